Background: an optimization exercise with open tools, aiming at small area, a short achievable clock period and few clock cycles. Do not read the settings as production practice. At most, simulation tests tie the RTL to the original design; equivalence was not proved. Order is by start time. A run may have started before the one above it ended, and the first run may already hold edits. The series may have gaps, and a smaller design here may also do less where the tests do not look. No functional check of the RTL was part of runs 3 to 9, 14 to 20, 28 and 38.

File: config.mk
export PLATFORM = sky130hd
export DESIGN_NAME = Milestone_1
export DESIGN_NICKNAME = Milestone_1
export VERILOG_FILES = /design/flow/design.v
export SDC_FILE = /design/flow/constraint.sdc
export NUM_CORES = 4
export LEC_CHECK = 0
export CAP_MARGIN = 20
export CORE_MARGIN = 2
export CORE_UTILIZATION = 40
export PLACE_DENSITY = 0.6
export SLEW_MARGIN = 20
File: constraint.sdc
create_clock -name core_clock -period 12.0 [get_ports {Clock_50}]
set_input_delay 2.4000 -clock core_clock [delete_from_list [all_inputs] [get_ports {Clock_50}]]
set_output_delay 2.4000 -clock core_clock [all_outputs]
set_load 0.01 [all_outputs]
File: design.v
`timescale 1ns/100ps
`default_nettype none
module Milestone_1 (
		input logic Clock_50,
		input logic Resetn,
		input logic M1_Start,
		input logic [15:0] SRAM_read_data,
		output logic M1_Finish,
		output logic [15:0] M1_write_data,
		output logic [17:0] M1_address,
		output logic M1_we_n
);
typedef enum logic [4:0] {
	S_IDLE_M1,
	S_WAIT_NEW_PIXEL_ROW,
	S_LEAD_IN_DELAY_1,
	S_LEAD_IN_DELAY_2,
	S_LEAD_IN_DELAY_3,
	S_LEAD_IN_DELAY_4,
	S_LEAD_IN_DELAY_5,
	S_LEAD_IN_DELAY_6,
	S_LEAD_IN_DELAY_7,
	S_LEAD_IN_DELAY_8,
	S_CM_0,
	S_CM_1,
	S_CM_TEST_STATE,
	S_CM_2,
	S_CM_3,
	S_CM_4,
	S_CM_5,
	S_CM_6,
	S_CM_7,
	S_LEAD_OUT_0,
	S_M1_DONE
} M1_SRAM_state_type;
M1_SRAM_state_type M1_SRAM_state;
logic [15:0] u_segment_start;
logic [15:0] v_segment_start;
logic [17:0] rgb_segment_start;
logic [15:0] y_offset_counter;
logic [17:0] rgb_offset_counter;
logic [15:0] new_row_offset_counter;
logic left_lead_in;
logic [15:0] Y_reg;
logic [7:0] U_reg;
logic [7:0] V_reg;
logic [7:0] Y_reg_buf;
logic [31:0] Mult1_op_1, Mult1_op_2, Mult1_result;
logic [63:0] Mult1_result_long;
logic [31:0] Mult2_op_1, Mult2_op_2, Mult2_result;
logic [63:0] Mult2_result_long;
logic [31:0] Mult3_op_1, Mult3_op_2, Mult3_result;
logic [63:0] Mult3_result_long;
logic [17:0] CC_a;
logic [17:0] CC_b;
logic [17:0] CC_c;
logic [17:0] CC_d;
logic [17:0] CC_e;
logic [31:0] CC_even_Y_a;
logic [31:0] CC_even_U_b;
logic [31:0] CC_even_V_c;
logic [31:0] CC_even_U_d;
logic [31:0] CC_even_V_e;
logic [31:0] CC_odd_Y_a;
logic [31:0] CC_odd_U_b;
logic [31:0] CC_odd_V_c;
logic [31:0] CC_odd_U_d;
logic [31:0] CC_odd_V_e;
logic [15:0] int_addr_u1;
logic [15:0] int_addr_u2;
logic [15:0] int_addr_u3;
logic [15:0] int_addr_v1;
logic [15:0] int_addr_v2;
logic [15:0] int_addr_v3;
logic [31:0] int_mult_u1_odd;
logic [31:0] int_mult_u2_odd;
logic [31:0] int_mult_u3_odd;
logic [31:0] int_mult_v1_odd;
logic [31:0] int_mult_v2_odd;
logic [31:0] int_mult_v3_odd;
logic [31:0] int_acc_u_odd;
logic [31:0] int_acc_v_odd;
logic [31:0] CC_acc_R_even;
logic [31:0] CC_acc_G_even;
logic [31:0] CC_acc_B_even;
logic [31:0] CC_acc_R_odd;
logic [31:0] CC_acc_G_odd;
logic [31:0] CC_acc_B_odd;
logic [31:0] reg_16a;
logic [31:0] reg_128c;
logic [31:0] reg_128b;
logic [31:0] reg_128e;
logic [31:0] reg_128d;
logic [7:0] int_shift_reg_u [5:0];
logic [7:0] int_shift_reg_v [5:0];
always_ff @ (posedge Clock_50 or negedge Resetn) begin
	if (Resetn == 1'b0) begin
		M1_SRAM_state <= S_IDLE_M1;			
		M1_we_n <= 1'b1;
		M1_Finish <= 1'b0;
		M1_write_data <= 16'd0;
		M1_address <= 18'd0;
		u_segment_start <= 16'd38400;
		v_segment_start <= 16'd57600;
		rgb_segment_start <= 18'd146944;
		y_offset_counter <= 16'd0;
		rgb_offset_counter <= 18'd0;
		new_row_offset_counter <= 16'd0;
		Y_reg <= 16'd0;
		Y_reg_buf <= 8'd0;
		U_reg <= 8'd0;
		V_reg <= 8'd0;
		left_lead_in <= 1'b1;
		CC_a <= 18'd76284;
		CC_b <= -18'd25624;
		CC_c <= 18'd104595;
		CC_d <= 18'd132251;
		CC_e <= -18'd53281;
		Mult1_op_1 <= 32'd0;
		Mult1_op_2 <= 32'd0;
		Mult2_op_1 <= 32'd0;
		Mult2_op_2 <= 32'd0;
		Mult3_op_1 <= 32'd0;
		Mult3_op_2 <= 32'd0;
		CC_even_Y_a <= 32'd0;
		CC_even_U_b <= 32'd0;
		CC_even_V_c <= 32'd0;
		CC_even_U_d <= 32'd0;
		CC_even_V_e <= 32'd0;
		CC_odd_Y_a <= 32'd0;
		CC_odd_U_b <= 32'd0;
		CC_odd_V_c <= 32'd0;
		CC_odd_U_d <= 32'd0;
		CC_odd_V_e <= 32'd0;
		int_addr_u1 <= 16'd0;
		int_addr_u2 <= 16'd0;
		int_addr_u3 <= 16'd0;
		int_addr_v1 <= 16'd0;
		int_addr_v2 <= 16'd0;
		int_addr_v3 <= 16'd0;
		int_mult_u1_odd <= 32'd0;
		int_mult_u2_odd <= 32'd0;
		int_mult_u3_odd <= 32'd0;
		int_mult_v1_odd <= 32'd0;
		int_mult_v2_odd <= 32'd0;
		int_mult_v3_odd <= 32'd0;
		int_acc_u_odd <= 32'd0;
		int_acc_v_odd <= 32'd0;
		CC_acc_R_even <= 32'd0;
		CC_acc_G_even <= 32'd0;
		CC_acc_B_even <= 32'd0;
		CC_acc_R_odd <= 32'd0;
		CC_acc_G_odd <= 32'd0;
		CC_acc_B_odd <= 32'd0;
		reg_128c <= 32'd13388160;
		reg_16a <= 32'd1220544;
		reg_128b <= 32'd3279872;
		reg_128e <= 32'd6819968;
		reg_128d <= 32'd16928128;
		int_shift_reg_u[5] <= 8'd0;
		int_shift_reg_u[4] <= 8'd0;
		int_shift_reg_u[3] <= 8'd0;
		int_shift_reg_u[2] <= 8'd0;
		int_shift_reg_u[1] <= 8'd0;
		int_shift_reg_u[0] <= 8'd0;
		int_shift_reg_v[5] <= 8'd0;
		int_shift_reg_v[4] <= 8'd0;
		int_shift_reg_v[3] <= 8'd0;
		int_shift_reg_v[2] <= 8'd0;
		int_shift_reg_v[1] <= 8'd0;
		int_shift_reg_v[0] <= 8'd0;
	end else begin
		case (M1_SRAM_state)
			S_IDLE_M1: begin
				if (M1_Start == 1'b0) begin
					M1_SRAM_state <= S_IDLE_M1;
				end else begin
					M1_SRAM_state <= S_WAIT_NEW_PIXEL_ROW;
				end
			end
			S_WAIT_NEW_PIXEL_ROW: begin
				if (y_offset_counter == 16'd38400) begin
					M1_we_n <= 1'b1;
					M1_Finish <= 1'b0;
					M1_write_data <= 16'd0;
					M1_address <= 18'd0;
					u_segment_start <= 16'd38400;
					v_segment_start <= 16'd57600;
					rgb_segment_start <= 18'd146944;
					y_offset_counter <= 16'd0;
					rgb_offset_counter <= 18'd0;
					new_row_offset_counter <= 16'd0;
					Y_reg <= 16'd0;
					Y_reg_buf <= 8'd0;
					U_reg <= 8'd0;
					V_reg <= 8'd0;
					left_lead_in <= 1'b1;
					CC_a <= 18'd76284;
					CC_b <= 18'd25624;
					CC_c <= 18'd104595;
					CC_d <= 18'd132251;
					CC_e <= 18'd53281;
					Mult1_op_1 <= 32'd0;
					Mult1_op_2 <= 32'd0;
					Mult2_op_1 <= 32'd0;
					Mult2_op_2 <= 32'd0;
					Mult3_op_1 <= 32'd0;
					Mult3_op_2 <= 32'd0;
					CC_even_Y_a <= 32'd0;
					CC_even_U_b <= 32'd0;
					CC_even_V_c <= 32'd0;
					CC_even_U_d <= 32'd0;
					CC_even_V_e <= 32'd0;
					CC_odd_Y_a <= 32'd0;
					CC_odd_U_b <= 32'd0;
					CC_odd_V_c <= 32'd0;
					CC_odd_U_d <= 32'd0;
					CC_odd_V_e <= 32'd0;
					int_addr_u1 <= 16'd0;
					int_addr_u2 <= 16'd0;
					int_addr_u3 <= 16'd0;
					int_addr_v1 <= 16'd0;
					int_addr_v2 <= 16'd0;
					int_addr_v3 <= 16'd0;
					int_mult_u1_odd <= 32'd0;
					int_mult_u2_odd <= 32'd0;
					int_mult_u3_odd <= 32'd0;
					int_mult_v1_odd <= 32'd0;
					int_mult_v2_odd <= 32'd0;
					int_mult_v3_odd <= 32'd0;
					int_acc_u_odd <= 32'd0;
					int_acc_v_odd <= 32'd0;
					CC_acc_R_even <= 32'd0;
					CC_acc_G_even <= 32'd0;
					CC_acc_B_even <= 32'd0;
					CC_acc_R_odd <= 32'd0;
					CC_acc_G_odd <= 32'd0;
					CC_acc_B_odd <= 32'd0;
					reg_128c <= 32'd13388160;
					reg_16a <= 32'd1220544;
					reg_128b <= 32'd3279872;
					reg_128e <= 32'd6819968;
					reg_128d <= 32'd16928128;
					int_shift_reg_u[5] <= 8'd0;
					int_shift_reg_u[4] <= 8'd0;
					int_shift_reg_u[3] <= 8'd0;
					int_shift_reg_u[2] <= 8'd0;
					int_shift_reg_u[1] <= 8'd0;
					int_shift_reg_u[0] <= 8'd0;
					int_shift_reg_v[5] <= 8'd0;
					int_shift_reg_v[4] <= 8'd0;
					int_shift_reg_v[3] <= 8'd0;
					int_shift_reg_v[2] <= 8'd0;
					int_shift_reg_v[1] <= 8'd0;
					int_shift_reg_v[0] <= 8'd0;
					M1_SRAM_state <= S_M1_DONE;
				end else begin
					new_row_offset_counter <= 16'd0;
					int_acc_u_odd <= 32'd0;
					int_acc_v_odd <= 32'd0;
					CC_acc_R_even <= 32'd0;
					CC_acc_G_even <= 32'd0;
					CC_acc_B_even <= 32'd0;
					CC_acc_R_odd <= 32'd0;
					CC_acc_G_odd <= 32'd0;
					CC_acc_B_odd <= 32'd0;
					Mult1_op_1 <= 32'd0;
					Mult1_op_2 <= 32'd0;
					Mult2_op_1 <= 32'd0;
					Mult2_op_2 <= 32'd0;
					Mult3_op_1 <= 32'd0;
					Mult3_op_2 <= 32'd0;
					CC_even_Y_a <= 32'd0;
					CC_even_U_b <= 32'd0;
					CC_even_V_c <= 32'd0;
					CC_even_U_d <= 32'd0;
					CC_even_V_e <= 32'd0;
					CC_odd_Y_a <= 32'd0;
					CC_odd_U_b <= 32'd0;
					CC_odd_V_c <= 32'd0;
					CC_odd_U_d <= 32'd0;
					CC_odd_V_e <= 32'd0;
					Y_reg <= 16'd0;
					Y_reg_buf <= 8'd0;
					U_reg <= 8'd0;
					V_reg <= 8'd0;
					M1_write_data <= 16'd0;
					M1_address <= 18'd0;
					M1_SRAM_state <= S_LEAD_IN_DELAY_1;
				end
				M1_we_n <= 1'b1;
			end
			S_LEAD_IN_DELAY_1: begin  
				M1_address <= y_offset_counter;
				M1_SRAM_state <= S_LEAD_IN_DELAY_2;
			end
			S_LEAD_IN_DELAY_2: begin  
				M1_address <= u_segment_start + (y_offset_counter >> 1);
				M1_SRAM_state <= S_LEAD_IN_DELAY_3;
			end
			S_LEAD_IN_DELAY_3: begin  
				M1_address <= v_segment_start + (y_offset_counter >> 1);
				y_offset_counter <= y_offset_counter + 16'd1;
				new_row_offset_counter <= new_row_offset_counter + 16'd1;
				M1_SRAM_state <= S_LEAD_IN_DELAY_4;
			end
			S_LEAD_IN_DELAY_4: begin  
				M1_address <= u_segment_start + (y_offset_counter >> 1) + 18'd1;
				Y_reg <= SRAM_read_data;
				M1_SRAM_state <= S_LEAD_IN_DELAY_5;
			end
			S_LEAD_IN_DELAY_5: begin  
				M1_address <= v_segment_start + (y_offset_counter >> 1) + 18'd1;
				U_reg <= SRAM_read_data[15:8];
				int_shift_reg_u[5] <= SRAM_read_data[15:8];  
				int_shift_reg_u[4] <= SRAM_read_data[15:8];
				int_shift_reg_u[3] <= SRAM_read_data[15:8];
				int_shift_reg_u[2] <= SRAM_read_data[7:0];
				int_shift_reg_u[1] <= SRAM_read_data[15:8];
				int_shift_reg_u[0] <= SRAM_read_data[15:8];  
				M1_SRAM_state <= S_LEAD_IN_DELAY_6;
			end
			S_LEAD_IN_DELAY_6: begin  
				V_reg <= SRAM_read_data[15:8];
				int_shift_reg_v[5] <= SRAM_read_data[15:8];  
				int_shift_reg_v[4] <= SRAM_read_data[15:8];
				int_shift_reg_v[3] <= SRAM_read_data[15:8];
				int_shift_reg_v[2] <= SRAM_read_data[7:0];
				int_shift_reg_v[1] <= SRAM_read_data[15:8];
				int_shift_reg_v[0] <= SRAM_read_data[15:8];  
				M1_SRAM_state <= S_LEAD_IN_DELAY_7;
			end
			S_LEAD_IN_DELAY_7: begin  
				int_shift_reg_u[1] <= SRAM_read_data[15:8];
				int_shift_reg_u[0] <= SRAM_read_data[7:0];  
				M1_SRAM_state <= S_LEAD_IN_DELAY_8;
			end
			S_LEAD_IN_DELAY_8: begin  
				int_shift_reg_v[1] <= SRAM_read_data[15:8];
				int_shift_reg_v[0] <= SRAM_read_data[7:0];  
				left_lead_in <= 1'b1;
				M1_SRAM_state <= S_CM_0;
			end
			S_CM_0: begin  
				M1_address <= y_offset_counter;
				M1_we_n <= 1'b1;
				M1_SRAM_state <= S_CM_1;
			end
			S_CM_1: begin  
				if (new_row_offset_counter >= 16'd157 && new_row_offset_counter <= 16'd160) begin
					if (new_row_offset_counter == 16'd157) begin
						if (y_offset_counter[0] == 1'b1) begin  
							M1_address <= u_segment_start + ((y_offset_counter >> 1) + 18'd1);  
						end else begin  
							M1_address <= u_segment_start + ((y_offset_counter >> 1) + 18'd1);  
						end
					end else begin
						if (y_offset_counter[0] == 1'b1) begin  
							M1_address <= u_segment_start + ((y_offset_counter >> 1));  
						end else begin  
							M1_address <= u_segment_start + ((y_offset_counter >> 1));  
						end
					end
				end else begin
					if (y_offset_counter[0] == 1'b1) begin  
						M1_address <= u_segment_start + ((y_offset_counter >> 1) + 18'd2);  
					end else begin  
						M1_address <= u_segment_start + ((y_offset_counter >> 1) + 18'd1);  
					end
				end
				Mult1_op_1 <= Y_reg[15:8];
				Mult1_op_2 <= CC_a;
				Mult2_op_1 <= V_reg;
				Mult2_op_2 <= CC_c;
				Mult3_op_1 <= U_reg;
				Mult3_op_2 <= $signed(CC_b);
				int_addr_u1 <= int_shift_reg_u[5] + int_shift_reg_u[0];
				int_addr_u2 <= int_shift_reg_u[4] + int_shift_reg_u[1];
				int_addr_u3 <= int_shift_reg_u[3] + int_shift_reg_u[2];
				M1_SRAM_state <= S_CM_2;
			end
			S_CM_2: begin  
				CC_even_Y_a <= Mult1_result;  
				CC_even_V_c <= Mult2_result;
				CC_even_U_b <= Mult3_result;
				if (new_row_offset_counter >= 16'd157 && new_row_offset_counter <= 16'd160) begin
					if (new_row_offset_counter == 16'd157) begin
						if (y_offset_counter[0] == 1'b1) begin  
							M1_address <= v_segment_start + ((y_offset_counter >> 1) + 18'd1);  
						end else begin  
							M1_address <= v_segment_start + ((y_offset_counter >> 1) + 18'd1);  
						end
					end else begin
						if (y_offset_counter[0] == 1'b1) begin  
							M1_address <= v_segment_start + ((y_offset_counter >> 1));  
						end else begin  
							M1_address <= v_segment_start + ((y_offset_counter >> 1));  
						end
					end
				end else begin
					if (y_offset_counter[0] == 1'b1) begin  
						M1_address <= v_segment_start + ((y_offset_counter >> 1) + 18'd2);  
					end else begin  
						M1_address <= v_segment_start + ((y_offset_counter >> 1) + 18'd1);  
					end
				end
				int_addr_v1 <= int_shift_reg_v[5] + int_shift_reg_v[0];
				int_addr_v2 <= int_shift_reg_v[4] + int_shift_reg_v[1];
				int_addr_v3 <= int_shift_reg_v[3] + int_shift_reg_v[2];
				Mult1_op_1 <= 32'd21;
				Mult1_op_2 <= int_addr_u1;
				Mult2_op_1 <= 32'd52;
				Mult2_op_2 <= int_addr_u2;
				Mult3_op_1 <= 32'd159;
				Mult3_op_2 <= int_addr_u3;
				int_acc_u_odd <= 32'd128;
				M1_SRAM_state <= S_CM_3;
			end
			S_CM_3: begin  
				if (y_offset_counter[0] == 1'b1) begin  
					M1_address <= u_segment_start + ((y_offset_counter >> 1));  
				end else begin  
					M1_address <= u_segment_start + ((y_offset_counter >> 1));  
				end
				Y_reg_buf <= Y_reg[7:0];
				Y_reg <= SRAM_read_data;
				Mult1_op_1 <= 32'd21;
				Mult1_op_2 <= int_addr_v1;
				Mult2_op_1 <= 32'd52;
				Mult2_op_2 <= int_addr_v2;
				Mult3_op_1 <= 32'd159;
				Mult3_op_2 <= int_addr_v3;
				int_acc_u_odd <= ((int_acc_u_odd + Mult1_result - Mult2_result + Mult3_result) >> 8);
				int_acc_v_odd <= 32'd128;
				M1_SRAM_state <= S_CM_4;
			end
			S_CM_4: begin  
				if (y_offset_counter[0] == 1'b1) begin  
					M1_address <= v_segment_start + ((y_offset_counter >> 1));  
				end else begin  
					M1_address <= v_segment_start + ((y_offset_counter >> 1));  
				end
				if (new_row_offset_counter >= 16'd157 && new_row_offset_counter <= 16'd160) begin
					if (y_offset_counter[0] == 1'b1) begin
						int_shift_reg_u[5] <= int_shift_reg_u[4];
						int_shift_reg_u[4] <= int_shift_reg_u[3];
						int_shift_reg_u[3] <= int_shift_reg_u[2];
						int_shift_reg_u[2] <= int_shift_reg_u[1];
						int_shift_reg_u[1] <= int_shift_reg_u[0];
						int_shift_reg_u[0] <= SRAM_read_data[7:0];  
					end else begin
						int_shift_reg_u[5] <= int_shift_reg_u[4];
						int_shift_reg_u[4] <= int_shift_reg_u[3];
						int_shift_reg_u[3] <= int_shift_reg_u[2];
						int_shift_reg_u[2] <= int_shift_reg_u[1];
						int_shift_reg_u[1] <= int_shift_reg_u[0];
						int_shift_reg_u[0] <= SRAM_read_data[7:0];  
					end
				end else begin
					if (y_offset_counter[0] == 1'b1) begin
						int_shift_reg_u[5] <= int_shift_reg_u[4];
						int_shift_reg_u[4] <= int_shift_reg_u[3];
						int_shift_reg_u[3] <= int_shift_reg_u[2];
						int_shift_reg_u[2] <= int_shift_reg_u[1];
						int_shift_reg_u[1] <= int_shift_reg_u[0];
						int_shift_reg_u[0] <= SRAM_read_data[15:8];  
					end else begin
						int_shift_reg_u[5] <= int_shift_reg_u[4];
						int_shift_reg_u[4] <= int_shift_reg_u[3];
						int_shift_reg_u[3] <= int_shift_reg_u[2];
						int_shift_reg_u[2] <= int_shift_reg_u[1];
						int_shift_reg_u[1] <= int_shift_reg_u[0];
						int_shift_reg_u[0] <= SRAM_read_data[7:0];  
					end
				end
				Mult1_op_1 <= V_reg;
				Mult1_op_2 <= $signed(CC_e);
				Mult2_op_1 <= U_reg;
				Mult2_op_2 <= CC_d;
				Mult3_op_1 <= int_acc_u_odd;
				Mult3_op_2 <= CC_d;
				int_acc_v_odd <= ((int_acc_v_odd + Mult1_result - Mult2_result + Mult3_result) >> 8);
				CC_acc_R_even <= ($signed(CC_even_Y_a - reg_16a + CC_even_V_c - reg_128c) >>> 16);
				M1_SRAM_state <= S_CM_5;
			end
			S_CM_5: begin  
				CC_even_U_d <= Mult2_result;
				CC_odd_U_d <= Mult3_result;
				if (left_lead_in == 1'b0) begin
					M1_address <= rgb_segment_start + rgb_offset_counter;
					M1_we_n <= 1'b0;
					if (CC_acc_B_odd[31] == 1'b1 || CC_acc_G_odd[31] == 1'b1) begin  
						if (CC_acc_B_odd[31] == 1'b1 && CC_acc_G_odd[31] == 1'b1) begin
							M1_write_data <= {8'd0, 8'd0};
						end
						if (CC_acc_B_odd[31] == 1'b1 && CC_acc_G_odd[31] == 1'b0 && CC_acc_G_odd <= 32'd255) begin
							M1_write_data <= {CC_acc_G_odd[7:0], 8'd0};
						end
						if (CC_acc_B_odd[31] == 1'b1 && CC_acc_G_odd[31] == 1'b0 && CC_acc_G_odd > 32'd255) begin
							M1_write_data <= {8'd255, 8'd0};
						end
						if (CC_acc_B_odd[31] == 1'b0 && CC_acc_G_odd[31] == 1'b1 && CC_acc_B_odd <= 32'd255) begin
							M1_write_data <= {8'd0, CC_acc_B_odd[7:0]};
						end
						if (CC_acc_B_odd[31] == 1'b0 && CC_acc_G_odd[31] == 1'b1 && CC_acc_B_odd > 32'd255) begin
							M1_write_data <= {8'd0, 8'd255};
						end
					end else begin
						if (CC_acc_B_odd > 32'd255 || CC_acc_G_odd > 32'd255) begin  
							if (CC_acc_B_odd > 32'd255 && CC_acc_G_odd > 32'd255) begin
								M1_write_data <= {8'd255, 8'd255};
							end
							if (CC_acc_B_odd > 32'd255 && CC_acc_G_odd <= 32'd255) begin
								M1_write_data <= {CC_acc_G_odd[7:0], 8'd255};
							end
							if (CC_acc_B_odd <= 32'd255 && CC_acc_G_odd > 32'd255) begin
								M1_write_data <= {8'd255, CC_acc_B_odd[7:0]};
							end
						end else begin
							M1_write_data <= {CC_acc_G_odd[7:0], CC_acc_B_odd[7:0]};  
						end
					end
					rgb_offset_counter <= rgb_offset_counter + 18'd1;
				end
				if (new_row_offset_counter >= 16'd157 && new_row_offset_counter <= 16'd160) begin
					if (y_offset_counter[0] == 1'b1) begin
						int_shift_reg_v[5] <= int_shift_reg_v[4];
						int_shift_reg_v[4] <= int_shift_reg_v[3];
						int_shift_reg_v[3] <= int_shift_reg_v[2];
						int_shift_reg_v[2] <= int_shift_reg_v[1];
						int_shift_reg_v[1] <= int_shift_reg_v[0];
						int_shift_reg_v[0] <= SRAM_read_data[7:0];  
					end else begin
						int_shift_reg_v[5] <= int_shift_reg_v[4];
						int_shift_reg_v[4] <= int_shift_reg_v[3];
						int_shift_reg_v[3] <= int_shift_reg_v[2];
						int_shift_reg_v[2] <= int_shift_reg_v[1];
						int_shift_reg_v[1] <= int_shift_reg_v[0];
						int_shift_reg_v[0] <= SRAM_read_data[7:0];  
					end
				end else begin
					if (y_offset_counter[0] == 1'b1) begin
						int_shift_reg_v[5] <= int_shift_reg_v[4];
						int_shift_reg_v[4] <= int_shift_reg_v[3];
						int_shift_reg_v[3] <= int_shift_reg_v[2];
						int_shift_reg_v[2] <= int_shift_reg_v[1];
						int_shift_reg_v[1] <= int_shift_reg_v[0];
						int_shift_reg_v[0] <= SRAM_read_data[15:8];  
					end else begin
						int_shift_reg_v[5] <= int_shift_reg_v[4];
						int_shift_reg_v[4] <= int_shift_reg_v[3];
						int_shift_reg_v[3] <= int_shift_reg_v[2];
						int_shift_reg_v[2] <= int_shift_reg_v[1];
						int_shift_reg_v[1] <= int_shift_reg_v[0];
						int_shift_reg_v[0] <= SRAM_read_data[7:0];  
					end
				end
				Mult1_op_1 <= Y_reg_buf;
				Mult1_op_2 <= CC_a;
				Mult2_op_1 <= int_acc_v_odd;
				Mult2_op_2 <= CC_c;
				Mult3_op_1 <= int_acc_u_odd;
				Mult3_op_2 <= $signed(CC_b);
				CC_acc_G_even <= ($signed(CC_even_Y_a - reg_16a + CC_even_U_b + reg_128b + Mult1_result + reg_128e) >>> 16);
				M1_SRAM_state <= S_CM_6;
			end
			S_CM_6: begin  
				CC_odd_Y_a <= Mult1_result;
				CC_odd_U_b <= Mult3_result;
				M1_address <= rgb_segment_start + rgb_offset_counter;
				M1_we_n <= 1'b0;
				if (CC_acc_G_even[31] == 1'b1 || CC_acc_R_even[31] == 1'b1) begin  
					if (CC_acc_G_even[31] == 1'b1 && CC_acc_R_even[31] == 1'b1) begin
						M1_write_data <= {8'd0, 8'd0};
					end
					if (CC_acc_G_even[31] == 1'b1 && CC_acc_R_even[31] == 1'b0 && CC_acc_R_even <= 32'd255) begin
						M1_write_data <= {CC_acc_R_even[7:0], 8'd0};
					end
					if (CC_acc_G_even[31] == 1'b1 && CC_acc_R_even[31] == 1'b0 && CC_acc_R_even > 32'd255) begin
						M1_write_data <= {8'd255, 8'd0};
					end
					if (CC_acc_G_even[31] == 1'b0 && CC_acc_R_even[31] == 1'b1 && CC_acc_G_even <= 32'd255) begin
						M1_write_data <= {8'd0, CC_acc_G_even[7:0]};
					end
					if (CC_acc_G_even[31] == 1'b0 && CC_acc_R_even[31] == 1'b1 && CC_acc_G_even > 32'd255) begin
						M1_write_data <= {8'd0, 8'd255};
					end
				end else begin
					if (CC_acc_G_even > 32'd255 || CC_acc_R_even > 32'd255) begin  
						if (CC_acc_G_even > 32'd255 && CC_acc_R_even > 32'd255) begin
							M1_write_data <= {8'd255, 8'd255};
						end
						if (CC_acc_G_even > 32'd255 && CC_acc_R_even <= 32'd255) begin
							M1_write_data <= {CC_acc_R_even[7:0], 8'd255};
						end
						if (CC_acc_G_even <= 32'd255 && CC_acc_R_even > 32'd255) begin
							M1_write_data <= {8'd255, CC_acc_G_even[7:0]};
						end
					end else begin
						M1_write_data <= {CC_acc_R_even[7:0], CC_acc_G_even[7:0]};  
					end
				end
				rgb_offset_counter <= rgb_offset_counter + 18'd1;
				if (y_offset_counter[0] == 1'b1) begin  
					U_reg <= SRAM_read_data[7:0];  
				end else begin  
					U_reg <= SRAM_read_data[15:8];  
				end
				Mult1_op_1 <= int_acc_v_odd;
				Mult1_op_2 <= $signed(CC_e);
				CC_acc_R_odd <= ($signed(Mult1_result - reg_16a + Mult2_result - reg_128c) >>> 16);
				CC_acc_B_even <= ($signed(CC_even_Y_a - reg_16a + CC_even_U_d - reg_128d) >>> 16);
				CC_acc_B_odd <= ($signed(Mult1_result - reg_16a + CC_odd_U_d - reg_128d) >>> 16);
				left_lead_in <= 1'b0;  
				M1_SRAM_state <= S_CM_7;
			end
			S_CM_7: begin  
				M1_address <= rgb_segment_start + rgb_offset_counter;
				if (CC_acc_R_odd[31] == 1'b1 || CC_acc_B_even[31] == 1'b1) begin  
					if (CC_acc_R_odd[31] == 1'b1 && CC_acc_B_even[31] == 1'b1) begin
						M1_write_data <= {8'd0, 8'd0};
					end
					if (CC_acc_R_odd[31] == 1'b1 && CC_acc_B_even[31] == 1'b0 && CC_acc_B_even <= 32'd255) begin
						M1_write_data <= {CC_acc_B_even[7:0], 8'd0};
					end
					if (CC_acc_R_odd[31] == 1'b1 && CC_acc_B_even[31] == 1'b0 && CC_acc_B_even > 32'd255) begin
						M1_write_data <= {8'd255, 8'd0};
					end
					if (CC_acc_R_odd[31] == 1'b0 && CC_acc_B_even[31] == 1'b1 && CC_acc_R_odd <= 32'd255) begin
						M1_write_data <= {8'd0, CC_acc_R_odd[7:0]};
					end
					if (CC_acc_R_odd[31] == 1'b0 && CC_acc_B_even[31] == 1'b1 && CC_acc_R_odd > 32'd255) begin
						M1_write_data <= {8'd0, 8'd255};
					end
				end else begin
					if (CC_acc_R_odd > 32'd255 || CC_acc_B_even > 32'd255) begin  
						if (CC_acc_R_odd > 32'd255 && CC_acc_B_even > 32'd255) begin
							M1_write_data <= {8'd255, 8'd255};
						end
						if (CC_acc_R_odd > 32'd255 && CC_acc_B_even <= 32'd255) begin
							M1_write_data <= {CC_acc_B_even[7:0], 8'd255};
						end
						if (CC_acc_R_odd <= 32'd255 && CC_acc_B_even > 32'd255) begin
							M1_write_data <= {8'd255, CC_acc_R_odd[7:0]};
						end
					end else begin
						M1_write_data <= {CC_acc_B_even[7:0], CC_acc_R_odd[7:0]};  
					end
				end
				rgb_offset_counter <= rgb_offset_counter + 18'd1;
				if (y_offset_counter[0] == 1'b1) begin  
					V_reg <= SRAM_read_data[7:0];  
				end else begin  
					V_reg <= SRAM_read_data[15:8];  
				end
				CC_acc_G_odd <= ($signed(CC_odd_Y_a - reg_16a + CC_odd_U_b + reg_128b + Mult1_result + reg_128e) >>> 16);
				y_offset_counter <= y_offset_counter + 16'd1;
				new_row_offset_counter <= new_row_offset_counter + 16'd1;
				if (new_row_offset_counter == 16'd160) begin 
					M1_SRAM_state <= S_LEAD_OUT_0;  
				end else begin
					M1_SRAM_state <= S_CM_0;  
				end
			end
			S_LEAD_OUT_0: begin
				M1_address <= rgb_segment_start + rgb_offset_counter;
				if (CC_acc_B_odd[31] == 1'b1 || CC_acc_G_odd[31] == 1'b1) begin  
					if (CC_acc_B_odd[31] == 1'b1 && CC_acc_G_odd[31] == 1'b1) begin
						M1_write_data <= {8'd0, 8'd0};
					end
					if (CC_acc_B_odd[31] == 1'b1 && CC_acc_G_odd[31] == 1'b0 && CC_acc_G_odd <= 32'd255) begin
						M1_write_data <= {CC_acc_G_odd[7:0], 8'd0};
					end
					if (CC_acc_B_odd[31] == 1'b1 && CC_acc_G_odd[31] == 1'b0 && CC_acc_G_odd > 32'd255) begin
						M1_write_data <= {8'd255, 8'd0};
					end
					if (CC_acc_B_odd[31] == 1'b0 && CC_acc_G_odd[31] == 1'b1 && CC_acc_B_odd <= 32'd255) begin
						M1_write_data <= {8'd0, CC_acc_B_odd[7:0]};
					end
					if (CC_acc_B_odd[31] == 1'b0 && CC_acc_G_odd[31] == 1'b1 && CC_acc_B_odd > 32'd255) begin
						M1_write_data <= {8'd0, 8'd255};
					end
				end else begin
					if (CC_acc_B_odd > 32'd255 || CC_acc_G_odd > 32'd255) begin  
						if (CC_acc_B_odd > 32'd255 && CC_acc_G_odd > 32'd255) begin
							M1_write_data <= {8'd255, 8'd255};
						end
						if (CC_acc_B_odd > 32'd255 && CC_acc_G_odd <= 32'd255) begin
							M1_write_data <= {CC_acc_G_odd[7:0], 8'd255};
						end
						if (CC_acc_B_odd <= 32'd255 && CC_acc_G_odd > 32'd255) begin
							M1_write_data <= {8'd255, CC_acc_B_odd[7:0]};
						end
					end else begin
						M1_write_data <= {CC_acc_G_odd[7:0], CC_acc_B_odd[7:0]};  
					end
				end
				rgb_offset_counter <= rgb_offset_counter + 18'd1;
				y_offset_counter <= y_offset_counter - 16'd1;
				M1_SRAM_state <= S_WAIT_NEW_PIXEL_ROW;
			end
			S_M1_DONE: begin
				M1_we_n <= 1'b1;
				M1_Finish <= 1'b1;
				M1_SRAM_state <= S_IDLE_M1;
			end
		default: M1_SRAM_state <= S_IDLE_M1;
		endcase
	end
end
assign Mult1_result_long = Mult1_op_1 * Mult1_op_2;
assign Mult1_result = Mult1_result_long[31:0];
assign Mult2_result_long = Mult2_op_1 * Mult2_op_2;
assign Mult2_result = Mult2_result_long[31:0];
assign Mult3_result_long = Mult3_op_1 * Mult3_op_2;
assign Mult3_result = Mult3_result_long[31:0];
endmodule
File: run.sh
#!/bin/bash
# synth_recipe.tcl (not shown) runs the flow's synth.tcl, then flattens the netlist and writes it again
# the make line also repeats each setting of config.mk as NAME=value (left out here)
make -C /OpenROAD-flow-scripts/flow DESIGN_CONFIG=/design/flow/config.mk WORK_HOME=/design/flow/orfs CLKGATE_MAP_FILE= SYNTH_SCRIPT=/design/flow/synth_recipe.tcl finish
==> impl_metrics.ini, run 1 <==
[synthesis]
syn_area_per_cell_sq_um = 9.44
ys_ff_latch = 760
syn_inst = 9220
synth_warnings = 3
yosysTopAreaCell = fa_1
async_flop_share = 1.00
synth_flop_cell = dfrtp_1
netlist_area_sq_um = 87100
syn-num-nets = 11300
ys_seq_area_frac = 0.218
synth_top_area_frac = 0.250
synth_edf_count = 0
synthTopCellsByArea = fa_1, dfrtp_1, ha_1
synth_cell_types = 92

[die]
coreArea_sq_um = 217000
die_area_sq_um = 221000
fp.dieH_microns = 471
ioPinCount = 55
rows = 171
initial_core_util = 0.402
die-width_microns = 471

[clock_tree]
clk-insertion-delay-late_ns = 0.71
holdBufCountCts = 0
clock_sink_count = 760
ctsHtreeMaxLevel = 3
cts_setup_buffers = 0
ctsResizeCount = 0
cts_root_buffer = clkbuf_16
numCtsBuffers = 92
clk_pin_slew_ns = 0.06
clock_path_buffers = 3
cts_tree = done

[worst_setup_path]
path_common_cell = fa_1
required_ns = 12.59
crit_fanout = 19
critPathArrivalTime_ns = 11.88
startpoint_type = register
cp_top_family = adder cells
crit_slowest_cell = a2111oi_1
slowest_delay_ns = 0.84
critPathBufInv = 6
criticalPathCategory = register to register
crit_path_end_kind = register

[sta]
setup_viol = 0
skew_ns = 0.0215
slew-limit-headroom = 0.187
grt_setup_unrepaired = no
maxSlewViolCount = 0
setup_ws_ns = 0.711
min_period_ns = 11.29
hold_viol = 0
tightest_slew_ns = 1.22
setup-tns-final_ns = 0
fmax_ghz = 0.0886
fin_crit_sh = 0.941

[global_route]
grt_antenna_before_repair = 11
grtUsageTotal = 0.253
overflow = 0
grt_max_degree = 154
grt_pass1_wl_mm = 431
grt_pass1_vias = 69300

[cells_and_area]
final_util = 0.435
final_nets = 11200
syn2layout_area_growth_pct = 8.35
top_regs = int_shift_reg_u x48, int_shift_reg_v x48
stdcell_count = 12100
drive_above_1_share = 0.0424
layout_commonest_cell = inv_1
layout_common_cells = inv_1, fa_1, ha_1, nand2_1, dfrtp_1
nFillCells = 20900

[place]
numPortBuffers = 54
pre_cts_slack_ns = 0.900
dp.cells = 11900
dp_hpwl_mm = 223
gp_congestion = 0.967

[status]
run_status = finished clean

[route]
avgRoutedWirePerCell_microns = 23.2
vias = 66600
drt_iter0_drc = 5925
ant_nets = 0
drtPass1Iterations = 10
drt_wl_total_mm = 280
remaining_drc_errors = 0
vias_per_cell = 5.52

[run]
maxCapViolCount = 0

[hold_path]
hp-class = register to register
[final cells by class]
cell class	count	area, sq um	share of cell area
inverters	1606	6030	0.0639
clock buffers	126	2630	0.0279
repair buffers	201	1690	0.0180
diodes	2	5.00	0.0000530
well taps	2854	3570	0.0379
flip-flops and latches	760	19000	0.202
clock inverters	45	559	0.00593
multi-input cells	6474	60800	0.645
[synthesized netlist by cell type (165+ instances only)]
master / number
a21oi_1: 277
a22o_1: 175
and2_1: 488
clkbuf_1: 345
dfrtp_1: 757
fa_1: 1089
ha_1: 972
inv_1: 1604
nand2_1: 956
nand3_1: 165
nor2_1: 224
o21ai_0: 533
xnor2_1: 316
xor2_1: 194
[layer usage]
metal  vias to the layer above  part of all wire  GRT usage
li1                      29900                 -          -
met1                     33800              0.43      0.344
met2                      2419              0.46      0.410
met3                       491             0.068     0.0368
met4                         6             0.040     0.0932
met5                         -           0.00015          0
[worst register-to-register path, delay by kind of cell, from the launching register on]
family                   cells  cell delay (ns)
adder cells (fa/ha/maj)     12             5.18
XOR/XNOR                     2             0.51
AO/OA/AOI/OAI                9             3.55
AND/OR/NAND/NOR              3             0.54
buffers and inverters        6             0.95
flip-flops                   1             0.41
[cells by family (layout without fill, tap and decap cells)]
| kind of cell | after synthesis | in the layout | synth area share |
|---|---|---|---|
| simple gates | 2158 | 2158 | 0.119 |
| fa+ha+maj | 2066 | 2066 | 0.391 |
| buf+inv | 1986 | 1978 | 0.0857 |
| compound gates | 1711 | 1711 | 0.131 |
| flops | 760 | 760 | 0.218 |
| xor+xnor | 513 | 513 | 0.0521 |
| mux | 26 | 26 | 0.00312 |
| other cells | 0 | 2 | 0 |
[final timing paths]
| check | startpoint | to | slack [ns] | cells past startpoint |
|---|---|---|---|---|
| worst max-delay path | Mult3_op_2[30]$_DFFE_PN0P_ | int_acc_u_odd[19]$_DFFE_PN0P_ | 0.71 | 32 |
| worst min register to register | CC_acc_R_even[4]$_DFFE_PN0P_ | CC_acc_R_even[4]$_DFFE_PN0P_ | 0.47 | 2 |
| worst max register to register | Mult3_op_2[30]$_DFFE_PN0P_ | int_acc_u_odd[19]$_DFFE_PN0P_ | 0.71 | 32 |
| worst min-delay path | CC_acc_R_even[4]$_DFFE_PN0P_ | CC_acc_R_even[4]$_DFFE_PN0P_ | 0.47 | 2 |
| min in group asynchronous | Resetn | new_row_offset_counter[4]$_DFFE_PN0P_ | 1.69 | 1 |
| max in group asynchronous | Resetn | Mult1_op_2[5]$_DFFE_PN0P_ | 8.00 | 3 |
[per-stage QoR]
stage               instance area (sq um)  hold slack [ns]
floorplan                           87100            0.443
global placement                    91100            0.459
detailed placement                  91100            0.466
CTS                                 94300            0.480
global route                        94300            0.508
finish                              94300            0.475
Testbench counts, summed over its fixed seeds: cycles 1,238,412.
Power of run 1 is not shown: the default activity estimate is doubtful for this run.
==> inputs of run 2 (changes only) <==
==> design.v (replaced) <==
`timescale 1ns/100ps
`default_nettype none
module Milestone_1 (
		input logic Clock_50,
		input logic Resetn,
		input logic M1_Start,
		input logic [15:0] SRAM_read_data,
		output logic M1_Finish,
		output logic [15:0] M1_write_data,
		output logic [17:0] M1_address,
		output logic M1_we_n
);
localparam logic [17:0] U_BASE   = 18'd38400;
localparam logic [17:0] V_BASE   = 18'd57600;
localparam logic [17:0] RGB_BASE = 18'd146944;
logic        running;
logic [1:0]  fin_cnt;      
logic        fin_wait;
logic [2:0]  ph;           
logic [7:0]  kk;           
logic [15:0] ypt;          
logic [14:0] uvp;          
logic [17:0] wpt;          
logic ph0, ph1, ph2, ph3, ph4;
assign ph0 = (ph == 3'd0);
assign ph1 = (ph == 3'd1);
assign ph2 = (ph == 3'd2);
assign ph3 = (ph == 3'd3);
assign ph4 = (ph == 3'd4);
logic lead0, lead1, pair;    
assign lead0 = (kk == 8'd0);
assign lead1 = (kk == 8'd1);
assign pair  = ~lead0 & ~lead1;
logic last_slot;             
assign last_slot = (kk == 8'd161);
logic uv_rd_slot;
assign uv_rd_slot = (kk <= 8'd155);
logic y_rd_slot;
assign y_rd_slot = (kk <= 8'd159);
logic clamp;
assign clamp = (kk >= 8'd158);
logic is_write;
assign is_write = running & pair & (ph0 | ph1 | ph2);
logic rd_u, rd_v;    
always_comb begin
	rd_u = 1'b0;
	rd_v = 1'b0;
	if (lead0) begin
		rd_u = ph0 | ph2;
		rd_v = ph1 | ph3;
	end else if (lead1) begin
		rd_v = ph0;
		rd_u = ph3;
	end else if (ph3 & uv_rd_slot) begin
		rd_v = ~kk[0];
		rd_u = kk[0];
	end
end
logic uv_inc;
assign uv_inc = running & (lead0 ? rd_v : rd_u);
logic [17:0] uv_addr;
assign uv_addr = (rd_v ? V_BASE : U_BASE) + {3'd0, uvp};
logic row_end, frame_end;
assign row_end   = last_slot & ph2;
assign frame_end = row_end & (ypt == 16'd38400);
always_ff @(posedge Clock_50 or negedge Resetn) begin
	if (!Resetn) begin
		running   <= 1'b0;
		fin_wait  <= 1'b0;
		fin_cnt   <= 2'd0;
		M1_Finish <= 1'b0;
		M1_we_n   <= 1'b1;
		ph        <= 3'd0;
		kk        <= 8'd0;
		ypt       <= 16'd0;
		uvp       <= 15'd0;
		wpt       <= RGB_BASE;
	end else begin
		M1_we_n <= ~is_write;
		if (running) begin
			if (frame_end) begin
				running  <= 1'b0;
				fin_wait <= 1'b1;
			end
			if (row_end) begin
				ph <= 3'd0;
				kk <= 8'd0;
			end else if (ph4) begin
				ph <= 3'd0;
				kk <= kk + 8'd1;
			end else begin
				ph <= ph + 3'd1;
			end
			if (ph4 & y_rd_slot) ypt <= ypt + 16'd1;
			if (uv_inc) uvp <= uvp + 15'd1;
			if (is_write) wpt <= wpt + 18'd1;
		end else if (fin_wait) begin
			fin_cnt <= fin_cnt + 2'd1;
			if (fin_cnt == 2'd1) begin
				M1_Finish <= 1'b1;
				fin_wait  <= 1'b0;
			end
		end else if (M1_Start & ~M1_Finish) begin
			running <= 1'b1;
		end
	end
end
always_ff @(posedge Clock_50) begin
	if (is_write)
		M1_address <= wpt;
	else if (rd_u | rd_v)
		M1_address <= uv_addr;
	else
		M1_address <= {2'd0, ypt};
end
logic [7:0]  wu0, wu1, wu2, wu3, wu4, wu5;    
logic [7:0]  wv0, wv1, wv2, wv3, wv4, wv5;    
logic [15:0] pend;                             
logic [15:0] y_reg;
logic [8:0]  su, sv;                           
logic        nu, nv;                           
logic [7:0]  b0_reg;
wire [7:0] dh = SRAM_read_data[15:8];
wire [7:0] dl = SRAM_read_data[7:0];
logic [7:0] u_in, v_in;
always_comb begin
	if (clamp) begin
		u_in = wu5;
		v_in = wv5;
	end else if (~kk[0]) begin    
		u_in = dh;
		v_in = pend[15:8];
	end else begin
		u_in = pend[15:8];
		v_in = pend[7:0];
	end
end
always_ff @(posedge Clock_50) begin
	if (ph2) y_reg <= SRAM_read_data;
	if (lead0 & ph3) begin
		wu0 <= dh; wu1 <= dh; wu2 <= dh; wu3 <= dl;
	end else if (lead1 & ph0) begin
		wu4 <= dh; wu5 <= dl;
	end else if (pair & ph1) begin
		wu0 <= wu1; wu1 <= wu2; wu2 <= wu3; wu3 <= wu4; wu4 <= wu5; wu5 <= u_in;
	end
	if (lead0 & ph4) begin
		wv0 <= dh; wv1 <= dh; wv2 <= dh; wv3 <= dl;
	end else if (lead1 & ph1) begin
		wv4 <= dh; wv5 <= dl;
	end else if (pair & ph1) begin
		wv0 <= wv1; wv1 <= wv2; wv2 <= wv3; wv3 <= wv4; wv4 <= wv5; wv5 <= v_in;
	end
	if (lead1 & ph3)
		pend <= SRAM_read_data;
	else if (pair & ph1)
		pend <= kk[0] ? SRAM_read_data : {dl, pend[7:0]};
end
logic [7:0] f0, f1, f2, f3, f4, f5;
assign f0 = ph4 ? wv0 : wu0;
assign f1 = ph4 ? wv1 : wu1;
assign f2 = ph4 ? wv2 : wu2;
assign f3 = ph4 ? wv3 : wu3;
assign f4 = ph4 ? wv4 : wu4;
assign f5 = ph4 ? wv5 : wu5;
logic signed [18:0] ftot;
assign ftot = 19'sd128
            + 19'sd21  * $signed({11'd0, f0} + {11'd0, f5})
            - 19'sd52  * $signed({11'd0, f1} + {11'd0, f4})
            + 19'sd159 * $signed({11'd0, f2} + {11'd0, f3});
always_ff @(posedge Clock_50) begin
	if (ph3) begin
		su <= ftot[16:8];
		nu <= ftot[18];
	end
	if (ph4) begin
		sv <= ftot[16:8];
		nv <= ftot[18];
	end
end
logic        odd;
logic [7:0]  py;
logic [8:0]  pu, pv;
logic        pnu, pnv;
assign odd = ~ph0;
assign py  = odd ? y_reg[7:0] : y_reg[15:8];
assign pu  = odd ? su : {1'b0, wu2};
assign pv  = odd ? sv : {1'b0, wv2};
assign pnu = odd & nu;
assign pnv = odd & nv;
logic signed [27:0] r_sum, g_sum, b_sum;
assign r_sum = $signed({20'd0, py}) * 28'sd76284 + $signed({19'd0, pv}) * 28'sd104595 - 28'sd14608704;
assign g_sum = $signed({20'd0, py}) * 28'sd76284 - $signed({19'd0, pu}) * 28'sd25624
             - $signed({19'd0, pv}) * 28'sd53281 + 28'sd8879296;
assign b_sum = $signed({20'd0, py}) * 28'sd76284 + $signed({19'd0, pu}) * 28'sd132251 - 28'sd18148672;
function automatic [7:0] clip(input logic signed [27:0] s, input logic neg);
	if (neg | s[27])
		clip = 8'd0;
	else if (|s[26:24])
		clip = 8'd255;
	else
		clip = s[23:16];
endfunction
logic [7:0] r_px, g_px, b_px;
assign r_px = clip(r_sum, pnv);
assign g_px = clip(g_sum, pnu | pnv);
assign b_px = clip(b_sum, pnu);
always_ff @(posedge Clock_50) begin
	b0_reg <= b_px;
	if (ph0)
		M1_write_data <= {r_px, g_px};
	else if (ph1)
		M1_write_data <= {b0_reg, r_px};
	else
		M1_write_data <= {g_px, b_px};
end
endmodule
==> impl_metrics.ini, run 2 <==
[global_route]
grt_pass1_vias = 20100
grt_pass1_wl_mm = 108
grtUsageTotal = 0.186
grt_antenna_before_repair = 0
overflow = 0
grt_max_degree = 67

[sta]
setup_viol = 0
slew-limit-headroom = 0.293
hold_viol = 0
tightest_slew_ns = 1.06
skew_ns = 0.0504
setup-tns-final_ns = 0
fin_crit_sh = 0.852
grt_setup_unrepaired = no
min_period_ns = 10.22
fmax_ghz = 0.0978
maxSlewViolCount = 0

[synthesis]
synth_top_area_frac = 0.246
netlist_area_sq_um = 28300
synth_edf_count = 148
async_flop_share = 0.258
synth_compound_area_frac = 0.101
syn_inst = 3035
synth_top_family_by_area = adder cells
yosys-top-cells-count = ha_1, inv_1, nand2_1, fa_1, edfxtp_1
synth_most_common_cell = ha_1
synthTopCellsByArea = ha_1, edfxtp_1, fa_1
synth_warnings = 1
syn_area_per_cell_sq_um = 9.33
yosysTopAreaCell = ha_1
synthXorXnorAreaFrac = 0.0628
synth.area.mux_share = 0.0256
synth_adder_area_share = 0.371
ys_seq_area_frac = 0.245
ys_ff_latch = 256
synth-simple-area-share = 0.118
synth_flop_cell = edfxtp_1
syn-num-nets = 3788
synth_cell_types = 80

[clock_tree]
cts_root_buffer = clkbuf_16
clock_path_buffers = 3
numCtsBuffers = 30
ctsResizeCount = 0
holdBufCountCts = 0
cts_setup_buffers = 0
ctsHtreeMaxLevel = 1
clk_pin_slew_ns = 0.07
clock_sink_count = 256
cts_tree = done
clk-insertion-delay-late_ns = 0.60

[route]
vias = 20100
drt_wl_total_mm = 67.3
ant_nets = 0
drt_iter0_drc = 982
remaining_drc_errors = 0
vias_per_cell = 4.96
drtPass1Iterations = 5
avgRoutedWirePerCell_microns = 16.6

[place]
gp_congestion = 0.858
dp_hpwl_mm = 55.6
dp.cells = 3999
numPortBuffers = 54

[worst_setup_path]
required_ns = 12.42
slowest_delay_ns = 0.64
criticalPathCategory = register to register
critPathArrivalTime_ns = 10.64
startpoint_type = register
cp_top_family = adder cells
crit_slowest_cell = nor2b_4
crit_path_end_kind = register
crit_fanout = 18
path_common_cell = ha_1
critPathBufInv = 6

[die]
rows = 97
die-width_microns = 270
initial_core_util = 0.405
ioPinCount = 55
die_area_sq_um = 73000
coreArea_sq_um = 70000
fp.dieH_microns = 270

[cells_and_area]
final_nets = 3844
top_regs = M1_address x18, wpt x18
layout_commonest_cell = ha_1
syn2layout_area_growth_pct = 9.26
drive_above_1_share = 0.0417
layout_common_cells = ha_1, inv_1, nand2_1, fa_1, edfxtp_1
stdcell_count = 4054
nFillCells = 6883
n_antenna_cell = 0

[hold_path]
hp-class = register to register

[run]
maxCapViolCount = 0

[status]
run_status = finished clean
## run 2: final cells by class
| type | count | area [sq um] | area share |
|---|---|---|---|
| sequential | 256 | 6950 | 0.224 |
| timing repair buffer | 74 | 686 | 0.0222 |
| clock inverter | 5 | 58.8 | 0.00190 |
| multi-input combinational | 2203 | 19200 | 0.621 |
| clock buffer | 50 | 898 | 0.0290 |
| tap | 940 | 1180 | 0.0380 |
| inverter | 526 | 1970 | 0.0638 |
## run 2: cells by family (layout without fill, tap and decap cells)
logic type | Yosys count | in the layout
buffers and inverters | 576 | 655
AND/OR/NAND/NOR | 757 | 757
XOR/XNOR | 203 | 203
adder cells (fa/ha/maj) | 734 | 734
multiplexers | 69 | 69
flip-flops | 256 | 256
AO/OA/AOI/OAI | 440 | 440
## run 2: through the flow
stage	hold slack, ns	setup slack [ns]	util	instance area [sq um]
floorplan	0.448	2.80	-	28300
global placement	0.466	1.92	0.428	30000
detailed placement	0.471	1.84	0.428	30000
CTS	0.483	1.75	0.442	31000
global route	0.504	0.904	0.442	31000
finish	0.477	1.78	0.442	31000
## run 2: path summary, 6_finish.rpt
check	startpoint	to	slack [ns]	cells after the start
min in group asynchronous	Resetn	wpt[15]$_DFFE_PN0P_	1.99	2
max in group asynchronous	Resetn	ph[2]$_DFFE_PN0P_	9.39	2
min reg2reg	fin_cnt[0]$_DFFE_PN0P_	fin_cnt[0]$_DFFE_PN0P_	0.48	1
min	fin_cnt[0]$_DFFE_PN0P_	fin_cnt[0]$_DFFE_PN0P_	0.48	1
max	ph[0]$_DFFE_PN0P_	M1_write_data[3]$_DFF_P_	1.78	36
max reg2reg	ph[0]$_DFFE_PN0P_	M1_write_data[3]$_DFF_P_	1.78	36
## run 2: layer usage
layer | track usage | part of all wire | vias up | wire [microns]
met1 | 0.249 | 0.46 | 9508 | 31100
li1 | - | - | 10200 | -
met4 | 0.0482 | 0.029 | 0 | 1930
met2 | 0.316 | 0.47 | 301 | 31600
met5 | 0 | 0 | - | 0
met3 | 0.0240 | 0.038 | 82 | 2570
Testbench counts for the RTL of run 2, summed over its fixed seeds: cycles 775,692.
Power of run 2 is left out: the tool's default activity adds up to more than one toggle a clock period on the data nets, which glitch-free logic cannot reach.
==> inputs of run 3 (changes only) <==
--- a/design.v
+++ b/design.v
@@ -105,6 +105,22 @@
 		end
 	end
 end
+logic [2:0] ph_n;
+always_comb begin
+	if (~running | row_end | ph4)
+		ph_n = 3'd0;
+	else
+		ph_n = ph + 3'd1;
+end
+logic sel_fv, sel_e, sel_f, sel_w0, sel_w1, en_su;
+always_ff @(posedge Clock_50) begin
+	sel_fv     <= (ph_n == 3'd3);
+	en_su      <= (ph_n == 3'd3);
+	sel_e      <= (ph_n == 3'd3);
+	sel_f      <= (ph_n == 3'd4);
+	sel_w0     <= (ph_n == 3'd0);
+	sel_w1     <= (ph_n == 3'd1);
+end
 always_ff @(posedge Clock_50) begin
 	if (is_write)
 		M1_address <= wpt;
@@ -117,8 +133,8 @@
 logic [7:0]  wv0, wv1, wv2, wv3, wv4, wv5;    
 logic [15:0] pend;                             
 logic [15:0] y_reg;
-logic [8:0]  su, sv;                           
-logic        nu, nv;                           
+logic [8:0]  su;                               
+logic        nu;                               
 logic [7:0]  b0_reg;
 wire [7:0] dh = SRAM_read_data[15:8];
 wire [7:0] dl = SRAM_read_data[7:0];
@@ -157,49 +173,1092 @@
 		pend <= kk[0] ? SRAM_read_data : {dl, pend[7:0]};
 end
 logic [7:0] f0, f1, f2, f3, f4, f5;
-assign f0 = ph4 ? wv0 : wu0;
-assign f1 = ph4 ? wv1 : wu1;
-assign f2 = ph4 ? wv2 : wu2;
-assign f3 = ph4 ? wv3 : wu3;
-assign f4 = ph4 ? wv4 : wu4;
-assign f5 = ph4 ? wv5 : wu5;
-logic signed [18:0] ftot;
-assign ftot = 19'sd128
-            + 19'sd21  * $signed({11'd0, f0} + {11'd0, f5})
-            - 19'sd52  * $signed({11'd0, f1} + {11'd0, f4})
-            + 19'sd159 * $signed({11'd0, f2} + {11'd0, f3});
+assign f0 = sel_fv ? wv0 : wu0;
+assign f1 = sel_fv ? wv1 : wu1;
+assign f2 = sel_fv ? wv2 : wu2;
+assign f3 = sel_fv ? wv3 : wu3;
+assign f4 = sel_fv ? wv4 : wu4;
+assign f5 = sel_fv ? wv5 : wu5;
+logic [8:0] p05, p14, p23;
+always_ff @(posedge Clock_50) begin
+	p05 <= {1'b0, f0} + {1'b0, f5};
+	p14 <= {1'b0, f1} + {1'b0, f4};
+	p23 <= {1'b0, f2} + {1'b0, f3};
+end
+wire [18:0] ftot;
+wire ft_w1;
+wire ft_w2;
+wire ft_w3;
+wire ft_w4;
+wire ft_w5;
+wire ft_w6;
+wire ft_w7;
+wire ft_w8;
+wire ft_w9;
+wire ft_w10;
+wire ft_w11;
+wire ft_w12;
+wire ft_w13;
+wire ft_w14;
+wire ft_w15;
+wire ft_w16;
+wire ft_w17;
+wire ft_w18;
+wire ft_w19;
+wire ft_w20;
+wire ft_w21;
+wire ft_w22;
+wire ft_w23;
+wire ft_w24;
+wire ft_w25;
+wire ft_w26;
+wire ft_w27;
+wire ft_w28;
+wire ft_w29;
+wire ft_w30;
+wire ft_w31;
+wire ft_w32;
+wire ft_w33;
+wire ft_w34;
+wire ft_w35;
+wire ft_w36;
+wire ft_w37;
+wire ft_w38;
+wire ft_w39;
+wire ft_w40;
+wire ft_w41;
+wire ft_w42;
+wire ft_w43;
+wire ft_w44;
+wire ft_w45;
+wire ft_w46;
+wire ft_w47;
+wire ft_w48;
+wire ft_w49;
+wire ft_w50;
+wire ft_w51;
+wire ft_w52;
+wire ft_w53;
+wire ft_w54;
+wire ft_w55;
+wire ft_w56;
+wire ft_w57;
+wire ft_w58;
+wire ft_w59;
+wire ft_w60;
+wire ft_w61;
+wire ft_w62;
+wire ft_w63;
+wire ft_w64;
+wire ft_w65;
+wire ft_w66;
+wire ft_w67;
+wire ft_w68;
+wire ft_w69;
+wire ft_w70;
+wire ft_w71;
+wire ft_w72;
+wire ft_w73;
+wire ft_w74;
+wire ft_w75;
+wire ft_w76;
+wire ft_w77;
+wire ft_w78;
+wire ft_w79;
+wire ft_w80;
+wire ft_w81;
+wire ft_w82;
+wire ft_w83;
+wire ft_w84;
+wire ft_w85;
+wire ft_w86;
+wire ft_w87;
+wire ft_w88;
+wire ft_w89;
+wire ft_w90;
+wire ft_w91;
+wire ft_w92;
+wire ft_w93;
+wire ft_w94;
+wire ft_w95;
+wire ft_w96;
+wire ft_w97;
+wire ft_w98;
+wire ft_w99;
+wire ft_w100;
+wire ft_w101;
+wire ft_w102;
+wire ft_w103;
+wire ft_w104;
+wire ft_w105;
+wire ft_w106;
+wire ft_w107;
+wire ft_w108;
+wire ft_w109;
+wire ft_w110;
+wire ft_w111;
+wire ft_w112;
+wire ft_w113;
+wire ft_w114;
+wire ft_w115;
+wire ft_w116;
+wire ft_w117;
+wire ft_w118;
+wire ft_w119;
+wire ft_w120;
+wire ft_w121;
+wire ft_w122;
+wire ft_w123;
+wire ft_w124;
+wire ft_w125;
+wire ft_w126;
+wire ft_w127;
+wire ft_w128;
+wire ft_w129;
+wire ft_w130;
+wire ft_w131;
+wire ft_w132;
+wire ft_w133;
+wire ft_w134;
+wire ft_w135;
+wire ft_w136;
+wire ft_w137;
+wire ft_w138;
+wire ft_w139;
+wire ft_w140;
+wire ft_w141;
+wire ft_w142;
+wire ft_w143;
+wire ft_w144;
+assign {ft_w2, ft_w1} = p05[5] + p05[3];
+assign {ft_w4, ft_w3} = p05[8] + p05[6] + p05[4];
+assign {ft_w6, ft_w5} = p05[5] + p05[3];
+assign {ft_w8, ft_w7} = p05[4] + p05[2] + p14[2];
+assign {ft_w10, ft_w9} = p23[1] + {~p14[4]};
+assign {ft_w12, ft_w11} = p14[3] + p23[2] + p23[0];
+assign {ft_w14, ft_w13} = p05[6] + ft_w1 + {~p14[5]};
+assign {ft_w16, ft_w15} = {~p14[1]} + {~p23[7]};
+assign {ft_w18, ft_w17} = p14[4] + p23[3] + p23[1];
+assign {ft_w20, ft_w19} = p05[7] + ft_w2 + ft_w3;
+assign {ft_w22, ft_w21} = p14[6] + p14[2] + p23[8];
+assign {ft_w24, ft_w23} = p05[5] + p14[5] + p23[4];
+assign {ft_w26, ft_w25} = p23[2] + ft_w4 + {~p14[7]};
+assign {ft_w28, ft_w27} = {~p14[3]} + {~p05[7]};
+assign {ft_w30, ft_w29} = p05[6] + p14[6] + p23[5];
+assign {ft_w32, ft_w31} = p23[3] + p05[7] + {~p14[8]};
+assign {ft_w34, ft_w33} = {~p14[4]} + {~p05[8]};
+assign {ft_w36, ft_w35} = p05[7] + p14[7] + p23[6];
+assign {ft_w38, ft_w37} = p23[4] + p05[8];
+assign {ft_w40, ft_w39} = p14[8] + p23[7];
+assign {ft_w42, ft_w41} = p05[3] + p05[1];
+assign {ft_w44, ft_w43} = p05[4] + p05[2] + p05[0];
+assign {ft_w46, ft_w45} = p14[0] + {~p14[2]};
+assign {ft_w48, ft_w47} = p05[1] + p14[1] + p23[0];
+assign {ft_w50, ft_w49} = ft_w5 + {~p14[3]} + {~p23[5]};
+assign {ft_w52, ft_w51} = ft_w6 + ft_w7 + ft_w9;
+assign {ft_w54, ft_w53} = p14[0] + p23[6] + p05[6];
+assign {ft_w56, ft_w55} = ft_w8 + ft_w10 + ft_w11;
+assign {ft_w58, ft_w57} = ft_w13 + ft_w15 + {~p05[7]};
+assign {ft_w60, ft_w59} = ft_w12 + ft_w14 + ft_w16;
+assign {ft_w62, ft_w61} = ft_w17 + ft_w19 + {~ft_w21};
+assign {ft_w64, ft_w63} = ft_w18 + ft_w20 + ft_w23;
+assign {ft_w66, ft_w65} = ft_w25 + ft_w27 + {~ft_w22};
+assign {ft_w68, ft_w67} = ft_w24 + ft_w26 + ft_w28;
+assign {ft_w70, ft_w69} = ft_w29 + ft_w31 + ft_w33;
+assign {ft_w72, ft_w71} = ft_w30 + ft_w32 + ft_w34;
+assign {ft_w74, ft_w73} = ft_w35 + ft_w37 + {~p14[5]};
+assign {ft_w76, ft_w75} = p23[5] + ft_w36 + ft_w38;
+assign {ft_w78, ft_w77} = ft_w39 + {~p14[6]} + {~p05[8]};
+assign {ft_w80, ft_w79} = p23[8] + p23[6] + p05[8];
+assign {ft_w82, ft_w81} = p14[7] + ft_w40;
+assign {ft_w84, ft_w83} = p23[7] + p14[8];
+assign {ft_w86, ft_w85} = p05[0] + {~p14[0]};
+assign {ft_w88, ft_w87} = p05[2] + ft_w41 + {~p14[1]};
+assign {ft_w90, ft_w89} = ft_w42 + ft_w43 + ft_w45;
+assign {ft_w92, ft_w91} = ft_w44 + ft_w46 + ft_w47;
+assign {ft_w94, ft_w93} = ft_w48 + ft_w50 + ft_w51;
+assign {ft_w96, ft_w95} = ft_w52 + ft_w55 + ft_w57;
+assign {ft_w98, ft_w97} = ft_w56 + ft_w58 + ft_w59;
+assign {ft_w100, ft_w99} = ft_w60 + ft_w62 + ft_w63;
+assign {ft_w102, ft_w101} = ft_w64 + ft_w66 + ft_w67;
+assign {ft_w104, ft_w103} = ft_w68 + ft_w70 + ft_w71;
+assign {ft_w106, ft_w105} = ft_w72 + ft_w74 + ft_w75;
+assign {ft_w108, ft_w107} = ft_w76 + ft_w78 + ft_w79;
+assign {ft_w110, ft_w109} = ft_w80 + ft_w82 + ft_w83;
+assign {ft_w112, ft_w111} = p23[8] + ft_w84;
+assign {ft_w114, ft_w113} = p05[1] + p05[0];
+assign {ft_w116, ft_w115} = ft_w85 + {~p23[2]} + {~p05[2]};
+assign {ft_w118, ft_w117} = ft_w86 + ft_w87 + {~p23[3]};
+assign {ft_w120, ft_w119} = ft_w88 + ft_w89 + {~p23[4]};
+assign {ft_w122, ft_w121} = ft_w49 + ft_w90 + ft_w91;
+assign {ft_w124, ft_w123} = ft_w92 + ft_w93 + {~ft_w53};
+assign {ft_w126, ft_w125} = ft_w94 + ft_w95 + {~ft_w54};
+assign {ft_w128, ft_w127} = ft_w61 + ft_w96 + ft_w97;
+assign {ft_w130, ft_w129} = ft_w65 + ft_w98 + ft_w99;
+assign {ft_w132, ft_w131} = ft_w69 + ft_w100 + ft_w101;
+assign {ft_w134, ft_w133} = ft_w73 + ft_w102 + ft_w103;
+assign {ft_w136, ft_w135} = ft_w77 + ft_w104 + ft_w105;
+assign {ft_w138, ft_w137} = ft_w81 + ft_w106 + ft_w107;
+assign {ft_w140, ft_w139} = ft_w108 + ft_w109 + {~p14[7]};
+assign {ft_w142, ft_w141} = ft_w110 + ft_w111 + {~p14[8]};
+assign {ft_w144, ft_w143} = 1'b1 + ft_w112;
+wire [18:0] ft_ra = {1'b1, 1'b1, ft_w142, ft_w140, ft_w138, ft_w136, ft_w134, ft_w132, ft_w130, ft_w128, ft_w126, ft_w124, ft_w122, ft_w120, ft_w118, ft_w116, ft_w114, {~p23[1]}, {~p23[0]}};
+wire [18:0] ft_rb = {1'b0, ft_w144, ft_w143, ft_w141, ft_w139, ft_w137, ft_w135, ft_w133, ft_w131, ft_w129, ft_w127, ft_w125, ft_w123, ft_w121, ft_w119, ft_w117, ft_w115, ft_w113, {~p05[0]}};
+assign ftot = ft_ra + ft_rb;
 always_ff @(posedge Clock_50) begin
-	if (ph3) begin
+	if (en_su) begin
 		su <= ftot[16:8];
 		nu <= ftot[18];
 	end
-	if (ph4) begin
-		sv <= ftot[16:8];
-		nv <= ftot[18];
-	end
-end
-logic        odd;
-logic [7:0]  py;
-logic [8:0]  pu, pv;
-logic        pnu, pnv;
-assign odd = ~ph0;
-assign py  = odd ? y_reg[7:0] : y_reg[15:8];
-assign pu  = odd ? su : {1'b0, wu2};
-assign pv  = odd ? sv : {1'b0, wv2};
-assign pnu = odd & nu;
-assign pnv = odd & nv;
-logic signed [27:0] r_sum, g_sum, b_sum;
-assign r_sum = $signed({20'd0, py}) * 28'sd76284 + $signed({19'd0, pv}) * 28'sd104595 - 28'sd14608704;
-assign g_sum = $signed({20'd0, py}) * 28'sd76284 - $signed({19'd0, pu}) * 28'sd25624
-             - $signed({19'd0, pv}) * 28'sd53281 + 28'sd8879296;
-assign b_sum = $signed({20'd0, py}) * 28'sd76284 + $signed({19'd0, pu}) * 28'sd132251 - 28'sd18148672;
-function automatic [7:0] clip(input logic signed [27:0] s, input logic neg);
-	if (neg | s[27])
+end
+logic [7:0] ly, hy;
+logic [8:0] lu, lv, hu, hv;
+logic       lnu, lnv, hnu, hnv;
+always_ff @(posedge Clock_50) begin
+	if (sel_e) begin
+		ly  <= y_reg[15:8];
+		lu  <= {1'b0, wu2};
+		lv  <= {1'b0, wv2};
+		lnu <= 1'b0;
+		lnv <= 1'b0;
+	end else begin
+		ly  <= y_reg[7:0];
+		lu  <= su;
+		lnu <= nu;
+		if (sel_f) begin
+			lv  <= ftot[16:8];
+			lnv <= ftot[18];
+		end
+	end
+	hy  <= ly;
+	hu  <= lu;
+	hv  <= lv;
+	hnu <= lnu;
+	hnv <= lnv;
+end
+logic pnu, pnv;
+assign pnu = hnu;
+assign pnv = hnv;
+wire [20:0] r_lsum;
+wire rlo_w1;
+wire rlo_w2;
+wire rlo_w3;
+wire rlo_w4;
+wire rlo_w5;
+wire rlo_w6;
+wire rlo_w7;
+wire rlo_w8;
+wire rlo_w9;
+wire rlo_w10;
+wire rlo_w11;
+wire rlo_w12;
+wire rlo_w13;
+wire rlo_w14;
+wire rlo_w15;
+wire rlo_w16;
+wire rlo_w17;
+wire rlo_w18;
+wire rlo_w19;
+wire rlo_w20;
+wire rlo_w21;
+wire rlo_w22;
+wire rlo_w23;
+wire rlo_w24;
+wire rlo_w25;
+wire rlo_w26;
+wire rlo_w27;
+wire rlo_w28;
+wire rlo_w29;
+wire rlo_w30;
+wire rlo_w31;
+wire rlo_w32;
+wire rlo_w33;
+wire rlo_w34;
+wire rlo_w35;
+wire rlo_w36;
+wire rlo_w37;
+wire rlo_w38;
+wire rlo_w39;
+wire rlo_w40;
+wire rlo_w41;
+wire rlo_w42;
+wire rlo_w43;
+wire rlo_w44;
+wire rlo_w45;
+wire rlo_w46;
+wire rlo_w47;
+wire rlo_w48;
+wire rlo_w49;
+wire rlo_w50;
+wire rlo_w51;
+wire rlo_w52;
+wire rlo_w53;
+wire rlo_w54;
+wire rlo_w55;
+wire rlo_w56;
+wire rlo_w57;
+wire rlo_w58;
+wire rlo_w59;
+wire rlo_w60;
+wire rlo_w61;
+wire rlo_w62;
+wire rlo_w63;
+wire rlo_w64;
+wire rlo_w65;
+wire rlo_w66;
+wire rlo_w67;
+wire rlo_w68;
+wire rlo_w69;
+wire rlo_w70;
+wire rlo_w71;
+wire rlo_w72;
+wire rlo_w73;
+wire rlo_w74;
+wire rlo_w75;
+wire rlo_w76;
+wire rlo_w77;
+wire rlo_w78;
+wire rlo_w79;
+wire rlo_w80;
+wire rlo_w81;
+wire rlo_w82;
+wire rlo_w83;
+wire rlo_w84;
+wire rlo_w85;
+wire rlo_w86;
+wire rlo_w87;
+wire rlo_w88;
+wire rlo_w89;
+wire rlo_w90;
+wire rlo_w91;
+wire rlo_w92;
+wire rlo_w93;
+wire rlo_w94;
+wire rlo_w95;
+wire rlo_w96;
+wire rlo_w97;
+wire rlo_w98;
+wire rlo_w99;
+wire rlo_w100;
+wire rlo_w101;
+wire rlo_w102;
+wire rlo_w103;
+wire rlo_w104;
+wire rlo_w105;
+wire rlo_w106;
+wire rlo_w107;
+wire rlo_w108;
+wire rlo_w109;
+wire rlo_w110;
+wire rlo_w111;
+wire rlo_w112;
+wire rlo_w113;
+wire rlo_w114;
+wire rlo_w115;
+wire rlo_w116;
+wire rlo_w117;
+wire rlo_w118;
+assign {rlo_w2, rlo_w1} = ly[4] + ly[2];
+assign {rlo_w4, rlo_w3} = ly[5] + ly[3];
+assign {rlo_w6, rlo_w5} = ly[4] + ly[2] + lv[8];
+assign {rlo_w8, rlo_w7} = ly[5] + ly[3] + ly[0];
+assign {rlo_w10, rlo_w9} = lv[3] + ly[6];
+assign {rlo_w12, rlo_w11} = ly[6] + ly[4] + ly[1];
+assign {rlo_w14, rlo_w13} = lv[4] + lv[0] + ly[7];
+assign {rlo_w16, rlo_w15} = lv[5] + lv[3] + lv[0];
+assign {rlo_w18, rlo_w17} = lv[6] + lv[4] + lv[1];
+assign {rlo_w20, rlo_w19} = {~ly[6]} + {~lv[8]};
+assign {rlo_w22, rlo_w21} = ly[0] + lv[7] + lv[5];
+assign {rlo_w24, rlo_w23} = lv[2] + {~ly[7]};
+assign {rlo_w26, rlo_w25} = ly[1] + lv[8] + lv[6];
+assign {rlo_w28, rlo_w27} = ly[0] + lv[7] + lv[4];
+assign {rlo_w30, rlo_w29} = ly[1] + lv[8] + lv[5];
+assign {rlo_w32, rlo_w31} = ly[2] + {~lv[1]};
+assign {rlo_w34, rlo_w33} = ly[0] + lv[6] + lv[0];
+assign {rlo_w36, rlo_w35} = ly[3] + rlo_w1 + {~lv[2]};
+assign {rlo_w38, rlo_w37} = ly[1] + lv[7] + lv[1];
+assign {rlo_w40, rlo_w39} = rlo_w2 + rlo_w3 + {~lv[3]};
+assign {rlo_w42, rlo_w41} = lv[2] + rlo_w4 + rlo_w5;
+assign {rlo_w44, rlo_w43} = lv[4] + lv[0] + ly[6];
+assign {rlo_w46, rlo_w45} = rlo_w6 + rlo_w7 + rlo_w9;
+assign {rlo_w48, rlo_w47} = lv[5] + lv[1] + ly[7];
+assign {rlo_w50, rlo_w49} = rlo_w8 + rlo_w10 + rlo_w11;
+assign {rlo_w52, rlo_w51} = rlo_w13 + {~lv[6]} + {~lv[2]};
+assign {rlo_w54, rlo_w53} = lv[1] + {~ly[1]};
+assign {rlo_w56, rlo_w55} = lv[2] + lv[0] + {~ly[2]};
+assign {rlo_w58, rlo_w57} = lv[3] + lv[1] + {~ly[3]};
+assign {rlo_w60, rlo_w59} = lv[4] + lv[2] + ly[4];
+assign {rlo_w62, rlo_w61} = ly[5] + rlo_w15 + {~lv[7]};
+assign {rlo_w64, rlo_w63} = rlo_w16 + rlo_w17 + rlo_w19;
+assign {rlo_w66, rlo_w65} = rlo_w18 + rlo_w20 + rlo_w21;
+assign {rlo_w68, rlo_w67} = lv[3] + rlo_w22 + rlo_w24;
+assign {rlo_w70, rlo_w69} = rlo_w26 + rlo_w27 + {~lv[0]};
+assign {rlo_w72, rlo_w71} = rlo_w28 + rlo_w29 + rlo_w31;
+assign {rlo_w74, rlo_w73} = rlo_w30 + rlo_w32 + rlo_w33;
+assign {rlo_w76, rlo_w75} = rlo_w34 + rlo_w36 + rlo_w37;
+assign {rlo_w78, rlo_w77} = rlo_w38 + rlo_w40 + rlo_w41;
+assign {rlo_w80, rlo_w79} = rlo_w42 + rlo_w45 + {~rlo_w44};
+assign {rlo_w82, rlo_w81} = rlo_w46 + rlo_w49 + rlo_w51;
+assign {rlo_w84, rlo_w83} = rlo_w12 + rlo_w14 + rlo_w50;
+assign {rlo_w86, rlo_w85} = lv[0] + ly[0];
+assign {rlo_w88, rlo_w87} = rlo_w53 + {~lv[3]} + {~ly[0]};
+assign {rlo_w90, rlo_w89} = rlo_w54 + rlo_w55 + {~lv[4]};
+assign {rlo_w92, rlo_w91} = rlo_w56 + rlo_w57 + {~lv[5]};
+assign {rlo_w94, rlo_w93} = rlo_w58 + rlo_w59 + {~lv[6]};
+assign {rlo_w96, rlo_w95} = rlo_w60 + rlo_w61 + {~ly[4]};
+assign {rlo_w98, rlo_w97} = rlo_w62 + rlo_w63 + {~ly[5]};
+assign {rlo_w100, rlo_w99} = rlo_w23 + rlo_w64 + rlo_w65;
+assign {rlo_w102, rlo_w101} = rlo_w25 + rlo_w66 + rlo_w67;
+assign {rlo_w104, rlo_w103} = rlo_w68 + rlo_w69 + {~ly[2]};
+assign {rlo_w106, rlo_w105} = rlo_w70 + rlo_w71 + {~ly[3]};
+assign {rlo_w108, rlo_w107} = rlo_w35 + rlo_w72 + rlo_w73;
+assign {rlo_w110, rlo_w109} = rlo_w39 + rlo_w74 + rlo_w75;
+assign {rlo_w112, rlo_w111} = rlo_w76 + rlo_w77 + {~rlo_w43};
+assign {rlo_w114, rlo_w113} = rlo_w78 + rlo_w79 + {~rlo_w47};
+assign {rlo_w116, rlo_w115} = rlo_w80 + rlo_w81 + {~rlo_w48};
+assign {rlo_w118, rlo_w117} = rlo_w52 + rlo_w82 + rlo_w83;
+wire [20:0] rlo_ra = {1'b0, rlo_w84, rlo_w116, rlo_w114, rlo_w112, rlo_w110, rlo_w108, rlo_w106, rlo_w104, rlo_w102, rlo_w100, rlo_w98, rlo_w96, rlo_w94, rlo_w92, rlo_w90, rlo_w88, rlo_w86, {~lv[2]}, {~lv[1]}, lv[0]};
+wire [20:0] rlo_rb = {1'b0, rlo_w118, rlo_w117, rlo_w115, rlo_w113, rlo_w111, rlo_w109, rlo_w107, rlo_w105, rlo_w103, rlo_w101, rlo_w99, rlo_w97, rlo_w95, rlo_w93, rlo_w91, rlo_w89, rlo_w87, rlo_w85, {~lv[0]}, 1'b0};
+assign r_lsum = rlo_ra + rlo_rb;
+logic [2:0] r_cy;
+always_ff @(posedge Clock_50) r_cy <= r_lsum[20:18];
+wire [8:0] r_sum;
+wire rhi_w1;
+wire rhi_w2;
+wire rhi_w3;
+wire rhi_w4;
+wire rhi_w5;
+wire rhi_w6;
+wire rhi_w7;
+wire rhi_w8;
+wire rhi_w9;
+wire rhi_w10;
+wire rhi_w11;
+wire rhi_w12;
+wire rhi_w13;
+wire rhi_w14;
+wire rhi_w15;
+wire rhi_w16;
+wire rhi_w17;
+wire rhi_w18;
+wire rhi_w19;
+wire rhi_w20;
+wire rhi_w21;
+wire rhi_w22;
+wire rhi_w23;
+wire rhi_w24;
+wire rhi_w25;
+wire rhi_w26;
+wire rhi_w27;
+wire rhi_w28;
+wire rhi_w29;
+wire rhi_w30;
+wire rhi_w31;
+wire rhi_w32;
+wire rhi_w33;
+wire rhi_w34;
+wire rhi_w35;
+wire rhi_w36;
+wire rhi_w37;
+wire rhi_w38;
+wire rhi_w39;
+wire rhi_w40;
+wire rhi_w41;
+wire rhi_w42;
+wire rhi_w43;
+wire rhi_w44;
+wire rhi_w45;
+wire rhi_w46;
+wire rhi_w47;
+wire rhi_w48;
+assign {rhi_w2, rhi_w1} = hy[7] + hy[5] + hy[2];
+assign {rhi_w4, rhi_w3} = hy[6] + hy[3] + hv[6];
+assign {rhi_w6, rhi_w5} = hy[4] + hv[7];
+assign {rhi_w8, rhi_w7} = hv[5] + hv[1] + r_cy[0];
+assign {rhi_w10, rhi_w9} = hv[2] + r_cy[1] + rhi_w2;
+assign {rhi_w12, rhi_w11} = rhi_w3 + {~hv[8]};
+assign {rhi_w14, rhi_w13} = hv[3] + r_cy[2] + rhi_w4;
+assign {rhi_w16, rhi_w15} = rhi_w5 + {~hv[5]} + {~hy[7]};
+assign {rhi_w18, rhi_w17} = hy[5] + hv[8] + hv[4];
+assign {rhi_w20, rhi_w19} = hy[7] + rhi_w6 + {~hv[6]};
+assign {rhi_w22, rhi_w21} = hy[6] + hv[5];
+assign {rhi_w24, rhi_w23} = rhi_w1 + rhi_w7;
+assign {rhi_w26, rhi_w25} = rhi_w8 + rhi_w9 + rhi_w11;
+assign {rhi_w28, rhi_w27} = rhi_w10 + rhi_w12 + rhi_w13;
+assign {rhi_w30, rhi_w29} = rhi_w14 + rhi_w16 + rhi_w17;
+assign {rhi_w32, rhi_w31} = rhi_w18 + rhi_w20 + rhi_w21;
+assign {rhi_w34, rhi_w33} = hy[7] + hv[6] + rhi_w22;
+assign {rhi_w36, rhi_w35} = rhi_w23 + {~hv[7]};
+assign {rhi_w38, rhi_w37} = rhi_w24 + rhi_w25 + {~hv[4]};
+assign {rhi_w40, rhi_w39} = rhi_w15 + rhi_w26 + rhi_w27;
+assign {rhi_w42, rhi_w41} = rhi_w19 + rhi_w28 + rhi_w29;
+assign {rhi_w44, rhi_w43} = rhi_w30 + rhi_w31 + {~hv[7]};
+assign {rhi_w46, rhi_w45} = rhi_w32 + rhi_w33 + {~hv[8]};
+assign {rhi_w48, rhi_w47} = hv[7] + rhi_w34;
+wire [8:0] rhi_ra = {{~hv[8]}, {~hv[8]}, rhi_w46, rhi_w44, rhi_w42, rhi_w40, rhi_w38, rhi_w36, {~hv[3]}};
+wire [8:0] rhi_rb = {1'b0, rhi_w48, rhi_w47, rhi_w45, rhi_w43, rhi_w41, rhi_w39, rhi_w37, rhi_w35};
+assign r_sum = rhi_ra + rhi_rb;
+wire [21:0] g_lsum;
+wire glo_w1;
+wire glo_w2;
+wire glo_w3;
+wire glo_w4;
+wire glo_w5;
+wire glo_w6;
+wire glo_w7;
+wire glo_w8;
+wire glo_w9;
+wire glo_w10;
+wire glo_w11;
+wire glo_w12;
+wire glo_w13;
+wire glo_w14;
+wire glo_w15;
+wire glo_w16;
+wire glo_w17;
+wire glo_w18;
+wire glo_w19;
+wire glo_w20;
+wire glo_w21;
+wire glo_w22;
+wire glo_w23;
+wire glo_w24;
+wire glo_w25;
+wire glo_w26;
+wire glo_w27;
+wire glo_w28;
+wire glo_w29;
+wire glo_w30;
+wire glo_w31;
+wire glo_w32;
+wire glo_w33;
+wire glo_w34;
+wire glo_w35;
+wire glo_w36;
+wire glo_w37;
+wire glo_w38;
+wire glo_w39;
+wire glo_w40;
+wire glo_w41;
+wire glo_w42;
+wire glo_w43;
+wire glo_w44;
+wire glo_w45;
+wire glo_w46;
+wire glo_w47;
+wire glo_w48;
+wire glo_w49;
+wire glo_w50;
+wire glo_w51;
+wire glo_w52;
+wire glo_w53;
+wire glo_w54;
+wire glo_w55;
+wire glo_w56;
+wire glo_w57;
+wire glo_w58;
+wire glo_w59;
+wire glo_w60;
+wire glo_w61;
+wire glo_w62;
+wire glo_w63;
+wire glo_w64;
+wire glo_w65;
+wire glo_w66;
+wire glo_w67;
+wire glo_w68;
+wire glo_w69;
+wire glo_w70;
+wire glo_w71;
+wire glo_w72;
+wire glo_w73;
+wire glo_w74;
+wire glo_w75;
+wire glo_w76;
+wire glo_w77;
+wire glo_w78;
+wire glo_w79;
+wire glo_w80;
+wire glo_w81;
+wire glo_w82;
+wire glo_w83;
+wire glo_w84;
+wire glo_w85;
+wire glo_w86;
+wire glo_w87;
+wire glo_w88;
+wire glo_w89;
+wire glo_w90;
+wire glo_w91;
+wire glo_w92;
+wire glo_w93;
+wire glo_w94;
+wire glo_w95;
+wire glo_w96;
+wire glo_w97;
+wire glo_w98;
+wire glo_w99;
+wire glo_w100;
+wire glo_w101;
+wire glo_w102;
+wire glo_w103;
+wire glo_w104;
+wire glo_w105;
+wire glo_w106;
+wire glo_w107;
+wire glo_w108;
+wire glo_w109;
+wire glo_w110;
+wire glo_w111;
+wire glo_w112;
+wire glo_w113;
+wire glo_w114;
+wire glo_w115;
+wire glo_w116;
+wire glo_w117;
+wire glo_w118;
+wire glo_w119;
+wire glo_w120;
+wire glo_w121;
+wire glo_w122;
+wire glo_w123;
+wire glo_w124;
+wire glo_w125;
+wire glo_w126;
+wire glo_w127;
+wire glo_w128;
+wire glo_w129;
+wire glo_w130;
+wire glo_w131;
+wire glo_w132;
+wire glo_w133;
+wire glo_w134;
+wire glo_w135;
+wire glo_w136;
+wire glo_w137;
+wire glo_w138;
+wire glo_w139;
+wire glo_w140;
+wire glo_w141;
+wire glo_w142;
+assign {glo_w2, glo_w1} = ly[7] + ly[5] + ly[3];
+assign {glo_w4, glo_w3} = ly[6] + ly[4];
+assign {glo_w6, glo_w5} = ly[3] + ly[1];
+assign {glo_w8, glo_w7} = ly[4] + ly[2] + ly[0];
+assign {glo_w10, glo_w9} = lu[0] + {~lu[8]};
+assign {glo_w12, glo_w11} = ly[5] + ly[3] + ly[1];
+assign {glo_w14, glo_w13} = lu[1] + lv[0];
+assign {glo_w16, glo_w15} = ly[4] + ly[2] + lu[2];
+assign {glo_w18, glo_w17} = lv[1] + {~lu[5]} + {~lu[0]};
+assign {glo_w20, glo_w19} = ly[0] + lu[3] + lv[2];
+assign {glo_w22, glo_w21} = ly[6] + glo_w1 + {~lu[6]};
+assign {glo_w24, glo_w23} = {~lu[1]} + {~lv[4]};
+assign {glo_w26, glo_w25} = ly[1] + lu[4] + lv[3];
+assign {glo_w28, glo_w27} = glo_w2 + glo_w3 + {~lu[7]};
+assign {glo_w30, glo_w29} = lu[2] + lv[5] + lv[1];
+assign {glo_w32, glo_w31} = lu[2] + {~ly[3]};
+assign {glo_w34, glo_w33} = lu[3] + {~ly[4]} + {~lu[1]};
+assign {glo_w36, glo_w35} = lu[4] + {~ly[5]} + {~lu[2]};
+assign {glo_w38, glo_w37} = lu[5] + ly[6] + {~lu[3]};
+assign {glo_w40, glo_w39} = ly[0] + lu[6] + ly[7];
+assign {glo_w42, glo_w41} = {~lu[4]} + {~lv[4]};
+assign {glo_w44, glo_w43} = ly[1] + lu[7] + {~lu[5]};
+assign {glo_w46, glo_w45} = lu[0] + lv[5] + ly[7];
+assign {glo_w48, glo_w47} = ly[0] + lu[8] + {~lu[6]};
+assign {glo_w50, glo_w49} = lu[1] + lv[6] + ly[2];
+assign {glo_w52, glo_w51} = ly[2] + glo_w5 + {~lu[7]};
+assign {glo_w54, glo_w53} = lu[2] + lv[7] + lv[0];
+assign {glo_w56, glo_w55} = glo_w6 + glo_w7 + glo_w9;
+assign {glo_w58, glo_w57} = lu[3] + lv[8] + lv[1];
+assign {glo_w60, glo_w59} = glo_w8 + glo_w10 + glo_w11;
+assign {glo_w62, glo_w61} = glo_w13 + {~lu[4]} + {~lv[2]};
+assign {glo_w64, glo_w63} = glo_w12 + glo_w14 + glo_w15;
+assign {glo_w66, glo_w65} = glo_w17 + {~lv[3]} + {~ly[6]};
+assign {glo_w68, glo_w67} = glo_w16 + glo_w18 + glo_w19;
+assign {glo_w70, glo_w69} = glo_w21 + glo_w23 + {~lv[0]};
+assign {glo_w72, glo_w71} = glo_w20 + glo_w22 + glo_w24;
+assign {glo_w74, glo_w73} = glo_w25 + glo_w27 + {~glo_w29};
+assign {glo_w76, glo_w75} = glo_w4 + glo_w26 + glo_w28;
+assign {glo_w78, glo_w77} = lu[0] + {~ly[1]};
+assign {glo_w80, glo_w79} = lu[1] + {~ly[2]};
+assign {glo_w82, glo_w81} = glo_w31 + {~lu[0]} + {~lv[5]};
+assign {glo_w84, glo_w83} = glo_w32 + glo_w33 + {~lv[6]};
+assign {glo_w86, glo_w85} = glo_w34 + glo_w35 + {~lv[7]};
+assign {glo_w88, glo_w87} = glo_w36 + glo_w37 + {~lv[8]};
+assign {glo_w90, glo_w89} = glo_w38 + glo_w39 + glo_w41;
+assign {glo_w92, glo_w91} = glo_w40 + glo_w42 + glo_w43;
+assign {glo_w94, glo_w93} = glo_w44 + glo_w47 + {~glo_w46};
+assign {glo_w96, glo_w95} = glo_w48 + glo_w51 + {~glo_w50};
+assign {glo_w98, glo_w97} = glo_w52 + glo_w55 + {~glo_w54};
+assign {glo_w100, glo_w99} = glo_w56 + glo_w59 + glo_w61;
+assign {glo_w102, glo_w101} = glo_w60 + glo_w62 + glo_w63;
+assign {glo_w104, glo_w103} = glo_w64 + glo_w66 + glo_w67;
+assign {glo_w106, glo_w105} = glo_w68 + glo_w70 + glo_w71;
+assign {glo_w108, glo_w107} = glo_w72 + glo_w74 + glo_w75;
+assign {glo_w110, glo_w109} = glo_w77 + {~lv[3]};
+assign {glo_w112, glo_w111} = glo_w78 + glo_w79 + {~lv[4]};
+assign {glo_w114, glo_w113} = glo_w80 + glo_w81 + {~lv[0]};
+assign {glo_w116, glo_w115} = glo_w82 + glo_w83 + {~lv[1]};
+assign {glo_w118, glo_w117} = glo_w84 + glo_w85 + {~lv[2]};
+assign {glo_w120, glo_w119} = glo_w86 + glo_w87 + {~lv[3]};
+assign {glo_w122, glo_w121} = glo_w88 + glo_w89 + {~ly[6]};
+assign {glo_w124, glo_w123} = glo_w90 + glo_w91 + {~glo_w45};
+assign {glo_w126, glo_w125} = glo_w92 + glo_w93 + {~glo_w49};
+assign {glo_w128, glo_w127} = glo_w94 + glo_w95 + {~glo_w53};
+assign {glo_w130, glo_w129} = glo_w96 + glo_w97 + {~glo_w57};
+assign {glo_w132, glo_w131} = glo_w98 + glo_w99 + {~glo_w58};
+assign {glo_w134, glo_w133} = glo_w65 + glo_w100 + glo_w101;
+assign {glo_w136, glo_w135} = glo_w69 + glo_w102 + glo_w103;
+assign {glo_w138, glo_w137} = glo_w73 + glo_w104 + glo_w105;
+assign {glo_w140, glo_w139} = glo_w106 + glo_w107 + {~glo_w30};
+assign {glo_w142, glo_w141} = glo_w76 + glo_w108;
+wire [21:0] glo_ra = {1'b0, glo_w142, glo_w140, glo_w138, glo_w136, glo_w134, glo_w132, glo_w130, glo_w128, glo_w126, glo_w124, glo_w122, glo_w120, glo_w118, glo_w116, glo_w114, glo_w112, glo_w110, {~ly[0]}, ly[0], {~lv[1]}, lv[0]};
+wire [21:0] glo_rb = {1'b0, 1'b0, glo_w141, glo_w139, glo_w137, glo_w135, glo_w133, glo_w131, glo_w129, glo_w127, glo_w125, glo_w123, glo_w121, glo_w119, glo_w117, glo_w115, glo_w113, glo_w111, glo_w109, {~lv[2]}, {~lv[0]}, 1'b0};
+assign g_lsum = glo_ra + glo_rb;
+logic [3:0] g_cy;
+always_ff @(posedge Clock_50) g_cy <= g_lsum[21:18];
+wire [8:0] g_sum;
+wire ghi_w1;
+wire ghi_w2;
+wire ghi_w3;
+wire ghi_w4;
+wire ghi_w5;
+wire ghi_w6;
+wire ghi_w7;
+wire ghi_w8;
+wire ghi_w9;
+wire ghi_w10;
+wire ghi_w11;
+wire ghi_w12;
+wire ghi_w13;
+wire ghi_w14;
+wire ghi_w15;
+wire ghi_w16;
+wire ghi_w17;
+wire ghi_w18;
+wire ghi_w19;
+wire ghi_w20;
+wire ghi_w21;
+wire ghi_w22;
+wire ghi_w23;
+wire ghi_w24;
+wire ghi_w25;
+wire ghi_w26;
+wire ghi_w27;
+wire ghi_w28;
+wire ghi_w29;
+wire ghi_w30;
+wire ghi_w31;
+wire ghi_w32;
+wire ghi_w33;
+wire ghi_w34;
+wire ghi_w35;
+wire ghi_w36;
+wire ghi_w37;
+wire ghi_w38;
+wire ghi_w39;
+wire ghi_w40;
+wire ghi_w41;
+wire ghi_w42;
+wire ghi_w43;
+wire ghi_w44;
+wire ghi_w45;
+wire ghi_w46;
+wire ghi_w47;
+wire ghi_w48;
+wire ghi_w49;
+wire ghi_w50;
+wire ghi_w51;
+wire ghi_w52;
+wire ghi_w53;
+wire ghi_w54;
+wire ghi_w55;
+wire ghi_w56;
+wire ghi_w57;
+wire ghi_w58;
+wire ghi_w59;
+wire ghi_w60;
+wire ghi_w61;
+wire ghi_w62;
+wire ghi_w63;
+wire ghi_w64;
+wire ghi_w65;
+wire ghi_w66;
+wire ghi_w67;
+wire ghi_w68;
+wire ghi_w69;
+wire ghi_w70;
+wire ghi_w71;
+wire ghi_w72;
+wire ghi_w73;
+wire ghi_w74;
+wire ghi_w75;
+wire ghi_w76;
+assign {ghi_w2, ghi_w1} = hy[7] + hy[5];
+assign {ghi_w4, ghi_w3} = hy[2] + hu[5] + hv[4];
+assign {ghi_w6, ghi_w5} = g_cy[0] + ghi_w1;
+assign {ghi_w8, ghi_w7} = hy[6] + hy[3] + hu[6];
+assign {ghi_w10, ghi_w9} = hv[5] + g_cy[1] + ghi_w2;
+assign {ghi_w12, ghi_w11} = {~hu[4]} + {~hv[7]};
+assign {ghi_w14, ghi_w13} = hy[7] + hy[4] + hu[7];
+assign {ghi_w16, ghi_w15} = hv[6] + g_cy[2] + {~hu[5]};
+assign {ghi_w18, ghi_w17} = {~hv[8]} + {~hv[4]};
+assign {ghi_w20, ghi_w19} = hu[8] + hv[7] + g_cy[3];
+assign {ghi_w22, ghi_w21} = {~hu[6]} + {~hv[5]};
+assign {ghi_w24, ghi_w23} = hv[8] + hy[5];
+assign {ghi_w26, ghi_w25} = ghi_w3 + ghi_w5 + {~hu[8]};
+assign {ghi_w28, ghi_w27} = ghi_w4 + ghi_w6 + ghi_w7;
+assign {ghi_w30, ghi_w29} = ghi_w9 + ghi_w11;
+assign {ghi_w32, ghi_w31} = ghi_w8 + ghi_w10 + ghi_w12;
+assign {ghi_w34, ghi_w33} = ghi_w13 + ghi_w15 + ghi_w17;
+assign {ghi_w36, ghi_w35} = ghi_w14 + ghi_w16 + ghi_w18;
+assign {ghi_w38, ghi_w37} = ghi_w19 + ghi_w21 + {~hy[5]};
+assign {ghi_w40, ghi_w39} = ghi_w20 + ghi_w22 + ghi_w23;
+assign {ghi_w42, ghi_w41} = hu[7] + hv[6] + hy[6];
+assign {ghi_w44, ghi_w43} = hy[7] + hy[6] + ghi_w24;
+assign {ghi_w46, ghi_w45} = {~hu[8]} + {~hv[7]};
+assign {ghi_w48, ghi_w47} = ghi_w25 + {~hu[3]};
+assign {ghi_w50, ghi_w49} = ghi_w26 + ghi_w27 + ghi_w29;
+assign {ghi_w52, ghi_w51} = ghi_w28 + ghi_w30 + ghi_w31;
+assign {ghi_w54, ghi_w53} = ghi_w32 + ghi_w34 + ghi_w35;
+assign {ghi_w56, ghi_w55} = ghi_w36 + ghi_w38 + ghi_w39;
+assign {ghi_w58, ghi_w57} = ghi_w40 + ghi_w43 + ghi_w45;
+assign {ghi_w60, ghi_w59} = hv[8] + ghi_w44;
+assign {ghi_w62, ghi_w61} = ghi_w47 + {~hv[6]};
+assign {ghi_w64, ghi_w63} = ghi_w48 + ghi_w49 + {~hv[3]};
+assign {ghi_w66, ghi_w65} = ghi_w33 + ghi_w50 + ghi_w51;
+assign {ghi_w68, ghi_w67} = ghi_w37 + ghi_w52 + ghi_w53;
+assign {ghi_w70, ghi_w69} = ghi_w54 + ghi_w55 + {~ghi_w41};
+assign {ghi_w72, ghi_w71} = ghi_w56 + ghi_w57 + {~ghi_w42};
+assign {ghi_w74, ghi_w73} = ghi_w46 + ghi_w58 + ghi_w59;
+assign {ghi_w76, ghi_w75} = ghi_w60 + {~hv[8]};
+wire [8:0] ghi_ra = {1'b1, ghi_w74, ghi_w72, ghi_w70, ghi_w68, ghi_w66, ghi_w64, ghi_w62, {~hv[2]}};
+wire [8:0] ghi_rb = {ghi_w76, ghi_w75, ghi_w73, ghi_w71, ghi_w69, ghi_w67, ghi_w65, ghi_w63, ghi_w61};
+assign g_sum = ghi_ra + ghi_rb;
+wire [20:0] b_lsum;
+wire blo_w1;
+wire blo_w2;
+wire blo_w3;
+wire blo_w4;
+wire blo_w5;
+wire blo_w6;
+wire blo_w7;
+wire blo_w8;
+wire blo_w9;
+wire blo_w10;
+wire blo_w11;
+wire blo_w12;
+wire blo_w13;
+wire blo_w14;
+wire blo_w15;
+wire blo_w16;
+wire blo_w17;
+wire blo_w18;
+wire blo_w19;
+wire blo_w20;
+wire blo_w21;
+wire blo_w22;
+wire blo_w23;
+wire blo_w24;
+wire blo_w25;
+wire blo_w26;
+wire blo_w27;
+wire blo_w28;
+wire blo_w29;
+wire blo_w30;
+wire blo_w31;
+wire blo_w32;
+wire blo_w33;
+wire blo_w34;
+wire blo_w35;
+wire blo_w36;
+wire blo_w37;
+wire blo_w38;
+wire blo_w39;
+wire blo_w40;
+wire blo_w41;
+wire blo_w42;
+wire blo_w43;
+wire blo_w44;
+wire blo_w45;
+wire blo_w46;
+wire blo_w47;
+wire blo_w48;
+wire blo_w49;
+wire blo_w50;
+wire blo_w51;
+wire blo_w52;
+wire blo_w53;
+wire blo_w54;
+wire blo_w55;
+wire blo_w56;
+wire blo_w57;
+wire blo_w58;
+wire blo_w59;
+wire blo_w60;
+wire blo_w61;
+wire blo_w62;
+wire blo_w63;
+wire blo_w64;
+wire blo_w65;
+wire blo_w66;
+wire blo_w67;
+wire blo_w68;
+wire blo_w69;
+wire blo_w70;
+wire blo_w71;
+wire blo_w72;
+wire blo_w73;
+wire blo_w74;
+wire blo_w75;
+wire blo_w76;
+wire blo_w77;
+wire blo_w78;
+wire blo_w79;
+wire blo_w80;
+wire blo_w81;
+wire blo_w82;
+wire blo_w83;
+wire blo_w84;
+wire blo_w85;
+wire blo_w86;
+wire blo_w87;
+wire blo_w88;
+wire blo_w89;
+wire blo_w90;
+wire blo_w91;
+wire blo_w92;
+wire blo_w93;
+wire blo_w94;
+wire blo_w95;
+wire blo_w96;
+wire blo_w97;
+wire blo_w98;
+wire blo_w99;
+wire blo_w100;
+wire blo_w101;
+wire blo_w102;
+wire blo_w103;
+wire blo_w104;
+wire blo_w105;
+wire blo_w106;
+assign {blo_w2, blo_w1} = lu[2] + lu[0] + ly[5];
+assign {blo_w4, blo_w3} = lu[3] + lu[1] + {~ly[6]};
+assign {blo_w6, blo_w5} = {~lu[8]} + {~lu[6]};
+assign {blo_w8, blo_w7} = ly[0] + lu[4] + lu[2];
+assign {blo_w10, blo_w9} = {~ly[7]} + {~lu[7]};
+assign {blo_w12, blo_w11} = lu[5] + lu[3] + lu[0];
+assign {blo_w14, blo_w13} = {~lu[8]} + {~ly[1]};
+assign {blo_w16, blo_w15} = ly[2] + ly[0] + lu[6];
+assign {blo_w18, blo_w17} = lu[4] + lu[1] + ly[1];
+assign {blo_w20, blo_w19} = ly[3] + ly[1] + lu[7];
+assign {blo_w22, blo_w21} = lu[5] + lu[2];
+assign {blo_w24, blo_w23} = ly[4] + ly[2] + ly[0];
+assign {blo_w26, blo_w25} = lu[8] + lu[6] + lu[3];
+assign {blo_w28, blo_w27} = ly[5] + ly[3] + ly[1];
+assign {blo_w30, blo_w29} = lu[7] + lu[4];
+assign {blo_w32, blo_w31} = ly[6] + ly[4] + ly[2];
+assign {blo_w34, blo_w33} = lu[8] + lu[5];
+assign {blo_w36, blo_w35} = ly[5] + ly[3] + ly[0];
+assign {blo_w38, blo_w37} = lu[6] + {~ly[7]};
+assign {blo_w40, blo_w39} = ly[4] + ly[1] + lu[7];
+assign {blo_w42, blo_w41} = lu[0] + ly[7] + {~ly[6]};
+assign {blo_w44, blo_w43} = {~ly[2]} + {~lu[4]};
+assign {blo_w46, blo_w45} = lu[0] + {~ly[3]} + {~lu[5]};
+assign {blo_w48, blo_w47} = lu[1] + ly[4] + {~lu[6]};
+assign {blo_w50, blo_w49} = blo_w1 + {~lu[7]} + {~lu[5]};
+assign {blo_w52, blo_w51} = blo_w2 + blo_w3 + blo_w5;
+assign {blo_w54, blo_w53} = blo_w4 + blo_w6 + blo_w7;
+assign {blo_w56, blo_w55} = blo_w8 + blo_w10 + blo_w11;
+assign {blo_w58, blo_w57} = blo_w12 + blo_w14 + blo_w15;
+assign {blo_w60, blo_w59} = blo_w16 + blo_w18 + blo_w19;
+assign {blo_w62, blo_w61} = blo_w20 + blo_w22 + blo_w23;
+assign {blo_w64, blo_w63} = blo_w24 + blo_w26 + blo_w27;
+assign {blo_w66, blo_w65} = blo_w28 + blo_w30 + blo_w31;
+assign {blo_w68, blo_w67} = blo_w32 + blo_w34 + blo_w35;
+assign {blo_w70, blo_w69} = blo_w36 + blo_w38 + blo_w39;
+assign {blo_w72, blo_w71} = ly[6] + blo_w40;
+assign {blo_w74, blo_w73} = {~ly[0]} + {~lu[2]};
+assign {blo_w76, blo_w75} = ly[1] + {~lu[3]} + {~lu[1]};
+assign {blo_w78, blo_w77} = blo_w43 + {~lu[2]} + {~ly[1]};
+assign {blo_w80, blo_w79} = blo_w44 + blo_w45 + {~lu[3]};
+assign {blo_w82, blo_w81} = blo_w46 + blo_w47 + {~lu[4]};
+assign {blo_w84, blo_w83} = blo_w48 + blo_w49 + {~ly[4]};
+assign {blo_w86, blo_w85} = blo_w50 + blo_w51 + {~ly[5]};
+assign {blo_w88, blo_w87} = blo_w9 + blo_w52 + blo_w53;
+assign {blo_w90, blo_w89} = blo_w13 + blo_w54 + blo_w55;
+assign {blo_w92, blo_w91} = blo_w17 + blo_w56 + blo_w57;
+assign {blo_w94, blo_w93} = blo_w21 + blo_w58 + blo_w59;
+assign {blo_w96, blo_w95} = blo_w25 + blo_w60 + blo_w61;
+assign {blo_w98, blo_w97} = blo_w29 + blo_w62 + blo_w63;
+assign {blo_w100, blo_w99} = blo_w33 + blo_w64 + blo_w65;
+assign {blo_w102, blo_w101} = blo_w37 + blo_w66 + blo_w67;
+assign {blo_w104, blo_w103} = blo_w41 + blo_w68 + blo_w69;
+assign {blo_w106, blo_w105} = blo_w42 + blo_w70 + blo_w71;
+wire [20:0] blo_ra = {1'b0, blo_w72, blo_w104, blo_w102, blo_w100, blo_w98, blo_w96, blo_w94, blo_w92, blo_w90, blo_w88, blo_w86, blo_w84, blo_w82, blo_w80, blo_w78, blo_w76, blo_w74, {~lu[0]}, {~lu[1]}, lu[0]};
+wire [20:0] blo_rb = {1'b0, blo_w106, blo_w105, blo_w103, blo_w101, blo_w99, blo_w97, blo_w95, blo_w93, blo_w91, blo_w89, blo_w87, blo_w85, blo_w83, blo_w81, blo_w79, blo_w77, blo_w75, blo_w73, {~lu[0]}, 1'b0};
+assign b_lsum = blo_ra + blo_rb;
+logic [2:0] b_cy;
+always_ff @(posedge Clock_50) b_cy <= b_lsum[20:18];
+wire [8:0] b_sum;
+wire bhi_w1;
+wire bhi_w2;
+wire bhi_w3;
+wire bhi_w4;
+wire bhi_w5;
+wire bhi_w6;
+wire bhi_w7;
+wire bhi_w8;
+wire bhi_w9;
+wire bhi_w10;
+wire bhi_w11;
+wire bhi_w12;
+wire bhi_w13;
+wire bhi_w14;
+wire bhi_w15;
+wire bhi_w16;
+wire bhi_w17;
+wire bhi_w18;
+wire bhi_w19;
+wire bhi_w20;
+wire bhi_w21;
+wire bhi_w22;
+wire bhi_w23;
+wire bhi_w24;
+wire bhi_w25;
+wire bhi_w26;
+wire bhi_w27;
+wire bhi_w28;
+wire bhi_w29;
+wire bhi_w30;
+wire bhi_w31;
+wire bhi_w32;
+assign {bhi_w2, bhi_w1} = hy[7] + hy[5] + hy[2];
+assign {bhi_w4, bhi_w3} = hy[3] + hu[2];
+assign {bhi_w6, bhi_w5} = hy[7] + hy[4] + hu[3];
+assign {bhi_w8, bhi_w7} = hu[8] + hu[1];
+assign {bhi_w10, bhi_w9} = b_cy[1] + bhi_w2 + bhi_w3;
+assign {bhi_w12, bhi_w11} = b_cy[2] + hy[6] + bhi_w4;
+assign {bhi_w14, bhi_w13} = hu[4] + bhi_w6;
+assign {bhi_w16, bhi_w15} = hu[5] + hy[5];
+assign {bhi_w18, bhi_w17} = hu[6] + hy[6];
+assign {bhi_w20, bhi_w19} = b_cy[0] + bhi_w1;
+assign {bhi_w22, bhi_w21} = bhi_w8 + bhi_w9 + {~hy[6]};
+assign {bhi_w24, bhi_w23} = bhi_w5 + bhi_w10 + bhi_w11;
+assign {bhi_w26, bhi_w25} = bhi_w12 + bhi_w13 + {~hy[5]};
+assign {bhi_w28, bhi_w27} = bhi_w14 + bhi_w15 + {~hy[6]};
+assign {bhi_w30, bhi_w29} = bhi_w16 + bhi_w17 + {~hy[7]};
+assign {bhi_w32, bhi_w31} = hu[7] + hy[7] + bhi_w18;
+wire [8:0] bhi_ra = {{~hu[8]}, {~hu[8]}, bhi_w30, bhi_w28, bhi_w26, bhi_w24, bhi_w22, bhi_w20, bhi_w7};
+wire [8:0] bhi_rb = {1'b0, bhi_w32, bhi_w31, bhi_w29, bhi_w27, bhi_w25, bhi_w23, bhi_w21, bhi_w19};
+assign b_sum = bhi_ra + bhi_rb;
+function automatic [7:0] clip(input logic [8:0] s, input logic neg);
+	if (neg | s[8])
 		clip = 8'd0;
-	else if (|s[26:24])
+	else if (|s[7:6])
 		clip = 8'd255;
 	else
-		clip = s[23:16];
+		clip = s[5:-2];
 endfunction
 logic [7:0] r_px, g_px, b_px;
 assign r_px = clip(r_sum, pnv);
@@ -207,9 +1266,9 @@
 assign b_px = clip(b_sum, pnu);
 always_ff @(posedge Clock_50) begin
 	b0_reg <= b_px;
-	if (ph0)
+	if (sel_w0)
 		M1_write_data <= {r_px, g_px};
-	else if (ph1)
+	else if (sel_w1)
 		M1_write_data <= {b0_reg, r_px};
 	else
 		M1_write_data <= {g_px, b_px};
==> impl_metrics.ini, run 3 <==
[cells_and_area]
regArea_sq_um = 8530
syn2layout_area_growth_pct = 11.1
drive_above_1_share = 0.0822
layout_common_cells = inv_1, fa_1, nand2_1, ha_1, edfxtp_1
nFillCells = 5748
layout_commonest_cell = inv_1
final_nets = 2883
multi_input_area_sq_um = 14400
n_antenna_cell = 0
top_regs = M1_address x18, wpt x18

[synthesis]
synth_cell_types = 87
synth_most_common_cell = inv_1
syn_area_per_cell_sq_um = 10.7
netlist_area_sq_um = 24800
yosys-top-cells-count = inv_1, fa_1, nand2_1, ha_1, edfxtp_1
async_flop_share = 0.196
synth_flop_cell = edfxtp_1
synthTopCellsByArea = fa_1, edfxtp_1, ha_1
synth_top_area_frac = 0.214
ys_seq_area_frac = 0.343
yosysTopAreaCell = fa_1
synth_edf_count = 146
syn-num-nets = 2818
synth_warnings = 4
ys_ff_latch = 336
syn_inst = 2325

[worst_setup_path]
reg2regPathDepth = 17
required_ns = 12.47
crit_fanout = 13
crit_path_end_kind = register
critPathArrivalTime_ns = 5.64
r2r_start = hy[6]$_DFF_P_
cp-startpoint = hy[6]$_DFF_P_
criticalPathCategory = register to register
r2r-end = M1_write_data[14]$_DFF_P_
startpoint_type = register
endpoint = M1_write_data[14]$_DFF_P_
ff2ff_setup_slack_ns = 6.83

[sta]
maxSlewViolCount = 0
setup_ws_ns = 6.83
setup_viol = 0
setup-tns-final_ns = 0
tightest_slew_ns = 1.08
min_period_ns = 5.17
slew-limit-headroom = 0.281
fin_crit_sh = 0.431
hold_viol = 0
fmax_ghz = 0.193
skew_ns = 0.0275
grt_setup_unrepaired = no

[die]
die_area_sq_um = 64100
rows = 91
fp.dieH_microns = 253
ioPinCount = 55
coreArea_sq_um = 61500
die-width_microns = 253
initial_core_util = 0.404

[global_route]
grtUsageTotal = 0.189
grt_max_degree = 67
grt_antenna_before_repair = 0
grt_pass1_wl_mm = 93.6
overflow = 0
grt_pass1_vias = 17100

[clock_tree]
clk-insertion-delay-late_ns = 0.57
cts_root_buffer = clkbuf_16
holdBufCountCts = 0
numCtsBuffers = 40
clock_path_buffers = 3
ctsHtreeMaxLevel = 2
ctsResizeCount = 0
clock_sink_count = 336
cts_tree = done
cts_setup_buffers = 0
clk_pin_slew_ns = 0.06

[place]
dp_hpwl_mm = 45.7
pre_cts_slack_ns = 6.85
gp_congestion = 0.912
numPortBuffers = 54

[status]
run_status = finished clean

[route]
vias_per_cell = 5.03
wl_met2_mm = 27.9
drt-met1-wl_mm = 26.6
drtPass1Iterations = 6
avgRoutedWirePerCell_microns = 18.2
drt_iter0_drc = 1021
remaining_drc_errors = 0
top_layer = met4
route.met3.wl_mm = 2.58
ant_nets = 0
vias = 16200
drt_wl_total_mm = 58.3

[run]
maxCapViolCount = 0

[hold_path]
hp-class = register to register
hold_start = lnv$_SDFFE_PP0P_
run 3: worst min-delay path by stage:
stage                             end  cells after the start
after floorplan           hnu$_DFF_P_                      0
after global placement    hnv$_DFF_P_                      0
after detailed placement  hnv$_DFF_P_                      0
after CTS                 hnv$_DFF_P_                      0
after global routing      hnv$_DFF_P_                      0
final                     hnv$_DFF_P_                      0
run 3: area by class of cell:
| cell class | instances | area share |
|---|---|---|
| clock buffers | 48 | 0.0395 |
| clock inverters | 25 | 0.00907 |
| inverters | 451 | 0.0614 |
| multi-input cells | 1490 | 0.521 |
| flip-flops and latches | 336 | 0.309 |
| well taps | 790 | 0.0358 |
| repair buffers | 71 | 0.0240 |
run 3: metal layers:
| layer | vias to the layer above | GRT usage |
|---|---|---|
| met1 | 8009 | 0.261 |
| met2 | 360 | 0.312 |
| met4 | 0 | 0.0475 |
| met5 | - | 0 |
| met3 | 69 | 0.0263 |
| li1 | 7723 | - |
run 3: worst max-delay path, stage by stage, from the launching register on:
cell,delay (ns)
dfxtp_1,0.47
inv_1,0.25
fa_1,0.56
inv_1,0.05
fa_1,0.49
inv_1,0.05
fa_1,0.47
inv_1,0.05
fa_1,0.50
inv_1,0.06
fa_1,0.42
nor2b_1,0.21
o2111ai_1,0.26
nand4b_1,0.16
a21boi_0,0.18
and3_1,0.48
nor3_1,0.13
a221oi_1,0.29
run 3: metrics by stage:
| stage | hold slack (ns) | cells | cell area, sq um | util |
|---|---|---|---|---|
| detailed placement | 0.337 | 3138 | 26200 | 0.427 |
| finish | 0.346 | 3211 | 27600 | 0.449 |
| CTS | 0.349 | 3211 | 27600 | 0.449 |
| global placement | 0.335 | 3138 | 26200 | 0.427 |
| global route | 0.364 | 3211 | 27600 | 0.449 |
| floorplan | 0.310 | 2325 | 24800 | - |
run 3: cells by family after synthesis:
kind of cell | Yosys count | share of synthesized area
and+or+nand+nor | 517 | 0.0971
DFF | 336 | 0.343
buffers and inverters | 499 | 0.0778
AOI/OAI and AO/OA | 285 | 0.0772
xor gates and xnor gates | 99 | 0.0349
adders and majority gates | 474 | 0.319
muxes | 115 | 0.0505
Power of run 3 is left out for the same reason.
==> inputs of run 4 (changes only) <==
--- a/config.mk
+++ b/config.mk
@@ -7,6 +7,6 @@
 export LEC_CHECK = 0
 export CAP_MARGIN = 20
 export CORE_MARGIN = 2
-export CORE_UTILIZATION = 40
-export PLACE_DENSITY = 0.6
+export CORE_UTILIZATION = 65
+export PLACE_DENSITY = 0.75
 export SLEW_MARGIN = 20
==> impl_metrics.ini, run 4 <==
[worst_setup_path]
crit_path_end_kind = register
slowest_delay_ns = 0.56
critPathArrivalTime_ns = 5.62
reg2regPathDepth = 17
cp_cell_sequence = inv_1 > fa_1 > inv_1 > fa_1 > inv_1 > fa_1 > inv_1 > fa_1 > inv_1 > fa_1 > nor2b_1 > o2111ai_1 > nand4b_1 > a21boi_0 > and3_1 > nor3_1 > a221oi_1
crit_slowest_cell = fa_1
r2r-end = M1_write_data[14]$_DFF_P_
required_ns = 12.42
crit_fanout = 13
r2r_start = hy[6]$_DFF_P_
startpoint_type = register
criticalPathCategory = register to register
ff2ff_setup_slack_ns = 6.80

[cells_and_area]
top_regs = M1_address x18, wpt x18
syn2layout_area_growth_pct = 9.26
nFillCells = 2806
layout_commonest_cell = inv_1
final_nets = 2878
drive_above_1_share = 0.0783
regArea_sq_um = 8530
layout_common_cells = inv_1, fa_1, nand2_1, ha_1, edfxtp_1
n_antenna_cell = 0
multi_input_area_sq_um = 14400

[synthesis]
netlist_area_sq_um = 24800
synth_flop_cell = edfxtp_1
synth_top_area_frac = 0.214
synth_cell_types = 87
yosysTopAreaCell = fa_1
ys_ff_latch = 336
syn-num-nets = 2818
yosys-top-cells-count = inv_1, fa_1, nand2_1, ha_1, edfxtp_1
synth_warnings = 4
synthTopCellsByArea = fa_1, edfxtp_1, ha_1
async_flop_share = 0.196
syn_inst = 2325
syn_area_per_cell_sq_um = 10.7
ys_seq_area_frac = 0.343
synth_edf_count = 146
synth_most_common_cell = inv_1

[route]
ant_nets = 0
avgRoutedWirePerCell_microns = 19.3
vias_per_cell = 5.67
vias = 16600
drtPass1Iterations = 5
drt_wl_total_mm = 56.3
drt_iter0_drc = 1108
remaining_drc_errors = 0

[clock_tree]
numCtsBuffers = 37
clk-insertion-delay-late_ns = 0.54
cts_root_buffer = clkbuf_16
clk_pin_slew_ns = 0.06
cts_tree = done
cts_setup_buffers = 0
clock_path_buffers = 3
clock_sink_count = 336
holdBufCountCts = 0
ctsResizeCount = 0
ctsHtreeMaxLevel = 2

[sta]
slew-limit-headroom = 0.246
setup-tns-final_ns = 0
hold_viol = 0
skew_ns = 0.0219
fmax_ghz = 0.192
fin_crit_sh = 0.434
maxSlewViolCount = 0
tightest_slew_ns = 1.13
grt_setup_unrepaired = no
min_period_ns = 5.20
setup_viol = 0

[hold_path]
hp-class = register to register
hold_path_depth = 0
worstHoldEndpoint = hnu$_DFF_P_
hold_start = lnu$_SDFF_PP0_

[global_route]
grt_pass1_wl_mm = 91.2
use_met2 = 0.493
grt_pass1_vias = 17200
grt_max_degree = 67
top_usage_layer = met2
grt_antenna_before_repair = 2
gr-usage-met3 = 0.0523
grt_use_met1 = 0.415
grtUsageTotal = 0.300
overflow = 0

[die]
fp.dieH_microns = 199
die_area_sq_um = 39800
ioPinCount = 55
initial_core_util = 0.659
coreArea_sq_um = 37700
rows = 71
die-width_microns = 199

[place]
gp_congestion = 0.922
dp_hpwl_mm = 43.6
numPortBuffers = 54

[status]
run_status = finished clean

[run]
maxCapViolCount = 0
[run 4: cell count changes in the layout (fill, tap and decap cells not counted), sizes merged]
cell	previous run	this run
inv	456	455
clkinvlp	2	0
clkbuf	48	58
bufinv	4	1
buf	18	16
clkinv	14	4
[run 4: cell families after synthesis]
logic type / after synthesis / share of synthesized area
buffers and inverters: 499 / 0.0778
flip-flops: 336 / 0.343
XOR/XNOR: 99 / 0.0349
adder cells (fa/ha/maj): 474 / 0.319
AND/OR/NAND/NOR: 517 / 0.0971
AO/OA/AOI/OAI: 285 / 0.0772
multiplexers: 115 / 0.0505
[run 4: how the worst max path moves through the flow]
stage | cells after the start | slack, ns | end | startpoint
after global routing | 17 | 6.35 | M1_write_data[14]$_DFF_P_ | hy[6]$_DFF_P_
final | 17 | 6.80 | M1_write_data[14]$_DFF_P_ | hy[6]$_DFF_P_
after detailed placement | 17 | 6.84 | M1_write_data[14]$_DFF_P_ | hy[6]$_DFF_P_
after CTS | 17 | 6.82 | M1_write_data[14]$_DFF_P_ | hy[6]$_DFF_P_
after global placement | 17 | 7.01 | M1_write_data[13]$_DFF_P_ | hy[6]$_DFF_P_
after floorplan | 18 | 7.41 | M1_write_data[7]$_DFF_P_ | hy[6]$_DFF_P_
[run 4: final cells by class]
cell class / instances / area share
Inverter: 451 / 0.0624
Multi-Input combinational cell: 1490 / 0.530
Sequential cell: 336 / 0.314
Tap cell: 511 / 0.0236
Clock inverter: 9 / 0.00323
Timing Repair Buffer: 69 / 0.0239
Clock buffer: 58 / 0.0428
[run 4: metrics by stage]
step,hold WS [ns],std cells,worst slack [ns],area (sq um),utilization
6_report,0.336,2924,6.80,27100,0.720
5_1_grt,0.340,2924,6.35,27100,0.720
4_1_cts,0.341,2924,6.82,27100,0.720
3_5_place_dp,0.328,2857,6.84,25900,0.687
3_3_place_gp,0.313,2857,7.01,25900,0.687
2_1_floorplan,0.310,2325,7.41,24800,-
[run 4: worst max-delay path: cells and delay by family, from the launching register on]
family | cells | cell delay (ns)
AOI/OAI and AO/OA | 3 | 0.75
adders and majority gates | 5 | 2.47
buffers and inverters | 5 | 0.44
DFF | 1 | 0.45
and+or+nand+nor | 4 | 0.98
[run 4: metal layers]
layer / part of all wire / up-vias
met5: 0.00023 / -
met4: 0.027 / 2
met3: 0.065 / 106
met2: 0.48 / 455
met1: 0.43 / 8294
li1: - / 7724
Power of run 4 is left out for the same reason.
==> inputs of run 5 (changes only) <==
==> flow/run.sh (new file) <==
#!/bin/bash
# Standard layout, but with timing repair aiming for extra setup slack
# (the clock period and constraints stay the design's).
set -euo pipefail
MARGIN=${MARGIN:-8}
bash standard.sh SETUP_SLACK_MARGIN=$MARGIN finish > standard_flow.log 2>&1
==> standard.sh (new file) <==
#!/bin/bash
# synth_recipe.tcl (not shown) runs the flow's synth.tcl, then flattens the netlist and writes it again
# the make line also repeats each setting of config.mk as NAME=value (left out here)
make -C /OpenROAD-flow-scripts/flow DESIGN_CONFIG=/design/flow/config.mk WORK_HOME=/design/flow/orfs CLKGATE_MAP_FILE= SYNTH_SCRIPT=/design/flow/synth_recipe.tcl "${@:-finish}"
--- a/config.mk
+++ b/config.mk
@@ -7,6 +7,6 @@
 export LEC_CHECK = 0
 export CAP_MARGIN = 20
 export CORE_MARGIN = 2
-export CORE_UTILIZATION = 65
-export PLACE_DENSITY = 0.75
+export CORE_UTILIZATION = 40
+export PLACE_DENSITY = 0.6
 export SLEW_MARGIN = 20
removed: run.sh
==> impl_metrics.ini, run 5 <==
[die]
die_area_sq_um = 64100
coreArea_sq_um = 61500
die-width_microns = 253
initial_core_util = 0.404
rows = 91
fp.dieH_microns = 253
ioPinCount = 55

[synthesis]
synth_most_common_cell = inv_1
yosys-top-cells-count = inv_1, fa_1, nand2_1, ha_1, edfxtp_1
synth_edf_count = 146
async_flop_share = 0.196
syn_area_per_cell_sq_um = 10.7
synth_top_area_frac = 0.214
synth_flop_cell = edfxtp_1
ys_ff_latch = 336
ys_seq_area_frac = 0.343
synthTopCellsByArea = fa_1, edfxtp_1, ha_1
syn-num-nets = 2818
syn_inst = 2325
synth_warnings = 4
netlist_area_sq_um = 24800
synth_cell_types = 87
yosysTopAreaCell = fa_1

[cells_and_area]
top_regs = M1_address x18, wpt x18
layout_common_cells = inv_1, fa_1, nand2_1, ha_1, edfxtp_1
layout_commonest_cell = inv_1
drive_above_1_share = 0.147
syn2layout_area_growth_pct = 15.5
final_util = 0.467
n_antenna_cell = 0
regArea_sq_um = 8600
nFillCells = 5622
multi_input_area_sq_um = 15000
final_nets = 2933

[clock_tree]
ctsHtreeMaxLevel = 2
clock_sink_count = 336
clk_pin_slew_ns = 0.06
cts_root_buffer = clkbuf_16
holdBufCountCts = 0
clock_path_buffers = 3
cts_tree = done
numCtsBuffers = 41
clk-insertion-delay-late_ns = 0.56

[route]
drt_iter0_drc = 895
ant_nets = 0
drtPass1Iterations = 5
avgRoutedWirePerCell_microns = 18.2
vias = 16500
remaining_drc_errors = 0
drt_wl_total_mm = 59.2
vias_per_cell = 5.06

[worst_setup_path]
crit_path_end_kind = register
startpoint_type = register
crit_fanout = 4
required_ns = 12.31
critPathArrivalTime_ns = 4.78
criticalPathCategory = register to register

[sta]
setup_ws_ns = 7.53
fmax_ghz = 0.223
setup-tns-final_ns = 0
slew-limit-headroom = 0.331
setup_viol = 0
grt_setup_unrepaired = yes
tightest_slew_ns = 1.00
min_period_ns = 4.47
fin_crit_sh = 0.373
holdWs_ns = 0.379
hold_viol = 0
maxSlewViolCount = 0
skew_ns = 0.0140

[global_route]
grt_pass1_vias = 17500
grt_antenna_before_repair = 2
overflow = 0
grtUsageTotal = 0.190
grt_pass1_wl_mm = 95.0
grt_max_degree = 71

[place]
pre_cts_slack_ns = 7.32
dp_hpwl_mm = 44.9
numPortBuffers = 54
gp_congestion = 0.866

[status]
run_status = finished clean

[run]
maxCapViolCount = 0

[hold_path]
hp-class = register to register
-- run 5: cell counts after synthesis --
No cell type changed its count.
-- run 5: worst max-delay path: stages, from the launching register on --
cell and delay [ns]:
dfxtp_4 0.35, fa_1 0.57, fa_2 0.45, fa_2 0.34, inv_2 0.06, fa_1 0.42
fa_1 0.50, inv_2 0.05, ha_4 0.25, and3_4 0.16, a211oi_4 0.33, a21boi_2 0.12
buf_4 0.17, xor2_4 0.16, mux2_4 0.27
-- run 5: kinds of logic (layout without fill, tap and decap cells) --
logic type,after synthesis,count (layout),synth area share
buf+inv,499,645,0.0778
compound gates,285,285,0.0772
xor+xnor,99,99,0.0349
mux,115,115,0.0505
fa+ha+maj,474,474,0.319
simple gates,517,518,0.0971
flops,336,336,0.343
-- run 5: cell type report --
type                       count  area share
clock buffer                  62      0.0435
clock inverter                13     0.00384
inverter                     451      0.0593
multi-input combinational   1491       0.522
sequential                   336       0.300
tap                          790      0.0345
timing repair buffer         119      0.0373
-- run 5: metrics by stage --
stage	std cells	cell area [sq um]
after CTS	3254	28400
after detailed placement	3134	26300
final	3262	28700
after global routing	3262	28700
after global placement	3134	26300
after floorplan	2325	25000
-- run 5: final timing paths --
| kind | startpoint | endpoint | slack (ns) | cells past startpoint |
|---|---|---|---|---|
| min reg2reg | lnu$_SDFF_PP0_ | hnu$_DFF_P_ | 0.38 | 0 |
| min in group asynchronous | Resetn | fin_cnt[0]$_DFFE_PN0P_ | 2.00 | 2 |
| max reg2reg | p05[4]$_DFF_P_ | lv[4]$_DFFE_PP_ | 7.53 | 14 |
| min | lnu$_SDFF_PP0_ | hnu$_DFF_P_ | 0.38 | 0 |
| max in group asynchronous | Resetn | wpt[2]$_DFFE_PN0P_ | 9.39 | 2 |
| max | p05[4]$_DFF_P_ | lv[4]$_DFFE_PP_ | 7.53 | 14 |
-- run 5: routing by layer --
layer | GRT usage | share of wire
met2 | 0.332 | 0.50
met4 | 0.0592 | 0.030
met1 | 0.244 | 0.43
met5 | 0 | 0
met3 | 0.0259 | 0.039
-- run 5: timing repair --
| action | CTS | global route |
|---|---|---|
| resized for setup | 91 | 43 |
| buffers inserted | 44 | 8 |
| gates cloned | 1 | 0 |
| pin swaps | 33 | 32 |
| setup endpoints to repair | 51 | 57 |
Power of run 5 is left out for the same reason.
--- run 6: outline of the changes from run 5 ---
design.v: 1276 -> 1284 lines; modules unchanged: 0
  Milestone_1: edited, 1274 -> 1282 lines, shown in part
==> module Milestone_1, changes in run 6, first 33 of 957 lines <==
@@ -15,9 +15,10 @@
 logic [1:0]  fin_cnt;      
 logic        fin_wait;
 logic [2:0]  ph;           
-logic [7:0]  kk;           
+logic [7:0]  kk;
+logic        lin;          
+logic [3:0]  li;           
 logic [15:0] ypt;          
-logic [14:0] uvp;          
 logic [17:0] wpt;          
 logic ph0, ph1, ph2, ph3, ph4;
 assign ph0 = (ph == 3'd0);
@@ -25,41 +26,36 @@
 assign ph2 = (ph == 3'd2);
 assign ph3 = (ph == 3'd3);
 assign ph4 = (ph == 3'd4);
-logic lead0, lead1, pair;    
-assign lead0 = (kk == 8'd0);
-assign lead1 = (kk == 8'd1);
-assign pair  = ~lead0 & ~lead1;
-logic last_slot;             
-assign last_slot = (kk == 8'd161);
-logic uv_rd_slot;
-assign uv_rd_slot = (kk <= 8'd155);
-logic y_rd_slot;
-assign y_rd_slot = (kk <= 8'd159);
+logic pair, wait_lead;
+assign pair      = (kk >= 8'd2);
+assign wait_lead = (kk == 8'd0);
+logic l0, l1, l3, l4, l5, l6, l7, l8, l9, l10;
+assign l0  = lin & (li == 4'd0);
+assign l1  = lin & (li == 4'd1);
==> impl_metrics.ini, run 6 <==
[status]
run_status = finished clean

[clock_tree]
cts_tree = done
numCtsBuffers = 38
ctsHtreeMaxLevel = 2
clock_path_buffers = 3
cts_root_buffer = clkbuf_16
clk_pin_slew_ns = 0.06
clk-insertion-delay-late_ns = 0.57
clock_sink_count = 333

[global_route]
grt_antenna_before_repair = 2
grtUsageTotal = 0.191
overflow = 0
grt_pass1_vias = 16500
grt_pass1_wl_mm = 90.6
grt_max_degree = 57

[worst_setup_path]
cp_top_family = adder cells
reg2regPathDepth = 18
r2r-end = M1_write_data[9]$_DFF_P_
cp-startpoint = hy[4]$_DFF_P_
slowest_delay_ns = 0.58
required_ns = 12.49
criticalPathCategory = register to register
cp_cell_sequence = fa_1 > fa_1 > ha_1 > inv_2 > fa_1 > inv_1 > fa_1 > buf_4 > fa_2 > a211oi_2 > o21ai_0 > a21oi_2 > nor3_2 > a311oi_4 > buf_4 > o21ai_2 > o21a_1 > a21oi_1
crit_slowest_cell = fa_1
crit_fanout = 3
critPathBufInv = 4
r2r_start = hy[4]$_DFF_P_
path_common_cell = fa_1
critPathArrivalTime_ns = 5.23
crit_path_end_kind = register
ff2ff_setup_slack_ns = 7.26
startpoint_type = register

[synthesis]
ys_ff_latch = 333
syn_inst = 2135
yosys-top-cells-count = inv_1, fa_1, ha_1, edfxtp_1, dfxtp_1
synth_flop_cell = edfxtp_1
synth_top_area_frac = 0.224
synth_most_common_cell = inv_1
synth_cell_types = 78
ys_seq_area_frac = 0.354
async_flop_share = 0.168
syn_area_per_cell_sq_um = 11.1
synth_edf_count = 146
netlist_area_sq_um = 23800
synth_warnings = 1
synthTopCellsByArea = fa_1, edfxtp_1, dfxtp_1
syn-num-nets = 2622
yosysTopAreaCell = fa_1

[sta]
tightest_slew_ns = 1.03
setup_viol = 0
skew_ns = 0.0261
hold_viol = 0
setup-tns-final_ns = 0
fin_crit_sh = 0.395
maxSlewViolCount = 0
slew-limit-headroom = 0.311
grt_setup_unrepaired = yes
holdWs_ns = 0.330
fmax_ghz = 0.211
min_period_ns = 4.74
setup_ws_ns = 7.26

[hold_path]
hold_start = lnu$_SDFF_PP0_
hp-class = register to register
worstHoldEndpoint = hnu$_DFF_P_
hold_path_depth = 0

[route]
drt_wl_total_mm = 56.7
vias = 15500
ant_nets = 0
remaining_drc_errors = 0
vias_per_cell = 5.03
drtPass1Iterations = 5
avgRoutedWirePerCell_microns = 18.4
drt_iter0_drc = 663

[die]
initial_core_util = 0.404
rows = 89
ioPinCount = 55
die-width_microns = 248
coreArea_sq_um = 58900
fp.dieH_microns = 248
die_area_sq_um = 61400

[place]
dp_hpwl_mm = 43.6
pre_cts_slack_ns = 6.92
gp_congestion = 0.879
numPortBuffers = 54

[cells_and_area]
nFillCells = 5331
layout_commonest_cell = inv_1
final_nets = 2764
syn2layout_area_growth_pct = 16.6
layout_common_cells = inv_1, fa_1, ha_1, edfxtp_1, nand2_1
final_util = 0.470
n_antenna_cell = 0
drive_above_1_share = 0.160
top_regs = M1_address x18, wpt x18

[run]
maxCapViolCount = 0
run 6: what timing repair did:
| item | 4_1_cts | 5_1_grt |
|---|---|---|
| endpoints found under the setup margin | 55 | 58 |
| pin swaps | 42 | 30 |
| gates resized for setup | 71 | 69 |
| buffers inserted | 50 | 26 |
| cloned | 1 | 0 |
| hold buffers | 0 | 0 |
run 6: how the worst max path moves through the flow:
stage | cells past startpoint | to | slack [ns]
3_3_place_gp | 15 | M1_write_data[4]$_DFF_P_ | 6.96
3_5_place_dp | 15 | M1_write_data[1]$_DFF_P_ | 6.92
6_report | 18 | M1_write_data[9]$_DFF_P_ | 7.26
5_1_grt | 18 | M1_write_data[11]$_DFF_P_ | 7.02
2_1_floorplan | 16 | M1_write_data[10]$_DFF_P_ | 7.40
4_1_cts | 17 | M1_write_data[11]$_DFF_P_ | 7.15
run 6: final cells by class:
| class | instances | area [sq um] | area share |
|---|---|---|---|
| timing repair buffer | 136 | 1220 | 0.0441 |
| clock inverter | 25 | 224 | 0.00808 |
| tap | 773 | 967 | 0.0349 |
| inverter | 442 | 1670 | 0.0601 |
| clock buffer | 45 | 1020 | 0.0368 |
| sequential | 333 | 8490 | 0.307 |
| multi-input combinational | 1326 | 14100 | 0.509 |
run 6: cells by family (layout without fill, tap and decap cells):
logic type / Yosys count / count (layout) / synth area share
flops: 333 / 333 / 0.354
buf+inv: 477 / 648 / 0.0758
compound gates: 324 / 325 / 0.0898
xor+xnor: 93 / 93 / 0.0343
simple gates: 342 / 342 / 0.0703
mux: 98 / 98 / 0.0455
fa+ha+maj: 468 / 468 / 0.330
run 6: through the flow:
stage | cells | instance area [sq um]
final | 3080 | 27700
after global routing | 3080 | 27700
after CTS | 3054 | 27200
after detailed placement | 2933 | 25400
after global placement | 2933 | 25300
after floorplan | 2135 | 23900
run 6: routing by layer:
metal  up-vias  GRT usage  routed length (microns)
li1       7343          -                        -
met1      7828      0.250                    25400
met2       248      0.332                    28300
met3        74     0.0268                     1840
met4         0     0.0451                     1230
met5         -          0                        0
Power of run 6 is left out for the same reason.
==> run 7: too many edits to list; what changed since run 6 <==
design.v: 1284 -> 1308 lines; modules unchanged: 0
  Milestone_1: edited, 1282 -> 1306 lines, not shown
==> impl_metrics.ini, run 7 <==
[worst_setup_path]
required_ns = 12.30
reg2regPathDepth = 15
criticalPathCategory = register to register
crit_fanout = 5
critPathArrivalTime_ns = 4.78
crit_path_end_kind = register
startpoint_type = register

[place]
gp_congestion = 0.897
placed_area_sq_um = 26300
dp_hpwl_mm = 45.7
numPortBuffers = 54
dp.cells = 3077

[route]
remaining_drc_errors = 0
vias_per_cell = 5.08
vias = 16500
ant_nets = 0
drtPass1Iterations = 5
drt_iter0_drc = 996
avgRoutedWirePerCell_microns = 18.7
drt_wl_total_mm = 60.8

[clock_tree]
ctsHtreeMaxLevel = 2
clk_pin_slew_ns = 0.06
numCtsBuffers = 40
cts_root_buffer = clkbuf_16
clock_path_buffers = 3
clock_sink_count = 335
cts_tree = done
clk-insertion-delay-late_ns = 0.57

[synthesis]
ys_seq_area_frac = 0.341
yosysTopAreaCell = fa_1
synth_top_area_frac = 0.214
synth_most_common_cell = inv_1
synth_edf_count = 146
netlist_area_sq_um = 24800
yosys-top-cells-count = inv_1, fa_1, ha_1, edfxtp_1, dfxtp_1
syn_inst = 2272
ys_ff_latch = 335
syn-num-nets = 2769
synth_cell_types = 86
synthTopCellsByArea = fa_1, edfxtp_1, ha_1
synth_flop_cell = edfxtp_1
syn_area_per_cell_sq_um = 10.9
synth_warnings = 1
async_flop_share = 0.167

[status]
run_status = finished clean

[die]
initial_core_util = 0.403
rows = 91
fp.dieH_microns = 253
ioPinCount = 55
coreArea_sq_um = 61500
die-width_microns = 253
die_area_sq_um = 63900

[sta]
grt_setup_unrepaired = yes
tightest_slew_ns = 1.04
maxSlewViolCount = 0
fin_crit_sh = 0.373
hold_viol = 0
min_period_ns = 4.48
setup_viol = 0
slew-limit-headroom = 0.305
fmax_ghz = 0.223
skew_ns = 0.0342
setup-tns-final_ns = 0

[cells_and_area]
syn2layout_area_growth_pct = 19.0
layout_common_cells = inv_1, fa_1, ha_1, edfxtp_1, nor2_1
layout_commonest_cell = inv_1
final_nets = 2917
n_antenna_cell = 0
drive_above_1_share = 0.197
top_regs = M1_address x18, wpt x18
fin_area_sq_um = 29500
stdcell_count = 3242

[run]
maxCapViolCount = 0

[global_route]
grt_max_degree = 57
grtUsageTotal = 0.195
grt_pass1_wl_mm = 97.1
grt_pass1_vias = 17600
grt_antenna_before_repair = 0
overflow = 0

[hold_path]
hold_path_depth = 0
hp-class = register to register
run 7: cell count changes after synthesis, sizes merged, moves of 12 or more:
cell	change
o21ai	-21
a21oi	+16
nor2	+46
inv	+12
nand2	-13
nand3	+12
run 7: cells by family (layout without fill, tap and decap cells):
family / count (synthesis) / after routing / share of synthesized area
multiplexers: 100 / 100 / 0.0446
XOR/XNOR: 97 / 97 / 0.0343
buffers and inverters: 497 / 676 / 0.0771
flip-flops: 335 / 335 / 0.341
adder cells (fa/ha/maj): 478 / 478 / 0.322
AND/OR/NAND/NOR: 427 / 427 / 0.0904
AO/OA/AOI/OAI: 338 / 339 / 0.0904
run 7: area by class of cell:
type,count,area (sq um)
tap,790,988
timing repair buffer,148,1350
clock buffer,54,1170
sequential,335,8550
multi-input combinational,1441,15400
inverter,454,1720
fill,5458,32000
clock inverter,20,280
run 7: metal layers:
metal | GRT usage | vias up | wire [microns]
met5 | 0 | - | 0
met2 | 0.318 | 332 | 28600
met4 | 0.0590 | 0 | 1840
met1 | 0.268 | 8140 | 27600
met3 | 0.0296 | 102 | 2650
li1 | - | 7885 | -
run 7: through the flow:
stage	utilization	hold WS (ns)	setup WS (ns)
after global routing	0.479	0.342	7.38
after floorplan	-	0.310	7.55
final	0.479	0.326	7.52
after CTS	0.470	0.329	7.50
after global placement	0.428	0.313	7.28
after detailed placement	0.428	0.318	7.21
run 7: final timing paths:
kind | slack, ns | startpoint | end
max | 7.52 | p05[8]$_DFF_P_ | lv[6]$_DFFE_PP_
min | 0.33 | lnu$_SDFF_PP0_ | hnu$_DFF_P_
max reg2reg | 7.52 | p05[8]$_DFF_P_ | lv[6]$_DFFE_PP_
min reg2reg | 0.33 | lnu$_SDFF_PP0_ | hnu$_DFF_P_
max in group asynchronous | 9.53 | Resetn | li[1]$_DFFE_PN0P_
min in group asynchronous | 1.96 | Resetn | wpt[14]$_DFFE_PN0P_
run 7: worst max-delay path, stage by stage (launching register included):
cell      delay (ns)
dfxtp_4         0.35
fa_1            0.49
fa_2            0.37
inv_2           0.06
fa_1            0.42
fa_1            0.49
fa_1            0.53
inv_2           0.05
ha_4            0.17
a211o_1         0.26
a211oi_2        0.21
o211ai_1        0.15
a21oi_2         0.16
buf_6           0.15
xnor2_4         0.08
mux2_2          0.25
run 7: timing repair:
item                                    CTS  global route
resized for setup                       143            77
buffers inserted                         59            29
pin swaps                                64            45
cloned                                    2             0
hold buffers                              0             0
endpoints found under the setup margin   53            59
endpoints found under the hold margin     0             0
Power of run 7 is left out for the same reason.
==> inputs of run 8 (changes only) <==
==> flow/run.sh (replaced) <==
#!/bin/bash
# Standard layout, but with timing repair aiming for extra setup slack
# (the clock period and constraints stay the design's).
set -euo pipefail
MARGIN=${MARGIN:-10}
bash standard.sh SETUP_SLACK_MARGIN=$MARGIN finish > standard_flow.log 2>&1
==> impl_metrics.ini, run 8 <==
[synthesis]
yosys-top-cells-count = inv_1, fa_1, ha_1, edfxtp_1, dfxtp_1
syn_inst = 2272
synth_compound_area_frac = 0.0904
synth_adder_area_share = 0.322
synth.area.mux_share = 0.0446
yosysTopAreaCell = fa_1
async_flop_share = 0.167
synth-simple-area-share = 0.0904
synth_edf_count = 146
synth_most_common_cell = inv_1
synth_top_family_by_area = adder cells
syn-num-nets = 2769
synthTopCellsByArea = fa_1, edfxtp_1, ha_1
netlist_area_sq_um = 24800
syn_area_per_cell_sq_um = 10.9
synth_flop_cell = edfxtp_1
synthXorXnorAreaFrac = 0.0343
synth_warnings = 1
synth_cell_types = 86
ys_seq_area_frac = 0.341
ys_ff_latch = 335
synth_top_area_frac = 0.214

[sta]
min_period_ns = 4.54
skew_ns = 0.0385
fmax_ghz = 0.220
fin_crit_sh = 0.378
tightest_slew_ns = 1.35
maxSlewViolCount = 0
setup_ws_ns = 7.46
hold_viol = 0
setup_viol = 0
setup-tns-final_ns = 0
slew-limit-headroom = 0.0979
grt_setup_unrepaired = yes

[clock_tree]
clock_path_buffers = 3
clock_sink_count = 335
ctsHtreeMaxLevel = 2
cts_tree = done
cts_root_buffer = clkbuf_16
numCtsBuffers = 39
holdBufCountCts = 0
clk_pin_slew_ns = 0.06
clk-insertion-delay-late_ns = 0.59

[hold_path]
hold_start = lnu$_SDFF_PP0_
hp-class = register to register

[global_route]
grt_max_degree = 28
overflow = 0
grt_pass1_wl_mm = 106
grt_pass1_vias = 18800
grt_antenna_before_repair = 2
grtUsageTotal = 0.215

[worst_setup_path]
crit_fanout = 5
required_ns = 12.32
ff2ff_setup_slack_ns = 7.46
critPathArrivalTime_ns = 4.86
slowest_delay_ns = 0.57
startpoint_type = register
cp_top_family = adder cells
r2r_start = p05[4]$_DFF_P_
critPathBufInv = 2
path_common_cell = fa_1
cp_cell_sequence = fa_1 > fa_2 > fa_2 > inv_2 > fa_1 > fa_1 > inv_2 > ha_4 > o21a_1 > a211oi_2 > o211ai_1 > a21oi_4 > xnor2_2 > mux2_2
crit_slowest_cell = fa_1
cp-startpoint = p05[4]$_DFF_P_
criticalPathCategory = register to register
crit_path_end_kind = register

[route]
vias_per_cell = 5.26
drt_wl_total_mm = 69.8
drt_iter0_drc = 1098
drt-met1-wl_mm = 30.8
ant_nets = 0
top_layer = met4
drtPass1Iterations = 5
vias = 18000
route.met3.wl_mm = 3.05
avgRoutedWirePerCell_microns = 20.4
wl_met2_mm = 34.1
remaining_drc_errors = 0

[place]
pre_cts_slack_ns = 7.27
gp_congestion = 0.845
dp_hpwl_mm = 47.8
numPortBuffers = 54

[status]
run_status = finished clean

[cells_and_area]
drive_above_1_share = 0.384
final_nets = 3095
layout_common_cells = inv_1, fa_1, ha_1, buf_4, edfxtp_1
syn2layout_area_growth_pct = 36.4
layout_commonest_cell = inv_1
top_regs = M1_address x18, wpt x18

[die]
coreArea_sq_um = 61500
ioPinCount = 55
die_area_sq_um = 63900
rows = 91
initial_core_util = 0.403
fp.dieH_microns = 253
die-width_microns = 253

[run]
maxCapViolCount = 0
-- run 8: cell count changes in the layout (fill, tap and decap cells not counted), moves of 38 or more --
cell	delta
buf_4	+83
ha_4	+38
buf_6	+81
dfxtp_1	-42
clkdlybuf4s50_1	-52
-- run 8: layout make-up --
| class | count | area (sq um) |
|---|---|---|
| fillers | 5049 | 27700 |
| multi-input cells | 1457 | 17700 |
| flip-flops and latches | 335 | 8640 |
| clock buffers | 46 | 1030 |
| inverters | 454 | 1750 |
| well taps | 790 | 988 |
| repair inverters | 2 | 27.5 |
| diodes | 1 | 2.50 |
| repair buffers | 309 | 3350 |
| clock inverters | 26 | 337 |
-- run 8: timing repair --
action,CTS,global route
pin swaps,138,142
hold endpoints to repair,0,0
setup buffers,177,66
setup endpoints to repair,428,349
resized for setup,610,208
cloned,18,10
-- run 8: metrics by stage --
stage / utilization / cell area [sq um] / hold WS [ns] / std cells
after global routing: 0.550 / 33800 / 0.344 / 3419
after floorplan: - / 26200 / 0.310 / 2272
after detailed placement: 0.445 / 27400 / 0.317 / 3076
after global placement: 0.445 / 27400 / 0.313 / 3076
after CTS: 0.522 / 32100 / 0.329 / 3343
final: 0.550 / 33800 / 0.326 / 3420
-- run 8: logic make-up (layout without fill, tap and decap cells) --
family                     Yosys count  in the layout
AOI/OAI and AO/OA                  338            339
xor gates and xnor gates            97             97
adders and majority gates          478            478
buffers and inverters              497            837
DFF                                335            335
muxes                              100            100
other                                0              1
and+or+nand+nor                    427            443
-- run 8: worst paths after layout --
| kind | endpoint | depth (start not counted) |
|---|---|---|
| max in group asynchronous | wpt[12]$_DFFE_PN1P_ | 2 |
| min in group asynchronous | kk[1]$_DFFE_PN0P_ | 2 |
| max | lv[6]$_DFFE_PP_ | 14 |
| max reg2reg | lv[6]$_DFFE_PP_ | 14 |
| min reg2reg | hnu$_DFF_P_ | 0 |
| min | hnu$_DFF_P_ | 0 |
-- run 8: metal layers --
metal  up-vias  GRT usage
met5         -          0
met4         0     0.0558
met3       112     0.0263
met2       436      0.362
met1      9166      0.294
li1       8277          -
Power of run 8 is left out for the same reason.
==> inputs of run 9 (changes only) <==
==> flow/run.sh (replaced) <==
#!/bin/bash
# Standard layout, but with timing repair aiming for extra setup slack
# (the clock period and constraints stay the design's).
set -euo pipefail
MARGIN=${MARGIN:-6}
bash standard.sh SETUP_SLACK_MARGIN=$MARGIN finish > standard_flow.log 2>&1
==> impl_metrics.ini, run 9 <==
[clock_tree]
clk_pin_slew_ns = 0.06
ctsResizeCount = 0
cts_root_buffer = clkbuf_16
numCtsBuffers = 39
clock_path_buffers = 3
ctsHtreeMaxLevel = 2
cts_setup_buffers = 0
clk-insertion-delay-late_ns = 0.58
cts_tree = done
holdBufCountCts = 0
clock_sink_count = 335

[die]
die_area_sq_um = 63900
ioPinCount = 55
rows = 91
fp.dieH_microns = 253
coreArea_sq_um = 61500
initial_core_util = 0.403
die-width_microns = 253

[sta]
grt_setup_unrepaired = no
tightest_slew_ns = 1.10
holdWs_ns = 0.325
fmax_ghz = 0.189
hold_viol = 0
setup_viol = 0
maxSlewViolCount = 0
skew_ns = 0.0428
fin_crit_sh = 0.441
min_period_ns = 5.29
slew-limit-headroom = 0.265
setup-tns-final_ns = 0

[worst_setup_path]
slowest_delay_ns = 0.61
startpoint_type = register
reg2regPathDepth = 16
crit_fanout = 9
criticalPathCategory = register to register
cp_cell_sequence = inv_1 > fa_1 > inv_1 > fa_1 > inv_1 > fa_1 > inv_1 > fa_1 > inv_1 > fa_1 > nand2b_1 > a21oi_1 > o22ai_1 > mux2i_1 > nand2_1 > o221ai_1
required_ns = 12.49
critPathArrivalTime_ns = 5.78
crit_path_end_kind = register
crit_slowest_cell = mux2i_1
ff2ff_setup_slack_ns = 6.71

[global_route]
overflow = 0
grt_pass1_wl_mm = 92.5
grt_pass1_vias = 16900
grtUsageTotal = 0.185
grt_antenna_before_repair = 1
grt_max_degree = 70

[synthesis]
synth_warnings = 1
synth_top_area_frac = 0.214
synthTopCellsByArea = fa_1, edfxtp_1, ha_1
syn-num-nets = 2769
netlist_area_sq_um = 24800
synth_most_common_cell = inv_1
synth_flop_cell = edfxtp_1
synth_edf_count = 146
yosysTopAreaCell = fa_1
ys_ff_latch = 335
async_flop_share = 0.167
ys_seq_area_frac = 0.341
yosys-top-cells-count = inv_1, fa_1, ha_1, edfxtp_1, dfxtp_1
syn_area_per_cell_sq_um = 10.9
synth_cell_types = 86
syn_inst = 2272

[cells_and_area]
n_antenna_cell = 0
layout_commonest_cell = inv_1
final_nets = 2834
layout_common_cells = inv_1, fa_1, ha_1, edfxtp_1, dfxtp_1
top_regs = M1_address x18, wpt x18
syn2layout_area_growth_pct = 11.1
drive_above_1_share = 0.0836

[route]
avgRoutedWirePerCell_microns = 18.2
ant_nets = 0
remaining_drc_errors = 0
drtPass1Iterations = 5
drt_wl_total_mm = 57.4
vias = 16100
vias_per_cell = 5.10
drt_iter0_drc = 1030

[place]
numPortBuffers = 54
gp_congestion = 0.885
dp_hpwl_mm = 45.6

[hold_path]
hp-class = register to register
hold_path_depth = 0

[run]
maxCapViolCount = 0

[status]
run_status = finished clean
run 9: cell count changes in the layout (fill, tap and decap cells not counted), moves of 38 or more:
cell | before | now
a21oi_1 | 42 | 90
buf_6 | 97 | 0
dfxtp_2 | 48 | 0
buf_4 | 156 | 12
dfxtp_1 | 58 | 132
ha_4 | 50 | 0
clkdlybuf4s50_1 | 0 | 53
ha_1 | 159 | 213
inv_1 | 415 | 453
run 9: critical path: cells and delay by family, from the launching register on:
family	cells	cell delay [ns]
simple gates	2	0.51
compound gates	3	0.73
fa+ha+maj	5	2.45
flops	1	0.46
mux	1	0.61
buf+inv	5	0.45
run 9: metal layers:
| metal | share of wire | wire, microns | GRT usage |
|---|---|---|---|
| met5 | 0 | 0 | 0 |
| met1 | 0.46 | 26400 | 0.253 |
| met4 | 0.015 | 854 | 0.0347 |
| met2 | 0.48 | 27600 | 0.312 |
| met3 | 0.044 | 2520 | 0.0277 |
run 9: stage by stage:
| step | setup slack (ns) | cell area, sq um | util | std cells |
|---|---|---|---|---|
| floorplan | 7.36 | 24800 | - | 2272 |
| global placement | 6.84 | 26200 | 0.426 | 3085 |
| detailed placement | 6.75 | 26200 | 0.426 | 3085 |
| CTS | 6.73 | 27500 | 0.447 | 3157 |
| global route | 6.34 | 27500 | 0.448 | 3158 |
| finish | 6.71 | 27500 | 0.448 | 3158 |
run 9: layout make-up:
class	count	area [sq um]
fill	5732	34000
multi-input combinational	1440	14400
sequential	335	8460
inverter	454	1710
clock buffer	54	1090
tap	790	988
timing repair buffer	67	646
clock inverter	18	210
run 9: path summary, 6_finish.rpt:
path                                       endpoint            from
max                        M1_write_data[3]$_DFF_P_   hy[6]$_DFF_P_
min                                     hnu$_DFF_P_  lnu$_SDFF_PP0_
max reg2reg                M1_write_data[3]$_DFF_P_   hy[6]$_DFF_P_
min reg2reg                             hnu$_DFF_P_  lnu$_SDFF_PP0_
max in group asynchronous        ypt[6]$_DFFE_PN0P_          Resetn
min in group asynchronous       wpt[14]$_DFFE_PN0P_          Resetn
run 9: cell families after synthesis:
logic type      after synthesis  share of synthesized area
mux                         100                     0.0446
compound gates              338                     0.0904
xor+xnor                     97                     0.0343
simple gates                427                     0.0904
buf+inv                     497                     0.0771
flops                       335                      0.341
fa+ha+maj                   478                      0.322
Power of run 9 is left out for the same reason.
==> inputs of run 10 (changes only) <==
--- a/design.v
+++ b/design.v
@@ -202,11 +202,16 @@
 assign f3 = sel_fv ? wv3 : wu3;
 assign f4 = sel_fv ? wv4 : wu4;
 assign f5 = sel_fv ? wv5 : wu5;
-logic [8:0] p05, p14, p23;
+wire [8:0] fs1 = {1'b0, f0} + {1'b0, f5};
+wire [8:0] fs2 = {1'b0, f1} + {1'b0, f4};
+wire [8:0] fs3 = {1'b0, f2} + {1'b0, f3};
+logic [9:0] fD13, fD12, fD32;
+logic [8:0] fS3;
 always_ff @(posedge Clock_50) begin
-	p05 <= {1'b0, f0} + {1'b0, f5};
-	p14 <= {1'b0, f1} + {1'b0, f4};
-	p23 <= {1'b0, f2} + {1'b0, f3};
+	fS3  <= fs3;
+	fD13 <= {1'b0, fs1} - {1'b0, fs3};
+	fD12 <= {1'b0, fs1} - {1'b0, fs2};
+	fD32 <= {1'b0, fs3} - {1'b0, fs2};
 end
 wire [18:0] ftot;
 wire ft_w1;
@@ -275,158 +280,41 @@
 wire ft_w64;
 wire ft_w65;
 wire ft_w66;
-wire ft_w67;
-wire ft_w68;
-wire ft_w69;
-wire ft_w70;
-wire ft_w71;
-wire ft_w72;
-wire ft_w73;
-wire ft_w74;
-wire ft_w75;
-wire ft_w76;
-wire ft_w77;
-wire ft_w78;
-wire ft_w79;
-wire ft_w80;
-wire ft_w81;
-wire ft_w82;
-wire ft_w83;
-wire ft_w84;
-wire ft_w85;
-wire ft_w86;
-wire ft_w87;
-wire ft_w88;
-wire ft_w89;
-wire ft_w90;
-wire ft_w91;
-wire ft_w92;
-wire ft_w93;
-wire ft_w94;
-wire ft_w95;
-wire ft_w96;
-wire ft_w97;
-wire ft_w98;
-wire ft_w99;
-wire ft_w100;
-wire ft_w101;
-wire ft_w102;
-wire ft_w103;
-wire ft_w104;
-wire ft_w105;
-wire ft_w106;
-wire ft_w107;
-wire ft_w108;
-wire ft_w109;
-wire ft_w110;
-wire ft_w111;
-wire ft_w112;
-wire ft_w113;
-wire ft_w114;
-wire ft_w115;
-wire ft_w116;
-wire ft_w117;
-wire ft_w118;
-wire ft_w119;
-wire ft_w120;
-wire ft_w121;
-wire ft_w122;
-wire ft_w123;
-wire ft_w124;
-wire ft_w125;
-wire ft_w126;
-wire ft_w127;
-wire ft_w128;
-wire ft_w129;
-wire ft_w130;
-wire ft_w131;
-wire ft_w132;
-wire ft_w133;
-wire ft_w134;
-wire ft_w135;
-wire ft_w136;
-wire ft_w137;
-wire ft_w138;
-wire ft_w139;
-wire ft_w140;
-wire ft_w141;
-wire ft_w142;
-wire ft_w143;
-wire ft_w144;
-assign {ft_w2, ft_w1} = p05[5] + p05[3];
-assign {ft_w4, ft_w3} = p05[8] + p05[6] + p05[4];
-assign {ft_w6, ft_w5} = p05[5] + p05[3];
-assign {ft_w8, ft_w7} = p05[4] + p05[2] + p14[2];
-assign {ft_w10, ft_w9} = p23[1] + {~p14[4]};
-assign {ft_w12, ft_w11} = p14[3] + p23[2] + p23[0];
-assign {ft_w14, ft_w13} = p05[6] + ft_w1 + {~p14[5]};
-assign {ft_w16, ft_w15} = {~p14[1]} + {~p23[7]};
-assign {ft_w18, ft_w17} = p14[4] + p23[3] + p23[1];
-assign {ft_w20, ft_w19} = p05[7] + ft_w2 + ft_w3;
-assign {ft_w22, ft_w21} = p14[6] + p14[2] + p23[8];
-assign {ft_w24, ft_w23} = p05[5] + p14[5] + p23[4];
-assign {ft_w26, ft_w25} = p23[2] + ft_w4 + {~p14[7]};
-assign {ft_w28, ft_w27} = {~p14[3]} + {~p05[7]};
-assign {ft_w30, ft_w29} = p05[6] + p14[6] + p23[5];
-assign {ft_w32, ft_w31} = p23[3] + p05[7] + {~p14[8]};
-assign {ft_w34, ft_w33} = {~p14[4]} + {~p05[8]};
-assign {ft_w36, ft_w35} = p05[7] + p14[7] + p23[6];
-assign {ft_w38, ft_w37} = p23[4] + p05[8];
-assign {ft_w40, ft_w39} = p14[8] + p23[7];
-assign {ft_w42, ft_w41} = p05[3] + p05[1];
-assign {ft_w44, ft_w43} = p05[4] + p05[2] + p05[0];
-assign {ft_w46, ft_w45} = p14[0] + {~p14[2]};
-assign {ft_w48, ft_w47} = p05[1] + p14[1] + p23[0];
-assign {ft_w50, ft_w49} = ft_w5 + {~p14[3]} + {~p23[5]};
-assign {ft_w52, ft_w51} = ft_w6 + ft_w7 + ft_w9;
-assign {ft_w54, ft_w53} = p14[0] + p23[6] + p05[6];
-assign {ft_w56, ft_w55} = ft_w8 + ft_w10 + ft_w11;
-assign {ft_w58, ft_w57} = ft_w13 + ft_w15 + {~p05[7]};
-assign {ft_w60, ft_w59} = ft_w12 + ft_w14 + ft_w16;
-assign {ft_w62, ft_w61} = ft_w17 + ft_w19 + {~ft_w21};
-assign {ft_w64, ft_w63} = ft_w18 + ft_w20 + ft_w23;
-assign {ft_w66, ft_w65} = ft_w25 + ft_w27 + {~ft_w22};
-assign {ft_w68, ft_w67} = ft_w24 + ft_w26 + ft_w28;
-assign {ft_w70, ft_w69} = ft_w29 + ft_w31 + ft_w33;
-assign {ft_w72, ft_w71} = ft_w30 + ft_w32 + ft_w34;
-assign {ft_w74, ft_w73} = ft_w35 + ft_w37 + {~p14[5]};
-assign {ft_w76, ft_w75} = p23[5] + ft_w36 + ft_w38;
-assign {ft_w78, ft_w77} = ft_w39 + {~p14[6]} + {~p05[8]};
-assign {ft_w80, ft_w79} = p23[8] + p23[6] + p05[8];
-assign {ft_w82, ft_w81} = p14[7] + ft_w40;
-assign {ft_w84, ft_w83} = p23[7] + p14[8];
-assign {ft_w86, ft_w85} = p05[0] + {~p14[0]};
-assign {ft_w88, ft_w87} = p05[2] + ft_w41 + {~p14[1]};
-assign {ft_w90, ft_w89} = ft_w42 + ft_w43 + ft_w45;
-assign {ft_w92, ft_w91} = ft_w44 + ft_w46 + ft_w47;
-assign {ft_w94, ft_w93} = ft_w48 + ft_w50 + ft_w51;
-assign {ft_w96, ft_w95} = ft_w52 + ft_w55 + ft_w57;
-assign {ft_w98, ft_w97} = ft_w56 + ft_w58 + ft_w59;
-assign {ft_w100, ft_w99} = ft_w60 + ft_w62 + ft_w63;
-assign {ft_w102, ft_w101} = ft_w64 + ft_w66 + ft_w67;
-assign {ft_w104, ft_w103} = ft_w68 + ft_w70 + ft_w71;
-assign {ft_w106, ft_w105} = ft_w72 + ft_w74 + ft_w75;
-assign {ft_w108, ft_w107} = ft_w76 + ft_w78 + ft_w79;
-assign {ft_w110, ft_w109} = ft_w80 + ft_w82 + ft_w83;
-assign {ft_w112, ft_w111} = p23[8] + ft_w84;
-assign {ft_w114, ft_w113} = p05[1] + p05[0];
-assign {ft_w116, ft_w115} = ft_w85 + {~p23[2]} + {~p05[2]};
-assign {ft_w118, ft_w117} = ft_w86 + ft_w87 + {~p23[3]};
-assign {ft_w120, ft_w119} = ft_w88 + ft_w89 + {~p23[4]};
-assign {ft_w122, ft_w121} = ft_w49 + ft_w90 + ft_w91;
-assign {ft_w124, ft_w123} = ft_w92 + ft_w93 + {~ft_w53};
-assign {ft_w126, ft_w125} = ft_w94 + ft_w95 + {~ft_w54};
-assign {ft_w128, ft_w127} = ft_w61 + ft_w96 + ft_w97;
-assign {ft_w130, ft_w129} = ft_w65 + ft_w98 + ft_w99;
-assign {ft_w132, ft_w131} = ft_w69 + ft_w100 + ft_w101;
-assign {ft_w134, ft_w133} = ft_w73 + ft_w102 + ft_w103;
-assign {ft_w136, ft_w135} = ft_w77 + ft_w104 + ft_w105;
-assign {ft_w138, ft_w137} = ft_w81 + ft_w106 + ft_w107;
-assign {ft_w140, ft_w139} = ft_w108 + ft_w109 + {~p14[7]};
-assign {ft_w142, ft_w141} = ft_w110 + ft_w111 + {~p14[8]};
-assign {ft_w144, ft_w143} = 1'b1 + ft_w112;
-wire [18:0] ft_ra = {1'b1, 1'b1, ft_w142, ft_w140, ft_w138, ft_w136, ft_w134, ft_w132, ft_w130, ft_w128, ft_w126, ft_w124, ft_w122, ft_w120, ft_w118, ft_w116, ft_w114, {~p23[1]}, {~p23[0]}};
-wire [18:0] ft_rb = {1'b0, ft_w144, ft_w143, ft_w141, ft_w139, ft_w137, ft_w135, ft_w133, ft_w131, ft_w129, ft_w127, ft_w125, ft_w123, ft_w121, ft_w119, ft_w117, ft_w115, ft_w113, {~p05[0]}};
+assign {ft_w2, ft_w1} = fD12[5] + fD12[3];
+assign {ft_w4, ft_w3} = fD13[8] + fD12[6] + fD12[4];
+assign {ft_w6, ft_w5} = fD32[3] + fS3[1];
+assign {ft_w8, ft_w7} = fD12[7] + fD12[5] + fD32[4];
+assign {ft_w10, ft_w9} = fS3[2] + fD13[9];
+assign {ft_w12, ft_w11} = fD12[6] + fD32[5] + fS3[3];
+assign {ft_w14, ft_w13} = {~fD13[9]} + {~fD12[8]};
+assign {ft_w16, ft_w15} = fD12[7] + fD32[6] + fS3[4];
+assign {ft_w18, ft_w17} = fD12[8] + {~fD12[9]};
+assign {ft_w20, ft_w19} = fD32[7] + fS3[5];
+assign {ft_w22, ft_w21} = fD32[8] + fS3[6];
+assign {ft_w24, ft_w23} = fD13[5] + fD12[3];
+assign {ft_w26, ft_w25} = fD13[6] + fD12[4] + fD12[2];
+assign {ft_w28, ft_w27} = fD32[2] + fS3[0] + ft_w1;
+assign {ft_w30, ft_w29} = fD13[7] + ft_w2 + ft_w3;
+assign {ft_w32, ft_w31} = ft_w4 + ft_w6 + ft_w7;
+assign {ft_w34, ft_w33} = ft_w8 + ft_w10 + ft_w11;
+assign {ft_w36, ft_w35} = ft_w12 + ft_w14 + ft_w15;
+assign {ft_w38, ft_w37} = ft_w16 + ft_w18 + ft_w19;
+assign {ft_w40, ft_w39} = fD12[8] + ft_w20 + ft_w21;
+assign {ft_w42, ft_w41} = fS3[7] + ft_w22;
+assign {ft_w44, ft_w43} = fD13[4] + fD12[2];
+assign {ft_w46, ft_w45} = fD12[1] + fD32[0] + ft_w23;
+assign {ft_w48, ft_w47} = fD32[1] + ft_w24 + ft_w25;
+assign {ft_w50, ft_w49} = ft_w26 + ft_w27 + {~fD13[7]};
+assign {ft_w52, ft_w51} = ft_w5 + ft_w28 + ft_w29;
+assign {ft_w54, ft_w53} = ft_w9 + ft_w30 + ft_w31;
+assign {ft_w56, ft_w55} = ft_w13 + ft_w32 + ft_w33;
+assign {ft_w58, ft_w57} = ft_w17 + ft_w34 + ft_w35;
+assign {ft_w60, ft_w59} = ft_w36 + ft_w37 + {~fD12[8]};
+assign {ft_w62, ft_w61} = ft_w38 + ft_w39 + {~fD12[9]};
+assign {ft_w64, ft_w63} = ft_w40 + ft_w41 + {~fD32[9]};
+assign {ft_w66, ft_w65} = ft_w42 + {~fS3[8]};
+wire [18:0] ft_ra = {{~fS3[8]}, {~fS3[8]}, {~fS3[8]}, ft_w64, ft_w62, ft_w60, ft_w58, ft_w56, ft_w54, ft_w52, ft_w50, ft_w48, ft_w46, ft_w44, fD12[0], fD13[3], fD13[2], fD13[1], fD13[0]};
+wire [18:0] ft_rb = {1'b0, 1'b0, ft_w66, ft_w65, ft_w63, ft_w61, ft_w59, ft_w57, ft_w55, ft_w53, ft_w51, ft_w49, ft_w47, ft_w45, ft_w43, fD12[1], fD12[0], 1'b0, 1'b0};
 assign ftot = ft_ra + ft_rb;
 always_ff @(posedge Clock_50) begin
 	if (en_su) begin
==> flow/run.sh (replaced) <==
#!/bin/bash
# Standard layout, but with timing repair aiming for extra setup slack
# (the clock period and constraints stay the design's).
set -euo pipefail
MARGIN=${MARGIN:-8}
bash standard.sh SETUP_SLACK_MARGIN=$MARGIN finish > standard_flow.log 2>&1
==> impl_metrics.ini, run 10 <==
[synthesis]
yosysTopAreaCell = fa_1
synthTopCellsByArea = fa_1, edfxtp_1, ha_1
netlist_area_sq_um = 24200
syn_area_per_cell_sq_um = 11.1
synth_edf_count = 146
synth_cell_types = 88
async_flop_share = 0.162
synth_flop_cell = edfxtp_1
ys_seq_area_frac = 0.357
syn-num-nets = 2675
ys_ff_latch = 345
yosys-top-cells-count = inv_1, ha_1, fa_1, edfxtp_1, dfxtp_1
synth_top_area_frac = 0.193
synth_warnings = 1
synth_most_common_cell = inv_1
syn_inst = 2188

[route]
remaining_drc_errors = 0
avgRoutedWirePerCell_microns = 18.1
ant_nets = 0
drt_wl_total_mm = 57.2
vias_per_cell = 5.03
vias = 15900
drtPass1Iterations = 5
drt_iter0_drc = 922

[sta]
tightest_slew_ns = 0.924
maxSlewViolCount = 0
skew_ns = 0.0284
min_period_ns = 4.61
grt_setup_unrepaired = yes
fin_crit_sh = 0.384
fmax_ghz = 0.217
slew-limit-headroom = 0.380
hold_viol = 0
setup-tns-final_ns = 0
setup_viol = 0

[worst_setup_path]
critPathArrivalTime_ns = 5.05
crit_fanout = 6
criticalPathCategory = register to register
crit_path_end_kind = register
required_ns = 12.44
startpoint_type = register

[cells_and_area]
layout_common_cells = inv_1, fa_1, ha_1, edfxtp_1, dfxtp_1
layout_commonest_cell = inv_1
n_antenna_cell = 0
syn2layout_area_growth_pct = 17.7
nFillCells = 5467
top_regs = M1_address x18, wpt x18
final_nets = 2844
drive_above_1_share = 0.181

[clock_tree]
clock_path_buffers = 3
ctsHtreeMaxLevel = 2
numCtsBuffers = 38
clock_sink_count = 345
cts_tree = done
holdBufCountCts = 0
cts_root_buffer = clkbuf_16
clk-insertion-delay-late_ns = 0.58
clk_pin_slew_ns = 0.06

[global_route]
overflow = 0
grt_antenna_before_repair = 1
grt_pass1_wl_mm = 92.1
grt_pass1_vias = 17100
grt_max_degree = 62
grtUsageTotal = 0.187

[die]
rows = 90
coreArea_sq_um = 60100
initial_core_util = 0.403
ioPinCount = 55
die_area_sq_um = 62600
fp.dieH_microns = 250
die-width_microns = 250

[place]
gp_congestion = 0.869
dp_hpwl_mm = 42.9
numPortBuffers = 54

[status]
run_status = finished clean

[hold_path]
hp-class = register to register

[run]
maxCapViolCount = 0
## run 10: cell count changes in the layout (fill, tap and decap cells not counted), sizes merged, moves of 16 or more
cell	before	now
inv	458	435
ha	213	235
o21bai	3	19
buf	14	106
fa	265	233
nor2	115	77
a21oi	92	114
## run 10: final cells by class
type,count,area (sq um),area share
Multi-Input combinational cell,1375,14400,0.504
Sequential cell,345,8730,0.306
Inverter,438,1680,0.0587
Timing Repair Buffer,159,1490,0.0523
Clock buffer,54,1100,0.0387
Tap cell,782,978,0.0343
Clock inverter,15,153,0.00535
## run 10: critical path: stages (launching register included)
cell	delay [ns]
dfxtp_4	0.37
inv_8	0.03
fa_1	0.51
inv_2	0.05
fa_1	0.50
inv_1	0.05
fa_1	0.50
inv_2	0.04
fa_2	0.55
inv_2	0.04
fa_2	0.36
nor2b_4	0.13
o31a_1	0.20
o31a_1	0.23
nor2_2	0.08
a211oi_4	0.27
buf_6	0.17
nand2_1	0.08
a221o_1	0.32
## run 10: logic make-up (layout without fill, tap and decap cells)
group	count (synthesis)	count (layout)	share of synthesized area
adders and majority gates	468	468	0.314
buffers and inverters	468	666	0.0732
and+or+nand+nor	357	357	0.0761
DFF	345	345	0.357
muxes	104	104	0.0478
AOI/OAI and AO/OA	334	334	0.0912
xor gates and xnor gates	112	112	0.0405
## run 10: what timing repair did
item | in CTS | in global routing
cloned | 0 | 0
setup endpoints to repair | 59 | 60
buffers inserted | 62 | 36
resized for setup | 75 | 90
pin swaps | 30 | 54
## run 10: path summary, 6_finish.rpt
kind / start / end / slack [ns] / cells after the start
worst max-delay path: hy[6]$_DFF_P_ / M1_write_data[3]$_DFF_P_ / 7.39 / 18
worst min-delay path: lnu$_SDFF_PP0_ / hnu$_DFF_P_ / 0.35 / 0
worst max register to register: hy[6]$_DFF_P_ / M1_write_data[3]$_DFF_P_ / 7.39 / 18
worst min register to register: lnu$_SDFF_PP0_ / hnu$_DFF_P_ / 0.35 / 0
max in group asynchronous: Resetn / kk[0]$_DFFE_PN0P_ / 9.49 / 2
min in group asynchronous: Resetn / wpt[7]$_DFFE_PN0P_ / 1.98 / 2
## run 10: per-stage QoR
step	worst slack [ns]	util	cells	instance area [sq um]	hold WS [ns]
after floorplan	7.55	-	2188	24400	0.310
after detailed placement	7.16	0.429	2999	25800	0.320
after CTS	7.43	0.463	3130	27800	0.351
after global placement	7.23	0.429	2999	25800	0.321
after global routing	7.23	0.474	3168	28500	0.357
final	7.39	0.474	3168	28500	0.347
## run 10: per-layer routing
metal	global-route usage	vias up	wire length (microns)	part of all wire
met1	0.247	7897	25800	0.45
li1	-	7627	-	-
met3	0.0326	98	2540	0.044
met5	0	-	0	0
met4	0.0554	0	1560	0.027
met2	0.316	310	27300	0.48
Testbench counts for the RTL of run 10, summed over its fixed seeds: cycles 773,792.
Power of run 10 is left out for the same reason.
==> inputs of run 11 (changes only) <==
==> flow/run.sh (replaced) <==
#!/bin/bash
# Standard layout, but with timing repair aiming for extra setup slack
# (the clock period and constraints stay the design's).
set -euo pipefail
MARGIN=${MARGIN:-7}
bash standard.sh SETUP_SLACK_MARGIN=$MARGIN finish > standard_flow.log 2>&1
==> impl_metrics.ini, run 11 <==
[status]
run_status = finished clean

[route]
remaining_drc_errors = 0
ant_nets = 0
drt_wl_total_mm = 54.4
vias = 15400
drt_iter0_drc = 929
vias_per_cell = 5.01
drtPass1Iterations = 5
avgRoutedWirePerCell_microns = 17.7

[synthesis]
synth_cell_types = 88
synth.area.mux_share = 0.0478
async_flop_share = 0.162
synth_compound_area_frac = 0.0912
synth_edf_count = 146
yosysTopAreaCell = fa_1
syn_inst = 2188
synthXorXnorAreaFrac = 0.0405
synthTopCellsByArea = fa_1, edfxtp_1, ha_1
ys_seq_area_frac = 0.357
synth_most_common_cell = inv_1
synth-simple-area-share = 0.0761
synth_warnings = 1
ys_ff_latch = 345
syn_area_per_cell_sq_um = 11.1
yosys-top-cells-count = inv_1, ha_1, fa_1, edfxtp_1, dfxtp_1
synth_flop_cell = edfxtp_1
syn-num-nets = 2675
synth_top_area_frac = 0.193
synth_top_family_by_area = adder cells
synth_adder_area_share = 0.314
netlist_area_sq_um = 24200

[sta]
maxSlewViolCount = 0
tightest_slew_ns = 1.05
setup-tns-final_ns = 0
slew-limit-headroom = 0.300
setup_viol = 0
fin_crit_sh = 0.402
holdWs_ns = 0.338
fmax_ghz = 0.208
min_period_ns = 4.82
skew_ns = 0.0499
grt_setup_unrepaired = yes
hold_viol = 0

[worst_setup_path]
slowest_delay_ns = 0.54
criticalPathCategory = register to register
ff2ff_setup_slack_ns = 7.18
required_ns = 12.45
crit_path_end_kind = register
cp_cell_sequence = inv_1 > fa_1 > fa_1 > inv_1 > fa_1 > fa_1 > ha_1 > o21a_1 > o31a_1 > o31a_1 > o22ai_2 > mux2i_2 > nor2_2 > a221o_1
startpoint_type = register
path_common_cell = fa_1
crit_fanout = 8
critPathArrivalTime_ns = 5.27
crit_slowest_cell = fa_1

[cells_and_area]
syn2layout_area_growth_pct = 12.3
drive_above_1_share = 0.0996
nFillCells = 5534
n_antenna_cell = 0
layout_commonest_cell = inv_1
top_regs = M1_address x18, wpt x18
stdcell_count = 3082
final_nets = 2754
layout_common_cells = inv_1, ha_1, fa_1, edfxtp_1, dfxtp_1

[die]
ioPinCount = 55
fp.dieH_microns = 250
coreArea_sq_um = 60100
rows = 90
die-width_microns = 250
die_area_sq_um = 62600
initial_core_util = 0.403

[clock_tree]
numCtsBuffers = 42
clk-insertion-delay-late_ns = 0.59
clk_pin_slew_ns = 0.06
clock_sink_count = 345
clock_path_buffers = 3
ctsHtreeMaxLevel = 2
cts_tree = done
cts_root_buffer = clkbuf_16
holdBufCountCts = 0

[global_route]
overflow = 0
grt_max_degree = 62
grt_antenna_before_repair = 3
grt_pass1_vias = 16500
grt_pass1_wl_mm = 88.7
grtUsageTotal = 0.180

[place]
gp_congestion = 0.884
dp.cells = 3002
numPortBuffers = 54
dp_hpwl_mm = 43.2

[run]
maxCapViolCount = 0

[hold_path]
hp-class = register to register
==> run 11: cell counts after synthesis <==
No cell type changed its count.
==> run 11: logic make-up after synthesis <==
group,after synthesis
AOI/OAI and AO/OA,334
xor gates and xnor gates,112
adders and majority gates,468
buffers and inverters,468
DFF,345
muxes,104
and+or+nand+nor,357
==> run 11: critical path: cells and delay by family (launching register included) <==
family,cells,cell delay [ns]
adder cells (fa/ha/maj),5,2.28
buffers and inverters,2,0.27
AND/OR/NAND/NOR,1,0.15
multiplexers,1,0.34
AO/OA/AOI/OAI,5,1.15
flip-flops,1,0.49
==> run 11: metrics by stage <==
step | util | worst slack (ns) | cell area [sq um]
final | 0.452 | 7.18 | 27200
after detailed placement | 0.427 | 6.80 | 25700
after CTS | 0.452 | 7.01 | 27200
after floorplan | - | 7.30 | 24200
after global routing | 0.452 | 6.97 | 27200
after global placement | 0.427 | 6.93 | 25700
==> run 11: layout make-up <==
type	count	area (sq um)	area share
multi-input combinational	1375	13800	0.508
sequential	345	8670	0.319
inverter	438	1650	0.0605
clock buffer	54	1190	0.0436
tap	782	978	0.0360
timing repair buffer	65	631	0.0232
clock inverter	23	278	0.0102
==> run 11: path summary, 6_finish.rpt <==
path / startpoint / to / cells after the start
worst max-delay path: hy[7]$_DFF_P_ / M1_write_data[0]$_DFF_P_ / 14
worst min-delay path: lnu$_SDFF_PP0_ / hnu$_DFF_P_ / 0
worst max register to register: hy[7]$_DFF_P_ / M1_write_data[0]$_DFF_P_ / 14
worst min register to register: lnu$_SDFF_PP0_ / hnu$_DFF_P_ / 0
max in group asynchronous: Resetn / ypt[3]$_DFFE_PN0P_ / 2
min in group asynchronous: Resetn / wpt[8]$_DFFE_PN0P_ / 2
==> run 11: per-layer routing <==
metal	track usage	vias to the layer above	part of all wire
met5	0	-	0
met4	0.0477	0	0.021
met3	0.0231	69	0.033
met2	0.316	233	0.50
met1	0.233	7680	0.45
li1	-	7445	-
==> run 11: what timing repair did <==
item                       4_1_cts  5_1_grt
pin swaps                        1        0
hold endpoints to repair         0        0
cloned                           0        0
setup buffers                    2        0
resized for setup                3       12
setup endpoints to repair       16       21
Power of run 11 is left out for the same reason.
==> inputs of run 12 (changes only) <==
==> flow/run.sh (replaced) <==
#!/bin/bash
# Standard layout, but with timing repair aiming for extra setup slack
# (the clock period and constraints stay the design's).
set -euo pipefail
MARGIN=${MARGIN:-8}
bash standard.sh SETUP_SLACK_MARGIN=$MARGIN finish > standard_flow.log 2>&1
--- a/config.mk
+++ b/config.mk
@@ -5,6 +5,7 @@
 export SDC_FILE = /design/flow/constraint.sdc
 export NUM_CORES = 4
 export LEC_CHECK = 0
+export ABC_CLOCK_PERIOD_IN_PS = 4000
 export CAP_MARGIN = 20
 export CORE_MARGIN = 2
 export CORE_UTILIZATION = 40
==> impl_metrics.ini, run 12 <==
[die]
initial_core_util = 0.403
ioPinCount = 55
coreArea_sq_um = 60100
die_area_sq_um = 62600
rows = 90
fp.dieH_microns = 250
die-width_microns = 250

[synthesis]
synth_edf_count = 146
syn_inst = 2188
synthXorXnorAreaFrac = 0.0405
netlist_area_sq_um = 24200
synth_most_common_cell = inv_1
synth_warnings = 1
yosysTopAreaCell = fa_1
synth_flop_cell = edfxtp_1
synth_top_family_by_area = adder cells
synth-simple-area-share = 0.0761
syn_area_per_cell_sq_um = 11.1
synth_cell_types = 88
synth_compound_area_frac = 0.0912
syn-num-nets = 2675
synth_top_area_frac = 0.193
synth_adder_area_share = 0.314
synthTopCellsByArea = fa_1, edfxtp_1, ha_1
ys_ff_latch = 345
async_flop_share = 0.162
yosys-top-cells-count = inv_1, ha_1, fa_1, edfxtp_1, dfxtp_1
synth.area.mux_share = 0.0478
ys_seq_area_frac = 0.357

[hold_path]
hold_start = lnu$_SDFF_PP0_
hp-class = register to register

[sta]
min_period_ns = 4.61
setup_ws_ns = 7.39
slew-limit-headroom = 0.380
setup-tns-final_ns = 0
fmax_ghz = 0.217
tightest_slew_ns = 0.924
fin_crit_sh = 0.384
maxSlewViolCount = 0
hold_viol = 0
setup_viol = 0
grt_setup_unrepaired = yes
skew_ns = 0.0284

[route]
vias_per_cell = 5.03
drt_iter0_drc = 922
remaining_drc_errors = 0
avgRoutedWirePerCell_microns = 18.1
drtPass1Iterations = 5
vias = 15900
ant_nets = 0
drt_wl_total_mm = 57.2

[cells_and_area]
final_nets = 2844
syn2layout_area_growth_pct = 17.7
top_regs = M1_address x18, wpt x18
n_antenna_cell = 0
layout_commonest_cell = inv_1
nFillCells = 5467
final_util = 0.474
layout_common_cells = inv_1, fa_1, ha_1, edfxtp_1, dfxtp_1
drive_above_1_share = 0.181

[worst_setup_path]
startpoint_type = register
crit_path_end_kind = register
cp-startpoint = hy[6]$_DFF_P_
crit_fanout = 6
cp_cell_sequence = inv_8 > fa_1 > inv_2 > fa_1 > inv_1 > fa_1 > inv_2 > fa_2 > inv_2 > fa_2 > nor2b_4 > o31a_1 > o31a_1 > nor2_2 > a211oi_4 > buf_6 > nand2_1 > a221o_1
critPathArrivalTime_ns = 5.05
required_ns = 12.44
criticalPathCategory = register to register
slowest_delay_ns = 0.55
crit_slowest_cell = fa_2
r2r_start = hy[6]$_DFF_P_

[global_route]
grt_max_degree = 62
overflow = 0
grt_pass1_wl_mm = 92.1
grt_pass1_vias = 17100
grtUsageTotal = 0.187
grt_antenna_before_repair = 1

[clock_tree]
clock_sink_count = 345
clock_path_buffers = 3
cts_root_buffer = clkbuf_16
holdBufCountCts = 0
clk_pin_slew_ns = 0.06
cts_tree = done
numCtsBuffers = 38
clk-insertion-delay-late_ns = 0.58
ctsHtreeMaxLevel = 2

[status]
run_status = finished clean

[run]
maxCapViolCount = 0

[place]
gp_congestion = 0.869
dp_hpwl_mm = 42.9
numPortBuffers = 54
pre_cts_slack_ns = 7.16
-- run 12: cell counts after synthesis --
No cell type changed its count.
-- run 12: cells by family after synthesis --
logic type      Yosys count
buf+inv                 468
fa+ha+maj               468
simple gates            357
flops                   345
compound gates          334
xor+xnor                112
mux                     104
-- run 12: through the flow --
stage / std cells / hold WS (ns) / area (sq um)
global placement: 2999 / 0.321 / 25800
detailed placement: 2999 / 0.320 / 25800
floorplan: 2188 / 0.310 / 24400
CTS: 3130 / 0.351 / 27800
finish: 3168 / 0.347 / 28500
global route: 3168 / 0.357 / 28500
-- run 12: worst max-delay path: cells and delay by family (launching register included) --
family                     cells  cell delay [ns]
adders and majority gates      5             2.42
AOI/OAI and AO/OA              4             1.02
buffers and inverters          6             0.38
DFF                            1             0.37
and+or+nand+nor                3             0.29
-- run 12: path summary, 6_finish.rpt --
check                      cells after the start  slack, ns                       end
hold / removal                                 0       0.35               hnu$_DFF_P_
setup reg to reg                              18       7.39  M1_write_data[3]$_DFF_P_
setup / recovery                              18       7.39  M1_write_data[3]$_DFF_P_
hold reg to reg                                0       0.35               hnu$_DFF_P_
min in group asynchronous                      2       1.98        wpt[7]$_DFFE_PN0P_
max in group asynchronous                      2       9.49         kk[0]$_DFFE_PN0P_
-- run 12: layer usage --
layer,global-route usage,share of wire
met5,0,0
met1,0.247,0.45
met4,0.0554,0.027
met3,0.0326,0.044
met2,0.316,0.48
-- run 12: timing repair --
item                                    4_1_cts  5_1_grt
buffers inserted                             62       36
resized for setup                            75       90
endpoints found under the hold margin         0        0
gates cloned                                  0        0
endpoints found under the setup margin       59       60
pin swaps                                    30       54
-- run 12: cell type report --
cell class | count | area [sq um] | share of cell area
Inverter | 438 | 1680 | 0.0587
Timing Repair Buffer | 159 | 1490 | 0.0523
Tap cell | 782 | 978 | 0.0343
Clock buffer | 54 | 1100 | 0.0387
Sequential cell | 345 | 8730 | 0.306
Multi-Input combinational cell | 1375 | 14400 | 0.504
Clock inverter | 15 | 153 | 0.00535
Power of run 12 is left out for the same reason.
==> inputs of run 13 (changes only) <==
==> config.mk (replaced) <==
export PLATFORM = sky130hd
export DESIGN_NAME = Milestone_1
export DESIGN_NICKNAME = Milestone_1
export VERILOG_FILES = /design/flow/design.v
export SDC_FILE = /design/flow/constraint.sdc
export NUM_CORES = 4
export LEC_CHECK = 0
export CAP_MARGIN = 20
export CORE_MARGIN = 2
export CORE_UTILIZATION = 60
export PLACE_DENSITY = 0.75
export SLEW_MARGIN = 20
==> impl_metrics.ini, run 13 <==
[worst_setup_path]
r2r_start = hy[3]$_DFF_P_
crit_fanout = 8
r2r-end = M1_write_data[3]$_DFF_P_
criticalPathCategory = register to register
reg2regPathDepth = 19
critPathArrivalTime_ns = 5.00
crit_path_end_kind = register
required_ns = 12.44
ff2ff_setup_slack_ns = 7.44
startpoint_type = register

[sta]
grt_setup_unrepaired = yes
setup-tns-final_ns = 0
holdWs_ns = 0.360
fmax_ghz = 0.219
skew_ns = 0.0276
setup_viol = 0
slew-limit-headroom = 0.306
min_period_ns = 4.56
tightest_slew_ns = 1.04
hold_viol = 0
maxSlewViolCount = 0
fin_crit_sh = 0.380

[hold_path]
hold_start = lnu$_SDFF_PP0_
worstHoldEndpoint = hnu$_DFF_P_
hold_path_depth = 0
hp-class = register to register

[synthesis]
ys_seq_area_frac = 0.357
synth_edf_count = 146
syn_area_per_cell_sq_um = 11.1
synth_warnings = 1
synthTopCellsByArea = fa_1, edfxtp_1, ha_1
synth_compound_area_frac = 0.0912
synth_top_family_by_area = adder cells
synthXorXnorAreaFrac = 0.0405
async_flop_share = 0.162
synth.area.mux_share = 0.0478
synth-simple-area-share = 0.0761
synth_adder_area_share = 0.314
synth_top_area_frac = 0.193
ys_ff_latch = 345
syn_inst = 2188
syn-num-nets = 2675
synth_cell_types = 88
synth_most_common_cell = inv_1
yosys-top-cells-count = inv_1, ha_1, fa_1, edfxtp_1, dfxtp_1
netlist_area_sq_um = 24200
synth_flop_cell = edfxtp_1
yosysTopAreaCell = fa_1

[die]
coreArea_sq_um = 39800
die_area_sq_um = 42000
initial_core_util = 0.608
fp.dieH_microns = 205
die-width_microns = 205
ioPinCount = 55
rows = 73

[cells_and_area]
final_nets = 2823
layout_common_cells = inv_1, fa_1, ha_1, edfxtp_1, dfxtp_1
drive_above_1_share = 0.174
layout_commonest_cell = inv_1
syn2layout_area_growth_pct = 16.2
top_regs = M1_address x18, wpt x18
fin_area_sq_um = 28200

[clock_tree]
cts_tree = done
ctsHtreeMaxLevel = 2
clk-insertion-delay-late_ns = 0.57
clock_path_buffers = 3
cts_root_buffer = clkbuf_16
holdBufCountCts = 0
numCtsBuffers = 37
clk_pin_slew_ns = 0.07
clock_sink_count = 345

[place]
numPortBuffers = 54
gp_congestion = 0.904
placed_area_sq_um = 25500
dp_hpwl_mm = 41.7

[route]
drtPass1Iterations = 5
vias = 16400
ant_nets = 0
drt_wl_total_mm = 58.0
remaining_drc_errors = 0
avgRoutedWirePerCell_microns = 20.1
vias_per_cell = 5.66
drt_iter0_drc = 1098

[global_route]
grt_pass1_vias = 17200
grt_antenna_before_repair = 1
grt_pass1_wl_mm = 92.2
overflow = 0
grt_max_degree = 60
grtUsageTotal = 0.286

[run]
maxCapViolCount = 0

[status]
run_status = finished clean
run 13: what timing repair did:
| item | in CTS | in global routing |
|---|---|---|
| cloned | 0 | 1 |
| buffers inserted | 52 | 28 |
| pin swaps | 49 | 72 |
| resized for setup | 72 | 98 |
| setup endpoints to repair | 54 | 62 |
run 13: how the worst max path moves through the flow:
stage,startpoint,to,slack [ns]
after floorplan,hy[6]$_DFF_P_,M1_write_data[14]$_DFF_P_,7.55
after global placement,hy[6]$_DFF_P_,M1_write_data[14]$_DFF_P_,7.27
after detailed placement,hy[6]$_DFF_P_,M1_write_data[14]$_DFF_P_,7.16
after CTS,hy[3]$_DFF_P_,M1_write_data[11]$_DFF_P_,7.45
after global routing,hy[3]$_DFF_P_,M1_write_data[1]$_DFF_P_,7.29
final,hy[3]$_DFF_P_,M1_write_data[3]$_DFF_P_,7.44
run 13: layout make-up:
| cell class | count | area (sq um) |
|---|---|---|
| antenna | 1 | 2.50 |
| clock buffer | 51 | 1050 |
| clock inverter | 17 | 223 |
| fill | 2850 | 11700 |
| inverter | 438 | 1670 |
| multi-input combinational | 1375 | 14500 |
| sequential | 345 | 8730 |
| tap | 525 | 657 |
| timing repair buffer | 139 | 1340 |
run 13: routing by layer:
layer / global-route usage / wire length [microns] / vias up
met5: 0 / 13 / -
met4: 0.0768 / 1460 / 2
met3: 0.0563 / 4190 / 120
met2: 0.457 / 27100 / 550
met1: 0.402 / 25300 / 8105
li1: - / - / 7598
run 13: critical path, cell delays in order (launching register included):
cell	delay [ns]
dfxtp_2	0.34
inv_2	0.04
fa_1	0.52
inv_1	0.05
fa_1	0.48
inv_1	0.05
fa_1	0.49
inv_2	0.04
fa_2	0.55
inv_2	0.05
fa_2	0.39
nor2b_4	0.13
o31a_1	0.15
o31a_1	0.22
buf_4	0.14
nor2_2	0.04
a211oi_4	0.16
buf_6	0.17
nand2_1	0.08
a221o_1	0.35
run 13: stage by stage:
stage,worst slack (ns),instances,util
after global placement,7.27,2741,0.640
after global routing,7.29,2890,0.707
after CTS,7.45,2861,0.689
final,7.44,2891,0.707
after floorplan,7.55,2188,-
after detailed placement,7.16,2741,0.640
run 13: kinds of logic (layout without fill, tap and decap cells):
kind of cell	count (synthesis)	in the layout
fa+ha+maj	468	468
mux	104	104
compound gates	334	334
other cells	0	1
xor+xnor	112	112
flops	345	345
buf+inv	468	645
simple gates	357	357
Power of run 13 is left out for the same reason.
--- run 14: outline of the changes from run 13 ---
design.v: 1196 -> 1160 lines; modules unchanged: 0
  Milestone_1: edited, 1194 -> 1158 lines, not shown
--- a/config.mk
+++ b/config.mk
@@ -7,6 +7,6 @@
 export LEC_CHECK = 0
 export CAP_MARGIN = 20
 export CORE_MARGIN = 2
-export CORE_UTILIZATION = 60
-export PLACE_DENSITY = 0.75
+export CORE_UTILIZATION = 40
+export PLACE_DENSITY = 0.6
 export SLEW_MARGIN = 20
==> impl_metrics.ini, run 14 <==
[cells_and_area]
top_regs = M1_address x18, wpt x18
final_util = 0.477
syn2layout_area_growth_pct = 18.0
drive_above_1_share = 0.171
fin_area_sq_um = 28800
final_nets = 2899
layout_common_cells = inv_1, ha_1, fa_1, edfxtp_1, dfxtp_1
n_antenna_cell = 0
layout_commonest_cell = inv_1
nFillCells = 5499

[place]
pre_cts_slack_ns = 7.09
placed_area_sq_um = 25800
numPortBuffers = 54
gp_congestion = 0.893
dp_hpwl_mm = 45.4

[synthesis]
netlist_area_sq_um = 24400
synth_adder_area_share = 0.309
synth.area.mux_share = 0.0429
synth_edf_count = 146
synth_top_family_by_area = adder cells
syn_inst = 2229
ys_seq_area_frac = 0.359
synth_most_common_cell = inv_1
synth_warnings = 1
synth_cell_types = 78
synth_compound_area_frac = 0.0890
syn-num-nets = 2714
synth_top_area_frac = 0.186
yosysTopAreaCell = fa_1
synth_flop_cell = dfxtp_1
synthXorXnorAreaFrac = 0.0492
synth-simple-area-share = 0.0836
ys_ff_latch = 350
async_flop_share = 0.160
syn_area_per_cell_sq_um = 11.0
synthTopCellsByArea = fa_1, edfxtp_1, ha_1
yosys-top-cells-count = inv_1, ha_1, fa_1, dfxtp_1, edfxtp_1

[clock_tree]
cts_tree = done
cts_root_buffer = clkbuf_16
clock_path_buffers = 3
clk-insertion-delay-late_ns = 0.57
clock_sink_count = 350
clk_pin_slew_ns = 0.06
holdBufCountCts = 0
numCtsBuffers = 41
ctsHtreeMaxLevel = 2

[global_route]
grt_antenna_before_repair = 0
top_usage_layer = met2
grt_max_degree = 57
grtUsageTotal = 0.195
grt_pass1_vias = 17200
grt_pass1_wl_mm = 95.7
gr-usage-met3 = 0.0236
grt_use_met1 = 0.258
use_met2 = 0.333
overflow = 0

[die]
rows = 90
die-width_microns = 251
ioPinCount = 55
die_area_sq_um = 63000
initial_core_util = 0.404
fp.dieH_microns = 251
coreArea_sq_um = 60400

[route]
vias = 16400
remaining_drc_errors = 0
drt_iter0_drc = 862
vias_per_cell = 5.08
ant_nets = 0
avgRoutedWirePerCell_microns = 18.8
drtPass1Iterations = 7
drt_wl_total_mm = 60.5

[status]
run_status = finished clean

[sta]
fin_crit_sh = 0.336
skew_ns = 0.0219
setup-tns-final_ns = 0
slew-limit-headroom = 0.301
fmax_ghz = 0.248
hold_viol = 0
min_period_ns = 4.03
grt_setup_unrepaired = yes
setup_viol = 0
maxSlewViolCount = 0
tightest_slew_ns = 1.04
setup_ws_ns = 7.97

[worst_setup_path]
critPathArrivalTime_ns = 4.49
ff2ff_setup_slack_ns = 7.97
startpoint_type = register
required_ns = 12.46
crit_fanout = 7
criticalPathCategory = register to register
crit_path_end_kind = register

[run]
maxCapViolCount = 0

[hold_path]
hp-class = register to register
==> run 14: changes by cell type after synthesis, sizes merged, moves of 8 or more <==
cell    change
nor2       +25
xor2       +19
o21ai      +15
a21o       +12
and2        -9
mux2        -8
nor3       +10
inv        -40
nand4       +8
nor2b       +8
a21oi      -19
a221o      -13
clkbuf     +15
==> run 14: cell families (layout without fill, tap and decap cells) <==
logic type / count (synthesis) / in the layout
muxes: 94 / 94
buffers and inverters: 436 / 652
DFF: 350 / 350
AOI/OAI and AO/OA: 340 / 340
and+or+nand+nor: 406 / 406
adders and majority gates: 466 / 466
xor gates and xnor gates: 137 / 137
==> run 14: worst max-delay path: stages, from the launching register on <==
cell,delay (ns)
dfxtp_4,0.40
buf_6,0.14
ha_1,0.27
inv_1,0.05
fa_1,0.49
inv_1,0.06
fa_1,0.49
inv_1,0.05
fa_1,0.47
inv_1,0.06
ha_4,0.26
a211oi_2,0.17
o21a_1,0.22
nor4b_4,0.32
o31ai_4,0.12
a21o_1,0.18
and2_1,0.15
==> run 14: layout make-up <==
class	instances	area [sq um]	area share
Tap cell	782	978	0.0340
Sequential cell	350	8820	0.306
Inverter	397	1540	0.0535
Clock buffer	49	1120	0.0388
Clock inverter	25	293	0.0102
Timing Repair Buffer	181	1630	0.0566
Multi-Input combinational cell	1443	14400	0.501
==> run 14: worst paths after layout <==
| kind | from | endpoint | depth (start not counted) |
|---|---|---|---|
| max | ly[3]$_DFF_P_ | g_cy[3]$_DFF_P_ | 16 |
| min in group asynchronous | Resetn | wpt[16]$_DFFE_PN0P_ | 2 |
| max in group asynchronous | Resetn | kk[2]$_DFFE_PN0P_ | 2 |
| min | lnu$_SDFF_PP0_ | hnu$_DFF_P_ | 0 |
| min reg2reg | lnu$_SDFF_PP0_ | hnu$_DFF_P_ | 0 |
| max reg2reg | ly[3]$_DFF_P_ | g_cy[3]$_DFF_P_ | 16 |
==> run 14: timing repair <==
action,in CTS,in global routing
pin swaps,34,29
cloned,0,1
resized for setup,65,77
endpoints found under the setup margin,44,32
setup buffers,83,40
==> run 14: metal layers <==
metal,share of wire,up-vias
li1,-,7838
met1,0.45,8104
met2,0.48,355
met3,0.040,109
met4,0.030,0
met5,0,-
==> run 14: stage by stage <==
step	instances	hold WS, ns
after detailed placement	3029	0.312
after floorplan	2229	0.310
final	3227	0.327
after global placement	3029	0.317
after global routing	3227	0.359
after CTS	3186	0.328
Power of run 14 is not shown: the default activity estimate is doubtful for this run.
==> run 15: too many edits to list; what changed since run 14 <==
design.v: 1160 -> 1078 lines; modules unchanged: 0
  Milestone_1: edited, 1158 -> 1076 lines, not shown
==> impl_metrics.ini, run 15 <==
[run]
maxCapViolCount = 0

[worst_setup_path]
crit_fanout = 3
criticalPathCategory = register to register
critPathArrivalTime_ns = 4.49
crit_slowest_cell = fa_1
slowest_delay_ns = 0.57
cp_cell_sequence = fa_1 > inv_2 > fa_1 > fa_1 > fa_1 > inv_2 > ha_4 > nand3_2 > o21bai_1 > a21o_1 > a2bb2oi_2 > a21boi_2 > a211o_1 > a21o_1
crit_path_end_kind = register
startpoint_type = register
cp.depth = 14
ff2ff_setup_slack_ns = 7.98
path_common_cell = fa_1
critPathBufInv = 2
cp_top_family = adder cells
reg2regPathDepth = 14
required_ns = 12.47

[route]
ant_nets = 0
remaining_drc_errors = 0
drt_iter0_drc = 966
vias = 16300
vias_per_cell = 5.09
avgRoutedWirePerCell_microns = 19.0
drtPass1Iterations = 5
drt_wl_total_mm = 60.7

[synthesis]
synth_most_common_cell = inv_1
yosysTopAreaCell = edfxtp_1
ys_ff_latch = 368
syn-num-nets = 2732
synth_top_area_frac = 0.178
netlist_area_sq_um = 24600
yosys-top-cells-count = inv_1, ha_1, fa_1, dfxtp_1, edfxtp_1
ys_seq_area_frac = 0.370
synthTopCellsByArea = edfxtp_1, fa_1, dfxtp_1
synth_cell_types = 86
synth_warnings = 1
syn_area_per_cell_sq_um = 10.9
async_flop_share = 0.152
synth_edf_count = 146
syn_inst = 2260
synth_flop_cell = dfxtp_1

[cells_and_area]
drive_above_1_share = 0.123
top_regs = M1_address x18, wpt x18
n_antenna_cell = 0
syn2layout_area_growth_pct = 14.1
layout_commonest_cell = inv_1
final_nets = 2858
layout_common_cells = inv_1, ha_1, fa_1, dfxtp_1, edfxtp_1

[clock_tree]
numCtsBuffers = 43
cts_tree = done
clock_sink_count = 368
clk-insertion-delay-late_ns = 0.58
clock_path_buffers = 3
clk_pin_slew_ns = 0.06
cts_root_buffer = clkbuf_16
ctsHtreeMaxLevel = 2

[global_route]
grt_pass1_wl_mm = 95.1
grt_pass1_vias = 17000
grt_max_degree = 57
grt_antenna_before_repair = 2
overflow = 0
grtUsageTotal = 0.194

[sta]
tightest_slew_ns = 1.10
slew-limit-headroom = 0.265
grt_setup_unrepaired = yes
setup_viol = 0
skew_ns = 0.0258
min_period_ns = 4.02
fin_crit_sh = 0.335
holdWs_ns = 0.328
setup-tns-final_ns = 0
maxSlewViolCount = 0
hold_viol = 0
fmax_ghz = 0.249

[die]
initial_core_util = 0.407
rows = 90
die_area_sq_um = 63600
coreArea_sq_um = 60600
ioPinCount = 55
die-width_microns = 252
fp.dieH_microns = 252

[status]
run_status = finished clean

[place]
gp_congestion = 0.920
dp_hpwl_mm = 47.7
numPortBuffers = 54

[hold_path]
hold_path_depth = 0
hp-class = register to register
-- run 15: layout make-up --
class / count / area, sq um
inverter: 410 / 1580
sequential: 368 / 9160
multi-input combinational: 1444 / 14000
clock buffer: 59 / 1230
timing repair buffer: 119 / 1060
tap: 782 / 978
fill: 5597 / 32500
clock inverter: 18 / 145
-- run 15: per-stage QoR --
step | std cells | setup WS (ns) | area [sq um] | util
finish | 3200 | 7.98 | 28100 | 0.464
global route | 3200 | 7.84 | 28100 | 0.464
CTS | 3184 | 7.98 | 27800 | 0.460
detailed placement | 3065 | 7.52 | 26100 | 0.430
global placement | 3065 | 7.58 | 26100 | 0.430
floorplan | 2260 | 7.97 | 24700 | -
-- run 15: cells by family after synthesis --
group | count (synthesis) | share of synthesized area
adder cells (fa/ha/maj) | 453 | 0.293
buffers and inverters | 448 | 0.0693
AO/OA/AOI/OAI | 399 | 0.102
flip-flops | 368 | 0.370
AND/OR/NAND/NOR | 352 | 0.0710
XOR/XNOR | 142 | 0.0505
multiplexers | 98 | 0.0439
-- run 15: timing repair --
action	in CTS	in global routing
endpoints found under the hold margin	0	0
cloned	0	0
pin swaps	5	12
hold buffers	0	0
resized for setup	30	35
setup endpoints to repair	30	29
buffers inserted	42	15
-- run 15: final timing paths --
kind / from / end
worst max-delay path: lv[0]$_DFFE_PP_ / g_cy[2]$_DFF_P_
worst min-delay path: lnu$_SDFF_PP0_ / hnu$_DFF_P_
worst max register to register: lv[0]$_DFFE_PP_ / g_cy[2]$_DFF_P_
worst min register to register: lnu$_SDFF_PP0_ / hnu$_DFF_P_
max in group asynchronous: Resetn / kk[0]$_DFFE_PN0P_
min in group asynchronous: Resetn / wpt[16]$_DFFE_PN0P_
-- run 15: routing by layer --
| layer | global-route usage | part of all wire |
|---|---|---|
| met1 | 0.252 | 0.44 |
| met2 | 0.332 | 0.48 |
| met3 | 0.0277 | 0.042 |
| met4 | 0.0698 | 0.034 |
| met5 | 0 | 0.00021 |
Power of run 15 is left out: the tool's default activity adds up to more than one toggle a clock period on the data nets, which glitch-free logic cannot reach.
==> inputs of run 16 (changes only) <==
==> design.v: back to that of run 14 <==
==> flow/run.sh (replaced) <==
#!/bin/bash
# Standard layout with two changes to how it is made (the clock period and
# constraints stay the design's): timing repair aims for extra setup slack,
# and the port buffers are plain buffers (buf_2) rather than the resizer's
# default pick.
set -euo pipefail
MARGIN=${MARGIN:-8}
bash standard.sh SETUP_SLACK_MARGIN=$MARGIN "BUFFER_PORTS_ARGS=-buffer_cell sky130_fd_sc_hd__buf_2" finish > standard_flow.log 2>&1
==> impl_metrics.ini, run 16 <==
[synthesis]
synth_cell_types = 78
ys_ff_latch = 350
syn_inst = 2229
yosys-top-cells-count = inv_1, ha_1, fa_1, dfxtp_1, edfxtp_1
synthTopCellsByArea = fa_1, edfxtp_1, ha_1
netlist_area_sq_um = 24400
ys_seq_area_frac = 0.359
synth_top_area_frac = 0.186
synth_most_common_cell = inv_1
syn-num-nets = 2714
synth_warnings = 1
async_flop_share = 0.160
synth_edf_count = 146
syn_area_per_cell_sq_um = 11.0
synth_flop_cell = dfxtp_1
yosysTopAreaCell = fa_1

[cells_and_area]
top_regs = M1_address x18, wpt x18
fin_area_sq_um = 28300
nFillCells = 5511
final_nets = 2882
syn2layout_area_growth_pct = 15.9
n_antenna_cell = 0
layout_common_cells = inv_1, ha_1, fa_1, edfxtp_1, dfxtp_1
drive_above_1_share = 0.184
layout_commonest_cell = inv_1

[status]
run_status = finished clean

[place]
dp_hpwl_mm = 45.3
placed_area_sq_um = 25600
numPortBuffers = 54
gp_congestion = 0.897

[route]
drtPass1Iterations = 5
avgRoutedWirePerCell_microns = 18.8
remaining_drc_errors = 0
vias_per_cell = 5.11
ant_nets = 0
drt_iter0_drc = 979
drt_wl_total_mm = 60.3
vias = 16400

[clock_tree]
clock_sink_count = 350
clk-insertion-delay-late_ns = 0.59
cts_root_buffer = clkbuf_16
holdBufCountCts = 0
numCtsBuffers = 40
clk_pin_slew_ns = 0.06
clock_path_buffers = 3
cts_tree = done
ctsHtreeMaxLevel = 2

[worst_setup_path]
crit_slowest_cell = fa_2
criticalPathCategory = register to register
crit_path_end_kind = register
critPathArrivalTime_ns = 4.55
required_ns = 12.45
critPathBufInv = 3
startpoint_type = register
cp_top_family = adder cells
crit_fanout = 3
cp_cell_sequence = buf_4 > fa_2 > inv_2 > fa_2 > fa_1 > fa_1 > inv_1 > ha_4 > o21ai_1 > o21a_1 > nor4b_4 > o31ai_4 > a21o_1 > xor2_1
slowest_delay_ns = 0.55

[die]
initial_core_util = 0.404
coreArea_sq_um = 60400
die_area_sq_um = 63000
die-width_microns = 251
fp.dieH_microns = 251
ioPinCount = 55
rows = 90

[sta]
setup_viol = 0
holdWs_ns = 0.332
hold_viol = 0
slew-limit-headroom = 0.295
fmax_ghz = 0.244
grt_setup_unrepaired = yes
maxSlewViolCount = 0
setup-tns-final_ns = 0
skew_ns = 0.0278
tightest_slew_ns = 1.05
min_period_ns = 4.10
fin_crit_sh = 0.341

[global_route]
grtUsageTotal = 0.195
grt_antenna_before_repair = 1
grt_pass1_wl_mm = 96.0
grt_pass1_vias = 17300
overflow = 0
grt_max_degree = 57

[run]
maxCapViolCount = 0

[hold_path]
hp-class = register to register
[run 16: changes by cell type after synthesis, moves of 16 or more]
| cell | before | now |
|---|---|---|
| a21oi_1 | 131 | 94 |
| xnor2_1 | 99 | 77 |
| fa_1 | 207 | 227 |
| dfxtp_1 | 166 | 148 |
| nor2_1 | 85 | 102 |
| xor2_1 | 43 | 60 |
| nor3_1 | 14 | 30 |
[run 16: cell families after synthesis]
family	synth area share
adder cells (fa/ha/maj)	0.309
buffers and inverters	0.0679
AND/OR/NAND/NOR	0.0836
flip-flops	0.359
AO/OA/AOI/OAI	0.0890
XOR/XNOR	0.0492
multiplexers	0.0429
[run 16: area by class of cell]
| cell class | count | area (sq um) | share of cell area |
|---|---|---|---|
| well taps | 782 | 978 | 0.0346 |
| flip-flops and latches | 350 | 8820 | 0.312 |
| multi-input cells | 1443 | 14400 | 0.510 |
| inverters | 397 | 1550 | 0.0549 |
| clock buffers | 60 | 1160 | 0.0409 |
| clock inverters | 12 | 139 | 0.00491 |
| repair buffers | 165 | 1230 | 0.0433 |
[run 16: metrics by stage]
stage | setup WS [ns] | instances | utilization
final | 7.90 | 3209 | 0.469
after global routing | 7.75 | 3209 | 0.469
after CTS | 7.87 | 3187 | 0.462
after detailed placement | 7.14 | 3030 | 0.424
after global placement | 7.14 | 3030 | 0.424
after floorplan | 7.95 | 2229 | -
[run 16: final timing paths]
| check | cells past startpoint | to | from | slack [ns] |
|---|---|---|---|---|
| max | 14 | g_cy[2]$_DFF_P_ | ly[3]$_DFF_P_ | 7.90 |
| min | 0 | hnu$_DFF_P_ | lnu$_SDFF_PP0_ | 0.33 |
| max reg2reg | 14 | g_cy[2]$_DFF_P_ | ly[3]$_DFF_P_ | 7.90 |
| min reg2reg | 0 | hnu$_DFF_P_ | lnu$_SDFF_PP0_ | 0.33 |
| max in group asynchronous | 2 | ypt[8]$_DFFE_PN0P_ | Resetn | 9.55 |
| min in group asynchronous | 2 | wpt[14]$_DFFE_PN0P_ | Resetn | 1.95 |
[run 16: worst register-to-register path, stage by stage, from the launching register on]
cell and delay (ns):
dfxtp_4 0.38, buf_4 0.18, fa_2 0.54, inv_2 0.06, fa_2 0.55, fa_1 0.44
fa_1 0.49, inv_1 0.06, ha_4 0.24, o21ai_1 0.08, o21a_1 0.18, nor4b_4 0.31
o31ai_4 0.11, a21o_1 0.20, xor2_1 0.16
[run 16: timing repair]
action                     4_1_cts  5_1_grt
setup endpoints to repair       42       34
setup buffers                   84       22
cloned                           1        0
pin swaps                       21       35
gates resized for setup         77       56
[run 16: routing by layer]
metal / part of all wire / global-route usage / vias up
li1: - / - / 7797
met1: 0.45 / 0.255 / 8209
met2: 0.49 / 0.339 / 314
met3: 0.039 / 0.0271 / 74
met4: 0.021 / 0.0505 / 0
met5: 0 / 0 / -
Power of run 16 is not shown: the default activity estimate is doubtful for this run.
==> inputs of run 17 (changes only) <==
==> design.v: back to that of run 15 <==
==> impl_metrics.ini, run 17 <==
[status]
run_status = finished clean

[clock_tree]
clock_sink_count = 368
holdBufCountCts = 0
ctsHtreeMaxLevel = 2
clk_pin_slew_ns = 0.06
numCtsBuffers = 44
clk-insertion-delay-late_ns = 0.59
cts_root_buffer = clkbuf_16
clock_path_buffers = 3
cts_tree = done

[synthesis]
synthTopCellsByArea = edfxtp_1, fa_1, dfxtp_1
ys_seq_area_frac = 0.370
async_flop_share = 0.152
syn_area_per_cell_sq_um = 10.9
synth_most_common_cell = inv_1
yosysTopAreaCell = edfxtp_1
syn_inst = 2260
netlist_area_sq_um = 24600
synth_cell_types = 86
synth_flop_cell = dfxtp_1
ys_ff_latch = 368
yosys-top-cells-count = inv_1, ha_1, fa_1, dfxtp_1, edfxtp_1
synth_edf_count = 146
synth_top_area_frac = 0.178
syn-num-nets = 2732
synth_warnings = 1

[hold_path]
hp-class = register to register
hold_start = lnu$_SDFF_PP0_

[die]
ioPinCount = 55
rows = 90
die-width_microns = 252
die_area_sq_um = 63600
coreArea_sq_um = 60600
fp.dieH_microns = 252
initial_core_util = 0.407

[worst_setup_path]
cp_cell_sequence = buf_12 > fa_1 > inv_1 > fa_1 > fa_1 > fa_1 > inv_2 > ha_4 > nand3_2 > o21bai_1 > a21o_1 > a2bb2oi_2 > buf_4 > buf_6 > buf_6 > buf_6 > nand2_1 > nor2_2 > nor2_1
critPathArrivalTime_ns = 4.53
criticalPathCategory = register to register
required_ns = 12.49
cp-startpoint = lv[0]$_DFFE_PP_
cp_top_family = adder cells
crit_fanout = 2
startpoint_type = register
critPathBufInv = 7
path_common_cell = fa_1
crit_slowest_cell = fa_1
r2r_start = lv[0]$_DFFE_PP_
slowest_delay_ns = 0.50
crit_path_end_kind = register

[global_route]
grt_max_degree = 72
grt_pass1_wl_mm = 95.3
overflow = 0
grt_antenna_before_repair = 0
grtUsageTotal = 0.195
grt_pass1_vias = 17100

[cells_and_area]
layout_common_cells = inv_1, ha_1, fa_1, dfxtp_1, edfxtp_1
final_nets = 2863
top_regs = M1_address x18, wpt x18
layout_commonest_cell = inv_1
nFillCells = 5592
regArea_sq_um = 9160
drive_above_1_share = 0.152
multi_input_area_sq_um = 14100
syn2layout_area_growth_pct = 14.2

[place]
dp_hpwl_mm = 47.6
numPortBuffers = 54
gp_congestion = 0.936

[sta]
skew_ns = 0.0338
tightest_slew_ns = 0.892
setup_viol = 0
maxSlewViolCount = 0
min_period_ns = 4.04
setup-tns-final_ns = 0
hold_viol = 0
fmax_ghz = 0.248
grt_setup_unrepaired = yes
slew-limit-headroom = 0.405
fin_crit_sh = 0.336

[route]
remaining_drc_errors = 0
ant_nets = 0
drtPass1Iterations = 5
drt_wl_total_mm = 61.1
vias = 16300
avgRoutedWirePerCell_microns = 19.1
drt_iter0_drc = 880
vias_per_cell = 5.10

[run]
maxCapViolCount = 0
==> run 17: cell count changes after synthesis, sizes merged, moves of 11 or more <==
cell,before,now
a21oi,95,132
xnor2,77,99
fa,227,207
dfxtp,148,166
nor2,102,85
xor2,60,43
o21ai,82,98
nor3,30,16
inv,397,410
clkbuf,32,20
buf,7,18
==> run 17: cell type report <==
cell class | instances | share of cell area
sequential | 368 | 0.326
antenna | 1 | 0.0000889
inverter | 410 | 0.0559
clock inverter | 21 | 0.0104
timing repair buffer | 123 | 0.0320
tap | 782 | 0.0348
clock buffer | 57 | 0.0412
multi-input combinational | 1444 | 0.500
==> run 17: cells by family after synthesis <==
logic type,after synthesis,share of synthesized area
AO/OA/AOI/OAI,399,0.102
XOR/XNOR,142,0.0505
adder cells (fa/ha/maj),453,0.293
buffers and inverters,448,0.0693
flip-flops,368,0.370
multiplexers,98,0.0439
AND/OR/NAND/NOR,352,0.0710
==> run 17: per-layer routing <==
| layer | up-vias | wire, microns | track usage |
|---|---|---|---|
| met5 | - | 0 | 0 |
| met4 | 0 | 2040 | 0.0663 |
| met3 | 106 | 2070 | 0.0233 |
| met2 | 334 | 30500 | 0.346 |
| met1 | 8070 | 26500 | 0.245 |
| li1 | 7837 | - | - |
==> run 17: final timing paths <==
| check | to | slack (ns) | cells past startpoint |
|---|---|---|---|
| setup / recovery | g_lb[0]$_DFF_P_ | 7.96 | 19 |
| hold / removal | hnu$_DFF_P_ | 0.32 | 0 |
| setup reg to reg | g_lb[0]$_DFF_P_ | 7.96 | 19 |
| hold reg to reg | hnu$_DFF_P_ | 0.32 | 0 |
| max in group asynchronous | kk[0]$_DFFE_PN0P_ | 9.53 | 2 |
| min in group asynchronous | wpt[14]$_DFFE_PN0P_ | 1.91 | 2 |
==> run 17: metrics by stage <==
step                cell area, sq um  worst slack [ns]  hold slack [ns]  cells  utilization
floorplan                      24700              7.97            0.310   2260            -
global placement               25800              7.63            0.311   3066        0.426
global route                   28100              7.79            0.335   3205        0.464
detailed placement             25800              7.56            0.314   3066        0.426
CTS                            27700              7.94            0.327   3178        0.457
finish                         28100              7.96            0.325   3206        0.464
==> run 17: what timing repair did <==
item / CTS / global route
setup endpoints to repair: 31 / 33
setup buffers: 34 / 26
gates resized for setup: 44 / 57
pin swaps: 12 / 26
Power of run 17 is not shown: default switching activity piles up to over one toggle a cycle in this logic, so the estimate is an artifact.
## Run 18: large edit since run 17, in outline
design.v: 1078 -> 1075 lines; modules unchanged: 0
  Milestone_1: edited, 1076 -> 1073 lines, not shown
==> impl_metrics.ini, run 18 <==
[status]
run_status = finished clean

[worst_setup_path]
r2r_start = ly[5]$_DFF_P_
cp-startpoint = ly[5]$_DFF_P_
startpoint_type = register
crit_path_end_kind = register
reg2regPathDepth = 13
required_ns = 12.46
r2r-end = g_cy[2]$_DFF_P_
crit_fanout = 4
criticalPathCategory = register to register
endpoint = g_cy[2]$_DFF_P_
ff2ff_setup_slack_ns = 8.07
critPathArrivalTime_ns = 4.39

[place]
gp_congestion = 0.944
dp_hpwl_mm = 48.2
numPortBuffers = 54

[synthesis]
syn-num-nets = 2795
syn_area_per_cell_sq_um = 10.8
async_flop_share = 0.152
synthTopCellsByArea = edfxtp_1, fa_1, dfxtp_1
ys_seq_area_frac = 0.362
yosysTopAreaCell = edfxtp_1
synth_warnings = 1
synth_cell_types = 95
synth_edf_count = 146
synth_most_common_cell = inv_1
netlist_area_sq_um = 25200
synth_top_area_frac = 0.174
syn_inst = 2322
yosys-top-cells-count = inv_1, ha_1, fa_1, dfxtp_1, edfxtp_1
synth_flop_cell = dfxtp_1
ys_ff_latch = 368

[cells_and_area]
regArea_sq_um = 9160
syn2layout_area_growth_pct = 13.4
drive_above_1_share = 0.145
final_nets = 2927
multi_input_area_sq_um = 14500
nFillCells = 5844
layout_commonest_cell = inv_1
top_regs = M1_address x18, wpt x18
layout_common_cells = inv_1, ha_1, fa_1, dfxtp_1, edfxtp_1

[route]
avgRoutedWirePerCell_microns = 18.4
top_layer = met4
drt_wl_total_mm = 61.3
remaining_drc_errors = 0
route.met3.wl_mm = 2.46
drtPass1Iterations = 6
ant_nets = 0
vias_per_cell = 5.07
drt-met1-wl_mm = 26.1
vias = 16800
drt_iter0_drc = 1104
wl_met2_mm = 30.3

[sta]
skew_ns = 0.0350
maxSlewViolCount = 0
min_period_ns = 3.93
fmax_ghz = 0.255
setup_viol = 0
slew-limit-headroom = 0.324
hold_viol = 0
fin_crit_sh = 0.327
setup-tns-final_ns = 0
tightest_slew_ns = 1.01
grt_setup_unrepaired = yes

[die]
die-width_microns = 255
initial_core_util = 0.406
rows = 91
coreArea_sq_um = 61900
ioPinCount = 55
die_area_sq_um = 64900
fp.dieH_microns = 255

[global_route]
grtUsageTotal = 0.193
grt_pass1_vias = 17900
grt_pass1_wl_mm = 96.9
grt_antenna_before_repair = 0
overflow = 0
grt_max_degree = 57

[clock_tree]
ctsHtreeMaxLevel = 2
clock_sink_count = 368
cts_tree = done
clock_path_buffers = 3
holdBufCountCts = 0
cts_root_buffer = clkbuf_16
clk_pin_slew_ns = 0.07
clk-insertion-delay-late_ns = 0.58
numCtsBuffers = 41

[run]
maxCapViolCount = 0

[hold_path]
hp-class = register to register
-- run 18: cell types whose count changed after synthesis, sizes merged, moves of 6 or more --
cell    delta
a21oi     -44
a21boi     +8
nand3      +9
nor2      +33
o21a       +7
buf        +6
a21o       -8
a22oi      -8
nor3      +16
o21bai    -15
a31oi      +9
nor2b      +6
nand4      +8
clkbuf     -9
-- run 18: stage by stage --
step / instance area [sq um] / util / instances / hold WS, ns / setup slack (ns)
2_1_floorplan: 25200 / - / 2322 / 0.310 / 7.98
3_3_place_gp: 26400 / 0.426 / 3184 / 0.311 / 7.60
3_5_place_dp: 26400 / 0.426 / 3184 / 0.327 / 7.41
4_1_cts: 28100 / 0.454 / 3299 / 0.341 / 8.00
5_1_grt: 28500 / 0.460 / 3324 / 0.353 / 7.97
6_report: 28500 / 0.460 / 3325 / 0.339 / 8.07
-- run 18: per-layer routing --
metal	GRT usage	vias up
li1	-	8090
met1	0.238	8282
met2	0.342	366
met3	0.0254	107
met4	0.0740	0
met5	0	-
-- run 18: worst max-delay path, stage by stage (launching register included) --
cell and delay, ns:
dfxtp_4 0.37, buf_12 0.14, fa_1 0.53, inv_1 0.05, fa_2 0.54, fa_2 0.44, fa_1 0.48, inv_1 0.06
ha_4 0.22, o21ai_2 0.13, a21oi_2 0.06, o31a_1 0.33, o31a_1 0.26, or2_1 0.20
-- run 18: timing repair --
action                     4_1_cts  5_1_grt
resized for setup               43       42
buffers inserted                39       24
pin swaps                        5       15
gates cloned                     0        1
setup endpoints to repair       42       34
-- run 18: cells by family after synthesis --
logic type / share of synthesized area
simple gates: 0.0880
mux: 0.0429
flops: 0.362
fa+ha+maj: 0.288
compound gates: 0.0989
xor+xnor: 0.0522
buf+inv: 0.0680
-- run 18: cell type report --
class | count | area share
diodes | 1 | 0.0000877
inverters | 411 | 0.0553
clock buffers | 53 | 0.0387
multi-input cells | 1508 | 0.509
flip-flops and latches | 368 | 0.321
clock inverters | 23 | 0.00702
repair buffers | 124 | 0.0319
well taps | 837 | 0.0367
-- run 18: how the worst min path moves through the flow --
stage	from	end	cells after the start
3_5_place_dp	lnu$_SDFF_PP0_	hnu$_DFF_P_	0
5_1_grt	lnu$_SDFF_PP0_	hnu$_DFF_P_	0
4_1_cts	lnu$_SDFF_PP0_	hnu$_DFF_P_	0
3_3_place_gp	lnu$_SDFF_PP0_	hnu$_DFF_P_	0
2_1_floorplan	lnu$_SDFF_PP0_	hnu$_DFF_P_	0
6_report	lnu$_SDFF_PP0_	hnu$_DFF_P_	0
Power of run 18 is not shown: the default activity estimate is doubtful for this run.
## Run 19: large edit since run 18, in outline
design.v: 1075 -> 1070 lines; modules unchanged: 0
  Milestone_1: edited, 1073 -> 1068 lines, not shown
==> impl_metrics.ini, run 19 <==
[global_route]
grtUsageTotal = 0.194
grt_antenna_before_repair = 2
overflow = 0
grt_pass1_wl_mm = 96.3
grt_max_degree = 57
grt_pass1_vias = 17700

[sta]
setup-tns-final_ns = 0
tightest_slew_ns = 1.02
setup_viol = 0
slew-limit-headroom = 0.314
grt_setup_unrepaired = yes
fin_crit_sh = 0.342
maxSlewViolCount = 0
min_period_ns = 4.10
skew_ns = 0.0404
fmax_ghz = 0.244
hold_viol = 0

[synthesis]
netlist_area_sq_um = 24900
synth_top_family_by_area = adder cells
syn_area_per_cell_sq_um = 10.8
synth_cell_types = 73
yosys-top-cells-count = inv_1, ha_1, fa_1, dfxtp_1, edfxtp_1
synth-simple-area-share = 0.0867
async_flop_share = 0.152
syn_inst = 2302
yosysTopAreaCell = edfxtp_1
synth_most_common_cell = inv_1
ys_seq_area_frac = 0.366
synth_compound_area_frac = 0.0946
synth_top_area_frac = 0.176
synth_adder_area_share = 0.290
synth.area.mux_share = 0.0442
synth_warnings = 1
syn-num-nets = 2774
synthXorXnorAreaFrac = 0.0514
synth_edf_count = 146
synth_flop_cell = dfxtp_1
ys_ff_latch = 368
synthTopCellsByArea = edfxtp_1, fa_1, dfxtp_1

[route]
avgRoutedWirePerCell_microns = 18.4
ant_nets = 0
remaining_drc_errors = 0
drt_wl_total_mm = 60.9
drt_iter0_drc = 802
drtPass1Iterations = 5
vias_per_cell = 5.03
vias = 16700

[cells_and_area]
syn2layout_area_growth_pct = 14.8
nFillCells = 5684
layout_common_cells = inv_1, ha_1, fa_1, dfxtp_1, edfxtp_1
regArea_sq_um = 9160
n_antenna_cell = 0
top_regs = M1_address x18, wpt x18
drive_above_1_share = 0.146
final_nets = 2912
layout_commonest_cell = inv_1
multi_input_area_sq_um = 14300

[clock_tree]
ctsHtreeMaxLevel = 2
cts_root_buffer = clkbuf_16
clock_sink_count = 368
clk-insertion-delay-late_ns = 0.59
clock_path_buffers = 3
clk_pin_slew_ns = 0.06
cts_tree = done
holdBufCountCts = 0
numCtsBuffers = 42

[place]
numPortBuffers = 54
gp_congestion = 0.910
dp_hpwl_mm = 46.2

[worst_setup_path]
ff2ff_setup_slack_ns = 7.90
crit_path_end_kind = register
startpoint_type = register
crit_fanout = 2
path_common_cell = fa_1
slowest_delay_ns = 0.54
r2r_start = lv[3]$_DFFE_PP_
cp_top_family = adder cells
critPathBufInv = 0
required_ns = 12.48
cp_cell_sequence = fa_1 > fa_1 > fa_1 > fa_2 > ha_1 > a21o_1 > a21oi_2 > o21ai_2 > or4_4 > a211o_1 > o211ai_1
criticalPathCategory = register to register
reg2regPathDepth = 11
critPathArrivalTime_ns = 4.58
r2r-end = g_hreg[9]$_DFF_P_
crit_slowest_cell = fa_1

[die]
die_area_sq_um = 64200
ioPinCount = 55
initial_core_util = 0.404
fp.dieH_microns = 253
die-width_microns = 253
coreArea_sq_um = 61600
rows = 91

[status]
run_status = finished clean

[hold_path]
hp-class = register to register
hold_start = lnu$_SDFF_PP0_
hold_path_depth = 0
worstHoldEndpoint = hnu$_DFF_P_

[run]
maxCapViolCount = 0
[run 19: cell count changes in the layout (fill, tap and decap cells not counted), sizes merged, moves of 5 or more]
cell and delta:
nand2 +8, a21oi -9, buf +7, clkinv -7, bufinv +7, nand4 -5, o311ai +5, and2 +5
nor4 +5, nor2 -8, inv -11, a31oi -6
[run 19: worst register-to-register path: cells and delay by family, from the launching register on]
kind	cells	cell delay [ns]
AO/OA/AOI/OAI	5	0.82
adder cells (fa/ha/maj)	5	2.30
flip-flops	1	0.47
AND/OR/NAND/NOR	1	0.42
[run 19: final cells by class]
class | instances | share of cell area
Inverter | 399 | 0.0535
Sequential cell | 368 | 0.321
Clock buffer | 54 | 0.0398
Clock inverter | 24 | 0.0147
Timing Repair Buffer | 131 | 0.0338
Multi-Input combinational cell | 1498 | 0.501
Tap cell | 837 | 0.0367
[run 19: how the worst max path moves through the flow]
stage,endpoint,cells after the start,start,slack (ns)
2_1_floorplan,g_hreg[9]$_DFF_P_,12,lv[4]$_DFFE_PP_,8.00
3_3_place_gp,fD13[8]$_DFF_P_,14,en_su$_DFF_P_,7.43
3_5_place_dp,fD13[8]$_DFF_P_,14,en_su$_DFF_P_,7.34
4_1_cts,g_hreg[9]$_DFF_P_,11,lv[3]$_DFFE_PP_,7.94
5_1_grt,g_hreg[9]$_DFF_P_,13,lv[4]$_DFFE_PP_,7.85
6_report,g_hreg[9]$_DFF_P_,11,lv[3]$_DFFE_PP_,7.90
[run 19: logic make-up after synthesis]
family,after synthesis
fa+ha+maj,453
simple gates,439
buf+inv,436
flops,368
compound gates,360
xor+xnor,146
mux,100
[run 19: metrics by stage]
step / cells / setup slack, ns / utilization / instance area, sq um / hold slack (ns)
after floorplan: 2302 / 8.00 / - / 24900 / 0.310
after global placement: 3161 / 7.43 / 0.424 / 26100 / 0.396
after detailed placement: 3161 / 7.34 / 0.424 / 26100 / 0.403
after CTS: 3284 / 7.94 / 0.457 / 28200 / 0.413
after global routing: 3311 / 7.85 / 0.464 / 28600 / 0.420
final: 3311 / 7.90 / 0.464 / 28600 / 0.404
[run 19: metal layers]
metal | track usage | up-vias | share of wire
met4 | 0.0705 | 0 | 0.034
met2 | 0.348 | 328 | 0.50
li1 | - | 8025 | -
met5 | 0 | - | 0
met1 | 0.236 | 8203 | 0.43
met3 | 0.0284 | 113 | 0.038
[run 19: what timing repair did]
action	in CTS	in global routing
endpoints found under the setup margin	35	26
pin swaps	4	12
endpoints found under the hold margin	0	0
resized for setup	33	42
gates cloned	1	0
buffers inserted	44	25
Power of run 19 is not shown: the default activity estimate is doubtful for this run.
--- run 20: outline of the changes from run 19 ---
design.v: 1070 -> 948 lines; modules unchanged: 0
  Milestone_1: edited, 1068 -> 946 lines, shown in part
==> module Milestone_1, changes in run 20, first 27 of 691 lines <==
@@ -29,9 +29,9 @@
 logic pair, wait_lead;
 assign pair      = (kk >= 8'd2);
 assign wait_lead = (kk == 8'd0);
-logic l0, l1, l3, l4, l5, l6, l7, l8, l9, l10;
+logic l0, l2, l3, l4, l5, l6, l7, l8, l9, l10, l11;
 assign l0  = lin & (li == 4'd0);
-assign l1  = lin & (li == 4'd1);
+assign l2  = lin & (li == 4'd2);
 assign l3  = lin & (li == 4'd3);
 assign l4  = lin & (li == 4'd4);
 assign l5  = lin & (li == 4'd5);
@@ -40,23 +40,24 @@
 assign l8  = lin & (li == 4'd8);
 assign l9  = lin & (li == 4'd9);
 assign l10 = lin & (li == 4'd10);
+assign l11 = lin & (li == 4'd11);
 logic clamp;
 assign clamp = (kk >= 8'd158);
 logic is_write;
-assign is_write = running & pair & (ph0 | ph1 | ph2);
+assign is_write = running & pair & (ph0 | ph1 | ph3);
 logic uv_rd_slot;
-assign uv_rd_slot = ph3 & (kk != 8'd0) & (kk <= 8'd155);
+assign uv_rd_slot = ph2 & (kk != 8'd0) & (kk <= 8'd155);
 logic rd_u, rd_v, rd_y;
 assign rd_u = l0 | l5 | (uv_rd_slot & kk[0]);
==> impl_metrics.ini, run 20 <==
[die]
initial_core_util = 0.406
rows = 90
coreArea_sq_um = 60600
fp.dieH_microns = 252
ioPinCount = 55
die_area_sq_um = 63500
die-width_microns = 252

[worst_setup_path]
r2r_start = lu3[0]$_DFF_P_
criticalPathCategory = register to register
cp-startpoint = lu3[0]$_DFF_P_
crit_path_end_kind = register
slowest_delay_ns = 0.53
path_common_cell = fa_1
crit_slowest_cell = fa_1
startpoint_type = register
required_ns = 12.46
crit_fanout = 3
cp_cell_sequence = fa_1 > inv_1 > fa_1 > inv_1 > fa_1 > fa_1 > inv_2 > ha_4 > o21a_1 > o211ai_1 > a31o_2 > o311ai_4 > o31a_1 > a21oi_2 > xnor2_1
critPathArrivalTime_ns = 4.49

[cells_and_area]
multi_input_area_sq_um = 13500
drive_above_1_share = 0.135
n_antenna_cell = 0
stdcell_count = 3204
layout_commonest_cell = inv_1
syn2layout_area_growth_pct = 13.3
nFillCells = 5587
top_regs = M1_address x18, wpt x18
regArea_sq_um = 9590
layout_common_cells = inv_1, ha_1, fa_1, dfxtp_1, edfxtp_1
final_nets = 2838

[route]
drt_iter0_drc = 720
avgRoutedWirePerCell_microns = 17.7
vias_per_cell = 4.97
ant_nets = 0
drtPass1Iterations = 5
drt_wl_total_mm = 56.6
vias = 15900
remaining_drc_errors = 0

[sta]
slew-limit-headroom = 0.406
grt_setup_unrepaired = yes
hold_viol = 0
fin_crit_sh = 0.335
setup_ws_ns = 7.98
fmax_ghz = 0.249
maxSlewViolCount = 0
setup_viol = 0
skew_ns = 0.0244
tightest_slew_ns = 0.884
min_period_ns = 4.02
setup-tns-final_ns = 0

[place]
dp_hpwl_mm = 44.2
pre_cts_slack_ns = 7.49
dp.cells = 3085
gp_congestion = 0.874
numPortBuffers = 54

[synthesis]
synth_cell_types = 71
synth_top_area_frac = 0.181
syn-num-nets = 2726
yosysTopAreaCell = edfxtp_1
yosys-top-cells-count = inv_1, ha_1, dfxtp_1, fa_1, edfxtp_1
synth_flop_cell = dfxtp_1
ys_ff_latch = 388
synthTopCellsByArea = edfxtp_1, dfxtp_1, fa_1
netlist_area_sq_um = 24600
syn_area_per_cell_sq_um = 10.8
syn_inst = 2274
synth_warnings = 1
ys_seq_area_frac = 0.388
async_flop_share = 0.144
synth_edf_count = 148
synth_most_common_cell = inv_1

[clock_tree]
clk_pin_slew_ns = 0.06
holdBufCountCts = 0
clk-insertion-delay-late_ns = 0.60
cts_tree = done
cts_root_buffer = clkbuf_16
numCtsBuffers = 45
clock_sink_count = 388
clock_path_buffers = 3
ctsHtreeMaxLevel = 2

[global_route]
grt_pass1_wl_mm = 90.1
grt_antenna_before_repair = 1
grtUsageTotal = 0.183
grt_pass1_vias = 16700
overflow = 0
grt_max_degree = 59

[hold_path]
hp-class = register to register
hold_start = lnv$_DFF_P_

[run]
maxCapViolCount = 0

[status]
run_status = finished clean
## run 20: changes by cell type after synthesis, sizes merged, moves of 18 or more
cell	previous run	this run
a21oi	79	102
dfxtp	166	184
fa	207	177
inv	399	418
nor3	33	13
o21bai	9	28
## run 20: layer usage
metal | up-vias | global-route usage | part of all wire
li1 | 7761 | - | -
met1 | 7860 | 0.247 | 0.46
met2 | 236 | 0.302 | 0.47
met3 | 81 | 0.0284 | 0.039
met4 | 0 | 0.0543 | 0.025
met5 | - | 0 | 0
## run 20: cell type report
cell class / instances / share of cell area
Tap cell: 782 / 0.0351
Multi-Input combinational cell: 1434 / 0.485
Timing Repair Buffer: 99 / 0.0240
Sequential cell: 388 / 0.344
Clock inverter: 17 / 0.00858
Clock buffer: 66 / 0.0468
Inverter: 418 / 0.0569
## run 20: through the flow
stage | hold slack [ns] | area, sq um | utilization
2_1_floorplan | 0.310 | 24600 | -
3_3_place_gp | 0.323 | 25800 | 0.426
3_5_place_dp | 0.325 | 25800 | 0.426
4_1_cts | 0.339 | 27600 | 0.455
5_1_grt | 0.344 | 27900 | 0.460
6_report | 0.336 | 27900 | 0.460
## run 20: kinds of logic (layout without fill, tap and decap cells)
logic type / count (synthesis) / count (layout) / synth area share
buf+inv: 452 / 600 / 0.0695
fa+ha+maj: 433 / 433 / 0.274
simple gates: 389 / 389 / 0.0766
flops: 388 / 388 / 0.388
compound gates: 365 / 365 / 0.0944
xor+xnor: 143 / 143 / 0.0509
mux: 104 / 104 / 0.0465
## run 20: worst paths after layout
kind | to | slack [ns] | cells past startpoint
worst max-delay path | g_cy[1]$_DFF_P_ | 7.98 | 15
max in group asynchronous | ypt[12]$_DFFE_PN0P_ | 9.54 | 2
worst min register to register | hnv$_DFF_P_ | 0.34 | 0
worst min-delay path | hnv$_DFF_P_ | 0.34 | 0
worst max register to register | g_cy[1]$_DFF_P_ | 7.98 | 15
min in group asynchronous | wpt[8]$_DFFE_PN0P_ | 1.95 | 2
## run 20: worst max-delay path: cells and delay by family (launching register included)
family                     cells  cell delay (ns)
adders and majority gates      5             2.19
AOI/OAI and AO/OA              6             1.11
DFF                            1             0.35
buffers and inverters          3             0.15
xor gates and xnor gates       1             0.09
## run 20: repair_timing
item / CTS / global route
pin swaps: 13 / 21
endpoints found under the setup margin: 36 / 30
resized for setup: 42 / 29
cloned: 0 / 1
setup buffers: 16 / 19
Power of run 20 is not shown: the default activity estimate is doubtful for this run.
==> inputs of run 21 (changes only) <==
--- a/design.v
+++ b/design.v
@@ -505,7 +505,7 @@
 always_ff @(posedge Clock_50) r_hreg <= r_hpre;
 wire [8:0] r_hsum = r_hreg + {6'd0, r_cy} + 9'd456;
 wire [10:0] r_sum = {r_hsum, r_lb};
-wire [20:0] g_lsum;
+wire [19:0] g_lsum;
 wire glo_w1;
 wire glo_w2;
 wire glo_w3;
@@ -608,80 +608,65 @@
 wire glo_w100;
 wire glo_w101;
 wire glo_w102;
-wire glo_w103;
-wire glo_w104;
-wire glo_w105;
-wire glo_w106;
-wire glo_w107;
-wire glo_w108;
-wire glo_w109;
-wire glo_w110;
-wire glo_w111;
-wire glo_w112;
 assign {glo_w2, glo_w1} = ly[3] + ly5[1];
 assign {glo_w4, glo_w3} = ly5[2] + {~lu[3]} + {~lu3[0]};
 assign {glo_w6, glo_w5} = ly5[3] + ly[4] + {~lu[4]};
 assign {glo_w8, glo_w7} = ly[6] + ly5[4] + ly[5];
 assign {glo_w10, glo_w9} = ly[7] + ly5[5] + {~lu[6]};
-assign {glo_w12, glo_w11} = ly5[6] + ly[0] + {~lu[7]};
-assign {glo_w14, glo_w13} = ly[4] + {~lu3[3]};
-assign {glo_w16, glo_w15} = ly[5] + {~lu3[4]} + {~lv[2]};
-assign {glo_w18, glo_w17} = ly[6] + lu3[5] + lv[3];
-assign {glo_w20, glo_w19} = {~ly[7]} + {~lu3[6]};
-assign {glo_w22, glo_w21} = ly[1] + ly[0] + {~lu[0]};
-assign {glo_w24, glo_w23} = ly5[0] + {~lu[1]} + {~lu3[8]};
-assign {glo_w26, glo_w25} = ly[2] + glo_w1 + {~lu[2]};
-assign {glo_w28, glo_w27} = {~lu3[9]} + {~lv[0]};
-assign {glo_w30, glo_w29} = glo_w2 + glo_w3 + {~lu3[10]};
-assign {glo_w32, glo_w31} = lv[1] + lv[8] + ly[4];
-assign {glo_w34, glo_w33} = glo_w4 + glo_w5 + {~lu3[1]};
-assign {glo_w36, glo_w35} = lv[2] + lv3[0] + ly[5];
-assign {glo_w38, glo_w37} = glo_w6 + glo_w7 + {~lu[5]};
-assign {glo_w40, glo_w39} = lu3[2] + lv[3] + lv3[1];
-assign {glo_w42, glo_w41} = glo_w8 + glo_w9 + {~lu3[3]};
-assign {glo_w44, glo_w43} = lv[4] + lv3[2] + ly[0];
-assign {glo_w46, glo_w45} = glo_w10 + glo_w11 + {~lu3[4]};
-assign {glo_w48, glo_w47} = lv[5] + lv3[3] + ly[1];
-assign {glo_w50, glo_w49} = ly[1] + {~lu3[0]};
-assign {glo_w52, glo_w51} = ly[2] + lu3[1] + lv[4];
-assign {glo_w54, glo_w53} = ly[3] + {~lu3[2]} + {~lv[0]};
-assign {glo_w56, glo_w55} = glo_w13 + {~lv[1]} + {~lv[6]};
-assign {glo_w58, glo_w57} = glo_w14 + glo_w15 + {~lv[7]};
-assign {glo_w60, glo_w59} = glo_w16 + {~lv[8]} + {~ly[5]};
-assign {glo_w62, glo_w61} = glo_w19 + {~lv[4]} + {~ly[0]};
-assign {glo_w64, glo_w63} = glo_w20 + glo_w21 + {~lu3[7]};
-assign {glo_w66, glo_w65} = glo_w22 + glo_w23 + {~lv[6]};
-assign {glo_w68, glo_w67} = glo_w24 + glo_w25 + glo_w27;
-assign {glo_w70, glo_w69} = glo_w26 + glo_w28 + glo_w29;
-assign {glo_w72, glo_w71} = glo_w30 + glo_w33 + {~glo_w32};
-assign {glo_w74, glo_w73} = glo_w34 + glo_w37 + {~glo_w36};
-assign {glo_w76, glo_w75} = glo_w38 + glo_w41 + {~glo_w40};
-assign {glo_w78, glo_w77} = glo_w42 + glo_w45 + {~glo_w44};
-assign {glo_w80, glo_w79} = ly[1] + glo_w12 + glo_w46;
-assign {glo_w82, glo_w81} = glo_w49 + {~lv[3]};
-assign {glo_w84, glo_w83} = glo_w50 + {~ly[1]} + {~glo_w51};
-assign {glo_w86, glo_w85} = glo_w53 + {~lv[5]} + {~glo_w52};
-assign {glo_w88, glo_w87} = glo_w54 + glo_w55 + {~ly[3]};
-assign {glo_w90, glo_w89} = glo_w56 + glo_w57 + {~ly[4]};
-assign {glo_w92, glo_w91} = glo_w58 + glo_w59 + {~glo_w17};
-assign {glo_w94, glo_w93} = glo_w60 + glo_w61 + {~glo_w18};
-assign {glo_w96, glo_w95} = glo_w62 + glo_w63 + {~lv[5]};
-assign {glo_w98, glo_w97} = glo_w64 + glo_w65 + {~ly[2]};
-assign {glo_w100, glo_w99} = glo_w66 + glo_w67 + {~lv[7]};
-assign {glo_w102, glo_w101} = glo_w68 + glo_w69 + {~glo_w31};
-assign {glo_w104, glo_w103} = glo_w70 + glo_w71 + {~glo_w35};
-assign {glo_w106, glo_w105} = glo_w72 + glo_w73 + {~glo_w39};
-assign {glo_w108, glo_w107} = glo_w74 + glo_w75 + {~glo_w43};
-assign {glo_w110, glo_w109} = glo_w76 + glo_w77 + {~glo_w47};
-assign {glo_w112, glo_w111} = glo_w78 + glo_w79 + {~glo_w48};
-wire [20:0] glo_ra = {1'b0, glo_w80, glo_w110, glo_w108, glo_w106, glo_w104, glo_w102, glo_w100, glo_w98, glo_w96, glo_w94, glo_w92, glo_w90, glo_w88, glo_w86, glo_w84, glo_w82, {~ly[0]}, ly[0], {~lv[1]}, lv[0]};
-wire [20:0] glo_rb = {1'b0, glo_w112, glo_w111, glo_w109, glo_w107, glo_w105, glo_w103, glo_w101, glo_w99, glo_w97, glo_w95, glo_w93, glo_w91, glo_w89, glo_w87, glo_w85, glo_w83, glo_w81, {~lv[2]}, {~lv[0]}, 1'b0};
+assign {glo_w12, glo_w11} = ly[4] + {~lu3[3]};
+assign {glo_w14, glo_w13} = ly[5] + {~lu3[4]} + {~lv[2]};
+assign {glo_w16, glo_w15} = ly[6] + lu3[5] + lv[3];
+assign {glo_w18, glo_w17} = {~ly[7]} + {~lu3[6]};
+assign {glo_w20, glo_w19} = ly[1] + ly[0] + {~lu[0]};
+assign {glo_w22, glo_w21} = ly5[0] + {~lu[1]} + {~lu3[8]};
+assign {glo_w24, glo_w23} = ly[2] + glo_w1 + {~lu[2]};
+assign {glo_w26, glo_w25} = {~lu3[9]} + {~lv[0]};
+assign {glo_w28, glo_w27} = glo_w2 + glo_w3 + {~lu3[10]};
+assign {glo_w30, glo_w29} = lv[1] + lv[8] + ly[4];
+assign {glo_w32, glo_w31} = glo_w4 + glo_w5 + {~lu3[1]};
+assign {glo_w34, glo_w33} = lv[2] + lv3[0] + ly[5];
+assign {glo_w36, glo_w35} = glo_w6 + glo_w7 + {~lu[5]};
+assign {glo_w38, glo_w37} = lu3[2] + lv[3] + lv3[1];
+assign {glo_w40, glo_w39} = glo_w8 + glo_w9 + {~lu3[3]};
+assign {glo_w42, glo_w41} = lv[4] + lv3[2] + ly[0];
+assign {glo_w44, glo_w43} = ly[1] + {~lu3[0]};
+assign {glo_w46, glo_w45} = ly[2] + lu3[1] + lv[4];
+assign {glo_w48, glo_w47} = ly[3] + {~lu3[2]} + {~lv[0]};
+assign {glo_w50, glo_w49} = glo_w11 + {~lv[1]} + {~lv[6]};
+assign {glo_w52, glo_w51} = glo_w12 + glo_w13 + {~lv[7]};
+assign {glo_w54, glo_w53} = glo_w14 + {~lv[8]} + {~ly[5]};
+assign {glo_w56, glo_w55} = glo_w17 + {~lv[4]} + {~ly[0]};
+assign {glo_w58, glo_w57} = glo_w18 + glo_w19 + {~lu3[7]};
+assign {glo_w60, glo_w59} = glo_w20 + glo_w21 + {~lv[6]};
+assign {glo_w62, glo_w61} = glo_w22 + glo_w23 + glo_w25;
+assign {glo_w64, glo_w63} = glo_w24 + glo_w26 + glo_w27;
+assign {glo_w66, glo_w65} = glo_w28 + glo_w31 + {~glo_w30};
+assign {glo_w68, glo_w67} = glo_w32 + glo_w35 + {~glo_w34};
+assign {glo_w70, glo_w69} = glo_w36 + glo_w39 + {~glo_w38};
+assign {glo_w72, glo_w71} = ly[0] + glo_w10 + glo_w40;
+assign {glo_w74, glo_w73} = glo_w43 + {~lv[3]};
+assign {glo_w76, glo_w75} = glo_w44 + {~ly[1]} + {~glo_w45};
+assign {glo_w78, glo_w77} = glo_w47 + {~lv[5]} + {~glo_w46};
+assign {glo_w80, glo_w79} = glo_w48 + glo_w49 + {~ly[3]};
+assign {glo_w82, glo_w81} = glo_w50 + glo_w51 + {~ly[4]};
+assign {glo_w84, glo_w83} = glo_w52 + glo_w53 + {~glo_w15};
+assign {glo_w86, glo_w85} = glo_w54 + glo_w55 + {~glo_w16};
+assign {glo_w88, glo_w87} = glo_w56 + glo_w57 + {~lv[5]};
+assign {glo_w90, glo_w89} = glo_w58 + glo_w59 + {~ly[2]};
+assign {glo_w92, glo_w91} = glo_w60 + glo_w61 + {~lv[7]};
+assign {glo_w94, glo_w93} = glo_w62 + glo_w63 + {~glo_w29};
+assign {glo_w96, glo_w95} = glo_w64 + glo_w65 + {~glo_w33};
+assign {glo_w98, glo_w97} = glo_w66 + glo_w67 + {~glo_w37};
+assign {glo_w100, glo_w99} = glo_w68 + glo_w69 + {~glo_w41};
+assign {glo_w102, glo_w101} = glo_w70 + glo_w71 + {~glo_w42};
+wire [19:0] glo_ra = {1'b0, glo_w72, glo_w100, glo_w98, glo_w96, glo_w94, glo_w92, glo_w90, glo_w88, glo_w86, glo_w84, glo_w82, glo_w80, glo_w78, glo_w76, glo_w74, {~ly[0]}, ly[0], {~lv[1]}, lv[0]};
+wire [19:0] glo_rb = {1'b0, glo_w102, glo_w101, glo_w99, glo_w97, glo_w95, glo_w93, glo_w91, glo_w89, glo_w87, glo_w85, glo_w83, glo_w81, glo_w79, glo_w77, glo_w75, glo_w73, {~lv[2]}, {~lv[0]}, 1'b0};
 assign g_lsum = glo_ra + glo_rb;
 logic [2:0] g_cy;
-always_ff @(posedge Clock_50) g_cy <= g_lsum[20:18];
-logic [1:0] g_lb;
-always_ff @(posedge Clock_50) g_lb <= g_lsum[17:16];
-wire [8:0] g_hpre;
+always_ff @(posedge Clock_50) g_cy <= g_lsum[19:17];
+logic [0:0] g_lb;
+always_ff @(posedge Clock_50) g_lb <= g_lsum[16:16];
+wire [9:0] g_hpre;
 wire ghi_w1;
 wire ghi_w2;
 wire ghi_w3;
@@ -716,29 +701,47 @@
 wire ghi_w32;
 wire ghi_w33;
 wire ghi_w34;
-assign {ghi_w2, ghi_w1} = ly[2] + ly5[7] + {~lu[8]};
-assign {ghi_w4, ghi_w3} = ly[3] + ly5[8] + {~lu3[6]};
-assign {ghi_w6, ghi_w5} = ly[4] + ly5[9] + {~lu3[7]};
-assign {ghi_w8, ghi_w7} = ly[5] + ly5[10];
-assign {ghi_w10, ghi_w9} = ghi_w1 + {~lu3[5]};
-assign {ghi_w12, ghi_w11} = ghi_w2 + ghi_w3 + {~lv[7]};
-assign {ghi_w14, ghi_w13} = ghi_w4 + ghi_w5 + {~lv[8]};
-assign {ghi_w16, ghi_w15} = ghi_w6 + ghi_w7 + {~lu3[8]};
-assign {ghi_w18, ghi_w17} = ly[6] + ghi_w8 + {~lu3[9]};
-assign {ghi_w20, ghi_w19} = ly[7] + {~lu3[10]};
-assign {ghi_w22, ghi_w21} = ghi_w9 + {~lv[6]};
-assign {ghi_w24, ghi_w23} = ghi_w10 + ghi_w11 + {~lv3[5]};
-assign {ghi_w26, ghi_w25} = ghi_w12 + ghi_w13 + {~lv3[6]};
-assign {ghi_w28, ghi_w27} = ghi_w14 + ghi_w15 + {~lv3[7]};
-assign {ghi_w30, ghi_w29} = ghi_w16 + ghi_w17 + {~lv3[8]};
-assign {ghi_w32, ghi_w31} = ghi_w18 + ghi_w19 + {~lv3[9]};
-assign {ghi_w34, ghi_w33} = ghi_w20 + {~lv3[10]};
-wire [8:0] ghi_ra = {1'b0, ghi_w34, ghi_w32, ghi_w30, ghi_w28, ghi_w26, ghi_w24, ghi_w22, {~lv3[4]}};
-wire [8:0] ghi_rb = {1'b0, 1'b0, ghi_w33, ghi_w31, ghi_w29, ghi_w27, ghi_w25, ghi_w23, ghi_w21};
+wire ghi_w35;
+wire ghi_w36;
+wire ghi_w37;
+wire ghi_w38;
+wire ghi_w39;
+wire ghi_w40;
+wire ghi_w41;
+wire ghi_w42;
+wire ghi_w43;
+wire ghi_w44;
+wire ghi_w45;
+wire ghi_w46;
+assign {ghi_w2, ghi_w1} = ly[1] + ly5[6] + {~lu[7]};
+assign {ghi_w4, ghi_w3} = ly[2] + ly5[7] + {~lu[8]};
+assign {ghi_w6, ghi_w5} = {~lu3[5]} + {~lv[6]};
+assign {ghi_w8, ghi_w7} = ly[3] + ly5[8] + {~lu3[6]};
+assign {ghi_w10, ghi_w9} = {~lv[7]} + {~lv3[5]};
+assign {ghi_w12, ghi_w11} = ly[4] + ly5[9] + {~lu3[7]};
+assign {ghi_w14, ghi_w13} = {~lv[8]} + {~lv3[6]};
+assign {ghi_w16, ghi_w15} = ly[5] + ly5[10] + {~lu3[8]};
+assign {ghi_w18, ghi_w17} = ghi_w1 + {~lu3[4]};
+assign {ghi_w20, ghi_w19} = ghi_w2 + ghi_w3 + ghi_w5;
+assign {ghi_w22, ghi_w21} = ghi_w4 + ghi_w6 + ghi_w7;
+assign {ghi_w24, ghi_w23} = ghi_w8 + ghi_w10 + ghi_w11;
+assign {ghi_w26, ghi_w25} = ghi_w12 + ghi_w14 + ghi_w15;
+assign {ghi_w28, ghi_w27} = ly[6] + ghi_w16 + {~lu3[9]};
+assign {ghi_w30, ghi_w29} = ly[7] + {~lu3[10]};
+assign {ghi_w32, ghi_w31} = ghi_w17 + {~lv[5]};
+assign {ghi_w34, ghi_w33} = ghi_w18 + ghi_w19 + {~lv3[4]};
+assign {ghi_w36, ghi_w35} = ghi_w9 + ghi_w20 + ghi_w21;
+assign {ghi_w38, ghi_w37} = ghi_w13 + ghi_w22 + ghi_w23;
+assign {ghi_w40, ghi_w39} = ghi_w24 + ghi_w25 + {~lv3[7]};
+assign {ghi_w42, ghi_w41} = ghi_w26 + ghi_w27 + {~lv3[8]};
+assign {ghi_w44, ghi_w43} = ghi_w28 + ghi_w29 + {~lv3[9]};
+assign {ghi_w46, ghi_w45} = ghi_w30 + {~lv3[10]};
+wire [9:0] ghi_ra = {1'b0, ghi_w46, ghi_w44, ghi_w42, ghi_w40, ghi_w38, ghi_w36, ghi_w34, ghi_w32, {~lv3[3]}};
+wire [9:0] ghi_rb = {1'b0, 1'b0, ghi_w45, ghi_w43, ghi_w41, ghi_w39, ghi_w37, ghi_w35, ghi_w33, ghi_w31};
 assign g_hpre = ghi_ra + ghi_rb;
-logic [8:0] g_hreg;
+logic [9:0] g_hreg;
 always_ff @(posedge Clock_50) g_hreg <= g_hpre;
-wire [8:0] g_hsum = g_hreg + {6'd0, g_cy} + 9'd343;
+wire [9:0] g_hsum = g_hreg + {7'd0, g_cy} + 10'd687;
 wire [10:0] g_sum = {g_hsum, g_lb};
 wire [20:0] b_lsum;
 wire blo_w1;
--- a/flow/run.sh
+++ b/flow/run.sh
@@ -4,5 +4,5 @@
 # and the port buffers are plain buffers (buf_2) rather than the resizer's
 # default pick.
 set -euo pipefail
-MARGIN=${MARGIN:-8}
+MARGIN=${MARGIN:-8.5}
 bash standard.sh SETUP_SLACK_MARGIN=$MARGIN "BUFFER_PORTS_ARGS=-buffer_cell sky130_fd_sc_hd__buf_2" finish > standard_flow.log 2>&1
==> impl_metrics.ini, run 21 <==
[synthesis]
yosysTopAreaCell = edfxtp_1
ys_seq_area_frac = 0.376
syn-num-nets = 2810
ys_ff_latch = 388
syn_inst = 2355
synth_most_common_cell = inv_1
yosys-top-cells-count = inv_1, ha_1, dfxtp_1, fa_1, edfxtp_1
syn_area_per_cell_sq_um = 10.8
synth_cell_types = 85
synth_warnings = 1
netlist_area_sq_um = 25300
async_flop_share = 0.144
synthTopCellsByArea = edfxtp_1, dfxtp_1, fa_1
synth_edf_count = 148
synth_top_area_frac = 0.175
synth_flop_cell = dfxtp_1

[die]
rows = 92
initial_core_util = 0.403
die-width_microns = 256
coreArea_sq_um = 62900
die_area_sq_um = 65400
fp.dieH_microns = 256
ioPinCount = 55

[hold_path]
hp-class = register to register
hold_path_depth = 0

[sta]
hold_viol = 0
skew_ns = 0.0333
maxSlewViolCount = 0
setup_viol = 0
fin_crit_sh = 0.319
grt_setup_unrepaired = yes
tightest_slew_ns = 1.01
min_period_ns = 3.82
setup-tns-final_ns = 0
slew-limit-headroom = 0.321
fmax_ghz = 0.262

[cells_and_area]
layout_commonest_cell = inv_1
syn2layout_area_growth_pct = 16.6
layout_common_cells = inv_1, ha_1, fa_1, edfxtp_1, dfxtp_1
n_antenna_cell = 0
drive_above_1_share = 0.188
top_regs = M1_address x18, wpt x18
final_nets = 2951

[clock_tree]
ctsHtreeMaxLevel = 2
clk_pin_slew_ns = 0.06
clock_sink_count = 388
clk-insertion-delay-late_ns = 0.61
clock_path_buffers = 3
holdBufCountCts = 0
numCtsBuffers = 46
cts_root_buffer = clkbuf_16
cts_tree = done

[route]
vias = 17000
vias_per_cell = 5.03
ant_nets = 0
avgRoutedWirePerCell_microns = 18.2
drtPass1Iterations = 5
remaining_drc_errors = 0
drt_wl_total_mm = 61.6
drt_iter0_drc = 928

[worst_setup_path]
required_ns = 12.53
startpoint_type = register
criticalPathCategory = register to register
critPathArrivalTime_ns = 4.36
reg2regPathDepth = 15
crit_fanout = 3
crit_path_end_kind = register

[place]
gp_congestion = 0.874
dp_hpwl_mm = 46.8
numPortBuffers = 54

[status]
run_status = finished clean

[global_route]
grt_pass1_wl_mm = 96.8
grt_antenna_before_repair = 0
grt_pass1_vias = 17900
grt_max_degree = 57
overflow = 0
grtUsageTotal = 0.187

[run]
maxCapViolCount = 0
-- run 21: cell types whose count changed in the layout (fill, tap and decap cells not counted), sizes merged, moves of 12 or more --
| cell | delta |
|---|---|
| o21ai | -13 |
| buf | +26 |
| nand4 | +12 |
| nor3 | +24 |
| nor2 | +15 |
| o21bai | -18 |
| nor2b | +18 |
| inv | -16 |
-- run 21: repair_timing --
action                                  4_1_cts  5_1_grt
pin swaps                                    38       50
gates resized for setup                     107       96
cloned                                        2        1
setup buffers                                40       19
endpoints found under the setup margin       60       63
-- run 21: path summary, 6_finish.rpt --
| path | to | startpoint | slack, ns |
|---|---|---|---|
| min in group asynchronous | wpt[2]$_DFFE_PN0P_ | Resetn | 1.95 |
| max in group asynchronous | kk[1]$_DFFE_PN0P_ | Resetn | 9.49 |
| hold reg to reg | hnu$_DFF_P_ | lnu$_DFF_P_ | 0.33 |
| setup reg to reg | g_cy[1]$_DFF_P_ | ly[4]$_DFF_P_ | 8.18 |
| hold / removal | hnu$_DFF_P_ | lnu$_DFF_P_ | 0.33 |
| setup / recovery | g_cy[1]$_DFF_P_ | ly[4]$_DFF_P_ | 8.18 |
-- run 21: per-stage QoR --
stage | worst slack, ns | cells | util | hold slack, ns | instance area [sq um]
2_1_floorplan | 8.03 | 2355 | - | 0.310 | 25400
3_3_place_gp | 7.67 | 3232 | 0.424 | 0.313 | 26600
3_5_place_dp | 7.61 | 3232 | 0.424 | 0.316 | 26600
4_1_cts | 8.20 | 3360 | 0.460 | 0.330 | 28900
5_1_grt | 8.02 | 3380 | 0.470 | 0.342 | 29600
6_report | 8.18 | 3380 | 0.470 | 0.329 | 29600
-- run 21: cells by family after synthesis --
logic type | Yosys count | share of synthesized area
and+or+nand+nor | 457 | 0.0915
adders and majority gates | 436 | 0.267
buffers and inverters | 435 | 0.0663
DFF | 388 | 0.376
AOI/OAI and AO/OA | 384 | 0.101
xor gates and xnor gates | 145 | 0.0501
muxes | 110 | 0.0474
-- run 21: routing by layer --
layer | global-route usage | wire, microns | up-vias
li1 | - | - | 8249
met1 | 0.245 | 27900 | 8353
met2 | 0.324 | 30100 | 303
met3 | 0.0237 | 2220 | 89
met4 | 0.0533 | 1430 | 0
met5 | 0 | 0 | -
-- run 21: layout make-up --
cell class | count | area (sq um)
Inverter | 401 | 1520
Multi-Input combinational cell | 1532 | 14900
Tap cell | 846 | 1060
Timing Repair Buffer | 127 | 943
Clock inverter | 26 | 299
Sequential cell | 388 | 9640
Fill cell | 5786 | 33300
Clock buffer | 60 | 1250
-- run 21: worst max-delay path: stages, from the launching register on --
cell	delay, ns
dfxtp_4	0.36
clkinvlp_4	0.09
fa_1	0.48
inv_1	0.05
fa_1	0.47
inv_1	0.05
fa_1	0.40
fa_1	0.54
inv_1	0.04
ha_1	0.31
nand2_1	0.09
nor2_1	0.06
a21oi_1	0.17
nand2_2	0.12
a2111oi_2	0.38
nand3b_1	0.15
Testbench counts for the RTL of run 21, summed over its fixed seeds: cycles 774,760.
Power of run 21 is not shown: the default activity estimate is doubtful for this run.
==> inputs of run 22 (changes only) <==
--- a/flow/run.sh
+++ b/flow/run.sh
@@ -4,5 +4,5 @@
 # and the port buffers are plain buffers (buf_2) rather than the resizer's
 # default pick.
 set -euo pipefail
-MARGIN=${MARGIN:-8.5}
+MARGIN=${MARGIN:-9}
 bash standard.sh SETUP_SLACK_MARGIN=$MARGIN "BUFFER_PORTS_ARGS=-buffer_cell sky130_fd_sc_hd__buf_2" finish > standard_flow.log 2>&1
==> impl_metrics.ini, run 22 <==
[status]
run_status = finished clean

[clock_tree]
clk_pin_slew_ns = 0.06
numCtsBuffers = 44
clock_sink_count = 388
cts_tree = done
clk-insertion-delay-late_ns = 0.60
clock_path_buffers = 3
cts_root_buffer = clkbuf_16
ctsHtreeMaxLevel = 2

[synthesis]
synth_flop_cell = dfxtp_1
yosys-top-cells-count = inv_1, ha_1, dfxtp_1, fa_1, edfxtp_1
syn_inst = 2355
yosysTopAreaCell = edfxtp_1
ys_ff_latch = 388
ys_seq_area_frac = 0.376
synth_adder_area_share = 0.267
synthXorXnorAreaFrac = 0.0501
synthTopCellsByArea = edfxtp_1, dfxtp_1, fa_1
synth_most_common_cell = inv_1
synth_warnings = 1
synth_edf_count = 148
netlist_area_sq_um = 25300
async_flop_share = 0.144
synth.area.mux_share = 0.0474
synth-simple-area-share = 0.0915
synth_top_family_by_area = adder cells
synth_top_area_frac = 0.175
syn-num-nets = 2810
syn_area_per_cell_sq_um = 10.8
synth_compound_area_frac = 0.101
synth_cell_types = 85

[cells_and_area]
layout_common_cells = inv_1, ha_1, fa_1, edfxtp_1, dfxtp_1
nFillCells = 5492
layout_commonest_cell = inv_1
drive_above_1_share = 0.278
final_nets = 3035
n_antenna_cell = 0
syn2layout_area_growth_pct = 25.2
final_util = 0.505
top_regs = M1_address x18, wpt x18

[worst_setup_path]
critPathArrivalTime_ns = 4.37
ff2ff_setup_slack_ns = 8.17
path_common_cell = fa_1
r2r-end = g_cy[1]$_DFF_P_
reg2regPathDepth = 14
crit_path_end_kind = register
crit_fanout = 3
slowest_delay_ns = 0.51
crit_slowest_cell = fa_1
startpoint_type = register
required_ns = 12.53
cp_cell_sequence = clkinvlp_4 > fa_1 > inv_1 > fa_1 > inv_1 > fa_1 > fa_1 > inv_2 > ha_4 > a21oi_4 > nand3_1 > a311o_1 > a2111oi_2 > nand3b_1
criticalPathCategory = register to register
r2r_start = ly[4]$_DFF_P_

[sta]
tightest_slew_ns = 1.05
setup-tns-final_ns = 0
min_period_ns = 3.83
fin_crit_sh = 0.320
holdWs_ns = 0.330
fmax_ghz = 0.261
slew-limit-headroom = 0.297
maxSlewViolCount = 0
skew_ns = 0.0360
grt_setup_unrepaired = yes
setup_viol = 0
hold_viol = 0

[global_route]
grt_max_degree = 57
grtUsageTotal = 0.194
overflow = 0
grt_pass1_wl_mm = 100
grt_pass1_vias = 18300
grt_antenna_before_repair = 0

[hold_path]
hp-class = register to register
hold_path_depth = 0
worstHoldEndpoint = hnu$_DFF_P_
hold_start = lnu$_DFF_P_

[die]
die-width_microns = 256
fp.dieH_microns = 256
initial_core_util = 0.403
coreArea_sq_um = 62900
die_area_sq_um = 65400
ioPinCount = 55
rows = 92

[route]
drt_wl_total_mm = 64.4
remaining_drc_errors = 0
vias = 17600
vias_per_cell = 5.08
drt_iter0_drc = 955
avgRoutedWirePerCell_microns = 18.6
drtPass1Iterations = 5
ant_nets = 0

[place]
gp_congestion = 0.916
dp_hpwl_mm = 47.3
numPortBuffers = 54

[run]
maxCapViolCount = 0
-- run 22: cell type report --
| type | instances | area [sq um] | share of cell area |
|---|---|---|---|
| multi-input cells | 1532 | 16200 | 0.511 |
| flip-flops and latches | 388 | 9650 | 0.304 |
| repair buffers | 213 | 1810 | 0.0569 |
| inverters | 401 | 1530 | 0.0482 |
| clock buffers | 62 | 1230 | 0.0387 |
| well taps | 846 | 1060 | 0.0334 |
| clock inverters | 20 | 243 | 0.00765 |
-- run 22: logic make-up after synthesis --
group	Yosys count
AND/OR/NAND/NOR	457
adder cells (fa/ha/maj)	436
buffers and inverters	435
flip-flops	388
AO/OA/AOI/OAI	384
XOR/XNOR	145
multiplexers	110
-- run 22: timing repair --
| action | 4_1_cts | 5_1_grt |
|---|---|---|
| pin swaps | 99 | 100 |
| resized for setup | 184 | 194 |
| setup buffers | 79 | 66 |
| endpoints found under the setup margin | 130 | 127 |
| gates cloned | 2 | 1 |
| hold buffers | 0 | 0 |
-- run 22: stage by stage --
stage / std cells / cell area (sq um) / worst slack [ns]
2_1_floorplan: 2355 / 26100 / 8.03
3_3_place_gp: 3232 / 27200 / 7.81
3_5_place_dp: 3232 / 27200 / 7.73
4_1_cts: 3395 / 30300 / 8.16
5_1_grt: 3462 / 31700 / 8.02
6_report: 3462 / 31700 / 8.17
-- run 22: worst max-delay path by stage --
stage / from / slack (ns) / to
finish: ly[4]$_DFF_P_ / 8.17 / g_cy[1]$_DFF_P_
global route: ly[4]$_DFF_P_ / 8.02 / g_cy[0]$_DFF_P_
CTS: ly[4]$_DFF_P_ / 8.16 / g_cy[1]$_DFF_P_
detailed placement: ly[4]$_DFF_P_ / 7.73 / g_cy[1]$_DFF_P_
global placement: ly[4]$_DFF_P_ / 7.81 / g_cy[1]$_DFF_P_
floorplan: ly[4]$_DFF_P_ / 8.03 / g_cy[1]$_DFF_P_
-- run 22: per-layer routing --
layer / track usage / wire length, microns / up-vias
li1: - / - / 8415
met1: 0.253 / 28700 / 8793
met2: 0.341 / 32200 / 279
met3: 0.0261 / 2130 / 97
met4: 0.0461 / 1480 / 0
met5: 0 / 0 / -
-- run 22: worst max-delay path: cells and delay by family (launching register included) --
kind	cells	cell delay, ns
compound gates	3	0.79
fa+ha+maj	5	2.16
buf+inv	4	0.24
flops	1	0.36
simple gates	2	0.24
Power of run 22 is not shown: the default activity estimate is doubtful for this run.
==> inputs of run 23 (changes only) <==
--- a/flow/run.sh
+++ b/flow/run.sh
@@ -4,5 +4,5 @@
 # and the port buffers are plain buffers (buf_2) rather than the resizer's
 # default pick.
 set -euo pipefail
-MARGIN=${MARGIN:-9}
+MARGIN=${MARGIN:-8}
 bash standard.sh SETUP_SLACK_MARGIN=$MARGIN "BUFFER_PORTS_ARGS=-buffer_cell sky130_fd_sc_hd__buf_2" finish > standard_flow.log 2>&1
--- a/config.mk
+++ b/config.mk
@@ -7,6 +7,6 @@
 export LEC_CHECK = 0
 export CAP_MARGIN = 20
 export CORE_MARGIN = 2
-export CORE_UTILIZATION = 40
-export PLACE_DENSITY = 0.6
+export CORE_UTILIZATION = 60
+export PLACE_DENSITY = 0.75
 export SLEW_MARGIN = 20
==> impl_metrics.ini, run 23 <==
[worst_setup_path]
critPathArrivalTime_ns = 4.52
criticalPathCategory = register to register
startpoint_type = register
ff2ff_setup_slack_ns = 7.99
crit_path_end_kind = register
required_ns = 12.51
crit_fanout = 3

[clock_tree]
ctsHtreeMaxLevel = 2
holdBufCountCts = 0
clock_path_buffers = 3
cts_root_buffer = clkbuf_16
cts_tree = done
numCtsBuffers = 43
clk-insertion-delay-late_ns = 0.57
clock_sink_count = 388
clk_pin_slew_ns = 0.06

[place]
numPortBuffers = 54
dp_hpwl_mm = 44.3
gp_congestion = 0.955
pre_cts_slack_ns = 7.60

[die]
fp.dieH_microns = 210
die_area_sq_um = 43900
coreArea_sq_um = 41900
initial_core_util = 0.606
rows = 75
die-width_microns = 210
ioPinCount = 55

[cells_and_area]
top_regs = M1_address x18, wpt x18
nFillCells = 3185
n_antenna_cell = 0
drive_above_1_share = 0.113
syn2layout_area_growth_pct = 9.65
layout_commonest_cell = inv_1
final_nets = 2890
layout_common_cells = inv_1, ha_1, fa_1, dfxtp_1, edfxtp_1

[route]
vias_per_cell = 5.67
drt_wl_total_mm = 57.1
ant_nets = 0
avgRoutedWirePerCell_microns = 19.0
remaining_drc_errors = 0
drtPass1Iterations = 5
drt_iter0_drc = 920
vias = 17100

[synthesis]
synth_flop_cell = dfxtp_1
syn-num-nets = 2810
netlist_area_sq_um = 25300
yosys-top-cells-count = inv_1, ha_1, dfxtp_1, fa_1, edfxtp_1
ys_seq_area_frac = 0.376
synth_cell_types = 85
syn_area_per_cell_sq_um = 10.8
synth_most_common_cell = inv_1
synth_edf_count = 148
async_flop_share = 0.144
synth_warnings = 1
ys_ff_latch = 388
syn_inst = 2355
synthTopCellsByArea = edfxtp_1, dfxtp_1, fa_1
synth_top_area_frac = 0.175
yosysTopAreaCell = edfxtp_1

[sta]
grt_setup_unrepaired = yes
fmax_ghz = 0.250
skew_ns = 0.0132
hold_viol = 0
tightest_slew_ns = 1.02
setup-tns-final_ns = 0
slew-limit-headroom = 0.320
fin_crit_sh = 0.334
setup_ws_ns = 7.99
maxSlewViolCount = 0
min_period_ns = 4.01
setup_viol = 0

[global_route]
grt_pass1_vias = 17500
grt_pass1_wl_mm = 91.0
grt_antenna_before_repair = 0
grt_max_degree = 59
overflow = 0
grtUsageTotal = 0.265

[status]
run_status = finished clean

[run]
maxCapViolCount = 0

[hold_path]
hp-class = register to register
## run 23: cell counts after synthesis
No cell type changed its count.
## run 23: worst paths after layout
path                                      end  depth (start not counted)     startpoint
max                           g_cy[1]$_DFF_P_                         14  ly[4]$_DFF_P_
min                               hnu$_DFF_P_                          0    lnu$_DFF_P_
max reg2reg                   g_cy[1]$_DFF_P_                         14  ly[4]$_DFF_P_
min reg2reg                       hnu$_DFF_P_                          0    lnu$_DFF_P_
max in group asynchronous  ypt[6]$_DFFE_PN0P_                          2         Resetn
min in group asynchronous   li[2]$_DFFE_PN0P_                          2         Resetn
## run 23: layer usage
metal | vias up | GRT usage | share of wire | routed length [microns]
li1 | 8132 | - | - | -
met3 | 122 | 0.0389 | 0.047 | 2700
met2 | 431 | 0.459 | 0.49 | 28300
met4 | 0 | 0.106 | 0.037 | 2120
met1 | 8370 | 0.338 | 0.42 | 24000
met5 | - | 0 | 0 | 0
## run 23: kinds of logic after synthesis
logic type	count (synthesis)	share of synthesized area
multiplexers	110	0.0474
buffers and inverters	435	0.0663
XOR/XNOR	145	0.0501
AND/OR/NAND/NOR	457	0.0915
adder cells (fa/ha/maj)	436	0.267
flip-flops	388	0.376
AO/OA/AOI/OAI	384	0.101
## run 23: metrics by stage
| step | instance area, sq um | instances | hold WS, ns | util |
|---|---|---|---|---|
| 5_1_grt | 27800 | 3008 | 0.333 | 0.664 |
| 3_3_place_gp | 26200 | 2924 | 0.312 | 0.626 |
| 6_report | 27800 | 3008 | 0.326 | 0.664 |
| 2_1_floorplan | 25400 | 2355 | 0.310 | - |
| 3_5_place_dp | 26200 | 2924 | 0.312 | 0.626 |
| 4_1_cts | 27700 | 3007 | 0.326 | 0.661 |
## run 23: layout make-up
cell class	count	area, sq um	area share
Multi-Input combinational cell	1532	14200	0.512
Sequential cell	388	9570	0.344
Inverter	401	1510	0.0544
Clock buffer	61	1220	0.0438
Tap cell	539	674	0.0243
Timing Repair Buffer	69	425	0.0153
Clock inverter	18	161	0.00581
## run 23: repair_timing
item	4_1_cts	5_1_grt
resized for setup	25	23
cloned	0	1
setup buffers	4	0
setup endpoints to repair	25	24
pin swaps	0	6
## run 23: worst max-delay path, cell delays in order (launching register included)
cell and delay (ns):
dfxtp_4 0.36, clkinvlp_4 0.10, fa_1 0.55, inv_1 0.05
fa_1 0.47, inv_1 0.06, fa_1 0.46, fa_1 0.49
inv_1 0.07, ha_4 0.26, a21oi_4 0.16, nand3_1 0.09
a311o_1 0.40, a2111oi_4 0.31, nand3b_1 0.14
Power of run 23 is not shown: the default activity estimate is doubtful for this run.
==> inputs of run 24 (changes only) <==
--- a/config.mk
+++ b/config.mk
@@ -7,6 +7,6 @@
 export LEC_CHECK = 0
 export CAP_MARGIN = 20
 export CORE_MARGIN = 2
-export CORE_UTILIZATION = 60
-export PLACE_DENSITY = 0.75
+export CORE_UTILIZATION = 70
+export PLACE_DENSITY = 0.85
 export SLEW_MARGIN = 20
==> impl_metrics.ini, run 24 <==
[clock_tree]
cts_tree = done
clock_sink_count = 388
ctsHtreeMaxLevel = 2
clock_path_buffers = 3
numCtsBuffers = 41
cts_root_buffer = clkbuf_16
clk-insertion-delay-late_ns = 0.59
clk_pin_slew_ns = 0.07

[place]
gp_congestion = 0.992
placed_area_sq_um = 26100
dp.cells = 2846
numPortBuffers = 54
dp_hpwl_mm = 44.9

[cells_and_area]
top_regs = M1_address x18, wpt x18
multi_input_area_sq_um = 14200
n_antenna_cell = 0
final_nets = 2912
syn2layout_area_growth_pct = 10.4
nFillCells = 2199
final_util = 0.785
fin_area_sq_um = 28000
layout_commonest_cell = inv_1
layout_common_cells = inv_1, ha_1, fa_1, dfxtp_1, edfxtp_1
regArea_sq_um = 9580
stdcell_count = 2951
drive_above_1_share = 0.127

[synthesis]
async_flop_share = 0.144
synth_warnings = 1
yosysTopAreaCell = edfxtp_1
syn_area_per_cell_sq_um = 10.8
synth_flop_cell = dfxtp_1
netlist_area_sq_um = 25300
synth_most_common_cell = inv_1
synthTopCellsByArea = edfxtp_1, dfxtp_1, fa_1
ys_seq_area_frac = 0.376
ys_ff_latch = 388
syn-num-nets = 2810
synth_cell_types = 85
synth_top_area_frac = 0.175
yosys-top-cells-count = inv_1, ha_1, dfxtp_1, fa_1, edfxtp_1
syn_inst = 2355
synth_edf_count = 148

[worst_setup_path]
required_ns = 12.53
crit_fanout = 3
startpoint_type = register
critPathArrivalTime_ns = 4.54
criticalPathCategory = register to register
crit_path_end_kind = register

[die]
initial_core_util = 0.711
coreArea_sq_um = 35700
ioPinCount = 55
fp.dieH_microns = 194
rows = 69
die-width_microns = 194
die_area_sq_um = 37700

[global_route]
grt_pass1_vias = 18300
grtUsageTotal = 0.327
grt_max_degree = 59
overflow = 0
grt_pass1_wl_mm = 96.1
grt_antenna_before_repair = 0

[sta]
tightest_slew_ns = 0.989
fmax_ghz = 0.249
setup_viol = 0
slew-limit-headroom = 0.337
skew_ns = 0.0317
maxSlewViolCount = 0
grt_setup_unrepaired = yes
hold_viol = 0
min_period_ns = 4.01
fin_crit_sh = 0.334
setup-tns-final_ns = 0

[route]
ant_nets = 0
drt_iter0_drc = 1257
vias = 17800
vias_per_cell = 6.03
drt_wl_total_mm = 60.3
avgRoutedWirePerCell_microns = 20.4
drtPass1Iterations = 24
remaining_drc_errors = 0

[status]
run_status = finished clean

[hold_path]
hp-class = register to register

[run]
maxCapViolCount = 0
[run 24: cell counts after synthesis]
No cell type changed its count.
[run 24: worst max-delay path: stages, from the launching register on]
cell and delay, ns:
dfxtp_4 0.37, clkinvlp_4 0.09, fa_1 0.53, inv_1 0.05, fa_1 0.50, inv_2 0.04
fa_1 0.45, fa_1 0.51, inv_2 0.05, ha_4 0.23, a21oi_4 0.19, nand3_2 0.09
a311o_1 0.38, a2111oi_2 0.31, nand3b_1 0.17
[run 24: final timing paths]
path                       cells after the start                  end     startpoint  slack [ns]
max in group asynchronous                      2  ypt[12]$_DFFE_PN0P_         Resetn        9.55
setup / recovery                              14      g_cy[1]$_DFF_P_  ly[4]$_DFF_P_        7.99
hold reg to reg                                0          hnu$_DFF_P_    lnu$_DFF_P_        0.33
min in group asynchronous                      2   wpt[8]$_DFFE_PN0P_         Resetn        1.96
setup reg to reg                              14      g_cy[1]$_DFF_P_  ly[4]$_DFF_P_        7.99
hold / removal                                 0          hnu$_DFF_P_    lnu$_DFF_P_        0.33
[run 24: routing by layer]
| metal | global-route usage | vias to the layer above | wire length (microns) |
|---|---|---|---|
| li1 | - | 8187 | - |
| met1 | 0.402 | 8701 | 23300 |
| met2 | 0.579 | 734 | 30500 |
| met3 | 0.0536 | 172 | 4170 |
| met4 | 0.129 | 0 | 2390 |
| met5 | 0 | - | 0 |
[run 24: cell type report]
| class | count | share of cell area |
|---|---|---|
| tap | 461 | 0.0206 |
| multi-input combinational | 1532 | 0.509 |
| timing repair buffer | 93 | 0.0215 |
| clock inverter | 23 | 0.0118 |
| clock buffer | 53 | 0.0405 |
| inverter | 401 | 0.0542 |
| sequential | 388 | 0.342 |
[run 24: what timing repair did]
action,4_1_cts,5_1_grt
hold buffers,0,0
endpoints found under the hold margin,0,0
resized for setup,26,33
buffers inserted,6,22
gates cloned,0,1
endpoints found under the setup margin,30,21
pin swaps,2,4
[run 24: cell families after synthesis]
kind of cell	Yosys count	share of synthesized area
buffers and inverters	435	0.0663
adders and majority gates	436	0.267
AOI/OAI and AO/OA	384	0.101
DFF	388	0.376
xor gates and xnor gates	145	0.0501
muxes	110	0.0474
and+or+nand+nor	457	0.0915
[run 24: metrics by stage]
stage	setup slack (ns)	hold WS [ns]
final	7.99	0.326
after global routing	7.88	0.335
after CTS	7.93	0.329
after detailed placement	7.43	0.315
after global placement	7.62	0.311
after floorplan	8.01	0.310
Power of run 24 is not shown: the default activity estimate is doubtful for this run.
==> inputs of run 25 (changes only) <==
--- a/config.mk
+++ b/config.mk
@@ -7,6 +7,7 @@
 export LEC_CHECK = 0
 export CAP_MARGIN = 20
 export CORE_MARGIN = 2
-export CORE_UTILIZATION = 70
-export PLACE_DENSITY = 0.85
+export CORE_UTILIZATION = 40
+export CTS_BUF_LIST = sky130_fd_sc_hd__clkbuf_4 sky130_fd_sc_hd__clkbuf_8
+export PLACE_DENSITY = 0.6
 export SLEW_MARGIN = 20
==> impl_metrics.ini, run 25 <==
[status]
run_status = finished clean

[route]
vias_per_cell = 4.99
drtPass1Iterations = 5
drt_wl_total_mm = 60.1
drt_iter0_drc = 846
ant_nets = 0
vias = 16900
avgRoutedWirePerCell_microns = 17.8
remaining_drc_errors = 0

[cells_and_area]
layout_common_cells = inv_1, ha_1, fa_1, dfxtp_1, edfxtp_1
nFillCells = 5957
final_nets = 2935
drive_above_1_share = 0.138
syn2layout_area_growth_pct = 11.9
top_regs = M1_address x18, wpt x18
layout_commonest_cell = inv_1

[synthesis]
syn_area_per_cell_sq_um = 10.8
synth_top_area_frac = 0.175
synth_most_common_cell = inv_1
synth_warnings = 1
synth_cell_types = 85
yosysTopAreaCell = edfxtp_1
ys_seq_area_frac = 0.376
ys_ff_latch = 388
syn-num-nets = 2810
synth_edf_count = 148
yosys-top-cells-count = inv_1, ha_1, dfxtp_1, fa_1, edfxtp_1
synthTopCellsByArea = edfxtp_1, dfxtp_1, fa_1
async_flop_share = 0.144
netlist_area_sq_um = 25300
syn_inst = 2355
synth_flop_cell = dfxtp_1

[die]
fp.dieH_microns = 256
initial_core_util = 0.403
die_area_sq_um = 65400
die-width_microns = 256
rows = 92
coreArea_sq_um = 62900
ioPinCount = 55

[worst_setup_path]
criticalPathCategory = register to register
startpoint_type = register
endpoint = g_cy[1]$_DFF_P_
cp-startpoint = lu3[0]$_DFF_P_
ff2ff_setup_slack_ns = 8.08
required_ns = 12.61
slowest_delay_ns = 0.51
r2r_start = lu3[0]$_DFF_P_
cp_cell_sequence = fa_1 > inv_1 > fa_1 > inv_1 > fa_2 > fa_1 > inv_1 > ha_1 > a21oi_4 > nand3_1 > a311o_1 > a2111oi_2 > nand3b_1
crit_fanout = 7
crit_path_end_kind = register
crit_slowest_cell = dfxtp_2
r2r-end = g_cy[1]$_DFF_P_
critPathArrivalTime_ns = 4.53
reg2regPathDepth = 13

[sta]
min_period_ns = 3.92
grt_setup_unrepaired = yes
hold_viol = 0
setup_viol = 0
fmax_ghz = 0.255
slew-limit-headroom = 0.306
maxSlewViolCount = 0
skew_ns = 0.0458
tightest_slew_ns = 1.04
fin_crit_sh = 0.327
setup-tns-final_ns = 0

[global_route]
grt_pass1_vias = 17700
overflow = 0
grtUsageTotal = 0.187
grt_max_degree = 59
grt_pass1_wl_mm = 96.0
grt_antenna_before_repair = 2

[clock_tree]
cts_tree = done
clk_pin_slew_ns = 0.06
ctsHtreeMaxLevel = 3
numCtsBuffers = 70
clock_sink_count = 388
clock_path_buffers = 3
cts_root_buffer = clkbuf_8
holdBufCountCts = 0
clk-insertion-delay-late_ns = 0.68

[place]
numPortBuffers = 54
gp_congestion = 0.915
dp_hpwl_mm = 47.3

[hold_path]
hp-class = register to register

[run]
maxCapViolCount = 0
## run 25: changes by cell type in the layout (fill, tap and decap cells not counted), sizes merged
cell	delta
diode	+3
clkinv	-5
clkbuf	+53
inv	+3
buf	-6
bufinv	-7
clkinvlp	+3
## run 25: what timing repair did
| item | CTS | global route |
|---|---|---|
| pin swaps | 2 | 5 |
| setup buffers | 7 | 14 |
| resized for setup | 23 | 26 |
| gates cloned | 0 | 1 |
| setup endpoints to repair | 29 | 21 |
## run 25: how the worst min path moves through the flow
stage	start	end	cells past startpoint
CTS	lnu$_DFF_P_	hnu$_DFF_P_	0
floorplan	lnu$_DFF_P_	hnu$_DFF_P_	0
global route	lnu$_DFF_P_	hnu$_DFF_P_	0
detailed placement	lnu$_DFF_P_	hnu$_DFF_P_	0
finish	lnu$_DFF_P_	hnu$_DFF_P_	0
global placement	lnu$_DFF_P_	hnu$_DFF_P_	0
## run 25: cells by family (layout without fill, tap and decap cells)
kind of cell,after synthesis,after routing,share of synthesized area
other,0,3,0
multiplexers,110,110,0.0474
AO/OA/AOI/OAI,384,384,0.101
buffers and inverters,435,611,0.0663
adder cells (fa/ha/maj),436,436,0.267
XOR/XNOR,145,145,0.0501
AND/OR/NAND/NOR,457,457,0.0915
flip-flops,388,388,0.376
## run 25: stage by stage
| stage | instance area (sq um) | hold slack [ns] | cells | util | worst slack, ns |
|---|---|---|---|---|---|
| 2_1_floorplan | 25400 | 0.310 | 2355 | - | 8.01 |
| 3_3_place_gp | 26600 | 0.316 | 3232 | 0.423 | 7.51 |
| 3_5_place_dp | 26600 | 0.316 | 3232 | 0.423 | 7.45 |
| 4_1_cts | 28100 | 0.337 | 3362 | 0.448 | 8.00 |
| 5_1_grt | 28400 | 0.351 | 3379 | 0.451 | 7.94 |
| 6_report | 28400 | 0.326 | 3380 | 0.451 | 8.08 |
## run 25: worst max-delay path: cells and delay by family, from the launching register on
family	cells	cell delay, ns
and+or+nand+nor	2	0.23
adders and majority gates	5	2.05
AOI/OAI and AO/OA	3	0.87
DFF	1	0.51
buffers and inverters	3	0.23
## run 25: final cells by class
cell class                 count  area (sq um)  area share
clock buffer                 106          1320      0.0464
inverter                     401          1520      0.0535
sequential                   388          9590       0.338
timing repair buffer          87           548      0.0193
clock inverter                17           129     0.00454
antenna                        3          7.51    0.000265
tap                          846          1060      0.0373
multi-input combinational   1532         14200       0.501
## run 25: layer usage
layer  GRT usage  part of all wire  vias up
met1       0.240              0.45     8208
met2       0.320              0.49      333
met4      0.0570             0.024        0
li1            -                 -     8248
met3      0.0329             0.038       90
met5           0                 0        -
Power of run 25 is not shown: the default activity estimate is doubtful for this run.
==> inputs of run 26 (changes only) <==
--- a/config.mk
+++ b/config.mk
@@ -8,6 +8,7 @@
 export CAP_MARGIN = 20
 export CORE_MARGIN = 2
 export CORE_UTILIZATION = 40
-export CTS_BUF_LIST = sky130_fd_sc_hd__clkbuf_4 sky130_fd_sc_hd__clkbuf_8
+export CTS_BUF_LIST = sky130_fd_sc_hd__clkbuf_8
+export CTS_CLUSTER_SIZE = 30
 export PLACE_DENSITY = 0.6
 export SLEW_MARGIN = 20
==> impl_metrics.ini, run 26 <==
[route]
drt_iter0_drc = 925
drt_wl_total_mm = 60.1
vias_per_cell = 4.99
remaining_drc_errors = 0
avgRoutedWirePerCell_microns = 17.8
drtPass1Iterations = 5
vias = 16900
ant_nets = 0

[global_route]
grt_pass1_vias = 17700
grt_pass1_wl_mm = 96.0
overflow = 0
grt_max_degree = 59
grt_antenna_before_repair = 2
grtUsageTotal = 0.187

[synthesis]
ys_ff_latch = 388
yosys-top-cells-count = inv_1, ha_1, dfxtp_1, fa_1, edfxtp_1
synth_warnings = 1
synth_cell_types = 85
synth_flop_cell = dfxtp_1
synthTopCellsByArea = edfxtp_1, dfxtp_1, fa_1
syn_inst = 2355
yosysTopAreaCell = edfxtp_1
synth_edf_count = 148
syn-num-nets = 2810
synth_top_area_frac = 0.175
async_flop_share = 0.144
netlist_area_sq_um = 25300
ys_seq_area_frac = 0.376
synth_most_common_cell = inv_1
syn_area_per_cell_sq_um = 10.8

[worst_setup_path]
critPathArrivalTime_ns = 4.57
crit_fanout = 4
required_ns = 12.60
startpoint_type = register
criticalPathCategory = register to register
crit_path_end_kind = register

[die]
coreArea_sq_um = 62900
ioPinCount = 55
fp.dieH_microns = 256
die-width_microns = 256
rows = 92
initial_core_util = 0.403
die_area_sq_um = 65400

[clock_tree]
clk_pin_slew_ns = 0.06
cts_tree = done
cts_root_buffer = clkbuf_8
clock_sink_count = 388
clock_path_buffers = 3
holdBufCountCts = 0
clk-insertion-delay-late_ns = 0.68
numCtsBuffers = 70
ctsHtreeMaxLevel = 3

[cells_and_area]
layout_commonest_cell = inv_1
regArea_sq_um = 9590
top_regs = M1_address x18, wpt x18
syn2layout_area_growth_pct = 11.5
nFillCells = 5974
layout_common_cells = inv_1, ha_1, fa_1, dfxtp_1, edfxtp_1
drive_above_1_share = 0.128
final_nets = 2935
multi_input_area_sq_um = 14200

[sta]
grt_setup_unrepaired = yes
fin_crit_sh = 0.330
setup-tns-final_ns = 0
skew_ns = 0.0431
min_period_ns = 3.96
setup_viol = 0
tightest_slew_ns = 1.01
hold_viol = 0
slew-limit-headroom = 0.325
fmax_ghz = 0.252
maxSlewViolCount = 0

[status]
run_status = finished clean

[run]
maxCapViolCount = 0

[place]
dp_hpwl_mm = 47.3
gp_congestion = 0.915
numPortBuffers = 54

[hold_path]
hp-class = register to register
[run 26: cell counts after synthesis]
No cell type changed its count.
[run 26: cells by family after synthesis]
group           share of synthesized area
simple gates                       0.0915
xor+xnor                           0.0501
flops                               0.376
mux                                0.0474
fa+ha+maj                           0.267
compound gates                      0.101
buf+inv                            0.0663
[run 26: per-stage QoR]
step            util  std cells  hold slack, ns  setup slack (ns)  instance area (sq um)
4_1_cts        0.446       3362           0.336              8.00                  28000
5_1_grt        0.450       3379           0.349              7.92                  28300
6_report       0.450       3380           0.325              8.04                  28300
3_3_place_gp   0.423       3232           0.316              7.51                  26600
3_5_place_dp   0.423       3232           0.316              7.45                  26600
2_1_floorplan      -       2355           0.310              8.01                  25400
[run 26: final timing paths]
path | from | end | slack, ns | cells after the start
setup / recovery | lu[3]$_DFF_P_ | g_cy[1]$_DFF_P_ | 8.04 | 13
hold / removal | lnu$_DFF_P_ | hnu$_DFF_P_ | 0.33 | 0
setup reg to reg | lu[3]$_DFF_P_ | g_cy[1]$_DFF_P_ | 8.04 | 13
hold reg to reg | lnu$_DFF_P_ | hnu$_DFF_P_ | 0.33 | 0
max in group asynchronous | Resetn | wpt[5]$_DFFE_PN0P_ | 9.62 | 2
min in group asynchronous | Resetn | wpt[15]$_DFFE_PN0P_ | 1.86 | 2
[run 26: critical path, cell delays in order, from the launching register on]
cell       delay (ns)
dfxtp_1          0.54
fa_1             0.48
inv_1            0.08
fa_1             0.41
inv_1            0.10
fa_2             0.45
fa_1             0.49
inv_1            0.05
ha_1             0.24
a21oi_4          0.19
nand3_1          0.09
a311o_1          0.38
a2111oi_2        0.30
nand3b_1         0.14
[run 26: area by class of cell]
| cell class | instances | area share |
|---|---|---|
| sequential | 388 | 0.339 |
| clock buffer | 83 | 0.0404 |
| timing repair buffer | 87 | 0.0194 |
| clock inverter | 40 | 0.00761 |
| antenna | 3 | 0.000266 |
| multi-input combinational | 1532 | 0.502 |
| tap | 846 | 0.0374 |
| inverter | 401 | 0.0536 |
[run 26: layer usage]
metal,share of wire,global-route usage,vias up
met1,0.45,0.240,8210
met3,0.039,0.0329,91
met4,0.024,0.0557,0
li1,-,-,8239
met5,0,0,-
met2,0.49,0.321,323
[run 26: repair_timing]
item	4_1_cts	5_1_grt
gates cloned	0	1
gates resized for setup	23	25
endpoints found under the setup margin	29	21
pin swaps	2	5
setup buffers	7	14
Power of run 26 is not shown: the default activity estimate is doubtful for this run.
==> inputs of run 27 (changes only) <==
--- a/config.mk
+++ b/config.mk
@@ -8,7 +8,5 @@
 export CAP_MARGIN = 20
 export CORE_MARGIN = 2
 export CORE_UTILIZATION = 40
-export CTS_BUF_LIST = sky130_fd_sc_hd__clkbuf_8
-export CTS_CLUSTER_SIZE = 30
 export PLACE_DENSITY = 0.6
 export SLEW_MARGIN = 20
==> impl_metrics.ini, run 27 <==
[status]
run_status = finished clean

[clock_tree]
clock_path_buffers = 3
cts_root_buffer = clkbuf_16
numCtsBuffers = 45
clk_pin_slew_ns = 0.06
clock_sink_count = 388
holdBufCountCts = 0
ctsHtreeMaxLevel = 2
cts_tree = done
clk-insertion-delay-late_ns = 0.61

[synthesis]
synth_most_common_cell = inv_1
netlist_area_sq_um = 25300
synthXorXnorAreaFrac = 0.0501
synth_adder_area_share = 0.267
syn-num-nets = 2810
syn_area_per_cell_sq_um = 10.8
synth_flop_cell = dfxtp_1
yosys-top-cells-count = inv_1, ha_1, dfxtp_1, fa_1, edfxtp_1
ys_seq_area_frac = 0.376
synthTopCellsByArea = edfxtp_1, dfxtp_1, fa_1
synth_top_area_frac = 0.175
synth_warnings = 1
synth_edf_count = 148
synth_cell_types = 85
synth.area.mux_share = 0.0474
synth_compound_area_frac = 0.101
async_flop_share = 0.144
syn_inst = 2355
synth_top_family_by_area = adder cells
synth-simple-area-share = 0.0915
yosysTopAreaCell = edfxtp_1
ys_ff_latch = 388

[cells_and_area]
drive_above_1_share = 0.120
n_antenna_cell = 0
regArea_sq_um = 9580
top_regs = M1_address x18, wpt x18
final_nets = 2911
layout_common_cells = inv_1, ha_1, fa_1, dfxtp_1, edfxtp_1
multi_input_area_sq_um = 14200
final_util = 0.453
nFillCells = 5914
stdcell_count = 3339
syn2layout_area_growth_pct = 12.4
layout_commonest_cell = inv_1

[die]
rows = 92
die-width_microns = 256
ioPinCount = 55
die_area_sq_um = 65400
coreArea_sq_um = 62900
initial_core_util = 0.403
fp.dieH_microns = 256

[sta]
fin_crit_sh = 0.324
slew-limit-headroom = 0.312
tightest_slew_ns = 1.02
setup-tns-final_ns = 0
fmax_ghz = 0.257
grt_setup_unrepaired = yes
skew_ns = 0.0612
hold_viol = 0
holdWs_ns = 0.328
setup_viol = 0
min_period_ns = 3.88
maxSlewViolCount = 0

[route]
wl_met2_mm = 28.7
route.met3.wl_mm = 2.48
drt-met1-wl_mm = 26.7
drt_iter0_drc = 843
vias = 16700
vias_per_cell = 5.01
ant_nets = 0
avgRoutedWirePerCell_microns = 17.9
drt_wl_total_mm = 59.6
drtPass1Iterations = 5
remaining_drc_errors = 0
top_layer = met4

[worst_setup_path]
cp_top_family = adder cells
critPathBufInv = 3
crit_path_end_kind = register
criticalPathCategory = register to register
required_ns = 12.54
slowest_delay_ns = 0.52
startpoint_type = register
critPathArrivalTime_ns = 4.42
crit_slowest_cell = dfxtp_2
cp_cell_sequence = fa_1 > inv_1 > fa_1 > inv_1 > fa_2 > fa_1 > inv_1 > ha_1 > a21oi_2 > nand3_1 > a311o_1 > a2111oi_2 > nand3b_1
crit_fanout = 7

[run]
maxCapViolCount = 0

[global_route]
grt_pass1_vias = 17400
grtUsageTotal = 0.184
overflow = 0
grt_antenna_before_repair = 0
grt_max_degree = 59
grt_pass1_wl_mm = 94.8

[hold_path]
hp-class = register to register

[place]
numPortBuffers = 54
gp_congestion = 0.915
dp.cells = 3232
dp_hpwl_mm = 47.3
-- run 27: cell count changes in the layout (fill, tap and decap cells not counted), moves of 4 or more --
cell	before	now
bufinv_16	0	4
clkbuf_1	0	18
clkbuf_16	1	49
clkbuf_8	83	5
clkinv_1	8	1
inv_1	420	397
-- run 27: layer usage --
layer | vias up | GRT usage
met5 | - | 0
met4 | 0 | 0.0585
met3 | 94 | 0.0284
met2 | 322 | 0.315
met1 | 8125 | 0.239
li1 | 8176 | -
-- run 27: worst paths after layout --
| check | start | end | slack, ns | cells past startpoint |
|---|---|---|---|---|
| worst max-delay path | lu3[0]$_DFF_P_ | g_cy[1]$_DFF_P_ | 8.12 | 13 |
| worst min-delay path | lnu$_DFF_P_ | hnu$_DFF_P_ | 0.33 | 0 |
| worst max register to register | lu3[0]$_DFF_P_ | g_cy[1]$_DFF_P_ | 8.12 | 13 |
| worst min register to register | lnu$_DFF_P_ | hnu$_DFF_P_ | 0.33 | 0 |
| max in group asynchronous | Resetn | ph[1]$_DFFE_PN0P_ | 9.52 | 2 |
| min in group asynchronous | Resetn | wpt[15]$_DFFE_PN0P_ | 1.93 | 2 |
-- run 27: kinds of logic after synthesis --
| logic type | count (synthesis) |
|---|---|
| simple gates | 457 |
| mux | 110 |
| buf+inv | 435 |
| flops | 388 |
| xor+xnor | 145 |
| fa+ha+maj | 436 |
| compound gates | 384 |
-- run 27: layout make-up --
| class | count | area share |
|---|---|---|
| clock buffers | 72 | 0.0472 |
| clock inverters | 12 | 0.00803 |
| inverters | 401 | 0.0532 |
| multi-input cells | 1532 | 0.498 |
| flip-flops and latches | 388 | 0.336 |
| well taps | 846 | 0.0371 |
| repair buffers | 88 | 0.0204 |
-- run 27: what timing repair did --
action	in CTS	in global routing
buffers inserted	3	19
pin swaps	0	0
resized for setup	21	24
gates cloned	0	1
setup endpoints to repair	27	22
-- run 27: stage by stage --
stage | setup slack [ns] | instance area (sq um)
4_1_cts | 8.01 | 28200
3_3_place_gp | 7.51 | 26600
6_report | 8.12 | 28500
3_5_place_dp | 7.45 | 26600
2_1_floorplan | 8.01 | 25400
5_1_grt | 7.99 | 28500
Power of run 27 is not shown: the default activity estimate is doubtful for this run.
==> inputs of run 28 (changes only) <==
--- a/design.v
+++ b/design.v
@@ -505,7 +505,7 @@
 always_ff @(posedge Clock_50) r_hreg <= r_hpre;
 wire [8:0] r_hsum = r_hreg + {6'd0, r_cy} + 9'd456;
 wire [10:0] r_sum = {r_hsum, r_lb};
-wire [19:0] g_lsum;
+wire [18:0] g_lsum;
 wire glo_w1;
 wire glo_w2;
 wire glo_w3;
@@ -598,75 +598,58 @@
 wire glo_w90;
 wire glo_w91;
 wire glo_w92;
-wire glo_w93;
-wire glo_w94;
-wire glo_w95;
-wire glo_w96;
-wire glo_w97;
-wire glo_w98;
-wire glo_w99;
-wire glo_w100;
-wire glo_w101;
-wire glo_w102;
 assign {glo_w2, glo_w1} = ly[3] + ly5[1];
 assign {glo_w4, glo_w3} = ly5[2] + {~lu[3]} + {~lu3[0]};
 assign {glo_w6, glo_w5} = ly5[3] + ly[4] + {~lu[4]};
 assign {glo_w8, glo_w7} = ly[6] + ly5[4] + ly[5];
-assign {glo_w10, glo_w9} = ly[7] + ly5[5] + {~lu[6]};
-assign {glo_w12, glo_w11} = ly[4] + {~lu3[3]};
-assign {glo_w14, glo_w13} = ly[5] + {~lu3[4]} + {~lv[2]};
-assign {glo_w16, glo_w15} = ly[6] + lu3[5] + lv[3];
-assign {glo_w18, glo_w17} = {~ly[7]} + {~lu3[6]};
-assign {glo_w20, glo_w19} = ly[1] + ly[0] + {~lu[0]};
-assign {glo_w22, glo_w21} = ly5[0] + {~lu[1]} + {~lu3[8]};
-assign {glo_w24, glo_w23} = ly[2] + glo_w1 + {~lu[2]};
-assign {glo_w26, glo_w25} = {~lu3[9]} + {~lv[0]};
-assign {glo_w28, glo_w27} = glo_w2 + glo_w3 + {~lu3[10]};
-assign {glo_w30, glo_w29} = lv[1] + lv[8] + ly[4];
-assign {glo_w32, glo_w31} = glo_w4 + glo_w5 + {~lu3[1]};
-assign {glo_w34, glo_w33} = lv[2] + lv3[0] + ly[5];
-assign {glo_w36, glo_w35} = glo_w6 + glo_w7 + {~lu[5]};
-assign {glo_w38, glo_w37} = lu3[2] + lv[3] + lv3[1];
-assign {glo_w40, glo_w39} = glo_w8 + glo_w9 + {~lu3[3]};
-assign {glo_w42, glo_w41} = lv[4] + lv3[2] + ly[0];
-assign {glo_w44, glo_w43} = ly[1] + {~lu3[0]};
-assign {glo_w46, glo_w45} = ly[2] + lu3[1] + lv[4];
-assign {glo_w48, glo_w47} = ly[3] + {~lu3[2]} + {~lv[0]};
-assign {glo_w50, glo_w49} = glo_w11 + {~lv[1]} + {~lv[6]};
-assign {glo_w52, glo_w51} = glo_w12 + glo_w13 + {~lv[7]};
-assign {glo_w54, glo_w53} = glo_w14 + {~lv[8]} + {~ly[5]};
-assign {glo_w56, glo_w55} = glo_w17 + {~lv[4]} + {~ly[0]};
-assign {glo_w58, glo_w57} = glo_w18 + glo_w19 + {~lu3[7]};
-assign {glo_w60, glo_w59} = glo_w20 + glo_w21 + {~lv[6]};
-assign {glo_w62, glo_w61} = glo_w22 + glo_w23 + glo_w25;
-assign {glo_w64, glo_w63} = glo_w24 + glo_w26 + glo_w27;
-assign {glo_w66, glo_w65} = glo_w28 + glo_w31 + {~glo_w30};
-assign {glo_w68, glo_w67} = glo_w32 + glo_w35 + {~glo_w34};
-assign {glo_w70, glo_w69} = glo_w36 + glo_w39 + {~glo_w38};
-assign {glo_w72, glo_w71} = ly[0] + glo_w10 + glo_w40;
-assign {glo_w74, glo_w73} = glo_w43 + {~lv[3]};
-assign {glo_w76, glo_w75} = glo_w44 + {~ly[1]} + {~glo_w45};
-assign {glo_w78, glo_w77} = glo_w47 + {~lv[5]} + {~glo_w46};
-assign {glo_w80, glo_w79} = glo_w48 + glo_w49 + {~ly[3]};
-assign {glo_w82, glo_w81} = glo_w50 + glo_w51 + {~ly[4]};
-assign {glo_w84, glo_w83} = glo_w52 + glo_w53 + {~glo_w15};
-assign {glo_w86, glo_w85} = glo_w54 + glo_w55 + {~glo_w16};
-assign {glo_w88, glo_w87} = glo_w56 + glo_w57 + {~lv[5]};
-assign {glo_w90, glo_w89} = glo_w58 + glo_w59 + {~ly[2]};
-assign {glo_w92, glo_w91} = glo_w60 + glo_w61 + {~lv[7]};
-assign {glo_w94, glo_w93} = glo_w62 + glo_w63 + {~glo_w29};
-assign {glo_w96, glo_w95} = glo_w64 + glo_w65 + {~glo_w33};
-assign {glo_w98, glo_w97} = glo_w66 + glo_w67 + {~glo_w37};
-assign {glo_w100, glo_w99} = glo_w68 + glo_w69 + {~glo_w41};
-assign {glo_w102, glo_w101} = glo_w70 + glo_w71 + {~glo_w42};
-wire [19:0] glo_ra = {1'b0, glo_w72, glo_w100, glo_w98, glo_w96, glo_w94, glo_w92, glo_w90, glo_w88, glo_w86, glo_w84, glo_w82, glo_w80, glo_w78, glo_w76, glo_w74, {~ly[0]}, ly[0], {~lv[1]}, lv[0]};
-wire [19:0] glo_rb = {1'b0, glo_w102, glo_w101, glo_w99, glo_w97, glo_w95, glo_w93, glo_w91, glo_w89, glo_w87, glo_w85, glo_w83, glo_w81, glo_w79, glo_w77, glo_w75, glo_w73, {~lv[2]}, {~lv[0]}, 1'b0};
+assign {glo_w10, glo_w9} = ly[4] + {~lu3[3]};
+assign {glo_w12, glo_w11} = ly[5] + {~lu3[4]} + {~lv[2]};
+assign {glo_w14, glo_w13} = ly[6] + lu3[5] + lv[3];
+assign {glo_w16, glo_w15} = {~ly[7]} + {~lu3[6]};
+assign {glo_w18, glo_w17} = ly[1] + ly[0] + {~lu[0]};
+assign {glo_w20, glo_w19} = ly5[0] + {~lu[1]} + {~lu3[8]};
+assign {glo_w22, glo_w21} = ly[2] + glo_w1 + {~lu[2]};
+assign {glo_w24, glo_w23} = {~lu3[9]} + {~lv[0]};
+assign {glo_w26, glo_w25} = glo_w2 + glo_w3 + {~lu3[10]};
+assign {glo_w28, glo_w27} = lv[1] + lv[8] + ly[4];
+assign {glo_w30, glo_w29} = glo_w4 + glo_w5 + {~lu3[1]};
+assign {glo_w32, glo_w31} = lv[2] + lv3[0] + ly[5];
+assign {glo_w34, glo_w33} = glo_w6 + glo_w7 + {~lu[5]};
+assign {glo_w36, glo_w35} = lu3[2] + lv[3] + lv3[1];
+assign {glo_w38, glo_w37} = ly[1] + {~lu3[0]};
+assign {glo_w40, glo_w39} = ly[2] + lu3[1] + lv[4];
+assign {glo_w42, glo_w41} = ly[3] + {~lu3[2]} + {~lv[0]};
+assign {glo_w44, glo_w43} = glo_w9 + {~lv[1]} + {~lv[6]};
+assign {glo_w46, glo_w45} = glo_w10 + glo_w11 + {~lv[7]};
+assign {glo_w48, glo_w47} = glo_w12 + {~lv[8]} + {~ly[5]};
+assign {glo_w50, glo_w49} = glo_w15 + {~lv[4]} + {~ly[0]};
+assign {glo_w52, glo_w51} = glo_w16 + glo_w17 + {~lu3[7]};
+assign {glo_w54, glo_w53} = glo_w18 + glo_w19 + {~lv[6]};
+assign {glo_w56, glo_w55} = glo_w20 + glo_w21 + glo_w23;
+assign {glo_w58, glo_w57} = glo_w22 + glo_w24 + glo_w25;
+assign {glo_w60, glo_w59} = glo_w26 + glo_w29 + {~glo_w28};
+assign {glo_w62, glo_w61} = glo_w30 + glo_w33 + {~glo_w32};
+assign {glo_w64, glo_w63} = glo_w8 + glo_w34;
+assign {glo_w66, glo_w65} = glo_w37 + {~lv[3]};
+assign {glo_w68, glo_w67} = glo_w38 + {~ly[1]} + {~glo_w39};
+assign {glo_w70, glo_w69} = glo_w41 + {~lv[5]} + {~glo_w40};
+assign {glo_w72, glo_w71} = glo_w42 + glo_w43 + {~ly[3]};
+assign {glo_w74, glo_w73} = glo_w44 + glo_w45 + {~ly[4]};
+assign {glo_w76, glo_w75} = glo_w46 + glo_w47 + {~glo_w13};
+assign {glo_w78, glo_w77} = glo_w48 + glo_w49 + {~glo_w14};
+assign {glo_w80, glo_w79} = glo_w50 + glo_w51 + {~lv[5]};
+assign {glo_w82, glo_w81} = glo_w52 + glo_w53 + {~ly[2]};
+assign {glo_w84, glo_w83} = glo_w54 + glo_w55 + {~lv[7]};
+assign {glo_w86, glo_w85} = glo_w56 + glo_w57 + {~glo_w27};
+assign {glo_w88, glo_w87} = glo_w58 + glo_w59 + {~glo_w31};
+assign {glo_w90, glo_w89} = glo_w60 + glo_w61 + {~glo_w35};
+assign {glo_w92, glo_w91} = glo_w62 + glo_w63 + {~glo_w36};
+wire [18:0] glo_ra = {1'b0, glo_w64, glo_w90, glo_w88, glo_w86, glo_w84, glo_w82, glo_w80, glo_w78, glo_w76, glo_w74, glo_w72, glo_w70, glo_w68, glo_w66, {~ly[0]}, ly[0], {~lv[1]}, lv[0]};
+wire [18:0] glo_rb = {1'b0, glo_w92, glo_w91, glo_w89, glo_w87, glo_w85, glo_w83, glo_w81, glo_w79, glo_w77, glo_w75, glo_w73, glo_w71, glo_w69, glo_w67, glo_w65, {~lv[2]}, {~lv[0]}, 1'b0};
 assign g_lsum = glo_ra + glo_rb;
 logic [2:0] g_cy;
-always_ff @(posedge Clock_50) g_cy <= g_lsum[19:17];
-logic [0:0] g_lb;
-always_ff @(posedge Clock_50) g_lb <= g_lsum[16:16];
-wire [9:0] g_hpre;
+always_ff @(posedge Clock_50) g_cy <= g_lsum[18:16];
+wire [10:0] g_hpre;
 wire ghi_w1;
 wire ghi_w2;
 wire ghi_w3;
@@ -713,36 +696,57 @@
 wire ghi_w44;
 wire ghi_w45;
 wire ghi_w46;
-assign {ghi_w2, ghi_w1} = ly[1] + ly5[6] + {~lu[7]};
-assign {ghi_w4, ghi_w3} = ly[2] + ly5[7] + {~lu[8]};
-assign {ghi_w6, ghi_w5} = {~lu3[5]} + {~lv[6]};
-assign {ghi_w8, ghi_w7} = ly[3] + ly5[8] + {~lu3[6]};
-assign {ghi_w10, ghi_w9} = {~lv[7]} + {~lv3[5]};
-assign {ghi_w12, ghi_w11} = ly[4] + ly5[9] + {~lu3[7]};
-assign {ghi_w14, ghi_w13} = {~lv[8]} + {~lv3[6]};
-assign {ghi_w16, ghi_w15} = ly[5] + ly5[10] + {~lu3[8]};
-assign {ghi_w18, ghi_w17} = ghi_w1 + {~lu3[4]};
-assign {ghi_w20, ghi_w19} = ghi_w2 + ghi_w3 + ghi_w5;
-assign {ghi_w22, ghi_w21} = ghi_w4 + ghi_w6 + ghi_w7;
-assign {ghi_w24, ghi_w23} = ghi_w8 + ghi_w10 + ghi_w11;
-assign {ghi_w26, ghi_w25} = ghi_w12 + ghi_w14 + ghi_w15;
-assign {ghi_w28, ghi_w27} = ly[6] + ghi_w16 + {~lu3[9]};
-assign {ghi_w30, ghi_w29} = ly[7] + {~lu3[10]};
-assign {ghi_w32, ghi_w31} = ghi_w17 + {~lv[5]};
-assign {ghi_w34, ghi_w33} = ghi_w18 + ghi_w19 + {~lv3[4]};
-assign {ghi_w36, ghi_w35} = ghi_w9 + ghi_w20 + ghi_w21;
-assign {ghi_w38, ghi_w37} = ghi_w13 + ghi_w22 + ghi_w23;
-assign {ghi_w40, ghi_w39} = ghi_w24 + ghi_w25 + {~lv3[7]};
-assign {ghi_w42, ghi_w41} = ghi_w26 + ghi_w27 + {~lv3[8]};
-assign {ghi_w44, ghi_w43} = ghi_w28 + ghi_w29 + {~lv3[9]};
-assign {ghi_w46, ghi_w45} = ghi_w30 + {~lv3[10]};
-wire [9:0] ghi_ra = {1'b0, ghi_w46, ghi_w44, ghi_w42, ghi_w40, ghi_w38, ghi_w36, ghi_w34, ghi_w32, {~lv3[3]}};
-wire [9:0] ghi_rb = {1'b0, 1'b0, ghi_w45, ghi_w43, ghi_w41, ghi_w39, ghi_w37, ghi_w35, ghi_w33, ghi_w31};
+wire ghi_w47;
+wire ghi_w48;
+wire ghi_w49;
+wire ghi_w50;
+wire ghi_w51;
+wire ghi_w52;
+wire ghi_w53;
+wire ghi_w54;
+wire ghi_w55;
+wire ghi_w56;
+wire ghi_w57;
+wire ghi_w58;
+wire ghi_w59;
+wire ghi_w60;
+assign {ghi_w2, ghi_w1} = ly[0] + ly[7];
+assign {ghi_w4, ghi_w3} = ly[1] + ly5[6];
+assign {ghi_w6, ghi_w5} = ly[2] + ly5[7];
+assign {ghi_w8, ghi_w7} = ly5[5] + ghi_w1 + {~lu[6]};
+assign {ghi_w10, ghi_w9} = ghi_w2 + ghi_w3 + {~lu[7]};
+assign {ghi_w12, ghi_w11} = {~lu3[4]} + {~lv[5]};
+assign {ghi_w14, ghi_w13} = ghi_w4 + ghi_w5 + {~lu[8]};
+assign {ghi_w16, ghi_w15} = lu3[5] + lv[6] + lv3[4];
+assign {ghi_w18, ghi_w17} = ly[3] + ly5[8] + ghi_w6;
+assign {ghi_w20, ghi_w19} = lu3[6] + lv[7] + lv3[5];
+assign {ghi_w22, ghi_w21} = ly[4] + ly5[9] + {~lu3[7]};
+assign {ghi_w24, ghi_w23} = {~lv[8]} + {~lv3[6]};
+assign {ghi_w26, ghi_w25} = ly[5] + ly5[10] + {~lu3[8]};
+assign {ghi_w28, ghi_w27} = ghi_w7 + {~lu3[3]};
+assign {ghi_w30, ghi_w29} = ghi_w8 + ghi_w9 + ghi_w11;
+assign {ghi_w32, ghi_w31} = ghi_w10 + ghi_w12 + ghi_w13;
+assign {ghi_w34, ghi_w33} = ghi_w14 + ghi_w17 + {~ghi_w16};
+assign {ghi_w36, ghi_w35} = ghi_w18 + ghi_w21 + ghi_w23;
+assign {ghi_w38, ghi_w37} = ghi_w22 + ghi_w24 + ghi_w25;
+assign {ghi_w40, ghi_w39} = ly[6] + ghi_w26 + {~lu3[9]};
+assign {ghi_w42, ghi_w41} = ly[7] + {~lu3[10]};
+assign {ghi_w44, ghi_w43} = ghi_w27 + {~lv[4]};
+assign {ghi_w46, ghi_w45} = ghi_w28 + ghi_w29 + {~lv3[3]};
+assign {ghi_w48, ghi_w47} = ghi_w30 + ghi_w31 + {~ghi_w15};
+assign {ghi_w50, ghi_w49} = ghi_w32 + ghi_w33 + {~ghi_w19};
+assign {ghi_w52, ghi_w51} = ghi_w34 + ghi_w35 + {~ghi_w20};
+assign {ghi_w54, ghi_w53} = ghi_w36 + ghi_w37 + {~lv3[7]};
+assign {ghi_w56, ghi_w55} = ghi_w38 + ghi_w39 + {~lv3[8]};
+assign {ghi_w58, ghi_w57} = ghi_w40 + ghi_w41 + {~lv3[9]};
+assign {ghi_w60, ghi_w59} = ghi_w42 + {~lv3[10]};
+wire [10:0] ghi_ra = {1'b0, ghi_w60, ghi_w58, ghi_w56, ghi_w54, ghi_w52, ghi_w50, ghi_w48, ghi_w46, ghi_w44, {~lv3[2]}};
+wire [10:0] ghi_rb = {1'b0, 1'b0, ghi_w59, ghi_w57, ghi_w55, ghi_w53, ghi_w51, ghi_w49, ghi_w47, ghi_w45, ghi_w43};
 assign g_hpre = ghi_ra + ghi_rb;
-logic [9:0] g_hreg;
+logic [10:0] g_hreg;
 always_ff @(posedge Clock_50) g_hreg <= g_hpre;
-wire [9:0] g_hsum = g_hreg + {7'd0, g_cy} + 10'd687;
-wire [10:0] g_sum = {g_hsum, g_lb};
+wire [10:0] g_hsum = g_hreg + {8'd0, g_cy} + 11'd1375;
+wire [10:0] g_sum = g_hsum;
 wire [20:0] b_lsum;
 wire blo_w1;
 wire blo_w2;
==> impl_metrics.ini, run 28 <==
[die]
fp.dieH_microns = 252
coreArea_sq_um = 61400
rows = 91
die_area_sq_um = 63700
ioPinCount = 55
initial_core_util = 0.402
die-width_microns = 252

[synthesis]
yosysTopAreaCell = edfxtp_1
syn-num-nets = 2739
synthTopCellsByArea = edfxtp_1, dfxtp_1, fa_1
yosys-top-cells-count = inv_1, ha_1, dfxtp_1, fa_1, edfxtp_1
syn_inst = 2282
ys_seq_area_frac = 0.386
syn_area_per_cell_sq_um = 10.8
async_flop_share = 0.144
netlist_area_sq_um = 24700
synth_flop_cell = dfxtp_1
ys_ff_latch = 388
synth_warnings = 1
synth_most_common_cell = inv_1
synth_cell_types = 81
synth_edf_count = 148
synth_top_area_frac = 0.180

[sta]
slew-limit-headroom = 0.251
tightest_slew_ns = 1.11
setup-tns-final_ns = 0
min_period_ns = 3.91
setup_viol = 0
grt_setup_unrepaired = yes
fmax_ghz = 0.256
hold_viol = 0
fin_crit_sh = 0.326
maxSlewViolCount = 0
skew_ns = 0.0242

[global_route]
grt_max_degree = 59
grt_pass1_vias = 16700
grtUsageTotal = 0.179
grt_antenna_before_repair = 0
grt_pass1_wl_mm = 89.3
overflow = 0

[route]
vias_per_cell = 5.04
ant_nets = 0
remaining_drc_errors = 0
drt_iter0_drc = 849
avgRoutedWirePerCell_microns = 17.4
drtPass1Iterations = 5
vias = 16200
drt_wl_total_mm = 55.8

[clock_tree]
numCtsBuffers = 42
clk-insertion-delay-late_ns = 0.57
ctsHtreeMaxLevel = 2
cts_root_buffer = clkbuf_16
cts_tree = done
holdBufCountCts = 0
clock_path_buffers = 3
clock_sink_count = 388
clk_pin_slew_ns = 0.06

[cells_and_area]
layout_commonest_cell = inv_1
n_antenna_cell = 0
layout_common_cells = inv_1, ha_1, fa_1, dfxtp_1, edfxtp_1
syn2layout_area_growth_pct = 12.5
top_regs = M1_address x18, wpt x18
drive_above_1_share = 0.128
nFillCells = 5615
final_nets = 2847

[worst_setup_path]
crit_path_end_kind = register
slowest_delay_ns = 0.60
criticalPathCategory = register to register
path_common_cell = fa_1
r2r_start = lv[8]$_DFF_P_
critPathArrivalTime_ns = 4.37
cp_cell_sequence = fa_1 > fa_1 > inv_1 > fa_1 > inv_1 > ha_1 > o21ai_0 > a211oi_1 > o21ai_0 > a41oi_1 > o21a_1 > nor2_1 > xnor2_1
crit_slowest_cell = dfxtp_1
r2r-end = r_cy[0]$_DFF_P_
required_ns = 12.46
ff2ff_setup_slack_ns = 8.09
reg2regPathDepth = 13
startpoint_type = register
crit_fanout = 4

[hold_path]
hp-class = register to register
hold_path_depth = 0
hold_start = lnv$_DFF_P_
worstHoldEndpoint = hnv$_DFF_P_

[place]
dp_hpwl_mm = 43.9
gp_congestion = 0.892
numPortBuffers = 54

[status]
run_status = finished clean

[run]
maxCapViolCount = 0
-- run 28: cell count changes after synthesis, sizes merged, moves of 11 or more --
cell / before / now
a21oi: 106 / 117
inv: 400 / 413
mux2i: 30 / 18
nand2: 111 / 100
nand3: 29 / 44
nor2: 128 / 105
nor2b: 51 / 32
o211ai: 17 / 3
o21bai: 10 / 23
o221ai: 3 / 15
-- run 28: repair_timing --
action	CTS	global route
endpoints found under the hold margin	0	0
gates resized for setup	18	27
pin swaps	1	14
setup buffers	7	23
endpoints found under the setup margin	20	30
-- run 28: metrics by stage --
step / hold slack, ns / instance area, sq um / worst slack, ns / instances / util
after floorplan: 0.310 / 24700 / 8.01 / 2282 / -
after global placement: 0.321 / 25900 / 7.71 / 3104 / 0.422
after detailed placement: 0.323 / 25900 / 7.65 / 3106 / 0.423
after CTS: 0.338 / 27500 / 7.88 / 3190 / 0.448
after global routing: 0.352 / 27800 / 7.97 / 3213 / 0.453
final: 0.332 / 27800 / 8.09 / 3213 / 0.453
-- run 28: how the worst max path moves through the flow --
stage                          from  cells after the start                end
global route        fD12[5]$_DFF_P_                     13    sv[8]$_DFFE_PP_
detailed placement    ly[7]$_DFF_P_                     12  g_hreg[9]$_DFF_P_
finish                lv[8]$_DFF_P_                     13    r_cy[0]$_DFF_P_
CTS                   ly[2]$_DFF_P_                     13  g_hreg[9]$_DFF_P_
global placement      ly[7]$_DFF_P_                     12  g_hreg[9]$_DFF_P_
floorplan             en_su$_DFF_P_                     15    fD13[9]$_DFF_P_
-- run 28: layout make-up --
class	count	area, sq um	area share
inverter	414	1570	0.0565
timing repair buffer	96	636	0.0229
clock buffer	61	1330	0.0479
tap	790	988	0.0356
sequential	388	9580	0.345
clock inverter	16	125	0.00450
multi-input combinational	1448	13600	0.488
-- run 28: cell families after synthesis --
family                   Yosys count  share of synthesized area
AND/OR/NAND/NOR                  394                     0.0788
buffers and inverters            446                     0.0686
XOR/XNOR                         144                     0.0511
adder cells (fa/ha/maj)          438                      0.275
multiplexers                     100                     0.0447
flip-flops                       388                      0.386
AO/OA/AOI/OAI                    372                     0.0955
-- run 28: worst max-delay path, delay by kind of cell (launching register included) --
family / cells / cell delay (ns)
flops: 1 / 0.60
compound gates: 5 / 1.19
buf+inv: 2 / 0.09
fa+ha+maj: 4 / 1.77
simple gates: 1 / 0.05
xor+xnor: 1 / 0.12
-- run 28: routing by layer --
layer	part of all wire	global-route usage	wire (microns)
met2	0.47	0.298	26500
met1	0.46	0.244	25900
met3	0.037	0.0227	2050
met4	0.024	0.0529	1360
met5	0	0	0
Power of run 28 is not shown: default switching activity piles up to over one toggle a cycle in this logic, so the estimate is an artifact.
==> inputs of run 29 (changes only) <==
--- a/design.v
+++ b/design.v
@@ -21,7 +21,7 @@
 logic        lin;          
 logic [3:0]  li;           
 logic [15:0] ypt;          
-logic [17:0] wpt;          
+logic [16:0] wpt;          
 logic ph0, ph1, ph2, ph3, ph4;
 assign ph0 = (ph == 3'd0);
 assign ph1 = (ph == 3'd1);
@@ -72,7 +72,7 @@
 		lin       <= 1'b0;
 		li        <= 4'd0;
 		ypt       <= 16'd0;
-		wpt       <= RGB_BASE;
+		wpt       <= RGB_BASE[16:0];
 	end else begin
 		M1_we_n <= ~is_write;
 		if (running) begin
@@ -101,7 +101,7 @@
 				if (li == 4'd11) lin <= 1'b0;
 			end
 			if (rd_y) ypt <= ypt + 16'd1;
-			if (is_write) wpt <= wpt + 18'd1;
+			if (is_write) wpt <= wpt + 17'd1;
 		end else if (fin_wait) begin
 			fin_cnt <= fin_cnt + 2'd1;
 			if (fin_cnt == 2'd1) begin
@@ -133,7 +133,7 @@
 end
 always_ff @(posedge Clock_50) begin
 	if (is_write)
-		M1_address <= wpt;
+		M1_address <= {1'b1, wpt};
 	else if (rd_u | rd_v)
 		M1_address <= uv_addr;
 	else
--- a/config.mk
+++ b/config.mk
@@ -7,6 +7,6 @@
 export LEC_CHECK = 0
 export CAP_MARGIN = 20
 export CORE_MARGIN = 2
-export CORE_UTILIZATION = 40
-export PLACE_DENSITY = 0.6
+export CORE_UTILIZATION = 55
+export PLACE_DENSITY = 0.7
 export SLEW_MARGIN = 20
==> impl_metrics.ini, run 29 <==
[global_route]
overflow = 0
grtUsageTotal = 0.241
grt_pass1_vias = 16700
grt_antenna_before_repair = 0
grt_pass1_wl_mm = 88.1
grt_max_degree = 58

[clock_tree]
clock_path_buffers = 3
clk_pin_slew_ns = 0.06
cts_root_buffer = clkbuf_16
clock_sink_count = 387
ctsHtreeMaxLevel = 2
cts_tree = done
numCtsBuffers = 42
clk-insertion-delay-late_ns = 0.56
holdBufCountCts = 0

[worst_setup_path]
cp-startpoint = fD13[8]$_DFF_P_
r2r_start = fD13[8]$_DFF_P_
critPathArrivalTime_ns = 4.22
required_ns = 12.35
startpoint_type = register
crit_path_end_kind = register
criticalPathCategory = register to register
crit_fanout = 4

[synthesis]
yosys-top-cells-count = inv_1, ha_1, dfxtp_1, fa_1, edfxtp_1
syn-num-nets = 2725
syn_area_per_cell_sq_um = 10.9
synth_edf_count = 148
async_flop_share = 0.142
syn_inst = 2268
synth_most_common_cell = inv_1
ys_seq_area_frac = 0.384
synth_flop_cell = dfxtp_1
synth_cell_types = 94
synth_warnings = 1
yosysTopAreaCell = edfxtp_1
synthTopCellsByArea = edfxtp_1, dfxtp_1, fa_1
netlist_area_sq_um = 24800
synth_top_area_frac = 0.179
ys_ff_latch = 387

[cells_and_area]
layout_commonest_cell = inv_1
final_nets = 2828
n_antenna_cell = 0
final_util = 0.621
stdcell_count = 2996
fin_area_sq_um = 27500
drive_above_1_share = 0.134
syn2layout_area_growth_pct = 11.1
largest_reg_flops = 18
top_regs = M1_address x18, wpt x17
regMostFlops = M1_address
layout_common_cells = inv_1, ha_1, fa_1, dfxtp_1, edfxtp_1

[die]
fp.dieH_microns = 216
die-width_microns = 216
coreArea_sq_um = 44300
die_area_sq_um = 46800
rows = 77
initial_core_util = 0.559
ioPinCount = 55

[sta]
grt_setup_unrepaired = no
fmax_ghz = 0.258
tightest_slew_ns = 0.783
setup-tns-final_ns = 0
maxSlewViolCount = 0
slew-limit-headroom = 0.478
hold_viol = 0
skew_ns = 0.0279
fin_crit_sh = 0.323
min_period_ns = 3.87
setup_viol = 0

[route]
wl_met2_mm = 26.6
route.met3.wl_mm = 2.09
vias = 16100
vias_per_cell = 5.38
ant_nets = 0
drt_wl_total_mm = 55.1
avgRoutedWirePerCell_microns = 18.4
drt-met1-wl_mm = 25.2
remaining_drc_errors = 0
drt_iter0_drc = 855
top_layer = met4
drtPass1Iterations = 5

[status]
run_status = finished clean

[place]
numPortBuffers = 54
gp_congestion = 0.901
placed_area_sq_um = 25700
dp_hpwl_mm = 42.8
dp.cells = 2888

[run]
maxCapViolCount = 0

[hold_path]
hold_start = lnv$_DFF_P_
hp-class = register to register
==> run 29: cell type report <==
type | count | area, sq um
Sequential cell | 387 | 9550
Timing Repair Buffer | 93 | 601
Inverter | 416 | 1580
Fill cell | 3649 | 16800
Multi-Input combinational cell | 1431 | 13600
Clock buffer | 58 | 1230
Tap cell | 592 | 741
Clock inverter | 19 | 211
==> run 29: timing repair <==
action | in CTS | in global routing
setup endpoints to repair | 26 | 27
gates resized for setup | 16 | 30
buffers inserted | 8 | 22
cloned | 0 | 1
pin swaps | 0 | 13
==> run 29: final timing paths <==
| path | depth (start not counted) | to | slack [ns] |
|---|---|---|---|
| worst max-delay path | 12 | nu$_DFFE_PP_ | 8.13 |
| worst min-delay path | 0 | hnv$_DFF_P_ | 0.33 |
| worst max register to register | 12 | nu$_DFFE_PP_ | 8.13 |
| worst min register to register | 0 | hnv$_DFF_P_ | 0.33 |
| max in group asynchronous | 2 | wpt[15]$_DFFE_PN0P_ | 9.54 |
| min in group asynchronous | 2 | wpt[2]$_DFFE_PN0P_ | 1.97 |
==> run 29: logic make-up after synthesis <==
kind of cell	synth area share
AND/OR/NAND/NOR	0.0759
XOR/XNOR	0.0527
AO/OA/AOI/OAI	0.0985
adder cells (fa/ha/maj)	0.274
flip-flops	0.384
multiplexers	0.0453
buffers and inverters	0.0698
==> run 29: metal layers <==
layer,track usage,up-vias
li1,-,7788
met2,0.410,311
met1,0.328,7949
met5,0,-
met3,0.0312,62
met4,0.0584,0
==> run 29: worst max-delay path, cell delays in order (launching register included) <==
cell and delay (ns):
dfxtp_1 0.31, fa_1 0.53, inv_1 0.05, fa_1 0.46, fa_1 0.52, inv_1 0.05
ha_2 0.30, and3_2 0.21, a221oi_4 0.31, o21ai_4 0.11, o41ai_4 0.38, nor3_2 0.09
a311oi_2 0.34
==> run 29: metrics by stage <==
stage / setup slack (ns) / hold slack (ns)
4_1_cts: 8.00 / 0.328
6_report: 8.13 / 0.326
5_1_grt: 8.00 / 0.335
2_1_floorplan: 8.06 / 0.310
3_3_place_gp: 7.54 / 0.313
3_5_place_dp: 7.46 / 0.314
Testbench counts for the RTL of run 29, summed over its fixed seeds: cycles 774,760.
Power of run 29 is not shown: the default activity estimate is doubtful for this run.
==> inputs of run 30 (changes only) <==
--- a/config.mk
+++ b/config.mk
@@ -7,6 +7,6 @@
 export LEC_CHECK = 0
 export CAP_MARGIN = 20
 export CORE_MARGIN = 2
-export CORE_UTILIZATION = 55
-export PLACE_DENSITY = 0.7
+export CORE_UTILIZATION = 40
+export PLACE_DENSITY = 0.6
 export SLEW_MARGIN = 20
==> impl_metrics.ini, run 30 <==
[run]
maxCapViolCount = 0

[clock_tree]
cts_tree = done
numCtsBuffers = 43
ctsHtreeMaxLevel = 2
clock_sink_count = 387
clk_pin_slew_ns = 0.06
clk-insertion-delay-late_ns = 0.58
cts_root_buffer = clkbuf_16
clock_path_buffers = 3

[synthesis]
synth_warnings = 1
synth-simple-area-share = 0.0759
synth_adder_area_share = 0.274
syn-num-nets = 2725
synth_flop_cell = dfxtp_1
synth_edf_count = 148
synth.area.mux_share = 0.0453
synthXorXnorAreaFrac = 0.0527
syn_inst = 2268
synth_compound_area_frac = 0.0985
yosysTopAreaCell = edfxtp_1
yosys-top-cells-count = inv_1, ha_1, dfxtp_1, fa_1, edfxtp_1
netlist_area_sq_um = 24800
synth_most_common_cell = inv_1
synthTopCellsByArea = edfxtp_1, dfxtp_1, fa_1
synth_top_area_frac = 0.179
async_flop_share = 0.142
ys_ff_latch = 387
ys_seq_area_frac = 0.384
synth_cell_types = 94
syn_area_per_cell_sq_um = 10.9
synth_top_family_by_area = adder cells

[global_route]
grt_max_degree = 58
grtUsageTotal = 0.177
grt_pass1_vias = 16700
grt_pass1_wl_mm = 88.6
grt_antenna_before_repair = 0
overflow = 0

[die]
rows = 91
coreArea_sq_um = 61500
fp.dieH_microns = 253
die_area_sq_um = 64000
initial_core_util = 0.403
ioPinCount = 55
die-width_microns = 253

[worst_setup_path]
required_ns = 12.35
ff2ff_setup_slack_ns = 8.12
reg2regPathDepth = 12
critPathArrivalTime_ns = 4.22
endpoint = sv[8]$_DFFE_PP_
criticalPathCategory = register to register
r2r-end = sv[8]$_DFFE_PP_
r2r_start = fD12[5]$_DFF_P_
crit_fanout = 4
cp-startpoint = fD12[5]$_DFF_P_
crit_path_end_kind = register
startpoint_type = register

[cells_and_area]
syn2layout_area_growth_pct = 11.8
drive_above_1_share = 0.131
largest_reg_flops = 18
layout_common_cells = inv_1, ha_1, fa_1, dfxtp_1, edfxtp_1
regMostFlops = M1_address
n_antenna_cell = 0
final_nets = 2827
layout_commonest_cell = inv_1
top_regs = M1_address x18, wpt x17

[sta]
skew_ns = 0.0314
setup-tns-final_ns = 0
fmax_ghz = 0.258
min_period_ns = 3.88
tightest_slew_ns = 0.829
hold_viol = 0
fin_crit_sh = 0.323
grt_setup_unrepaired = no
slew-limit-headroom = 0.447
maxSlewViolCount = 0
setup_viol = 0

[hold_path]
hold_start = lnu$_DFF_P_
hp-class = register to register

[place]
gp_congestion = 0.867
dp_hpwl_mm = 43.7
numPortBuffers = 54

[route]
drt_wl_total_mm = 55.2
vias = 16000
avgRoutedWirePerCell_microns = 17.3
remaining_drc_errors = 0
ant_nets = 0
vias_per_cell = 5.01
drt_iter0_drc = 771
drtPass1Iterations = 5

[status]
run_status = finished clean
[run 30: cell counts after synthesis]
Identical to the previous run, type by type.
[run 30: kinds of logic (layout without fill, tap and decap cells)]
kind of cell / Yosys count / after routing
AOI/OAI and AO/OA: 368 / 368
and+or+nand+nor: 374 / 374
adders and majority gates: 438 / 438
buffers and inverters: 450 / 587
muxes: 102 / 102
xor gates and xnor gates: 149 / 149
DFF: 387 / 387
[run 30: repair_timing]
item                                    in CTS  in global routing
gates cloned                                 0                  1
setup buffers                                5                 21
pin swaps                                    1                  6
endpoints found under the setup margin      22                 26
resized for setup                           15                 26
hold buffers                                 0                  0
[run 30: final cells by class]
cell class	count	area (sq um)
clock buffer	58	1220
clock inverter	22	188
fill	5770	33800
inverter	416	1580
multi-input combinational	1431	13600
sequential	387	9550
tap	790	988
timing repair buffer	91	586
[run 30: stage by stage]
stage / instances / hold WS [ns] / cell area (sq um) / setup slack (ns) / utilization
2_1_floorplan: 2268 / 0.310 / 24800 / 8.06 / -
3_3_place_gp: 3088 / 0.315 / 26000 / 7.65 / 0.422
3_5_place_dp: 3088 / 0.317 / 26000 / 7.59 / 0.422
4_1_cts: 3173 / 0.334 / 27400 / 8.00 / 0.446
5_1_grt: 3195 / 0.350 / 27700 / 7.97 / 0.451
6_report: 3195 / 0.333 / 27700 / 8.12 / 0.451
[run 30: per-layer routing]
| layer | up-vias | GRT usage | share of wire | wire length, microns |
|---|---|---|---|---|
| met4 | 0 | 0.0406 | 0.016 | 866 |
| met5 | - | 0 | 0 | 0 |
| met1 | 7902 | 0.242 | 0.47 | 26000 |
| li1 | 7798 | - | - | - |
| met3 | 57 | 0.0274 | 0.041 | 2260 |
| met2 | 260 | 0.294 | 0.47 | 26200 |
[run 30: critical path, cell delays in order (launching register included)]
cell and delay [ns]:
dfxtp_1 0.33, fa_1 0.50, fa_1 0.52, inv_1 0.05, fa_1 0.49, inv_1 0.04
ha_1 0.20, or2_2 0.32, a221oi_4 0.26, o21ai_2 0.13, o41ai_4 0.39, o21bai_1 0.14
xor2_1 0.28
[run 30: worst min path at each step]
stage	endpoint	slack, ns	cells past startpoint
after floorplan	hnu$_DFF_P_	0.31	0
after global placement	hnu$_DFF_P_	0.31	0
after detailed placement	hnu$_DFF_P_	0.32	0
final	hnu$_DFF_P_	0.33	0
after global routing	hnv$_DFF_P_	0.35	0
after CTS	hnu$_DFF_P_	0.33	0
Power of run 30 is not shown: the default activity estimate is doubtful for this run.
==> inputs of run 31 (changes only) <==
--- a/flow/run.sh
+++ b/flow/run.sh
@@ -4,5 +4,5 @@
 # and the port buffers are plain buffers (buf_2) rather than the resizer's
 # default pick.
 set -euo pipefail
-MARGIN=${MARGIN:-8}
+MARGIN=${MARGIN:-7.75}
 bash standard.sh SETUP_SLACK_MARGIN=$MARGIN "BUFFER_PORTS_ARGS=-buffer_cell sky130_fd_sc_hd__buf_2" finish > standard_flow.log 2>&1
==> impl_metrics.ini, run 31 <==
[sta]
setup-tns-final_ns = 0
maxSlewViolCount = 0
setup_viol = 0
grt_setup_unrepaired = yes
tightest_slew_ns = 0.852
hold_viol = 0
min_period_ns = 4.03
slew-limit-headroom = 0.432
skew_ns = 0.0286
fmax_ghz = 0.248
fin_crit_sh = 0.336

[worst_setup_path]
critPathBufInv = 3
startpoint_type = register
criticalPathCategory = register to register
cp_cell_sequence = buf_6 > fa_1 > fa_1 > inv_1 > fa_1 > inv_1 > ha_1 > o21a_1 > o21ai_0 > a21oi_1 > a311oi_2 > a21oi_2 > a21oi_2 > xnor2_1
crit_slowest_cell = fa_1
r2r_start = ly5[0]$_DFF_P_
cp-startpoint = ly5[0]$_DFF_P_
required_ns = 12.51
slowest_delay_ns = 0.52
crit_path_end_kind = register
critPathArrivalTime_ns = 4.54
cp_top_family = adder cells
crit_fanout = 9
path_common_cell = fa_1

[cells_and_area]
drive_above_1_share = 0.118
final_nets = 2802
regMostFlops = M1_address
layout_common_cells = inv_1, ha_1, fa_1, dfxtp_1, edfxtp_1
fin_area_sq_um = 27500
layout_commonest_cell = inv_1
largest_reg_flops = 18
top_regs = M1_address x18, wpt x17
final_util = 0.448
syn2layout_area_growth_pct = 11.1

[synthesis]
ys_seq_area_frac = 0.384
synth_edf_count = 148
async_flop_share = 0.142
yosys-top-cells-count = inv_1, ha_1, dfxtp_1, fa_1, edfxtp_1
synth_most_common_cell = inv_1
synth_cell_types = 94
synth_flop_cell = dfxtp_1
synth_top_area_frac = 0.179
syn_area_per_cell_sq_um = 10.9
netlist_area_sq_um = 24800
syn_inst = 2268
syn-num-nets = 2725
synthTopCellsByArea = edfxtp_1, dfxtp_1, fa_1
yosysTopAreaCell = edfxtp_1
synth_warnings = 1
ys_ff_latch = 387

[route]
ant_nets = 0
remaining_drc_errors = 0
wl_met2_mm = 25.9
drt-met1-wl_mm = 25.8
avgRoutedWirePerCell_microns = 17.3
drt_wl_total_mm = 55.0
drtPass1Iterations = 5
vias = 16000
vias_per_cell = 5.04
drt_iter0_drc = 874
route.met3.wl_mm = 2.13
top_layer = met4

[status]
run_status = finished clean

[clock_tree]
cts_root_buffer = clkbuf_16
clock_path_buffers = 3
numCtsBuffers = 44
ctsHtreeMaxLevel = 2
cts_tree = done
clk_pin_slew_ns = 0.06
clock_sink_count = 387
clk-insertion-delay-late_ns = 0.59

[die]
ioPinCount = 55
initial_core_util = 0.403
rows = 91
fp.dieH_microns = 253
coreArea_sq_um = 61500
die_area_sq_um = 64000
die-width_microns = 253

[global_route]
grt_max_degree = 58
grt_antenna_before_repair = 0
grt_pass1_wl_mm = 88.9
grtUsageTotal = 0.177
grt_pass1_vias = 16800
overflow = 0

[place]
gp_congestion = 0.878
dp_hpwl_mm = 43.7
placed_area_sq_um = 26000
numPortBuffers = 54

[hold_path]
hold_start = lnv$_DFF_P_
hp-class = register to register

[run]
maxCapViolCount = 0
[run 31: changes by cell type in the layout (fill, tap and decap cells not counted), moves of 3 or more]
| cell | before | now |
|---|---|---|
| buf_4 | 34 | 8 |
| clkinvlp_4 | 7 | 1 |
| a21oi_1 | 91 | 95 |
| a21oi_2 | 8 | 4 |
| dfxtp_4 | 7 | 3 |
| bufinv_16 | 1 | 4 |
| clkinv_4 | 6 | 3 |
| inv_1 | 410 | 413 |
| inv_6 | 2 | 5 |
[run 31: routing by layer]
metal	GRT usage	up-vias
li1	-	7745
met1	0.245	7921
met2	0.292	247
met3	0.0252	75
met4	0.0468	0
met5	0	-
[run 31: final timing paths]
| check | end | cells past startpoint | slack, ns |
|---|---|---|---|
| worst max-delay path | b_cy[1]$_DFF_P_ | 14 | 7.97 |
| worst min-delay path | hnv$_DFF_P_ | 0 | 0.34 |
| worst max register to register | b_cy[1]$_DFF_P_ | 14 | 7.97 |
| worst min register to register | hnv$_DFF_P_ | 0 | 0.34 |
| max in group asynchronous | li[1]$_DFFE_PN0P_ | 2 | 9.59 |
| min in group asynchronous | wpt[14]$_DFFE_PN0P_ | 2 | 1.94 |
[run 31: metrics by stage]
step	hold slack (ns)	worst slack (ns)	std cells
global placement	0.316	7.27	3088
floorplan	0.310	7.96	2268
detailed placement	0.323	7.21	3088
finish	0.336	7.97	3171
global route	0.352	7.71	3170
CTS	0.337	7.76	3169
[run 31: final cells by class]
class	instances	area [sq um]
Sequential cell	387	9540
Clock inverter	24	277
Timing Repair Buffer	65	368
Clock buffer	57	1220
Antenna cell	1	2.50
Inverter	416	1560
Fill cell	5794	34000
Multi-Input combinational cell	1431	13600
Tap cell	790	988
[run 31: cell families after synthesis]
| kind of cell | after synthesis | synth area share |
|---|---|---|
| buffers and inverters | 450 | 0.0698 |
| adders and majority gates | 438 | 0.274 |
| DFF | 387 | 0.384 |
| and+or+nand+nor | 374 | 0.0759 |
| AOI/OAI and AO/OA | 368 | 0.0985 |
| xor gates and xnor gates | 149 | 0.0527 |
| muxes | 102 | 0.0453 |
[run 31: worst register-to-register path, cell delays in order (launching register included)]
cell      delay [ns]
dfxtp_2         0.44
buf_6           0.23
fa_1            0.47
fa_1            0.52
inv_1           0.05
fa_1            0.50
inv_1           0.05
ha_1            0.28
o21a_1          0.16
o21ai_0         0.24
a21oi_1         0.13
a311oi_2        0.43
a21oi_2         0.13
a21oi_2         0.19
xnor2_1         0.13
[run 31: what timing repair did]
| action | CTS | global route |
|---|---|---|
| buffers inserted | 0 | 1 |
| endpoints found under the setup margin | 14 | 22 |
| resized for setup | 6 | 17 |
| pin swaps | 1 | 1 |
| hold buffers | 0 | 0 |
Power of run 31 is not shown: the default activity estimate is doubtful for this run.
==> inputs of run 32 (changes only) <==
--- a/flow/run.sh
+++ b/flow/run.sh
@@ -4,5 +4,5 @@
 # and the port buffers are plain buffers (buf_2) rather than the resizer's
 # default pick.
 set -euo pipefail
-MARGIN=${MARGIN:-7.75}
+MARGIN=${MARGIN:-8.5}
 bash standard.sh SETUP_SLACK_MARGIN=$MARGIN "BUFFER_PORTS_ARGS=-buffer_cell sky130_fd_sc_hd__buf_2" finish > standard_flow.log 2>&1
==> impl_metrics.ini, run 32 <==
[status]
run_status = finished clean

[cells_and_area]
drive_above_1_share = 0.175
largest_reg_flops = 18
syn2layout_area_growth_pct = 14.5
final_util = 0.461
top_regs = M1_address x18, wpt x17
n_antenna_cell = 0
multi_input_area_sq_um = 14000
regArea_sq_um = 9590
layout_common_cells = inv_1, ha_1, fa_1, dfxtp_1, edfxtp_1
regMostFlops = M1_address
nFillCells = 5669
final_nets = 2856
stdcell_count = 3222
layout_commonest_cell = inv_1

[global_route]
grt_antenna_before_repair = 1
grt_pass1_vias = 17000
grt_max_degree = 56
grt_pass1_wl_mm = 90.4
grtUsageTotal = 0.181
overflow = 0

[place]
dp_hpwl_mm = 43.6
gp_congestion = 0.889
numPortBuffers = 54
dp.cells = 3086

[route]
ant_nets = 0
drtPass1Iterations = 5
vias = 16200
drt_iter0_drc = 820
vias_per_cell = 5.02
avgRoutedWirePerCell_microns = 17.6
drt_wl_total_mm = 56.6
remaining_drc_errors = 0

[die]
fp.dieH_microns = 253
initial_core_util = 0.403
coreArea_sq_um = 61500
die-width_microns = 253
die_area_sq_um = 64000
rows = 91
ioPinCount = 55

[synthesis]
synth_cell_types = 94
yosys-top-cells-count = inv_1, ha_1, dfxtp_1, fa_1, edfxtp_1
synth_edf_count = 148
syn_inst = 2268
netlist_area_sq_um = 24800
syn-num-nets = 2725
ys_seq_area_frac = 0.384
synth_warnings = 1
synth_top_area_frac = 0.179
yosysTopAreaCell = edfxtp_1
async_flop_share = 0.142
synthTopCellsByArea = edfxtp_1, dfxtp_1, fa_1
syn_area_per_cell_sq_um = 10.9
ys_ff_latch = 387
synth_flop_cell = dfxtp_1
synth_most_common_cell = inv_1

[sta]
setup-tns-final_ns = 0
min_period_ns = 3.72
fmax_ghz = 0.269
setup_viol = 0
skew_ns = 0.0237
grt_setup_unrepaired = yes
holdWs_ns = 0.326
hold_viol = 0
fin_crit_sh = 0.310
maxSlewViolCount = 0
slew-limit-headroom = 0.493
tightest_slew_ns = 0.761

[run]
maxCapViolCount = 0

[clock_tree]
clock_path_buffers = 3
cts_tree = done
numCtsBuffers = 43
cts_root_buffer = clkbuf_16
clock_sink_count = 387
clk_pin_slew_ns = 0.07
holdBufCountCts = 0
ctsHtreeMaxLevel = 2
clk-insertion-delay-late_ns = 0.58

[worst_setup_path]
required_ns = 12.52
startpoint_type = register
crit_path_end_kind = register
crit_fanout = 2
criticalPathCategory = register to register
critPathArrivalTime_ns = 4.24

[hold_path]
hp-class = register to register
## run 32: cell counts after synthesis
No cell type changed its count.
## run 32: worst max-delay path, cell delays in order (launching register included)
cell and delay (ns):
dfxtp_4 0.37, inv_2 0.04, fa_1 0.52, inv_1 0.05, fa_1 0.47, inv_1 0.05
fa_1 0.45, fa_1 0.50, inv_2 0.05, ha_4 0.26, o21a_1 0.13, o21ai_2 0.05
a31o_2 0.22, a21oi_2 0.17, a21o_1 0.18, xor2_1 0.15
## run 32: stage by stage
step | area, sq um | worst slack [ns]
global placement | 26100 | 8.05
global route | 28400 | 8.10
finish | 28400 | 8.28
CTS | 28100 | 8.25
floorplan | 24900 | 8.33
detailed placement | 26100 | 8.02
## run 32: timing repair
action	in CTS	in global routing
pin swaps	46	29
setup endpoints to repair	47	45
resized for setup	71	45
buffers inserted	45	13
## run 32: worst paths after layout
kind	depth (start not counted)	startpoint	slack, ns	to
setup / recovery	15	ly5[2]$_DFF_P_	8.28	g_cy[1]$_DFF_P_
hold / removal	0	lnu$_DFF_P_	0.33	hnu$_DFF_P_
max in group asynchronous	2	Resetn	9.51	kk[0]$_DFFE_PN0P_
hold reg to reg	0	lnu$_DFF_P_	0.33	hnu$_DFF_P_
min in group asynchronous	2	Resetn	1.97	ypt[5]$_DFFE_PN0P_
setup reg to reg	15	ly5[2]$_DFF_P_	8.28	g_cy[1]$_DFF_P_
## run 32: cell families (layout without fill, tap and decap cells)
family	Yosys count	in the layout	synth area share
AO/OA/AOI/OAI	368	368	0.0985
multiplexers	102	102	0.0453
buffers and inverters	450	614	0.0698
XOR/XNOR	149	149	0.0527
adder cells (fa/ha/maj)	438	438	0.274
flip-flops	387	387	0.384
AND/OR/NAND/NOR	374	374	0.0759
## run 32: final cells by class
class	instances	share of cell area
tap	790	0.0348
multi-input combinational	1431	0.493
inverter	416	0.0557
clock buffer	61	0.0428
clock inverter	17	0.00467
timing repair buffer	120	0.0305
sequential	387	0.338
## run 32: per-layer routing
layer  share of wire  global-route usage  up-vias
li1                -                   -     7823
met1            0.46               0.248     7984
met2            0.47               0.298      298
met3           0.044              0.0257       82
met4           0.026              0.0536        0
met5               0                   0        -
Power of run 32 is not shown: the default activity estimate is doubtful for this run.
==> inputs of run 33 (changes only) <==
--- a/flow/run.sh
+++ b/flow/run.sh
@@ -4,5 +4,5 @@
 # and the port buffers are plain buffers (buf_2) rather than the resizer's
 # default pick.
 set -euo pipefail
-MARGIN=${MARGIN:-8.5}
+MARGIN=${MARGIN:-8.4}
 bash standard.sh SETUP_SLACK_MARGIN=$MARGIN "BUFFER_PORTS_ARGS=-buffer_cell sky130_fd_sc_hd__buf_2" finish > standard_flow.log 2>&1
==> impl_metrics.ini, run 33 <==
[clock_tree]
clock_path_buffers = 3
numCtsBuffers = 43
clk_pin_slew_ns = 0.06
cts_root_buffer = clkbuf_16
clk-insertion-delay-late_ns = 0.60
ctsHtreeMaxLevel = 2
clock_sink_count = 387
cts_tree = done

[place]
dp_hpwl_mm = 44.0
pre_cts_slack_ns = 7.95
dp.cells = 3086
numPortBuffers = 54
gp_congestion = 0.907

[run]
maxCapViolCount = 0

[cells_and_area]
regArea_sq_um = 9590
layout_commonest_cell = inv_1
largest_reg_flops = 18
syn2layout_area_growth_pct = 15.6
final_nets = 2854
layout_common_cells = inv_1, ha_1, fa_1, dfxtp_1, edfxtp_1
regMostFlops = M1_address
multi_input_area_sq_um = 14100
n_antenna_cell = 0
final_util = 0.466
top_regs = M1_address x18, wpt x17
drive_above_1_share = 0.179
nFillCells = 5614
stdcell_count = 3222

[die]
rows = 91
die_area_sq_um = 64000
fp.dieH_microns = 253
coreArea_sq_um = 61500
die-width_microns = 253
initial_core_util = 0.403
ioPinCount = 55

[synthesis]
synth_cell_types = 94
yosys-top-cells-count = inv_1, ha_1, dfxtp_1, fa_1, edfxtp_1
synth_edf_count = 148
synthTopCellsByArea = edfxtp_1, dfxtp_1, fa_1
syn_inst = 2268
ys_seq_area_frac = 0.384
syn_area_per_cell_sq_um = 10.9
synth_most_common_cell = inv_1
yosysTopAreaCell = edfxtp_1
netlist_area_sq_um = 24800
ys_ff_latch = 387
synth_warnings = 1
syn-num-nets = 2725
synth_flop_cell = dfxtp_1
async_flop_share = 0.142
synth_top_area_frac = 0.179

[global_route]
grt_max_degree = 56
grtUsageTotal = 0.183
grt_use_met1 = 0.250
overflow = 0
use_met2 = 0.302
grt_pass1_vias = 16900
gr-usage-met3 = 0.0284
grt_pass1_wl_mm = 91.2
grt_antenna_before_repair = 1
top_usage_layer = met2

[route]
drt_wl_total_mm = 57.2
drt_iter0_drc = 763
drtPass1Iterations = 5
vias = 16100
vias_per_cell = 5.00
avgRoutedWirePerCell_microns = 17.8
ant_nets = 0
remaining_drc_errors = 0

[sta]
hold_viol = 0
min_period_ns = 3.70
fmax_ghz = 0.270
setup_viol = 0
setup-tns-final_ns = 0
maxSlewViolCount = 0
grt_setup_unrepaired = yes
setup_ws_ns = 8.30
slew-limit-headroom = 0.477
fin_crit_sh = 0.308
skew_ns = 0.0394
tightest_slew_ns = 0.784

[worst_setup_path]
startpoint_type = register
critPathArrivalTime_ns = 4.20
criticalPathCategory = register to register
r2r-end = g_cy[1]$_DFF_P_
r2r_start = ly5[2]$_DFF_P_
ff2ff_setup_slack_ns = 8.30
crit_fanout = 2
required_ns = 12.50
reg2regPathDepth = 15
crit_path_end_kind = register

[hold_path]
worstHoldEndpoint = hnv$_DFF_P_
hp-class = register to register
hold_start = lnv$_DFF_P_
hold_path_depth = 0

[status]
run_status = finished clean
run 33: cell counts after synthesis:
Identical to the previous run, type by type.
run 33: cell families after synthesis:
kind of cell | share of synthesized area
compound gates | 0.0985
xor+xnor | 0.0527
fa+ha+maj | 0.274
buf+inv | 0.0698
flops | 0.384
mux | 0.0453
simple gates | 0.0759
run 33: how the worst max path moves through the flow:
stage	startpoint	end
finish	ly5[2]$_DFF_P_	g_cy[1]$_DFF_P_
global route	ly5[1]$_DFF_P_	g_hreg[9]$_DFF_P_
CTS	fD13[8]$_DFF_P_	sv[8]$_DFFE_PP_
detailed placement	ly[5]$_DFF_P_	g_cy[2]$_DFF_P_
global placement	ly[5]$_DFF_P_	g_cy[2]$_DFF_P_
floorplan	ly[4]$_DFF_P_	g_cy[1]$_DFF_P_
run 33: final cells by class:
type / count / share of cell area
multi-input combinational: 1431 / 0.492
sequential: 387 / 0.335
tap: 790 / 0.0345
timing repair buffer: 118 / 0.0318
clock inverter: 26 / 0.0114
clock buffer: 54 / 0.0408
inverter: 416 / 0.0551
run 33: metrics by stage:
| stage | cell area (sq um) | hold slack, ns |
|---|---|---|
| 5_1_grt | 28600 | 0.346 |
| 3_5_place_dp | 26000 | 0.313 |
| 2_1_floorplan | 24900 | 0.310 |
| 6_report | 28600 | 0.340 |
| 4_1_cts | 28100 | 0.344 |
| 3_3_place_gp | 26000 | 0.314 |
run 33: worst max-delay path, cell delays in order, from the launching register on:
cell	delay [ns]
dfxtp_4	0.38
inv_2	0.04
fa_1	0.52
inv_1	0.05
fa_1	0.47
inv_1	0.05
fa_1	0.45
fa_1	0.51
inv_2	0.05
ha_4	0.26
o21a_1	0.11
o21ai_1	0.06
a31o_2	0.22
a21oi_2	0.16
a21o_1	0.16
xor2_1	0.14
run 33: routing by layer:
metal | part of all wire | routed length, microns
met5 | 0.00023 | 13
met1 | 0.46 | 26500
met2 | 0.47 | 27000
met4 | 0.023 | 1310
met3 | 0.040 | 2310
run 33: what timing repair did:
action,4_1_cts,5_1_grt
endpoints found under the setup margin,43,43
gates cloned,1,1
pin swaps,46,48
resized for setup,63,76
setup buffers,37,17
hold buffers,0,0
Power of run 33 is not shown: the default activity estimate is doubtful for this run.
==> inputs of run 34 (changes only) <==
--- a/flow/run.sh
+++ b/flow/run.sh
@@ -4,5 +4,5 @@
 # and the port buffers are plain buffers (buf_2) rather than the resizer's
 # default pick.
 set -euo pipefail
-MARGIN=${MARGIN:-8.4}
+MARGIN=${MARGIN:-8.25}
 bash standard.sh SETUP_SLACK_MARGIN=$MARGIN "BUFFER_PORTS_ARGS=-buffer_cell sky130_fd_sc_hd__buf_2" finish > standard_flow.log 2>&1
==> impl_metrics.ini, run 34 <==
[cells_and_area]
nFillCells = 5661
layout_commonest_cell = inv_1
multi_input_area_sq_um = 13900
fin_area_sq_um = 28200
syn2layout_area_growth_pct = 14.0
layout_common_cells = inv_1, ha_1, fa_1, dfxtp_1, edfxtp_1
final_nets = 2848
regMostFlops = M1_address
n_antenna_cell = 0
largest_reg_flops = 18
drive_above_1_share = 0.162
regArea_sq_um = 9590
top_regs = M1_address x18, wpt x17

[die]
rows = 91
initial_core_util = 0.403
coreArea_sq_um = 61500
die_area_sq_um = 64000
ioPinCount = 55
fp.dieH_microns = 253
die-width_microns = 253

[sta]
tightest_slew_ns = 0.753
grt_setup_unrepaired = yes
fin_crit_sh = 0.308
maxSlewViolCount = 0
hold_viol = 0
setup-tns-final_ns = 0
skew_ns = 0.0193
fmax_ghz = 0.271
setup_viol = 0
slew-limit-headroom = 0.498
min_period_ns = 3.69

[synthesis]
yosysTopAreaCell = edfxtp_1
yosys-top-cells-count = inv_1, ha_1, dfxtp_1, fa_1, edfxtp_1
ys_seq_area_frac = 0.384
netlist_area_sq_um = 24800
synth_flop_cell = dfxtp_1
syn_inst = 2268
synth_warnings = 1
syn_area_per_cell_sq_um = 10.9
synth_most_common_cell = inv_1
synth_edf_count = 148
synth_top_area_frac = 0.179
ys_ff_latch = 387
synth_cell_types = 94
async_flop_share = 0.142
synthTopCellsByArea = edfxtp_1, dfxtp_1, fa_1
syn-num-nets = 2725

[global_route]
grt_pass1_vias = 16600
grt_max_degree = 56
grtUsageTotal = 0.179
overflow = 0
grt_antenna_before_repair = 1
grt_pass1_wl_mm = 89.2

[place]
numPortBuffers = 54
placed_area_sq_um = 26000
gp_congestion = 0.865
dp_hpwl_mm = 44.0

[route]
drt_wl_total_mm = 57.0
avgRoutedWirePerCell_microns = 17.7
vias_per_cell = 5.00
remaining_drc_errors = 0
ant_nets = 0
drtPass1Iterations = 5
drt_iter0_drc = 792
vias = 16100

[worst_setup_path]
required_ns = 12.46
criticalPathCategory = register to register
critPathArrivalTime_ns = 4.16
crit_fanout = 2
startpoint_type = register
crit_path_end_kind = register

[clock_tree]
numCtsBuffers = 44
cts_root_buffer = clkbuf_16
holdBufCountCts = 0
clock_path_buffers = 3
ctsHtreeMaxLevel = 2
clk-insertion-delay-late_ns = 0.58
clock_sink_count = 387
clk_pin_slew_ns = 0.06
cts_tree = done

[hold_path]
hp-class = register to register

[status]
run_status = finished clean

[run]
maxCapViolCount = 0
==> run 34: layout make-up <==
| class | instances | share of cell area |
|---|---|---|
| inverter | 416 | 0.0559 |
| tap | 790 | 0.0350 |
| clock inverter | 18 | 0.00594 |
| clock buffer | 64 | 0.0444 |
| multi-input combinational | 1431 | 0.491 |
| sequential | 387 | 0.340 |
| timing repair buffer | 111 | 0.0286 |
==> run 34: cells by family after synthesis <==
group	share of synthesized area
xor+xnor	0.0527
compound gates	0.0985
flops	0.384
mux	0.0453
fa+ha+maj	0.274
buf+inv	0.0698
simple gates	0.0759
==> run 34: through the flow <==
step / hold slack (ns) / worst slack [ns] / std cells / util
6_report: 0.325 / 8.31 / 3217 / 0.459
3_3_place_gp: 0.314 / 7.75 / 3087 / 0.422
3_5_place_dp: 0.312 / 7.67 / 3087 / 0.422
4_1_cts: 0.325 / 8.24 / 3199 / 0.453
5_1_grt: 0.340 / 8.17 / 3217 / 0.459
2_1_floorplan: 0.310 / 8.24 / 2268 / -
==> run 34: worst paths after layout <==
path / slack, ns / depth (start not counted) / end / startpoint
worst max-delay path: 8.31 / 14 / g_cy[2]$_DFF_P_ / ly5[2]$_DFF_P_
worst min-delay path: 0.32 / 0 / hnu$_DFF_P_ / lnu$_DFF_P_
worst max register to register: 8.31 / 14 / g_cy[2]$_DFF_P_ / ly5[2]$_DFF_P_
worst min register to register: 0.32 / 0 / hnu$_DFF_P_ / lnu$_DFF_P_
max in group asynchronous: 9.55 / 2 / kk[0]$_DFFE_PN0P_ / Resetn
min in group asynchronous: 1.94 / 2 / wpt[16]$_DFFE_PN0P_ / Resetn
==> run 34: routing by layer <==
layer | vias to the layer above | track usage | part of all wire
li1 | 7833 | - | -
met3 | 94 | 0.0268 | 0.034
met1 | 7930 | 0.244 | 0.47
met5 | - | 0 | 0.00030
met4 | 2 | 0.0548 | 0.027
met2 | 232 | 0.295 | 0.47
==> run 34: worst max-delay path, stage by stage, from the launching register on <==
cell,delay (ns)
dfxtp_4,0.37
inv_2,0.04
fa_1,0.52
inv_1,0.05
fa_1,0.48
inv_1,0.06
fa_1,0.46
fa_1,0.51
inv_2,0.05
ha_4,0.23
a211oi_2,0.22
a31o_2,0.19
a21oi_2,0.06
a21o_1,0.19
a21o_1,0.15
==> run 34: what timing repair did <==
item                                    CTS  global route
endpoints found under the setup margin   36            35
cloned                                    1             1
resized for setup                        54            60
buffers inserted                         29            17
pin swaps                                23            44
Power of run 34 is not shown: the default activity estimate is doubtful for this run.
==> inputs of run 35 (changes only) <==
--- a/config.mk
+++ b/config.mk
@@ -7,6 +7,6 @@
 export LEC_CHECK = 0
 export CAP_MARGIN = 20
 export CORE_MARGIN = 2
-export CORE_UTILIZATION = 40
-export PLACE_DENSITY = 0.6
+export CORE_UTILIZATION = 55
+export PLACE_DENSITY = 0.7
 export SLEW_MARGIN = 20
==> impl_metrics.ini, run 35 <==
[status]
run_status = finished clean

[clock_tree]
ctsHtreeMaxLevel = 2
clk_pin_slew_ns = 0.06
cts_root_buffer = clkbuf_16
clock_path_buffers = 3
numCtsBuffers = 42
clk-insertion-delay-late_ns = 0.57
holdBufCountCts = 0
clock_sink_count = 387
cts_tree = done

[cells_and_area]
regMostFlops = M1_address
layout_common_cells = inv_1, ha_1, fa_1, dfxtp_1, edfxtp_1
layout_commonest_cell = inv_1
n_antenna_cell = 0
fin_area_sq_um = 27800
top_regs = M1_address x18, wpt x17
syn2layout_area_growth_pct = 12.3
largest_reg_flops = 18
final_nets = 2843
drive_above_1_share = 0.153

[place]
numPortBuffers = 54
gp_congestion = 0.908
placed_area_sq_um = 25700
dp_hpwl_mm = 42.8

[global_route]
grt_pass1_wl_mm = 89.1
grtUsageTotal = 0.243
grt_max_degree = 59
grt_antenna_before_repair = 1
grt_pass1_vias = 16900
overflow = 0

[sta]
setup_viol = 0
min_period_ns = 3.71
hold_viol = 0
slew-limit-headroom = 0.495
fmax_ghz = 0.269
grt_setup_unrepaired = yes
maxSlewViolCount = 0
tightest_slew_ns = 0.758
setup-tns-final_ns = 0
fin_crit_sh = 0.309
skew_ns = 0.0156

[run]
maxCapViolCount = 0

[worst_setup_path]
crit_path_end_kind = register
criticalPathCategory = register to register
critPathArrivalTime_ns = 4.01
startpoint_type = register
reg2regPathDepth = 13
endpoint = su[8]$_DFFE_PP_
crit_fanout = 4
ff2ff_setup_slack_ns = 8.29
required_ns = 12.30
r2r_start = fD12[4]$_DFF_P_
r2r-end = su[8]$_DFFE_PP_
cp-startpoint = fD12[4]$_DFF_P_

[die]
rows = 77
ioPinCount = 55
die_area_sq_um = 46800
initial_core_util = 0.559
fp.dieH_microns = 216
die-width_microns = 216
coreArea_sq_um = 44300

[hold_path]
hp-class = register to register

[route]
remaining_drc_errors = 0
ant_nets = 0
avgRoutedWirePerCell_microns = 18.5
drtPass1Iterations = 5
vias_per_cell = 5.41
drt_wl_total_mm = 55.7
vias = 16300
drt_iter0_drc = 899

[synthesis]
async_flop_share = 0.142
synth_flop_cell = dfxtp_1
synth_edf_count = 148
synth_most_common_cell = inv_1
syn-num-nets = 2725
synth_warnings = 1
synthTopCellsByArea = edfxtp_1, dfxtp_1, fa_1
ys_ff_latch = 387
synth_top_area_frac = 0.179
netlist_area_sq_um = 24800
synth_cell_types = 94
yosysTopAreaCell = edfxtp_1
syn_inst = 2268
syn_area_per_cell_sq_um = 10.9
ys_seq_area_frac = 0.384
yosys-top-cells-count = inv_1, ha_1, dfxtp_1, fa_1, edfxtp_1
-- run 35: per-layer routing --
| layer | vias up | wire, microns | track usage | share of wire |
|---|---|---|---|---|
| li1 | 7828 | - | - | - |
| met1 | 8050 | 25800 | 0.337 | 0.46 |
| met2 | 317 | 26100 | 0.398 | 0.47 |
| met3 | 80 | 2390 | 0.0362 | 0.043 |
| met4 | 2 | 1450 | 0.0712 | 0.026 |
| met5 | - | 8 | 0 | 0.00014 |
-- run 35: timing repair --
item | in CTS | in global routing
buffers inserted | 21 | 22
hold endpoints to repair | 0 | 0
gates cloned | 0 | 2
gates resized for setup | 37 | 63
pin swaps | 8 | 48
endpoints found under the setup margin | 35 | 37
-- run 35: cell type report --
cell class,count,area (sq um)
clock buffers,54,1120
inverters,416,1580
flip-flops and latches,387,9580
well taps,592,741
fillers,3527,16500
multi-input cells,1431,13800
clock inverters,23,209
repair buffers,108,762
-- run 35: critical path, cell delays in order, from the launching register on --
cell      delay, ns
dfxtp_1        0.34
fa_1           0.51
inv_1          0.05
fa_1           0.46
fa_1           0.56
inv_2          0.05
ha_4           0.23
and3_4         0.16
a221oi_4       0.27
o21ai_2        0.14
o41ai_4        0.27
buf_4          0.18
o21bai_1       0.07
xor2_1         0.17
-- run 35: cell families (layout without fill, tap and decap cells) --
group,after synthesis,in the layout,synth area share
AO/OA/AOI/OAI,368,368,0.0985
AND/OR/NAND/NOR,374,374,0.0759
adder cells (fa/ha/maj),438,438,0.274
flip-flops,387,387,0.384
XOR/XNOR,149,149,0.0527
buffers and inverters,450,601,0.0698
multiplexers,102,102,0.0453
-- run 35: how the worst min path moves through the flow --
stage | from | to | slack [ns] | cells past startpoint
after global placement | lnu$_DFF_P_ | hnu$_DFF_P_ | 0.31 | 0
after floorplan | lnu$_DFF_P_ | hnu$_DFF_P_ | 0.31 | 0
after global routing | lnv$_DFF_P_ | hnv$_DFF_P_ | 0.34 | 0
after CTS | lnv$_DFF_P_ | hnv$_DFF_P_ | 0.33 | 0
final | lnv$_DFF_P_ | hnv$_DFF_P_ | 0.34 | 0
after detailed placement | lnv$_DFF_P_ | hnv$_DFF_P_ | 0.32 | 0
-- run 35: per-stage QoR --
| stage | utilization | hold WS (ns) | instances | setup slack, ns |
|---|---|---|---|---|
| after floorplan | - | 0.310 | 2268 | 8.24 |
| after global placement | 0.580 | 0.313 | 2889 | 7.77 |
| after detailed placement | 0.580 | 0.321 | 2889 | 7.71 |
| after CTS | 0.617 | 0.335 | 2987 | 8.21 |
| after global routing | 0.628 | 0.335 | 3011 | 8.13 |
| final | 0.628 | 0.336 | 3011 | 8.29 |
Power of run 35 is not shown: the default activity estimate is doubtful for this run.
==> inputs of run 36 (changes only) <==
--- a/flow/run.sh
+++ b/flow/run.sh
@@ -4,5 +4,5 @@
 # and the port buffers are plain buffers (buf_2) rather than the resizer's
 # default pick.
 set -euo pipefail
-MARGIN=${MARGIN:-8.25}
+MARGIN=${MARGIN:-8.1}
 bash standard.sh SETUP_SLACK_MARGIN=$MARGIN "BUFFER_PORTS_ARGS=-buffer_cell sky130_fd_sc_hd__buf_2" finish > standard_flow.log 2>&1
--- a/config.mk
+++ b/config.mk
@@ -7,6 +7,6 @@
 export LEC_CHECK = 0
 export CAP_MARGIN = 20
 export CORE_MARGIN = 2
-export CORE_UTILIZATION = 55
-export PLACE_DENSITY = 0.7
+export CORE_UTILIZATION = 40
+export PLACE_DENSITY = 0.6
 export SLEW_MARGIN = 20
==> impl_metrics.ini, run 36 <==
[cells_and_area]
fin_area_sq_um = 27800
syn2layout_area_growth_pct = 12.1
stdcell_count = 3195
drive_above_1_share = 0.136
layout_common_cells = inv_1, ha_1, fa_1, dfxtp_1, edfxtp_1
largest_reg_flops = 18
layout_commonest_cell = inv_1
regArea_sq_um = 9560
top_regs = M1_address x18, wpt x17
multi_input_area_sq_um = 13700
final_nets = 2828
nFillCells = 5759
regMostFlops = M1_address
n_antenna_cell = 0

[status]
run_status = finished clean

[route]
remaining_drc_errors = 0
drtPass1Iterations = 5
vias = 16200
drt_wl_total_mm = 56.7
vias_per_cell = 5.06
drt_iter0_drc = 909
ant_nets = 0
avgRoutedWirePerCell_microns = 17.7

[sta]
slew-limit-headroom = 0.455
min_period_ns = 3.79
setup_ws_ns = 8.21
grt_setup_unrepaired = yes
hold_viol = 0
fmax_ghz = 0.264
setup_viol = 0
skew_ns = 0.0322
tightest_slew_ns = 0.818
setup-tns-final_ns = 0
fin_crit_sh = 0.316
maxSlewViolCount = 0

[place]
pre_cts_slack_ns = 7.63
numPortBuffers = 54
dp.cells = 3086
dp_hpwl_mm = 44.4
placed_area_sq_um = 25900
gp_congestion = 0.868

[hold_path]
hp-class = register to register

[clock_tree]
numCtsBuffers = 43
ctsHtreeMaxLevel = 2
clock_sink_count = 387
clk_pin_slew_ns = 0.06
cts_tree = done
cts_root_buffer = clkbuf_16
clk-insertion-delay-late_ns = 0.58
clock_path_buffers = 3

[global_route]
grt_antenna_before_repair = 0
overflow = 0
grt_pass1_vias = 16600
grtUsageTotal = 0.180
grt_pass1_wl_mm = 89.7
grt_max_degree = 59

[die]
fp.dieH_microns = 253
coreArea_sq_um = 61500
initial_core_util = 0.403
die_area_sq_um = 64000
ioPinCount = 55
rows = 91
die-width_microns = 253

[worst_setup_path]
criticalPathCategory = register to register
startpoint_type = register
crit_fanout = 4
crit_path_end_kind = register
critPathArrivalTime_ns = 4.24
required_ns = 12.45

[synthesis]
synthTopCellsByArea = edfxtp_1, dfxtp_1, fa_1
syn-num-nets = 2725
synth_cell_types = 94
synth_most_common_cell = inv_1
ys_ff_latch = 387
yosysTopAreaCell = edfxtp_1
yosys-top-cells-count = inv_1, ha_1, dfxtp_1, fa_1, edfxtp_1
synth_top_area_frac = 0.179
synth_edf_count = 148
syn_inst = 2268
ys_seq_area_frac = 0.384
synth_flop_cell = dfxtp_1
synth_warnings = 1
async_flop_share = 0.142
netlist_area_sq_um = 24800
syn_area_per_cell_sq_um = 10.9

[run]
maxCapViolCount = 0
-- run 36: metrics by stage --
stage | hold slack [ns] | util
finish | 0.330 | 0.452
global route | 0.342 | 0.452
CTS | 0.334 | 0.448
detailed placement | 0.320 | 0.422
global placement | 0.316 | 0.422
floorplan | 0.310 | -
-- run 36: per-layer routing --
metal / up-vias / track usage / wire (microns)
met5: - / 0 / 0
li1: 7793 / - / -
met4: 0 / 0.0480 / 1310
met1: 8034 / 0.245 / 26300
met2: 276 / 0.299 / 26700
met3: 68 / 0.0287 / 2310
-- run 36: final cells by class --
cell class / count / area share
clock inverters: 22 / 0.00851
well taps: 790 / 0.0356
inverters: 416 / 0.0567
repair buffers: 92 / 0.0216
clock buffers: 57 / 0.0415
multi-input cells: 1431 / 0.492
flip-flops and latches: 387 / 0.344
-- run 36: cells by family after synthesis --
| family | after synthesis | synth area share |
|---|---|---|
| AOI/OAI and AO/OA | 368 | 0.0985 |
| buffers and inverters | 450 | 0.0698 |
| muxes | 102 | 0.0453 |
| adders and majority gates | 438 | 0.274 |
| xor gates and xnor gates | 149 | 0.0527 |
| and+or+nand+nor | 374 | 0.0759 |
| DFF | 387 | 0.384 |
-- run 36: what timing repair did --
item,4_1_cts,5_1_grt
hold buffers,0,0
buffers inserted,18,11
resized for setup,28,30
setup endpoints to repair,28,28
cloned,0,1
pin swaps,6,12
-- run 36: worst max-delay path, cell delays in order (launching register included) --
cell	delay, ns
dfxtp_4	0.38
buf_4	0.17
ha_1	0.31
fa_1	0.46
fa_1	0.49
inv_1	0.05
fa_1	0.47
inv_1	0.04
ha_1	0.30
a21o_1	0.18
a211oi_2	0.22
a31o_2	0.19
a21oi_2	0.06
a21o_1	0.17
a21o_1	0.17
-- run 36: path summary, 6_finish.rpt --
kind | from | cells past startpoint | slack [ns] | to
hold / removal | lnv$_DFF_P_ | 0 | 0.33 | hnv$_DFF_P_
max in group asynchronous | Resetn | 2 | 9.56 | ypt[8]$_DFFE_PN0P_
hold reg to reg | lnv$_DFF_P_ | 0 | 0.33 | hnv$_DFF_P_
setup / recovery | ly5[1]$_DFF_P_ | 14 | 8.21 | g_cy[2]$_DFF_P_
min in group asynchronous | Resetn | 2 | 1.93 | wpt[16]$_DFFE_PN0P_
setup reg to reg | ly5[1]$_DFF_P_ | 14 | 8.21 | g_cy[2]$_DFF_P_
Power of run 36 is not shown: the default activity estimate is doubtful for this run.
==> inputs of run 37 (changes only) <==
--- a/flow/run.sh
+++ b/flow/run.sh
@@ -4,5 +4,5 @@
 # and the port buffers are plain buffers (buf_2) rather than the resizer's
 # default pick.
 set -euo pipefail
-MARGIN=${MARGIN:-8.1}
+MARGIN=${MARGIN:-8.35}
 bash standard.sh SETUP_SLACK_MARGIN=$MARGIN "BUFFER_PORTS_ARGS=-buffer_cell sky130_fd_sc_hd__buf_2" finish > standard_flow.log 2>&1
==> impl_metrics.ini, run 37 <==
[status]
run_status = finished clean

[hold_path]
hp-class = register to register

[cells_and_area]
largest_reg_flops = 18
regMostFlops = M1_address
fin_area_sq_um = 28300
drive_above_1_share = 0.165
layout_common_cells = inv_1, ha_1, fa_1, dfxtp_1, edfxtp_1
syn2layout_area_growth_pct = 14.1
layout_commonest_cell = inv_1
top_regs = M1_address x18, wpt x17
nFillCells = 5691
final_nets = 2847

[die]
initial_core_util = 0.403
die-width_microns = 253
fp.dieH_microns = 253
ioPinCount = 55
die_area_sq_um = 64000
coreArea_sq_um = 61500
rows = 91

[clock_tree]
clock_sink_count = 387
clk-insertion-delay-late_ns = 0.60
clk_pin_slew_ns = 0.06
ctsHtreeMaxLevel = 2
numCtsBuffers = 44
clock_path_buffers = 3
cts_tree = done
cts_root_buffer = clkbuf_16

[synthesis]
yosysTopAreaCell = edfxtp_1
ys_ff_latch = 387
async_flop_share = 0.142
synth_most_common_cell = inv_1
synthTopCellsByArea = edfxtp_1, dfxtp_1, fa_1
netlist_area_sq_um = 24800
syn-num-nets = 2725
syn_area_per_cell_sq_um = 10.9
ys_seq_area_frac = 0.384
syn_inst = 2268
synth_flop_cell = dfxtp_1
synth_edf_count = 148
synth_warnings = 1
synth_top_area_frac = 0.179
synth_cell_types = 94
yosys-top-cells-count = inv_1, ha_1, dfxtp_1, fa_1, edfxtp_1

[route]
drt_iter0_drc = 815
drt_wl_total_mm = 57.6
avgRoutedWirePerCell_microns = 17.9
remaining_drc_errors = 0
vias = 16100
ant_nets = 0
drtPass1Iterations = 5
vias_per_cell = 5.00

[sta]
setup-tns-final_ns = 0
slew-limit-headroom = 0.477
fmax_ghz = 0.268
maxSlewViolCount = 0
fin_crit_sh = 0.311
tightest_slew_ns = 0.784
setup_ws_ns = 8.27
grt_setup_unrepaired = yes
setup_viol = 0
min_period_ns = 3.73
hold_viol = 0
skew_ns = 0.0320

[global_route]
gr-usage-met3 = 0.0278
grt_antenna_before_repair = 1
top_usage_layer = met2
grt_max_degree = 56
overflow = 0
grt_pass1_wl_mm = 92.0
grtUsageTotal = 0.184
grt_pass1_vias = 16900
grt_use_met1 = 0.252
use_met2 = 0.304

[worst_setup_path]
slowest_delay_ns = 0.53
cp_cell_sequence = buf_12 > ha_4 > fa_2 > fa_1 > fa_1 > ha_1 > a21o_1 > a21oi_2 > o21bai_1 > a21oi_2 > o21ai_2 > nor4b_2 > a211o_1
critPathArrivalTime_ns = 4.25
critPathBufInv = 1
crit_fanout = 4
crit_path_end_kind = register
required_ns = 12.52
crit_slowest_cell = fa_2
startpoint_type = register
cp_top_family = adder cells
criticalPathCategory = register to register

[run]
maxCapViolCount = 0

[place]
placed_area_sq_um = 26000
numPortBuffers = 54
dp_hpwl_mm = 45.0
gp_congestion = 0.870
pre_cts_slack_ns = 7.91
-- run 37: cell counts after synthesis --
Identical to the previous run, type by type.
-- run 37: cells by family (layout without fill, tap and decap cells) --
| kind of cell | count (synthesis) | after routing | synth area share |
|---|---|---|---|
| buffers and inverters | 450 | 606 | 0.0698 |
| AO/OA/AOI/OAI | 368 | 368 | 0.0985 |
| flip-flops | 387 | 387 | 0.384 |
| AND/OR/NAND/NOR | 374 | 374 | 0.0759 |
| XOR/XNOR | 149 | 149 | 0.0527 |
| adder cells (fa/ha/maj) | 438 | 438 | 0.274 |
| other | 0 | 1 | 0 |
| multiplexers | 102 | 102 | 0.0453 |
-- run 37: repair_timing --
action	CTS	global route
pin swaps	27	40
endpoints found under the setup margin	46	43
cloned	1	1
hold buffers	0	0
resized for setup	69	48
hold endpoints to repair	0	0
buffers inserted	34	10
-- run 37: final timing paths --
| check | slack, ns | depth (start not counted) | start | to |
|---|---|---|---|---|
| setup reg to reg | 8.27 | 13 | ly5[1]$_DFF_P_ | g_hreg[9]$_DFF_P_ |
| setup / recovery | 8.27 | 13 | ly5[1]$_DFF_P_ | g_hreg[9]$_DFF_P_ |
| hold reg to reg | 0.32 | 0 | lnu$_DFF_P_ | hnu$_DFF_P_ |
| min in group asynchronous | 1.93 | 2 | Resetn | ypt[8]$_DFFE_PN0P_ |
| hold / removal | 0.32 | 0 | lnu$_DFF_P_ | hnu$_DFF_P_ |
| max in group asynchronous | 9.59 | 2 | Resetn | ypt[9]$_DFFE_PN0P_ |
-- run 37: per-layer routing --
layer  share of wire  vias to the layer above
li1                -                     7818
met1            0.46                     7906
met2            0.47                      289
met3           0.041                       75
met4           0.027                        0
met5               0                        -
-- run 37: stage by stage --
stage,cells,util,hold slack [ns]
final,3215,0.460,0.324
after global placement,3088,0.423,0.316
after global routing,3214,0.460,0.328
after floorplan,2268,-,0.310
after CTS,3203,0.455,0.327
after detailed placement,3088,0.423,0.314
-- run 37: cell type report --
type                            instances  area [sq um]  share of cell area
Clock buffer                           57          1180              0.0418
Multi-Input combinational cell       1431         13900               0.492
Tap cell                              790           988              0.0350
Timing Repair Buffer                  110           796              0.0281
Clock inverter                         23           234             0.00827
Antenna cell                            1          2.50           0.0000885
Inverter                              416          1580              0.0558
Sequential cell                       387          9580               0.339
Power of run 37 is not shown: the default activity estimate is doubtful for this run.
--- run 38: outline of the changes from run 37 ---
design.v: 955 -> 955 lines; modules unchanged: 0
  Milestone_1: edited, 953 -> 953 lines, not shown
--- a/flow/run.sh
+++ b/flow/run.sh
@@ -4,5 +4,5 @@
 # and the port buffers are plain buffers (buf_2) rather than the resizer's
 # default pick.
 set -euo pipefail
-MARGIN=${MARGIN:-8.35}
+MARGIN=${MARGIN:-8.25}
 bash standard.sh SETUP_SLACK_MARGIN=$MARGIN "BUFFER_PORTS_ARGS=-buffer_cell sky130_fd_sc_hd__buf_2" finish > standard_flow.log 2>&1
==> impl_metrics.ini, run 38 <==
[hold_path]
hp-class = register to register

[worst_setup_path]
critPathArrivalTime_ns = 4.31
crit_slowest_cell = fa_1
crit_path_end_kind = register
cp_cell_sequence = fa_1 > inv_1 > fa_1 > inv_1 > fa_1 > ha_4 > a2111oi_4 > o21ai_1 > o21ai_1 > a31oi_2 > or3_4 > a31oi_4 > xnor2_1
startpoint_type = register
slowest_delay_ns = 0.54
criticalPathCategory = register to register
path_common_cell = fa_1
cp_top_family = adder cells
critPathBufInv = 2
crit_fanout = 3
required_ns = 12.47

[sta]
hold_viol = 0
skew_ns = 0.0361
slew-limit-headroom = 0.304
grt_setup_unrepaired = yes
fin_crit_sh = 0.320
fmax_ghz = 0.261
setup_viol = 0
min_period_ns = 3.83
maxSlewViolCount = 0
setup-tns-final_ns = 0
tightest_slew_ns = 1.04

[die]
fp.dieH_microns = 254
coreArea_sq_um = 61700
ioPinCount = 55
die-width_microns = 254
die_area_sq_um = 64300
rows = 91
initial_core_util = 0.404

[synthesis]
netlist_area_sq_um = 24900
synth_flop_cell = dfxtp_1
yosys-top-cells-count = inv_1, ha_1, dfxtp_1, fa_1, edfxtp_1
synthTopCellsByArea = edfxtp_1, dfxtp_1, fa_1
synth_top_area_frac = 0.178
ys_ff_latch = 390
syn_inst = 2330
async_flop_share = 0.141
ys_seq_area_frac = 0.384
syn_area_per_cell_sq_um = 10.7
syn-num-nets = 2776
synth_most_common_cell = inv_1
yosysTopAreaCell = edfxtp_1
synth_edf_count = 148
synth_cell_types = 75
synth_warnings = 1

[clock_tree]
cts_tree = done
numCtsBuffers = 45
clock_path_buffers = 3
cts_root_buffer = clkbuf_16
holdBufCountCts = 0
clk-insertion-delay-late_ns = 0.61
ctsHtreeMaxLevel = 2
clk_pin_slew_ns = 0.06
clock_sink_count = 390

[cells_and_area]
nFillCells = 5732
multi_input_area_sq_um = 14200
largest_reg_flops = 18
final_nets = 2899
n_antenna_cell = 0
drive_above_1_share = 0.158
top_regs = M1_address x18, wpt x17
layout_common_cells = inv_1, ha_1, fa_1, dfxtp_1, edfxtp_1
regArea_sq_um = 9640
layout_commonest_cell = inv_1
syn2layout_area_growth_pct = 15.2
regMostFlops = M1_address

[route]
drt_iter0_drc = 781
drtPass1Iterations = 5
ant_nets = 0
avgRoutedWirePerCell_microns = 17.8
remaining_drc_errors = 0
vias_per_cell = 5.06
vias = 16800
drt_wl_total_mm = 59.3

[global_route]
grt_antenna_before_repair = 0
overflow = 0
grtUsageTotal = 0.186
grt_pass1_wl_mm = 93.0
grt_max_degree = 59
grt_pass1_vias = 17400

[status]
run_status = finished clean

[run]
maxCapViolCount = 0

[place]
numPortBuffers = 54
dp_hpwl_mm = 45.5
gp_congestion = 0.910
## run 38: cell types whose count changed in the layout (fill, tap and decap cells not counted), moves of 7 or more
| cell | delta |
|---|---|
| o221ai_1 | -16 |
| inv_1 | -12 |
| nor2_1 | +16 |
| a21oi_1 | +30 |
| a21boi_0 | +9 |
| o21ai_0 | +16 |
| ha_1 | -15 |
| inv_2 | -7 |
| clkinv_2 | -7 |
| o31a_1 | +8 |
## run 38: path summary, 6_finish.rpt
check	from	cells past startpoint	slack [ns]	endpoint
worst max-delay path	lu3[7]$_DFF_P_	13	8.17	b_cy[1]$_DFF_P_
worst min-delay path	lnu$_DFF_P_	0	0.33	hnu$_DFF_P_
worst min register to register	lnu$_DFF_P_	0	0.33	hnu$_DFF_P_
max in group asynchronous	Resetn	2	9.57	kk[2]$_DFFE_PN0P_
worst max register to register	lu3[7]$_DFF_P_	13	8.17	b_cy[1]$_DFF_P_
min in group asynchronous	Resetn	2	1.94	wpt[8]$_DFFE_PN0P_
## run 38: cell type report
cell class                 count  share of cell area
tap                          837              0.0365
timing repair buffer         115              0.0284
sequential                   390               0.336
multi-input combinational   1505               0.494
clock buffer                  66              0.0449
inverter                     396              0.0524
clock inverter                16             0.00797
## run 38: cell families (layout without fill, tap and decap cells)
kind of cell | after synthesis | after routing | share of synthesized area
xor+xnor | 140 | 140 | 0.0492
flops | 390 | 390 | 0.384
compound gates | 437 | 437 | 0.112
buf+inv | 435 | 593 | 0.0659
simple gates | 395 | 395 | 0.0760
fa+ha+maj | 429 | 429 | 0.267
mux | 104 | 104 | 0.0459
## run 38: per-layer routing
layer	GRT usage	routed length, microns
met3	0.0263	2120
met1	0.248	27300
met4	0.0541	1410
met2	0.314	28500
met5	0	0
## run 38: repair_timing
item                                   CTS  global route
pin swaps                               28            53
endpoints found under the hold margin    0             0
cloned                                   0             2
setup endpoints to repair               36            39
setup buffers                           30            15
gates resized for setup                 70            71
## run 38: through the flow
step,cell area [sq um],hold WS (ns),utilization,setup slack [ns],instances
after global placement,26200,0.315,0.425,7.88,3196
after global routing,28700,0.331,0.465,8.03,3325
after CTS,28300,0.329,0.458,8.17,3308
after floorplan,25000,0.310,-,8.16,2330
final,28700,0.329,0.465,8.17,3325
after detailed placement,26200,0.315,0.425,7.86,3196
Power of run 38 is not shown: the default activity estimate is doubtful for this run.
==> inputs of run 39 (changes only) <==
--- a/design.v
+++ b/design.v
@@ -505,7 +505,7 @@
 always_ff @(posedge Clock_50) r_hreg <= r_hpre;
 wire [8:0] r_hsum = r_hreg + {6'd0, r_cy} + 9'd456;
 wire [10:0] r_sum = {r_hsum, r_lb};
-wire [15:0] g_lsum;
+wire [16:0] g_lsum;
 wire glo_w1;
 wire glo_w2;
 wire glo_w3;
@@ -568,43 +568,61 @@
 wire glo_w60;
 wire glo_w61;
 wire glo_w62;
+wire glo_w63;
+wire glo_w64;
+wire glo_w65;
+wire glo_w66;
+wire glo_w67;
+wire glo_w68;
+wire glo_w69;
+wire glo_w70;
+wire glo_w71;
+wire glo_w72;
+wire glo_w73;
+wire glo_w74;
 assign {glo_w2, glo_w1} = ly5[1] + lv3[0];
-assign {glo_w4, glo_w3} = ly[4] + {~lu3[3]};
-assign {glo_w6, glo_w5} = ly[5] + {~lu3[4]} + {~lv[2]};
-assign {glo_w8, glo_w7} = ly[6] + lu3[5] + lv[3];
-assign {glo_w10, glo_w9} = {~ly[7]} + {~lu3[6]};
-assign {glo_w12, glo_w11} = ly[1] + ly[0] + {~lu[0]};
-assign {glo_w14, glo_w13} = ly5[0] + {~lu[1]} + {~lu3[8]};
-assign {glo_w16, glo_w15} = ly[2] + glo_w1 + {~lu[2]};
-assign {glo_w18, glo_w17} = {~lu3[9]} + {~lv[7]};
-assign {glo_w20, glo_w19} = ly[1] + {~lu3[0]};
-assign {glo_w22, glo_w21} = ly[2] + lu3[1] + lv[4];
-assign {glo_w24, glo_w23} = ly[3] + {~lu3[2]} + {~lv[0]};
-assign {glo_w26, glo_w25} = glo_w3 + {~lv[1]} + {~lv[6]};
-assign {glo_w28, glo_w27} = glo_w4 + glo_w5 + {~lv[7]};
-assign {glo_w30, glo_w29} = glo_w6 + {~lv[8]} + {~ly[5]};
-assign {glo_w32, glo_w31} = glo_w9 + {~lv[4]} + {~ly[0]};
-assign {glo_w34, glo_w33} = glo_w10 + glo_w11 + {~lu3[7]};
-assign {glo_w36, glo_w35} = glo_w12 + glo_w13 + {~lv[6]};
-assign {glo_w38, glo_w37} = glo_w14 + glo_w15 + glo_w17;
-assign {glo_w40, glo_w39} = ly[3] + glo_w2 + glo_w16;
-assign {glo_w42, glo_w41} = glo_w19 + {~lv[3]};
-assign {glo_w44, glo_w43} = glo_w20 + {~ly[1]} + {~glo_w21};
-assign {glo_w46, glo_w45} = glo_w23 + {~lv[5]} + {~glo_w22};
-assign {glo_w48, glo_w47} = glo_w24 + glo_w25 + {~ly[3]};
-assign {glo_w50, glo_w49} = glo_w26 + glo_w27 + {~ly[4]};
-assign {glo_w52, glo_w51} = glo_w28 + glo_w29 + {~glo_w7};
-assign {glo_w54, glo_w53} = glo_w30 + glo_w31 + {~glo_w8};
-assign {glo_w56, glo_w55} = glo_w32 + glo_w33 + {~lv[5]};
-assign {glo_w58, glo_w57} = glo_w34 + glo_w35 + {~ly[2]};
-assign {glo_w60, glo_w59} = glo_w36 + glo_w37 + {~ly[3]};
-assign {glo_w62, glo_w61} = glo_w18 + glo_w38 + glo_w39;
-wire [15:0] glo_ra = {1'b0, glo_w40, glo_w60, glo_w58, glo_w56, glo_w54, glo_w52, glo_w50, glo_w48, glo_w46, glo_w44, glo_w42, {~ly[0]}, ly[0], {~lv[1]}, lv[0]};
-wire [15:0] glo_rb = {1'b0, glo_w62, glo_w61, glo_w59, glo_w57, glo_w55, glo_w53, glo_w51, glo_w49, glo_w47, glo_w45, glo_w43, glo_w41, {~lv[2]}, {~lv[0]}, 1'b0};
+assign {glo_w4, glo_w3} = ly[4] + ly5[2] + lv3[1];
+assign {glo_w6, glo_w5} = ly[3] + {~lu[3]};
+assign {glo_w8, glo_w7} = ly[4] + {~lu3[3]};
+assign {glo_w10, glo_w9} = ly[5] + {~lu3[4]} + {~lv[2]};
+assign {glo_w12, glo_w11} = ly[6] + lu3[5] + lv[3];
+assign {glo_w14, glo_w13} = {~ly[7]} + {~lu3[6]};
+assign {glo_w16, glo_w15} = ly[1] + ly[0] + {~lu[0]};
+assign {glo_w18, glo_w17} = ly5[0] + {~lu[1]} + {~lu3[8]};
+assign {glo_w20, glo_w19} = ly[2] + glo_w1 + {~lu[2]};
+assign {glo_w22, glo_w21} = {~lu3[9]} + {~lv[7]};
+assign {glo_w24, glo_w23} = glo_w2 + glo_w3 + glo_w5;
+assign {glo_w26, glo_w25} = lu3[0] + lu3[10] + lv[8];
+assign {glo_w28, glo_w27} = ly[1] + {~lu3[0]};
+assign {glo_w30, glo_w29} = ly[2] + lu3[1] + lv[4];
+assign {glo_w32, glo_w31} = ly[3] + {~lu3[2]} + {~lv[0]};
+assign {glo_w34, glo_w33} = glo_w7 + {~lv[1]} + {~lv[6]};
+assign {glo_w36, glo_w35} = glo_w8 + glo_w9 + {~lv[7]};
+assign {glo_w38, glo_w37} = glo_w10 + {~lv[8]} + {~ly[5]};
+assign {glo_w40, glo_w39} = glo_w13 + {~lv[4]} + {~ly[0]};
+assign {glo_w42, glo_w41} = glo_w14 + glo_w15 + {~lu3[7]};
+assign {glo_w44, glo_w43} = glo_w16 + glo_w17 + {~lv[6]};
+assign {glo_w46, glo_w45} = glo_w18 + glo_w19 + glo_w21;
+assign {glo_w48, glo_w47} = glo_w20 + glo_w22 + glo_w23;
+assign {glo_w50, glo_w49} = glo_w4 + glo_w6 + glo_w24;
+assign {glo_w52, glo_w51} = glo_w27 + {~lv[3]};
+assign {glo_w54, glo_w53} = glo_w28 + {~ly[1]} + {~glo_w29};
+assign {glo_w56, glo_w55} = glo_w31 + {~lv[5]} + {~glo_w30};
+assign {glo_w58, glo_w57} = glo_w32 + glo_w33 + {~ly[3]};
+assign {glo_w60, glo_w59} = glo_w34 + glo_w35 + {~ly[4]};
+assign {glo_w62, glo_w61} = glo_w36 + glo_w37 + {~glo_w11};
+assign {glo_w64, glo_w63} = glo_w38 + glo_w39 + {~glo_w12};
+assign {glo_w66, glo_w65} = glo_w40 + glo_w41 + {~lv[5]};
+assign {glo_w68, glo_w67} = glo_w42 + glo_w43 + {~ly[2]};
+assign {glo_w70, glo_w69} = glo_w44 + glo_w45 + {~ly[3]};
+assign {glo_w72, glo_w71} = glo_w46 + glo_w47 + {~glo_w25};
+assign {glo_w74, glo_w73} = glo_w48 + glo_w49 + {~glo_w26};
+wire [16:0] glo_ra = {1'b0, glo_w50, glo_w72, glo_w70, glo_w68, glo_w66, glo_w64, glo_w62, glo_w60, glo_w58, glo_w56, glo_w54, glo_w52, {~ly[0]}, ly[0], {~lv[1]}, lv[0]};
+wire [16:0] glo_rb = {1'b0, glo_w74, glo_w73, glo_w71, glo_w69, glo_w67, glo_w65, glo_w63, glo_w61, glo_w59, glo_w57, glo_w55, glo_w53, glo_w51, {~lv[2]}, {~lv[0]}, 1'b0};
 assign g_lsum = glo_ra + glo_rb;
 logic [2:0] g_cy;
-always_ff @(posedge Clock_50) g_cy <= g_lsum[15:13];
-wire [13:0] g_hpre;
+always_ff @(posedge Clock_50) g_cy <= g_lsum[16:14];
+wire [12:0] g_hpre;
 wire ghi_w1;
 wire ghi_w2;
 wire ghi_w3;
@@ -683,70 +701,52 @@
 wire ghi_w76;
 wire ghi_w77;
 wire ghi_w78;
-wire ghi_w79;
-wire ghi_w80;
-wire ghi_w81;
-wire ghi_w82;
-wire ghi_w83;
-wire ghi_w84;
-wire ghi_w85;
-wire ghi_w86;
-wire ghi_w87;
-wire ghi_w88;
-wire ghi_w89;
-wire ghi_w90;
-assign {ghi_w2, ghi_w1} = ly[4] + ly5[2];
-assign {ghi_w4, ghi_w3} = ly[0] + ly[7];
-assign {ghi_w6, ghi_w5} = ly[1] + ly5[6];
-assign {ghi_w8, ghi_w7} = ly[2] + ly5[7];
-assign {ghi_w10, ghi_w9} = lv3[1] + ghi_w1 + {~lu[3]};
-assign {ghi_w12, ghi_w11} = ly[5] + ly5[3] + lv3[2];
-assign {ghi_w14, ghi_w13} = ghi_w2 + {~lu[4]};
-assign {ghi_w16, ghi_w15} = ly[6] + ly5[4] + lv3[3];
-assign {ghi_w18, ghi_w17} = {~lu[5]} + {~lu3[2]};
-assign {ghi_w20, ghi_w19} = ly5[5] + lv3[4] + ghi_w3;
-assign {ghi_w22, ghi_w21} = lu[6] + lu3[3] + lv[0];
-assign {ghi_w24, ghi_w23} = lv3[5] + ghi_w4 + ghi_w5;
-assign {ghi_w26, ghi_w25} = lu[7] + lu3[4] + lv[1];
-assign {ghi_w28, ghi_w27} = lv3[6] + ghi_w6 + ghi_w7;
-assign {ghi_w30, ghi_w29} = lu[8] + lu3[5] + lv[2];
-assign {ghi_w32, ghi_w31} = ly[3] + ly5[8] + lv3[7];
-assign {ghi_w34, ghi_w33} = ghi_w8 + {~lu3[6]} + {~lv[3]};
-assign {ghi_w36, ghi_w35} = ly[4] + ly5[9] + lv3[8];
-assign {ghi_w38, ghi_w37} = {~lu3[7]} + {~lv[4]};
-assign {ghi_w40, ghi_w39} = ly[5] + ly5[10] + lv3[9];
-assign {ghi_w42, ghi_w41} = {~lu3[8]} + {~lv[5]};
-assign {ghi_w44, ghi_w43} = ly[6] + lv3[10] + {~lu3[9]};
-assign {ghi_w46, ghi_w45} = ghi_w9 + {~lu3[0]};
-assign {ghi_w48, ghi_w47} = ghi_w10 + ghi_w11 + ghi_w13;
-assign {ghi_w50, ghi_w49} = ghi_w12 + ghi_w14 + ghi_w15;
-assign {ghi_w52, ghi_w51} = ghi_w16 + ghi_w18 + ghi_w19;
-assign {ghi_w54, ghi_w53} = ghi_w20 + ghi_w23 + {~ghi_w22};
-assign {ghi_w56, ghi_w55} = ghi_w24 + ghi_w27 + {~ghi_w26};
-assign {ghi_w58, ghi_w57} = ghi_w28 + ghi_w31 + ghi_w33;
-assign {ghi_w60, ghi_w59} = ghi_w32 + ghi_w34 + ghi_w35;
-assign {ghi_w62, ghi_w61} = ghi_w36 + ghi_w38 + ghi_w39;
-assign {ghi_w64, ghi_w63} = ghi_w40 + ghi_w42 + ghi_w43;
-assign {ghi_w66, ghi_w65} = ly[7] + ghi_w44 + {~lu3[10]};
-assign {ghi_w68, ghi_w67} = ghi_w45 + {~lu3[10]};
-assign {ghi_w70, ghi_w69} = ghi_w46 + ghi_w47 + {~lu3[1]};
-assign {ghi_w72, ghi_w71} = ghi_w17 + ghi_w48 + ghi_w49;
-assign {ghi_w74, ghi_w73} = ghi_w50 + ghi_w51 + {~ghi_w21};
-assign {ghi_w76, ghi_w75} = ghi_w52 + ghi_w53 + {~ghi_w25};
-assign {ghi_w78, ghi_w77} = ghi_w54 + ghi_w55 + {~ghi_w29};
-assign {ghi_w80, ghi_w79} = ghi_w56 + ghi_w57 + {~ghi_w30};
-assign {ghi_w82, ghi_w81} = ghi_w37 + ghi_w58 + ghi_w59;
-assign {ghi_w84, ghi_w83} = ghi_w41 + ghi_w60 + ghi_w61;
-assign {ghi_w86, ghi_w85} = ghi_w62 + ghi_w63 + {~lv[6]};
-assign {ghi_w88, ghi_w87} = ghi_w64 + ghi_w65 + {~lv[7]};
-assign {ghi_w90, ghi_w89} = ghi_w66 + {~lv[8]};
-wire [13:0] ghi_ra = {1'b0, ghi_w90, ghi_w88, ghi_w86, ghi_w84, ghi_w82, ghi_w80, ghi_w78, ghi_w76, ghi_w74, ghi_w72, ghi_w70, ghi_w68, {~lv[8]}};
-wire [13:0] ghi_rb = {1'b0, 1'b0, ghi_w89, ghi_w87, ghi_w85, ghi_w83, ghi_w81, ghi_w79, ghi_w77, ghi_w75, ghi_w73, ghi_w71, ghi_w69, ghi_w67};
+assign {ghi_w2, ghi_w1} = ly[0] + ly[7];
+assign {ghi_w4, ghi_w3} = ly[1] + ly5[6];
+assign {ghi_w6, ghi_w5} = ly[2] + ly5[7];
+assign {ghi_w8, ghi_w7} = ly[5] + ly5[3];
+assign {ghi_w10, ghi_w9} = ly[6] + ly5[4] + lv3[3];
+assign {ghi_w12, ghi_w11} = ly5[5] + lv3[4] + ghi_w1;
+assign {ghi_w14, ghi_w13} = {~lu[6]} + {~lu3[3]};
+assign {ghi_w16, ghi_w15} = lv3[5] + ghi_w2 + ghi_w3;
+assign {ghi_w18, ghi_w17} = lu[7] + lu3[4] + lv[1];
+assign {ghi_w20, ghi_w19} = lv3[6] + ghi_w4 + ghi_w5;
+assign {ghi_w22, ghi_w21} = lu[8] + lu3[5] + lv[2];
+assign {ghi_w24, ghi_w23} = ly[3] + ly5[8] + lv3[7];
+assign {ghi_w26, ghi_w25} = ghi_w6 + {~lu3[6]} + {~lv[3]};
+assign {ghi_w28, ghi_w27} = ly[4] + ly5[9] + lv3[8];
+assign {ghi_w30, ghi_w29} = {~lu3[7]} + {~lv[4]};
+assign {ghi_w32, ghi_w31} = ly[5] + ly5[10] + lv3[9];
+assign {ghi_w34, ghi_w33} = {~lu3[8]} + {~lv[5]};
+assign {ghi_w36, ghi_w35} = ly[6] + lv3[10] + {~lu3[9]};
+assign {ghi_w38, ghi_w37} = lv3[2] + ghi_w7;
+assign {ghi_w40, ghi_w39} = ghi_w8 + ghi_w9 + {~lu[5]};
+assign {ghi_w42, ghi_w41} = ghi_w10 + ghi_w11 + ghi_w13;
+assign {ghi_w44, ghi_w43} = ghi_w12 + ghi_w14 + ghi_w15;
+assign {ghi_w46, ghi_w45} = ghi_w16 + ghi_w19 + {~ghi_w18};
+assign {ghi_w48, ghi_w47} = ghi_w20 + ghi_w23 + ghi_w25;
+assign {ghi_w50, ghi_w49} = ghi_w24 + ghi_w26 + ghi_w27;
+assign {ghi_w52, ghi_w51} = ghi_w28 + ghi_w30 + ghi_w31;
+assign {ghi_w54, ghi_w53} = ghi_w32 + ghi_w34 + ghi_w35;
+assign {ghi_w56, ghi_w55} = ly[7] + ghi_w36 + {~lu3[10]};
+assign {ghi_w58, ghi_w57} = ghi_w37 + {~lu[4]};
+assign {ghi_w60, ghi_w59} = ghi_w38 + ghi_w39 + {~lu3[2]};
+assign {ghi_w62, ghi_w61} = ghi_w40 + ghi_w41 + {~lv[0]};
+assign {ghi_w64, ghi_w63} = ghi_w42 + ghi_w43 + {~ghi_w17};
+assign {ghi_w66, ghi_w65} = ghi_w44 + ghi_w45 + {~ghi_w21};
+assign {ghi_w68, ghi_w67} = ghi_w46 + ghi_w47 + {~ghi_w22};
+assign {ghi_w70, ghi_w69} = ghi_w29 + ghi_w48 + ghi_w49;
+assign {ghi_w72, ghi_w71} = ghi_w33 + ghi_w50 + ghi_w51;
+assign {ghi_w74, ghi_w73} = ghi_w52 + ghi_w53 + {~lv[6]};
+assign {ghi_w76, ghi_w75} = ghi_w54 + ghi_w55 + {~lv[7]};
+assign {ghi_w78, ghi_w77} = ghi_w56 + {~lv[8]};
+wire [12:0] ghi_ra = {1'b0, ghi_w78, ghi_w76, ghi_w74, ghi_w72, ghi_w70, ghi_w68, ghi_w66, ghi_w64, ghi_w62, ghi_w60, ghi_w58, {~lu3[1]}};
+wire [12:0] ghi_rb = {1'b0, 1'b0, ghi_w77, ghi_w75, ghi_w73, ghi_w71, ghi_w69, ghi_w67, ghi_w65, ghi_w63, ghi_w61, ghi_w59, ghi_w57};
 assign g_hpre = ghi_ra + ghi_rb;
-logic [13:0] g_hreg;
+logic [12:0] g_hreg;
 always_ff @(posedge Clock_50) g_hreg <= g_hpre;
-wire [13:0] g_hsum = g_hreg + {11'd0, g_cy} + 14'd11264;
-wire [10:0] g_sum = g_hsum[13:3];
+wire [12:0] g_hsum = g_hreg + {10'd0, g_cy} + 13'd5632;
+wire [10:0] g_sum = g_hsum[12:2];
 wire [20:0] b_lsum;
 wire blo_w1;
 wire blo_w2;
==> impl_metrics.ini, run 39 <==
[synthesis]
synth_flop_cell = dfxtp_1
syn-num-nets = 2761
synth_warnings = 1
synth_top_family_by_area = adder cells
yosysTopAreaCell = edfxtp_1
syn_inst = 2315
synth_cell_types = 84
async_flop_share = 0.141
syn_area_per_cell_sq_um = 10.8
synth_compound_area_frac = 0.101
netlist_area_sq_um = 25000
synthXorXnorAreaFrac = 0.0505
synth.area.mux_share = 0.0457
synth_most_common_cell = inv_1
synth_adder_area_share = 0.266
ys_ff_latch = 389
synth_edf_count = 148
synth-simple-area-share = 0.0892
synthTopCellsByArea = edfxtp_1, dfxtp_1, fa_1
ys_seq_area_frac = 0.383
synth_top_area_frac = 0.178
yosys-top-cells-count = inv_1, ha_1, dfxtp_1, fa_1, edfxtp_1

[worst_setup_path]
cp_cell_sequence = buf_12 > mux2_2 > ha_1 > fa_1 > a21o_1 > a21oi_2 > o21bai_1 > a21oi_2 > xor2_1 > ha_1 > or2_2 > a21oi_1 > a21oi_1 > xor2_1
crit_slowest_cell = fa_1
critPathBufInv = 1
crit_path_end_kind = register
reg2regPathDepth = 14
slowest_delay_ns = 0.43
cp_top_family = adder cells
criticalPathCategory = register to register
required_ns = 12.46
crit_fanout = 15
startpoint_type = register
cp.depth = 14
critPathArrivalTime_ns = 4.11

[route]
drt_iter0_drc = 840
drt_wl_total_mm = 58.2
route.met3.wl_mm = 2.41
avgRoutedWirePerCell_microns = 17.7
top_layer = met4
drtPass1Iterations = 5
wl_met2_mm = 27.6
vias = 16600
vias_per_cell = 5.06
remaining_drc_errors = 0
ant_nets = 0
drt-met1-wl_mm = 27.0

[die]
die-width_microns = 254
initial_core_util = 0.405
rows = 91
fp.dieH_microns = 254
die_area_sq_um = 64400
coreArea_sq_um = 61700
ioPinCount = 55

[place]
dp_hpwl_mm = 45.5
gp_congestion = 0.948
numPortBuffers = 54

[clock_tree]
clock_sink_count = 389
cts_root_buffer = clkbuf_16
ctsHtreeMaxLevel = 2
numCtsBuffers = 44
clock_path_buffers = 3
clk-insertion-delay-late_ns = 0.58
cts_tree = done
clk_pin_slew_ns = 0.06

[hold_path]
hp-class = register to register
hold_path_depth = 0

[sta]
fin_crit_sh = 0.304
maxSlewViolCount = 0
skew_ns = 0.0241
setup_viol = 0
min_period_ns = 3.65
grt_setup_unrepaired = yes
hold_viol = 0
slew-limit-headroom = 0.418
tightest_slew_ns = 0.867
fmax_ghz = 0.274
setup-tns-final_ns = 0

[cells_and_area]
layout_common_cells = inv_1, ha_1, fa_1, dfxtp_1, edfxtp_1
nFillCells = 5775
top_regs = M1_address x18, wpt x17
final_nets = 2863
n_antenna_cell = 0
layout_commonest_cell = inv_1
drive_above_1_share = 0.138
regMostFlops = M1_address
largest_reg_flops = 18
syn2layout_area_growth_pct = 13.4

[global_route]
grt_pass1_wl_mm = 92.7
grtUsageTotal = 0.184
overflow = 0
grt_max_degree = 56
grt_pass1_vias = 17200
grt_antenna_before_repair = 1

[status]
run_status = finished clean

[run]
maxCapViolCount = 0
==> run 39: what timing repair did <==
action	CTS	global route
endpoints found under the setup margin	35	31
gates cloned	1	1
buffers inserted	8	21
pin swaps	0	20
hold buffers	0	0
resized for setup	29	47
==> run 39: path summary, 6_finish.rpt <==
| check | to | slack, ns | from |
|---|---|---|---|
| setup / recovery | fD12[8]$_DFF_P_ | 8.35 | en_su$_DFF_P_ |
| hold / removal | hnv$_DFF_P_ | 0.32 | lnv$_DFF_P_ |
| setup reg to reg | fD12[8]$_DFF_P_ | 8.35 | en_su$_DFF_P_ |
| hold reg to reg | hnv$_DFF_P_ | 0.32 | lnv$_DFF_P_ |
| max in group asynchronous | ph[0]$_DFFE_PN0P_ | 9.55 | Resetn |
| min in group asynchronous | wpt[7]$_DFFE_PN0P_ | 1.96 | Resetn |
==> run 39: routing by layer <==
| layer | global-route usage | vias up |
|---|---|---|
| met1 | 0.249 | 8224 |
| li1 | - | 8049 |
| met2 | 0.307 | 296 |
| met5 | 0 | - |
| met4 | 0.0472 | 0 |
| met3 | 0.0284 | 80 |
==> run 39: cell type report <==
| cell class | count | area [sq um] | share of cell area |
|---|---|---|---|
| Timing Repair Buffer | 96 | 657 | 0.0232 |
| Sequential cell | 389 | 9600 | 0.339 |
| Clock buffer | 61 | 1250 | 0.0440 |
| Tap cell | 837 | 1050 | 0.0370 |
| Multi-Input combinational cell | 1505 | 14000 | 0.494 |
| Inverter | 381 | 1450 | 0.0510 |
| Clock inverter | 21 | 332 | 0.0117 |
==> run 39: cells by family (layout without fill, tap and decap cells) <==
family / after synthesis / in the layout
buf+inv: 421 / 559
flops: 389 / 389
fa+ha+maj: 428 / 428
mux: 104 / 104
compound gates: 380 / 380
xor+xnor: 144 / 144
simple gates: 449 / 449
==> run 39: worst register-to-register path, stage by stage, from the launching register on <==
cell      delay (ns)
dfxtp_4         0.39
buf_12          0.16
mux2_2          0.37
ha_1            0.23
fa_1            0.43
a21o_1          0.22
a21oi_2         0.21
o21bai_1        0.10
a21oi_2         0.17
xor2_1          0.24
ha_1            0.30
or2_2           0.32
a21oi_1         0.18
a21oi_1         0.07
xor2_1          0.15
==> run 39: per-stage QoR <==
stage / utilization / hold WS (ns) / std cells / cell area, sq um / setup slack, ns
2_1_floorplan: - / 0.310 / 2315 / 25000 / 8.27
3_3_place_gp: 0.424 / 0.315 / 3177 / 26200 / 7.78
3_5_place_dp: 0.424 / 0.312 / 3177 / 26200 / 7.75
4_1_cts: 0.453 / 0.323 / 3268 / 27900 / 8.26
5_1_grt: 0.459 / 0.339 / 3290 / 28300 / 8.19
6_report: 0.459 / 0.323 / 3290 / 28300 / 8.35
Testbench counts for the RTL of run 39, summed over its fixed seeds: cycles 774,760.
Power of run 39 is not shown: the default activity estimate is doubtful for this run.

## separate check: timing with driven ports
How much do the figures lean on ideal ports? The routed layouts below were timed once more, with nothing changed but the port constraints. Step 1 (the two cells are an assumption about what drives the block):
set clk [get_ports {Clock_50}]
set_driving_cell -lib_cell sky130_fd_sc_hd__clkbuf_16 $clk
set_driving_cell -lib_cell sky130_fd_sc_hd__buf_2 [delete_from_list [all_inputs] $clk]
Step 2 also shifts input and output timing later by t, the mid clock arrival at the registers, as if the neighbouring blocks saw the same clock. Three values: no drivers, after step 1, after step 2; two values: the first two.
| run | t (ns) | setup WS [ns] | worst setup path after step 2 | worst data-port slew with drivers (ns) |
|---|---|---|---|---|
| run 1 | 0.788 | 0.711 / 0.711 / 0.711 | register to register | 0.05 |
| run 2 | 0.639 | 1.778 / 1.778 / 1.778 | register to register | 0.04 |
| run 3 | 0.620 | 6.827 / 6.827 / 6.827 | register to register | 0.04 |
| run 4 | 0.578 | 6.795 / 6.795 / 6.795 | register to register | 0.05 |
| run 5 | 0.615 | 7.525 / 7.525 / 7.525 | register to register | 0.04 |
| run 6 | 0.609 | 7.260 / 7.260 / 7.260 | register to register | 0.06 |
| run 7 | 0.616 | 7.524 / 7.524 / 7.524 | register to register | 0.04 |
| run 8 | 0.629 | 7.460 / 7.460 / 7.460 | register to register | 0.09 |
| run 9 | 0.621 | 6.708 / 6.708 / 6.708 | register to register | 0.06 |
| run 10 | 0.628 | 7.387 / 7.387 / 7.387 | register to register | 0.04 |
| run 11 | 0.619 | 7.182 / 7.182 / 7.182 | register to register | 0.04 |
| run 12 | 0.628 | 7.387 / 7.387 / 7.387 | register to register | 0.04 |
| run 13 | 0.617 | 7.441 / 7.441 / 7.441 | register to register | 0.04 |
| run 14 | 0.619 | 7.968 / 7.968 / 7.968 | register to register | 0.05 |
| run 15 | 0.619 | 7.980 / 7.980 / 7.767 | input to register | 0.04 |
| run 16 | 0.631 | 7.903 / 7.903 / 7.903 | register to register | 0.04 |
| run 17 | 0.640 | 7.964 / 7.964 / 7.964 | register to register | 0.05 |
| run 18 | 0.613 | 8.075 / 8.075 / 8.075 | register to register | 0.04 |
| run 19 | 0.637 | 7.898 / 7.898 / 7.898 | register to register | 0.04 |
| run 20 | 0.641 | 7.976 / 7.976 / 7.976 | register to register | 0.05 |
| run 21 | 0.650 | 8.178 / 8.178 / 8.178 | register to register | 0.03 |
| run 22 | 0.639 | 8.165 / 8.165 / 8.165 | register to register | 0.04 |
| run 23 | 0.623 | 7.992 / 7.992 / 7.992 | register to register | 0.03 |
| run 24 | 0.631 | 7.988 / 7.988 / 7.988 | register to register | 0.03 |
| run 25 | 0.706 | 8.076 / 8.076 / 8.076 | register to register | 0.03 |
| run 26 | 0.704 | 8.038 / 8.038 / 8.038 | register to register | 0.03 |
| run 27 | 0.633 | 8.116 / 8.116 / 8.116 | register to register | 0.04 |
| run 28 | 0.619 | 8.090 / 8.090 / 8.090 | register to register | 0.04 |
| run 29 | 0.607 | 8.126 / 8.126 / 8.126 | register to register | 0.05 |
| run 30 | 0.619 | 8.121 / 8.121 / 8.121 | register to register | 0.04 |
| run 31 | 0.633 | 7.974 / 7.974 / 7.974 | register to register | 0.03 |
| run 32 | 0.631 | 8.277 / 8.277 / 8.277 | register to register | 0.03 |
| run 33 | 0.639 | 8.299 / 8.299 / 8.237 | input to register | 0.03 |
| run 34 | 0.636 | 8.307 / 8.307 / 8.249 | input to register | 0.03 |
| run 35 | 0.619 | 8.289 / 8.289 / 8.217 | input to register | 0.03 |
| run 36 | 0.629 | 8.212 / 8.212 / 8.212 | register to register | 0.03 |
| run 37 | 0.643 | 8.269 / 8.269 / 8.168 | input to register | 0.04 |
| run 38 | 0.653 | 8.165 / 8.165 / 8.165 | register to register | 0.03 |
| run 39 | 0.623 | 8.349 / 8.343 / 8.349 | register to register | 0.04 |
After both steps every run listed still meets setup and hold. For run 15, which loses most, drivers alone change the setup slack by 0.000 ns; drivers and shift together by -0.213 ns.
